This is an optimization exercise on Yosys and OpenROAD, whose aim is small area, not a production implementation.
At most, simulation tests tie the RTL to the original design; equivalence was not proved.
Order is by start time. A run may have started before the one above it ended, and the first run may already hold edits.
Not every run is shown, and edits may drop behaviour that the tests do not exercise.
Function not checked in runs 4, 7, 11 to 20, 22, 23, 28, 30 and 34: the RTL went through the layout flow alone.

[config.mk]
export PLATFORM = sky130hd
export DESIGN_NAME = cordic_pipe_rtl
export DESIGN_NICKNAME = cordic_pipe_rtl
export VERILOG_FILES = /design/flow/design.v
export SDC_FILE = /design/flow/constraint.sdc
export NUM_CORES = 4
export LEC_CHECK = 0
export CAP_MARGIN = 20
export CORE_MARGIN = 2
export CORE_UTILIZATION = 40
export SLEW_MARGIN = 20
[constraint.sdc]
create_clock -name core_clock -period 5.0 [get_ports {clock}]
set_input_delay 1.0000 -clock core_clock [delete_from_list [all_inputs] [get_ports {clock}]]
set_output_delay 1.0000 -clock core_clock [all_outputs]
set_load 0.01 [all_outputs]
[design.v]
module cordic_step ( clock, ce, sin_in, cos_in, angle_in, t_angle, atan,
sin_out, cos_out, angle_out, t_angle_out );
parameter integer step = 0;  
parameter integer W = 12;  
input clock, ce;
input signed [W-1:0] sin_in, cos_in, angle_in, t_angle, atan;
output reg signed [W-1:0] sin_out, cos_out, angle_out, t_angle_out;
always @ (posedge clock)
begin
    if( ce == 1'b1 )
    begin
    if(t_angle > angle_in)
    begin
        cos_out <= cos_in - (sin_in >>> step);  
        sin_out <= (cos_in >>> step) + sin_in;
        angle_out <= angle_in + atan;
    end
    else
    begin
        cos_out <= cos_in + (sin_in >>> step);
        sin_out <= -(cos_in >>> step) + sin_in;
        angle_out <= angle_in - atan;
    end
    t_angle_out <= t_angle;
    end  
end
endmodule
`timescale 1ns / 1ps
module mul_Kn(clock, ce, value_in, value_out);
    parameter integer W = 12;  
    parameter FXP_SHIFT = 10;  
    input clock, ce;
    input signed[W-1:0] value_in;
    output reg signed[W-1:0] value_out;
    reg signed [2*W-1:0] val, val_0, val_2, val_4, val_5, val_7, val_7_9_d, val_9;  
    reg signed [2*W-1:0] val_0_2, val_4_5, val_7_9, val_0_2_4_5, val_0_2_4_5_7_9;  
    always @ (posedge clock)
    begin
        if( ce == 1'b1 )
        begin
            val = value_in; val_0 <= val; val_2 <= val << 2; val_4 <= val << 4;
            val_5 <= val << 5; val_7 <= val << 7; val_9 <= val << 9;
            val_0_2 <= val_0 - val_2; val_4_5 <= val_4 - val_5; val_7_9 <= val_7 + val_9;
            val_0_2_4_5 <= val_0_2 + val_4_5;
            val_7_9_d <= val_7_9;  
            val_0_2_4_5_7_9 = val_0_2_4_5 + val_7_9_d;
            value_out <= val_0_2_4_5_7_9 >>> FXP_SHIFT;
        end
    end
endmodule
module cordic_pipe_rtl( clock, reset, ce, angle_in, sin_out, cos_out, valid_out );
parameter integer W = 12;  
parameter FXP_MUL = 1024;  
parameter PIPE_LATENCY = 15;  
input clock, reset, ce;
input [W-1:0] angle_in;  
output [W-1:0] sin_out, cos_out;
output valid_out;  
  wire signed [11:0] atan[0:10];
  assign atan[0] = 12'b001100100100;
  assign atan[1] = 12'b000111011011;
  assign atan[2] = 12'b000011111011;
  assign atan[3] = 12'b000001111111;
  assign atan[4] = 12'b000001000000;
  assign atan[5] = 12'b000000100000;
  assign atan[6] = 12'b000000010000;
  assign atan[7] = 12'b000000001000;
  assign atan[8] = 12'b000000000100;
  assign atan[9] = 12'b000000000010;
  assign atan[10] = 12'b000000000001;
wire signed [W-1:0] sin_tab [0:11];
wire signed [W-1:0] cos_tab [0:11];
wire signed [W-1:0] t_angle_tab [0:11];  
wire signed [W-1:0] angle_tab [0:11];
reg [4:0] valid_cnt;  
always@(posedge clock)
begin
    if ( reset == 1'b1 )
    valid_cnt <= PIPE_LATENCY;  
    else
    if( ( valid_cnt != 0 ) && ( ce == 1'b1 ) )
    valid_cnt <= valid_cnt - 1;  
end
assign valid_out = ( valid_cnt == 0 )? 1'b1 : 1'b0;  
assign cos_tab[0] = 1.0 * FXP_MUL;
assign sin_tab[0] = 0;
assign angle_tab[0] = 0;
assign t_angle_tab[0] = angle_in;
genvar j;
generate for (j=0; j<11; j=j+1)
begin: cordic_step_loop
    cordic_step #(j) cordic_step_0 ( clock, ce, sin_tab[j], cos_tab[j], angle_tab[j], t_angle_tab[j], atan[j],
                                 sin_tab[j+1], cos_tab[j+1], angle_tab[j+1], t_angle_tab[j+1] );
end  
endgenerate  
mul_Kn mul_Kn_sin ( clock, ce, sin_tab[11], sin_out );
mul_Kn mul_Kn_cos ( clock, ce, cos_tab[11], cos_out );
endmodule
[run.sh]
#!/bin/bash
# synth_recipe.tcl (not shown) runs the flow's synth.tcl, then flattens the netlist and writes it again
# the make line also repeats each setting of config.mk as NAME=value (left out here)
make -C /OpenROAD-flow-scripts/flow DESIGN_CONFIG=/design/flow/config.mk WORK_HOME=/design/flow/orfs CLKGATE_MAP_FILE= SYNTH_SCRIPT=/design/flow/synth_recipe.tcl finish
==> results of run 1 <==
## through the flow
step	hold WS (ns)	cell area, um^2	std cells
finish	0.412	39200	4237
global route	0.419	39200	4237
CTS	0.414	39200	4234
detailed placement	0.405	36900	4108
global placement	0.401	36900	4108
floorplan	0.400	35000	2924
## Yosys cell counts (22+ instances only)
library cell  number
edfxtp_1         590
nor3_1            64
mux2i_1           22
inv_1            299
a21oi_1          196
fa_1              28
xor2_1            94
o21a_1            47
o21ai_0          107
nand2_1           96
nand3_1           27
o21bai_1          43
nand2b_1          39
nor2b_1           39
ha_1             451
a21o_1            85
xnor2_1          233
nor2_1           216
clkbuf_1          24
## cells by family (layout without fill, tap and decap cells)
group | count (synthesis) | after routing | share of synthesized area
AO/OA/AOI/OAI | 600 | 600 | 0.109
flip-flops | 595 | 595 | 0.510
AND/OR/NAND/NOR | 553 | 553 | 0.0740
adder cells (fa/ha/maj) | 483 | 483 | 0.179
buffers and inverters | 331 | 489 | 0.0357
XOR/XNOR | 329 | 329 | 0.0832
multiplexers | 33 | 33 | 0.00984
## how the worst max path moves through the flow
stage / start / slack [ns] / to
global placement: cordic_step_loop[4].cordic_step_0.angle_out[2]$_DFFE_PP_ / 0.39 / cordic_step_loop[5].cordic_step_0.sin_out[11]$_DFFE_PP_
global route: cordic_step_loop[4].cordic_step_0.t_angle_out[2]$_DFFE_PP_ / 0.03 / cordic_step_loop[5].cordic_step_0.sin_out[11]$_DFFE_PP_
finish: cordic_step_loop[4].cordic_step_0.t_angle_out[2]$_DFFE_PP_ / 0.42 / cordic_step_loop[5].cordic_step_0.sin_out[11]$_DFFE_PP_
detailed placement: cordic_step_loop[4].cordic_step_0.t_angle_out[2]$_DFFE_PP_ / 0.35 / cordic_step_loop[5].cordic_step_0.cos_out[11]$_DFFE_PP_
floorplan: cordic_step_loop[4].cordic_step_0.t_angle_out[2]$_DFFE_PP_ / 0.37 / cordic_step_loop[5].cordic_step_0.cos_out[11]$_DFFE_PP_
CTS: cordic_step_loop[4].cordic_step_0.t_angle_out[2]$_DFFE_PP_ / 0.34 / cordic_step_loop[5].cordic_step_0.cos_out[11]$_DFFE_PP_
## flip-flops by register name, summed over array words and instances, names as in the netlist, 14 cells and up
signal / flops
cordic_step_loop.cordic_step_0.sin_out: 95
cordic_step_loop.cordic_step_0.t_angle_out: 120
mul_Kn_sin.val_0_2_4_5: 14
cordic_step_loop.cordic_step_0.cos_out: 95
cordic_step_loop.cordic_step_0.angle_out: 100
mul_Kn_cos.val_0_2_4_5: 14
## final cells by class
type	count	area share
Clock buffer	91	0.0472
Clock inverter	35	0.0105
Inverter	301	0.0289
Multi-Input combinational cell	1998	0.406
Sequential cell	595	0.455
Tap cell	1155	0.0369
Timing Repair Buffer	62	0.0159
## routing by layer
| metal | GRT usage | vias up | wire length [um] | share of wire |
|---|---|---|---|---|
| met4 | 0.0492 | 0 | 1880 | 0.033 |
| met2 | 0.253 | 170 | 30300 | 0.53 |
| met5 | 0 | - | 0 | 0 |
| met1 | 0.139 | 9426 | 23200 | 0.41 |
| met3 | 0.0208 | 114 | 1350 | 0.024 |
| li1 | - | 10759 | - | - |
## worst max-delay path, cell delays in order (launching register included)
cell and delay (ns):
edfxtp_1 0.39, ha_1 0.30, a21o_1 0.18, a21o_1 0.17, a21o_1 0.18, a21o_1 0.17, a21oi_1 0.19, o211ai_1 0.15
a31oi_2 0.21, buf_6 0.18, mux2i_2 0.24, inv_1 0.06, ha_1 0.29, o21a_1 0.21, o21a_1 0.18, o21ai_0 0.19
a21boi_0 0.14, o21ai_0 0.17, nand2b_1 0.10, a21o_1 0.20, a21oi_2 0.16, o21ai_0 0.12, xnor2_1 0.14
## repair_timing
action | CTS | global route
hold endpoints to repair | 0 | 0
buffers inserted | 0 | 3
setup endpoints to repair | 0 | 2
hold buffers | 0 | 0
gates resized for setup | 0 | 4
==> metrics.cfg, run 1 <==
[global_route]
grt_usage = 0.130
grt_pass1_wl_mm = 96.7
grt_max_degree = 123
grt_pass1_vias = 20768
grt-ovfl-total = 0
antenna_found_initial = 0

[routing]
vias_per_cell = 4.83
ant_nets = 0
detail_route.iter0.violations = 720
routedWlPerCell_um = 13.4
drc_errors = 0
vias = 20469
drtPass1Iterations = 4
wl_mm = 56.7

[cts]
cts_buffers = 71
htreeDepth = 3
clock_path_buffers = 3
cts_tree = done
cts.clk_slew.worst_paths_ns = 0.06
insertion_delay_ns = 0.61
root_buffer = clkbuf_16
clock-sinks = 595

[flow_run]
maxCapViolCount = 0

[placed_design]
dpl_worst_slack_ns = 0.352
io_buffer_count = 39
gp_congestion = 0.789
dp_hpwl_mm = 42.4

[timing]
hold_viol = 0
fin_skew_ns = 0.0306
rsz0062_at_grt = false
slew_viol_final = 0
period_share = 0.916
worst_pin_slew_ns = 0.726
setup_violations = 0
finalWorstSetupSlack_ns = 0.420
finalSetupTns_ns = 0
finalCriticalPeriod_ns = 4.58
max_clock_freq_mhz = 218
slew-limit-headroom = 0.503

[logic_synthesis]
synthArstFlopShare = 0
yosysSeqAreaShare = 0.510
syn_avg_cell_area_um2 = 12.0
ys_types = 72
synth.top_cell.area_share = 0.507
synthCells = 2924
synth-edff-count = 590
yosys_register_bits = 595
synth_largest_area_cell = edfxtp_1
synthesis.nets = 3418
syn_area_um2 = 35000
yosys-top-cells-area = edfxtp_1, ha_1, xnor2_1
yosys_warnings = 15
synth_top_flop_cell = edfxtp_1

[cells_and_area]
final_common_cell = edfxtp_1
fill_cells = 7945
multi_input_area_um2 = 15900
drive_above_1_share = 0.0513
utilization = 0.452
layout_common_cells = edfxtp_1, ha_1, inv_1, xnor2_1, nor2_1
regArea_um2 = 17800
diodes = 0
synthToLayoutAreaGrowth_pct = 12.1
final_nets = 3523

[hold_path]
hp-start = mul_Kn_sin.val_0_2[1]$_DFFE_PP_
hold_path.class = flop to flop
min_path_cells = 0
min_to = mul_Kn_sin.val_0_2_4_5[1]$_DFFE_PP_

[floorplanning]
ios = 40
die-area_um2 = 89800
die_h_um = 300
fp-row-count = 108
core_area_um2 = 86800
fp.dieW_um = 300
start_util = 0.403

[worst_setup_path]
crit_required_ns = 5.34
reg2reg_depth = 22
endpoint_kind = flop
cp.arrival_ns = 4.92
criticalPathCategory = flop to flop
rr_startpoint = cordic_step_loop[4].cordic_step_0.t_angle_out[2]$_DFFE_PP_
startpoint_type = flop
cp_max_fo = 10
r2r_end = cordic_step_loop[5].cordic_step_0.sin_out[11]$_DFFE_PP_
reg2reg_slack_ns = 0.42

[outcome]
status = no timing/DRC/antenna violations

Power of run 1 is not shown: default switching activity piles up to over one toggle a cycle in this logic, so the estimate is an artifact.
==> run 2: changes to the inputs <==
==> design.v (replaced) <==
module rca12 #(parameter J = 0) (input [11:0] a, input [11:0] b, input neg, output [11:0] y);
wire signed [11:0] bs = b;
wire [11:0] x = (bs >>> J) ^ {12{neg}};
wire [12:0] c;
assign c[0] = neg;
genvar i;
generate for (i = 0; i < 12; i = i + 1) begin : g
  assign y[i] = a[i] ^ x[i] ^ c[i];
  assign c[i+1] = (a[i] & x[i]) | (a[i] & c[i]) | (x[i] & c[i]);
end endgenerate
endmodule
module hyb12 #(parameter J = 1) (input [11:0] a, input [11:0] b, input neg, output [11:0] y);
localparam N = 12 - J;
wire signed [11:0] bs = b;
wire [11:0] x = (bs >>> J) ^ {12{neg}};
wire [N:0] c;
assign c[0] = neg;
genvar i;
generate for (i = 0; i < N; i = i + 1) begin : g
  assign y[i] = a[i] ^ x[i] ^ c[i];
  assign c[i+1] = (a[i] & x[i]) | (a[i] & c[i]) | (x[i] & c[i]);
end endgenerate
wire k = b[11] ^ neg;
wire chg = k ^ c[N];
wire up = c[N];
wire [J:0] run;
assign run[0] = chg;
generate for (i = 0; i < J; i = i + 1) begin : h
  assign y[N+i] = a[N+i] ^ run[i];
  assign run[i+1] = run[i] & ~(a[N+i] ^ up);
end endgenerate
endmodule
module mul621_fast (input [11:0] x, output [11:0] y);
wire signed [11:0] xx = x;
wire signed [21:0] xs = xx;
wire signed [21:0] a = (xs <<< 3) + xs;
wire signed [21:0] p = (a <<< 6) + (a <<< 2) + a;
assign y = p[21:10];
endmodule
module rcaN #(parameter N = 8) (input [N-1:0] a, input [N-1:0] b, input ci, output [N-1:0] s);
wire [N:0] c; assign c[0] = ci;
genvar i;
generate for (i = 0; i < N; i = i + 1) begin : g
  assign s[i] = a[i] ^ b[i] ^ c[i];
  assign c[i+1] = (a[i] & b[i]) | (a[i] & c[i]) | (b[i] & c[i]);
end endgenerate
endmodule
module mul621_rca (input [11:0] x, output [11:0] y);
wire signed [11:0] xx = x;
wire signed [21:0] xs = xx;
wire [21:0] a, b, p;
rcaN #(22) u1 (xs <<< 3, xs, 1'b0, a);
rcaN #(22) u2 (a << 4, a, 1'b0, b);
rcaN #(22) u3 (b << 2, a, 1'b0, p);
assign y = p[21:10];
endmodule
module cordic_pipe_rtl( clock, reset, ce, angle_in, sin_out, cos_out, valid_out );
input clock, reset, ce;
input [11:0] angle_in;
output [11:0] sin_out, cos_out;
output valid_out;
reg [3:0] vcnt;
always @(posedge clock) if (reset) vcnt <= 4'd0; else if (ce && vcnt != 4'd15) vcnt <= vcnt + 4'd1;
assign valid_out = (vcnt == 4'd15);
wire signed [11:0] a = angle_in;
wire d0 = (a > 12'sd0);
wire signed [12:0] z1 = d0 ? a - 13'sd804 : a + 13'sd804;
wire signed [10:0] z1c = (z1 > 13'sd1023) ? 11'sd1023 : (z1 < -13'sd1024) ? -11'sd1024 : z1[10:0];
reg [11:0] r0; always @(posedge clock) if (ce) r0 <= {d0, z1c};
wire signed [10:0] q1 = r0[10:0];
wire d1 = (q1 > 11'sd0);
wire signed [11:0] z2 = d1 ? q1 - 12'sd475 : q1 + 12'sd475;
wire signed [9:0] z2c = (z2 > 12'sd511) ? 10'sd511 : (z2 < -12'sd512) ? -10'sd512 : z2[9:0];
reg [11:0] r1; always @(posedge clock) if (ce) r1 <= {r0[11], d1, z2c};
wire signed [9:0] q2 = r1[9:0];
wire d2 = (q2 > 10'sd0);
wire signed [10:0] z3 = d2 ? q2 - 11'sd251 : q2 + 11'sd251;
wire signed [8:0] z3c = (z3 > 11'sd255) ? 9'sd255 : (z3 < -11'sd256) ? -9'sd256 : z3[8:0];
reg [11:0] r2; always @(posedge clock) if (ce) r2 <= {r1[11:10], d2, z3c};
wire signed [8:0] q3 = r2[8:0];
wire d3 = (q3 > 9'sd0);
wire signed [9:0] y = d3 ? q3 : q3 + 10'sd254;
wire [6:0] v = y[9] ? 7'd0 : y[8] ? 7'd127 : y[7:1];
reg [10:0] r3; always @(posedge clock) if (ce) r3 <= {r2[11:9], d3, v};
reg [10:0] r4; always @(posedge clock) if (ce) r4 <= r3;
reg [10:0] r5; always @(posedge clock) if (ce) r5 <= r4;
reg [10:0] r6; always @(posedge clock) if (ce) r6 <= r5;
reg [10:0] r7; always @(posedge clock) if (ce) r7 <= r6;
reg [10:0] r8; always @(posedge clock) if (ce) r8 <= r7;
reg [11:0] sl1, cl2;
always @* case (r8[10:6])
  5'd0: begin sl1 = 12'd2421; cl2 = 12'd3911; end
  5'd1: begin sl1 = 12'd2411; cl2 = 12'd25; end
  5'd2: begin sl1 = 12'd2427; cl2 = 12'd233; end
  5'd3: begin sl1 = 12'd2469; cl2 = 12'd439; end
  5'd4: begin sl1 = 12'd2531; cl2 = 12'd625; end
  5'd5: begin sl1 = 12'd2621; cl2 = 12'd815; end
  5'd6: begin sl1 = 12'd2733; cl2 = 12'd991; end
  5'd7: begin sl1 = 12'd2867; cl2 = 12'd1153; end
  5'd8: begin sl1 = 12'd2943; cl2 = 12'd1229; end
  5'd9: begin sl1 = 12'd3105; cl2 = 12'd1363; end
  5'd10: begin sl1 = 12'd3281; cl2 = 12'd1475; end
  5'd11: begin sl1 = 12'd3471; cl2 = 12'd1565; end
  5'd12: begin sl1 = 12'd3657; cl2 = 12'd1627; end
  5'd13: begin sl1 = 12'd3863; cl2 = 12'd1669; end
  5'd14: begin sl1 = 12'd4071; cl2 = 12'd1685; end
  5'd15: begin sl1 = 12'd185; cl2 = 12'd1675; end
  5'd16: begin sl1 = 12'd3911; cl2 = 12'd1675; end
  5'd17: begin sl1 = 12'd25; cl2 = 12'd1685; end
  5'd18: begin sl1 = 12'd233; cl2 = 12'd1669; end
  5'd19: begin sl1 = 12'd439; cl2 = 12'd1627; end
  5'd20: begin sl1 = 12'd625; cl2 = 12'd1565; end
  5'd21: begin sl1 = 12'd815; cl2 = 12'd1475; end
  5'd22: begin sl1 = 12'd991; cl2 = 12'd1363; end
  5'd23: begin sl1 = 12'd1153; cl2 = 12'd1229; end
  5'd24: begin sl1 = 12'd1229; cl2 = 12'd1153; end
  5'd25: begin sl1 = 12'd1363; cl2 = 12'd991; end
  5'd26: begin sl1 = 12'd1475; cl2 = 12'd815; end
  5'd27: begin sl1 = 12'd1565; cl2 = 12'd625; end
  5'd28: begin sl1 = 12'd1627; cl2 = 12'd439; end
  5'd29: begin sl1 = 12'd1669; cl2 = 12'd233; end
  5'd30: begin sl1 = 12'd1685; cl2 = 12'd25; end
  5'd31: begin sl1 = 12'd1675; cl2 = 12'd3911; end
endcase
wire [11:0] s3, c4;
hyb12 #(5) us3 (.a(sl1), .b(cl2), .neg(~r8[5]), .y(s3));
hyb12 #(5) uc4 (.a(cl2), .b(sl1), .neg(r8[5]), .y(c4));
reg [11:0] rs9, rc9;
reg [4:0] rd9;
always @(posedge clock) if (ce) begin rs9 <= s3; rc9 <= c4; rd9 <= r8[4:0]; end
wire [11:0] s5, c6;
hyb12 #(6) us5 (.a(rs9), .b(rc9), .neg(~rd9[4]), .y(s5));
hyb12 #(6) uc6 (.a(rc9), .b(rs9), .neg(rd9[4]), .y(c6));
reg [11:0] rs10, rc10;
reg [3:0] rd10;
always @(posedge clock) if (ce) begin rs10 <= s5; rc10 <= c6; rd10 <= rd9[3:0]; end
wire [11:0] s7, c8;
hyb12 #(7) us7 (.a(rs10), .b(rc10), .neg(~rd10[3]), .y(s7));
hyb12 #(7) uc8 (.a(rc10), .b(rs10), .neg(rd10[3]), .y(c8));
reg [11:0] rs11, rc11;
reg [2:0] rd11;
always @(posedge clock) if (ce) begin rs11 <= s7; rc11 <= c8; rd11 <= rd10[2:0]; end
wire [11:0] s9, c10;
hyb12 #(8) us9 (.a(rs11), .b(rc11), .neg(~rd11[2]), .y(s9));
hyb12 #(8) uc10 (.a(rc11), .b(rs11), .neg(rd11[2]), .y(c10));
reg [11:0] rs12, rc12;
reg [1:0] rd12;
always @(posedge clock) if (ce) begin rs12 <= s9; rc12 <= c10; rd12 <= rd11[1:0]; end
wire [11:0] s11, c12;
hyb12 #(9) us11 (.a(rs12), .b(rc12), .neg(~rd12[1]), .y(s11));
hyb12 #(9) uc12 (.a(rc12), .b(rs12), .neg(rd12[1]), .y(c12));
wire [11:0] s13, c14;
hyb12 #(10) us13 (.a(s11), .b(c12), .neg(~rd12[0]), .y(s13));
hyb12 #(10) uc14 (.a(c12), .b(s11), .neg(rd12[0]), .y(c14));
reg [11:0] rs13, rc13;
always @(posedge clock) if (ce) begin rs13 <= s13; rc13 <= c14; end
wire [11:0] ms15, mc16;
mul621_fast ums15 (.x(rs13), .y(ms15));
mul621_fast umc16 (.x(rc13), .y(mc16));
reg [11:0] rs14, rc14;
always @(posedge clock) if (ce) begin rs14 <= ms15; rc14 <= mc16; end
assign sin_out = rs14; assign cos_out = rc14;
endmodule
--- a/config.mk
+++ b/config.mk
@@ -7,5 +7,5 @@
 export LEC_CHECK = 0
 export CAP_MARGIN = 20
 export CORE_MARGIN = 2
-export CORE_UTILIZATION = 40
+export CORE_UTILIZATION = 60
 export SLEW_MARGIN = 20
==> metrics.cfg, run 2 <==
[logic_synthesis]
synth.top_cells.by_count = edfxtp_1, inv_1, xnor2_1, nor2_1, nand2_1
synthCells = 1582  ; -46%
synth_top_flop_cell = edfxtp_1
yosysMostFrequentCell = edfxtp_1
yosys_warnings = 1  ; -14
yosys-top-cells-area = edfxtp_1, xnor2_1, fa_1
synth.top_cell.area_share = 0.438  ; -0.0688
synth_largest_area_cell = edfxtp_1
synthesis.nets = 1761  ; -48%
synthArstFlopShare = 0  ; unchanged
synth-edff-count = 260  ; -56%
yosys_register_bits = 286  ; -52%
yosysSeqAreaShare = 0.467  ; -0.0425
syn_area_um2 = 17800  ; -49%
syn_avg_cell_area_um2 = 11.3  ; -5.7%
ys_types = 72  ; unchanged

[routing]
vias = 11092  ; -46%
routedWlPerCell_um = 14.6  ; +9.0%
drtPass1Iterations = 5  ; +1
vias_per_cell = 5.35  ; +11%
ant_nets = 0  ; unchanged
drc_errors = 0  ; unchanged
wl_mm = 30.2  ; -47%
detail_route.iter0.violations = 541  ; -25%

[floorplanning]
fp.dieW_um = 176  ; -41%
start_util = 0.605  ; +0.202
fp-row-count = 63  ; -42%
die-area_um2 = 31100  ; -65%
core_area_um2 = 29500  ; -66%
ios = 40  ; unchanged
die_h_um = 176  ; -41%

[flow_run]
maxCapViolCount = 0  ; unchanged

[worst_setup_path]
endpoint_kind = flop
cp_max_fo = 5  ; -5
crit_required_ns = 5.30  ; -0.04 ns
rr_startpoint = rd12[1]$_DFFE_PP_
worstSetupStartpoint = rd12[1]$_DFFE_PP_
critPathBufInv = 1  ; -1
criticalPathCategory = flop to flop
path_cells = nor2_1 > a21oi_2 > fa_1 > inv_1 > fa_2 > nand2_1 > nor4_2 > or2_2 > nand2_1 > a21oi_2 > xnor2_1 > mux2_2 > fa_2 > or3_1 > mux2i_2 > o21ai_4 > a211oi_4 > mux2i_1 > xor2_1
crit_path_top_delay_cell = edfxtp_1
startpoint_type = flop
cp_slowest_stage_delay_ns = 0.48  ; +0.09 ns
cp.arrival_ns = 5.07  ; +0.15 ns
cpLargestDelayFamily = simple AND/OR/NAND/NOR gates

[timing]
fin_skew_ns = 0.00788  ; -0.0227 ns
max_clock_freq_mhz = 210  ; -3.9%
slew-limit-headroom = 0.313  ; -0.191
hold_viol = 0  ; unchanged
rsz0062_at_grt = true
setup_violations = 0  ; unchanged
finalCriticalPeriod_ns = 4.77  ; +0.186 ns
finalWorstSetupSlack_ns = 0.234  ; -0.186 ns
worst_pin_slew_ns = 1.00  ; +0.276 ns
slew_viol_final = 0  ; unchanged
finalSetupTns_ns = 0  ; unchanged
period_share = 0.953  ; +0.0371

[cts]
clock-sinks = 286  ; -52%
cts.clk_slew.worst_paths_ns = 0.06  ; about the same
insertion_delay_ns = 0.55  ; -0.06 ns
cts_tree = done
clock_path_buffers = 3  ; unchanged
cts_buffers = 31  ; -56%
root_buffer = clkbuf_16
htreeDepth = 1  ; -2

[cells_and_area]
layout_common_cells = edfxtp_1, inv_1, xnor2_1, nor2_1, nand2_1
final_nets = 1839  ; -48%
drive_above_1_share = 0.0963  ; +0.0450
synthToLayoutAreaGrowth_pct = 12.9
fill_cells = 2218  ; -72%
diodes = 0  ; unchanged
final_common_cell = edfxtp_1

[hold_path]
hp-start = r3[9]$_DFFE_PP_
hold_path.class = flop to flop

[global_route]
grt_pass1_wl_mm = 50.4  ; -48%
antenna_found_initial = 0  ; unchanged
grt_pass1_vias = 10829  ; -48%
grt_usage = 0.197  ; +0.0671
grt_max_degree = 168  ; +37%
grt-ovfl-total = 0  ; unchanged

[placed_design]
gp_congestion = 0.859  ; +8.9%
dp_hpwl_mm = 22.1  ; -48%
io_buffer_count = 39  ; unchanged
dpl_worst_slack_ns = -0.0204  ; -0.372 ns

[outcome]
status = no timing/DRC/antenna violations

[run 2: kinds of logic (layout without fill, tap and decap cells)]
group / after synthesis / count (layout) / synth area share
and+or+nand+nor: 362 / 362 / 0.0994
DFF: 286 / 286 / 0.467
AOI/OAI and AO/OA: 273 / 273 / 0.0989
muxes: 32 / 32 / 0.0188
buffers and inverters: 209 / 310 / 0.0446
adders and majority gates: 167 / 167 / 0.146
xor gates and xnor gates: 253 / 253 / 0.125
[run 2: metrics by stage]
step | cell area (um^2) | utilization | cells | hold WS, ns
after global placement | 18800 | 0.639 | 2003 | 0.403
after CTS | 19900 | 0.675 | 2060 | 0.419
after floorplan | 17800 | - | 1582 | 0.400
after global routing | 20100 | 0.683 | 2073 | 0.422
after detailed placement | 18800 | 0.639 | 2003 | 0.405
final | 20100 | 0.683 | 2073 | 0.417
[run 2: worst paths after layout]
kind / end / cells after the start / slack [ns]
min reg2reg: r4[9]$_DFFE_PP_ / 0 / 0.42
min: r4[9]$_DFFE_PP_ / 0 / 0.42
max: rc13[9]$_DFFE_PP_ / 19 / 0.23
max reg2reg: rc13[9]$_DFFE_PP_ / 19 / 0.23
[run 2: layout make-up]
| class | count | area, um^2 | area share |
|---|---|---|---|
| multi-input combinational | 1087 | 8860 | 0.440 |
| tap | 390 | 488 | 0.0242 |
| sequential | 286 | 8330 | 0.414 |
| clock buffer | 35 | 791 | 0.0393 |
| inverter | 161 | 604 | 0.0300 |
| clock inverter | 21 | 246 | 0.0122 |
| timing repair buffer | 93 | 813 | 0.0404 |
[run 2: layer usage]
metal  GRT usage  vias up  share of wire
met5           0        -              0
met4      0.0465        0          0.018
met3      0.0243       41          0.030
met2       0.355      135           0.50
met1       0.253     5233           0.45
li1            -     5683              -
[run 2: what timing repair did]
item | in CTS | in global routing
gates cloned | 0 | 0
setup endpoints to repair | 2 | 23
hold endpoints to repair | 0 | 0
resized for setup | 2 | 31
hold buffers | 0 | 0
buffers inserted | 1 | 13
pin swaps | 0 | 12
[run 2: worst reg2reg max path: stages, from the launching register on]
cell	delay [ns]
edfxtp_1	0.48
nor2_1	0.18
a21oi_2	0.05
fa_1	0.37
inv_1	0.08
fa_2	0.24
nand2_1	0.09
nor4_2	0.24
or2_2	0.16
nand2_1	0.09
a21oi_2	0.17
xnor2_1	0.16
mux2_2	0.37
fa_2	0.36
or3_1	0.40
mux2i_2	0.26
o21ai_4	0.13
a211oi_4	0.34
mux2i_1	0.25
xor2_1	0.08
Power of run 2 is left out for the same reason.
==> run 3: changes to the inputs <==
==> design.v (replaced) <==
module add_sh_rca #(parameter J = 0) (input [11:0] a, input [11:0] b, input neg, output [11:0] y);
wire signed [11:0] bs = b;
wire [11:0] x = (bs >>> J) ^ {12{neg}};
wire [12:0] c;
assign c[0] = neg;
genvar i;
generate for (i = 0; i < 12; i = i + 1) begin : g
  assign y[i] = a[i] ^ x[i] ^ c[i];
  assign c[i+1] = (a[i] & x[i]) | (a[i] & c[i]) | (x[i] & c[i]);
end endgenerate
endmodule
module add_sh_hyb #(parameter J = 1) (input [11:0] a, input [11:0] b, input neg, output [11:0] y);
localparam N = 12 - J;
wire signed [11:0] bs = b;
wire [11:0] x = (bs >>> J) ^ {12{neg}};
wire [N:0] c;
assign c[0] = neg;
genvar i;
generate for (i = 0; i < N; i = i + 1) begin : g
  assign y[i] = a[i] ^ x[i] ^ c[i];
  assign c[i+1] = (a[i] & x[i]) | (a[i] & c[i]) | (x[i] & c[i]);
end endgenerate
wire k = b[11] ^ neg;      
wire chg = k ^ c[N];       
wire [J:0] run;
assign run[0] = chg;
generate for (i = 0; i < J; i = i + 1) begin : h
  assign y[N+i] = a[N+i] ^ run[i];
  assign run[i+1] = run[i] & (a[N+i] ^ ~c[N]);
end endgenerate
endmodule
module add_sh_fast #(parameter J = 0) (input [11:0] a, input [11:0] b, input neg, output [11:0] y);
wire signed [11:0] bs = b;
wire [11:0] x = (bs >>> J) ^ {12{neg}};
wire [12:0] t = {a, 1'b1} + {x, neg};
assign y = t[12:1];
endmodule
module rcaN #(parameter N = 8) (input [N-1:0] a, input [N-1:0] b, input ci, output [N-1:0] s);
wire [N:0] c;
assign c[0] = ci;
genvar i;
generate for (i = 0; i < N; i = i + 1) begin : g
  assign s[i] = a[i] ^ b[i] ^ c[i];
  assign c[i+1] = (a[i] & b[i]) | (a[i] & c[i]) | (b[i] & c[i]);
end endgenerate
endmodule
module mul621_fast (input [11:0] x, output [11:0] y);
wire signed [11:0] xx = x;
wire signed [21:0] xs = xx;
wire signed [21:0] a = (xs <<< 3) + xs;
wire signed [21:0] p = (a <<< 6) + (a <<< 2) + a;
assign y = p[21:10];
endmodule
module mul621_rca (input [11:0] x, output [11:0] y);
wire signed [11:0] xx = x;
wire signed [21:0] xs = xx;
wire [21:0] a, b, p;
rcaN #(22) u1 (xs <<< 3, xs, 1'b0, a);
rcaN #(22) u2 (a << 4, a, 1'b0, b);
rcaN #(22) u3 (b << 2, a, 1'b0, p);
assign y = p[21:10];
endmodule
module mul9_rca (input [11:0] x, output [15:0] y);
wire signed [11:0] xx = x;
wire signed [15:0] xs = xx;
rcaN #(16) u1 (xs <<< 3, xs, 1'b0, y);
endmodule
module mul9_fast (input [11:0] x, output [15:0] y);
wire signed [11:0] xx = x;
wire signed [15:0] xs = xx;
assign y = (xs <<< 3) + xs;
endmodule
module mul69_rca (input [15:0] x, output [11:0] y);
wire signed [15:0] xx = x;
wire signed [21:0] a = xx;
wire [21:0] b, p;
rcaN #(22) u2 (a << 4, a, 1'b0, b);
rcaN #(22) u3 (b << 2, a, 1'b0, p);
assign y = p[21:10];
endmodule
module mul69_fast (input [15:0] x, output [11:0] y);
wire signed [15:0] xx = x;
wire signed [21:0] a = xx;
wire signed [21:0] p = (a <<< 6) + (a <<< 2) + a;
assign y = p[21:10];
endmodule
module csa3 #(parameter N = 8) (input [N-1:0] a, input [N-1:0] b, input [N-1:0] c, output [N-1:0] s, output [N-1:0] k);
assign s = a ^ b ^ c;
assign k = {(a[N-2:0] & b[N-2:0]) | (a[N-2:0] & c[N-2:0]) | (b[N-2:0] & c[N-2:0]), 1'b0};
endmodule
module mul621_csa (input [11:0] x, output [11:0] y);
wire signed [11:0] xx = x;
wire signed [21:0] xs = xx;
wire signed [21:0] a = (xs <<< 3) + xs;
wire [21:0] s, k;
csa3 #(22) u (a << 6, a << 2, a, s, k);
wire [21:0] p = s + k;
assign y = p[21:10];
endmodule
module mul621_csa2 (input [11:0] x, output [11:0] y);
wire signed [11:0] xx = x;
wire signed [21:0] xs = xx;
wire [21:0] s1, k1, s2, k2, s3, k3, s4, k4;
csa3 #(22) u1 (xs << 9, xs << 6, xs << 5, s1, k1);
csa3 #(22) u2 (xs << 3, xs << 2, xs, s2, k2);
csa3 #(22) u3 (s1, k1, s2, s3, k3);
csa3 #(22) u4 (s3, k3, k2, s4, k4);
wire [21:0] p = s4 + k4;
assign y = p[21:10];
endmodule
module cordic_pipe_rtl( clock, reset, ce, angle_in, sin_out, cos_out, valid_out );
input clock, reset, ce;
input [11:0] angle_in;
output [11:0] sin_out, cos_out;
output valid_out;
reg [3:0] vcnt;
always @(posedge clock) if (reset) vcnt <= 4'd0; else if (ce && vcnt != 4'd15) vcnt <= vcnt + 4'd1;
assign valid_out = (vcnt == 4'd15);
reg signed [11:0] r0;
always @(posedge clock) if (ce) r0 <= angle_in;
wire d0 = r0 > 12'sd0;
wire d1 = d0 ? (r0 > 12'sd804) : (r0 > -12'sd804);
reg d2, d3;
always @* case ({d0,d1})
  2'b11: d2 = r0 > 12'sd1279; 2'b10: d2 = r0 > 12'sd329; 2'b01: d2 = r0 > -12'sd329; default: d2 = r0 > -12'sd1279;
endcase
always @* case ({d0,d1,d2})
  3'b111: d3 = r0 > 12'sd1530; 3'b110: d3 = r0 > 12'sd1028; 3'b101: d3 = r0 > 12'sd580;  3'b100: d3 = r0 > 12'sd78;
  3'b011: d3 = r0 > -12'sd78;  3'b010: d3 = r0 > -12'sd580; 3'b001: d3 = r0 > -12'sd1028; default: d3 = r0 > -12'sd1530;
endcase
reg [15:0] r1;
always @(posedge clock) if (ce) r1 <= {d0, d1, d2, d3, r0};
wire signed [12:0] t4;    
wire [15:0] t4_b0 = 16'h0000;
assign t4[0] = t4_b0[r1[15:12]];
wire [15:0] t4_b1 = 16'h9696;
assign t4[1] = t4_b1[r1[15:12]];
wire [15:0] t4_b2 = 16'he8e8;
assign t4[2] = t4_b2[r1[15:12]];
wire [15:0] t4_b3 = 16'h3cc3;
assign t4[3] = t4_b3[r1[15:12]];
wire [15:0] t4_b4 = 16'h3f03;
assign t4[4] = t4_b4[r1[15:12]];
wire [15:0] t4_b5 = 16'h3f03;
assign t4[5] = t4_b5[r1[15:12]];
wire [15:0] t4_b6 = 16'h30f3;
assign t4[6] = t4_b6[r1[15:12]];
wire [15:0] t4_b7 = 16'h3f03;
assign t4[7] = t4_b7[r1[15:12]];
wire [15:0] t4_b8 = 16'h6a56;
assign t4[8] = t4_b8[r1[15:12]];
wire [15:0] t4_b9 = 16'he631;
assign t4[9] = t4_b9[r1[15:12]];
wire [15:0] t4_b10 = 16'h1e0f;
assign t4[10] = t4_b10[r1[15:12]];
wire [15:0] t4_b11 = 16'hfe00;
assign t4[11] = t4_b11[r1[15:12]];
wire [15:0] t4_b12 = 16'hfe00;
assign t4[12] = t4_b12[r1[15:12]];
wire signed [11:0] q1 = r1[11:0];
wire signed [12:0] y4 = q1 + t4;
wire [6:0] v = y4[12] ? 7'd0 : (y4[11:8] != 4'd0) ? 7'd127 : y4[7:1];
reg [10:0] r2;
always @(posedge clock) if (ce) r2 <= {r1[15:12], v};
reg [10:0] r3;
always @(posedge clock) if (ce) r3 <= r2;
reg [10:0] r4;
always @(posedge clock) if (ce) r4 <= r3;
reg [10:0] r5;
always @(posedge clock) if (ce) r5 <= r4;
reg [10:0] r6;
always @(posedge clock) if (ce) r6 <= r5;
reg [10:0] r7;
always @(posedge clock) if (ce) r7 <= r6;
reg [10:0] r8;
always @(posedge clock) if (ce) r8 <= r7;
wire [11:0] sl1, cl2;   
wire [31:0] sl1_b0 = 32'hffffffff;
assign sl1[0] = sl1_b0[r8[10:6]];
wire [31:0] sl1_b1 = 32'h96696996;
assign sl1[1] = sl1_b1[r8[10:6]];
wire [31:0] sl1_b2 = 32'h69696969;
assign sl1[2] = sl1_b2[r8[10:6]];
wire [31:0] sl1_b3 = 32'h99669966;
assign sl1[3] = sl1_b3[r8[10:6]];
wire [31:0] sl1_b4 = 32'h5a5aa5a5;
assign sl1[4] = sl1_b4[r8[10:6]];
wire [31:0] sl1_b5 = 32'h003cc3ff;
assign sl1[5] = sl1_b5[r8[10:6]];
wire [31:0] sl1_b6 = 32'h17555517;
assign sl1[6] = sl1_b6[r8[10:6]];
wire [31:0] sl1_b7 = 32'he5cccc58;
assign sl1[7] = sl1_b7[r8[10:6]];
wire [31:0] sl1_b8 = 32'h0669699f;
assign sl1[8] = sl1_b8[r8[10:6]];
wire [31:0] sl1_b9 = 32'hf87171e0;
assign sl1[9] = sl1_b9[r8[10:6]];
wire [31:0] sl1_b10 = 32'hff817e00;
assign sl1[10] = sl1_b10[r8[10:6]];
wire [31:0] sl1_b11 = 32'h00017fff;
assign sl1[11] = sl1_b11[r8[10:6]];
wire [31:0] cl2_b0 = 32'hffffffff;
assign cl2[0] = cl2_b0[r8[10:6]];
wire [31:0] cl2_b1 = 32'h96699669;
assign cl2[1] = cl2_b1[r8[10:6]];
wire [31:0] cl2_b2 = 32'h96966969;
assign cl2[2] = cl2_b2[r8[10:6]];
wire [31:0] cl2_b3 = 32'h66999966;
assign cl2[3] = cl2_b3[r8[10:6]];
wire [31:0] cl2_b4 = 32'h5a5a5a5a;
assign cl2[4] = cl2_b4[r8[10:6]];
wire [31:0] cl2_b5 = 32'h3c00003c;
assign cl2[5] = cl2_b5[r8[10:6]];
wire [31:0] cl2_b6 = 32'haae81755;
assign cl2[6] = cl2_b6[r8[10:6]];
wire [31:0] cl2_b7 = 32'h33a7e5cc;
assign cl2[7] = cl2_b7[r8[10:6]];
wire [31:0] cl2_b8 = 32'h96600669;
assign cl2[8] = cl2_b8[r8[10:6]];
wire [31:0] cl2_b9 = 32'h8e1ff871;
assign cl2[9] = cl2_b9[r8[10:6]];
wire [31:0] cl2_b10 = 32'h81ffff81;
assign cl2[10] = cl2_b10[r8[10:6]];
wire [31:0] cl2_b11 = 32'h80000001;
assign cl2[11] = cl2_b11[r8[10:6]];
wire [11:0] s3, c4;   
add_sh_hyb #(5) u_s3 (.a(sl1), .b(cl2), .neg(~r8[5]), .y(s3));
add_sh_hyb #(5) u_c4 (.a(cl2), .b(sl1), .neg(r8[5]), .y(c4));
reg [11:0] rs9, rc9;
reg [4:0] rd9;
always @(posedge clock) if (ce) begin rs9 <= s3; rc9 <= c4; rd9 <= r8[4:0]; end
wire [11:0] s5, c6;   
add_sh_hyb #(6) u_s5 (.a(rs9), .b(rc9), .neg(~rd9[4]), .y(s5));
add_sh_hyb #(6) u_c6 (.a(rc9), .b(rs9), .neg(rd9[4]), .y(c6));
reg [11:0] rs10, rc10;
reg [3:0] rd10;
always @(posedge clock) if (ce) begin rs10 <= s5; rc10 <= c6; rd10 <= rd9[3:0]; end
wire [11:0] s7, c8;   
add_sh_hyb #(7) u_s7 (.a(rs10), .b(rc10), .neg(~rd10[3]), .y(s7));
add_sh_hyb #(7) u_c8 (.a(rc10), .b(rs10), .neg(rd10[3]), .y(c8));
reg [11:0] rs11, rc11;
reg [2:0] rd11;
always @(posedge clock) if (ce) begin rs11 <= s7; rc11 <= c8; rd11 <= rd10[2:0]; end
wire [11:0] s9, c10;   
add_sh_hyb #(8) u_s9 (.a(rs11), .b(rc11), .neg(~rd11[2]), .y(s9));
add_sh_hyb #(8) u_c10 (.a(rc11), .b(rs11), .neg(rd11[2]), .y(c10));
reg [11:0] rs12, rc12;
reg [1:0] rd12;
always @(posedge clock) if (ce) begin rs12 <= s9; rc12 <= c10; rd12 <= rd11[1:0]; end
wire [11:0] s11, c12;   
add_sh_hyb #(9) u_s11 (.a(rs12), .b(rc12), .neg(~rd12[1]), .y(s11));
add_sh_hyb #(9) u_c12 (.a(rc12), .b(rs12), .neg(rd12[1]), .y(c12));
wire [11:0] s13, c14;   
add_sh_hyb #(10) u_s13 (.a(s11), .b(c12), .neg(~rd12[0]), .y(s13));
add_sh_hyb #(10) u_c14 (.a(c12), .b(s11), .neg(rd12[0]), .y(c14));
reg [11:0] rs13, rc13;
always @(posedge clock) if (ce) begin rs13 <= s13; rc13 <= c14; end
wire [11:0] ms15, mc16;
mul621_fast u_ms15 (.x(rs13), .y(ms15));
mul621_fast u_mc16 (.x(rc13), .y(mc16));
reg [11:0] rs14, rc14;
always @(posedge clock) if (ce) begin rs14 <= ms15; rc14 <= mc16; end
assign sin_out = rs14;
assign cos_out = rc14;
endmodule
--- a/config.mk
+++ b/config.mk
@@ -5,6 +5,7 @@
 export SDC_FILE = /design/flow/constraint.sdc
 export NUM_CORES = 4
 export LEC_CHECK = 0
+export ABC_CLOCK_PERIOD_IN_PS = 4400
 export CAP_MARGIN = 20
 export CORE_MARGIN = 2
 export CORE_UTILIZATION = 60
==> metrics.cfg, run 3 <==
[logic_synthesis]
ys_types = 82  ; +14%
yosys-top-cells-area = edfxtp_1, fa_1, xnor2_1
yosys_warnings = 1  ; unchanged
syn_avg_cell_area_um2 = 11.5  ; +2.3%
synth_top_flop_cell = edfxtp_1
synth.top_cells.by_count = edfxtp_1, xnor2_1, inv_1, ha_1, nor2_1
syn_area_um2 = 16900  ; -5.5%
synth_largest_area_cell = edfxtp_1
synth-edff-count = 262  ; +0.77%
synthesis.nets = 1638  ; -7.0%
synthCells = 1461  ; -7.6%
synth.top_cell.area_share = 0.467  ; +0.0290
yosysSeqAreaShare = 0.472  ; +0.00455
yosysMostFrequentCell = edfxtp_1
synthArstFlopShare = 0  ; unchanged
yosys_register_bits = 266  ; -7.0%

[cts]
cts_buffers = 29  ; -6.5%
cts.clk_slew.worst_paths_ns = 0.06  ; about the same
insertion_delay_ns = 0.54  ; about the same
clock_path_buffers = 3  ; unchanged
postCtsHoldBufs = 0  ; unchanged
cts_tree = done
clock-sinks = 266  ; -7.0%
htreeDepth = 1  ; unchanged
root_buffer = clkbuf_16

[cells_and_area]
synthToLayoutAreaGrowth_pct = 13.0  ; about the same
layout_common_cells = edfxtp_1, xnor2_1, inv_1, ha_1, nor2_1
final_nets = 1698  ; -7.7%
largest_reg_flops = 15
utilization = 0.687  ; +0.00429
drive_above_1_share = 0.111  ; +0.0145
final_common_cell = edfxtp_1
regArea_um2 = 7950  ; -4.6%
fin_cells = 1922  ; -7.3%
multi_input_area_um2 = 8370  ; -5.6%
top_register = r1
diodes = 0  ; unchanged
final_area_um2 = 19000  ; -5.4%
fill_cells = 2085  ; -6.0%

[routing]
ant_nets = 0  ; unchanged
routedWlPerCell_um = 14.9  ; +2.1%
vias_per_cell = 5.42  ; +1.3%
vias = 10417  ; -6.1%
detail_route.iter0.violations = 490  ; -9.4%
drc_errors = 0  ; unchanged
wl_mm = 28.6  ; -5.3%
drtPass1Iterations = 5  ; unchanged

[worst_setup_path]
cp.arrival_ns = 5.05  ; -0.02 ns
critPathBufInv = 2  ; +1
criticalPathCategory = flop to flop
path_cells = ha_1 > fa_1 > a21o_1 > a21oi_2 > o21bai_1 > a21oi_2 > xnor2_2 > inv_1 > fa_1 > inv_1 > ha_1 > a21o_1 > a2111oi_1 > o31ai_1 > a31oi_1 > a21oi_2 > and2_1 > a21oi_1 > xnor2_1
cp_slowest_stage_delay_ns = 0.54  ; +0.06 ns
crit_path_top_delay_cell = fa_1
r2r_end = rs14[10]$_DFFE_PP_
crit_required_ns = 5.30  ; about the same
startpoint_type = flop
endpoint_kind = flop
crit_top_cell = a21oi_2
reg2reg_slack_ns = 0.25  ; about the same
cp_max_fo = 3  ; -2
reg2reg_depth = 19  ; unchanged
rr_startpoint = rs13[3]$_DFFE_PP_
cpLargestDelayFamily = compound AO/OA/AOI/OAI gates

[global_route]
antenna_found_initial = 0  ; unchanged
grt_pass1_vias = 10182  ; -6.0%
grt_usage = 0.196  ; -0.000381
grt-ovfl-total = 0  ; unchanged
grt_pass1_wl_mm = 47.2  ; -6.3%
grt_max_degree = 123  ; -27%

[timing]
hold_viol = 0  ; unchanged
max_clock_freq_mhz = 210  ; +0.27%
fin_skew_ns = 0.0123  ; +0.00438 ns
slew-limit-headroom = 0.399  ; +0.0863
slew_viol_final = 0  ; unchanged
period_share = 0.951  ; -0.00261
worst_pin_slew_ns = 0.901  ; -0.101 ns
finalCriticalPeriod_ns = 4.75  ; -0.0131 ns
rsz0062_at_grt = true
setup_violations = 0  ; unchanged

[placed_design]
dp_hpwl_mm = 20.7  ; -6.4%
dpl_cell_area_um2 = 17800  ; -5.6%
dp_cells = 1858  ; -7.2%
gp_congestion = 0.880  ; +2.5%
io_buffer_count = 39  ; unchanged

[floorplanning]
start_util = 0.608  ; +0.00344
die_h_um = 172  ; -2.7%
ios = 40  ; unchanged
fp-row-count = 61  ; -3.2%
die-area_um2 = 29400  ; -5.4%
core_area_um2 = 27700  ; -6.0%
fp.dieW_um = 172  ; -2.7%

[hold_path]
min_path_cells = 0  ; unchanged
hold_path.class = flop to flop
hp-start = r2[5]$_SDFFCE_PP0P_
min_to = r3[5]$_DFFE_PP_

[outcome]
status = no timing/DRC/antenna violations

[flow_run]
maxCapViolCount = 0  ; unchanged

[run 3: area by class of cell]
class	count	area share
multi-input combinational	1004	0.440
sequential	266	0.417
clock buffer	41	0.0426
timing repair buffer	86	0.0405
inverter	134	0.0264
tap	378	0.0248
clock inverter	13	0.00861
[run 3: cell families (layout without fill, tap and decap cells)]
group	Yosys count	count (layout)	synth area share
compound gates	246	246	0.0958
xor+xnor	230	230	0.120
fa+ha+maj	164	164	0.151
buf+inv	191	274	0.0431
flops	266	266	0.472
mux	29	29	0.0192
simple gates	335	335	0.0991
[run 3: how the worst max path moves through the flow]
stage	start	endpoint	slack (ns)	cells after the start
2_1_floorplan	r8[9]$_DFFE_PP_	rs9[11]$_DFFE_PP_	0.01	22
3_3_place_gp	rc13[0]$_DFFE_PP_	rc14[10]$_DFFE_PP_	0.08	21
3_5_place_dp	rc13[0]$_DFFE_PP_	rc14[10]$_DFFE_PP_	-0.06	21
5_1_grt	rc13[0]$_DFFE_PP_	rc14[10]$_DFFE_PP_	-0.04	21
6_report	rs13[3]$_DFFE_PP_	rs14[10]$_DFFE_PP_	0.25	19
4_1_cts	rs13[0]$_DFFE_PP_	rs14[10]$_DFFE_PP_	0.002	19
[run 3: repair_timing]
action / 4_1_cts / 5_1_grt
buffers inserted: 1 / 9
endpoints found under the setup margin: 4 / 23
pin swaps: 1 / 10
endpoints found under the hold margin: 0 / 0
gates resized for setup: 2 / 43
[run 3: through the flow]
step                      worst slack, ns  TNS (ns)  hold slack (ns)
after floorplan                    0.0141         0            0.400
after detailed placement          -0.0564    -0.135            0.405
final                               0.247         0            0.414
after global placement             0.0755         0            0.401
after global routing              -0.0436   -0.0970            0.422
after CTS                         0.00192         0            0.415
[run 3: worst reg2reg max path, cell delays in order, from the launching register on]
cell	delay, ns
edfxtp_1	0.41
ha_1	0.23
fa_1	0.40
a21o_1	0.20
a21oi_2	0.17
o21bai_1	0.10
a21oi_2	0.21
xnor2_2	0.16
inv_1	0.12
fa_1	0.54
inv_1	0.04
ha_1	0.32
a21o_1	0.20
a2111oi_1	0.37
o31ai_1	0.17
a31oi_1	0.27
a21oi_2	0.13
and2_1	0.21
a21oi_1	0.18
xnor2_1	0.08
[run 3: routing by layer]
metal  global-route usage  routed length [um]  part of all wire
met5                    0                   0                 0
met4               0.0656                 908             0.032
met3               0.0255                 755             0.026
met2                0.362               14700              0.51
met1                0.237               12200              0.43
Power of run 3 is left out for the same reason.
==> run 4: changes to the inputs <==
--- a/design.v
+++ b/design.v
@@ -174,92 +174,88 @@
 always @(posedge clock) if (ce) r7 <= r6;
 reg [10:0] r8;
 always @(posedge clock) if (ce) r8 <= r7;
+reg [10:0] r9;
+always @(posedge clock) if (ce) r9 <= r8;
+reg [10:0] r10;
+always @(posedge clock) if (ce) r10 <= r9;
 wire [11:0] sl1, cl2;   
-wire [31:0] sl1_b0 = 32'hffffffff;
-assign sl1[0] = sl1_b0[r8[10:6]];
-wire [31:0] sl1_b1 = 32'h96696996;
-assign sl1[1] = sl1_b1[r8[10:6]];
-wire [31:0] sl1_b2 = 32'h69696969;
-assign sl1[2] = sl1_b2[r8[10:6]];
-wire [31:0] sl1_b3 = 32'h99669966;
-assign sl1[3] = sl1_b3[r8[10:6]];
-wire [31:0] sl1_b4 = 32'h5a5aa5a5;
-assign sl1[4] = sl1_b4[r8[10:6]];
-wire [31:0] sl1_b5 = 32'h003cc3ff;
-assign sl1[5] = sl1_b5[r8[10:6]];
-wire [31:0] sl1_b6 = 32'h17555517;
-assign sl1[6] = sl1_b6[r8[10:6]];
-wire [31:0] sl1_b7 = 32'he5cccc58;
-assign sl1[7] = sl1_b7[r8[10:6]];
-wire [31:0] sl1_b8 = 32'h0669699f;
-assign sl1[8] = sl1_b8[r8[10:6]];
-wire [31:0] sl1_b9 = 32'hf87171e0;
-assign sl1[9] = sl1_b9[r8[10:6]];
-wire [31:0] sl1_b10 = 32'hff817e00;
-assign sl1[10] = sl1_b10[r8[10:6]];
-wire [31:0] sl1_b11 = 32'h00017fff;
-assign sl1[11] = sl1_b11[r8[10:6]];
-wire [31:0] cl2_b0 = 32'hffffffff;
-assign cl2[0] = cl2_b0[r8[10:6]];
-wire [31:0] cl2_b1 = 32'h96699669;
-assign cl2[1] = cl2_b1[r8[10:6]];
-wire [31:0] cl2_b2 = 32'h96966969;
-assign cl2[2] = cl2_b2[r8[10:6]];
-wire [31:0] cl2_b3 = 32'h66999966;
-assign cl2[3] = cl2_b3[r8[10:6]];
-wire [31:0] cl2_b4 = 32'h5a5a5a5a;
-assign cl2[4] = cl2_b4[r8[10:6]];
-wire [31:0] cl2_b5 = 32'h3c00003c;
-assign cl2[5] = cl2_b5[r8[10:6]];
-wire [31:0] cl2_b6 = 32'haae81755;
-assign cl2[6] = cl2_b6[r8[10:6]];
-wire [31:0] cl2_b7 = 32'h33a7e5cc;
-assign cl2[7] = cl2_b7[r8[10:6]];
-wire [31:0] cl2_b8 = 32'h96600669;
-assign cl2[8] = cl2_b8[r8[10:6]];
-wire [31:0] cl2_b9 = 32'h8e1ff871;
-assign cl2[9] = cl2_b9[r8[10:6]];
-wire [31:0] cl2_b10 = 32'h81ffff81;
-assign cl2[10] = cl2_b10[r8[10:6]];
-wire [31:0] cl2_b11 = 32'h80000001;
-assign cl2[11] = cl2_b11[r8[10:6]];
+wire [63:0] sl1_b0 = 64'hf00ffffffffff00f;
+assign sl1[0] = sl1_b0[r10[10:5]];
+wire [63:0] sl1_b1 = 64'h0550c0033ffcfaaf;
+assign sl1[1] = sl1_b1[r10[10:5]];
+wire [63:0] sl1_b2 = 64'hbd24987cc1e6de12;
+assign sl1[2] = sl1_b2[r10[10:5]];
+wire [63:0] sl1_b3 = 64'h0f7168aaaae9704f;
+assign sl1[3] = sl1_b3[r10[10:5]];
+wire [63:0] sl1_b4 = 64'h74ae583333e58bd1;
+assign sl1[4] = sl1_b4[r10[10:5]];
+wire [63:0] sl1_b5 = 64'h069f929696b6069f;
+assign sl1[5] = sl1_b5[r10[10:5]];
+wire [63:0] sl1_b6 = 64'h072a498e8e6dab1f;
+assign sl1[6] = sl1_b6[r10[10:5]];
+wire [63:0] sl1_b7 = 64'hf83392d4d4b633e0;
+assign sl1[7] = sl1_b7[r10[10:5]];
+wire [63:0] sl1_b8 = 64'h003c1ce718c7c3ff;
+assign sl1[8] = sl1_b8[r10[10:5]];
+wire [63:0] sl1_b9 = 64'hffc01f071f07fc00;
+assign sl1[9] = sl1_b9[r10[10:5]];
+wire [63:0] sl1_b10 = 64'hffffe0071ff80000;
+assign sl1[10] = sl1_b10[r10[10:5]];
+wire [63:0] sl1_b11 = 64'h000000071fffffff;
+assign sl1[11] = sl1_b11[r10[10:5]];
+wire [63:0] cl2_b0 = 64'hfffff00f0ff00000;
+assign cl2[0] = cl2_b0[r10[10:5]];
+wire [63:0] cl2_b1 = 64'hc0030aa0a00a6aa9;
+assign cl2[1] = cl2_b1[r10[10:5]];
+wire [63:0] cl2_b2 = 64'h3e1924bdbd24187e;
+assign cl2[2] = cl2_b2[r10[10:5]];
+wire [63:0] cl2_b3 = 64'h55168ef00f71e8aa;
+assign cl2[3] = cl2_b3[r10[10:5]];
+wire [63:0] cl2_b4 = 64'hcc1a752e74ae5833;
+assign cl2[4] = cl2_b4[r10[10:5]];
+wire [63:0] cl2_b5 = 64'h6949f960069f9296;
+assign cl2[5] = cl2_b5[r10[10:5]];
+wire [63:0] cl2_b6 = 64'h719254e0072a498e;
+assign cl2[6] = cl2_b6[r10[10:5]];
+wire [63:0] cl2_b7 = 64'h2b49cc1ff83392d4;
+assign cl2[7] = cl2_b7[r10[10:5]];
+wire [63:0] cl2_b8 = 64'he7383c00003c1ce7;
+assign cl2[8] = cl2_b8[r10[10:5]];
+wire [63:0] cl2_b9 = 64'he0f803ffffc01f07;
+assign cl2[9] = cl2_b9[r10[10:5]];
+wire [63:0] cl2_b10 = 64'he007ffffffffe007;
+assign cl2[10] = cl2_b10[r10[10:5]];
+wire [63:0] cl2_b11 = 64'he000000000000007;
+assign cl2[11] = cl2_b11[r10[10:5]];
 wire [11:0] s3, c4;   
-add_sh_hyb #(5) u_s3 (.a(sl1), .b(cl2), .neg(~r8[5]), .y(s3));
-add_sh_hyb #(5) u_c4 (.a(cl2), .b(sl1), .neg(r8[5]), .y(c4));
-reg [11:0] rs9, rc9;
-reg [4:0] rd9;
-always @(posedge clock) if (ce) begin rs9 <= s3; rc9 <= c4; rd9 <= r8[4:0]; end
+add_sh_hyb #(6) u_s3 (.a(sl1), .b(cl2), .neg(~r10[4]), .y(s3));
+add_sh_hyb #(6) u_c4 (.a(cl2), .b(sl1), .neg(r10[4]), .y(c4));
+reg [11:0] rs11, rc11;
+reg [3:0] rd11;
+always @(posedge clock) if (ce) begin rs11 <= s3; rc11 <= c4; rd11 <= r10[3:0]; end
 wire [11:0] s5, c6;   
-add_sh_hyb #(6) u_s5 (.a(rs9), .b(rc9), .neg(~rd9[4]), .y(s5));
-add_sh_hyb #(6) u_c6 (.a(rc9), .b(rs9), .neg(rd9[4]), .y(c6));
-reg [11:0] rs10, rc10;
-reg [3:0] rd10;
-always @(posedge clock) if (ce) begin rs10 <= s5; rc10 <= c6; rd10 <= rd9[3:0]; end
+add_sh_hyb #(7) u_s5 (.a(rs11), .b(rc11), .neg(~rd11[3]), .y(s5));
+add_sh_hyb #(7) u_c6 (.a(rc11), .b(rs11), .neg(rd11[3]), .y(c6));
+reg [11:0] rs12, rc12;
+reg [2:0] rd12;
+always @(posedge clock) if (ce) begin rs12 <= s5; rc12 <= c6; rd12 <= rd11[2:0]; end
 wire [11:0] s7, c8;   
-add_sh_hyb #(7) u_s7 (.a(rs10), .b(rc10), .neg(~rd10[3]), .y(s7));
-add_sh_hyb #(7) u_c8 (.a(rc10), .b(rs10), .neg(rd10[3]), .y(c8));
-reg [11:0] rs11, rc11;
-reg [2:0] rd11;
-always @(posedge clock) if (ce) begin rs11 <= s7; rc11 <= c8; rd11 <= rd10[2:0]; end
+add_sh_hyb #(8) u_s7 (.a(rs12), .b(rc12), .neg(~rd12[2]), .y(s7));
+add_sh_hyb #(8) u_c8 (.a(rc12), .b(rs12), .neg(rd12[2]), .y(c8));
+reg [11:0] rs13, rc13;
+reg [1:0] rd13;
+always @(posedge clock) if (ce) begin rs13 <= s7; rc13 <= c8; rd13 <= rd12[1:0]; end
 wire [11:0] s9, c10;   
-add_sh_hyb #(8) u_s9 (.a(rs11), .b(rc11), .neg(~rd11[2]), .y(s9));
-add_sh_hyb #(8) u_c10 (.a(rc11), .b(rs11), .neg(rd11[2]), .y(c10));
-reg [11:0] rs12, rc12;
-reg [1:0] rd12;
-always @(posedge clock) if (ce) begin rs12 <= s9; rc12 <= c10; rd12 <= rd11[1:0]; end
+add_sh_hyb #(9) u_s9 (.a(rs13), .b(rc13), .neg(~rd13[1]), .y(s9));
+add_sh_hyb #(9) u_c10 (.a(rc13), .b(rs13), .neg(rd13[1]), .y(c10));
 wire [11:0] s11, c12;   
-add_sh_hyb #(9) u_s11 (.a(rs12), .b(rc12), .neg(~rd12[1]), .y(s11));
-add_sh_hyb #(9) u_c12 (.a(rc12), .b(rs12), .neg(rd12[1]), .y(c12));
-wire [11:0] s13, c14;   
-add_sh_hyb #(10) u_s13 (.a(s11), .b(c12), .neg(~rd12[0]), .y(s13));
-add_sh_hyb #(10) u_c14 (.a(c12), .b(s11), .neg(rd12[0]), .y(c14));
-reg [11:0] rs13, rc13;
-always @(posedge clock) if (ce) begin rs13 <= s13; rc13 <= c14; end
-wire [11:0] ms15, mc16;
-mul621_fast u_ms15 (.x(rs13), .y(ms15));
-mul621_fast u_mc16 (.x(rc13), .y(mc16));
+add_sh_hyb #(10) u_s11 (.a(s9), .b(c10), .neg(~rd13[0]), .y(s11));
+add_sh_hyb #(10) u_c12 (.a(c10), .b(s9), .neg(rd13[0]), .y(c12));
 reg [11:0] rs14, rc14;
-always @(posedge clock) if (ce) begin rs14 <= ms15; rc14 <= mc16; end
-assign sin_out = rs14;
-assign cos_out = rc14;
-endmodule
+always @(posedge clock) if (ce) begin rs14 <= s11; rc14 <= c12; end
+wire [11:0] ms13, mc14;
+mul621_fast u_ms13 (.x(rs14), .y(ms13));
+mul621_fast u_mc14 (.x(rc14), .y(mc14));
+assign sin_out = ms13;
+assign cos_out = mc14;
+endmodule
==> metrics.cfg, run 4 <==
[cells_and_area]
final_nets = 1862  ; +9.7%
top_register = r1
fin_cells = 2051  ; +6.7%
final_common_cell = edfxtp_1
synthToLayoutAreaGrowth_pct = 23.1
final_area_um2 = 19700  ; +3.6%
largest_reg_flops = 15  ; unchanged
diodes = 0  ; unchanged
drive_above_1_share = 0.262  ; +0.151
layout_common_cells = edfxtp_1, buf_4, xnor2_1, inv_1, nor2_1

[timing]
finalSetupTns_ns = -13.44  ; -13.44 ns
slew-limit-headroom = 0.375  ; -0.0243
rsz0062_at_grt = true
finalWorstSetupSlack_ns = -0.874  ; -1.12 ns
worst_pin_slew_ns = 0.938  ; +0.0365 ns
finalCriticalPeriod_ns = 5.87  ; +1.12 ns
max_clock_freq_mhz = 170  ; -19%
hold_ws_ns = 0.408  ; -0.00577 ns
setup_violations = 22  ; +22
period_share = 1.17  ; +0.224
hold_viol = 0  ; unchanged
fin_skew_ns = 0.0124  ; +0.000143 ns
slew_viol_final = 0  ; unchanged

[logic_synthesis]
yosys_register_bits = 235  ; -12%
synthesis.nets = 1642  ; +0.24%
yosys_warnings = 1  ; unchanged
yosysSeqAreaShare = 0.438  ; -0.0335
syn_area_um2 = 16000  ; -5.0%
syn_avg_cell_area_um2 = 10.8  ; -6.0%
synthArstFlopShare = 0  ; unchanged
synth_largest_area_cell = edfxtp_1
synth_top_flop_cell = edfxtp_1
yosys-top-cells-area = edfxtp_1, ha_1, xnor2_1
synth.top_cells.by_count = edfxtp_1, xnor2_1, inv_1, nor2_1, ha_1
ys_types = 83  ; +1.2%
synth.top_cell.area_share = 0.433  ; -0.0338
synth-edff-count = 231  ; -12%
yosysMostFrequentCell = edfxtp_1
synthCells = 1478  ; +1.2%

[cts]
cts_buffers = 24  ; -17%
insertion_delay_ns = 0.53  ; about the same
htreeDepth = 1  ; unchanged
cts_tree = done
cts.clk_slew.worst_paths_ns = 0.06  ; about the same
clock-sinks = 235  ; -12%
clock_path_buffers = 3  ; unchanged
root_buffer = clkbuf_16

[worst_setup_path]
criticalPathCategory = flop to primary output
cp_max_fo = 2  ; -1
crit_required_ns = 4.00  ; -1.30 ns
cp.arrival_ns = 4.87  ; -0.18 ns
crit_path_top_delay_cell = or4_4
path_cells = ha_2 > fa_2 > a21o_1 > a21oi_2 > o21bai_1 > a21oi_2 > o21bai_1 > a21oi_2 > mux2i_1 > nor2_1 > fa_1 > inv_1 > ha_2 > or4_4 > o21ai_2 > o211ai_1 > a31oi_1 > buf_4 > o21bai_1 > xor2_1 > buf_2
cp_slowest_stage_delay_ns = 0.53  ; about the same
endpoint_kind = primary output
startpoint_type = flop

[floorplanning]
start_util = 0.613  ; +0.00467
ios = 40  ; unchanged
fp.dieW_um = 167  ; -2.4%
fp-row-count = 59  ; -3.3%
die-area_um2 = 28000  ; -4.8%
die_h_um = 167  ; -2.4%
core_area_um2 = 26100  ; -5.7%

[routing]
detail_route.iter0.violations = 582  ; +19%
routedWlPerCell_um = 15.8  ; +6.1%
ant_nets = 0  ; unchanged
vias = 11652  ; +12%
vias_per_cell = 5.68  ; +4.8%
drc_errors = 0  ; unchanged
wl_mm = 32.4  ; +13%
drtPass1Iterations = 16  ; +11

[global_route]
grt_pass1_wl_mm = 53.5  ; +13%
antenna_found_initial = 0  ; unchanged
grt-ovfl-total = 0  ; unchanged
grt_max_degree = 129  ; +4.9%
grt_pass1_vias = 11329  ; +11%
grt_usage = 0.230  ; +0.0334

[placed_design]
dp_hpwl_mm = 23.4  ; +13%
dpl_cell_area_um2 = 18200  ; +2.1%
dp_cells = 1969  ; +6.0%
gp_congestion = 0.928  ; +5.4%
io_buffer_count = 39  ; unchanged

[outcome]
status = complete, but fails checks
check.faults = setup timing

[hold_path]
hold_path.class = flop to flop

[flow_run]
maxCapViolCount = 0  ; unchanged

-- run 4: changes by cell type in the layout (fill, tap and decap cells not counted), sizes merged, moves of 10 or more --
| cell | before | now |
|---|---|---|
| nor2 | 91 | 103 |
| fa | 67 | 55 |
| o21a | 8 | 18 |
| xnor2 | 141 | 127 |
| inv | 137 | 109 |
| buf | 48 | 249 |
| o21ai | 49 | 62 |
| clkdlybuf4s50 | 38 | 14 |
| xor2 | 89 | 69 |
| nor3 | 31 | 43 |
| clkbuf | 41 | 28 |
| edfxtp | 262 | 231 |
-- run 4: final cells by class --
cell class	count	area (um^2)
Sequential cell	235	7020
Fill cell	1755	6410
Inverter	108	408
Tap cell	335	419
Clock buffer	27	612
Clock inverter	17	156
Timing Repair Buffer	264	2100
Multi-Input combinational cell	1065	9010
-- run 4: per-layer routing --
| layer | track usage | routed length, um | share of wire |
|---|---|---|---|
| met2 | 0.436 | 17400 | 0.54 |
| met3 | 0.0232 | 1160 | 0.036 |
| met4 | 0.0552 | 638 | 0.020 |
| met1 | 0.282 | 13200 | 0.41 |
| met5 | 0 | 0 | 0 |
-- run 4: kinds of logic (layout without fill, tap and decap cells) --
family,Yosys count,in the layout,synth area share
AND/OR/NAND/NOR,397,397,0.125
AO/OA/AOI/OAI,284,284,0.114
flip-flops,235,235,0.438
XOR/XNOR,197,197,0.109
buffers and inverters,178,416,0.0427
adder cells (fa/ha/maj),149,149,0.142
multiplexers,38,38,0.0285
-- run 4: final timing paths --
kind | from | depth (start not counted) | to | slack, ns
setup / recovery | rs14[0]$_DFFE_PP_ | 21 | sin_out[11] | -0.87
setup reg to reg | r10[7]$_DFFE_PP_ | 16 | rs11[11]$_DFFE_PP_ | 0.05
hold reg to reg | r2[6]$_SDFFCE_PP0P_ | 0 | r3[6]$_DFFE_PP_ | 0.41
hold / removal | r2[6]$_SDFFCE_PP0P_ | 0 | r3[6]$_DFFE_PP_ | 0.41
-- run 4: worst max-delay path, delay by kind of cell, from the launching register on --
kind,cells,cell delay (ns)
DFF,1,0.40
and+or+nand+nor,2,0.62
AOI/OAI and AO/OA,10,1.41
muxes,1,0.25
xor gates and xnor gates,1,0.14
buffers and inverters,3,0.32
adders and majority gates,4,1.21
-- run 4: what timing repair did --
item / CTS / global route
setup endpoints to repair: 31 / 42
pin swaps: 50 / 49
buffers inserted: 33 / 23
resized for setup: 137 / 83
hold buffers: 0 / 0
-- run 4: per-stage QoR --
stage / setup slack, ns / util
2_1_floorplan: -0.212 / -
3_3_place_gp: -0.785 / 0.695
3_5_place_dp: -0.921 / 0.695
4_1_cts: -0.975 / 0.733
5_1_grt: -1.24 / 0.755
6_report: -0.874 / 0.755
Power of run 4 is left out for the same reason.
==> run 5: changes to the inputs <==
==> design.v: back to that of run 3 <==
--- a/config.mk
+++ b/config.mk
@@ -5,8 +5,10 @@
 export SDC_FILE = /design/flow/constraint.sdc
 export NUM_CORES = 4
 export LEC_CHECK = 0
-export ABC_CLOCK_PERIOD_IN_PS = 4400
 export CAP_MARGIN = 20
 export CORE_MARGIN = 2
 export CORE_UTILIZATION = 60
+export CTS_BUF_LIST = sky130_fd_sc_hd__clkbuf_8 sky130_fd_sc_hd__clkbuf_16
+export CTS_CLUSTER_DIAMETER = 60
+export CTS_CLUSTER_SIZE = 20
 export SLEW_MARGIN = 20
==> metrics.cfg, run 5 <==
[cells_and_area]
multi_input_area_um2 = 8380  ; -7.0%
fin_cells = 1914  ; -6.7%
regArea_um2 = 7950  ; +13%
layout_common_cells = edfxtp_1, xnor2_1, inv_1, ha_1, nor2_1
synthToLayoutAreaGrowth_pct = 12.9
largest_reg_flops = 15  ; unchanged
diodes = 0  ; unchanged
utilization = 0.687  ; -0.0678
final_common_cell = edfxtp_1
drive_above_1_share = 0.110  ; -0.152
top_register = r1
fill_cells = 2091  ; +19%
final_nets = 1693  ; -9.1%

[worst_setup_path]
reg2reg_slack_ns = 0.23  ; +0.18 ns
criticalPathCategory = flop to flop
r2r_end = rs14[10]$_DFFE_PP_
reg2reg_depth = 20  ; +4
crit_required_ns = 5.31  ; +1.31 ns
cp.arrival_ns = 5.08  ; +0.21 ns
cp_slowest_stage_delay_ns = 0.53  ; about the same
crit_top_cell = a21oi_2
endpoint_kind = flop
crit_path_top_delay_cell = fa_1
startpoint_type = flop
rr_startpoint = rs13[3]$_DFFE_PP_
cp_max_fo = 4  ; +2
path_cells = ha_1 > fa_1 > a21o_1 > a21oi_2 > o21bai_1 > a21oi_2 > o21bai_1 > a21o_1 > xor2_2 > inv_1 > fa_1 > inv_1 > ha_1 > a2111oi_1 > o31ai_1 > a31oi_1 > a21oi_2 > and2_1 > a21oi_1 > xnor2_1

[logic_synthesis]
yosysMostFrequentCell = edfxtp_1
ys_types = 82  ; -1.2%
synth_simple_gate_area_frac = 0.0991  ; -0.0263
synth_compound_area_frac = 0.0958  ; -0.0183
synth_top_family_by_area = adder cells
yosys_register_bits = 266  ; +13%
syn_area_um2 = 16900  ; +5.2%
synth.top_cell.area_share = 0.467  ; +0.0338
synthCells = 1461  ; -1.2%
syn_avg_cell_area_um2 = 11.5  ; +6.4%
yosys_warnings = 1  ; unchanged
synthesis.nets = 1638  ; -0.24%
synth_largest_area_cell = edfxtp_1
synth_top_flop_cell = edfxtp_1
synth_xor_area_frac = 0.120  ; +0.0109
synthArstFlopShare = 0  ; unchanged
synth-edff-count = 262  ; +13%
yosysSeqAreaShare = 0.472  ; +0.0335
synth_mux_area_frac = 0.0192  ; -0.00936
yosys-top-cells-area = edfxtp_1, fa_1, xnor2_1
synth.top_cells.by_count = edfxtp_1, xnor2_1, inv_1, ha_1, nor2_1
synth_fa_ha_area_frac = 0.151  ; +0.00915

[global_route]
grt_pass1_vias = 10239  ; -9.6%
grt_max_degree = 123  ; -4.7%
grt_pass1_wl_mm = 47.1  ; -12%
grt-ovfl-total = 0  ; unchanged
grt_usage = 0.196  ; -0.0336
antenna_found_initial = 0  ; unchanged

[cts]
root_buffer = clkbuf_16
cts.clk_slew.worst_paths_ns = 0.08  ; +0.02 ns
insertion_delay_ns = 0.56  ; +0.03 ns
cts_tree = done
clock-sinks = 266  ; +13%
htreeDepth = 1  ; unchanged
clock_path_buffers = 3  ; unchanged
cts_buffers = 27  ; +13%

[timing]
hold_viol = 0  ; unchanged
worst_pin_slew_ns = 0.897  ; -0.0406 ns
slew_viol_final = 0  ; unchanged
fin_skew_ns = 0.0184  ; +0.00598 ns
slew-limit-headroom = 0.402  ; +0.0271
setup_violations = 0  ; -100%
finalCriticalPeriod_ns = 4.77  ; -1.10 ns
finalSetupTns_ns = 0  ; +13.44 ns
period_share = 0.954  ; -0.220
max_clock_freq_mhz = 210  ; +23%

[routing]
wl_met1_mm = 12.2  ; -7.6%
highest_layer = met4
routedWlPerCell_um = 14.9  ; -5.4%
drtPass1Iterations = 5  ; -11
met2_length_mm = 14.8  ; -15%
vias = 10418  ; -11%
ant_nets = 0  ; unchanged
detail_route.iter0.violations = 501  ; -14%
drc_errors = 0  ; unchanged
met3_length_um = 825  ; -29%
wl_mm = 28.6  ; -12%
vias_per_cell = 5.44  ; -4.2%

[floorplanning]
die-area_um2 = 29400  ; +5.1%
die_h_um = 172  ; +2.5%
fp.dieW_um = 172  ; +2.5%
ios = 40  ; unchanged
fp-row-count = 61  ; +3.4%
start_util = 0.608  ; -0.00467
core_area_um2 = 27700  ; +6.0%

[hold_path]
min_to = r7[0]$_DFFE_PP_
hold_path.class = flop to flop
hp-start = r6[0]$_DFFE_PP_
min_path_cells = 0  ; unchanged

[outcome]
status = no timing/DRC/antenna violations

[placed_design]
dp_hpwl_mm = 20.7  ; -11%
gp_congestion = 0.880  ; -5.1%
io_buffer_count = 39  ; unchanged
dp_cells = 1858  ; -5.6%

[flow_run]
maxCapViolCount = 0  ; unchanged

==> run 5: changes by cell type after synthesis, sizes merged, moves of 6 or more <==
cell	before	now
buf	17	11
clkbuf	53	46
edfxtp	231	262
fa	55	67
inv	108	134
nand2	89	80
nand2b	17	11
nor2	103	91
nor3	43	31
o21a	18	8
o21ai	62	49
xnor2	127	141
xor2	69	89
==> run 5: final cells by class <==
type	instances	area share
Inverter	134	0.0264
Clock buffer	27	0.0355
Sequential cell	266	0.418
Tap cell	378	0.0249
Clock inverter	22	0.0162
Multi-Input combinational cell	1004	0.441
Timing Repair Buffer	83	0.0388
==> run 5: what timing repair did <==
action                                  CTS  global route
endpoints found under the setup margin    5            22
cloned                                    0             0
buffers inserted                          2             5
pin swaps                                 1             9
gates resized for setup                   2            39
hold buffers                              0             0
==> run 5: metal layers <==
layer	up-vias	global-route usage
met5	-	0
met4	0	0.0663
met3	48	0.0262
met2	133	0.362
met1	4981	0.236
li1	5256	-
==> run 5: kinds of logic (layout without fill, tap and decap cells) <==
family	Yosys count	in the layout
xor gates and xnor gates	230	230
buffers and inverters	191	266
and+or+nand+nor	335	335
AOI/OAI and AO/OA	246	246
DFF	266	266
muxes	29	29
adders and majority gates	164	164
==> run 5: metrics by stage <==
stage / hold slack (ns) / cell area, um^2 / worst slack [ns]
2_1_floorplan: 0.400 / 16900 / 0.0141
3_3_place_gp: 0.401 / 17800 / 0.0755
3_5_place_dp: 0.405 / 17800 / -0.0564
4_1_cts: 0.415 / 18800 / 0.0000968
5_1_grt: 0.420 / 19000 / -0.0180
6_report: 0.415 / 19000 / 0.228
==> run 5: worst max-delay path: cells and delay by family, from the launching register on <==
kind	cells	cell delay, ns
compound gates	11	2.12
fa+ha+maj	4	1.37
flops	1	0.42
xor+xnor	2	0.25
simple gates	1	0.21
buf+inv	2	0.14
==> run 5: how the worst max path moves through the flow <==
stage | startpoint | endpoint | slack (ns) | depth (start not counted)
5_1_grt | r8[8]$_DFFE_PP_ | rs9[10]$_DFFE_PP_ | -0.02 | 19
6_report | rs13[3]$_DFFE_PP_ | rs14[10]$_DFFE_PP_ | 0.23 | 20
3_5_place_dp | rc13[0]$_DFFE_PP_ | rc14[10]$_DFFE_PP_ | -0.06 | 21
2_1_floorplan | r8[9]$_DFFE_PP_ | rs9[11]$_DFFE_PP_ | 0.01 | 22
3_3_place_gp | rc13[0]$_DFFE_PP_ | rc14[10]$_DFFE_PP_ | 0.08 | 21
4_1_cts | rs13[3]$_DFFE_PP_ | rs14[10]$_DFFE_PP_ | 0.0001 | 19
Power of run 5 is left out for the same reason.
==> run 6: changes to the inputs <==
--- a/config.mk
+++ b/config.mk
@@ -8,7 +8,7 @@
 export CAP_MARGIN = 20
 export CORE_MARGIN = 2
 export CORE_UTILIZATION = 60
-export CTS_BUF_LIST = sky130_fd_sc_hd__clkbuf_8 sky130_fd_sc_hd__clkbuf_16
+export CTS_BUF_LIST = sky130_fd_sc_hd__clkbuf_8
 export CTS_CLUSTER_DIAMETER = 60
-export CTS_CLUSTER_SIZE = 20
+export CTS_CLUSTER_SIZE = 16
 export SLEW_MARGIN = 20
==> metrics.cfg, run 6 <==
[worst_setup_path]
cp_max_fo = 4  ; unchanged
criticalPathCategory = flop to flop
crit_required_ns = 5.36  ; +0.05 ns
reg2reg_slack_ns = 0.27  ; +0.04 ns
startpoint_type = flop
cp.arrival_ns = 5.10  ; +0.02 ns
endpoint_kind = flop

[placed_design]
io_buffer_count = 39  ; unchanged
dp_hpwl_mm = 20.7  ; unchanged
dpl_cell_area_um2 = 17800  ; unchanged
gp_congestion = 0.880  ; unchanged

[cts]
cts_buffers = 29  ; +7.4%
clock_path_buffers = 3  ; unchanged
cts.clk_slew.worst_paths_ns = 0.10  ; +0.02 ns
insertion_delay_ns = 0.60  ; +0.04 ns
root_buffer = clkbuf_8
cts_tree = done
htreeDepth = 1  ; unchanged
clock-sinks = 266  ; unchanged

[cells_and_area]
top_register = r1
layout_common_cells = edfxtp_1, xnor2_1, inv_1, ha_1, nor2_1
synthToLayoutAreaGrowth_pct = 11.0
largest_reg_flops = 15  ; unchanged
drive_above_1_share = 0.111  ; +0.00101
final_area_um2 = 18700  ; -1.7%
diodes = 0  ; unchanged
final_common_cell = edfxtp_1
final_nets = 1695  ; +0.12%
fill_cells = 2148  ; +2.7%
utilization = 0.675  ; -0.0117

[logic_synthesis]
yosysMostFrequentCell = edfxtp_1
synth_largest_area_cell = edfxtp_1
yosys_register_bits = 266  ; unchanged
synthesis.nets = 1638  ; unchanged
syn_avg_cell_area_um2 = 11.5  ; unchanged
synth-edff-count = 262  ; unchanged
synth.top_cell.area_share = 0.467  ; unchanged
synthArstFlopShare = 0  ; unchanged
synth_top_flop_cell = edfxtp_1
synth.top_cells.by_count = edfxtp_1, xnor2_1, inv_1, ha_1, nor2_1
syn_area_um2 = 16900  ; unchanged
ys_types = 82  ; unchanged
yosysSeqAreaShare = 0.472  ; unchanged
yosys-top-cells-area = edfxtp_1, fa_1, xnor2_1
synthCells = 1461  ; unchanged
yosys_warnings = 1  ; unchanged

[floorplanning]
die_h_um = 172  ; unchanged
fp.dieW_um = 172  ; unchanged
ios = 40  ; unchanged
die-area_um2 = 29400  ; unchanged
start_util = 0.608  ; unchanged
core_area_um2 = 27700  ; unchanged
fp-row-count = 61  ; unchanged

[routing]
routedWlPerCell_um = 14.9  ; -0.22%
vias_per_cell = 5.45  ; +0.13%
drtPass1Iterations = 4  ; -1
detail_route.iter0.violations = 449  ; -10%
ant_nets = 0  ; unchanged
wl_mm = 28.6  ; about the same
vias = 10453  ; +0.34%
drc_errors = 0  ; unchanged

[timing]
hold_ws_ns = 0.411  ; -0.00424 ns
hold_viol = 0  ; unchanged
worst_pin_slew_ns = 0.921  ; +0.0242 ns
slew-limit-headroom = 0.386  ; -0.0161
fin_skew_ns = 0.0299  ; +0.0115 ns
period_share = 0.947  ; -0.00784
max_clock_freq_mhz = 211  ; +0.83%
setup_violations = 0  ; unchanged
rsz0062_at_grt = true
finalSetupTns_ns = 0  ; unchanged
slew_viol_final = 0  ; unchanged
finalCriticalPeriod_ns = 4.73  ; -0.0392 ns

[global_route]
grt_pass1_wl_mm = 47.0  ; about the same
grt_usage = 0.196  ; -0.000625
grt_pass1_vias = 10194  ; -0.44%
antenna_found_initial = 0  ; unchanged
grt-ovfl-total = 0  ; unchanged
grt_max_degree = 123  ; unchanged

[hold_path]
hold_path.class = flop to flop

[flow_run]
maxCapViolCount = 0  ; unchanged

[outcome]
status = no timing/DRC/antenna violations

[run 6: cell counts after synthesis]
Identical to the previous run, type by type.
[run 6: repair_timing]
action / 4_1_cts / 5_1_grt
hold endpoints to repair: 0 / 0
setup endpoints to repair: 5 / 24
hold buffers: 0 / 0
cloned: 0 / 0
pin swaps: 1 / 8
buffers inserted: 2 / 5
resized for setup: 3 / 39
[run 6: final timing paths]
kind	endpoint	start	cells after the start
worst max-delay path	rc14[10]$_DFFE_PP_	rc13[0]$_DFFE_PP_	21
worst min-delay path	rd10[2]$_DFFE_PP_	rd9[2]$_DFFE_PP_	0
worst max register to register	rc14[10]$_DFFE_PP_	rc13[0]$_DFFE_PP_	21
worst min register to register	rd10[2]$_DFFE_PP_	rd9[2]$_DFFE_PP_	0
[run 6: layer usage]
metal  track usage  vias up  routed length [um]
li1              -     5246                   -
met1         0.236     4988               12200
met2         0.358      163               14600
met3        0.0267       56                 917
met4        0.0674        0                 816
met5             0        -                   0
[run 6: worst max-delay path: stages, from the launching register on]
cell,delay [ns]
edfxtp_1,0.45
ha_2,0.23
fa_1,0.39
a21o_1,0.18
a21oi_2,0.15
o21bai_1,0.09
a21oi_2,0.16
o21bai_1,0.09
a21oi_2,0.21
xnor2_2,0.15
inv_1,0.11
fa_1,0.54
inv_1,0.04
ha_1,0.34
and2_1,0.19
o21ai_2,0.19
a31oi_2,0.15
o41ai_2,0.35
buf_4,0.19
nor2b_1,0.06
a21oi_2,0.15
xnor2_1,0.07
[run 6: metrics by stage]
stage | setup WS, ns | std cells
final | 0.267 | 1918
after CTS | 0.0324 | 1913
after global placement | 0.0755 | 1858
after floorplan | 0.0141 | 1461
after global routing | -0.0383 | 1918
after detailed placement | -0.0564 | 1858
[run 6: logic make-up (layout without fill, tap and decap cells)]
logic type / Yosys count / count (layout) / share of synthesized area
adders and majority gates: 164 / 164 / 0.151
and+or+nand+nor: 335 / 335 / 0.0991
xor gates and xnor gates: 230 / 230 / 0.120
muxes: 29 / 29 / 0.0192
DFF: 266 / 266 / 0.472
AOI/OAI and AO/OA: 246 / 246 / 0.0958
buffers and inverters: 191 / 270 / 0.0431
[run 6: final cells by class]
type | instances | area, um^2 | area share
inverter | 134 | 503 | 0.0269
multi-input combinational | 1004 | 8380 | 0.448
timing repair buffer | 83 | 738 | 0.0395
tap | 378 | 473 | 0.0253
clock inverter | 22 | 234 | 0.0125
sequential | 266 | 7950 | 0.425
clock buffer | 31 | 427 | 0.0228
Power of run 6 is left out for the same reason.
==> run 7: changes to the inputs <==
--- a/design.v
+++ b/design.v
@@ -1,6 +1,7 @@
 module add_sh_rca #(parameter J = 0) (input [11:0] a, input [11:0] b, input neg, output [11:0] y);
 wire signed [11:0] bs = b;
-wire [11:0] x = (bs >>> J) ^ {12{neg}};
+wire signed [11:0] sh = bs >>> J;
+wire [11:0] x = sh ^ {12{neg}};
 wire [12:0] c;
 assign c[0] = neg;
 genvar i;
@@ -11,8 +12,7 @@
 endmodule
 module add_sh_hyb #(parameter J = 1) (input [11:0] a, input [11:0] b, input neg, output [11:0] y);
 localparam N = 12 - J;
-wire signed [11:0] bs = b;
-wire [11:0] x = (bs >>> J) ^ {12{neg}};
+wire [11:0] x = (b >> J) ^ {12{neg}};    
 wire [N:0] c;
 assign c[0] = neg;
 genvar i;
@@ -31,7 +31,8 @@
 endmodule
 module add_sh_fast #(parameter J = 0) (input [11:0] a, input [11:0] b, input neg, output [11:0] y);
 wire signed [11:0] bs = b;
-wire [11:0] x = (bs >>> J) ^ {12{neg}};
+wire signed [11:0] sh = bs >>> J;
+wire [11:0] x = sh ^ {12{neg}};
 wire [12:0] t = {a, 1'b1} + {x, neg};
 assign y = t[12:1];
 endmodule
@@ -107,6 +108,44 @@
 csa3 #(22) u4 (s3, k3, k2, s4, k4);
 wire [21:0] p = s4 + k4;
 assign y = p[21:10];
+endmodule
+module add_sh_hyb2 #(parameter J = 1) (input [11:0] a, input [11:0] b, input neg, output [11:0] y);
+localparam N = 12 - J;
+wire [11:0] x = (b >> J) ^ {12{neg}};    
+wire [N:0] c;
+assign c[0] = neg;
+genvar i;
+generate for (i = 0; i < N; i = i + 1) begin : g
+  assign y[i] = a[i] ^ x[i] ^ c[i];
+  assign c[i+1] = (a[i] & x[i]) | (a[i] & c[i]) | (x[i] & c[i]);
+end endgenerate
+wire k = b[11] ^ neg;      
+wire [J:0] pinc, pdec;
+assign pinc[0] = 1'b1;
+assign pdec[0] = 1'b1;
+generate for (i = 0; i < J; i = i + 1) begin : h
+  assign pinc[i+1] = pinc[i] & a[N+i];
+  assign pdec[i+1] = pdec[i] & ~a[N+i];
+  assign y[N+i] = c[N] ? (a[N+i] ^ (~k & pinc[i])) : (a[N+i] ^ (k & pdec[i]));
+end endgenerate
+endmodule
+module add_sh_hyb3 #(parameter J = 1) (input [11:0] a, input [11:0] b, input neg, output [11:0] y);
+localparam N = 12 - J;
+wire [11:0] x = (b >> J) ^ {12{neg}};    
+wire [N:0] c;
+assign c[0] = neg;
+genvar i;
+generate for (i = 0; i < N; i = i + 1) begin : g
+  assign {c[i+1], y[i]} = a[i] + x[i] + c[i];
+end endgenerate
+wire k = b[11] ^ neg;      
+wire chg = k ^ c[N];       
+wire [J:0] run;
+assign run[0] = chg;
+generate for (i = 0; i < J; i = i + 1) begin : h
+  assign y[N+i] = a[N+i] ^ run[i];
+  assign run[i+1] = run[i] & (a[N+i] ^ ~c[N]);
+end endgenerate
 endmodule
 module cordic_pipe_rtl( clock, reset, ce, angle_in, sin_out, cos_out, valid_out );
 input clock, reset, ce;
@@ -174,76 +213,75 @@
 always @(posedge clock) if (ce) r7 <= r6;
 reg [10:0] r8;
 always @(posedge clock) if (ce) r8 <= r7;
+reg [10:0] r9;
+always @(posedge clock) if (ce) r9 <= r8;
 wire [11:0] sl1, cl2;   
 wire [31:0] sl1_b0 = 32'hffffffff;
-assign sl1[0] = sl1_b0[r8[10:6]];
+assign sl1[0] = sl1_b0[r9[10:6]];
 wire [31:0] sl1_b1 = 32'h96696996;
-assign sl1[1] = sl1_b1[r8[10:6]];
+assign sl1[1] = sl1_b1[r9[10:6]];
 wire [31:0] sl1_b2 = 32'h69696969;
-assign sl1[2] = sl1_b2[r8[10:6]];
+assign sl1[2] = sl1_b2[r9[10:6]];
 wire [31:0] sl1_b3 = 32'h99669966;
-assign sl1[3] = sl1_b3[r8[10:6]];
+assign sl1[3] = sl1_b3[r9[10:6]];
 wire [31:0] sl1_b4 = 32'h5a5aa5a5;
-assign sl1[4] = sl1_b4[r8[10:6]];
+assign sl1[4] = sl1_b4[r9[10:6]];
 wire [31:0] sl1_b5 = 32'h003cc3ff;
-assign sl1[5] = sl1_b5[r8[10:6]];
+assign sl1[5] = sl1_b5[r9[10:6]];
 wire [31:0] sl1_b6 = 32'h17555517;
-assign sl1[6] = sl1_b6[r8[10:6]];
+assign sl1[6] = sl1_b6[r9[10:6]];
 wire [31:0] sl1_b7 = 32'he5cccc58;
-assign sl1[7] = sl1_b7[r8[10:6]];
+assign sl1[7] = sl1_b7[r9[10:6]];
 wire [31:0] sl1_b8 = 32'h0669699f;
-assign sl1[8] = sl1_b8[r8[10:6]];
+assign sl1[8] = sl1_b8[r9[10:6]];
 wire [31:0] sl1_b9 = 32'hf87171e0;
-assign sl1[9] = sl1_b9[r8[10:6]];
+assign sl1[9] = sl1_b9[r9[10:6]];
 wire [31:0] sl1_b10 = 32'hff817e00;
-assign sl1[10] = sl1_b10[r8[10:6]];
+assign sl1[10] = sl1_b10[r9[10:6]];
 wire [31:0] sl1_b11 = 32'h00017fff;
-assign sl1[11] = sl1_b11[r8[10:6]];
+assign sl1[11] = sl1_b11[r9[10:6]];
 wire [31:0] cl2_b0 = 32'hffffffff;
-assign cl2[0] = cl2_b0[r8[10:6]];
+assign cl2[0] = cl2_b0[r9[10:6]];
 wire [31:0] cl2_b1 = 32'h96699669;
-assign cl2[1] = cl2_b1[r8[10:6]];
+assign cl2[1] = cl2_b1[r9[10:6]];
 wire [31:0] cl2_b2 = 32'h96966969;
-assign cl2[2] = cl2_b2[r8[10:6]];
+assign cl2[2] = cl2_b2[r9[10:6]];
 wire [31:0] cl2_b3 = 32'h66999966;
-assign cl2[3] = cl2_b3[r8[10:6]];
+assign cl2[3] = cl2_b3[r9[10:6]];
 wire [31:0] cl2_b4 = 32'h5a5a5a5a;
-assign cl2[4] = cl2_b4[r8[10:6]];
+assign cl2[4] = cl2_b4[r9[10:6]];
 wire [31:0] cl2_b5 = 32'h3c00003c;
-assign cl2[5] = cl2_b5[r8[10:6]];
+assign cl2[5] = cl2_b5[r9[10:6]];
 wire [31:0] cl2_b6 = 32'haae81755;
-assign cl2[6] = cl2_b6[r8[10:6]];
+assign cl2[6] = cl2_b6[r9[10:6]];
 wire [31:0] cl2_b7 = 32'h33a7e5cc;
-assign cl2[7] = cl2_b7[r8[10:6]];
+assign cl2[7] = cl2_b7[r9[10:6]];
 wire [31:0] cl2_b8 = 32'h96600669;
-assign cl2[8] = cl2_b8[r8[10:6]];
+assign cl2[8] = cl2_b8[r9[10:6]];
 wire [31:0] cl2_b9 = 32'h8e1ff871;
-assign cl2[9] = cl2_b9[r8[10:6]];
+assign cl2[9] = cl2_b9[r9[10:6]];
 wire [31:0] cl2_b10 = 32'h81ffff81;
-assign cl2[10] = cl2_b10[r8[10:6]];
+assign cl2[10] = cl2_b10[r9[10:6]];
 wire [31:0] cl2_b11 = 32'h80000001;
-assign cl2[11] = cl2_b11[r8[10:6]];
+assign cl2[11] = cl2_b11[r9[10:6]];
 wire [11:0] s3, c4;   
-add_sh_hyb #(5) u_s3 (.a(sl1), .b(cl2), .neg(~r8[5]), .y(s3));
-add_sh_hyb #(5) u_c4 (.a(cl2), .b(sl1), .neg(r8[5]), .y(c4));
-reg [11:0] rs9, rc9;
-reg [4:0] rd9;
-always @(posedge clock) if (ce) begin rs9 <= s3; rc9 <= c4; rd9 <= r8[4:0]; end
+add_sh_hyb #(5) u_s3 (.a(sl1), .b(cl2), .neg(~r9[5]), .y(s3));
+add_sh_hyb #(5) u_c4 (.a(cl2), .b(sl1), .neg(r9[5]), .y(c4));
+reg [11:0] rs10, rc10;
+reg [4:0] rd10;
+always @(posedge clock) if (ce) begin rs10 <= s3; rc10 <= c4; rd10 <= r9[4:0]; end
 wire [11:0] s5, c6;   
-add_sh_hyb #(6) u_s5 (.a(rs9), .b(rc9), .neg(~rd9[4]), .y(s5));
-add_sh_hyb #(6) u_c6 (.a(rc9), .b(rs9), .neg(rd9[4]), .y(c6));
-reg [11:0] rs10, rc10;
-reg [3:0] rd10;
-always @(posedge clock) if (ce) begin rs10 <= s5; rc10 <= c6; rd10 <= rd9[3:0]; end
+add_sh_hyb #(6) u_s5 (.a(rs10), .b(rc10), .neg(~rd10[4]), .y(s5));
+add_sh_hyb #(6) u_c6 (.a(rc10), .b(rs10), .neg(rd10[4]), .y(c6));
+reg [11:0] rs11, rc11;
+reg [3:0] rd11;
+always @(posedge clock) if (ce) begin rs11 <= s5; rc11 <= c6; rd11 <= rd10[3:0]; end
 wire [11:0] s7, c8;   
-add_sh_hyb #(7) u_s7 (.a(rs10), .b(rc10), .neg(~rd10[3]), .y(s7));
-add_sh_hyb #(7) u_c8 (.a(rc10), .b(rs10), .neg(rd10[3]), .y(c8));
-reg [11:0] rs11, rc11;
-reg [2:0] rd11;
-always @(posedge clock) if (ce) begin rs11 <= s7; rc11 <= c8; rd11 <= rd10[2:0]; end
+add_sh_hyb #(7) u_s7 (.a(rs11), .b(rc11), .neg(~rd11[3]), .y(s7));
+add_sh_hyb #(7) u_c8 (.a(rc11), .b(rs11), .neg(rd11[3]), .y(c8));
 wire [11:0] s9, c10;   
-add_sh_hyb #(8) u_s9 (.a(rs11), .b(rc11), .neg(~rd11[2]), .y(s9));
-add_sh_hyb #(8) u_c10 (.a(rc11), .b(rs11), .neg(rd11[2]), .y(c10));
+add_sh_hyb #(8) u_s9 (.a(s7), .b(c8), .neg(~rd11[2]), .y(s9));
+add_sh_hyb #(8) u_c10 (.a(c8), .b(s7), .neg(rd11[2]), .y(c10));
 reg [11:0] rs12, rc12;
 reg [1:0] rd12;
 always @(posedge clock) if (ce) begin rs12 <= s9; rc12 <= c10; rd12 <= rd11[1:0]; end
--- a/config.mk
+++ b/config.mk
@@ -5,6 +5,7 @@
 export SDC_FILE = /design/flow/constraint.sdc
 export NUM_CORES = 4
 export LEC_CHECK = 0
+export ABC_AREA = 1
 export CAP_MARGIN = 20
 export CORE_MARGIN = 2
 export CORE_UTILIZATION = 60
==> metrics.cfg, run 7 <==
[routing]
vias = 11453  ; +9.6%
vias_per_cell = 5.20  ; -4.7%
routedWlPerCell_um = 14.1  ; -5.2%
ant_nets = 0  ; unchanged
drc_errors = 0  ; unchanged
detail_route.iter0.violations = 571  ; +27%
wl_mm = 31.2  ; +9.0%
drtPass1Iterations = 5  ; +1

[cells_and_area]
final_nets = 1987  ; +17%
layout_common_cells = nand2_1, edfxtp_1, inv_1, xor2_1, buf_4
fill_cells = 2047  ; -4.7%
diodes = 0  ; unchanged
final_common_cell = nand2_1
top_register = r1
drive_above_1_share = 0.173  ; +0.0620
utilization = 0.704  ; +0.0287
synthToLayoutAreaGrowth_pct = 14.6
largest_reg_flops = 15  ; unchanged
final_area_um2 = 19100  ; +2.0%

[timing]
max_clock_freq_mhz = 190  ; -10%
finalCriticalPeriod_ns = 5.26  ; +0.528 ns
setup_violations = 14  ; +14
slew_viol_final = 0  ; unchanged
finalWorstSetupSlack_ns = -0.261  ; -0.528 ns
hold_ws_ns = 0.411  ; +0.000360 ns
rsz0062_at_grt = true
period_share = 1.05  ; +0.106
fin_skew_ns = 0.0311  ; +0.00117 ns
slew-limit-headroom = 0.399  ; +0.0133
worst_pin_slew_ns = 0.901  ; -0.0200 ns
hold_viol = 0  ; unchanged

[logic_synthesis]
synth_compound_area_frac = 0.0727  ; -0.0231
syn_avg_cell_area_um2 = 10.1  ; -12%
synth.top_cells.by_count = nand2_1, edfxtp_1, inv_1, xor2_1, ha_1
synth_xor_area_frac = 0.102  ; -0.0179
yosys_warnings = 1  ; unchanged
synth_largest_area_cell = edfxtp_1
synth_fa_ha_area_frac = 0.150  ; -0.00154
yosysMostFrequentCell = nand2_1
yosys_register_bits = 250  ; -6.0%
synth_top_family_by_area = simple AND/OR/NAND/NOR gates
synth_simple_gate_area_frac = 0.165  ; +0.0655
ys_types = 56  ; -32%
synth_top_flop_cell = edfxtp_1
yosysSeqAreaShare = 0.449  ; -0.0229
synthArstFlopShare = 0  ; unchanged
synthCells = 1648  ; +13%
synth-edff-count = 246  ; -6.1%
syn_area_um2 = 16600  ; -1.3%
synthesis.nets = 1822  ; +11%
synth.top_cell.area_share = 0.444  ; -0.0229
yosys-top-cells-area = edfxtp_1, fa_1, xor2_1
synth_mux_area_frac = 0.00120  ; -0.0180

[cts]
clock_path_buffers = 3  ; unchanged
cts_buffers = 26  ; -10%
insertion_delay_ns = 0.59  ; about the same
clock-sinks = 250  ; -6.0%
root_buffer = clkbuf_8
htreeDepth = 1  ; unchanged
cts_tree = done
cts.clk_slew.worst_paths_ns = 0.09  ; about the same

[global_route]
grt_max_degree = 123  ; unchanged
grt_usage = 0.220  ; +0.0247
grt_pass1_wl_mm = 51.9  ; +10%
grt-ovfl-total = 0  ; unchanged
grt_pass1_vias = 11383  ; +12%
antenna_found_initial = 0  ; unchanged

[outcome]
check.faults = setup timing
status = complete, but fails checks

[worst_setup_path]
criticalPathCategory = flop to flop
startpoint_type = flop
cp.arrival_ns = 5.59  ; +0.49 ns
crit_path_top_delay_cell = fa_2
crit_top_cell = fa_2
cp_max_fo = 5  ; +1
endpoint_kind = flop
cp_slowest_stage_delay_ns = 0.42  ; -0.12 ns
crit_required_ns = 5.33  ; -0.03 ns

[placed_design]
io_buffer_count = 39  ; unchanged
dp_hpwl_mm = 23.3  ; +12%
dpl_cell_area_um2 = 18000  ; +1.3%
gp_congestion = 0.900  ; +2.3%

[floorplanning]
start_util = 0.614  ; +0.00576
fp.dieW_um = 171  ; -0.61%
die-area_um2 = 29100  ; -1.2%
fp-row-count = 60  ; -1.6%
ios = 40  ; unchanged
die_h_um = 171  ; -0.61%
core_area_um2 = 27100  ; -2.2%

[flow_run]
maxCapViolCount = 0  ; unchanged

[hold_path]
hold_path.class = flop to flop

==> run 7: per-layer routing <==
metal  wire, um  vias to the layer above  part of all wire  GRT usage
met5          0                        -                 0          0
li1           -                     5838                 -          -
met3       1160                       74             0.037     0.0303
met4        886                        0             0.028     0.0710
met2      15700                      214              0.50      0.401
met1      13400                     5327              0.43      0.271
==> run 7: path summary, 6_finish.rpt <==
kind                          start                  to  slack [ns]  depth (start not counted)
setup / recovery  rd11[3]$_DFFE_PP_  rc12[11]$_DFFE_PP_       -0.26                         28
hold / removal      r5[8]$_DFFE_PP_     r6[8]$_DFFE_PP_        0.41                          0
setup reg to reg  rd11[3]$_DFFE_PP_  rc12[11]$_DFFE_PP_       -0.26                         28
hold reg to reg     r5[8]$_DFFE_PP_     r6[8]$_DFFE_PP_        0.41                          0
==> run 7: through the flow <==
step	setup TNS [ns]	setup WS (ns)	std cells
6_report	-1.91	-0.261	2204
3_5_place_dp	-2.31	-0.294	2111
4_1_cts	-1.11	-0.159	2201
2_1_floorplan	-2.03	-0.273	1648
5_1_grt	-5.24	-0.485	2204
3_3_place_gp	-1.28	-0.185	2111
==> run 7: cell type report <==
class | count | area [um^2] | share of cell area
Multi-Input combinational cell | 1140 | 8390 | 0.440
Sequential cell | 250 | 7470 | 0.391
Timing Repair Buffer | 154 | 1300 | 0.0682
Inverter | 241 | 910 | 0.0477
Tap cell | 372 | 465 | 0.0244
Clock buffer | 27 | 372 | 0.0195
Clock inverter | 20 | 171 | 0.00899
==> run 7: timing repair <==
item	CTS	global route
hold buffers	0	0
setup buffers	43	8
gates cloned	0	0
resized for setup	18	31
setup endpoints to repair	14	32
pin swaps	18	3
==> run 7: kinds of logic after synthesis <==
logic type | Yosys count
buf+inv | 258
compound gates | 207
simple gates | 582
mux | 2
fa+ha+maj | 159
xor+xnor | 190
flops | 250
==> run 7: critical path: cells and delay by family, from the launching register on <==
family,cells,cell delay (ns)
simple gates,8,0.85
compound gates,5,0.63
xor+xnor,1,0.16
buf+inv,7,0.63
flops,1,0.34
fa+ha+maj,7,2.38
Power of run 7 is left out for the same reason.
==> run 8: changes to the inputs <==
==> design.v: back to that of run 3 <==
==> flow/run.sh (new file) <==
#!/bin/bash
# Layout flow: the standard ORFS flow with a smaller clock tree (no dummy loads,
# clkbuf_8 leaf buffers in clusters of at most 16 sinks) and buf_1 port buffers.
set -o pipefail
cp standard.sh standard_sh_copy.txt
export CTS_ARGS="-sink_clustering_enable -repair_clock_nets -dont_use_dummy_load -buf_list sky130_fd_sc_hd__clkbuf_8 -sink_clustering_size 16 -sink_clustering_max_diameter 60"
export BUFFER_PORTS_ARGS="-buffer_cell sky130_fd_sc_hd__buf_1"
bash standard.sh > standard.log 2>&1
==> standard.sh (new file) <==
#!/bin/bash
# synth_recipe.tcl (not shown) runs the flow's synth.tcl, then flattens the netlist and writes it again
# the make line also repeats each setting of config.mk as NAME=value (left out here)
make -C /OpenROAD-flow-scripts/flow DESIGN_CONFIG=/design/flow/config.mk WORK_HOME=/design/flow/orfs CLKGATE_MAP_FILE= SYNTH_SCRIPT=/design/flow/synth_recipe.tcl "${@:-finish}"
--- a/config.mk
+++ b/config.mk
@@ -5,7 +5,6 @@
 export SDC_FILE = /design/flow/constraint.sdc
 export NUM_CORES = 4
 export LEC_CHECK = 0
-export ABC_AREA = 1
 export CAP_MARGIN = 20
 export CORE_MARGIN = 2
 export CORE_UTILIZATION = 60
removed: run.sh
==> metrics.cfg, run 8 <==
[outcome]
status = no timing/DRC/antenna violations

[floorplanning]
core_area_um2 = 27700  ; +2.2%
die-area_um2 = 29400  ; +1.2%
fp.dieW_um = 172  ; +0.62%
die_h_um = 172  ; +0.62%
ios = 40  ; unchanged
fp-row-count = 61  ; +1.7%
start_util = 0.608  ; -0.00576

[worst_setup_path]
cp.arrival_ns = 5.01  ; -0.58 ns
reg2reg_depth = 17  ; -39%
reg2reg_slack_ns = 0.27  ; +0.53 ns
r2r_end = rc9[10]$_DFFE_PP_
startpoint_type = flop
crit_required_ns = 5.28  ; -0.05 ns
crit_end = rc9[10]$_DFFE_PP_
cp_max_fo = 5  ; unchanged
worstSetupStartpoint = r8[9]$_DFFE_PP_
endpoint_kind = flop
rr_startpoint = r8[9]$_DFFE_PP_
criticalPathCategory = flop to flop

[placed_design]
gp_congestion = 0.859  ; -4.6%
dp_hpwl_mm = 20.8  ; -10%
dpl_worst_slack_ns = -0.00816  ; +0.286 ns
io_buffer_count = 39  ; unchanged
dp_cells = 1859  ; -12%

[logic_synthesis]
ys_types = 82  ; +46%
synth_top_flop_cell = edfxtp_1
synth.top_cells.by_count = edfxtp_1, xnor2_1, inv_1, ha_1, nor2_1
yosys_register_bits = 266  ; +6.4%
yosysMostFrequentCell = edfxtp_1
synth.top_cell.area_share = 0.467  ; +0.0229
syn_area_um2 = 16900  ; +1.3%
synthesis.nets = 1638  ; -10%
syn_avg_cell_area_um2 = 11.5  ; +14%
yosys_warnings = 1  ; unchanged
synthArstFlopShare = 0  ; unchanged
yosysSeqAreaShare = 0.472  ; +0.0229
synthCells = 1461  ; -11%
yosys-top-cells-area = edfxtp_1, fa_1, xnor2_1
synth_largest_area_cell = edfxtp_1
synth-edff-count = 262  ; +6.5%

[hold_path]
hold_path.class = flop to flop

[cts]
postCtsHoldBufs = 0  ; unchanged
insertion_delay_ns = 0.58  ; about the same
cts_buffers = 26  ; unchanged
clock_path_buffers = 3  ; unchanged
cts_tree = done
root_buffer = clkbuf_8
clock-sinks = 266  ; +6.4%
htreeDepth = 1  ; unchanged
cts.clk_slew.worst_paths_ns = 0.10  ; about the same

[timing]
setup_violations = 0  ; -14
finalWorstSetupSlack_ns = 0.268  ; +0.529 ns
worst_pin_slew_ns = 0.724  ; -0.177 ns
fin_skew_ns = 0.0734  ; +0.0423 ns
slew_viol_final = 0  ; unchanged
period_share = 0.946  ; -0.106
max_clock_freq_mhz = 211  ; +11%
finalCriticalPeriod_ns = 4.73  ; -0.529 ns
rsz0062_at_grt = false
slew-limit-headroom = 0.517  ; +0.118
hold_viol = 0  ; unchanged
finalSetupTns_ns = 0  ; +1.91 ns

[cells_and_area]
synthToLayoutAreaGrowth_pct = 7.14
top_register = r1
fill_cells = 2171  ; +6.1%
final_nets = 1688  ; -15%
fin_cells = 1887  ; -14%
largest_reg_flops = 15  ; unchanged
diodes = 0  ; unchanged
drive_above_1_share = 0.0848  ; -0.0882
layout_common_cells = edfxtp_1, xnor2_1, inv_1, ha_1, nor2_1
final_common_cell = edfxtp_1

[global_route]
grt_usage = 0.193  ; -0.0269
antenna_found_initial = 0  ; unchanged
grt-ovfl-total = 0  ; unchanged
grt_max_degree = 140  ; +14%
grt_pass1_vias = 9955  ; -13%
grt_pass1_wl_mm = 46.0  ; -11%

[routing]
vias = 10351  ; -9.6%
routedWlPerCell_um = 15.0  ; +6.2%
drc_errors = 0  ; unchanged
ant_nets = 0  ; unchanged
drtPass1Iterations = 5  ; unchanged
vias_per_cell = 5.49  ; +5.6%
detail_route.iter0.violations = 496  ; -13%
wl_mm = 28.3  ; -9.1%

[flow_run]
maxCapViolCount = 0  ; unchanged

-- run 8: cell types whose count changed after synthesis, sizes merged, moves of 25 or more --
cell | before | now
inv | 241 | 134
nand3 | 95 | 29
clkbuf | 8 | 46
nand2 | 325 | 80
xnor2 | 56 | 141
xor2 | 134 | 89
o21ai | 74 | 49
-- run 8: cell type report --
| type | count | area (um^2) | share of cell area |
|---|---|---|---|
| Inverter | 134 | 503 | 0.0279 |
| Tap cell | 378 | 473 | 0.0262 |
| Timing Repair Buffer | 79 | 463 | 0.0256 |
| Sequential cell | 266 | 7950 | 0.440 |
| Clock buffer | 26 | 358 | 0.0198 |
| Multi-Input combinational cell | 1004 | 8310 | 0.460 |
-- run 8: how the worst min path moves through the flow --
| stage | startpoint | end | slack, ns | depth (start not counted) |
|---|---|---|---|---|
| after CTS | rd9[2]$_DFFE_PP_ | rd10[2]$_DFFE_PP_ | 0.42 | 0 |
| after global placement | r2[3]$_SDFFCE_PP0P_ | r3[3]$_DFFE_PP_ | 0.40 | 0 |
| after detailed placement | r4[3]$_DFFE_PP_ | r5[3]$_DFFE_PP_ | 0.41 | 0 |
| after floorplan | r2[0]$_SDFFCE_PP0P_ | r3[0]$_DFFE_PP_ | 0.40 | 0 |
| final | rd9[2]$_DFFE_PP_ | rd10[2]$_DFFE_PP_ | 0.41 | 0 |
| after global routing | rd9[2]$_DFFE_PP_ | rd10[2]$_DFFE_PP_ | 0.42 | 0 |
-- run 8: routing by layer --
| metal | routed length (um) | part of all wire | global-route usage | up-vias |
|---|---|---|---|---|
| met1 | 12300 | 0.43 | 0.239 | 4902 |
| met3 | 877 | 0.031 | 0.0237 | 59 |
| met5 | 0 | 0 | 0 | - |
| met2 | 14400 | 0.51 | 0.355 | 169 |
| li1 | - | - | - | 5221 |
| met4 | 776 | 0.027 | 0.0575 | 0 |
-- run 8: stage by stage --
stage / cell area, um^2 / util / hold WS [ns]
final: 18100 / 0.652 / 0.410
after global routing: 18100 / 0.652 / 0.422
after detailed placement: 17600 / 0.634 / 0.405
after global placement: 17600 / 0.634 / 0.402
after CTS: 17900 / 0.647 / 0.416
after floorplan: 16900 / - / 0.400
-- run 8: critical path, cell delays in order, from the launching register on --
cell and delay (ns):
edfxtp_1 0.50, xnor2_1 0.46, nor3_1 0.09, a21oi_1 0.24
buf_4 0.18, xnor2_1 0.13, fa_1 0.21, inv_1 0.05
fa_1 0.37, fa_1 0.39, fa_1 0.37, inv_1 0.09
fa_1 0.18, inv_1 0.05, fa_1 0.39, or3_1 0.40
mux2i_1 0.22, xor2_1 0.09
-- run 8: repair_timing --
action,in CTS,in global routing
pin swaps,1,1
setup endpoints to repair,1,19
buffers inserted,0,2
gates resized for setup,2,23
-- run 8: cell families (layout without fill, tap and decap cells) --
logic type      after synthesis  after routing  share of synthesized area
fa+ha+maj                   164            164                      0.151
flops                       266            266                      0.472
simple gates                335            335                     0.0991
mux                          29             29                     0.0192
compound gates              246            246                     0.0958
buf+inv                     191            239                     0.0431
xor+xnor                    230            230                      0.120
Power of run 8 is left out for the same reason.
==> run 9: changes to the inputs <==
==> flow/run.sh (replaced) <==
#!/bin/bash
# Layout flow: the standard ORFS flow with a smaller clock tree (no dummy loads,
# clkbuf_8 leaf buffers in clusters of at most 16 sinks) and buf_1 port buffers.
set -o pipefail
cp standard.sh standard_sh_copy.txt
export CTS_ARGS="-sink_clustering_enable -repair_clock_nets -dont_use_dummy_load -buf_list {sky130_fd_sc_hd__clkbuf_4 sky130_fd_sc_hd__clkbuf_8} -sink_clustering_size 14 -sink_clustering_max_diameter 60"
export BUFFER_PORTS_ARGS="-buffer_cell sky130_fd_sc_hd__buf_1"
bash standard.sh > standard.log 2>&1
==> metrics.cfg, run 9 <==
[global_route]
grt_max_degree = 140  ; unchanged
grt_usage = 0.195  ; +0.00113
grt_pass1_vias = 10012  ; +0.57%
grt_pass1_wl_mm = 46.4  ; +0.72%
antenna_found_initial = 0  ; unchanged
grt-ovfl-total = 0  ; unchanged

[cells_and_area]
drive_above_1_share = 0.0867  ; +0.00187
synthToLayoutAreaGrowth_pct = 7.35
fin_cells = 1889  ; +0.11%
final_area_um2 = 18100  ; +0.19%
final_common_cell = edfxtp_1
diodes = 0  ; unchanged
layout_common_cells = edfxtp_1, xnor2_1, inv_1, ha_1, nor2_1
top_register = r1
largest_reg_flops = 15  ; unchanged
final_nets = 1690  ; +0.12%

[placed_design]
dp_hpwl_mm = 20.8  ; unchanged
dpl_cell_area_um2 = 17600  ; unchanged
io_buffer_count = 39  ; unchanged
gp_congestion = 0.859  ; unchanged
dp_cells = 1859  ; unchanged

[timing]
hold_ws_ns = 0.419  ; +0.00900 ns
slew_viol_final = 0  ; unchanged
worst_pin_slew_ns = 0.775  ; +0.0508 ns
setup_violations = 0  ; unchanged
fin_skew_ns = 0.0830  ; +0.00965 ns
period_share = 0.944  ; -0.00222
hold_viol = 0  ; unchanged
finalSetupTns_ns = 0  ; unchanged
slew-limit-headroom = 0.484  ; -0.0338
finalCriticalPeriod_ns = 4.72  ; -0.0111 ns
max_clock_freq_mhz = 212  ; +0.23%

[logic_synthesis]
synthesis.nets = 1638  ; unchanged
yosysMostFrequentCell = edfxtp_1
yosys_register_bits = 266  ; unchanged
synthArstFlopShare = 0  ; unchanged
synth_top_flop_cell = edfxtp_1
yosysSeqAreaShare = 0.472  ; unchanged
synth.top_cells.by_count = edfxtp_1, xnor2_1, inv_1, ha_1, nor2_1
syn_avg_cell_area_um2 = 11.5  ; unchanged
yosys-top-cells-area = edfxtp_1, fa_1, xnor2_1
syn_area_um2 = 16900  ; unchanged
synthCells = 1461  ; unchanged
synth.top_cell.area_share = 0.467  ; unchanged
synth_largest_area_cell = edfxtp_1
ys_types = 82  ; unchanged
yosys_warnings = 1  ; unchanged
synth-edff-count = 262  ; unchanged

[cts]
htreeDepth = 1  ; unchanged
clock-sinks = 266  ; unchanged
cts_tree = done
root_buffer = clkbuf_8
insertion_delay_ns = 0.59  ; about the same
clock_path_buffers = 3  ; unchanged
cts.clk_slew.worst_paths_ns = 0.09  ; about the same
cts_buffers = 28  ; +7.7%

[routing]
drc_errors = 0  ; unchanged
vias = 10341  ; -0.097%
ant_nets = 0  ; unchanged
routedWlPerCell_um = 15.0  ; -0.26%
vias_per_cell = 5.47  ; -0.20%
detail_route.iter0.violations = 584  ; +18%
drtPass1Iterations = 5  ; unchanged
wl_mm = 28.3  ; -0.16%

[worst_setup_path]
endpoint_kind = flop
crit_path_top_delay_cell = fa_1
cp_max_fo = 4  ; -1
cp.arrival_ns = 5.06  ; +0.05 ns
path_cells = ha_1 > fa_1 > a21o_1 > a21oi_2 > o21bai_1 > a21oi_2 > xnor2_1 > inv_1 > fa_1 > inv_1 > ha_1 > nand3_1 > a211oi_1 > o2111ai_1 > a31oi_2 > o41ai_2 > buf_4 > nor2b_1 > a21oi_2 > xnor2_1
startpoint_type = flop
cp_slowest_stage_delay_ns = 0.56  ; +0.06 ns
crit_required_ns = 5.34  ; +0.06 ns
cpLargestDelayFamily = compound AO/OA/AOI/OAI gates
rr_startpoint = rc13[0]$_DFFE_PP_
worstSetupStartpoint = rc13[0]$_DFFE_PP_
criticalPathCategory = flop to flop
crit_top_cell = a21oi_2
critPathBufInv = 3  ; -1

[floorplanning]
ios = 40  ; unchanged
core_area_um2 = 27700  ; unchanged
die-area_um2 = 29400  ; unchanged
fp-row-count = 61  ; unchanged
fp.dieW_um = 172  ; unchanged
die_h_um = 172  ; unchanged
start_util = 0.608  ; unchanged

[flow_run]
maxCapViolCount = 0  ; unchanged

[hold_path]
hp-start = rd10[1]$_DFFE_PP_
hold_path.class = flop to flop

[outcome]
status = no timing/DRC/antenna violations

==> run 9: cell count changes in the layout (fill, tap and decap cells not counted) <==
| cell | before | now |
|---|---|---|
| clkbuf_8 | 26 | 28 |
| xnor2_1 | 140 | 139 |
| xnor2_2 | 1 | 2 |
==> run 9: kinds of logic after synthesis <==
group / Yosys count / share of synthesized area
buf+inv: 191 / 0.0431
fa+ha+maj: 164 / 0.151
simple gates: 335 / 0.0991
flops: 266 / 0.472
compound gates: 246 / 0.0958
mux: 29 / 0.0192
xor+xnor: 230 / 0.120
==> run 9: area by class of cell <==
class                      instances  area, um^2
tap                              378         473
clock buffer                      28         385
inverter                         134         503
timing repair buffer              79         463
fill                            2173        9610
sequential                       266        7950
multi-input combinational       1004        8320
==> run 9: worst paths after layout <==
| check | to | slack (ns) | cells after the start |
|---|---|---|---|
| hold reg to reg | rd11[1]$_DFFE_PP_ | 0.42 | 0 |
| setup reg to reg | rc14[10]$_DFFE_PP_ | 0.28 | 20 |
| setup / recovery | rc14[10]$_DFFE_PP_ | 0.28 | 20 |
| hold / removal | rd11[1]$_DFFE_PP_ | 0.42 | 0 |
==> run 9: worst register-to-register path: stages, from the launching register on <==
cell and delay, ns:
edfxtp_1 0.43, ha_1 0.25, fa_1 0.40, a21o_1 0.19
a21oi_2 0.17, o21bai_1 0.09, a21oi_2 0.17, xnor2_1 0.19
inv_1 0.14, fa_1 0.56, inv_1 0.04, ha_1 0.33
nand3_1 0.09, a211oi_1 0.31, o2111ai_1 0.24, a31oi_2 0.25
o41ai_2 0.09, buf_4 0.15, nor2b_1 0.20, a21oi_2 0.09
xnor2_1 0.12
==> run 9: what timing repair did <==
item,4_1_cts,5_1_grt
pin swaps,1,1
buffers inserted,0,2
hold buffers,0,0
setup endpoints to repair,1,20
gates resized for setup,2,24
==> run 9: per-layer routing <==
layer	share of wire	track usage
met1	0.43	0.241
met4	0.028	0.0623
met5	0	0
met3	0.032	0.0242
met2	0.51	0.354
==> run 9: through the flow <==
stage / worst slack [ns] / utilization
after global placement: 0.102 / 0.634
after global routing: -0.00263 / 0.653
after CTS: 0.00410 / 0.648
final: 0.279 / 0.653
after detailed placement: -0.00816 / 0.634
after floorplan: 0.0141 / -
Power of run 9 is left out for the same reason.
==> run 10: changes to the inputs <==
==> flow/run.sh (replaced) <==
#!/bin/bash
# Layout flow: the standard ORFS flow with a smaller clock tree (no dummy loads,
# clkbuf_8 leaf buffers in clusters of at most 16 sinks) and buf_1 port buffers.
set -o pipefail
cp standard.sh standard_sh_copy.txt
export CTS_ARGS="-sink_clustering_enable -repair_clock_nets -dont_use_dummy_load -buf_list sky130_fd_sc_hd__clkbuf_8 -sink_clustering_size 16 -sink_clustering_max_diameter 60"
export BUFFER_PORTS_ARGS="-buffer_cell sky130_fd_sc_hd__buf_1"
bash standard.sh > standard.log 2>&1
==> config.mk (replaced) <==
export PLATFORM = sky130hd
export DESIGN_NAME = cordic_pipe_rtl
export DESIGN_NICKNAME = cordic_pipe_rtl
export VERILOG_FILES = /design/flow/design.v
export SDC_FILE = /design/flow/constraint.sdc
export NUM_CORES = 4
export LEC_CHECK = 0
export ABC_AREA = 1
export CAP_MARGIN = 20
export CORE_MARGIN = 2
export CORE_UTILIZATION = 60
export SLEW_MARGIN = 20
==> metrics.cfg, run 10 <==
[outcome]
status = no timing/DRC/antenna violations

[cts]
cts_tree = done
root_buffer = clkbuf_8
htreeDepth = 1  ; unchanged
clock-sinks = 266  ; unchanged
cts.clk_slew.worst_paths_ns = 0.08  ; about the same
cts_buffers = 26  ; -7.1%
insertion_delay_ns = 0.57  ; -0.02 ns
clock_path_buffers = 3  ; unchanged

[timing]
hold_ws_ns = 0.412  ; -0.00767 ns
max_clock_freq_mhz = 209  ; -1.5%
fin_skew_ns = 0.0416  ; -0.0414 ns
slew_viol_final = 0  ; unchanged
finalCriticalPeriod_ns = 4.79  ; +0.0719 ns
setup_violations = 0  ; unchanged
worst_pin_slew_ns = 0.685  ; -0.0895 ns
hold_viol = 0  ; unchanged
slew-limit-headroom = 0.540  ; +0.0561
period_share = 0.959  ; +0.0144
finalWorstSetupSlack_ns = 0.207  ; -0.0719 ns

[worst_setup_path]
reg2reg_slack_ns = 0.21  ; -0.07 ns
path_cells = buf_4 > ha_1 > inv_1 > nor2_1 > nor4_2 > a211oi_4 > xor2_1 > fa_1 > fa_2 > fa_1 > fa_1 > inv_1 > fa_1 > inv_1 > fa_2 > inv_2 > nand2_1 > mux2i_2 > nand2_1 > nor2_1 > xor2_1
cp.arrival_ns = 5.08  ; +0.02 ns
crit_required_ns = 5.29  ; -0.05 ns
worstSetupStartpoint = r8[6]$_DFFE_PP_
rr_startpoint = r8[6]$_DFFE_PP_
critPathBufInv = 5  ; +2
reg2reg_depth = 21  ; +5.0%
cp_max_fo = 4  ; unchanged
startpoint_type = flop
r2r_end = rs9[11]$_DFFE_PP_
cp_slowest_stage_delay_ns = 0.44  ; -0.12 ns
crit_path_top_delay_cell = fa_1
endpoint_kind = flop
cp.depth = 21  ; +5.0%
crit_end = rs9[11]$_DFFE_PP_
crit_top_cell = fa_1
cpLargestDelayFamily = adder cells
criticalPathCategory = flop to flop

[routing]
vias_per_cell = 5.18  ; -5.4%
routedWlPerCell_um = 14.0  ; -6.3%
highest_layer = met4
met3_length_um = 800  ; -13%
wl_met1_mm = 12.0  ; -1.8%
detail_route.iter0.violations = 474  ; -19%
wl_mm = 28.8  ; +1.8%
ant_nets = 0  ; unchanged
drc_errors = 0  ; unchanged
met2_length_mm = 15.4  ; +7.1%
drtPass1Iterations = 5  ; unchanged
vias = 10625  ; +2.7%

[cells_and_area]
fill_cells = 2160  ; -0.60%
multi_input_area_um2 = 7970  ; -4.3%
utilization = 0.653  ; about the same
largest_reg_flops = 15  ; unchanged
drive_above_1_share = 0.0789  ; -0.00784
final_common_cell = edfxtp_1
layout_common_cells = edfxtp_1, nand2_1, inv_1, xor2_1, ha_1
top_register = r1
synthToLayoutAreaGrowth_pct = 7.24
diodes = 0  ; unchanged
final_nets = 1853  ; +9.6%
regArea_um2 = 7950  ; unchanged
fin_cells = 2052  ; +8.6%

[placed_design]
dpl_worst_slack_ns = -0.120  ; -0.112 ns
gp_congestion = 0.885  ; +3.0%
dp_cells = 2014  ; +8.3%
dp_hpwl_mm = 22.2  ; +6.8%
io_buffer_count = 39  ; unchanged

[floorplanning]
fp-row-count = 61  ; unchanged
ios = 40  ; unchanged
core_area_um2 = 27700  ; unchanged
die-area_um2 = 29500  ; +0.16%
die_h_um = 172  ; about the same
start_util = 0.609  ; +0.000948
fp.dieW_um = 172  ; about the same

[logic_synthesis]
ys_types = 62  ; -24%
synth-edff-count = 262  ; unchanged
synth.top_cell.area_share = 0.466  ; -0.000727
syn_area_um2 = 16900  ; +0.16%
synth_largest_area_cell = edfxtp_1
syn_avg_cell_area_um2 = 10.6  ; -8.3%
yosys_register_bits = 266  ; unchanged
synthCells = 1595  ; +9.2%
synth_top_flop_cell = edfxtp_1
yosysMostFrequentCell = edfxtp_1
yosysSeqAreaShare = 0.471  ; -0.000734
yosys-top-cells-area = edfxtp_1, fa_1, xor2_1
yosys_warnings = 1  ; unchanged
synthArstFlopShare = 0  ; unchanged
synthesis.nets = 1772  ; +8.2%
synth.top_cells.by_count = edfxtp_1, nand2_1, inv_1, xor2_1, ha_1

[flow_run]
maxCapViolCount = 0  ; unchanged

[global_route]
grt-ovfl-total = 0  ; unchanged
grt_usage = 0.200  ; +0.00552
antenna_found_initial = 0  ; unchanged
grt_max_degree = 100  ; -29%
grt_pass1_vias = 10419  ; +4.1%
grt_pass1_wl_mm = 47.7  ; +3.0%

[hold_path]
hold_path.class = flop to flop

-- run 10: cell count changes after synthesis, sizes merged, moves of 11 or more --
| cell | delta |
|---|---|
| xnor2 | -70 |
| a21oi | -11 |
| nand2 | +182 |
| mux2i | -13 |
| nand2b | -11 |
| clkbuf | -44 |
| and3 | -12 |
| nand3 | +54 |
| nor2b | -11 |
| inv | +113 |
| xor2 | +61 |
-- run 10: kinds of logic (layout without fill, tap and decap cells) --
family | count (synthesis) | count (layout) | share of synthesized area
AOI/OAI and AO/OA | 185 | 185 | 0.0637
xor gates and xnor gates | 221 | 221 | 0.117
muxes | 5 | 5 | 0.00297
buffers and inverters | 266 | 345 | 0.0620
and+or+nand+nor | 490 | 490 | 0.133
adders and majority gates | 162 | 162 | 0.150
DFF | 266 | 266 | 0.471
-- run 10: area by class of cell --
| type | instances | area share |
|---|---|---|
| multi-input cells | 1063 | 0.440 |
| flip-flops and latches | 266 | 0.439 |
| inverters | 249 | 0.0518 |
| well taps | 378 | 0.0261 |
| repair buffers | 70 | 0.0232 |
| clock buffers | 26 | 0.0198 |
-- run 10: metrics by stage --
stage	area, um^2	setup TNS [ns]
6_report	18100	0
5_1_grt	18100	-0.0652
4_1_cts	17900	0
3_5_place_dp	17600	-0.245
3_3_place_gp	17600	-0.141
2_1_floorplan	16900	0
-- run 10: how the worst min path moves through the flow --
| stage | start | end | slack, ns | cells past startpoint |
|---|---|---|---|---|
| floorplan | r2[0]$_SDFFCE_PP0P_ | r3[0]$_DFFE_PP_ | 0.40 | 0 |
| global placement | r4[0]$_DFFE_PP_ | r5[0]$_DFFE_PP_ | 0.40 | 0 |
| detailed placement | r4[8]$_DFFE_PP_ | r5[8]$_DFFE_PP_ | 0.41 | 0 |
| CTS | r4[7]$_DFFE_PP_ | r5[7]$_DFFE_PP_ | 0.41 | 0 |
| global route | r2[8]$_DFFE_PP_ | r3[8]$_DFFE_PP_ | 0.42 | 0 |
| finish | r2[10]$_DFFE_PP_ | r3[10]$_DFFE_PP_ | 0.41 | 0 |
-- run 10: routing by layer --
metal / global-route usage / vias up
met3: 0.0232 / 53
met1: 0.236 / 4987
met5: 0 / -
met2: 0.383 / 133
met4: 0.0542 / 0
li1: - / 5452
-- run 10: what timing repair did --
action,4_1_cts,5_1_grt
setup buffers,0,12
hold buffers,0,0
resized for setup,1,26
setup endpoints to repair,3,24
pin swaps,0,4
Power of run 10 is left out for the same reason.
==> run 11: changes to the inputs <==
==> design.v: back to that of run 7 <==
--- a/config.mk
+++ b/config.mk
@@ -9,4 +9,6 @@
 export CAP_MARGIN = 20
 export CORE_MARGIN = 2
 export CORE_UTILIZATION = 60
+export SETUP_SLACK_MARGIN = 0.2
 export SLEW_MARGIN = 20
+export TNS_END_PERCENT = 100
==> metrics.cfg, run 11 <==
[worst_setup_path]
endpoint_kind = flop
cpLargestDelayFamily = adder cells
startpoint_type = flop
crit_required_ns = 5.29  ; about the same
r2r_end = rc12[10]$_DFFE_PP_
cp_max_fo = 6  ; +2
rr_startpoint = rd11[3]$_DFFE_PP_
cp.arrival_ns = 5.56  ; +0.48 ns
crit_top_cell = fa_2
cp_slowest_stage_delay_ns = 0.43  ; about the same
criticalPathCategory = flop to flop
critPathBufInv = 8  ; +3
reg2reg_slack_ns = -0.27  ; -0.48 ns
crit_path_top_delay_cell = fa_2
reg2reg_depth = 26  ; +24%

[cells_and_area]
fin_cells = 2187  ; +6.6%
fill_cells = 2033  ; -5.9%
utilization = 0.699  ; +0.0458
largest_reg_flops = 15  ; unchanged
diodes = 0  ; unchanged
drive_above_1_share = 0.186  ; +0.107
final_area_um2 = 18900  ; +4.7%
final_common_cell = nand2_1
final_nets = 1991  ; +7.4%
synthToLayoutAreaGrowth_pct = 13.9
layout_common_cells = nand2_1, edfxtp_1, inv_1, xor2_1, buf_4
top_register = r1

[logic_synthesis]
synth_compound_area_frac = 0.0727  ; +0.00903
synth_xor_area_frac = 0.102  ; -0.0153
synth_top_flop_cell = edfxtp_1
synth-edff-count = 246  ; -6.1%
yosys-top-cells-area = edfxtp_1, fa_1, xor2_1
yosys_warnings = 1  ; unchanged
yosys_register_bits = 250  ; -6.0%
syn_avg_cell_area_um2 = 10.1  ; -4.6%
synth.top_cell.area_share = 0.444  ; -0.0222
synthCells = 1648  ; +3.3%
syn_area_um2 = 16600  ; -1.4%
synth_top_family_by_area = simple AND/OR/NAND/NOR gates
synth_simple_gate_area_frac = 0.165  ; +0.0313
yosysMostFrequentCell = nand2_1
synth_mux_area_frac = 0.00120  ; -0.00176
ys_types = 56  ; -9.7%
synthArstFlopShare = 0  ; unchanged
synth_fa_ha_area_frac = 0.150  ; about the same
yosysSeqAreaShare = 0.449  ; -0.0221
synthesis.nets = 1822  ; +2.8%
synth.top_cells.by_count = nand2_1, edfxtp_1, inv_1, xor2_1, ha_1
synth_largest_area_cell = edfxtp_1

[cts]
cts.clk_slew.worst_paths_ns = 0.08  ; about the same
cts_buffers = 27  ; +3.8%
clock_path_buffers = 3  ; unchanged
insertion_delay_ns = 0.60  ; +0.03 ns
cts_tree = done
htreeDepth = 1  ; unchanged
root_buffer = clkbuf_8
clock-sinks = 250  ; -6.0%

[timing]
worst_pin_slew_ns = 0.886  ; +0.201 ns
finalCriticalPeriod_ns = 5.27  ; +0.476 ns
slew_viol_final = 0  ; unchanged
slew-limit-headroom = 0.409  ; -0.130
finalWorstSetupSlack_ns = -0.269  ; -0.476 ns
hold_viol = 0  ; unchanged
period_share = 1.05  ; +0.0953
setup_violations = 11  ; +11
rsz0062_at_grt = true
fin_skew_ns = 0.0935  ; +0.0519 ns
max_clock_freq_mhz = 190  ; -9.0%

[floorplanning]
die_h_um = 171  ; -0.69%
fp-row-count = 60  ; -1.6%
fp.dieW_um = 171  ; -0.69%
core_area_um2 = 27100  ; -2.2%
die-area_um2 = 29100  ; -1.4%
start_util = 0.614  ; +0.00481
ios = 40  ; unchanged

[global_route]
grt_pass1_wl_mm = 50.9  ; +6.6%
grt_usage = 0.216  ; +0.0160
grt_pass1_vias = 11166  ; +7.2%
antenna_found_initial = 0  ; unchanged
grt-ovfl-total = 0  ; unchanged
grt_max_degree = 62  ; -38%

[routing]
wl_mm = 31.8  ; +10%
routedWlPerCell_um = 14.5  ; +3.6%
drc_errors = 0  ; unchanged
vias_per_cell = 5.26  ; +1.6%
vias = 11510  ; +8.3%
drtPass1Iterations = 6  ; +1
ant_nets = 0  ; unchanged
detail_route.iter0.violations = 573  ; +21%

[hold_path]
hold_path.class = flop to flop
min_path_cells = 0  ; unchanged
hp-start = r6[9]$_DFFE_PP_
min_to = r7[9]$_DFFE_PP_

[placed_design]
dp_cells = 2120  ; +5.3%
dp_hpwl_mm = 23.8  ; +7.0%
io_buffer_count = 39  ; unchanged
dpl_cell_area_um2 = 17800  ; +1.5%
gp_congestion = 0.886  ; +0.10%

[flow_run]
maxCapViolCount = 0  ; unchanged

[outcome]
check.faults = setup timing
status = complete, but fails checks

-- run 11: worst reg2reg max path, cell delays in order, from the launching register on --
cell and delay, ns:
edfxtp_1 0.34, buf_6 0.17, inv_6 0.05, buf_6 0.11, o21ai_4 0.13, fa_2 0.22, inv_2 0.04, fa_2 0.34
fa_2 0.35, fa_2 0.36, or2_4 0.26, o21ai_4 0.18, buf_4 0.14, nand4_1 0.13, nand2_1 0.14, xor2_1 0.10
fa_2 0.38, fa_2 0.35, fa_2 0.43, inv_4 0.13, buf_6 0.12, nand2_2 0.07, nor2_1 0.16, a21oi_2 0.07
nor2_4 0.14, buf_6 0.12, xnor2_2 0.06
-- run 11: worst max path at each step --
stage                            startpoint            endpoint  slack, ns  cells past startpoint
after floorplan           rc11[7]$_DFFE_PP_  rc12[11]$_DFFE_PP_      -0.27                     28
after global placement    rd11[3]$_DFFE_PP_  rs12[10]$_DFFE_PP_      -0.20                     25
after detailed placement  rd11[3]$_DFFE_PP_  rs12[11]$_DFFE_PP_      -0.30                     25
after CTS                 rs11[0]$_DFFE_PP_  rc12[11]$_DFFE_PP_      -0.10                     26
after global routing      rd11[3]$_DFFE_PP_  rc12[11]$_DFFE_PP_      -0.48                     27
final                     rd11[3]$_DFFE_PP_  rc12[10]$_DFFE_PP_      -0.27                     26
-- run 11: logic make-up (layout without fill, tap and decap cells) --
kind of cell               Yosys count  count (layout)
xor gates and xnor gates           190             190
and+or+nand+nor                    582             582
DFF                                250             250
buffers and inverters              258             425
AOI/OAI and AO/OA                  207             207
muxes                                2               2
adders and majority gates          159             159
-- run 11: stage by stage --
| step | setup WS [ns] | TNS (ns) | hold slack (ns) |
|---|---|---|---|
| final | -0.269 | -1.48 | 0.368 |
| after global routing | -0.476 | -4.31 | 0.386 |
| after CTS | -0.104 | -0.331 | 0.383 |
| after detailed placement | -0.300 | -2.76 | 0.405 |
| after global placement | -0.199 | -1.38 | 0.402 |
| after floorplan | -0.273 | -2.03 | 0.400 |
-- run 11: repair_timing --
item | in CTS | in global routing
gates cloned | 0 | 0
pin swaps | 18 | 27
hold buffers | 0 | 0
resized for setup | 29 | 84
setup endpoints to repair | 18 | 48
setup buffers | 15 | 25
-- run 11: layout make-up --
| class | count | area [um^2] | area share |
|---|---|---|---|
| tap | 372 | 465 | 0.0246 |
| sequential | 250 | 7470 | 0.394 |
| multi-input combinational | 1140 | 8630 | 0.455 |
| timing repair buffer | 157 | 1100 | 0.0582 |
| clock buffer | 27 | 372 | 0.0196 |
| inverter | 241 | 915 | 0.0483 |
-- run 11: routing by layer --
layer,GRT usage,part of all wire,vias to the layer above
met5,0,0,-
met4,0.0740,0.032,0
met3,0.0315,0.034,77
met2,0.392,0.51,171
met1,0.264,0.42,5448
li1,-,-,5814
Power of run 11 is left out for the same reason.
==> run 12: changes to the inputs <==
--- a/design.v
+++ b/design.v
@@ -147,6 +147,89 @@
   assign run[i+1] = run[i] & (a[N+i] ^ ~c[N]);
 end endgenerate
 endmodule
+module add_sh_hyb4 #(parameter J = 1) (input [11:0] a, input [11:0] b, input neg, output [11:0] y);
+localparam N = 12 - J;
+wire [11:0] x = (b >> J) ^ {12{neg}};    
+wire [N:0] c;
+assign c[0] = neg;
+genvar i;
+generate for (i = 0; i < N; i = i + 1) begin : g
+  assign y[i] = a[i] ^ x[i] ^ c[i];
+  assign c[i+1] = (a[i] & x[i]) | (a[i] & c[i]) | (x[i] & c[i]);
+end endgenerate
+wire [N:0] f;
+assign f[0] = neg;
+generate for (i = 0; i < N; i = i + 1) begin : q
+  assign f[i+1] = (a[i] & x[i]) | ((a[i] | x[i]) & f[i]);
+end endgenerate
+wire k = b[11] ^ neg;      
+wire [J:0] pinc, pdec;
+assign pinc[0] = 1'b1;
+assign pdec[0] = 1'b1;
+generate for (i = 0; i < J; i = i + 1) begin : h
+  assign pinc[i+1] = pinc[i] & a[N+i];
+  assign pdec[i+1] = pdec[i] & ~a[N+i];
+  assign y[N+i] = f[N] ? (a[N+i] ^ (~k & pinc[i])) : (a[N+i] ^ (k & pdec[i]));
+end endgenerate
+endmodule
+module add_sh_hyb5 #(parameter J = 1) (input [11:0] a, input [11:0] b, input neg, output [11:0] y);
+localparam N = 12 - J;
+wire [11:0] x = (b >> J) ^ {12{neg}};    
+wire [N:0] c;
+assign c[0] = neg;
+genvar i;
+generate for (i = 0; i < N; i = i + 1) begin : g
+  assign y[i] = a[i] ^ x[i] ^ c[i];
+  assign c[i+1] = (a[i] & x[i]) | ((a[i] ^ x[i]) & c[i]);
+end endgenerate
+wire k = b[11] ^ neg;      
+wire [J:0] pinc, pdec;
+assign pinc[0] = 1'b1;
+assign pdec[0] = 1'b1;
+generate for (i = 0; i < J; i = i + 1) begin : h
+  assign pinc[i+1] = pinc[i] & a[N+i];
+  assign pdec[i+1] = pdec[i] & ~a[N+i];
+  assign y[N+i] = c[N] ? (a[N+i] ^ (~k & pinc[i])) : (a[N+i] ^ (k & pdec[i]));
+end endgenerate
+endmodule
+module add_sh_hyb6 #(parameter J = 1) (input [11:0] a, input [11:0] b, input neg, output [11:0] y);
+localparam N = 12 - J;
+wire [11:0] x = (b >> J) ^ {12{neg}};    
+wire [N:0] c;
+assign c[0] = neg;
+genvar i;
+generate for (i = 0; i < N; i = i + 1) begin : g
+  assign y[i] = a[i] ^ x[i] ^ c[i];
+  assign c[i+1] = (a[i] & x[i]) | (c[i] & (a[i] | x[i]));
+end endgenerate
+wire k = b[11] ^ neg;      
+wire chg = k ^ c[N];       
+wire [J:0] run;
+assign run[0] = chg;
+generate for (i = 0; i < J; i = i + 1) begin : h
+  assign y[N+i] = a[N+i] ^ run[i];
+  assign run[i+1] = run[i] & (a[N+i] ^ ~c[N]);
+end endgenerate
+endmodule
+module add_sh_hyb7 #(parameter J = 1) (input [11:0] a, input [11:0] b, input neg, output [11:0] y);
+localparam N = 12 - J;
+wire [11:0] x = (b >> J) ^ {12{neg}};    
+wire [N:0] c;
+assign c[0] = neg;
+genvar i;
+generate for (i = 0; i < N; i = i + 1) begin : g
+  assign y[i] = a[i] ^ x[i] ^ c[i];
+  assign c[i+1] = ~((~a[i] & ~x[i]) | (~c[i] & (~a[i] | ~x[i])));
+end endgenerate
+wire k = b[11] ^ neg;      
+wire chg = k ^ c[N];       
+wire [J:0] run;
+assign run[0] = chg;
+generate for (i = 0; i < J; i = i + 1) begin : h
+  assign y[N+i] = a[N+i] ^ run[i];
+  assign run[i+1] = run[i] & (a[N+i] ^ ~c[N]);
+end endgenerate
+endmodule
 module cordic_pipe_rtl( clock, reset, ce, angle_in, sin_out, cos_out, valid_out );
 input clock, reset, ce;
 input [11:0] angle_in;
@@ -213,84 +296,85 @@
 always @(posedge clock) if (ce) r7 <= r6;
 reg [10:0] r8;
 always @(posedge clock) if (ce) r8 <= r7;
-reg [10:0] r9;
-always @(posedge clock) if (ce) r9 <= r8;
 wire [11:0] sl1, cl2;   
 wire [31:0] sl1_b0 = 32'hffffffff;
-assign sl1[0] = sl1_b0[r9[10:6]];
+assign sl1[0] = sl1_b0[r8[10:6]];
 wire [31:0] sl1_b1 = 32'h96696996;
-assign sl1[1] = sl1_b1[r9[10:6]];
+assign sl1[1] = sl1_b1[r8[10:6]];
 wire [31:0] sl1_b2 = 32'h69696969;
-assign sl1[2] = sl1_b2[r9[10:6]];
+assign sl1[2] = sl1_b2[r8[10:6]];
 wire [31:0] sl1_b3 = 32'h99669966;
-assign sl1[3] = sl1_b3[r9[10:6]];
+assign sl1[3] = sl1_b3[r8[10:6]];
 wire [31:0] sl1_b4 = 32'h5a5aa5a5;
-assign sl1[4] = sl1_b4[r9[10:6]];
+assign sl1[4] = sl1_b4[r8[10:6]];
 wire [31:0] sl1_b5 = 32'h003cc3ff;
-assign sl1[5] = sl1_b5[r9[10:6]];
+assign sl1[5] = sl1_b5[r8[10:6]];
 wire [31:0] sl1_b6 = 32'h17555517;
-assign sl1[6] = sl1_b6[r9[10:6]];
+assign sl1[6] = sl1_b6[r8[10:6]];
 wire [31:0] sl1_b7 = 32'he5cccc58;
-assign sl1[7] = sl1_b7[r9[10:6]];
+assign sl1[7] = sl1_b7[r8[10:6]];
 wire [31:0] sl1_b8 = 32'h0669699f;
-assign sl1[8] = sl1_b8[r9[10:6]];
+assign sl1[8] = sl1_b8[r8[10:6]];
 wire [31:0] sl1_b9 = 32'hf87171e0;
-assign sl1[9] = sl1_b9[r9[10:6]];
+assign sl1[9] = sl1_b9[r8[10:6]];
 wire [31:0] sl1_b10 = 32'hff817e00;
-assign sl1[10] = sl1_b10[r9[10:6]];
+assign sl1[10] = sl1_b10[r8[10:6]];
 wire [31:0] sl1_b11 = 32'h00017fff;
-assign sl1[11] = sl1_b11[r9[10:6]];
+assign sl1[11] = sl1_b11[r8[10:6]];
 wire [31:0] cl2_b0 = 32'hffffffff;
-assign cl2[0] = cl2_b0[r9[10:6]];
+assign cl2[0] = cl2_b0[r8[10:6]];
 wire [31:0] cl2_b1 = 32'h96699669;
-assign cl2[1] = cl2_b1[r9[10:6]];
+assign cl2[1] = cl2_b1[r8[10:6]];
 wire [31:0] cl2_b2 = 32'h96966969;
-assign cl2[2] = cl2_b2[r9[10:6]];
+assign cl2[2] = cl2_b2[r8[10:6]];
 wire [31:0] cl2_b3 = 32'h66999966;
-assign cl2[3] = cl2_b3[r9[10:6]];
+assign cl2[3] = cl2_b3[r8[10:6]];
 wire [31:0] cl2_b4 = 32'h5a5a5a5a;
-assign cl2[4] = cl2_b4[r9[10:6]];
+assign cl2[4] = cl2_b4[r8[10:6]];
 wire [31:0] cl2_b5 = 32'h3c00003c;
-assign cl2[5] = cl2_b5[r9[10:6]];
+assign cl2[5] = cl2_b5[r8[10:6]];
 wire [31:0] cl2_b6 = 32'haae81755;
-assign cl2[6] = cl2_b6[r9[10:6]];
+assign cl2[6] = cl2_b6[r8[10:6]];
 wire [31:0] cl2_b7 = 32'h33a7e5cc;
-assign cl2[7] = cl2_b7[r9[10:6]];
+assign cl2[7] = cl2_b7[r8[10:6]];
 wire [31:0] cl2_b8 = 32'h96600669;
-assign cl2[8] = cl2_b8[r9[10:6]];
+assign cl2[8] = cl2_b8[r8[10:6]];
 wire [31:0] cl2_b9 = 32'h8e1ff871;
-assign cl2[9] = cl2_b9[r9[10:6]];
+assign cl2[9] = cl2_b9[r8[10:6]];
 wire [31:0] cl2_b10 = 32'h81ffff81;
-assign cl2[10] = cl2_b10[r9[10:6]];
+assign cl2[10] = cl2_b10[r8[10:6]];
 wire [31:0] cl2_b11 = 32'h80000001;
-assign cl2[11] = cl2_b11[r9[10:6]];
+assign cl2[11] = cl2_b11[r8[10:6]];
 wire [11:0] s3, c4;   
-add_sh_hyb #(5) u_s3 (.a(sl1), .b(cl2), .neg(~r9[5]), .y(s3));
-add_sh_hyb #(5) u_c4 (.a(cl2), .b(sl1), .neg(r9[5]), .y(c4));
-reg [11:0] rs10, rc10;
-reg [4:0] rd10;
-always @(posedge clock) if (ce) begin rs10 <= s3; rc10 <= c4; rd10 <= r9[4:0]; end
+add_sh_hyb6 #(5) u_s3 (.a(sl1), .b(cl2), .neg(~r8[5]), .y(s3));
+add_sh_hyb6 #(5) u_c4 (.a(cl2), .b(sl1), .neg(r8[5]), .y(c4));
+reg [11:0] rs9, rc9;
+reg [4:0] rd9;
+always @(posedge clock) if (ce) begin rs9 <= s3; rc9 <= c4; rd9 <= r8[4:0]; end
 wire [11:0] s5, c6;   
-add_sh_hyb #(6) u_s5 (.a(rs10), .b(rc10), .neg(~rd10[4]), .y(s5));
-add_sh_hyb #(6) u_c6 (.a(rc10), .b(rs10), .neg(rd10[4]), .y(c6));
-reg [11:0] rs11, rc11;
-reg [3:0] rd11;
-always @(posedge clock) if (ce) begin rs11 <= s5; rc11 <= c6; rd11 <= rd10[3:0]; end
+add_sh_hyb6 #(6) u_s5 (.a(rs9), .b(rc9), .neg(~rd9[4]), .y(s5));
+add_sh_hyb6 #(6) u_c6 (.a(rc9), .b(rs9), .neg(rd9[4]), .y(c6));
+reg [11:0] rs10, rc10;
+reg [3:0] rd10;
+always @(posedge clock) if (ce) begin rs10 <= s5; rc10 <= c6; rd10 <= rd9[3:0]; end
 wire [11:0] s7, c8;   
-add_sh_hyb #(7) u_s7 (.a(rs11), .b(rc11), .neg(~rd11[3]), .y(s7));
-add_sh_hyb #(7) u_c8 (.a(rc11), .b(rs11), .neg(rd11[3]), .y(c8));
+add_sh_hyb6 #(7) u_s7 (.a(rs10), .b(rc10), .neg(~rd10[3]), .y(s7));
+add_sh_hyb6 #(7) u_c8 (.a(rc10), .b(rs10), .neg(rd10[3]), .y(c8));
+reg [11:0] rs11, rc11;
+reg [2:0] rd11;
+always @(posedge clock) if (ce) begin rs11 <= s7; rc11 <= c8; rd11 <= rd10[2:0]; end
 wire [11:0] s9, c10;   
-add_sh_hyb #(8) u_s9 (.a(s7), .b(c8), .neg(~rd11[2]), .y(s9));
-add_sh_hyb #(8) u_c10 (.a(c8), .b(s7), .neg(rd11[2]), .y(c10));
+add_sh_hyb6 #(8) u_s9 (.a(rs11), .b(rc11), .neg(~rd11[2]), .y(s9));
+add_sh_hyb6 #(8) u_c10 (.a(rc11), .b(rs11), .neg(rd11[2]), .y(c10));
 reg [11:0] rs12, rc12;
 reg [1:0] rd12;
 always @(posedge clock) if (ce) begin rs12 <= s9; rc12 <= c10; rd12 <= rd11[1:0]; end
 wire [11:0] s11, c12;   
-add_sh_hyb #(9) u_s11 (.a(rs12), .b(rc12), .neg(~rd12[1]), .y(s11));
-add_sh_hyb #(9) u_c12 (.a(rc12), .b(rs12), .neg(rd12[1]), .y(c12));
+add_sh_hyb6 #(9) u_s11 (.a(rs12), .b(rc12), .neg(~rd12[1]), .y(s11));
+add_sh_hyb6 #(9) u_c12 (.a(rc12), .b(rs12), .neg(rd12[1]), .y(c12));
 wire [11:0] s13, c14;   
-add_sh_hyb #(10) u_s13 (.a(s11), .b(c12), .neg(~rd12[0]), .y(s13));
-add_sh_hyb #(10) u_c14 (.a(c12), .b(s11), .neg(rd12[0]), .y(c14));
+add_sh_hyb6 #(10) u_s13 (.a(s11), .b(c12), .neg(~rd12[0]), .y(s13));
+add_sh_hyb6 #(10) u_c14 (.a(c12), .b(s11), .neg(rd12[0]), .y(c14));
 reg [11:0] rs13, rc13;
 always @(posedge clock) if (ce) begin rs13 <= s13; rc13 <= c14; end
 wire [11:0] ms15, mc16;
--- a/config.mk
+++ b/config.mk
@@ -5,10 +5,7 @@
 export SDC_FILE = /design/flow/constraint.sdc
 export NUM_CORES = 4
 export LEC_CHECK = 0
-export ABC_AREA = 1
 export CAP_MARGIN = 20
 export CORE_MARGIN = 2
 export CORE_UTILIZATION = 60
-export SETUP_SLACK_MARGIN = 0.2
 export SLEW_MARGIN = 20
-export TNS_END_PERCENT = 100
==> metrics.cfg, run 12 <==
[routing]
highest_layer = met4
drtPass1Iterations = 5  ; -1
ant_nets = 0  ; unchanged
met3_length_um = 674  ; -37%
drc_errors = 0  ; unchanged
met2_length_mm = 14.2  ; -13%
wl_met1_mm = 11.9  ; -11%
wl_mm = 27.2  ; -14%
vias_per_cell = 5.40  ; +2.6%
routedWlPerCell_um = 14.6  ; +0.32%
detail_route.iter0.violations = 495  ; -14%
vias = 10075  ; -12%

[worst_setup_path]
reg2reg_depth = 17  ; -35%
crit_required_ns = 5.40  ; +0.11 ns
cp_max_fo = 4  ; -2
endpoint_kind = flop
rr_startpoint = r8[7]$_DFFE_PP_
cp.arrival_ns = 5.19  ; -0.37 ns
criticalPathCategory = flop to flop
reg2reg_slack_ns = 0.22  ; +0.49 ns
worstSetupStartpoint = r8[7]$_DFFE_PP_
startpoint_type = flop
r2r_end = rs9[11]$_DFFE_PP_

[timing]
finalSetupTns_ns = 0  ; +1.48 ns
worst_pin_slew_ns = 0.899  ; +0.0128 ns
hold_viol = 0  ; unchanged
max_clock_freq_mhz = 209  ; +10%
period_share = 0.957  ; -0.0972
fin_skew_ns = 0.0578  ; -0.0357 ns
slew_viol_final = 0  ; unchanged
slew-limit-headroom = 0.401  ; -0.00852
finalWorstSetupSlack_ns = 0.217  ; +0.486 ns
finalCriticalPeriod_ns = 4.78  ; -0.486 ns
setup_violations = 0  ; -11

[logic_synthesis]
yosysSeqAreaShare = 0.478  ; +0.0295
synthArstFlopShare = 0  ; unchanged
yosys_warnings = 1  ; unchanged
syn_avg_cell_area_um2 = 11.7  ; +15%
syn_area_um2 = 16600  ; -0.14%
yosysMostFrequentCell = edfxtp_1
synth-edff-count = 262  ; +6.5%
synth_top_flop_cell = edfxtp_1
yosys-top-cells-area = edfxtp_1, fa_1, xnor2_1
ys_types = 77  ; +38%
synthesis.nets = 1597  ; -12%
yosys_register_bits = 266  ; +6.4%
synthCells = 1425  ; -14%
synth.top_cell.area_share = 0.473  ; +0.0295
synth.top_cells.by_count = edfxtp_1, xnor2_1, inv_1, ha_1, nand2_1
synth_largest_area_cell = edfxtp_1

[cells_and_area]
final_nets = 1667  ; -16%
drive_above_1_share = 0.100  ; -0.0852
layout_common_cells = edfxtp_1, xnor2_1, inv_1, ha_1, nand2_1
largest_reg_flops = 15  ; unchanged
diodes = 0  ; unchanged
fill_cells = 2087  ; +2.7%
utilization = 0.663  ; -0.0359
final_common_cell = edfxtp_1
fin_cells = 1865  ; -15%
synthToLayoutAreaGrowth_pct = 8.17
top_register = r1

[global_route]
grt_max_degree = 89  ; +44%
grt-ovfl-total = 0  ; unchanged
antenna_found_initial = 0  ; unchanged
grt_pass1_wl_mm = 45.4  ; -11%
grt_pass1_vias = 9800  ; -12%
grt_usage = 0.192  ; -0.0244

[placed_design]
dpl_worst_slack_ns = -0.0233  ; +0.277 ns
dp_hpwl_mm = 20.0  ; -16%
gp_congestion = 0.852  ; -3.9%
io_buffer_count = 39  ; unchanged
dp_cells = 1832  ; -14%

[hold_path]
hold_path.class = flop to flop
hp-start = r6[0]$_DFFE_PP_
min_path_cells = 0  ; unchanged
min_to = r7[0]$_DFFE_PP_

[cts]
cts_buffers = 26  ; -3.7%
cts_tree = done
postCtsHoldBufs = 0  ; unchanged
clock-sinks = 266  ; +6.4%
clock_path_buffers = 3  ; unchanged
root_buffer = clkbuf_8
insertion_delay_ns = 0.58  ; -0.02 ns
cts.clk_slew.worst_paths_ns = 0.10  ; +0.02 ns
htreeDepth = 1  ; unchanged

[floorplanning]
ios = 40  ; unchanged
die_h_um = 170  ; about the same
fp-row-count = 60  ; unchanged
core_area_um2 = 27100  ; unchanged
fp.dieW_um = 170  ; about the same
die-area_um2 = 29000  ; -0.13%
start_util = 0.613  ; -0.000831

[outcome]
status = no timing/DRC/antenna violations

[flow_run]
maxCapViolCount = 0  ; unchanged

## run 12: layer usage
layer	vias to the layer above	global-route usage
met5	-	0
met1	4791	0.242
met2	106	0.352
li1	5142	-
met3	36	0.0228
met4	0	0.0468
## run 12: how the worst max path moves through the flow
stage | endpoint | slack, ns
after floorplan | rs9[11]$_DFFE_PP_ | 0.01
after global placement | rs9[11]$_DFFE_PP_ | 0.10
after global routing | rc14[8]$_DFFE_PP_ | -0.03
after detailed placement | rs9[11]$_DFFE_PP_ | -0.02
after CTS | rs9[11]$_DFFE_PP_ | 0.01
final | rs9[11]$_DFFE_PP_ | 0.22
## run 12: timing repair
item | 4_1_cts | 5_1_grt
pin swaps | 1 | 6
buffers inserted | 0 | 7
setup endpoints to repair | 1 | 20
gates resized for setup | 2 | 38
## run 12: cell families (layout without fill, tap and decap cells)
| kind of cell | count (synthesis) | after routing | synth area share |
|---|---|---|---|
| AOI/OAI and AO/OA | 250 | 250 | 0.0981 |
| xor gates and xnor gates | 221 | 221 | 0.117 |
| adders and majority gates | 158 | 158 | 0.149 |
| buffers and inverters | 174 | 242 | 0.0399 |
| DFF | 266 | 266 | 0.478 |
| muxes | 22 | 22 | 0.0145 |
| and+or+nand+nor | 334 | 334 | 0.103 |
## run 12: per-stage QoR
step                      hold slack [ns]  instance area, um^2
after global routing                0.408                18000
after floorplan                     0.400                16600
final                               0.409                18000
after detailed placement            0.405                17400
after CTS                           0.413                17800
after global placement              0.401                17400
## run 12: area by class of cell
cell class / count / area (um^2) / share of cell area
multi-input cells: 985 / 8180 / 0.455
clock buffers: 26 / 358 / 0.0199
flip-flops and latches: 266 / 7950 / 0.442
well taps: 372 / 465 / 0.0259
inverters: 128 / 480 / 0.0267
repair buffers: 88 / 543 / 0.0302
## run 12: worst max-delay path, cell delays in order (launching register included)
cell and delay [ns]:
edfxtp_1 0.47, ha_2 0.22, or2_2 0.33, o21ai_0 0.16, o21ai_1 0.12, xnor2_1 0.15
fa_2 0.35, fa_2 0.35, fa_2 0.35, fa_2 0.36, fa_1 0.38, fa_1 0.39
inv_1 0.09, nand2_1 0.10, nor4bb_4 0.33, a21oi_2 0.09, o22a_1 0.20, o221ai_1 0.18
Power of run 12 is left out for the same reason.
==> run 13: changes to the inputs <==
--- a/design.v
+++ b/design.v
@@ -230,6 +230,26 @@
   assign run[i+1] = run[i] & (a[N+i] ^ ~c[N]);
 end endgenerate
 endmodule
+module add_sh_hyb8 #(parameter J = 1) (input [11:0] a, input [11:0] b, input neg, output [11:0] y);
+localparam N = 12 - J;
+wire [11:0] bj = b >> J;
+wire [11:0] x = neg ? ~bj : bj;    
+wire [N:0] c;
+assign c[0] = neg;
+genvar i;
+generate for (i = 0; i < N; i = i + 1) begin : g
+  assign y[i] = a[i] ^ x[i] ^ c[i];
+  assign c[i+1] = (a[i] & x[i]) | (c[i] & (a[i] | x[i]));
+end endgenerate
+wire k = b[11] ^ neg;      
+wire chg = k ^ c[N];       
+wire [J:0] run;
+assign run[0] = chg;
+generate for (i = 0; i < J; i = i + 1) begin : h
+  assign y[N+i] = a[N+i] ^ run[i];
+  assign run[i+1] = run[i] & (a[N+i] ^ ~c[N]);
+end endgenerate
+endmodule
 module cordic_pipe_rtl( clock, reset, ce, angle_in, sin_out, cos_out, valid_out );
 input clock, reset, ce;
 input [11:0] angle_in;
@@ -346,35 +366,35 @@
 wire [31:0] cl2_b11 = 32'h80000001;
 assign cl2[11] = cl2_b11[r8[10:6]];
 wire [11:0] s3, c4;   
-add_sh_hyb6 #(5) u_s3 (.a(sl1), .b(cl2), .neg(~r8[5]), .y(s3));
-add_sh_hyb6 #(5) u_c4 (.a(cl2), .b(sl1), .neg(r8[5]), .y(c4));
+add_sh_hyb8 #(5) u_s3 (.a(sl1), .b(cl2), .neg(~r8[5]), .y(s3));
+add_sh_hyb8 #(5) u_c4 (.a(cl2), .b(sl1), .neg(r8[5]), .y(c4));
 reg [11:0] rs9, rc9;
 reg [4:0] rd9;
 always @(posedge clock) if (ce) begin rs9 <= s3; rc9 <= c4; rd9 <= r8[4:0]; end
 wire [11:0] s5, c6;   
-add_sh_hyb6 #(6) u_s5 (.a(rs9), .b(rc9), .neg(~rd9[4]), .y(s5));
-add_sh_hyb6 #(6) u_c6 (.a(rc9), .b(rs9), .neg(rd9[4]), .y(c6));
+add_sh_hyb8 #(6) u_s5 (.a(rs9), .b(rc9), .neg(~rd9[4]), .y(s5));
+add_sh_hyb8 #(6) u_c6 (.a(rc9), .b(rs9), .neg(rd9[4]), .y(c6));
 reg [11:0] rs10, rc10;
 reg [3:0] rd10;
 always @(posedge clock) if (ce) begin rs10 <= s5; rc10 <= c6; rd10 <= rd9[3:0]; end
 wire [11:0] s7, c8;   
-add_sh_hyb6 #(7) u_s7 (.a(rs10), .b(rc10), .neg(~rd10[3]), .y(s7));
-add_sh_hyb6 #(7) u_c8 (.a(rc10), .b(rs10), .neg(rd10[3]), .y(c8));
+add_sh_hyb8 #(7) u_s7 (.a(rs10), .b(rc10), .neg(~rd10[3]), .y(s7));
+add_sh_hyb8 #(7) u_c8 (.a(rc10), .b(rs10), .neg(rd10[3]), .y(c8));
 reg [11:0] rs11, rc11;
 reg [2:0] rd11;
 always @(posedge clock) if (ce) begin rs11 <= s7; rc11 <= c8; rd11 <= rd10[2:0]; end
 wire [11:0] s9, c10;   
-add_sh_hyb6 #(8) u_s9 (.a(rs11), .b(rc11), .neg(~rd11[2]), .y(s9));
-add_sh_hyb6 #(8) u_c10 (.a(rc11), .b(rs11), .neg(rd11[2]), .y(c10));
+add_sh_hyb8 #(8) u_s9 (.a(rs11), .b(rc11), .neg(~rd11[2]), .y(s9));
+add_sh_hyb8 #(8) u_c10 (.a(rc11), .b(rs11), .neg(rd11[2]), .y(c10));
 reg [11:0] rs12, rc12;
 reg [1:0] rd12;
 always @(posedge clock) if (ce) begin rs12 <= s9; rc12 <= c10; rd12 <= rd11[1:0]; end
 wire [11:0] s11, c12;   
-add_sh_hyb6 #(9) u_s11 (.a(rs12), .b(rc12), .neg(~rd12[1]), .y(s11));
-add_sh_hyb6 #(9) u_c12 (.a(rc12), .b(rs12), .neg(rd12[1]), .y(c12));
+add_sh_hyb8 #(9) u_s11 (.a(rs12), .b(rc12), .neg(~rd12[1]), .y(s11));
+add_sh_hyb8 #(9) u_c12 (.a(rc12), .b(rs12), .neg(rd12[1]), .y(c12));
 wire [11:0] s13, c14;   
-add_sh_hyb6 #(10) u_s13 (.a(s11), .b(c12), .neg(~rd12[0]), .y(s13));
-add_sh_hyb6 #(10) u_c14 (.a(c12), .b(s11), .neg(rd12[0]), .y(c14));
+add_sh_hyb8 #(10) u_s13 (.a(s11), .b(c12), .neg(~rd12[0]), .y(s13));
+add_sh_hyb8 #(10) u_c14 (.a(c12), .b(s11), .neg(rd12[0]), .y(c14));
 reg [11:0] rs13, rc13;
 always @(posedge clock) if (ce) begin rs13 <= s13; rc13 <= c14; end
 wire [11:0] ms15, mc16;
==> metrics.cfg, run 13 <==
[timing]
worst_pin_slew_ns = 0.670  ; -0.229 ns
max_clock_freq_mhz = 207  ; -0.96%
slew_viol_final = 0  ; unchanged
fin_skew_ns = 0.0812  ; +0.0234 ns
hold_viol = 0  ; unchanged
finalCriticalPeriod_ns = 4.83  ; +0.0463 ns
setup_violations = 0  ; unchanged
period_share = 0.966  ; +0.00925
rsz0062_at_grt = true
slew-limit-headroom = 0.553  ; +0.153

[global_route]
grt_usage = 0.194  ; +0.00186
grt-busiest-layer = met2
met3_usage = 0.0250  ; +0.00219
grt_util_met1 = 0.243  ; +0.000783
grt_pass1_vias = 9962  ; +1.7%
antenna_found_initial = 0  ; unchanged
grt-ovfl-total = 0  ; unchanged
grt_max_degree = 108  ; +21%
use_met2 = 0.350  ; -0.00231
grt_pass1_wl_mm = 46.1  ; +1.5%

[cts]
insertion_delay_ns = 0.59  ; about the same
cts_buffers = 26  ; unchanged
cts.clk_slew.worst_paths_ns = 0.10  ; about the same
cts_tree = done
clock-sinks = 266  ; unchanged
clock_path_buffers = 3  ; unchanged
postCtsHoldBufs = 0  ; unchanged
htreeDepth = 1  ; unchanged
root_buffer = clkbuf_8

[logic_synthesis]
synthArstFlopShare = 0  ; unchanged
yosys-top-cells-area = edfxtp_1, fa_1, xnor2_1
yosys_register_bits = 266  ; unchanged
synthCells = 1452  ; +1.9%
synth_largest_area_cell = edfxtp_1
synth.top_cell.area_share = 0.470  ; -0.00357
yosys_warnings = 1  ; unchanged
synthesis.nets = 1624  ; +1.7%
yosysSeqAreaShare = 0.475  ; -0.00361
syn_avg_cell_area_um2 = 11.5  ; -1.1%
ys_types = 75  ; -2.6%
synth-edff-count = 262  ; unchanged
yosysMostFrequentCell = edfxtp_1
synth.top_cells.by_count = edfxtp_1, xnor2_1, inv_1, ha_1, nor2_1
syn_area_um2 = 16700  ; +0.76%
synth_top_flop_cell = edfxtp_1

[placed_design]
io_buffer_count = 39  ; unchanged
dp_hpwl_mm = 20.8  ; +4.3%
gp_congestion = 0.904  ; +6.2%

[floorplanning]
die_h_um = 171  ; +0.37%
die-area_um2 = 29300  ; +0.74%
ios = 40  ; unchanged
start_util = 0.606  ; -0.00714
fp.dieW_um = 171  ; +0.37%
core_area_um2 = 27600  ; +1.9%
fp-row-count = 61  ; +1.7%

[routing]
wl_mm = 27.9  ; +2.5%
drc_errors = 0  ; unchanged
drtPass1Iterations = 5  ; unchanged
detail_route.iter0.violations = 519  ; +4.8%
routedWlPerCell_um = 14.8  ; +1.2%
vias_per_cell = 5.47  ; +1.3%
ant_nets = 0  ; unchanged
vias = 10329  ; +2.5%

[flow_run]
maxCapViolCount = 0  ; unchanged

[worst_setup_path]
startpoint_type = flop
criticalPathCategory = flop to flop
path_cells = ha_2 > nand2b_1 > o21ai_2 > mux2_4 > o21ai_2 > xnor2_1 > fa_2 > fa_2 > fa_2 > fa_2 > fa_2 > fa_2 > or4_4 > mux2i_4 > a31oi_1 > o22a_1 > o211ai_1
cp_max_fo = 4  ; unchanged
crit_top_cell = fa_2
cp_slowest_stage_delay_ns = 0.46  ; about the same
crit_path_top_delay_cell = or4_4
cp.arrival_ns = 5.18  ; about the same
crit_required_ns = 5.35  ; -0.05 ns
endpoint_kind = flop

[cells_and_area]
layout_common_cells = edfxtp_1, xnor2_1, inv_1, ha_1
diodes = 0  ; unchanged
drive_above_1_share = 0.0980  ; -0.00246
final_common_cell = edfxtp_1
largest_reg_flops = 15  ; unchanged
utilization = 0.654  ; -0.00919
synthToLayoutAreaGrowth_pct = 7.93
final_nets = 1684  ; +1.0%
top_register = r1
fill_cells = 2202  ; +5.5%

[hold_path]
hold_path.class = flop to flop

[outcome]
status = no timing/DRC/antenna violations

run 13: stage by stage:
step	setup TNS (ns)	hold slack (ns)	setup WS [ns]	area, um^2	std cells
2_1_floorplan	0	0.400	0.0290	16800	1452
3_3_place_gp	0	0.401	0.128	17500	1853
3_5_place_dp	-0.00682	0.405	-0.00682	17500	1853
4_1_cts	0	0.417	0.0187	17900	1882
5_1_grt	-0.00595	0.433	-0.00566	18100	1888
6_report	0	0.415	0.171	18100	1888
run 13: worst paths after layout:
path / startpoint / endpoint / slack [ns] / cells after the start
worst max-delay path: r8[6]$_DFFE_PP_ / rs9[11]$_DFFE_PP_ / 0.17 / 17
worst min-delay path: r3[5]$_DFFE_PP_ / r4[5]$_DFFE_PP_ / 0.41 / 0
worst max register to register: r8[6]$_DFFE_PP_ / rs9[11]$_DFFE_PP_ / 0.17 / 17
worst min register to register: r3[5]$_DFFE_PP_ / r4[5]$_DFFE_PP_ / 0.41 / 0
run 13: cell type report:
| type | instances | area (um^2) | area share |
|---|---|---|---|
| clock buffers | 26 | 358 | 0.0198 |
| repair buffers | 85 | 524 | 0.0290 |
| multi-input cells | 1000 | 8270 | 0.458 |
| well taps | 378 | 473 | 0.0262 |
| inverters | 133 | 499 | 0.0276 |
| flip-flops and latches | 266 | 7950 | 0.440 |
run 13: worst max-delay path, delay by kind of cell (launching register included):
kind / cells / cell delay, ns
mux: 2 / 0.47
fa+ha+maj: 7 / 2.36
xor+xnor: 1 / 0.10
flops: 1 / 0.44
compound gates: 5 / 0.71
simple gates: 2 / 0.58
run 13: repair_timing:
| item | in CTS | in global routing |
|---|---|---|
| gates resized for setup | 2 | 39 |
| setup buffers | 3 | 6 |
| pin swaps | 0 | 6 |
| endpoints found under the setup margin | 1 | 23 |
run 13: kinds of logic (layout without fill, tap and decap cells):
group | Yosys count | after routing | synth area share
buffers and inverters | 186 | 244 | 0.0427
AND/OR/NAND/NOR | 340 | 340 | 0.102
XOR/XNOR | 224 | 224 | 0.118
adder cells (fa/ha/maj) | 158 | 158 | 0.148
multiplexers | 29 | 29 | 0.0188
AO/OA/AOI/OAI | 249 | 249 | 0.0956
flip-flops | 266 | 266 | 0.475
run 13: routing by layer:
layer	routed length (um)	vias to the layer above
li1	-	5192
met2	14000	155
met5	0	-
met4	727	0
met1	12300	4922
met3	892	60
Power of run 13 is left out for the same reason.
==> run 14: changes to the inputs <==
==> design.v: back to that of run 12 <==
--- a/config.mk
+++ b/config.mk
@@ -5,6 +5,7 @@
 export SDC_FILE = /design/flow/constraint.sdc
 export NUM_CORES = 4
 export LEC_CHECK = 0
+export ABC_AREA = 1
 export CAP_MARGIN = 20
 export CORE_MARGIN = 2
 export CORE_UTILIZATION = 60
==> metrics.cfg, run 14 <==
[flow_run]
maxCapViolCount = 0  ; unchanged

[floorplanning]
die-area_um2 = 29300  ; +0.15%
die_h_um = 171  ; about the same
start_util = 0.607  ; +0.000951
fp-row-count = 61  ; unchanged
ios = 40  ; unchanged
fp.dieW_um = 171  ; about the same
core_area_um2 = 27600  ; unchanged

[routing]
ant_nets = 0  ; unchanged
vias = 10625  ; +2.9%
drc_errors = 0  ; unchanged
detail_route.iter0.violations = 543  ; +4.6%
drtPass1Iterations = 5  ; unchanged
vias_per_cell = 5.24  ; -4.2%
wl_mm = 28.1  ; +0.61%
routedWlPerCell_um = 13.8  ; -6.3%

[logic_synthesis]
syn_area_um2 = 16800  ; +0.16%
synth_largest_area_cell = edfxtp_1
synthCells = 1591  ; +9.6%
yosys_warnings = 1  ; unchanged
syn_avg_cell_area_um2 = 10.5  ; -8.6%
synth_top_flop_cell = edfxtp_1
yosysMostFrequentCell = edfxtp_1
synth-edff-count = 262  ; unchanged
yosysSeqAreaShare = 0.474  ; -0.000744
synthesis.nets = 1763  ; +8.6%
yosys-top-cells-area = edfxtp_1, xor2_1, fa_1
yosys_register_bits = 266  ; unchanged
synthArstFlopShare = 0  ; unchanged
synth.top_cells.by_count = edfxtp_1, nand2_1, inv_1, xor2_1, ha_1
ys_types = 58  ; -23%
synth.top_cell.area_share = 0.469  ; -0.000736

[timing]
setup_violations = 0  ; unchanged
worst_pin_slew_ns = 0.773  ; +0.103 ns
slew-limit-headroom = 0.484  ; -0.0688
max_clock_freq_mhz = 216  ; +4.1%
slew_viol_final = 0  ; unchanged
finalSetupTns_ns = 0  ; unchanged
fin_skew_ns = 0.0536  ; -0.0277 ns
period_share = 0.928  ; -0.0378
finalCriticalPeriod_ns = 4.64  ; -0.189 ns
rsz0062_at_grt = false
hold_viol = 0  ; unchanged

[cells_and_area]
multi_input_area_um2 = 7800  ; -5.7%
fill_cells = 2250  ; +2.2%
drive_above_1_share = 0.0661  ; -0.0319
top_register = r1
regArea_um2 = 7950  ; unchanged
final_common_cell = edfxtp_1
final_nets = 1823  ; +8.3%
synthToLayoutAreaGrowth_pct = 6.04
utilization = 0.644  ; -0.0105
diodes = 0  ; unchanged
layout_common_cells = edfxtp_1, nand2_1, inv_1, xor2_1, ha_1
largest_reg_flops = 15  ; unchanged

[cts]
clock-sinks = 266  ; unchanged
cts_resized = 0  ; -2
clock_path_buffers = 3  ; unchanged
root_buffer = clkbuf_8
cts_tree = done
cts.clk_slew.worst_paths_ns = 0.10  ; about the same
htreeDepth = 1  ; unchanged
post_cts_buffers = 0  ; -3
postCtsHoldBufs = 0  ; unchanged
cts_buffers = 26  ; unchanged
insertion_delay_ns = 0.57  ; -0.02 ns

[worst_setup_path]
worstSetupStartpoint = r8[9]$_DFFE_PP_
critPathBufInv = 6  ; +6
startpoint_type = flop
rr_startpoint = r8[9]$_DFFE_PP_
path_cells = inv_1 > nor2_1 > nor2_1 > inv_1 > o21ai_1 > xor2_1 > inv_1 > fa_1 > fa_1 > fa_1 > fa_1 > inv_1 > fa_1 > inv_1 > fa_1 > inv_1 > nand2_1 > o21ai_1 > nand2_1 > xor2_1
crit_required_ns = 5.27  ; -0.08 ns
cp_max_fo = 10  ; +6
endpoint_kind = flop
cp.arrival_ns = 4.92  ; -0.26 ns
cpLargestDelayFamily = adder cells
crit_path_top_delay_cell = edfxtp_1
cp_slowest_stage_delay_ns = 0.56  ; +0.10 ns
criticalPathCategory = flop to flop

[placed_design]
io_buffer_count = 39  ; unchanged
gp_congestion = 0.879  ; -2.8%
dp_hpwl_mm = 21.4  ; +2.5%

[global_route]
grt_usage = 0.202  ; +0.00817
grt_max_degree = 109  ; +0.93%
antenna_found_initial = 0  ; unchanged
grt_pass1_wl_mm = 48.3  ; +4.8%
grt-ovfl-total = 0  ; unchanged
grt_pass1_vias = 10666  ; +7.1%

[hold_path]
hp-start = r2[4]$_SDFFCE_PP0P_
hold_path.class = flop to flop

[outcome]
status = no timing/DRC/antenna violations

==> run 14: cell types whose count changed in the layout (fill, tap and decap cells not counted), moves of 13 or more <==
cell      change
a21oi_2      -13
buf_4        -31
inv_1       +103
mux2i_1      -15
nand2_1     +166
nand2b_1     -17
nand3_1      +54
nor2_1       -15
nor2b_1      -14
nor3_1       -14
o21ai_0      +21
xnor2_1      -80
xor2_1       +76
==> run 14: kinds of logic (layout without fill, tap and decap cells) <==
logic type                 Yosys count  in the layout  synth area share
buffers and inverters              266            324            0.0623
AOI/OAI and AO/OA                  200            200            0.0692
DFF                                266            266             0.474
adders and majority gates          157            157             0.147
xor gates and xnor gates           220            220             0.117
and+or+nand+nor                    479            479             0.129
muxes                                3              3           0.00187
==> run 14: cell type report <==
class / instances / area share
clock buffers: 26 / 0.0201
repair buffers: 53 / 0.0158
flip-flops and latches: 266 / 0.447
inverters: 245 / 0.0521
well taps: 378 / 0.0266
multi-input cells: 1059 / 0.438
==> run 14: per-stage QoR <==
stage	area [um^2]	hold slack, ns	instances	worst slack [ns]
5_1_grt	17800	0.410	2027	0.0150
6_report	17800	0.401	2027	0.360
3_3_place_gp	17400	0.403	2001	0.262
3_5_place_dp	17400	0.405	2001	0.205
2_1_floorplan	16800	0.400	1591	0.188
4_1_cts	17800	0.399	2027	0.169
==> run 14: final timing paths <==
kind                      end  slack [ns]  cells past startpoint
max          rc9[9]$_DFFE_PP_        0.36                     20
min           r3[4]$_DFFE_PP_        0.40                      0
max reg2reg  rc9[9]$_DFFE_PP_        0.36                     20
min reg2reg   r3[4]$_DFFE_PP_        0.40                      0
==> run 14: worst register-to-register path, delay by kind of cell (launching register included) <==
kind	cells	cell delay [ns]
AOI/OAI and AO/OA	2	0.44
xor gates and xnor gates	2	0.31
adders and majority gates	6	2.12
buffers and inverters	6	0.55
DFF	1	0.56
and+or+nand+nor	4	0.36
==> run 14: per-layer routing <==
layer | vias to the layer above | wire (um) | track usage
met1 | 5034 | 12100 | 0.250
met3 | 39 | 899 | 0.0244
li1 | 5402 | - | -
met2 | 150 | 14500 | 0.375
met5 | - | 0 | 0
met4 | 0 | 548 | 0.0497
Power of run 14 is left out for the same reason.
==> run 15: changes to the inputs <==
==> design.v: back to that of run 13 <==
==> metrics.cfg, run 15 <==
[worst_setup_path]
cp_max_fo = 5  ; -5
rr_startpoint = r8[7]$_DFFE_PP_
crit_required_ns = 5.29  ; +0.02 ns
cp.arrival_ns = 5.13  ; +0.21 ns
endpoint_kind = flop
criticalPathCategory = flop to flop
reg2reg_depth = 20  ; unchanged
worstSetupStartpoint = r8[7]$_DFFE_PP_
startpoint_type = flop

[flow_run]
maxCapViolCount = 0  ; unchanged

[logic_synthesis]
ys_types = 60  ; +3.4%
synth.top_cell.area_share = 0.468  ; -0.00101
synth_largest_area_cell = edfxtp_1
syn_avg_cell_area_um2 = 10.4  ; -1.2%
yosys_register_bits = 266  ; unchanged
yosys-top-cells-area = edfxtp_1, fa_1, xor2_1
yosysMostFrequentCell = nand2_1
synth.top_cells.by_count = nand2_1, edfxtp_1, inv_1, xor2_1, ha_1
synthArstFlopShare = 0  ; unchanged
yosysSeqAreaShare = 0.473  ; -0.00102
syn_area_um2 = 16800  ; +0.22%
synthCells = 1614  ; +1.4%
synthesis.nets = 1786  ; +1.3%
synth-edff-count = 262  ; unchanged
yosys_warnings = 1  ; unchanged
synth_top_flop_cell = edfxtp_1

[hold_path]
hp-start = rd10[0]$_DFFE_PP_
min_path_cells = 0  ; unchanged
hold_path.class = flop to flop

[floorplanning]
start_util = 0.607  ; about the same
core_area_um2 = 27700  ; +0.28%
fp-row-count = 61  ; unchanged
fp.dieW_um = 171  ; +0.11%
die_h_um = 171  ; +0.11%
die-area_um2 = 29400  ; +0.22%
ios = 40  ; unchanged

[outcome]
status = no timing/DRC/antenna violations

[cts]
cts.clk_slew.worst_paths_ns = 0.09  ; about the same
clock-sinks = 266  ; unchanged
htreeDepth = 1  ; unchanged
root_buffer = clkbuf_8
clock_path_buffers = 3  ; unchanged
insertion_delay_ns = 0.56  ; about the same
cts_tree = done
cts_buffers = 25  ; -3.8%

[cells_and_area]
synthToLayoutAreaGrowth_pct = 6.87
utilization = 0.648  ; +0.00468
layout_common_cells = nand2_1, edfxtp_1, inv_1, xor2_1, ha_1
final_common_cell = nand2_1
largest_reg_flops = 15  ; unchanged
diodes = 0  ; unchanged
final_nets = 1860  ; +2.0%
final_area_um2 = 18000  ; +1.0%
top_register = r1
drive_above_1_share = 0.0712  ; +0.00507

[routing]
vias_per_cell = 5.15  ; -1.7%
drc_errors = 0  ; unchanged
vias = 10635  ; +0.094%
detail_route.iter0.violations = 502  ; -7.6%
drtPass1Iterations = 5  ; unchanged
routedWlPerCell_um = 13.6  ; -1.7%
wl_mm = 28.1  ; about the same
ant_nets = 0  ; unchanged

[global_route]
grt_pass1_vias = 10379  ; -2.7%
antenna_found_initial = 0  ; unchanged
grt_usage = 0.195  ; -0.00632
grt_max_degree = 99  ; -9.2%
grt-ovfl-total = 0  ; unchanged
grt_pass1_wl_mm = 46.7  ; -3.4%

[timing]
finalSetupTns_ns = 0  ; unchanged
setup_violations = 0  ; unchanged
slew-limit-headroom = 0.500  ; +0.0160
fin_skew_ns = 0.0397  ; -0.0139 ns
slew_viol_final = 0  ; unchanged
finalCriticalPeriod_ns = 4.84  ; +0.202 ns
hold_viol = 0  ; unchanged
period_share = 0.969  ; +0.0405
max_clock_freq_mhz = 207  ; -4.2%
worst_pin_slew_ns = 0.741  ; -0.0318 ns

[placed_design]
dpl_cell_area_um2 = 17500  ; +0.78%
dp_hpwl_mm = 21.6  ; +0.94%
gp_congestion = 0.885  ; +0.66%
io_buffer_count = 39  ; unchanged

## run 15: cell count changes in the layout (fill, tap and decap cells not counted), moves of 4 or more
cell     delta
inv_2       -5
buf_4      +13
nor2_2      -4
inv_1      +21
nand3_1     -8
nand2_1    +15
xor2_1      -6
o21ai_1     +4
xnor2_1     +5
## run 15: what timing repair did
item	CTS	global route
resized for setup	0	20
hold buffers	0	0
endpoints found under the setup margin	0	22
setup buffers	0	2
## run 15: metal layers
metal | share of wire | wire length (um) | track usage | vias to the layer above
met1 | 0.42 | 11700 | 0.232 | 4977
met3 | 0.031 | 880 | 0.0255 | 48
met4 | 0.026 | 727 | 0.0527 | 0
li1 | - | - | - | 5465
met2 | 0.53 | 14800 | 0.372 | 145
met5 | 0 | 0 | 0 | -
## run 15: final cells by class
type	count	area (um^2)
inverter	261	985
timing repair buffer	66	378
tap	378	473
fill	2239	9740
clock buffer	25	344
sequential	266	7950
multi-input combinational	1068	7840
## run 15: kinds of logic after synthesis
logic type | after synthesis | share of synthesized area
XOR/XNOR | 219 | 0.115
multiplexers | 1 | 0.000893
buffers and inverters | 280 | 0.0646
flip-flops | 266 | 0.473
AO/OA/AOI/OAI | 205 | 0.0697
adder cells (fa/ha/maj) | 157 | 0.147
AND/OR/NAND/NOR | 486 | 0.130
## run 15: stage by stage
step,hold WS (ns),cells,worst slack (ns)
final,0.402,2064,0.157
after global routing,0.408,2064,-0.0382
after CTS,0.403,2062,0.0643
after detailed placement,0.405,2037,0.0466
after global placement,0.401,2037,0.0973
after floorplan,0.400,1614,0.0407
## run 15: worst paths after layout
check	to	slack, ns
setup / recovery	rs9[11]$_DFFE_PP_	0.16
hold / removal	rd11[0]$_DFFE_PP_	0.40
setup reg to reg	rs9[11]$_DFFE_PP_	0.16
hold reg to reg	rd11[0]$_DFFE_PP_	0.40
## run 15: worst max-delay path, cell delays in order (launching register included)
cell and delay [ns]:
edfxtp_1 0.47, ha_2 0.24, nor2_1 0.13, inv_1 0.09
o21ai_1 0.11, nand2_1 0.07, o211ai_1 0.09, nand2_1 0.11
xor2_1 0.16, fa_1 0.39, fa_2 0.36, fa_1 0.40
fa_1 0.39, fa_1 0.39, fa_1 0.38, or2_2 0.31
nand2_1 0.06, nand2_1 0.08, nor3_2 0.14, nand2_1 0.09
xnor2_1 0.13
Power of run 15 is left out for the same reason.
==> run 16: changes to the inputs <==
--- a/design.v
+++ b/design.v
@@ -316,92 +316,88 @@
 always @(posedge clock) if (ce) r7 <= r6;
 reg [10:0] r8;
 always @(posedge clock) if (ce) r8 <= r7;
+reg [10:0] r9;
+always @(posedge clock) if (ce) r9 <= r8;
 wire [11:0] sl1, cl2;   
-wire [31:0] sl1_b0 = 32'hffffffff;
-assign sl1[0] = sl1_b0[r8[10:6]];
-wire [31:0] sl1_b1 = 32'h96696996;
-assign sl1[1] = sl1_b1[r8[10:6]];
-wire [31:0] sl1_b2 = 32'h69696969;
-assign sl1[2] = sl1_b2[r8[10:6]];
-wire [31:0] sl1_b3 = 32'h99669966;
-assign sl1[3] = sl1_b3[r8[10:6]];
-wire [31:0] sl1_b4 = 32'h5a5aa5a5;
-assign sl1[4] = sl1_b4[r8[10:6]];
-wire [31:0] sl1_b5 = 32'h003cc3ff;
-assign sl1[5] = sl1_b5[r8[10:6]];
-wire [31:0] sl1_b6 = 32'h17555517;
-assign sl1[6] = sl1_b6[r8[10:6]];
-wire [31:0] sl1_b7 = 32'he5cccc58;
-assign sl1[7] = sl1_b7[r8[10:6]];
-wire [31:0] sl1_b8 = 32'h0669699f;
-assign sl1[8] = sl1_b8[r8[10:6]];
-wire [31:0] sl1_b9 = 32'hf87171e0;
-assign sl1[9] = sl1_b9[r8[10:6]];
-wire [31:0] sl1_b10 = 32'hff817e00;
-assign sl1[10] = sl1_b10[r8[10:6]];
-wire [31:0] sl1_b11 = 32'h00017fff;
-assign sl1[11] = sl1_b11[r8[10:6]];
-wire [31:0] cl2_b0 = 32'hffffffff;
-assign cl2[0] = cl2_b0[r8[10:6]];
-wire [31:0] cl2_b1 = 32'h96699669;
-assign cl2[1] = cl2_b1[r8[10:6]];
-wire [31:0] cl2_b2 = 32'h96966969;
-assign cl2[2] = cl2_b2[r8[10:6]];
-wire [31:0] cl2_b3 = 32'h66999966;
-assign cl2[3] = cl2_b3[r8[10:6]];
-wire [31:0] cl2_b4 = 32'h5a5a5a5a;
-assign cl2[4] = cl2_b4[r8[10:6]];
-wire [31:0] cl2_b5 = 32'h3c00003c;
-assign cl2[5] = cl2_b5[r8[10:6]];
-wire [31:0] cl2_b6 = 32'haae81755;
-assign cl2[6] = cl2_b6[r8[10:6]];
-wire [31:0] cl2_b7 = 32'h33a7e5cc;
-assign cl2[7] = cl2_b7[r8[10:6]];
-wire [31:0] cl2_b8 = 32'h96600669;
-assign cl2[8] = cl2_b8[r8[10:6]];
-wire [31:0] cl2_b9 = 32'h8e1ff871;
-assign cl2[9] = cl2_b9[r8[10:6]];
-wire [31:0] cl2_b10 = 32'h81ffff81;
-assign cl2[10] = cl2_b10[r8[10:6]];
-wire [31:0] cl2_b11 = 32'h80000001;
-assign cl2[11] = cl2_b11[r8[10:6]];
+wire [63:0] sl1_b0 = 64'hf00ffffffffff00f;
+assign sl1[0] = sl1_b0[r9[10:5]];
+wire [63:0] sl1_b1 = 64'h0550c0033ffcfaaf;
+assign sl1[1] = sl1_b1[r9[10:5]];
+wire [63:0] sl1_b2 = 64'hbd24987cc1e6de12;
+assign sl1[2] = sl1_b2[r9[10:5]];
+wire [63:0] sl1_b3 = 64'h0f7168aaaae9704f;
+assign sl1[3] = sl1_b3[r9[10:5]];
+wire [63:0] sl1_b4 = 64'h74ae583333e58bd1;
+assign sl1[4] = sl1_b4[r9[10:5]];
+wire [63:0] sl1_b5 = 64'h069f929696b6069f;
+assign sl1[5] = sl1_b5[r9[10:5]];
+wire [63:0] sl1_b6 = 64'h072a498e8e6dab1f;
+assign sl1[6] = sl1_b6[r9[10:5]];
+wire [63:0] sl1_b7 = 64'hf83392d4d4b633e0;
+assign sl1[7] = sl1_b7[r9[10:5]];
+wire [63:0] sl1_b8 = 64'h003c1ce718c7c3ff;
+assign sl1[8] = sl1_b8[r9[10:5]];
+wire [63:0] sl1_b9 = 64'hffc01f071f07fc00;
+assign sl1[9] = sl1_b9[r9[10:5]];
+wire [63:0] sl1_b10 = 64'hffffe0071ff80000;
+assign sl1[10] = sl1_b10[r9[10:5]];
+wire [63:0] sl1_b11 = 64'h000000071fffffff;
+assign sl1[11] = sl1_b11[r9[10:5]];
+wire [63:0] cl2_b0 = 64'hfffff00f0ff00000;
+assign cl2[0] = cl2_b0[r9[10:5]];
+wire [63:0] cl2_b1 = 64'hc0030aa0a00a6aa9;
+assign cl2[1] = cl2_b1[r9[10:5]];
+wire [63:0] cl2_b2 = 64'h3e1924bdbd24187e;
+assign cl2[2] = cl2_b2[r9[10:5]];
+wire [63:0] cl2_b3 = 64'h55168ef00f71e8aa;
+assign cl2[3] = cl2_b3[r9[10:5]];
+wire [63:0] cl2_b4 = 64'hcc1a752e74ae5833;
+assign cl2[4] = cl2_b4[r9[10:5]];
+wire [63:0] cl2_b5 = 64'h6949f960069f9296;
+assign cl2[5] = cl2_b5[r9[10:5]];
+wire [63:0] cl2_b6 = 64'h719254e0072a498e;
+assign cl2[6] = cl2_b6[r9[10:5]];
+wire [63:0] cl2_b7 = 64'h2b49cc1ff83392d4;
+assign cl2[7] = cl2_b7[r9[10:5]];
+wire [63:0] cl2_b8 = 64'he7383c00003c1ce7;
+assign cl2[8] = cl2_b8[r9[10:5]];
+wire [63:0] cl2_b9 = 64'he0f803ffffc01f07;
+assign cl2[9] = cl2_b9[r9[10:5]];
+wire [63:0] cl2_b10 = 64'he007ffffffffe007;
+assign cl2[10] = cl2_b10[r9[10:5]];
+wire [63:0] cl2_b11 = 64'he000000000000007;
+assign cl2[11] = cl2_b11[r9[10:5]];
 wire [11:0] s3, c4;   
-add_sh_hyb8 #(5) u_s3 (.a(sl1), .b(cl2), .neg(~r8[5]), .y(s3));
-add_sh_hyb8 #(5) u_c4 (.a(cl2), .b(sl1), .neg(r8[5]), .y(c4));
-reg [11:0] rs9, rc9;
-reg [4:0] rd9;
-always @(posedge clock) if (ce) begin rs9 <= s3; rc9 <= c4; rd9 <= r8[4:0]; end
-wire [11:0] s5, c6;   
-add_sh_hyb8 #(6) u_s5 (.a(rs9), .b(rc9), .neg(~rd9[4]), .y(s5));
-add_sh_hyb8 #(6) u_c6 (.a(rc9), .b(rs9), .neg(rd9[4]), .y(c6));
+add_sh_hyb6 #(6) u_s3 (.a(sl1), .b(cl2), .neg(~r9[4]), .y(s3));
+add_sh_hyb6 #(6) u_c4 (.a(cl2), .b(sl1), .neg(r9[4]), .y(c4));
 reg [11:0] rs10, rc10;
 reg [3:0] rd10;
-always @(posedge clock) if (ce) begin rs10 <= s5; rc10 <= c6; rd10 <= rd9[3:0]; end
-wire [11:0] s7, c8;   
-add_sh_hyb8 #(7) u_s7 (.a(rs10), .b(rc10), .neg(~rd10[3]), .y(s7));
-add_sh_hyb8 #(7) u_c8 (.a(rc10), .b(rs10), .neg(rd10[3]), .y(c8));
+always @(posedge clock) if (ce) begin rs10 <= s3; rc10 <= c4; rd10 <= r9[3:0]; end
+wire [11:0] s5, c6;   
+add_sh_hyb6 #(7) u_s5 (.a(rs10), .b(rc10), .neg(~rd10[3]), .y(s5));
+add_sh_hyb6 #(7) u_c6 (.a(rc10), .b(rs10), .neg(rd10[3]), .y(c6));
 reg [11:0] rs11, rc11;
 reg [2:0] rd11;
-always @(posedge clock) if (ce) begin rs11 <= s7; rc11 <= c8; rd11 <= rd10[2:0]; end
+always @(posedge clock) if (ce) begin rs11 <= s5; rc11 <= c6; rd11 <= rd10[2:0]; end
+wire [11:0] s7, c8;   
+add_sh_hyb6 #(8) u_s7 (.a(rs11), .b(rc11), .neg(~rd11[2]), .y(s7));
+add_sh_hyb6 #(8) u_c8 (.a(rc11), .b(rs11), .neg(rd11[2]), .y(c8));
 wire [11:0] s9, c10;   
-add_sh_hyb8 #(8) u_s9 (.a(rs11), .b(rc11), .neg(~rd11[2]), .y(s9));
-add_sh_hyb8 #(8) u_c10 (.a(rc11), .b(rs11), .neg(rd11[2]), .y(c10));
+add_sh_hyb6 #(9) u_s9 (.a(s7), .b(c8), .neg(~rd11[1]), .y(s9));
+add_sh_hyb6 #(9) u_c10 (.a(c8), .b(s7), .neg(rd11[1]), .y(c10));
 reg [11:0] rs12, rc12;
-reg [1:0] rd12;
-always @(posedge clock) if (ce) begin rs12 <= s9; rc12 <= c10; rd12 <= rd11[1:0]; end
+reg [0:0] rd12;
+always @(posedge clock) if (ce) begin rs12 <= s9; rc12 <= c10; rd12 <= rd11[0:0]; end
 wire [11:0] s11, c12;   
-add_sh_hyb8 #(9) u_s11 (.a(rs12), .b(rc12), .neg(~rd12[1]), .y(s11));
-add_sh_hyb8 #(9) u_c12 (.a(rc12), .b(rs12), .neg(rd12[1]), .y(c12));
-wire [11:0] s13, c14;   
-add_sh_hyb8 #(10) u_s13 (.a(s11), .b(c12), .neg(~rd12[0]), .y(s13));
-add_sh_hyb8 #(10) u_c14 (.a(c12), .b(s11), .neg(rd12[0]), .y(c14));
+add_sh_hyb6 #(10) u_s11 (.a(rs12), .b(rc12), .neg(~rd12[0]), .y(s11));
+add_sh_hyb6 #(10) u_c12 (.a(rc12), .b(rs12), .neg(rd12[0]), .y(c12));
 reg [11:0] rs13, rc13;
-always @(posedge clock) if (ce) begin rs13 <= s13; rc13 <= c14; end
-wire [11:0] ms15, mc16;
-mul621_fast u_ms15 (.x(rs13), .y(ms15));
-mul621_fast u_mc16 (.x(rc13), .y(mc16));
+always @(posedge clock) if (ce) begin rs13 <= s11; rc13 <= c12; end
+wire [11:0] ms13, mc14;
+mul621_fast u_ms13 (.x(rs13), .y(ms13));
+mul621_fast u_mc14 (.x(rc13), .y(mc14));
 reg [11:0] rs14, rc14;
-always @(posedge clock) if (ce) begin rs14 <= ms15; rc14 <= mc16; end
+always @(posedge clock) if (ce) begin rs14 <= ms13; rc14 <= mc14; end
 assign sin_out = rs14;
 assign cos_out = rc14;
 endmodule
--- a/config.mk
+++ b/config.mk
@@ -5,7 +5,6 @@
 export SDC_FILE = /design/flow/constraint.sdc
 export NUM_CORES = 4
 export LEC_CHECK = 0
-export ABC_AREA = 1
 export CAP_MARGIN = 20
 export CORE_MARGIN = 2
 export CORE_UTILIZATION = 60
==> metrics.cfg, run 16 <==
[outcome]
status = complete, but fails checks
check.faults = setup timing

[floorplanning]
start_util = 0.611  ; +0.00473
die-area_um2 = 28800  ; -1.9%
die_h_um = 170  ; -0.97%
fp.dieW_um = 170  ; -0.97%
ios = 40  ; unchanged
fp-row-count = 60  ; -1.6%
core_area_um2 = 27000  ; -2.7%

[cells_and_area]
layout_common_cells = edfxtp_1, xnor2_1, buf_4, nand2_1, inv_1
fill_cells = 2022  ; -9.7%
top_register = r1
synthToLayoutAreaGrowth_pct = 12.6
largest_reg_flops = 15  ; unchanged
final_common_cell = edfxtp_1
drive_above_1_share = 0.171  ; +0.0998
final_nets = 1772  ; -4.7%
diodes = 0  ; unchanged

[logic_synthesis]
synth_top_flop_cell = edfxtp_1
synth-edff-count = 243  ; -7.3%
syn_area_um2 = 16500  ; -2.0%
ys_types = 85  ; +42%
yosys_warnings = 1  ; unchanged
synth.top_cells.by_count = edfxtp_1, xnor2_1, nand2_1, inv_1, ha_1
yosysMostFrequentCell = edfxtp_1
yosysSeqAreaShare = 0.448  ; -0.0251
yosys_register_bits = 247  ; -7.1%
synth.top_cell.area_share = 0.443  ; -0.0252
synth_largest_area_cell = edfxtp_1
yosys-top-cells-area = edfxtp_1, ha_1, fa_1
synthCells = 1495  ; -7.4%
syn_avg_cell_area_um2 = 11.0  ; +5.8%
synthesis.nets = 1657  ; -7.2%
synthArstFlopShare = 0  ; unchanged

[worst_setup_path]
worstSetupStartpoint = rd11[2]$_DFFE_PP_
reg2reg_slack_ns = -0.13  ; -0.29 ns
cp_max_fo = 6  ; +1
reg2reg_depth = 20  ; unchanged
cp.depth = 20  ; unchanged
critPathBufInv = 4  ; +3
cp.arrival_ns = 5.41  ; +0.28 ns
crit_path_top_delay_cell = edfxtp_1
startpoint_type = flop
cp_slowest_stage_delay_ns = 0.44  ; -0.03 ns
path_cells = buf_4 > buf_6 > xnor2_2 > fa_2 > fa_2 > fa_2 > or3_4 > nor3_4 > buf_4 > o21ai_1 > xor2_1 > xor2_1 > inv_1 > fa_2 > or3_4 > a21oi_2 > nor2_1 > a31oi_4 > o211ai_1 > xnor2_1
crit_top_cell = fa_2
endpoint_kind = flop
rr_startpoint = rd11[2]$_DFFE_PP_
crit_required_ns = 5.28  ; about the same
cpLargestDelayFamily = adder cells
criticalPathCategory = flop to flop

[timing]
finalCriticalPeriod_ns = 5.13  ; +0.289 ns
slew_viol_final = 0  ; unchanged
period_share = 1.03  ; +0.0578
rsz0062_at_grt = true
slew-limit-headroom = 0.378  ; -0.122
worst_pin_slew_ns = 0.933  ; +0.191 ns
fin_skew_ns = 0.0506  ; +0.0109 ns
hold_viol = 0  ; unchanged
finalWorstSetupSlack_ns = -0.132  ; -0.289 ns
setup_violations = 12  ; +12
hold_ws_ns = 0.421  ; +0.0198 ns
max_clock_freq_mhz = 195  ; -5.6%

[routing]
routedWlPerCell_um = 16.5  ; +21%
drtPass1Iterations = 5  ; unchanged
drc_errors = 0  ; unchanged
wl_mm = 32.2  ; +15%
detail_route.iter0.violations = 648  ; +29%
ant_nets = 0  ; unchanged
vias = 11388  ; +7.1%
vias_per_cell = 5.84  ; +13%

[global_route]
grt_usage = 0.222  ; +0.0263
grt_max_degree = 77  ; -22%
grt_pass1_wl_mm = 52.1  ; +12%
antenna_found_initial = 0  ; unchanged
grt-ovfl-total = 0  ; unchanged
grt_pass1_vias = 10851  ; +4.5%

[hold_path]
hold_path.class = flop to flop
min_path_cells = 0  ; unchanged
hp-start = r8[1]$_DFFE_PP_

[cts]
cts_buffers = 25  ; unchanged
htreeDepth = 1  ; unchanged
cts.clk_slew.worst_paths_ns = 0.09  ; about the same
root_buffer = clkbuf_8
postCtsHoldBufs = 0  ; unchanged
clock_path_buffers = 3  ; unchanged
clock-sinks = 247  ; -7.1%
cts_tree = done
insertion_delay_ns = 0.55  ; about the same

[placed_design]
dp_hpwl_mm = 23.6  ; +9.3%
io_buffer_count = 39  ; unchanged
gp_congestion = 0.902  ; +1.9%

[flow_run]
maxCapViolCount = 0  ; unchanged

## run 16: layout make-up
type	count	area (um^2)	share of cell area
sequential	247	7380	0.398
timing repair buffer	157	1120	0.0601
multi-input combinational	1080	8920	0.481
tap	341	427	0.0230
clock buffer	25	344	0.0185
inverter	99	374	0.0202
## run 16: cell families after synthesis
family / share of synthesized area
XOR/XNOR: 0.104
AND/OR/NAND/NOR: 0.120
AO/OA/AOI/OAI: 0.122
buffers and inverters: 0.0399
adder cells (fa/ha/maj): 0.138
flip-flops: 0.448
multiplexers: 0.0289
## run 16: worst paths after layout
path	to
min	r9[1]$_DFFE_PP_
max	rc12[11]$_DFFE_PP_
min reg2reg	r9[1]$_DFFE_PP_
max reg2reg	rc12[11]$_DFFE_PP_
## run 16: per-layer routing
layer,vias to the layer above,track usage,wire [um]
met4,0,0.0598,730
li1,5641,-,-
met5,-,0,0
met3,49,0.0219,943
met2,210,0.397,16400
met1,5488,0.289,14100
## run 16: through the flow
| stage | util | area [um^2] | worst slack (ns) | setup TNS, ns | std cells |
|---|---|---|---|---|---|
| after global placement | 0.657 | 17700 | -0.0806 | -0.345 | 1905 |
| after floorplan | - | 16700 | -0.104 | -0.177 | 1495 |
| after CTS | 0.677 | 18200 | -0.112 | -0.635 | 1939 |
| final | 0.688 | 18600 | -0.132 | -1.01 | 1949 |
| after global routing | 0.688 | 18600 | -0.362 | -3.83 | 1949 |
| after detailed placement | 0.657 | 17700 | -0.158 | -1.28 | 1905 |
## run 16: what timing repair did
action                     CTS  global route
gates resized for setup     31            63
pin swaps                   25            26
setup buffers                9            10
setup endpoints to repair   14            34
## run 16: worst reg2reg max path, delay by kind of cell, from the launching register on
family	cells	cell delay, ns
adders and majority gates	4	1.47
and+or+nand+nor	4	1.13
xor gates and xnor gates	4	0.71
AOI/OAI and AO/OA	4	0.61
buffers and inverters	4	0.52
DFF	1	0.44
Power of run 16 is not shown: the default activity estimate is doubtful for this run.
==> run 17: changes to the inputs <==
--- a/config.mk
+++ b/config.mk
@@ -5,6 +5,7 @@
 export SDC_FILE = /design/flow/constraint.sdc
 export NUM_CORES = 4
 export LEC_CHECK = 0
+export ABC_AREA = 1
 export CAP_MARGIN = 20
 export CORE_MARGIN = 2
 export CORE_UTILIZATION = 60
==> metrics.cfg, run 17 <==
[outcome]
status = no timing/DRC/antenna violations

[routing]
detail_route.iter0.violations = 609  ; -6.0%
vias_per_cell = 5.40  ; -7.6%
routedWlPerCell_um = 15.1  ; -8.8%
vias = 11340  ; -0.42%
drtPass1Iterations = 5  ; unchanged
ant_nets = 0  ; unchanged
wl_mm = 31.6  ; -1.7%
drc_errors = 0  ; unchanged

[logic_synthesis]
synthesis.nets = 1820  ; +9.8%
synth_mux_area_frac = 0.00185  ; -0.0271
yosys-top-cells-area = edfxtp_1, ha_1, fa_1
synthArstFlopShare = 0  ; unchanged
synth_top_flop_cell = edfxtp_1
synth_top_family_by_area = simple AND/OR/NAND/NOR gates
synth_xor_area_frac = 0.0951  ; -0.00878
synth_fa_ha_area_frac = 0.138  ; +0.000487
yosysMostFrequentCell = nand2_1
yosysSeqAreaShare = 0.453  ; +0.00558
synthCells = 1658  ; +11%
synth_simple_gate_area_frac = 0.159  ; +0.0385
synth_largest_area_cell = edfxtp_1
syn_area_um2 = 16300  ; -1.2%
synth.top_cell.area_share = 0.448  ; +0.00552
synth.top_cells.by_count = nand2_1, edfxtp_1, inv_1, xor2_1, nor2_1
ys_types = 67  ; -21%
synth_compound_area_frac = 0.0911  ; -0.0305
syn_avg_cell_area_um2 = 9.82  ; -11%
yosys_warnings = 1  ; unchanged
yosys_register_bits = 247  ; unchanged
synth-edff-count = 243  ; unchanged

[flow_run]
maxCapViolCount = 0  ; unchanged

[timing]
fin_skew_ns = 0.0740  ; +0.0234 ns
slew-limit-headroom = 0.385  ; +0.00714
max_clock_freq_mhz = 209  ; +7.3%
setup_violations = 0  ; -12
period_share = 0.957  ; -0.0695
worst_pin_slew_ns = 0.899  ; -0.0340 ns
hold_viol = 0  ; unchanged
finalWorstSetupSlack_ns = 0.216  ; +0.347 ns
slew_viol_final = 0  ; unchanged
finalCriticalPeriod_ns = 4.78  ; -0.347 ns

[cells_and_area]
diodes = 0  ; unchanged
largest_reg_flops = 15  ; unchanged
fill_cells = 2154  ; +6.5%
final_common_cell = nand2_1
top_register = r1
synthToLayoutAreaGrowth_pct = 8.76
final_nets = 1924  ; +8.6%
layout_common_cells = nand2_1, edfxtp_1, inv_1, xor2_1, nor2_1
drive_above_1_share = 0.109  ; -0.0625

[worst_setup_path]
startpoint_type = flop
crit_top_cell = fa_1
endpoint_kind = flop
path_cells = buf_4 > ha_1 > nand2_1 > nand2_2 > nor2_1 > nor2_1 > o21ai_2 > nand2_1 > nand2_2 > o21ai_0 > fa_1 > fa_1 > fa_1 > fa_1 > fa_2 > inv_1 > nand3_1 > o21ai_1 > nand3_1 > xor2_1
cp_max_fo = 5  ; -1
cp.arrival_ns = 5.03  ; -0.38 ns
cp_slowest_stage_delay_ns = 0.48  ; +0.04 ns
cpLargestDelayFamily = adder cells
cp.depth = 20  ; unchanged
criticalPathCategory = flop to flop
reg2reg_depth = 20  ; unchanged
critPathBufInv = 2  ; -2
crit_required_ns = 5.24  ; -0.04 ns
crit_path_top_delay_cell = edfxtp_1

[placed_design]
gp_congestion = 0.923  ; +2.3%
dp_hpwl_mm = 24.6  ; +4.5%
io_buffer_count = 39  ; unchanged
dpl_worst_slack_ns = -0.0504  ; +0.107 ns

[cts]
htreeDepth = 1  ; unchanged
root_buffer = clkbuf_8
cts.clk_slew.worst_paths_ns = 0.10  ; about the same
clock_path_buffers = 3  ; unchanged
clock-sinks = 247  ; unchanged
insertion_delay_ns = 0.57  ; +0.02 ns
cts_buffers = 23  ; -8.0%
cts_tree = done
postCtsHoldBufs = 0  ; unchanged

[global_route]
grt-ovfl-total = 0  ; unchanged
grt_max_degree = 95  ; +23%
grt_usage = 0.226  ; +0.00437
antenna_found_initial = 1  ; +1
grt_pass1_wl_mm = 52.7  ; +1.3%
grt_pass1_vias = 11240  ; +3.6%

[floorplanning]
die_h_um = 169  ; -0.60%
die-area_um2 = 28500  ; -1.2%
fp.dieW_um = 169  ; -0.60%
start_util = 0.607  ; -0.00414
ios = 40  ; unchanged
fp-row-count = 60  ; unchanged
core_area_um2 = 26800  ; -0.56%

[hold_path]
hold_path.class = flop to flop
min_path_cells = 0  ; unchanged

## run 17: cell count changes in the layout (fill, tap and decap cells not counted), sizes merged, moves of 15 or more
cell and delta:
nand2 +200, inv +129, xnor2 -64, nand3 +57, buf -56, nor2 +52
xor2 +47, mux2i -24, nor3 -23, o21ai +22, or3 -21, nand2b -15
## run 17: timing repair
action,4_1_cts,5_1_grt
endpoints found under the setup margin,4,30
buffers inserted,0,10
pin swaps,0,13
gates resized for setup,1,42
## run 17: final timing paths
| kind | from | to | slack, ns |
|---|---|---|---|
| setup / recovery | r9[5]$_DFFE_PP_ | rs10[10]$_DFFE_PP_ | 0.22 |
| hold / removal | r6[4]$_DFFE_PP_ | r7[4]$_DFFE_PP_ | 0.39 |
| setup reg to reg | r9[5]$_DFFE_PP_ | rs10[10]$_DFFE_PP_ | 0.22 |
| hold reg to reg | r6[4]$_DFFE_PP_ | r7[4]$_DFFE_PP_ | 0.39 |
## run 17: per-stage QoR
| step | std cells | setup TNS, ns | hold slack (ns) | area (um^2) | utilization |
|---|---|---|---|---|---|
| global route | 2101 | -0.0181 | 0.408 | 17700 | 0.660 |
| floorplan | 1658 | 0 | 0.400 | 16300 | - |
| CTS | 2091 | 0 | 0.390 | 17500 | 0.653 |
| finish | 2101 | 0 | 0.386 | 17700 | 0.660 |
| global placement | 2068 | 0 | 0.401 | 17200 | 0.641 |
| detailed placement | 2068 | -0.145 | 0.405 | 17200 | 0.641 |
## run 17: cells by family after synthesis
| group | count (synthesis) |
|---|---|
| AND/OR/NAND/NOR | 577 |
| AO/OA/AOI/OAI | 257 |
| buffers and inverters | 252 |
| flip-flops | 247 |
| XOR/XNOR | 175 |
| adder cells (fa/ha/maj) | 147 |
| multiplexers | 3 |
## run 17: area by class of cell
type	instances	area, um^2	area share
clock buffers	23	317	0.0179
inverters	230	870	0.0491
multi-input cells	1159	8030	0.454
flip-flops and latches	247	7380	0.417
well taps	341	427	0.0241
repair buffers	101	682	0.0385
## run 17: worst register-to-register path: cells and delay by family, from the launching register on
kind / cells / cell delay [ns]
buffers and inverters: 2 / 0.32
XOR/XNOR: 1 / 0.15
flip-flops: 1 / 0.48
adder cells (fa/ha/maj): 6 / 2.28
AND/OR/NAND/NOR: 8 / 0.90
AO/OA/AOI/OAI: 3 / 0.41
## run 17: metal layers
layer / vias up / global-route usage / share of wire
li1: 5779 / - / -
met1: 5317 / 0.287 / 0.44
met2: 191 / 0.407 / 0.50
met3: 51 / 0.0257 / 0.035
met4: 2 / 0.0697 / 0.027
met5: - / 0 / 0.00041
Power of run 17 is not shown: the default activity estimate is doubtful for this run.
==> run 18: changes to the inputs <==
--- a/design.v
+++ b/design.v
@@ -318,79 +318,78 @@
 always @(posedge clock) if (ce) r8 <= r7;
 reg [10:0] r9;
 always @(posedge clock) if (ce) r9 <= r8;
+reg [10:0] r10;
+always @(posedge clock) if (ce) r10 <= r9;
 wire [11:0] sl1, cl2;   
 wire [63:0] sl1_b0 = 64'hf00ffffffffff00f;
-assign sl1[0] = sl1_b0[r9[10:5]];
+assign sl1[0] = sl1_b0[r10[10:5]];
 wire [63:0] sl1_b1 = 64'h0550c0033ffcfaaf;
-assign sl1[1] = sl1_b1[r9[10:5]];
+assign sl1[1] = sl1_b1[r10[10:5]];
 wire [63:0] sl1_b2 = 64'hbd24987cc1e6de12;
-assign sl1[2] = sl1_b2[r9[10:5]];
+assign sl1[2] = sl1_b2[r10[10:5]];
 wire [63:0] sl1_b3 = 64'h0f7168aaaae9704f;
-assign sl1[3] = sl1_b3[r9[10:5]];
+assign sl1[3] = sl1_b3[r10[10:5]];
 wire [63:0] sl1_b4 = 64'h74ae583333e58bd1;
-assign sl1[4] = sl1_b4[r9[10:5]];
+assign sl1[4] = sl1_b4[r10[10:5]];
 wire [63:0] sl1_b5 = 64'h069f929696b6069f;
-assign sl1[5] = sl1_b5[r9[10:5]];
+assign sl1[5] = sl1_b5[r10[10:5]];
 wire [63:0] sl1_b6 = 64'h072a498e8e6dab1f;
-assign sl1[6] = sl1_b6[r9[10:5]];
+assign sl1[6] = sl1_b6[r10[10:5]];
 wire [63:0] sl1_b7 = 64'hf83392d4d4b633e0;
-assign sl1[7] = sl1_b7[r9[10:5]];
+assign sl1[7] = sl1_b7[r10[10:5]];
 wire [63:0] sl1_b8 = 64'h003c1ce718c7c3ff;
-assign sl1[8] = sl1_b8[r9[10:5]];
+assign sl1[8] = sl1_b8[r10[10:5]];
 wire [63:0] sl1_b9 = 64'hffc01f071f07fc00;
-assign sl1[9] = sl1_b9[r9[10:5]];
+assign sl1[9] = sl1_b9[r10[10:5]];
 wire [63:0] sl1_b10 = 64'hffffe0071ff80000;
-assign sl1[10] = sl1_b10[r9[10:5]];
+assign sl1[10] = sl1_b10[r10[10:5]];
 wire [63:0] sl1_b11 = 64'h000000071fffffff;
-assign sl1[11] = sl1_b11[r9[10:5]];
+assign sl1[11] = sl1_b11[r10[10:5]];
 wire [63:0] cl2_b0 = 64'hfffff00f0ff00000;
-assign cl2[0] = cl2_b0[r9[10:5]];
+assign cl2[0] = cl2_b0[r10[10:5]];
 wire [63:0] cl2_b1 = 64'hc0030aa0a00a6aa9;
-assign cl2[1] = cl2_b1[r9[10:5]];
+assign cl2[1] = cl2_b1[r10[10:5]];
 wire [63:0] cl2_b2 = 64'h3e1924bdbd24187e;
-assign cl2[2] = cl2_b2[r9[10:5]];
+assign cl2[2] = cl2_b2[r10[10:5]];
 wire [63:0] cl2_b3 = 64'h55168ef00f71e8aa;
-assign cl2[3] = cl2_b3[r9[10:5]];
+assign cl2[3] = cl2_b3[r10[10:5]];
 wire [63:0] cl2_b4 = 64'hcc1a752e74ae5833;
-assign cl2[4] = cl2_b4[r9[10:5]];
+assign cl2[4] = cl2_b4[r10[10:5]];
 wire [63:0] cl2_b5 = 64'h6949f960069f9296;
-assign cl2[5] = cl2_b5[r9[10:5]];
+assign cl2[5] = cl2_b5[r10[10:5]];
 wire [63:0] cl2_b6 = 64'h719254e0072a498e;
-assign cl2[6] = cl2_b6[r9[10:5]];
+assign cl2[6] = cl2_b6[r10[10:5]];
 wire [63:0] cl2_b7 = 64'h2b49cc1ff83392d4;
-assign cl2[7] = cl2_b7[r9[10:5]];
+assign cl2[7] = cl2_b7[r10[10:5]];
 wire [63:0] cl2_b8 = 64'he7383c00003c1ce7;
-assign cl2[8] = cl2_b8[r9[10:5]];
+assign cl2[8] = cl2_b8[r10[10:5]];
 wire [63:0] cl2_b9 = 64'he0f803ffffc01f07;
-assign cl2[9] = cl2_b9[r9[10:5]];
+assign cl2[9] = cl2_b9[r10[10:5]];
 wire [63:0] cl2_b10 = 64'he007ffffffffe007;
-assign cl2[10] = cl2_b10[r9[10:5]];
+assign cl2[10] = cl2_b10[r10[10:5]];
 wire [63:0] cl2_b11 = 64'he000000000000007;
-assign cl2[11] = cl2_b11[r9[10:5]];
+assign cl2[11] = cl2_b11[r10[10:5]];
 wire [11:0] s3, c4;   
-add_sh_hyb6 #(6) u_s3 (.a(sl1), .b(cl2), .neg(~r9[4]), .y(s3));
-add_sh_hyb6 #(6) u_c4 (.a(cl2), .b(sl1), .neg(r9[4]), .y(c4));
-reg [11:0] rs10, rc10;
-reg [3:0] rd10;
-always @(posedge clock) if (ce) begin rs10 <= s3; rc10 <= c4; rd10 <= r9[3:0]; end
-wire [11:0] s5, c6;   
-add_sh_hyb6 #(7) u_s5 (.a(rs10), .b(rc10), .neg(~rd10[3]), .y(s5));
-add_sh_hyb6 #(7) u_c6 (.a(rc10), .b(rs10), .neg(rd10[3]), .y(c6));
+add_sh_hyb6 #(6) u_s3 (.a(sl1), .b(cl2), .neg(~r10[4]), .y(s3));
+add_sh_hyb6 #(6) u_c4 (.a(cl2), .b(sl1), .neg(r10[4]), .y(c4));
 reg [11:0] rs11, rc11;
-reg [2:0] rd11;
-always @(posedge clock) if (ce) begin rs11 <= s5; rc11 <= c6; rd11 <= rd10[2:0]; end
+reg [3:0] rd11;
+always @(posedge clock) if (ce) begin rs11 <= s3; rc11 <= c4; rd11 <= r10[3:0]; end
+wire [11:0] s5, c6;   
+add_sh_hyb6 #(7) u_s5 (.a(rs11), .b(rc11), .neg(~rd11[3]), .y(s5));
+add_sh_hyb6 #(7) u_c6 (.a(rc11), .b(rs11), .neg(rd11[3]), .y(c6));
 wire [11:0] s7, c8;   
-add_sh_hyb6 #(8) u_s7 (.a(rs11), .b(rc11), .neg(~rd11[2]), .y(s7));
-add_sh_hyb6 #(8) u_c8 (.a(rc11), .b(rs11), .neg(rd11[2]), .y(c8));
-wire [11:0] s9, c10;   
-add_sh_hyb6 #(9) u_s9 (.a(s7), .b(c8), .neg(~rd11[1]), .y(s9));
-add_sh_hyb6 #(9) u_c10 (.a(c8), .b(s7), .neg(rd11[1]), .y(c10));
+add_sh_hyb6 #(8) u_s7 (.a(s5), .b(c6), .neg(~rd11[2]), .y(s7));
+add_sh_hyb6 #(8) u_c8 (.a(c6), .b(s5), .neg(rd11[2]), .y(c8));
 reg [11:0] rs12, rc12;
-reg [0:0] rd12;
-always @(posedge clock) if (ce) begin rs12 <= s9; rc12 <= c10; rd12 <= rd11[0:0]; end
+reg [1:0] rd12;
+always @(posedge clock) if (ce) begin rs12 <= s7; rc12 <= c8; rd12 <= rd11[1:0]; end
+wire [11:0] s9, c10;   
+add_sh_hyb6 #(9) u_s9 (.a(rs12), .b(rc12), .neg(~rd12[1]), .y(s9));
+add_sh_hyb6 #(9) u_c10 (.a(rc12), .b(rs12), .neg(rd12[1]), .y(c10));
 wire [11:0] s11, c12;   
-add_sh_hyb6 #(10) u_s11 (.a(rs12), .b(rc12), .neg(~rd12[0]), .y(s11));
-add_sh_hyb6 #(10) u_c12 (.a(rc12), .b(rs12), .neg(rd12[0]), .y(c12));
+add_sh_hyb6 #(10) u_s11 (.a(s9), .b(c10), .neg(~rd12[0]), .y(s11));
+add_sh_hyb6 #(10) u_c12 (.a(c10), .b(s9), .neg(rd12[0]), .y(c12));
 reg [11:0] rs13, rc13;
 always @(posedge clock) if (ce) begin rs13 <= s11; rc13 <= c12; end
 wire [11:0] ms13, mc14;
==> metrics.cfg, run 18 <==
[timing]
hold_ws_ns = 0.398  ; +0.0118 ns
hold_viol = 0  ; unchanged
max_clock_freq_mhz = 196  ; -6.1%
worst_pin_slew_ns = 0.942  ; +0.0429 ns
finalCriticalPeriod_ns = 5.10  ; +0.312 ns
slew-limit-headroom = 0.372  ; -0.0131
slew_viol_final = 0  ; unchanged
fin_skew_ns = 0.0469  ; -0.0272 ns
rsz0062_at_grt = true
setup_violations = 12  ; +12
finalWorstSetupSlack_ns = -0.0960  ; -0.312 ns
period_share = 1.02  ; +0.0624

[routing]
detail_route.iter0.violations = 638  ; +4.8%
ant_nets = 0  ; unchanged
drtPass1Iterations = 17  ; +12
wl_mm = 32.0  ; +1.0%
vias = 11473  ; +1.2%
drc_errors = 0  ; unchanged
vias_per_cell = 5.35  ; -0.86%
routedWlPerCell_um = 14.9  ; -0.99%

[cells_and_area]
multi_input_area_um2 = 8260  ; +2.9%
fill_cells = 2054  ; -4.6%
utilization = 0.687  ; +0.0264
drive_above_1_share = 0.172  ; +0.0634
final_common_cell = nand2_1
layout_common_cells = nand2_1, edfxtp_1, inv_1, xor2_1, buf_4
regArea_um2 = 6930  ; -6.1%
diodes = 0  ; unchanged
final_nets = 1973  ; +2.5%
final_area_um2 = 17900  ; +1.4%
synthToLayoutAreaGrowth_pct = 12.0
largest_reg_flops = 15  ; unchanged
top_register = r1
fin_cells = 2144  ; +2.0%

[worst_setup_path]
crit_top_cell = fa_2
path_cells = buf_4 > buf_6 > xnor2_1 > fa_2 > inv_2 > fa_2 > fa_2 > buf_4 > xnor2_2 > nor2_8 > xor2_2 > o21ai_0 > o21ai_0 > fa_2 > fa_2 > fa_2 > inv_4 > nor2_2 > mux2_4 > nand3_4 > nor2_4 > nand2_1 > nand2_1
cp_slowest_stage_delay_ns = 0.49  ; about the same
criticalPathCategory = flop to flop
cpLargestDelayFamily = adder cells
cp.arrival_ns = 5.38  ; +0.35 ns
crit_required_ns = 5.29  ; +0.05 ns
crit_path_top_delay_cell = fa_2
startpoint_type = flop
critPathBufInv = 5  ; +3
endpoint_kind = flop
cp_max_fo = 7  ; +2

[cts]
cts.clk_slew.worst_paths_ns = 0.09  ; about the same
clock_path_buffers = 3  ; unchanged
root_buffer = clkbuf_8
htreeDepth = 1  ; unchanged
cts_buffers = 22  ; -4.3%
postCtsHoldBufs = 0  ; unchanged
insertion_delay_ns = 0.53  ; -0.04 ns
clock-sinks = 232  ; -6.1%
cts_tree = done

[placed_design]
dpl_cell_area_um2 = 17300  ; +0.78%
dp_hpwl_mm = 25.1  ; +2.0%
dp_cells = 2103  ; +1.7%
io_buffer_count = 39  ; unchanged
gp_congestion = 0.897  ; -2.7%

[floorplanning]
core_area_um2 = 26100  ; -2.5%
fp-row-count = 59  ; -1.7%
fp.dieW_um = 167  ; -0.76%
die-area_um2 = 28000  ; -1.5%
start_util = 0.613  ; +0.00595
ios = 40  ; unchanged
die_h_um = 167  ; -0.76%

[global_route]
grt_pass1_vias = 11554  ; +2.8%
antenna_found_initial = 0  ; -1
grt_pass1_wl_mm = 53.9  ; +2.3%
grt_usage = 0.234  ; +0.00737
grt_max_degree = 69  ; -27%
grt-ovfl-total = 0  ; unchanged

[logic_synthesis]
yosysMostFrequentCell = nand2_1
syn_area_um2 = 16000  ; -1.5%
yosysSeqAreaShare = 0.432  ; -0.0210
yosys_warnings = 1  ; unchanged
synth_top_flop_cell = edfxtp_1
synth-edff-count = 228  ; -6.2%
synth_largest_area_cell = edfxtp_1
synth.top_cells.by_count = nand2_1, inv_1, edfxtp_1, xor2_1, nand3_1
synthCells = 1658  ; unchanged
ys_types = 67  ; unchanged
yosys-top-cells-area = edfxtp_1, nand2_1, ha_1
synthArstFlopShare = 0  ; unchanged
synth.top_cell.area_share = 0.427  ; -0.0211
yosys_register_bits = 232  ; -6.1%
syn_avg_cell_area_um2 = 9.66  ; -1.5%
synthesis.nets = 1820  ; unchanged

[outcome]
status = complete, but fails checks
check.faults = setup timing

[hold_path]
hold_path.class = flop to flop

[flow_run]
maxCapViolCount = 0  ; unchanged

## run 18: cell families (layout without fill, tap and decap cells)
group / after synthesis / count (layout) / synth area share
simple gates: 608 / 608 / 0.181
compound gates: 225 / 225 / 0.0835
buf+inv: 280 / 431 / 0.0693
fa+ha+maj: 147 / 147 / 0.141
mux: 2 / 2 / 0.00133
flops: 232 / 232 / 0.432
xor+xnor: 164 / 164 / 0.0920
## run 18: per-stage QoR
stage          worst slack (ns)  setup TNS [ns]
3_3_place_gp             -0.121          -0.550
6_report                -0.0960          -0.558
4_1_cts                  -0.109          -0.332
5_1_grt                  -0.321           -3.46
2_1_floorplan           0.00640               0
3_5_place_dp             -0.176           -1.46
## run 18: what timing repair did
| item | in CTS | in global routing |
|---|---|---|
| buffers inserted | 10 | 9 |
| gates resized for setup | 18 | 49 |
| endpoints found under the setup margin | 14 | 41 |
| pin swaps | 4 | 25 |
## run 18: per-layer routing
metal	vias to the layer above	wire length, um	GRT usage
met2	221	15900	0.416
met3	55	1290	0.0272
met1	5371	14000	0.305
met5	-	0	0
met4	0	772	0.0605
li1	5826	-	-
## run 18: path summary, 6_finish.rpt
kind	from	to	slack (ns)	cells past startpoint
worst max-delay path	rd11[3]$_DFFE_PP_	rc12[10]$_DFFE_PP_	-0.1	23
worst min-delay path	r2[3]$_SDFFCE_PP0P_	r3[3]$_DFFE_PP_	0.40	0
worst max register to register	rd11[3]$_DFFE_PP_	rc12[10]$_DFFE_PP_	-0.1	23
worst min register to register	r2[3]$_SDFFCE_PP0P_	r3[3]$_DFFE_PP_	0.40	0
## run 18: final cells by class
class                           instances  area share
Multi-Input combinational cell       1146       0.460
Timing Repair Buffer                  156      0.0600
Sequential cell                       232       0.386
Clock buffer                           22      0.0169
Inverter                              253      0.0535
Tap cell                              335      0.0234
Power of run 18 is not shown: default switching activity piles up to over one toggle a cycle in this logic, so the estimate is an artifact.
==> run 19: changes to the inputs <==
==> design.v: back to that of run 16 <==
==> flow/run.sh (replaced) <==
#!/bin/bash
# Layout flow: the standard ORFS flow (standard.sh) with
#  - synthesis without the generic ABC pass that yosys's synth runs before full-adder
#    extraction (registers are unchanged; only the combinational mapping differs),
#  - a smaller clock tree: no dummy loads, clkbuf_8 leaf buffers, clusters of at most 16 sinks,
#  - buf_1 cells as the port buffers.
# Each tool's output goes to standard.log in this folder.
set -o pipefail
export SYNTH_ARGS="-noabc"
export CTS_ARGS="-sink_clustering_enable -repair_clock_nets -dont_use_dummy_load -buf_list sky130_fd_sc_hd__clkbuf_8 -sink_clustering_size 16 -sink_clustering_max_diameter 60"
export BUFFER_PORTS_ARGS="-buffer_cell sky130_fd_sc_hd__buf_1"
bash standard.sh > standard.log 2>&1
==> metrics.cfg, run 19 <==
[outcome]
status = complete, but fails checks
check.faults = setup timing

[placed_design]
dp_hpwl_mm = 23.6  ; -5.9%
io_buffer_count = 39  ; unchanged
gp_congestion = 0.918  ; +2.3%

[floorplanning]
start_util = 0.609  ; -0.00432
fp-row-count = 59  ; unchanged
core_area_um2 = 25900  ; -0.85%
ios = 40  ; unchanged
fp.dieW_um = 166  ; -0.76%
die-area_um2 = 27600  ; -1.5%
die_h_um = 166  ; -0.76%

[worst_setup_path]
reg2reg_slack_ns = -0.43  ; -0.33 ns
startpoint_type = flop
cp.arrival_ns = 5.75  ; +0.37 ns
criticalPathCategory = flop to flop
crit_required_ns = 5.32  ; +0.03 ns
cp_max_fo = 7  ; unchanged
endpoint_kind = flop

[logic_synthesis]
synth.top_cell.area_share = 0.463  ; +0.0353
yosys_register_bits = 247  ; +6.5%
synthCells = 1529  ; -7.8%
synthArstFlopShare = 0  ; unchanged
synth-edff-count = 243  ; +6.6%
yosysSeqAreaShare = 0.468  ; +0.0353
synth_largest_area_cell = edfxtp_1
yosys_warnings = 1  ; unchanged
yosysMostFrequentCell = nand2_1
syn_avg_cell_area_um2 = 10.3  ; +6.8%
ys_types = 58  ; -13%
syn_area_um2 = 15800  ; -1.5%
synthesis.nets = 1692  ; -7.0%
synth.top_cells.by_count = nand2_1, edfxtp_1, inv_1, xor2_1
yosys-top-cells-area = edfxtp_1, fa_1, xor2_1
synth_top_flop_cell = edfxtp_1

[cts]
cts_buffers = 24  ; +9.1%
cts_tree = done
insertion_delay_ns = 0.56  ; +0.03 ns
root_buffer = clkbuf_8
clock_path_buffers = 3  ; unchanged
htreeDepth = 1  ; unchanged
clock-sinks = 247  ; +6.5%
cts.clk_slew.worst_paths_ns = 0.08  ; about the same
postCtsHoldBufs = 0  ; unchanged

[global_route]
grt_usage = 0.225  ; -0.00809
grt_pass1_wl_mm = 51.4  ; -4.7%
grt_pass1_vias = 10977  ; -5.0%
grt_max_degree = 130  ; +88%
grt-ovfl-total = 0  ; unchanged
antenna_found_initial = 0  ; unchanged

[timing]
slew_viol_final = 0  ; unchanged
finalCriticalPeriod_ns = 5.43  ; +0.333 ns
setup_violations = 17  ; +5
slew-limit-headroom = 0.506  ; +0.134
finalWorstSetupSlack_ns = -0.429  ; -0.333 ns
hold_viol = 0  ; unchanged
fin_skew_ns = 0.0543  ; +0.00739 ns
rsz0062_at_grt = true
max_clock_freq_mhz = 184  ; -6.1%
period_share = 1.09  ; +0.0666
finalSetupTns_ns = -5.95  ; -5.39 ns
worst_pin_slew_ns = 0.741  ; -0.200 ns

[routing]
met2_length_mm = 16.6  ; +4.7%
vias_per_cell = 5.53  ; +3.3%
detail_route.iter0.violations = 616  ; -3.4%
routedWlPerCell_um = 15.7  ; +5.2%
met3_length_mm = 1.18  ; -8.4%
highest_layer = met4
wl_met1_mm = 13.2  ; -5.5%
ant_nets = 0  ; unchanged
drc_errors = 0  ; unchanged
drtPass1Iterations = 5  ; -12
wl_mm = 31.8  ; -0.51%
vias = 11208  ; -2.3%

[cells_and_area]
layout_common_cells = nand2_1, edfxtp_1, inv_1, xor2_1, buf_4
final_nets = 1857  ; -5.9%
largest_reg_flops = 15  ; unchanged
diodes = 0  ; unchanged
synthToLayoutAreaGrowth_pct = 14.1
drive_above_1_share = 0.168  ; -0.00348
fill_cells = 1910  ; -7.0%
final_common_cell = nand2_1
top_register = r1

[hold_path]
hold_path.class = flop to flop

[flow_run]
maxCapViolCount = 0  ; unchanged

## run 19: cell count changes in the layout (fill, tap and decap cells not counted), sizes merged, moves of 15 or more
cell,delta
a21oi,+27
edfxtp,+15
inv,-105
nand2,-51
nand3,-15
xnor2,+17
## run 19: worst paths after layout
check | cells past startpoint | startpoint | to
max | 23 | rd11[2]$_DFFE_PP_ | rs12[11]$_DFFE_PP_
min | 0 | r4[8]$_DFFE_PP_ | r5[8]$_DFFE_PP_
max reg2reg | 23 | rd11[2]$_DFFE_PP_ | rs12[11]$_DFFE_PP_
min reg2reg | 0 | r4[8]$_DFFE_PP_ | r5[8]$_DFFE_PP_
## run 19: cells by family (layout without fill, tap and decap cells)
kind of cell / after synthesis / after routing / synth area share
fa+ha+maj: 148 / 148 / 0.148
simple gates: 534 / 534 / 0.148
mux: 1 / 1 / 0.000634
flops: 247 / 247 / 0.468
xor+xnor: 182 / 182 / 0.101
compound gates: 241 / 241 / 0.0901
buf+inv: 176 / 339 / 0.0448
## run 19: worst max-delay path, stage by stage (launching register included)
cell and delay, ns:
edfxtp_1 0.43, buf_6 0.15, xor2_1 0.17, fa_2 0.38, fa_2 0.37, fa_2 0.37
fa_2 0.39, or2_4 0.26, o21ai_4 0.15, inv_2 0.06, nor2_4 0.13, xor2_2 0.18
xor2_1 0.22, fa_2 0.22, inv_1 0.05, fa_2 0.36, fa_2 0.42, inv_4 0.12
xor2_2 0.17, nand4_1 0.20, nor2_4 0.25, nand3_2 0.08, nand2_1 0.06, nand2_1 0.05
## run 19: per-layer routing
metal,GRT usage,up-vias
li1,-,5557
met1,0.281,5377
met2,0.415,216
met3,0.0260,58
met4,0.0628,0
met5,0,-
## run 19: through the flow
step / hold WS, ns / util / setup slack [ns] / std cells / instance area (um^2)
2_1_floorplan: 0.400 / - / -0.504 / 1529 / 15900
3_3_place_gp: 0.401 / 0.658 / -0.369 / 1971 / 17100
3_5_place_dp: 0.405 / 0.658 / -0.516 / 1971 / 17100
4_1_cts: 0.389 / 0.682 / -0.333 / 2010 / 17700
5_1_grt: 0.398 / 0.695 / -0.640 / 2027 / 18000
6_report: 0.393 / 0.695 / -0.429 / 2027 / 18000
## run 19: area by class of cell
type	instances	area (um^2)	area share
clock buffers	24	330	0.0184
inverters	149	572	0.0318
multi-input cells	1106	8120	0.451
flip-flops and latches	247	7380	0.410
well taps	335	419	0.0233
repair buffers	166	1180	0.0657
## run 19: what timing repair did
action                     CTS  global route
setup endpoints to repair   28            32
pin swaps                   22            29
gates resized for setup     46            46
hold endpoints to repair     0             0
buffers inserted            15            17
Power of run 19 is left out for the same reason.
==> run 20: changes to the inputs <==
==> design.v (replaced) <==
module mul621_fast (input [11:0] x, output [11:0] y);
wire signed [11:0] xx = x;
wire signed [21:0] xs = xx;
wire signed [21:0] a = (xs <<< 3) + xs;
wire signed [21:0] p = (a <<< 6) + (a <<< 2) + a;
assign y = p[21:10];
endmodule
module add_sh_hyb6 #(parameter J = 1) (input [11:0] a, input [11:0] b, input neg, output [11:0] y);
localparam N = 12 - J;
wire [11:0] x = (b >> J) ^ {12{neg}};    
wire [N:0] c;
assign c[0] = neg;
genvar i;
generate for (i = 0; i < N; i = i + 1) begin : g
  assign y[i] = a[i] ^ x[i] ^ c[i];
  assign c[i+1] = (a[i] & x[i]) | (c[i] & (a[i] | x[i]));
end endgenerate
wire k = b[11] ^ neg;      
wire chg = k ^ c[N];       
wire [J:0] run;
assign run[0] = chg;
generate for (i = 0; i < J; i = i + 1) begin : h
  assign y[N+i] = a[N+i] ^ run[i];
  assign run[i+1] = run[i] & (a[N+i] ^ ~c[N]);
end endgenerate
endmodule
module cordic_pipe_rtl( clock, reset, ce, angle_in, sin_out, cos_out, valid_out );
input clock, reset, ce;
input [11:0] angle_in;
output [11:0] sin_out, cos_out;
output valid_out;
reg [3:0] vcnt;
always @(posedge clock) if (reset) vcnt <= 4'd0; else if (ce && vcnt != 4'd15) vcnt <= vcnt + 4'd1;
assign valid_out = (vcnt == 4'd15);
reg signed [11:0] r0;
always @(posedge clock) if (ce) r0 <= angle_in;
wire d0 = r0 > 12'sd0;
wire d1 = d0 ? (r0 > 12'sd804) : (r0 > -12'sd804);
reg d2, d3;
always @* case ({d0,d1})
  2'b11: d2 = r0 > 12'sd1279; 2'b10: d2 = r0 > 12'sd329; 2'b01: d2 = r0 > -12'sd329; default: d2 = r0 > -12'sd1279;
endcase
always @* case ({d0,d1,d2})
  3'b111: d3 = r0 > 12'sd1530; 3'b110: d3 = r0 > 12'sd1028; 3'b101: d3 = r0 > 12'sd580;  3'b100: d3 = r0 > 12'sd78;
  3'b011: d3 = r0 > -12'sd78;  3'b010: d3 = r0 > -12'sd580; 3'b001: d3 = r0 > -12'sd1028; default: d3 = r0 > -12'sd1530;
endcase
reg [15:0] r1;
always @(posedge clock) if (ce) r1 <= {d0, d1, d2, d3, r0};
wire signed [12:0] t4;    
wire [15:0] t4_b0 = 16'h0000;
assign t4[0] = t4_b0[r1[15:12]];
wire [15:0] t4_b1 = 16'h9696;
assign t4[1] = t4_b1[r1[15:12]];
wire [15:0] t4_b2 = 16'he8e8;
assign t4[2] = t4_b2[r1[15:12]];
wire [15:0] t4_b3 = 16'h3cc3;
assign t4[3] = t4_b3[r1[15:12]];
wire [15:0] t4_b4 = 16'h3f03;
assign t4[4] = t4_b4[r1[15:12]];
wire [15:0] t4_b5 = 16'h3f03;
assign t4[5] = t4_b5[r1[15:12]];
wire [15:0] t4_b6 = 16'h30f3;
assign t4[6] = t4_b6[r1[15:12]];
wire [15:0] t4_b7 = 16'h3f03;
assign t4[7] = t4_b7[r1[15:12]];
wire [15:0] t4_b8 = 16'h6a56;
assign t4[8] = t4_b8[r1[15:12]];
wire [15:0] t4_b9 = 16'he631;
assign t4[9] = t4_b9[r1[15:12]];
wire [15:0] t4_b10 = 16'h1e0f;
assign t4[10] = t4_b10[r1[15:12]];
wire [15:0] t4_b11 = 16'hfe00;
assign t4[11] = t4_b11[r1[15:12]];
wire [15:0] t4_b12 = 16'hfe00;
assign t4[12] = t4_b12[r1[15:12]];
wire signed [11:0] q1 = r1[11:0];
wire signed [12:0] y4 = q1 + t4;
wire [6:0] v = y4[12] ? 7'd0 : (y4[11:8] != 4'd0) ? 7'd127 : y4[7:1];
reg [10:0] r2;
always @(posedge clock) if (ce) r2 <= {r1[15:12], v};
reg [10:0] r3;
always @(posedge clock) if (ce) r3 <= r2;
reg [10:0] r4;
always @(posedge clock) if (ce) r4 <= r3;
reg [10:0] r5;
always @(posedge clock) if (ce) r5 <= r4;
reg [10:0] r6;
always @(posedge clock) if (ce) r6 <= r5;
reg [10:0] r7;
always @(posedge clock) if (ce) r7 <= r6;
reg [10:0] r8;
always @(posedge clock) if (ce) r8 <= r7;
wire [11:0] sl1, cl2;   
wire [31:0] sl1_b0 = 32'hffffffff;
assign sl1[0] = sl1_b0[r8[10:6]];
wire [31:0] sl1_b1 = 32'h96696996;
assign sl1[1] = sl1_b1[r8[10:6]];
wire [31:0] sl1_b2 = 32'h69696969;
assign sl1[2] = sl1_b2[r8[10:6]];
wire [31:0] sl1_b3 = 32'h99669966;
assign sl1[3] = sl1_b3[r8[10:6]];
wire [31:0] sl1_b4 = 32'h5a5aa5a5;
assign sl1[4] = sl1_b4[r8[10:6]];
wire [31:0] sl1_b5 = 32'h003cc3ff;
assign sl1[5] = sl1_b5[r8[10:6]];
wire [31:0] sl1_b6 = 32'h17555517;
assign sl1[6] = sl1_b6[r8[10:6]];
wire [31:0] sl1_b7 = 32'he5cccc58;
assign sl1[7] = sl1_b7[r8[10:6]];
wire [31:0] sl1_b8 = 32'h0669699f;
assign sl1[8] = sl1_b8[r8[10:6]];
wire [31:0] sl1_b9 = 32'hf87171e0;
assign sl1[9] = sl1_b9[r8[10:6]];
wire [31:0] sl1_b10 = 32'hff817e00;
assign sl1[10] = sl1_b10[r8[10:6]];
wire [31:0] sl1_b11 = 32'h00017fff;
assign sl1[11] = sl1_b11[r8[10:6]];
wire [31:0] cl2_b0 = 32'hffffffff;
assign cl2[0] = cl2_b0[r8[10:6]];
wire [31:0] cl2_b1 = 32'h96699669;
assign cl2[1] = cl2_b1[r8[10:6]];
wire [31:0] cl2_b2 = 32'h96966969;
assign cl2[2] = cl2_b2[r8[10:6]];
wire [31:0] cl2_b3 = 32'h66999966;
assign cl2[3] = cl2_b3[r8[10:6]];
wire [31:0] cl2_b4 = 32'h5a5a5a5a;
assign cl2[4] = cl2_b4[r8[10:6]];
wire [31:0] cl2_b5 = 32'h3c00003c;
assign cl2[5] = cl2_b5[r8[10:6]];
wire [31:0] cl2_b6 = 32'haae81755;
assign cl2[6] = cl2_b6[r8[10:6]];
wire [31:0] cl2_b7 = 32'h33a7e5cc;
assign cl2[7] = cl2_b7[r8[10:6]];
wire [31:0] cl2_b8 = 32'h96600669;
assign cl2[8] = cl2_b8[r8[10:6]];
wire [31:0] cl2_b9 = 32'h8e1ff871;
assign cl2[9] = cl2_b9[r8[10:6]];
wire [31:0] cl2_b10 = 32'h81ffff81;
assign cl2[10] = cl2_b10[r8[10:6]];
wire [31:0] cl2_b11 = 32'h80000001;
assign cl2[11] = cl2_b11[r8[10:6]];
wire [11:0] s3, c4;   
add_sh_hyb6 #(5) u_s3 (.a(sl1), .b(cl2), .neg(~r8[5]), .y(s3));
add_sh_hyb6 #(5) u_c4 (.a(cl2), .b(sl1), .neg(r8[5]), .y(c4));
reg [11:0] rs9, rc9;
reg [4:0] rd9;
always @(posedge clock) if (ce) begin rs9 <= s3; rc9 <= c4; rd9 <= r8[4:0]; end
wire [11:0] s5, c6;   
add_sh_hyb6 #(6) u_s5 (.a(rs9), .b(rc9), .neg(~rd9[4]), .y(s5));
add_sh_hyb6 #(6) u_c6 (.a(rc9), .b(rs9), .neg(rd9[4]), .y(c6));
reg [11:0] rs10, rc10;
reg [3:0] rd10;
always @(posedge clock) if (ce) begin rs10 <= s5; rc10 <= c6; rd10 <= rd9[3:0]; end
wire [11:0] s7, c8;   
add_sh_hyb6 #(7) u_s7 (.a(rs10), .b(rc10), .neg(~rd10[3]), .y(s7));
add_sh_hyb6 #(7) u_c8 (.a(rc10), .b(rs10), .neg(rd10[3]), .y(c8));
reg [11:0] rs11, rc11;
reg [2:0] rd11;
always @(posedge clock) if (ce) begin rs11 <= s7; rc11 <= c8; rd11 <= rd10[2:0]; end
wire [11:0] s9, c10;   
add_sh_hyb6 #(8) u_s9 (.a(rs11), .b(rc11), .neg(~rd11[2]), .y(s9));
add_sh_hyb6 #(8) u_c10 (.a(rc11), .b(rs11), .neg(rd11[2]), .y(c10));
reg [11:0] rs12, rc12;
reg [1:0] rd12;
always @(posedge clock) if (ce) begin rs12 <= s9; rc12 <= c10; rd12 <= rd11[1:0]; end
wire [11:0] s11, c12;   
add_sh_hyb6 #(9) u_s11 (.a(rs12), .b(rc12), .neg(~rd12[1]), .y(s11));
add_sh_hyb6 #(9) u_c12 (.a(rc12), .b(rs12), .neg(rd12[1]), .y(c12));
wire [11:0] s13, c14;   
add_sh_hyb6 #(10) u_s13 (.a(s11), .b(c12), .neg(~rd12[0]), .y(s13));
add_sh_hyb6 #(10) u_c14 (.a(c12), .b(s11), .neg(rd12[0]), .y(c14));
reg [11:0] rs13, rc13;
always @(posedge clock) if (ce) begin rs13 <= s13; rc13 <= c14; end
wire [11:0] ms15, mc16;
mul621_fast u_ms15 (.x(rs13), .y(ms15));
mul621_fast u_mc16 (.x(rc13), .y(mc16));
reg [11:0] rs14, rc14;
always @(posedge clock) if (ce) begin rs14 <= ms15; rc14 <= mc16; end
assign sin_out = rs14;
assign cos_out = rc14;
endmodule
==> metrics.cfg, run 20 <==
[outcome]
status = no timing/DRC/antenna violations

[timing]
hold_viol = 0  ; unchanged
period_share = 0.965  ; -0.121
slew_viol_final = 0  ; unchanged
max_clock_freq_mhz = 207  ; +13%
worst_pin_slew_ns = 0.847  ; +0.105 ns
finalWorstSetupSlack_ns = 0.177  ; +0.606 ns
finalCriticalPeriod_ns = 4.82  ; -0.606 ns
hold_ws_ns = 0.401  ; +0.00788 ns
slew-limit-headroom = 0.436  ; -0.0701
fin_skew_ns = 0.0696  ; +0.0154 ns
setup_violations = 0  ; -17

[floorplanning]
fp-row-count = 60  ; +1.7%
ios = 40  ; unchanged
die-area_um2 = 28900  ; +4.6%
start_util = 0.611  ; +0.00252
die_h_um = 170  ; +2.3%
fp.dieW_um = 170  ; +2.3%
core_area_um2 = 27000  ; +4.3%

[logic_synthesis]
yosys_warnings = 1  ; unchanged
synth.top_cells.by_count = edfxtp_1, nand2_1, xor2_1, inv_1, a21oi_1
ys_types = 63  ; +8.6%
synthArstFlopShare = 0  ; unchanged
syn_area_um2 = 16500  ; +4.7%
synth-edff-count = 262  ; +7.8%
yosysMostFrequentCell = edfxtp_1
synth_top_flop_cell = edfxtp_1
synthCells = 1478  ; -3.3%
yosysSeqAreaShare = 0.481  ; +0.0134
yosys_register_bits = 266  ; +7.7%
yosys-top-cells-area = edfxtp_1, fa_1, xor2_1
syn_avg_cell_area_um2 = 11.2  ; +8.3%
synth.top_cell.area_share = 0.476  ; +0.0136
synthesis.nets = 1657  ; -2.1%
synth_largest_area_cell = edfxtp_1

[cells_and_area]
final_area_um2 = 18100  ; +0.45%
largest_reg_flops = 15  ; unchanged
drive_above_1_share = 0.123  ; -0.0456
top_register = r1
final_common_cell = edfxtp_1
diodes = 0  ; unchanged
utilization = 0.669  ; -0.0257
fill_cells = 2040  ; +6.8%
layout_common_cells = edfxtp_1, nand2_1, xor2_1, inv_1, a21oi_1
synthToLayoutAreaGrowth_pct = 9.41
final_nets = 1768  ; -4.8%

[hold_path]
min_to = r7[3]$_DFFE_PP_
min_path_cells = 0  ; unchanged
hp-start = r6[3]$_DFFE_PP_
hold_path.class = flop to flop

[placed_design]
dpl_cell_area_um2 = 17300  ; +1.7%
gp_congestion = 0.911  ; -0.74%
dp_hpwl_mm = 21.9  ; -7.2%
dpl_worst_slack_ns = -0.0566  ; +0.460 ns
io_buffer_count = 39  ; unchanged

[global_route]
grt_pass1_vias = 10292  ; -6.2%
grt_usage = 0.203  ; -0.0228
grt-busiest-layer = met2
grt_util_met1 = 0.245  ; -0.0357
use_met2 = 0.375  ; -0.0407
grt_max_degree = 70  ; -46%
grt-ovfl-total = 0  ; unchanged
grt_pass1_wl_mm = 47.5  ; -7.6%
met3_usage = 0.0265  ; +0.000535
antenna_found_initial = 0  ; unchanged

[worst_setup_path]
r2r_end = rs13[9]$_DFFE_PP_
startpoint_type = flop
crit_required_ns = 5.28  ; -0.04 ns
rr_startpoint = rd12[1]$_DFFE_PP_
endpoint_kind = flop
reg2reg_slack_ns = 0.18  ; +0.61 ns
cp_max_fo = 7  ; unchanged
reg2reg_depth = 19  ; -17%
criticalPathCategory = flop to flop
cp.arrival_ns = 5.10  ; -0.65 ns

[cts]
clock_path_buffers = 3  ; unchanged
cts.clk_slew.worst_paths_ns = 0.09  ; about the same
insertion_delay_ns = 0.57  ; about the same
cts_buffers = 27  ; +13%
htreeDepth = 1  ; unchanged
root_buffer = clkbuf_8
clock-sinks = 266  ; +7.7%
cts_tree = done

[routing]
routedWlPerCell_um = 15.0  ; -4.5%
drc_errors = 0  ; unchanged
detail_route.iter0.violations = 569  ; -7.6%
vias_per_cell = 5.44  ; -1.5%
vias = 10496  ; -6.4%
drtPass1Iterations = 5  ; unchanged
ant_nets = 0  ; unchanged
wl_mm = 28.9  ; -9.2%

[flow_run]
maxCapViolCount = 0  ; unchanged

## run 20: cell count changes after synthesis, sizes merged, moves of 17 or more
cell	change
nor2	-20
xor2	+17
nand2	-25
edfxtp	+19
nand3	-20
o21ai	-24
xnor2	+22
## run 20: kinds of logic (layout without fill, tap and decap cells)
logic type               Yosys count  in the layout  synth area share
AO/OA/AOI/OAI                    192            192            0.0672
multiplexers                       6              6           0.00401
buffers and inverters            159            268            0.0385
AND/OR/NAND/NOR                  470            470             0.132
XOR/XNOR                         221            221             0.119
adder cells (fa/ha/maj)          164            164             0.159
flip-flops                       266            266             0.481
## run 20: per-stage QoR
| step | TNS (ns) | std cells |
|---|---|---|
| detailed placement | -0.222 | 1880 |
| finish | 0 | 1928 |
| global placement | 0 | 1880 |
| global route | -0.129 | 1928 |
| CTS | -0.0137 | 1909 |
| floorplan | 0 | 1478 |
## run 20: repair_timing
action                     CTS  global route
resized for setup            5            44
buffers inserted             2            19
setup endpoints to repair    7            26
hold buffers                 0             0
pin swaps                    2            22
## run 20: routing by layer
layer | wire [um] | part of all wire | up-vias
met4 | 922 | 0.032 | 0
met1 | 11800 | 0.41 | 5003
met3 | 940 | 0.033 | 63
met5 | 0 | 0 | -
li1 | - | - | 5239
met2 | 15200 | 0.53 | 191
## run 20: layout make-up
cell class	count	area, um^2	share of cell area
Clock buffer	27	372	0.0206
Inverter	140	533	0.0295
Multi-Input combinational cell	1053	8160	0.452
Sequential cell	266	7950	0.440
Tap cell	341	427	0.0236
Timing Repair Buffer	101	636	0.0352
## run 20: how the worst max path moves through the flow
stage	startpoint	end	slack, ns	cells past startpoint
floorplan	rd12[1]$_DFFE_PP_	rs13[9]$_DFFE_PP_	0.03	21
global placement	r8[6]$_DFFE_PP_	rs9[11]$_DFFE_PP_	0.06	23
detailed placement	rd12[1]$_DFFE_PP_	rs13[9]$_DFFE_PP_	-0.06	19
CTS	rd12[1]$_DFFE_PP_	rs13[9]$_DFFE_PP_	-0.01	19
global route	rd12[1]$_DFFE_PP_	rc13[11]$_DFFE_PP_	-0.04	20
finish	rd12[1]$_DFFE_PP_	rs13[9]$_DFFE_PP_	0.18	19
## run 20: worst max-delay path, stage by stage (launching register included)
cell	delay, ns
edfxtp_1	0.52
buf_6	0.19
fa_2	0.37
fa_2	0.38
fa_2	0.42
buf_6	0.16
xnor2_4	0.17
nand4_4	0.12
nor2_4	0.17
xor2_2	0.20
xor2_2	0.18
fa_2	0.21
inv_1	0.06
fa_2	0.47
clkinv_4	0.15
xor2_4	0.18
nand4_4	0.14
nor2_4	0.22
nand2_1	0.09
xor2_1	0.14
Power of run 20 is left out for the same reason.
==> run 21: changes to the inputs <==
==> design.v (replaced) <==
module mul621_fast (input [11:0] x, output [11:0] y);
wire signed [11:0] xx = x;
wire signed [21:0] xs = xx;
wire signed [21:0] a = (xs <<< 3) + xs;
wire signed [21:0] p = (a <<< 6) + (a <<< 2) + a;
assign y = p[21:10];
endmodule
module add_sh_hyb6 #(parameter J = 1) (input [11:0] a, input [11:0] b, input neg, output [11:0] y);
localparam N = 12 - J;
wire [11:0] x = (b >> J) ^ {12{neg}};    
wire [N:0] c;
assign c[0] = neg;
genvar i;
generate for (i = 0; i < N; i = i + 1) begin : g
  assign y[i] = a[i] ^ x[i] ^ c[i];
  assign c[i+1] = (a[i] & x[i]) | (c[i] & (a[i] | x[i]));
end endgenerate
wire k = b[11] ^ neg;      
wire chg = k ^ c[N];       
wire [J:0] run;
assign run[0] = chg;
generate for (i = 0; i < J; i = i + 1) begin : h
  assign y[N+i] = a[N+i] ^ run[i];
  assign run[i+1] = run[i] & (a[N+i] ^ ~c[N]);
end endgenerate
endmodule
module cordic_pipe_rtl( clock, reset, ce, angle_in, sin_out, cos_out, valid_out );
input clock, reset, ce;
input [11:0] angle_in;
output [11:0] sin_out, cos_out;
output valid_out;
reg [3:0] vcnt;
always @(posedge clock) if (reset) vcnt <= 4'd0; else if (ce && vcnt != 4'd15) vcnt <= vcnt + 4'd1;
assign valid_out = (vcnt == 4'd15);
reg signed [11:0] r0;
always @(posedge clock) if (ce) r0 <= angle_in;
wire d0 = r0 > 12'sd0;
wire d1 = d0 ? (r0 > 12'sd804) : (r0 > -12'sd804);
reg d2, d3;
always @* case ({d0,d1})
  2'b11: d2 = r0 > 12'sd1279; 2'b10: d2 = r0 > 12'sd329; 2'b01: d2 = r0 > -12'sd329; default: d2 = r0 > -12'sd1279;
endcase
always @* case ({d0,d1,d2})
  3'b111: d3 = r0 > 12'sd1530; 3'b110: d3 = r0 > 12'sd1028; 3'b101: d3 = r0 > 12'sd580;  3'b100: d3 = r0 > 12'sd78;
  3'b011: d3 = r0 > -12'sd78;  3'b010: d3 = r0 > -12'sd580; 3'b001: d3 = r0 > -12'sd1028; default: d3 = r0 > -12'sd1530;
endcase
reg [15:0] r1;
always @(posedge clock) if (ce) r1 <= {d0, d1, d2, d3, r0};
wire signed [12:0] t4;    
wire [15:0] t4_b0 = 16'h0000;
assign t4[0] = t4_b0[r1[15:12]];
wire [15:0] t4_b1 = 16'h9696;
assign t4[1] = t4_b1[r1[15:12]];
wire [15:0] t4_b2 = 16'he8e8;
assign t4[2] = t4_b2[r1[15:12]];
wire [15:0] t4_b3 = 16'h3cc3;
assign t4[3] = t4_b3[r1[15:12]];
wire [15:0] t4_b4 = 16'h3f03;
assign t4[4] = t4_b4[r1[15:12]];
wire [15:0] t4_b5 = 16'h3f03;
assign t4[5] = t4_b5[r1[15:12]];
wire [15:0] t4_b6 = 16'h30f3;
assign t4[6] = t4_b6[r1[15:12]];
wire [15:0] t4_b7 = 16'h3f03;
assign t4[7] = t4_b7[r1[15:12]];
wire [15:0] t4_b8 = 16'h6a56;
assign t4[8] = t4_b8[r1[15:12]];
wire [15:0] t4_b9 = 16'he631;
assign t4[9] = t4_b9[r1[15:12]];
wire [15:0] t4_b10 = 16'h1e0f;
assign t4[10] = t4_b10[r1[15:12]];
wire [15:0] t4_b11 = 16'hfe00;
assign t4[11] = t4_b11[r1[15:12]];
wire [15:0] t4_b12 = 16'hfe00;
assign t4[12] = t4_b12[r1[15:12]];
wire signed [11:0] q1 = r1[11:0];
wire signed [12:0] y4 = q1 + t4;
wire [6:0] v = y4[12] ? 7'd0 : (y4[11:8] != 4'd0) ? 7'd127 : y4[7:1];
reg [10:0] r2;
always @(posedge clock) if (ce) r2 <= {r1[15:12], v};
reg [10:0] r3;
always @(posedge clock) if (ce) r3 <= r2;
reg [10:0] r4;
always @(posedge clock) if (ce) r4 <= r3;
reg [10:0] r5;
always @(posedge clock) if (ce) r5 <= r4;
reg [10:0] r6;
always @(posedge clock) if (ce) r6 <= r5;
reg [10:0] r7;
always @(posedge clock) if (ce) r7 <= r6;
reg [10:0] r8;
always @(posedge clock) if (ce) r8 <= r7;
reg [10:0] r9;
always @(posedge clock) if (ce) r9 <= r8;
wire [11:0] sl1, cl2;   
wire [63:0] sl1_b0 = 64'hf00ffffffffff00f;
assign sl1[0] = sl1_b0[r9[10:5]];
wire [63:0] sl1_b1 = 64'h0550c0033ffcfaaf;
assign sl1[1] = sl1_b1[r9[10:5]];
wire [63:0] sl1_b2 = 64'hbd24987cc1e6de12;
assign sl1[2] = sl1_b2[r9[10:5]];
wire [63:0] sl1_b3 = 64'h0f7168aaaae9704f;
assign sl1[3] = sl1_b3[r9[10:5]];
wire [63:0] sl1_b4 = 64'h74ae583333e58bd1;
assign sl1[4] = sl1_b4[r9[10:5]];
wire [63:0] sl1_b5 = 64'h069f929696b6069f;
assign sl1[5] = sl1_b5[r9[10:5]];
wire [63:0] sl1_b6 = 64'h072a498e8e6dab1f;
assign sl1[6] = sl1_b6[r9[10:5]];
wire [63:0] sl1_b7 = 64'hf83392d4d4b633e0;
assign sl1[7] = sl1_b7[r9[10:5]];
wire [63:0] sl1_b8 = 64'h003c1ce718c7c3ff;
assign sl1[8] = sl1_b8[r9[10:5]];
wire [63:0] sl1_b9 = 64'hffc01f071f07fc00;
assign sl1[9] = sl1_b9[r9[10:5]];
wire [63:0] sl1_b10 = 64'hffffe0071ff80000;
assign sl1[10] = sl1_b10[r9[10:5]];
wire [63:0] sl1_b11 = 64'h000000071fffffff;
assign sl1[11] = sl1_b11[r9[10:5]];
wire [63:0] cl2_b0 = 64'hfffff00f0ff00000;
assign cl2[0] = cl2_b0[r9[10:5]];
wire [63:0] cl2_b1 = 64'hc0030aa0a00a6aa9;
assign cl2[1] = cl2_b1[r9[10:5]];
wire [63:0] cl2_b2 = 64'h3e1924bdbd24187e;
assign cl2[2] = cl2_b2[r9[10:5]];
wire [63:0] cl2_b3 = 64'h55168ef00f71e8aa;
assign cl2[3] = cl2_b3[r9[10:5]];
wire [63:0] cl2_b4 = 64'hcc1a752e74ae5833;
assign cl2[4] = cl2_b4[r9[10:5]];
wire [63:0] cl2_b5 = 64'h6949f960069f9296;
assign cl2[5] = cl2_b5[r9[10:5]];
wire [63:0] cl2_b6 = 64'h719254e0072a498e;
assign cl2[6] = cl2_b6[r9[10:5]];
wire [63:0] cl2_b7 = 64'h2b49cc1ff83392d4;
assign cl2[7] = cl2_b7[r9[10:5]];
wire [63:0] cl2_b8 = 64'he7383c00003c1ce7;
assign cl2[8] = cl2_b8[r9[10:5]];
wire [63:0] cl2_b9 = 64'he0f803ffffc01f07;
assign cl2[9] = cl2_b9[r9[10:5]];
wire [63:0] cl2_b10 = 64'he007ffffffffe007;
assign cl2[10] = cl2_b10[r9[10:5]];
wire [63:0] cl2_b11 = 64'he000000000000007;
assign cl2[11] = cl2_b11[r9[10:5]];
wire [11:0] s3, c4;   
add_sh_hyb6 #(6) u_s3 (.a(sl1), .b(cl2), .neg(~r9[4]), .y(s3));
add_sh_hyb6 #(6) u_c4 (.a(cl2), .b(sl1), .neg(r9[4]), .y(c4));
reg [11:0] rs10, rc10;
reg [3:0] rd10;
always @(posedge clock) if (ce) begin rs10 <= s3; rc10 <= c4; rd10 <= r9[3:0]; end
wire [11:0] s5, c6;   
add_sh_hyb6 #(7) u_s5 (.a(rs10), .b(rc10), .neg(~rd10[3]), .y(s5));
add_sh_hyb6 #(7) u_c6 (.a(rc10), .b(rs10), .neg(rd10[3]), .y(c6));
reg [11:0] rs11, rc11;
reg [2:0] rd11;
always @(posedge clock) if (ce) begin rs11 <= s5; rc11 <= c6; rd11 <= rd10[2:0]; end
wire [11:0] s7, c8;   
add_sh_hyb6 #(8) u_s7 (.a(rs11), .b(rc11), .neg(~rd11[2]), .y(s7));
add_sh_hyb6 #(8) u_c8 (.a(rc11), .b(rs11), .neg(rd11[2]), .y(c8));
reg [11:0] rs12, rc12;
reg [1:0] rd12;
always @(posedge clock) if (ce) begin rs12 <= s7; rc12 <= c8; rd12 <= rd11[1:0]; end
wire [11:0] s9, c10;   
add_sh_hyb6 #(9) u_s9 (.a(rs12), .b(rc12), .neg(~rd12[1]), .y(s9));
add_sh_hyb6 #(9) u_c10 (.a(rc12), .b(rs12), .neg(rd12[1]), .y(c10));
wire [11:0] s11, c12;   
add_sh_hyb6 #(10) u_s11 (.a(s9), .b(c10), .neg(~rd12[0]), .y(s11));
add_sh_hyb6 #(10) u_c12 (.a(c10), .b(s9), .neg(rd12[0]), .y(c12));
reg [11:0] rs13, rc13;
always @(posedge clock) if (ce) begin rs13 <= s11; rc13 <= c12; end
wire [11:0] ms13, mc14;
mul621_fast u_ms13 (.x(rs13), .y(ms13));
mul621_fast u_mc14 (.x(rc13), .y(mc14));
reg [11:0] rs14, rc14;
always @(posedge clock) if (ce) begin rs14 <= ms13; rc14 <= mc14; end
assign sin_out = rs14;
assign cos_out = rc14;
endmodule
==> metrics.cfg, run 21 <==
[floorplanning]
die_h_um = 166  ; -2.2%
start_util = 0.608  ; -0.00372
fp-row-count = 59  ; -1.7%
die-area_um2 = 27600  ; -4.3%
core_area_um2 = 26000  ; -3.9%
fp.dieW_um = 166  ; -2.2%
ios = 40  ; unchanged

[cts]
htreeDepth = 1  ; unchanged
cts_buffers = 25  ; -7.4%
cts.clk_slew.worst_paths_ns = 0.09  ; about the same
postCtsHoldBufs = 0  ; unchanged
root_buffer = clkbuf_8
cts_tree = done
clock-sinks = 248  ; -6.8%
insertion_delay_ns = 0.58  ; about the same
clock_path_buffers = 3  ; unchanged

[logic_synthesis]
synth_top_family_by_area = adder cells
synth_mux_area_frac = 0.00269  ; -0.00132
synth_fa_ha_area_frac = 0.148  ; -0.0110
yosys_register_bits = 248  ; -6.8%
ys_types = 64  ; +1.6%
syn_avg_cell_area_um2 = 10.5  ; -6.2%
yosys-top-cells-area = edfxtp_1, fa_1, ha_1
synth-edff-count = 244  ; -6.9%
synth_simple_gate_area_frac = 0.143  ; +0.0113
synth_compound_area_frac = 0.0904  ; +0.0232
yosysSeqAreaShare = 0.469  ; -0.0119
synth.top_cell.area_share = 0.464  ; -0.0121
synth.top_cells.by_count = nand2_1, edfxtp_1, inv_1, xor2_1, a21oi_1
synth_xor_area_frac = 0.101  ; -0.0179
syn_area_um2 = 15800  ; -4.4%
synthesis.nets = 1668  ; +0.66%
synth_largest_area_cell = edfxtp_1
synth_top_flop_cell = edfxtp_1
yosysMostFrequentCell = nand2_1
yosys_warnings = 1  ; unchanged
synthArstFlopShare = 0  ; unchanged
synthCells = 1505  ; +1.8%

[flow_run]
maxCapViolCount = 0  ; unchanged

[worst_setup_path]
crit_path_top_delay_cell = edfxtp_1
path_cells = inv_1 > nand2_1 > nand2_1 > o21ai_4 > o21ai_2 > a21oi_2 > o22ai_2 > xor2_2 > fa_2 > fa_2 > fa_2 > fa_2 > fa_2 > fa_2 > buf_6 > inv_4 > nor2_1 > inv_1 > nor2_2 > mux2_4 > xor2_1
startpoint_type = flop
rr_startpoint = r9[5]$_DFFE_PP_
reg2reg_depth = 21  ; +2
crit_end = rc10[8]$_DFFE_PP_
reg2reg_slack_ns = 0.09  ; -0.09 ns
cp.depth = 21  ; +2
critPathBufInv = 4  ; unchanged
worstSetupStartpoint = r9[5]$_DFFE_PP_
crit_top_cell = fa_2
cp_slowest_stage_delay_ns = 0.49  ; -0.03 ns
cpLargestDelayFamily = adder cells
criticalPathCategory = flop to flop
cp_max_fo = 5  ; -2
endpoint_kind = flop
cp.arrival_ns = 5.21  ; +0.11 ns
crit_required_ns = 5.30  ; +0.02 ns
r2r_end = rc10[8]$_DFFE_PP_

[outcome]
status = no timing/DRC/antenna violations

[routing]
vias_per_cell = 5.51  ; +1.3%
drc_errors = 0  ; unchanged
ant_nets = 0  ; unchanged
wl_mm = 30.4  ; +5.4%
routedWlPerCell_um = 15.4  ; +2.9%
detail_route.iter0.violations = 560  ; -1.6%
drtPass1Iterations = 5  ; unchanged
vias = 10893  ; +3.8%

[timing]
period_share = 0.982  ; +0.0177
slew-limit-headroom = 0.291  ; -0.144
rsz0062_at_grt = true
max_clock_freq_mhz = 204  ; -1.8%
finalCriticalPeriod_ns = 4.91  ; +0.0887 ns
setup_violations = 0  ; unchanged
worst_pin_slew_ns = 1.06  ; +0.216 ns
hold_viol = 0  ; unchanged
slew_viol_final = 0  ; unchanged
fin_skew_ns = 0.0679  ; -0.00178 ns

[placed_design]
dp_hpwl_mm = 23.3  ; +6.5%
dpl_cell_area_um2 = 16900  ; -2.7%
dp_cells = 1934  ; +2.9%
io_buffer_count = 39  ; unchanged
gp_congestion = 0.918  ; +0.78%

[global_route]
grt_pass1_wl_mm = 50.5  ; +6.4%
grt_usage = 0.220  ; +0.0175
antenna_found_initial = 0  ; unchanged
grt-ovfl-total = 0  ; unchanged
grt_pass1_vias = 10693  ; +3.9%
grt_max_degree = 80  ; +14%

[cells_and_area]
top_register = r1
layout_common_cells = nand2_1, edfxtp_1, inv_1, xor2_1, buf_4
diodes = 0  ; unchanged
final_common_cell = nand2_1
drive_above_1_share = 0.153  ; +0.0301
fill_cells = 1982  ; -2.8%
final_area_um2 = 17700  ; -2.3%
fin_cells = 1976  ; +2.5%
largest_reg_flops = 15  ; unchanged
final_nets = 1806  ; +2.1%
synthToLayoutAreaGrowth_pct = 11.9

[hold_path]
hold_path.class = flop to flop

## run 21: worst min-delay path by stage
stage                   startpoint         endpoint  slack (ns)  cells past startpoint
3_5_place_dp       r3[5]$_DFFE_PP_  r4[5]$_DFFE_PP_        0.40                      0
2_1_floorplan  r2[0]$_SDFFCE_PP0P_  r3[0]$_DFFE_PP_        0.40                      0
4_1_cts            r3[1]$_DFFE_PP_  r4[1]$_DFFE_PP_        0.39                      0
3_3_place_gp       r4[0]$_DFFE_PP_  r5[0]$_DFFE_PP_        0.40                      0
6_report           r3[1]$_DFFE_PP_  r4[1]$_DFFE_PP_        0.39                      0
5_1_grt            r3[1]$_DFFE_PP_  r4[1]$_DFFE_PP_        0.39                      0
## run 21: logic make-up (layout without fill, tap and decap cells)
kind of cell | count (synthesis) | in the layout
multiplexers | 4 | 4
buffers and inverters | 180 | 316
flip-flops | 248 | 248
AND/OR/NAND/NOR | 506 | 506
AO/OA/AOI/OAI | 241 | 241
XOR/XNOR | 178 | 178
adder cells (fa/ha/maj) | 148 | 148
## run 21: worst reg2reg max path, delay by kind of cell, from the launching register on
kind	cells	cell delay [ns]
simple gates	4	0.30
buf+inv	4	0.42
fa+ha+maj	6	2.37
compound gates	4	0.56
mux	1	0.28
xor+xnor	2	0.25
flops	1	0.49
## run 21: area by class of cell
| type | instances | area (um^2) | share of cell area |
|---|---|---|---|
| Timing Repair Buffer | 139 | 945 | 0.0535 |
| Tap cell | 335 | 419 | 0.0237 |
| Sequential cell | 248 | 7410 | 0.419 |
| Multi-Input combinational cell | 1077 | 7970 | 0.451 |
| Inverter | 152 | 576 | 0.0326 |
| Clock buffer | 25 | 344 | 0.0195 |
## run 21: metal layers
layer  part of all wire  vias to the layer above  global-route usage  routed length (um)
li1                   -                     5434                   -                   -
met1               0.41                     5182               0.277               12600
met2               0.52                      211               0.399               15800
met3              0.037                       66              0.0269                1120
met4              0.030                        0              0.0671                 906
met5                  0                        -                   0                   0
## run 21: metrics by stage
stage / setup WS (ns) / utilization / hold WS, ns / setup TNS, ns
after floorplan: -0.00682 / - / 0.400 / -0.00682
after global placement: -0.0906 / 0.649 / 0.401 / -0.391
after detailed placement: -0.184 / 0.649 / 0.405 / -1.32
after CTS: 0.00583 / 0.665 / 0.389 / 0
after global routing: -0.0992 / 0.680 / 0.391 / -0.487
final: 0.0880 / 0.680 / 0.391 / 0
## run 21: what timing repair did
item,4_1_cts,5_1_grt
buffers inserted,6,12
pin swaps,4,40
endpoints found under the setup margin,9,33
gates cloned,0,0
gates resized for setup,8,71
Power of run 21 is left out for the same reason.
==> run 22: changes to the inputs <==
--- a/design.v
+++ b/design.v
@@ -20,6 +20,27 @@
 wire [J:0] run;
 assign run[0] = chg;
 generate for (i = 0; i < J; i = i + 1) begin : h
+  assign y[N+i] = a[N+i] ^ run[i];
+  assign run[i+1] = run[i] & (a[N+i] ^ ~c[N]);
+end endgenerate
+endmodule
+module add_sh_hybn #(parameter J = 1, parameter N = 11) (input [11:0] a, input [11:0] b, input neg, output [11:0] y);
+localparam M = 12 - N;
+wire signed [11:0] bs = b;
+wire signed [11:0] sh = bs >>> J;
+wire [11:0] x = sh ^ {12{neg}};
+wire [N:0] c;
+assign c[0] = neg;
+genvar i;
+generate for (i = 0; i < N; i = i + 1) begin : g
+  assign y[i] = a[i] ^ x[i] ^ c[i];
+  assign c[i+1] = (a[i] & x[i]) | (c[i] & (a[i] | x[i]));
+end endgenerate
+wire k = b[11] ^ neg;      
+wire chg = k ^ c[N];       
+wire [M:0] run;
+assign run[0] = chg;
+generate for (i = 0; i < M; i = i + 1) begin : h
   assign y[N+i] = a[N+i] ^ run[i];
   assign run[i+1] = run[i] & (a[N+i] ^ ~c[N]);
 end endgenerate
@@ -148,14 +169,14 @@
 reg [3:0] rd10;
 always @(posedge clock) if (ce) begin rs10 <= s3; rc10 <= c4; rd10 <= r9[3:0]; end
 wire [11:0] s5, c6;   
-add_sh_hyb6 #(7) u_s5 (.a(rs10), .b(rc10), .neg(~rd10[3]), .y(s5));
-add_sh_hyb6 #(7) u_c6 (.a(rc10), .b(rs10), .neg(rd10[3]), .y(c6));
+add_sh_hybn #(7, 8) u_s5 (.a(rs10), .b(rc10), .neg(~rd10[3]), .y(s5));
+add_sh_hybn #(7, 8) u_c6 (.a(rc10), .b(rs10), .neg(rd10[3]), .y(c6));
 reg [11:0] rs11, rc11;
 reg [2:0] rd11;
 always @(posedge clock) if (ce) begin rs11 <= s5; rc11 <= c6; rd11 <= rd10[2:0]; end
 wire [11:0] s7, c8;   
-add_sh_hyb6 #(8) u_s7 (.a(rs11), .b(rc11), .neg(~rd11[2]), .y(s7));
-add_sh_hyb6 #(8) u_c8 (.a(rc11), .b(rs11), .neg(rd11[2]), .y(c8));
+add_sh_hybn #(8, 8) u_s7 (.a(rs11), .b(rc11), .neg(~rd11[2]), .y(s7));
+add_sh_hybn #(8, 8) u_c8 (.a(rc11), .b(rs11), .neg(rd11[2]), .y(c8));
 reg [11:0] rs12, rc12;
 reg [1:0] rd12;
 always @(posedge clock) if (ce) begin rs12 <= s7; rc12 <= c8; rd12 <= rd11[1:0]; end
==> metrics.cfg, run 22 <==
[cells_and_area]
final_area_um2 = 17900  ; +1.3%
drive_above_1_share = 0.178  ; +0.0248
final_nets = 1799  ; -0.39%
top_register = r1
fill_cells = 1940  ; -2.1%
final_common_cell = nand2_1
largest_reg_flops = 15  ; unchanged
synthToLayoutAreaGrowth_pct = 12.7
diodes = 0  ; unchanged
fin_cells = 1955  ; -1.1%
utilization = 0.688  ; +0.00852
layout_common_cells = nand2_1, edfxtp_1, inv_1, buf_4, xor2_1

[global_route]
grt_pass1_wl_mm = 50.8  ; +0.48%
grt-ovfl-total = 0  ; unchanged
met3_usage = 0.0250  ; -0.00198
use_met2 = 0.416  ; +0.0167
grt_util_met1 = 0.272  ; -0.00464
grt-busiest-layer = met2
grt_usage = 0.222  ; +0.00172
antenna_found_initial = 0  ; unchanged
grt_pass1_vias = 10879  ; +1.7%
grt_max_degree = 93  ; +16%

[worst_setup_path]
cp_slowest_stage_delay_ns = 0.47  ; -0.02 ns
crit_top_cell = fa_1
crit_path_top_delay_cell = fa_2
criticalPathCategory = flop to flop
reg2reg_depth = 14  ; -33%
rr_startpoint = rd11[2]$_DFFE_PP_
cp.arrival_ns = 5.10  ; -0.11 ns
worstSetupStartpoint = rd11[2]$_DFFE_PP_
r2r_end = rc12[11]$_DFFE_PP_
crit_required_ns = 5.28  ; -0.02 ns
crit_end = rc12[11]$_DFFE_PP_
cp_max_fo = 5  ; unchanged
reg2reg_slack_ns = 0.18  ; +0.09 ns
startpoint_type = flop
endpoint_kind = flop
path_cells = xor2_1 > fa_1 > fa_2 > fa_1 > fa_1 > fa_1 > fa_1 > fa_2 > fa_2 > xor2_2 > nand2_2 > a21oi_2 > nand2_1 > xnor2_1

[logic_synthesis]
synthCells = 1465  ; -2.7%
synth_simple_gate_area_frac = 0.143  ; +0.000315
synth_mux_area_frac = 0.00134  ; -0.00135
synth.top_cell.area_share = 0.462  ; -0.00230
syn_avg_cell_area_um2 = 10.8  ; +3.2%
synth_largest_area_cell = edfxtp_1
synthesis.nets = 1642  ; -1.6%
synth_fa_ha_area_frac = 0.165  ; +0.0169
synthArstFlopShare = 0  ; unchanged
synth_compound_area_frac = 0.0848  ; -0.00557
synth_top_flop_cell = edfxtp_1
yosys-top-cells-area = edfxtp_1, fa_1, ha_1
yosys_warnings = 1  ; unchanged
synth_xor_area_frac = 0.0931  ; -0.00752
yosysMostFrequentCell = nand2_1
yosys_register_bits = 248  ; unchanged
synth.top_cells.by_count = nand2_1, edfxtp_1, inv_1, xor2_1, nand3_1
ys_types = 67  ; +4.7%
synth-edff-count = 244  ; unchanged
yosysSeqAreaShare = 0.467  ; -0.00233
synth_top_family_by_area = adder cells
syn_area_um2 = 15900  ; +0.50%

[cts]
root_buffer = clkbuf_8
clock-sinks = 248  ; unchanged
clock_path_buffers = 3  ; unchanged
htreeDepth = 1  ; unchanged
cts_buffers = 27  ; +8.0%
cts_tree = done
postCtsHoldBufs = 0  ; unchanged
insertion_delay_ns = 0.59  ; about the same
cts.clk_slew.worst_paths_ns = 0.09  ; about the same

[floorplanning]
die_h_um = 167  ; +0.24%
ios = 40  ; unchanged
die-area_um2 = 27800  ; +0.49%
start_util = 0.611  ; +0.00303
core_area_um2 = 26000  ; unchanged
fp-row-count = 59  ; unchanged
fp.dieW_um = 167  ; +0.24%

[placed_design]
dp_cells = 1915  ; -0.98%
io_buffer_count = 39  ; unchanged
gp_congestion = 0.942  ; +2.6%
dpl_cell_area_um2 = 17100  ; +1.5%
dp_hpwl_mm = 23.7  ; +1.7%

[flow_run]
maxCapViolCount = 0  ; unchanged

[timing]
worst_pin_slew_ns = 0.958  ; -0.105 ns
setup_violations = 0  ; unchanged
slew_viol_final = 0  ; unchanged
max_clock_freq_mhz = 208  ; +2.0%
hold_viol = 0  ; unchanged
finalSetupTns_ns = 0  ; unchanged
slew-limit-headroom = 0.359  ; +0.0678
finalCriticalPeriod_ns = 4.82  ; -0.0944 ns
period_share = 0.964  ; -0.0189
fin_skew_ns = 0.0804  ; +0.0126 ns

[routing]
drtPass1Iterations = 7  ; +2
vias_per_cell = 5.45  ; -1.1%
ant_nets = 0  ; unchanged
detail_route.iter0.violations = 653  ; +17%
wl_mm = 30.4  ; about the same
drc_errors = 0  ; unchanged
routedWlPerCell_um = 15.6  ; +0.98%
vias = 10662  ; -2.1%

[outcome]
status = no timing/DRC/antenna violations

[hold_path]
hold_path.class = flop to flop
min_path_cells = 0  ; unchanged

## run 22: cell types whose count changed after synthesis, sizes merged, moves of 5 or more
cell | before | now
fa | 65 | 79
xor2 | 115 | 110
o31ai | 10 | 4
clkbuf | 15 | 10
a21oi | 97 | 86
a21o | 5 | 10
nand3 | 79 | 95
o21ai | 80 | 71
nor2 | 103 | 85
xnor2 | 63 | 54
nor3 | 20 | 11
## run 22: kinds of logic after synthesis
family,Yosys count
simple gates,486
flops,248
compound gates,223
buf+inv,180
xor+xnor,164
fa+ha+maj,162
mux,2
## run 22: worst max-delay path, delay by kind of cell, from the launching register on
family	cells	cell delay, ns
AO/OA/AOI/OAI	1	0.16
XOR/XNOR	3	0.53
flip-flops	1	0.45
AND/OR/NAND/NOR	2	0.17
adder cells (fa/ha/maj)	8	3.26
## run 22: how the worst min path moves through the flow
stage                              startpoint           endpoint  slack (ns)
final                         r8[2]$_DFFE_PP_    r9[2]$_DFFE_PP_        0.37
after CTS                     r8[2]$_DFFE_PP_    r9[2]$_DFFE_PP_        0.37
after global placement      rd10[0]$_DFFE_PP_  rd11[0]$_DFFE_PP_        0.40
after floorplan           r2[0]$_SDFFCE_PP0P_    r3[0]$_DFFE_PP_        0.40
after detailed placement  r2[3]$_SDFFCE_PP0P_    r3[3]$_DFFE_PP_        0.40
after global routing          r4[1]$_DFFE_PP_    r5[1]$_DFFE_PP_        0.37
## run 22: final cells by class
class / count / area (um^2) / area share
repair buffers: 155 / 1050 / 0.0589
clock buffers: 27 / 372 / 0.0208
well taps: 335 / 419 / 0.0234
inverters: 153 / 582 / 0.0325
flip-flops and latches: 248 / 7410 / 0.414
multi-input cells: 1037 / 8050 / 0.450
## run 22: layer usage
layer | wire [um] | vias up
met5 | 0 | -
met4 | 655 | 0
met3 | 1060 | 47
met2 | 16100 | 211
met1 | 12600 | 5080
li1 | - | 5324
## run 22: stage by stage
| stage | hold slack (ns) | worst slack [ns] |
|---|---|---|
| finish | 0.370 | 0.182 |
| global route | 0.374 | -0.0483 |
| CTS | 0.370 | 0.00251 |
| detailed placement | 0.405 | -0.0848 |
| global placement | 0.400 | 0.0525 |
| floorplan | 0.400 | 0.00689 |
## run 22: repair_timing
action                     CTS  global route
hold endpoints to repair     0             0
setup buffers                0            13
setup endpoints to repair   12            39
gates resized for setup     12            58
pin swaps                    0            16
Power of run 22 is left out for the same reason.
==> run 23: changes to the inputs <==
--- a/design.v
+++ b/design.v
@@ -169,14 +169,14 @@
 reg [3:0] rd10;
 always @(posedge clock) if (ce) begin rs10 <= s3; rc10 <= c4; rd10 <= r9[3:0]; end
 wire [11:0] s5, c6;   
-add_sh_hybn #(7, 8) u_s5 (.a(rs10), .b(rc10), .neg(~rd10[3]), .y(s5));
-add_sh_hybn #(7, 8) u_c6 (.a(rc10), .b(rs10), .neg(rd10[3]), .y(c6));
+add_sh_hybn #(7, 10) u_s5 (.a(rs10), .b(rc10), .neg(~rd10[3]), .y(s5));
+add_sh_hybn #(7, 10) u_c6 (.a(rc10), .b(rs10), .neg(rd10[3]), .y(c6));
 reg [11:0] rs11, rc11;
 reg [2:0] rd11;
 always @(posedge clock) if (ce) begin rs11 <= s5; rc11 <= c6; rd11 <= rd10[2:0]; end
 wire [11:0] s7, c8;   
-add_sh_hybn #(8, 8) u_s7 (.a(rs11), .b(rc11), .neg(~rd11[2]), .y(s7));
-add_sh_hybn #(8, 8) u_c8 (.a(rc11), .b(rs11), .neg(rd11[2]), .y(c8));
+add_sh_hybn #(8, 10) u_s7 (.a(rs11), .b(rc11), .neg(~rd11[2]), .y(s7));
+add_sh_hybn #(8, 10) u_c8 (.a(rc11), .b(rs11), .neg(rd11[2]), .y(c8));
 reg [11:0] rs12, rc12;
 reg [1:0] rd12;
 always @(posedge clock) if (ce) begin rs12 <= s7; rc12 <= c8; rd12 <= rd11[1:0]; end
==> metrics.cfg, run 23 <==
[outcome]
status = complete, but fails checks
check.faults = setup timing

[logic_synthesis]
yosysMostFrequentCell = edfxtp_1
synthesis.nets = 1630  ; -0.73%
syn_avg_cell_area_um2 = 10.9  ; +0.58%
synth_top_flop_cell = edfxtp_1
ys_types = 60  ; -10%
yosys-top-cells-area = edfxtp_1, fa_1, ha_1
syn_area_um2 = 15700  ; -0.79%
synthArstFlopShare = 0  ; unchanged
yosys_register_bits = 248  ; unchanged
yosysSeqAreaShare = 0.470  ; +0.00371
yosys_warnings = 1  ; unchanged
synth_largest_area_cell = edfxtp_1
synth.top_cells.by_count = edfxtp_1, nand2_1, inv_1, xor2_1, nand3_1
synth.top_cell.area_share = 0.465  ; +0.00367
synth-edff-count = 244  ; unchanged
synthCells = 1445  ; -1.4%

[worst_setup_path]
cp.arrival_ns = 5.32  ; +0.22 ns
startpoint_type = flop
crit_required_ns = 5.31  ; +0.03 ns
cp_max_fo = 3  ; -2
criticalPathCategory = flop to flop
reg2reg_depth = 16  ; +2
endpoint_kind = flop
worstSetupStartpoint = rd10[3]$_DFFE_PP_
rr_startpoint = rd10[3]$_DFFE_PP_

[cts]
clock-sinks = 248  ; unchanged
root_buffer = clkbuf_8
cts.clk_slew.worst_paths_ns = 0.09  ; about the same
htreeDepth = 1  ; unchanged
cts_buffers = 26  ; -3.7%
insertion_delay_ns = 0.58  ; about the same
cts_tree = done
clock_path_buffers = 3  ; unchanged

[timing]
fin_skew_ns = 0.0850  ; +0.00455 ns
finalCriticalPeriod_ns = 5.02  ; +0.200 ns
finalWorstSetupSlack_ns = -0.0174  ; -0.200 ns
hold_viol = 0  ; unchanged
slew_viol_final = 0  ; unchanged
slew-limit-headroom = 0.402  ; +0.0425
max_clock_freq_mhz = 199  ; -4.0%
setup_violations = 1  ; +1
worst_pin_slew_ns = 0.897  ; -0.0605 ns
rsz0062_at_grt = true
period_share = 1.00  ; +0.0400

[global_route]
grt_pass1_vias = 11025  ; +1.3%
grt_usage = 0.234  ; +0.0124
antenna_found_initial = 0  ; unchanged
grt-ovfl-total = 0  ; unchanged
grt_pass1_wl_mm = 52.8  ; +4.0%
grt_max_degree = 66  ; -29%

[routing]
vias_per_cell = 5.51  ; +0.97%
drc_errors = 0  ; unchanged
vias = 10837  ; +1.6%
wl_mm = 32.2  ; +6.0%
routedWlPerCell_um = 16.4  ; +5.3%
ant_nets = 0  ; unchanged
detail_route.iter0.violations = 582  ; -11%
drtPass1Iterations = 5  ; -2

[floorplanning]
fp-row-count = 59  ; unchanged
die_h_um = 166  ; -0.39%
core_area_um2 = 25900  ; -0.28%
start_util = 0.608  ; -0.00309
die-area_um2 = 27600  ; -0.77%
ios = 40  ; unchanged
fp.dieW_um = 166  ; -0.39%

[cells_and_area]
synthToLayoutAreaGrowth_pct = 15.4
final_nets = 1820  ; +1.2%
final_area_um2 = 18200  ; +1.6%
fin_cells = 1968  ; +0.66%
top_register = r1
layout_common_cells = edfxtp_1, nand2_1, inv_1, buf_4, xor2_1
diodes = 0  ; unchanged
largest_reg_flops = 15  ; unchanged
final_common_cell = edfxtp_1
drive_above_1_share = 0.209  ; +0.0310
utilization = 0.701  ; +0.0129

[hold_path]
hold_path.class = flop to flop
min_path_cells = 0  ; unchanged
hp-start = r3[7]$_DFFE_PP_

[placed_design]
gp_congestion = 0.950  ; +0.88%
dp_cells = 1911  ; -0.21%
io_buffer_count = 39  ; unchanged
dp_hpwl_mm = 24.6  ; +3.5%
dpl_cell_area_um2 = 17200  ; +0.50%

[flow_run]
maxCapViolCount = 0  ; unchanged

[run 23: logic make-up after synthesis]
kind of cell	share of synthesized area
AO/OA/AOI/OAI	0.0799
XOR/XNOR	0.0843
adder cells (fa/ha/maj)	0.177
buffers and inverters	0.0438
flip-flops	0.470
multiplexers	0.00389
AND/OR/NAND/NOR	0.141
[run 23: worst paths after layout]
kind | end | slack (ns)
worst max-delay path | rc11[11]$_DFFE_PP_ | -0.02
worst min-delay path | r4[7]$_DFFE_PP_ | 0.40
worst max register to register | rc11[11]$_DFFE_PP_ | -0.02
worst min register to register | r4[7]$_DFFE_PP_ | 0.40
[run 23: repair_timing]
| action | CTS | global route |
|---|---|---|
| pin swaps | 5 | 39 |
| setup buffers | 7 | 24 |
| hold endpoints to repair | 0 | 0 |
| endpoints found under the setup margin | 17 | 44 |
| hold buffers | 0 | 0 |
| cloned | 0 | 0 |
| resized for setup | 19 | 77 |
[run 23: metal layers]
layer,global-route usage,vias up,wire [um]
li1,-,5323,-
met1,0.295,5245,13400
met4,0.0654,0,777
met5,0,-,0
met2,0.426,211,16900
met3,0.0305,58,1180
[run 23: cell type report]
cell class / count / area, um^2
multi-input cells: 1023 / 8080
clock buffers: 26 / 358
repair buffers: 184 / 1330
flip-flops and latches: 248 / 7410
inverters: 152 / 578
well taps: 335 / 419
fillers: 1935 / 7740
[run 23: worst max-delay path, cell delays in order (launching register included)]
cell	delay (ns)
edfxtp_1	0.44
buf_6	0.15
xor2_1	0.17
fa_2	0.39
fa_2	0.37
fa_2	0.37
fa_2	0.42
fa_2	0.35
fa_2	0.35
fa_2	0.35
fa_2	0.35
fa_2	0.35
fa_2	0.34
inv_2	0.07
or2_2	0.11
mux2i_1	0.08
xor2_1	0.15
[run 23: per-stage QoR]
stage | hold slack, ns | TNS, ns | setup WS, ns
global route | 0.405 | -0.713 | -0.129
finish | 0.403 | -0.0174 | -0.0174
global placement | 0.401 | 0 | 0.0141
CTS | 0.404 | -0.0105 | -0.0105
detailed placement | 0.405 | -1.13 | -0.182
floorplan | 0.400 | -0.0128 | -0.0128
Power of run 23 is left out for the same reason.
==> run 24: changes to the inputs <==
--- a/design.v
+++ b/design.v
@@ -20,27 +20,6 @@
 wire [J:0] run;
 assign run[0] = chg;
 generate for (i = 0; i < J; i = i + 1) begin : h
-  assign y[N+i] = a[N+i] ^ run[i];
-  assign run[i+1] = run[i] & (a[N+i] ^ ~c[N]);
-end endgenerate
-endmodule
-module add_sh_hybn #(parameter J = 1, parameter N = 11) (input [11:0] a, input [11:0] b, input neg, output [11:0] y);
-localparam M = 12 - N;
-wire signed [11:0] bs = b;
-wire signed [11:0] sh = bs >>> J;
-wire [11:0] x = sh ^ {12{neg}};
-wire [N:0] c;
-assign c[0] = neg;
-genvar i;
-generate for (i = 0; i < N; i = i + 1) begin : g
-  assign y[i] = a[i] ^ x[i] ^ c[i];
-  assign c[i+1] = (a[i] & x[i]) | (c[i] & (a[i] | x[i]));
-end endgenerate
-wire k = b[11] ^ neg;      
-wire chg = k ^ c[N];       
-wire [M:0] run;
-assign run[0] = chg;
-generate for (i = 0; i < M; i = i + 1) begin : h
   assign y[N+i] = a[N+i] ^ run[i];
   assign run[i+1] = run[i] & (a[N+i] ^ ~c[N]);
 end endgenerate
@@ -169,14 +148,14 @@
 reg [3:0] rd10;
 always @(posedge clock) if (ce) begin rs10 <= s3; rc10 <= c4; rd10 <= r9[3:0]; end
 wire [11:0] s5, c6;   
-add_sh_hybn #(7, 10) u_s5 (.a(rs10), .b(rc10), .neg(~rd10[3]), .y(s5));
-add_sh_hybn #(7, 10) u_c6 (.a(rc10), .b(rs10), .neg(rd10[3]), .y(c6));
+add_sh_hyb6 #(7) u_s5 (.a(rs10), .b(rc10), .neg(~rd10[3]), .y(s5));
+add_sh_hyb6 #(7) u_c6 (.a(rc10), .b(rs10), .neg(rd10[3]), .y(c6));
 reg [11:0] rs11, rc11;
 reg [2:0] rd11;
 always @(posedge clock) if (ce) begin rs11 <= s5; rc11 <= c6; rd11 <= rd10[2:0]; end
 wire [11:0] s7, c8;   
-add_sh_hybn #(8, 10) u_s7 (.a(rs11), .b(rc11), .neg(~rd11[2]), .y(s7));
-add_sh_hybn #(8, 10) u_c8 (.a(rc11), .b(rs11), .neg(rd11[2]), .y(c8));
+add_sh_hyb6 #(8) u_s7 (.a(rs11), .b(rc11), .neg(~rd11[2]), .y(s7));
+add_sh_hyb6 #(8) u_c8 (.a(rc11), .b(rs11), .neg(rd11[2]), .y(c8));
 reg [11:0] rs12, rc12;
 reg [1:0] rd12;
 always @(posedge clock) if (ce) begin rs12 <= s7; rc12 <= c8; rd12 <= rd11[1:0]; end
--- a/flow/run.sh
+++ b/flow/run.sh
@@ -8,5 +8,6 @@
 set -o pipefail
 export SYNTH_ARGS="-noabc"
 export CTS_ARGS="-sink_clustering_enable -repair_clock_nets -dont_use_dummy_load -buf_list sky130_fd_sc_hd__clkbuf_8 -sink_clustering_size 16 -sink_clustering_max_diameter 60"
+export GPL_KEEP_OVERFLOW=0
 export BUFFER_PORTS_ARGS="-buffer_cell sky130_fd_sc_hd__buf_1"
 bash standard.sh > standard.log 2>&1
==> metrics.cfg, run 24 <==
[outcome]
status = complete, but fails checks
check.faults = setup timing

[timing]
finalCriticalPeriod_ns = 5.05  ; +0.0324 ns
rsz0062_at_grt = true
slew-limit-headroom = 0.458  ; +0.0559
worst_pin_slew_ns = 0.807  ; -0.0901 ns
hold_viol = 0  ; unchanged
fin_skew_ns = 0.0493  ; -0.0357 ns
hold_ws_ns = 0.382  ; -0.0205 ns
finalWorstSetupSlack_ns = -0.0498  ; -0.0324 ns
max_clock_freq_mhz = 198  ; -0.64%
setup_violations = 3  ; +2
period_share = 1.01  ; +0.00648
slew_viol_final = 0  ; unchanged

[placed_design]
io_buffer_count = 39  ; unchanged
dp_hpwl_mm = 22.4  ; -8.7%
gp_congestion = 0.879  ; -7.5%
dpl_worst_slack_ns = -1.04  ; -0.858 ns

[logic_synthesis]
synthArstFlopShare = 0  ; unchanged
synth_top_flop_cell = edfxtp_1
synth-edff-count = 244  ; unchanged
yosysMostFrequentCell = nand2_1
yosys_register_bits = 248  ; unchanged
synthesis.nets = 1668  ; +2.3%
yosys_warnings = 1  ; unchanged
yosys-top-cells-area = edfxtp_1, fa_1, ha_1
yosysSeqAreaShare = 0.469  ; -0.00138
synth.top_cells.by_count = nand2_1, edfxtp_1, inv_1, xor2_1, a21oi_1
ys_types = 64  ; +6.7%
syn_avg_cell_area_um2 = 10.5  ; -3.7%
synth.top_cell.area_share = 0.464  ; -0.00136
synthCells = 1505  ; +4.2%
syn_area_um2 = 15800  ; +0.29%
synth_largest_area_cell = edfxtp_1

[floorplanning]
die_h_um = 166  ; +0.14%
core_area_um2 = 26000  ; +0.28%
die-area_um2 = 27600  ; +0.29%
fp.dieW_um = 166  ; +0.14%
start_util = 0.608  ; about the same
ios = 40  ; unchanged
fp-row-count = 59  ; unchanged

[global_route]
grt_pass1_wl_mm = 50.2  ; -4.9%
antenna_found_initial = 0  ; unchanged
grt_pass1_vias = 10726  ; -2.7%
grt_max_degree = 37  ; -44%
grt-ovfl-total = 0  ; unchanged
grt_usage = 0.219  ; -0.0156

[cells_and_area]
layout_common_cells = nand2_1, edfxtp_1, inv_1, xor2_1, a21oi_1
largest_reg_flops = 15  ; unchanged
utilization = 0.685  ; -0.0158
synthToLayoutAreaGrowth_pct = 12.8
top_register = r1
final_nets = 1800  ; -1.1%
drive_above_1_share = 0.158  ; -0.0510
fill_cells = 1949  ; +0.72%
diodes = 0  ; unchanged
final_common_cell = nand2_1

[worst_setup_path]
crit_required_ns = 5.27  ; -0.04 ns
cpLargestDelayFamily = adder cells
cp_slowest_stage_delay_ns = 0.44  ; about the same
crit_path_top_delay_cell = edfxtp_1
rr_startpoint = r9[5]$_DFFE_PP_
path_cells = buf_4 > clkinvlp_4 > nand2_2 > nand2_1 > o21ai_2 > o21ai_2 > a21oi_2 > buf_4 > o22ai_4 > xor2_2 > fa_2 > fa_2 > fa_2 > fa_2 > fa_2 > fa_2 > inv_2 > nor2_1 > inv_1 > nor2_2 > mux2_4 > xor2_1
endpoint_kind = flop
cp_max_fo = 5  ; +2
crit_top_cell = fa_2
worstSetupStartpoint = r9[5]$_DFFE_PP_
startpoint_type = flop
criticalPathCategory = flop to flop
cp.arrival_ns = 5.32  ; about the same
critPathBufInv = 5  ; +3

[routing]
routedWlPerCell_um = 15.6  ; -4.7%
ant_nets = 0  ; unchanged
drc_errors = 0  ; unchanged
drtPass1Iterations = 7  ; +2
detail_route.iter0.violations = 583  ; +0.17%
vias = 11104  ; +2.5%
wl_mm = 30.8  ; -4.6%
vias_per_cell = 5.64  ; +2.4%

[cts]
clock-sinks = 248  ; unchanged
htreeDepth = 1  ; unchanged
insertion_delay_ns = 0.57  ; about the same
cts.clk_slew.worst_paths_ns = 0.09  ; about the same
cts_buffers = 26  ; unchanged
cts_tree = done
root_buffer = clkbuf_8
clock_path_buffers = 3  ; unchanged

[hold_path]
hp-start = r7[4]$_DFFE_PP_
hold_path.class = flop to flop

[flow_run]
maxCapViolCount = 0  ; unchanged

==> run 24: cell families (layout without fill, tap and decap cells) <==
logic type	count (synthesis)	count (layout)	share of synthesized area
flops	248	248	0.469
mux	4	4	0.00269
xor+xnor	178	178	0.101
simple gates	506	507	0.143
compound gates	241	241	0.0904
fa+ha+maj	148	148	0.148
buf+inv	180	309	0.0460
==> run 24: path summary, 6_finish.rpt <==
check	to	slack (ns)	depth (start not counted)
setup / recovery	rc10[8]$_DFFE_PP_	-0.05	22
hold / removal	r8[4]$_DFFE_PP_	0.38	0
setup reg to reg	rc10[8]$_DFFE_PP_	-0.05	22
hold reg to reg	r8[4]$_DFFE_PP_	0.38	0
==> run 24: worst register-to-register path, stage by stage (launching register included) <==
cell        delay, ns
edfxtp_1         0.44
buf_4            0.18
clkinvlp_4       0.11
nand2_2          0.08
nand2_1          0.10
o21ai_2          0.08
o21ai_2          0.14
a21oi_2          0.09
buf_4            0.15
o22ai_4          0.20
xor2_2           0.11
fa_2             0.42
fa_2             0.41
fa_2             0.41
fa_2             0.42
fa_2             0.36
fa_2             0.40
inv_2            0.09
nor2_1           0.04
inv_1            0.08
nor2_2           0.05
mux2_4           0.28
xor2_1           0.15
==> run 24: layout make-up <==
| type | instances | area (um^2) | area share |
|---|---|---|---|
| clock buffer | 26 | 358 | 0.0201 |
| inverter | 152 | 594 | 0.0334 |
| multi-input combinational | 1078 | 8080 | 0.453 |
| sequential | 248 | 7410 | 0.416 |
| tap | 335 | 419 | 0.0235 |
| timing repair buffer | 129 | 946 | 0.0531 |
| timing repair inverter | 2 | 10.0 | 0.000562 |
==> run 24: routing by layer <==
metal  global-route usage  vias up  share of wire
li1                     -     5433              -
met1                0.266     5327           0.40
met2                0.410      262           0.53
met3               0.0210       82          0.034
met4               0.0697        0          0.037
met5                    0        -              0
==> run 24: timing repair <==
item,in CTS,in global routing
buffers inserted,32,50
pin swaps,14,53
hold buffers,0,0
gates resized for setup,36,65
endpoints found under the setup margin,35,35
gates cloned,2,1
endpoints found under the hold margin,0,0
==> run 24: through the flow <==
step,setup TNS (ns),cell area [um^2],instances
after floorplan,-0.00682,15800,1505
after global placement,-1389.69,16200,1851
after detailed placement,-18.50,16400,1859
after CTS,0,17100,1919
after global routing,-1.48,17800,1970
final,-0.124,17800,1970
Power of run 24 is left out for the same reason.
==> run 25: changes to the inputs <==
--- a/flow/run.sh
+++ b/flow/run.sh
@@ -8,6 +8,5 @@
 set -o pipefail
 export SYNTH_ARGS="-noabc"
 export CTS_ARGS="-sink_clustering_enable -repair_clock_nets -dont_use_dummy_load -buf_list sky130_fd_sc_hd__clkbuf_8 -sink_clustering_size 16 -sink_clustering_max_diameter 60"
-export GPL_KEEP_OVERFLOW=0
 export BUFFER_PORTS_ARGS="-buffer_cell sky130_fd_sc_hd__buf_1"
 bash standard.sh > standard.log 2>&1
--- a/config.mk
+++ b/config.mk
@@ -9,4 +9,5 @@
 export CAP_MARGIN = 20
 export CORE_MARGIN = 2
 export CORE_UTILIZATION = 60
+export SETUP_SLACK_MARGIN = 0.1
 export SLEW_MARGIN = 20
==> metrics.cfg, run 25 <==
[routing]
routedWlPerCell_um = 15.3  ; -2.2%
wl_mm = 30.2  ; -1.8%
detail_route.iter0.violations = 559  ; -4.1%
vias_per_cell = 5.49  ; -2.6%
drc_errors = 0  ; unchanged
ant_nets = 0  ; unchanged
drtPass1Iterations = 5  ; -2
vias = 10856  ; -2.2%

[logic_synthesis]
yosysMostFrequentCell = nand2_1
synthesis.nets = 1668  ; unchanged
yosysSeqAreaShare = 0.469  ; unchanged
yosys_register_bits = 248  ; unchanged
yosys_warnings = 1  ; unchanged
synth_largest_area_cell = edfxtp_1
ys_types = 64  ; unchanged
synth-edff-count = 244  ; unchanged
yosys-top-cells-area = edfxtp_1, fa_1, ha_1
synth.top_cells.by_count = nand2_1, edfxtp_1, inv_1, xor2_1, a21oi_1
synthArstFlopShare = 0  ; unchanged
synth.top_cell.area_share = 0.464  ; unchanged
synth_top_flop_cell = edfxtp_1
synthCells = 1505  ; unchanged
syn_area_um2 = 15800  ; unchanged
syn_avg_cell_area_um2 = 10.5  ; unchanged

[placed_design]
gp_congestion = 0.908  ; +3.4%
io_buffer_count = 39  ; unchanged
dpl_cell_area_um2 = 16800  ; +2.7%
dp_cells = 1923  ; +3.4%
dp_hpwl_mm = 22.7  ; +1.3%

[floorplanning]
fp.dieW_um = 166  ; unchanged
fp-row-count = 59  ; unchanged
start_util = 0.608  ; unchanged
ios = 40  ; unchanged
die-area_um2 = 27600  ; unchanged
die_h_um = 166  ; unchanged
core_area_um2 = 26000  ; unchanged

[timing]
rsz0062_at_grt = true
period_share = 0.964  ; -0.0462
slew_viol_final = 0  ; unchanged
worst_pin_slew_ns = 0.693  ; -0.114 ns
fin_skew_ns = 0.0975  ; +0.0482 ns
setup_violations = 0  ; -3
finalCriticalPeriod_ns = 4.82  ; -0.231 ns
hold_viol = 0  ; unchanged
max_clock_freq_mhz = 208  ; +4.8%
slew-limit-headroom = 0.534  ; +0.0767

[cells_and_area]
fin_cells = 1978  ; +0.41%
final_area_um2 = 17700  ; -0.34%
fill_cells = 1956  ; +0.36%
layout_common_cells = nand2_1, edfxtp_1, inv_1, xor2_1, buf_4
largest_reg_flops = 15  ; unchanged
drive_above_1_share = 0.165  ; +0.00724
synthToLayoutAreaGrowth_pct = 12.4
final_nets = 1807  ; +0.39%
final_common_cell = nand2_1
top_register = r1

[cts]
clock_path_buffers = 3  ; unchanged
cts_tree = done
clock-sinks = 248  ; unchanged
cts_buffers = 25  ; -3.8%
htreeDepth = 1  ; unchanged
postCtsHoldBufs = 0  ; unchanged
insertion_delay_ns = 0.59  ; +0.02 ns
cts.clk_slew.worst_paths_ns = 0.08  ; about the same
root_buffer = clkbuf_8

[worst_setup_path]
cp_max_fo = 8  ; +3
endpoint_kind = flop
cp.arrival_ns = 5.13  ; -0.19 ns
crit_required_ns = 5.31  ; +0.04 ns
startpoint_type = flop
reg2reg_depth = 21  ; -4.5%
criticalPathCategory = flop to flop

[global_route]
grt-ovfl-total = 0  ; unchanged
grt_max_degree = 112  ; +200%
antenna_found_initial = 1  ; +1
grt_pass1_vias = 10567  ; -1.5%
grt_usage = 0.213  ; -0.00609
grt_pass1_wl_mm = 48.7  ; -3.0%

[outcome]
status = no timing/DRC/antenna violations

[hold_path]
hold_path.class = flop to flop
min_path_cells = 0  ; unchanged

[flow_run]
maxCapViolCount = 0  ; unchanged

run 25: cell counts after synthesis:
No cell type changed its count.
run 25: what timing repair did:
action                     4_1_cts  5_1_grt
gates cloned                     0        1
pin swaps                        3       45
setup endpoints to repair       18       34
setup buffers                    5       23
gates resized for setup         15       74
run 25: through the flow:
stage	util	worst slack (ns)	setup TNS, ns	hold WS [ns]
detailed placement	0.648	-0.0968	-0.492	0.405
global placement	0.648	-0.0218	-0.0518	0.402
finish	0.683	0.181	0	0.353
CTS	0.665	0.0574	0	0.360
floorplan	-	0.0820	0	0.400
global route	0.683	-0.112	-0.347	0.369
run 25: cell families (layout without fill, tap and decap cells):
kind of cell	after synthesis	count (layout)	share of synthesized area
AOI/OAI and AO/OA	241	241	0.0904
xor gates and xnor gates	178	178	0.101
adders and majority gates	148	148	0.148
buffers and inverters	180	316	0.0460
DFF	248	248	0.469
muxes	4	4	0.00269
other	0	1	0
and+or+nand+nor	506	507	0.143
run 25: metal layers:
layer | up-vias | share of wire | GRT usage | routed length [um]
met5 | - | 0 | 0 | 0
met4 | 0 | 0.030 | 0.0592 | 898
met3 | 73 | 0.037 | 0.0274 | 1110
met2 | 208 | 0.52 | 0.398 | 15800
met1 | 5135 | 0.41 | 0.258 | 12400
li1 | 5440 | - | - | -
run 25: cell type report:
cell class	instances	area [um^2]	share of cell area
repair buffers	139	950	0.0535
flip-flops and latches	248	7410	0.417
diodes	1	2.50	0.000141
multi-input cells	1078	8040	0.453
clock buffers	25	344	0.0194
well taps	335	419	0.0236
inverters	152	583	0.0329
run 25: critical path, stage by stage, from the launching register on:
cell,delay (ns)
edfxtp_1,0.45
xor2_1,0.22
fa_2,0.38
fa_2,0.37
fa_2,0.46
inv_2,0.13
nand3_1,0.11
nand2_2,0.09
nand4_1,0.17
nor2_4,0.19
xor2_2,0.21
xor2_2,0.19
fa_2,0.22
inv_2,0.04
fa_2,0.49
clkinv_4,0.13
xor2_4,0.18
nand4_4,0.14
nor2_4,0.18
nand3_2,0.09
nand2_1,0.09
nand2_1,0.05
run 25: path summary, 6_finish.rpt:
check,slack [ns],to,from
hold reg to reg,0.35,r7[5]$_DFFE_PP_,r6[5]$_DFFE_PP_
hold / removal,0.35,r7[5]$_DFFE_PP_,r6[5]$_DFFE_PP_
setup reg to reg,0.18,rs13[10]$_DFFE_PP_,rd12[1]$_DFFE_PP_
setup / recovery,0.18,rs13[10]$_DFFE_PP_,rd12[1]$_DFFE_PP_
Power of run 25 is left out for the same reason.
==> run 26: changes to the inputs <==
--- a/config.mk
+++ b/config.mk
@@ -8,6 +8,5 @@
 export ABC_AREA = 1
 export CAP_MARGIN = 20
 export CORE_MARGIN = 2
-export CORE_UTILIZATION = 60
-export SETUP_SLACK_MARGIN = 0.1
+export CORE_UTILIZATION = 75
 export SLEW_MARGIN = 20
==> metrics.cfg, run 26 <==
[outcome]
status = complete, but fails checks
check.faults = setup timing

[cells_and_area]
top_register = r1
layout_common_cells = nand2_1, edfxtp_1, inv_1, buf_4, xor2_1
utilization = 0.862  ; +0.179
final_nets = 1823  ; +0.89%
drive_above_1_share = 0.182  ; +0.0171
final_area_um2 = 18000  ; +1.1%
largest_reg_flops = 15  ; unchanged
final_common_cell = nand2_1
diodes = 0  ; -1
synthToLayoutAreaGrowth_pct = 13.7

[worst_setup_path]
crit_end = rs14[9]$_DFFE_PP_
crit_top_cell = a21oi_1
critPathBufInv = 2  ; -1
endpoint_kind = flop
cp.depth = 22  ; +4.8%
cp.arrival_ns = 6.22  ; +1.09 ns
crit_path_top_delay_cell = o21ai_1
reg2reg_slack_ns = -0.79  ; -0.97 ns
worstSetupStartpoint = rs13[0]$_DFFE_PP_
cp_slowest_stage_delay_ns = 0.52  ; +0.03 ns
path_cells = ha_1 > fa_1 > nand3_1 > nand2_1 > a21oi_1 > inv_1 > a21oi_2 > o21ai_0 > a21oi_1 > nor2_1 > nor2_1 > xor2_2 > fa_1 > ha_1 > nand2_1 > o21ai_1 > nor2_1 > o41ai_2 > buf_4 > a31o_2 > a21oi_1 > a21oi_1
cpLargestDelayFamily = compound AO/OA/AOI/OAI gates
criticalPathCategory = flop to flop
reg2reg_depth = 22  ; +4.8%
startpoint_type = flop
r2r_end = rs14[9]$_DFFE_PP_
crit_required_ns = 5.43  ; +0.12 ns
rr_startpoint = rs13[0]$_DFFE_PP_
cp_max_fo = 5  ; -3

[global_route]
grt_pass1_wl_mm = 59.1  ; +21%
grt_pass1_vias = 12243  ; +16%
antenna_found_initial = 0  ; -1
grt_usage = 0.337  ; +0.124
grt_max_degree = 93  ; -17%
grt-ovfl-total = 0  ; unchanged

[logic_synthesis]
synthCells = 1505  ; unchanged
yosys_register_bits = 248  ; unchanged
synth_largest_area_cell = edfxtp_1
yosysSeqAreaShare = 0.469  ; unchanged
synthArstFlopShare = 0  ; unchanged
synthesis.nets = 1668  ; unchanged
synth-edff-count = 244  ; unchanged
syn_avg_cell_area_um2 = 10.5  ; unchanged
syn_area_um2 = 15800  ; unchanged
yosys-top-cells-area = edfxtp_1, fa_1, ha_1
synth.top_cell.area_share = 0.464  ; unchanged
yosys_warnings = 1  ; unchanged
synth.top_cells.by_count = nand2_1, edfxtp_1, inv_1, xor2_1, a21oi_1
ys_types = 64  ; unchanged
yosysMostFrequentCell = nand2_1
synth_top_flop_cell = edfxtp_1

[timing]
hold_viol = 0  ; unchanged
rsz0062_at_grt = true
fin_skew_ns = 0.0778  ; -0.0197 ns
slew-limit-headroom = 0.361  ; -0.173
period_share = 1.16  ; +0.194
max_clock_freq_mhz = 173  ; -17%
slew_viol_final = 0  ; unchanged
finalWorstSetupSlack_ns = -0.790  ; -0.971 ns
finalCriticalPeriod_ns = 5.79  ; +0.971 ns
worst_pin_slew_ns = 0.958  ; +0.265 ns
setup_violations = 20  ; +20

[floorplanning]
start_util = 0.758  ; +0.151
die-area_um2 = 22200  ; -20%
ios = 40  ; unchanged
die_h_um = 149  ; -10%
fp.dieW_um = 149  ; -10%
fp-row-count = 53  ; -10%
core_area_um2 = 20800  ; -20%

[cts]
insertion_delay_ns = 0.57  ; -0.02 ns
cts_tree = done
cts_buffers = 22  ; -12%
cts.clk_slew.worst_paths_ns = 0.10  ; +0.02 ns
clock_path_buffers = 3  ; unchanged
clock-sinks = 248  ; unchanged
root_buffer = clkbuf_8
htreeDepth = 1  ; unchanged

[routing]
drc_errors = 0  ; unchanged
met3_length_mm = 4.79  ; +330%
ant_nets = 0  ; unchanged
detail_route.iter0.violations = 1650  ; +200%
highest_layer = met4
routedWlPerCell_um = 23.3  ; +52%
wl_met1_mm = 14.8  ; +20%
vias = 12976  ; +20%
drtPass1Iterations = 9  ; +4
vias_per_cell = 6.71  ; +22%
wl_mm = 45.0  ; +49%
met2_length_mm = 22.0  ; +39%

[placed_design]
dp_hpwl_mm = 26.8  ; +18%
gp_congestion = 0.928  ; +2.1%
io_buffer_count = 39  ; unchanged
dpl_cell_area_um2 = 16800  ; -0.50%

[hold_path]
hold_path.class = flop to flop
min_path_cells = 0  ; unchanged

[flow_run]
maxCapViolCount = 0  ; unchanged

## run 26: worst min path at each step
stage | from | endpoint | slack (ns)
floorplan | r2[0]$_SDFFCE_PP0P_ | r3[0]$_DFFE_PP_ | 0.40
global placement | r2[0]$_SDFFCE_PP0P_ | r3[0]$_DFFE_PP_ | 0.40
detailed placement | r7[10]$_DFFE_PP_ | r8[10]$_DFFE_PP_ | 0.40
CTS | r5[8]$_DFFE_PP_ | r6[8]$_DFFE_PP_ | 0.39
global route | r5[8]$_DFFE_PP_ | r6[8]$_DFFE_PP_ | 0.39
finish | r5[8]$_DFFE_PP_ | r6[8]$_DFFE_PP_ | 0.39
## run 26: repair_timing
action                                  4_1_cts  5_1_grt
hold buffers                                  0        0
cloned                                        0        2
buffers inserted                             11       33
resized for setup                            26      113
pin swaps                                     6       63
endpoints found under the setup margin       26       34
## run 26: logic make-up after synthesis
| family | share of synthesized area |
|---|---|
| flops | 0.469 |
| buf+inv | 0.0460 |
| simple gates | 0.143 |
| xor+xnor | 0.101 |
| compound gates | 0.0904 |
| mux | 0.00269 |
| fa+ha+maj | 0.148 |
## run 26: cell type report
cell class	count	area, um^2
fillers	912	2870
flip-flops and latches	248	7410
inverters	152	588
clock buffers	22	303
multi-input cells	1078	8190
repair buffers	158	1110
well taps	275	344
## run 26: through the flow
stage / setup WS (ns) / hold slack [ns] / std cells / setup TNS, ns
finish: -0.790 / 0.394 / 1933 / -5.26
global route: -0.826 / 0.392 / 1933 / -7.96
CTS: -0.0232 / 0.388 / 1901 / -0.0398
detailed placement: -0.354 / 0.405 / 1868 / -3.24
global placement: -0.0386 / 0.400 / 1868 / -0.0982
floorplan: -0.00682 / 0.400 / 1505 / -0.00682
## run 26: per-layer routing
metal,up-vias,global-route usage
li1,5468,-
met1,6137,0.396
met2,1057,0.613
met3,314,0.0462
met4,0,0.157
met5,-,0
Power of run 26 is left out for the same reason.
==> run 27: changes to the inputs <==
--- a/flow/run.sh
+++ b/flow/run.sh
@@ -7,6 +7,6 @@
 # Each tool's output goes to standard.log in this folder.
 set -o pipefail
 export SYNTH_ARGS="-noabc"
-export CTS_ARGS="-sink_clustering_enable -repair_clock_nets -dont_use_dummy_load -buf_list sky130_fd_sc_hd__clkbuf_8 -sink_clustering_size 16 -sink_clustering_max_diameter 60"
+export CTS_ARGS="-sink_clustering_enable -repair_clock_nets -dont_use_dummy_load -buf_list sky130_fd_sc_hd__clkbuf_8 -sink_clustering_size 20 -sink_clustering_max_diameter 60"
 export BUFFER_PORTS_ARGS="-buffer_cell sky130_fd_sc_hd__buf_1"
 bash standard.sh > standard.log 2>&1
--- a/config.mk
+++ b/config.mk
@@ -8,5 +8,5 @@
 export ABC_AREA = 1
 export CAP_MARGIN = 20
 export CORE_MARGIN = 2
-export CORE_UTILIZATION = 75
+export CORE_UTILIZATION = 60
 export SLEW_MARGIN = 20
==> metrics.cfg, run 27 <==
[floorplanning]
core_area_um2 = 26000  ; +25%
die-area_um2 = 27600  ; +24%
fp-row-count = 59  ; +11%
ios = 40  ; unchanged
start_util = 0.608  ; -0.151
die_h_um = 166  ; +11%
fp.dieW_um = 166  ; +11%

[cts]
clock_path_buffers = 3  ; unchanged
insertion_delay_ns = 0.58  ; about the same
cts_buffers = 24  ; +9.1%
clock-sinks = 248  ; unchanged
cts_tree = done
htreeDepth = 1  ; unchanged
root_buffer = clkbuf_8
cts.clk_slew.worst_paths_ns = 0.11  ; about the same

[worst_setup_path]
rr_startpoint = r9[5]$_DFFE_PP_
endpoint_kind = flop
crit_required_ns = 5.29  ; -0.14 ns
criticalPathCategory = flop to flop
cp.arrival_ns = 5.18  ; -1.04 ns
r2r_end = rc10[8]$_DFFE_PP_
reg2reg_slack_ns = 0.11  ; +0.90 ns
worstSetupStartpoint = r9[5]$_DFFE_PP_
cp_max_fo = 5  ; unchanged
startpoint_type = flop
reg2reg_depth = 21  ; -4.5%

[timing]
finalCriticalPeriod_ns = 4.89  ; -0.901 ns
max_clock_freq_mhz = 205  ; +18%
slew-limit-headroom = 0.287  ; -0.0744
rsz0062_at_grt = true
worst_pin_slew_ns = 1.07  ; +0.112 ns
setup_violations = 0  ; -100%
slew_viol_final = 0  ; unchanged
fin_skew_ns = 0.0730  ; -0.00480 ns
hold_viol = 0  ; unchanged
period_share = 0.978  ; -0.180

[routing]
detail_route.iter0.violations = 642  ; -61%
drtPass1Iterations = 5  ; -4
vias_per_cell = 5.50  ; -18%
routedWlPerCell_um = 15.4  ; -34%
drc_errors = 0  ; unchanged
vias = 10875  ; -16%
ant_nets = 0  ; unchanged
wl_mm = 30.4  ; -33%

[cells_and_area]
top_register = r1
fin_cells = 1976  ; +2.2%
layout_common_cells = nand2_1, edfxtp_1, inv_1, xor2_1, buf_4
drive_above_1_share = 0.151  ; -0.0310
synthToLayoutAreaGrowth_pct = 11.7
diodes = 0  ; unchanged
largest_reg_flops = 15  ; unchanged
fill_cells = 1991  ; +120%
final_common_cell = nand2_1
final_nets = 1806  ; -0.93%

[logic_synthesis]
synth.top_cell.area_share = 0.464  ; unchanged
yosys_warnings = 1  ; unchanged
synthesis.nets = 1668  ; unchanged
synth-edff-count = 244  ; unchanged
syn_area_um2 = 15800  ; unchanged
yosys-top-cells-area = edfxtp_1, fa_1, ha_1
synth.top_cells.by_count = nand2_1, edfxtp_1, inv_1, xor2_1, a21oi_1
ys_types = 64  ; unchanged
synthArstFlopShare = 0  ; unchanged
syn_avg_cell_area_um2 = 10.5  ; unchanged
synth_largest_area_cell = edfxtp_1
yosysMostFrequentCell = nand2_1
yosys_register_bits = 248  ; unchanged
synth_top_flop_cell = edfxtp_1
yosysSeqAreaShare = 0.469  ; unchanged
synthCells = 1505  ; unchanged

[hold_path]
min_to = r4[1]$_DFFE_PP_
hp-start = r3[1]$_DFFE_PP_
hold_path.class = flop to flop
min_path_cells = 0  ; unchanged

[placed_design]
dp_hpwl_mm = 23.3  ; -13%
dp_cells = 1934  ; +3.5%
io_buffer_count = 39  ; unchanged
gp_congestion = 0.918  ; -1.0%

[global_route]
grt-ovfl-total = 0  ; unchanged
grt_max_degree = 80  ; -14%
grt_pass1_vias = 10709  ; -13%
grt_usage = 0.220  ; -0.117
grt_pass1_wl_mm = 50.5  ; -15%
antenna_found_initial = 1  ; +1

[flow_run]
maxCapViolCount = 0  ; unchanged

[outcome]
status = no timing/DRC/antenna violations

-- run 27: cell types whose count changed in the layout (fill, tap and decap cells not counted), moves of 4 or more --
cell,before,now
buf_4,104,95
nor2_1,82,90
nor2_2,15,7
buf_6,11,4
nand2_1,248,253
nand3_1,71,76
nand3_2,8,3
xor2_1,99,104
xor2_2,13,9
-- run 27: worst max-delay path: stages, from the launching register on --
cell and delay [ns]:
edfxtp_1 0.50, nor2_4 0.23, buf_6 0.12, a21oi_1 0.05
nand2_1 0.09, o21ai_1 0.07, a21oi_2 0.18, o22ai_2 0.12
xor2_2 0.17, fa_2 0.42, fa_2 0.41, fa_2 0.40
fa_2 0.41, fa_2 0.35, fa_2 0.38, buf_6 0.13
inv_4 0.04, nor2_2 0.03, inv_2 0.07, nor2_4 0.04
mux2_4 0.28, xor2_1 0.14
-- run 27: cell families (layout without fill, tap and decap cells) --
| group | count (synthesis) | after routing | share of synthesized area |
|---|---|---|---|
| buffers and inverters | 180 | 316 | 0.0460 |
| and+or+nand+nor | 506 | 506 | 0.143 |
| DFF | 248 | 248 | 0.469 |
| adders and majority gates | 148 | 148 | 0.148 |
| AOI/OAI and AO/OA | 241 | 241 | 0.0904 |
| muxes | 4 | 4 | 0.00269 |
| xor gates and xnor gates | 178 | 178 | 0.101 |
-- run 27: worst max-delay path by stage --
stage                                    end  slack [ns]  depth (start not counted)
after floorplan            rs13[9]$_DFFE_PP_      -0.007                         23
after global placement     rc10[8]$_DFFE_PP_       -0.09                         22
after detailed placement  rs10[10]$_DFFE_PP_       -0.18                         23
after CTS                 rs10[10]$_DFFE_PP_       0.002                         23
after global routing      rs10[10]$_DFFE_PP_       -0.09                         24
final                      rc10[8]$_DFFE_PP_        0.11                         21
-- run 27: per-stage QoR --
stage / util / hold WS (ns) / TNS, ns / setup slack [ns] / area, um^2
floorplan: - / 0.400 / -0.00682 / -0.00682 / 15800
global placement: 0.649 / 0.401 / -0.391 / -0.0906 / 16900
detailed placement: 0.649 / 0.405 / -1.32 / -0.184 / 16900
CTS: 0.665 / 0.373 / 0 / 0.00168 / 17300
global route: 0.679 / 0.372 / -0.560 / -0.0937 / 17600
finish: 0.679 / 0.376 / 0 / 0.112 / 17600
-- run 27: routing by layer --
| metal | vias to the layer above | global-route usage | wire (um) |
|---|---|---|---|
| met4 | 2 | 0.0671 | 947 |
| li1 | 5431 | - | - |
| met2 | 226 | 0.399 | 15700 |
| met1 | 5146 | 0.276 | 12600 |
| met5 | - | 0 | 11 |
| met3 | 70 | 0.0296 | 1150 |
-- run 27: cell type report --
| class | count | area, um^2 | area share |
|---|---|---|---|
| tap | 335 | 419 | 0.0238 |
| timing repair buffer | 140 | 948 | 0.0538 |
| clock buffer | 24 | 330 | 0.0187 |
| inverter | 152 | 578 | 0.0328 |
| multi-input combinational | 1077 | 7950 | 0.451 |
| sequential | 248 | 7410 | 0.420 |
-- run 27: timing repair --
| item | CTS | global route |
|---|---|---|
| setup endpoints to repair | 11 | 32 |
| gates resized for setup | 10 | 66 |
| hold buffers | 0 | 0 |
| pin swaps | 5 | 40 |
| buffers inserted | 6 | 12 |
Power of run 27 is left out for the same reason.
==> run 28: changes to the inputs <==
--- a/design.v
+++ b/design.v
@@ -36,48 +36,47 @@
 always @(posedge clock) if (ce) r0 <= angle_in;
 wire d0 = r0 > 12'sd0;
 wire d1 = d0 ? (r0 > 12'sd804) : (r0 > -12'sd804);
-reg d2, d3;
+reg d2;
 always @* case ({d0,d1})
   2'b11: d2 = r0 > 12'sd1279; 2'b10: d2 = r0 > 12'sd329; 2'b01: d2 = r0 > -12'sd329; default: d2 = r0 > -12'sd1279;
 endcase
-always @* case ({d0,d1,d2})
-  3'b111: d3 = r0 > 12'sd1530; 3'b110: d3 = r0 > 12'sd1028; 3'b101: d3 = r0 > 12'sd580;  3'b100: d3 = r0 > 12'sd78;
-  3'b011: d3 = r0 > -12'sd78;  3'b010: d3 = r0 > -12'sd580; 3'b001: d3 = r0 > -12'sd1028; default: d3 = r0 > -12'sd1530;
-endcase
-reg [15:0] r1;
-always @(posedge clock) if (ce) r1 <= {d0, d1, d2, d3, r0};
-wire signed [12:0] t4;    
-wire [15:0] t4_b0 = 16'h0000;
-assign t4[0] = t4_b0[r1[15:12]];
-wire [15:0] t4_b1 = 16'h9696;
-assign t4[1] = t4_b1[r1[15:12]];
-wire [15:0] t4_b2 = 16'he8e8;
-assign t4[2] = t4_b2[r1[15:12]];
-wire [15:0] t4_b3 = 16'h3cc3;
-assign t4[3] = t4_b3[r1[15:12]];
-wire [15:0] t4_b4 = 16'h3f03;
-assign t4[4] = t4_b4[r1[15:12]];
-wire [15:0] t4_b5 = 16'h3f03;
-assign t4[5] = t4_b5[r1[15:12]];
-wire [15:0] t4_b6 = 16'h30f3;
-assign t4[6] = t4_b6[r1[15:12]];
-wire [15:0] t4_b7 = 16'h3f03;
-assign t4[7] = t4_b7[r1[15:12]];
-wire [15:0] t4_b8 = 16'h6a56;
-assign t4[8] = t4_b8[r1[15:12]];
-wire [15:0] t4_b9 = 16'he631;
-assign t4[9] = t4_b9[r1[15:12]];
-wire [15:0] t4_b10 = 16'h1e0f;
-assign t4[10] = t4_b10[r1[15:12]];
-wire [15:0] t4_b11 = 16'hfe00;
-assign t4[11] = t4_b11[r1[15:12]];
-wire [15:0] t4_b12 = 16'hfe00;
-assign t4[12] = t4_b12[r1[15:12]];
-wire signed [11:0] q1 = r1[11:0];
-wire signed [12:0] y4 = q1 + t4;
-wire [6:0] v = y4[12] ? 7'd0 : (y4[11:8] != 4'd0) ? 7'd127 : y4[7:1];
+wire signed [12:0] nang3;
+wire [7:0] nang3_b0 = 8'h00;
+assign nang3[0] = nang3_b0[{d0,d1,d2}];
+wire [7:0] nang3_b1 = 8'h99;
+assign nang3[1] = nang3_b1[{d0,d1,d2}];
+wire [7:0] nang3_b2 = 8'hee;
+assign nang3[2] = nang3_b2[{d0,d1,d2}];
+wire [7:0] nang3_b3 = 8'h69;
+assign nang3[3] = nang3_b3[{d0,d1,d2}];
+wire [7:0] nang3_b4 = 8'h71;
+assign nang3[4] = nang3_b4[{d0,d1,d2}];
+wire [7:0] nang3_b5 = 8'h71;
+assign nang3[5] = nang3_b5[{d0,d1,d2}];
+wire [7:0] nang3_b6 = 8'h4d;
+assign nang3[6] = nang3_b6[{d0,d1,d2}];
+wire [7:0] nang3_b7 = 8'h71;
+assign nang3[7] = nang3_b7[{d0,d1,d2}];
+wire [7:0] nang3_b8 = 8'h71;
+assign nang3[8] = nang3_b8[{d0,d1,d2}];
+wire [7:0] nang3_b9 = 8'hd4;
+assign nang3[9] = nang3_b9[{d0,d1,d2}];
+wire [7:0] nang3_b10 = 8'h33;
+assign nang3[10] = nang3_b10[{d0,d1,d2}];
+wire [7:0] nang3_b11 = 8'hf0;
+assign nang3[11] = nang3_b11[{d0,d1,d2}];
+wire [7:0] nang3_b12 = 8'hf0;
+assign nang3[12] = nang3_b12[{d0,d1,d2}];
+wire signed [12:0] z3 = r0 + nang3;
+wire [8:0] z3c = (z3[12:8] == 5'b00000 || z3[12:8] == 5'b11111) ? z3[8:0] : {z3[12], {8{~z3[12]}}};
+reg [11:0] r1;
+always @(posedge clock) if (ce) r1 <= {d0, d1, d2, z3c};
+wire signed [8:0] q3 = r1[8:0];
+wire d3 = q3 > 9'sd0;
+wire signed [9:0] y4 = d3 ? q3 : q3 + 10'sd254;    
+wire [6:0] v = y4[9] ? 7'd0 : y4[8] ? 7'd127 : y4[7:1];
 reg [10:0] r2;
-always @(posedge clock) if (ce) r2 <= {r1[15:12], v};
+always @(posedge clock) if (ce) r2 <= {r1[11:9], d3, v};
 reg [10:0] r3;
 always @(posedge clock) if (ce) r3 <= r2;
 reg [10:0] r4;
==> metrics.cfg, run 28 <==
[outcome]
status = no timing/DRC/antenna violations

[hold_path]
hp-start = r5[5]$_DFFE_PP_
hold_path.class = flop to flop

[global_route]
antenna_found_initial = 0  ; -1
grt-busiest-layer = met2
grt_max_degree = 74  ; -7.5%
grt_usage = 0.224  ; +0.00366
grt_pass1_vias = 10518  ; -1.8%
use_met2 = 0.419  ; +0.0204
grt_pass1_wl_mm = 48.6  ; -3.9%
met3_usage = 0.0260  ; -0.00358
grt_util_met1 = 0.272  ; -0.00356
grt-ovfl-total = 0  ; unchanged

[placed_design]
gp_congestion = 0.918  ; about the same
dp_hpwl_mm = 23.0  ; -1.3%
dp_cells = 1906  ; -1.4%
dpl_worst_slack_ns = -0.160  ; +0.0245 ns
io_buffer_count = 39  ; unchanged

[worst_setup_path]
criticalPathCategory = flop to flop
cp.arrival_ns = 5.06  ; -0.12 ns
cp_max_fo = 6  ; +1
rr_startpoint = rd12[1]$_DFFE_PP_
crit_required_ns = 5.25  ; -0.04 ns
endpoint_kind = flop
worstSetupStartpoint = rd12[1]$_DFFE_PP_
startpoint_type = flop

[logic_synthesis]
synth.top_cells.by_count = nand2_1, edfxtp_1, inv_1, xor2_1, a21oi_1
synth_largest_area_cell = edfxtp_1
synthCells = 1478  ; -1.8%
synth_top_flop_cell = edfxtp_1
ys_types = 60  ; -6.3%
synthesis.nets = 1642  ; -1.6%
yosysMostFrequentCell = nand2_1
syn_area_um2 = 15600  ; -1.4%
synth-edff-count = 241  ; -1.2%
synth.top_cell.area_share = 0.465  ; +0.000852
yosysSeqAreaShare = 0.470  ; +0.000924
synthArstFlopShare = 0  ; unchanged
syn_avg_cell_area_um2 = 10.5  ; +0.39%
yosys_warnings = 1  ; unchanged
yosys_register_bits = 245  ; -1.2%
yosys-top-cells-area = edfxtp_1, fa_1, xor2_1

[timing]
max_clock_freq_mhz = 208  ; +1.6%
period_share = 0.962  ; -0.0155
slew-limit-headroom = 0.325  ; +0.0379
setup_violations = 0  ; unchanged
hold_viol = 0  ; unchanged
slew_viol_final = 0  ; unchanged
worst_pin_slew_ns = 1.01  ; -0.0569 ns
finalCriticalPeriod_ns = 4.81  ; -0.0774 ns
fin_skew_ns = 0.104  ; +0.0307 ns
rsz0062_at_grt = true
finalWorstSetupSlack_ns = 0.189  ; +0.0774 ns

[cts]
root_buffer = clkbuf_8
clock_path_buffers = 3  ; unchanged
postCtsHoldBufs = 0  ; unchanged
htreeDepth = 1  ; unchanged
cts_buffers = 24  ; unchanged
cts_tree = done
cts.clk_slew.worst_paths_ns = 0.12  ; about the same
clock-sinks = 245  ; -1.2%
insertion_delay_ns = 0.59  ; about the same

[cells_and_area]
layout_common_cells = nand2_1, edfxtp_1, inv_1, xor2_1, buf_4
final_common_cell = nand2_1
fill_cells = 1887  ; -5.2%
diodes = 0  ; unchanged
drive_above_1_share = 0.156  ; +0.00470
fin_cells = 1960  ; -0.81%
synthToLayoutAreaGrowth_pct = 12.5
final_nets = 1796  ; -0.55%

[floorplanning]
start_util = 0.615  ; +0.00700
die-area_um2 = 27200  ; -1.4%
ios = 40  ; unchanged
fp-row-count = 58  ; -1.7%
die_h_um = 165  ; -0.69%
core_area_um2 = 25300  ; -2.5%
fp.dieW_um = 165  ; -0.69%

[routing]
drc_errors = 0  ; unchanged
detail_route.iter0.violations = 630  ; -1.9%
ant_nets = 0  ; unchanged
drtPass1Iterations = 5  ; unchanged
routedWlPerCell_um = 15.4  ; +0.40%
vias = 10644  ; -2.1%
wl_mm = 30.2  ; -0.41%
vias_per_cell = 5.43  ; -1.3%

[flow_run]
maxCapViolCount = 0  ; unchanged

run 28: metal layers:
metal | vias up | part of all wire
met5 | - | 0
met4 | 0 | 0.024
met3 | 49 | 0.032
met2 | 170 | 0.53
met1 | 5083 | 0.42
li1 | 5342 | -
run 28: through the flow:
| step | instance area [um^2] | utilization | hold slack (ns) | setup TNS, ns |
|---|---|---|---|---|
| after floorplan | 15600 | - | 0.400 | -0.00780 |
| after global placement | 16700 | 0.659 | 0.401 | -0.104 |
| after detailed placement | 16700 | 0.659 | 0.405 | -1.55 |
| after CTS | 17100 | 0.675 | 0.360 | -0.0152 |
| after global routing | 17500 | 0.692 | 0.386 | -0.119 |
| final | 17500 | 0.692 | 0.366 | 0 |
run 28: final timing paths:
check / to / slack [ns] / cells past startpoint
setup / recovery: rc13[11]$_DFFE_PP_ / 0.19 / 22
hold / removal: r6[5]$_DFFE_PP_ / 0.37 / 0
setup reg to reg: rc13[11]$_DFFE_PP_ / 0.19 / 22
hold reg to reg: r6[5]$_DFFE_PP_ / 0.37 / 0
run 28: worst max-delay path, stage by stage (launching register included):
cell and delay, ns:
edfxtp_1 0.49, buf_4 0.16, buf_4 0.13, fa_1 0.16
inv_1 0.05, fa_2 0.36, fa_2 0.43, inv_2 0.10
nand2_1 0.08, o21ai_2 0.22, nand4_4 0.14, nor2_4 0.16
xnor2_2 0.14, xor2_1 0.13, fa_2 0.39, fa_2 0.42
buf_4 0.18, or2_2 0.30, mux2i_1 0.14, buf_4 0.16
nand3_1 0.07, nand2_1 0.06, nand2_1 0.04
run 28: repair_timing:
action                     4_1_cts  5_1_grt
gates resized for setup          8       65
pin swaps                        1       28
gates cloned                     0        1
setup endpoints to repair       19       38
setup buffers                    5       24
run 28: final cells by class:
cell class              instances  area, um^2  share of cell area
clock buffers                  24         330              0.0189
well taps                     330         413              0.0236
flip-flops and latches        245        7320               0.418
inverters                     146         558              0.0319
repair buffers                152        1050              0.0600
multi-input cells            1063        7850               0.448
run 28: cells by family after synthesis:
group	share of synthesized area
AND/OR/NAND/NOR	0.144
flip-flops	0.470
AO/OA/AOI/OAI	0.0847
XOR/XNOR	0.106
buffers and inverters	0.0444
adder cells (fa/ha/maj)	0.151
multiplexers	0.000643
Power of run 28 is left out for the same reason.
==> run 29: changes to the inputs <==
--- a/design.v
+++ b/design.v
@@ -20,6 +20,27 @@
 wire [J:0] run;
 assign run[0] = chg;
 generate for (i = 0; i < J; i = i + 1) begin : h
+  assign y[N+i] = a[N+i] ^ run[i];
+  assign run[i+1] = run[i] & (a[N+i] ^ ~c[N]);
+end endgenerate
+endmodule
+module add_sh_hybn #(parameter J = 1, parameter N = 11) (input [11:0] a, input [11:0] b, input neg, output [11:0] y);
+localparam M = 12 - N;
+wire signed [11:0] bs = b;
+wire signed [11:0] sh = bs >>> J;
+wire [11:0] x = sh ^ {12{neg}};
+wire [N:0] c;
+assign c[0] = neg;
+genvar i;
+generate for (i = 0; i < N; i = i + 1) begin : g
+  assign y[i] = a[i] ^ x[i] ^ c[i];
+  assign c[i+1] = (a[i] & x[i]) | (c[i] & (a[i] | x[i]));
+end endgenerate
+wire k = b[11] ^ neg;      
+wire chg = k ^ c[N];       
+wire [M:0] run;
+assign run[0] = chg;
+generate for (i = 0; i < M; i = i + 1) begin : h
   assign y[N+i] = a[N+i] ^ run[i];
   assign run[i+1] = run[i] & (a[N+i] ^ ~c[N]);
 end endgenerate
@@ -153,8 +174,8 @@
 reg [2:0] rd11;
 always @(posedge clock) if (ce) begin rs11 <= s5; rc11 <= c6; rd11 <= rd10[2:0]; end
 wire [11:0] s7, c8;   
-add_sh_hyb6 #(8) u_s7 (.a(rs11), .b(rc11), .neg(~rd11[2]), .y(s7));
-add_sh_hyb6 #(8) u_c8 (.a(rc11), .b(rs11), .neg(rd11[2]), .y(c8));
+add_sh_hybn #(8, 9) u_s7 (.a(rs11), .b(rc11), .neg(~rd11[2]), .y(s7));
+add_sh_hybn #(8, 9) u_c8 (.a(rc11), .b(rs11), .neg(rd11[2]), .y(c8));
 reg [11:0] rs12, rc12;
 reg [1:0] rd12;
 always @(posedge clock) if (ce) begin rs12 <= s7; rc12 <= c8; rd12 <= rd11[1:0]; end
==> metrics.cfg, run 29 <==
[floorplanning]
fp.dieW_um = 165  ; -0.28%
start_util = 0.613  ; -0.00185
die-area_um2 = 27100  ; -0.57%
core_area_um2 = 25300  ; -0.29%
fp-row-count = 58  ; unchanged
die_h_um = 165  ; -0.28%
ios = 40  ; unchanged

[placed_design]
gp_congestion = 0.895  ; -2.5%
dpl_cell_area_um2 = 16700  ; about the same
io_buffer_count = 39  ; unchanged
dpl_worst_slack_ns = -0.180  ; -0.0200 ns
dp_hpwl_mm = 21.9  ; -5.0%

[worst_setup_path]
crit_required_ns = 5.25  ; about the same
cp_max_fo = 6  ; unchanged
cp_slowest_stage_delay_ns = 0.48  ; about the same
cpLargestDelayFamily = adder cells
critPathBufInv = 4  ; -2
endpoint_kind = flop
startpoint_type = flop
criticalPathCategory = flop to flop
crit_path_top_delay_cell = edfxtp_1
cp.arrival_ns = 5.13  ; +0.07 ns
path_cells = buf_4 > buf_4 > buf_4 > buf_4 > xor2_1 > fa_2 > fa_2 > fa_2 > fa_2 > fa_1 > fa_2 > fa_2 > fa_2 > xor2_2 > nand2_1 > xnor2_1
crit_top_cell = fa_2

[logic_synthesis]
synth_simple_gate_area_frac = 0.130  ; -0.0140
synthesis.nets = 1587  ; -3.3%
yosysSeqAreaShare = 0.473  ; +0.00277
ys_types = 61  ; +1.7%
syn_area_um2 = 15500  ; -0.59%
yosys_warnings = 1  ; unchanged
synth_top_family_by_area = adder cells
synthCells = 1413  ; -4.4%
synth_mux_area_frac = 0.00340  ; +0.00275
syn_avg_cell_area_um2 = 11.0  ; +4.0%
yosys_register_bits = 245  ; unchanged
synth-edff-count = 241  ; unchanged
synth.top_cells.by_count = edfxtp_1, nand2_1, inv_1, xor2_1, a21oi_1
yosysMostFrequentCell = edfxtp_1
synth_xor_area_frac = 0.103  ; -0.00293
yosys-top-cells-area = edfxtp_1, fa_1, xor2_1
synth_top_flop_cell = edfxtp_1
synthArstFlopShare = 0  ; unchanged
synth_largest_area_cell = edfxtp_1
synth_compound_area_frac = 0.0850  ; +0.000257
synth_fa_ha_area_frac = 0.165  ; +0.0138
synth.top_cell.area_share = 0.468  ; +0.00274

[cts]
cts_tree = done
cts_buffers = 22  ; -8.3%
root_buffer = clkbuf_8
htreeDepth = 1  ; unchanged
insertion_delay_ns = 0.55  ; -0.04 ns
clock_path_buffers = 3  ; unchanged
clock-sinks = 245  ; unchanged
postCtsHoldBufs = 0  ; unchanged
cts.clk_slew.worst_paths_ns = 0.11  ; about the same

[routing]
drc_errors = 0  ; unchanged
detail_route.iter0.violations = 621  ; -1.4%
drtPass1Iterations = 5  ; unchanged
vias_per_cell = 5.29  ; -2.6%
wl_mm = 28.4  ; -6.1%
ant_nets = 0  ; unchanged
routedWlPerCell_um = 15.0  ; -3.1%
vias = 10045  ; -5.6%

[timing]
fin_skew_ns = 0.0472  ; -0.0566 ns
finalSetupTns_ns = 0  ; unchanged
rsz0062_at_grt = true
hold_ws_ns = 0.400  ; +0.0342 ns
hold_viol = 0  ; unchanged
slew_viol_final = 0  ; unchanged
max_clock_freq_mhz = 205  ; -1.4%
slew-limit-headroom = 0.577  ; +0.252
finalWorstSetupSlack_ns = 0.119  ; -0.0703 ns
worst_pin_slew_ns = 0.628  ; -0.385 ns
finalCriticalPeriod_ns = 4.88  ; +0.0703 ns
period_share = 0.976  ; +0.0141
setup_violations = 0  ; unchanged

[outcome]
status = no timing/DRC/antenna violations

[hold_path]
hold_path.class = flop to flop

[cells_and_area]
diodes = 0  ; unchanged
fill_cells = 1916  ; +1.5%
final_nets = 1745  ; -2.8%
drive_above_1_share = 0.182  ; +0.0265
layout_common_cells = edfxtp_1, nand2_1, inv_1, buf_4, xor2_1
final_area_um2 = 17500  ; -0.16%
synthToLayoutAreaGrowth_pct = 13.0
final_common_cell = edfxtp_1

[global_route]
grt_pass1_wl_mm = 46.5  ; -4.2%
grt-ovfl-total = 0  ; unchanged
grt_pass1_vias = 9939  ; -5.5%
grt_max_degree = 91  ; +23%
grt_usage = 0.214  ; -0.00964
antenna_found_initial = 0  ; unchanged

[flow_run]
maxCapViolCount = 0  ; unchanged

-- run 29: cell types whose count changed in the layout (fill, tap and decap cells not counted), moves of 5 or more --
cell     before  now
nand2_1     265  234
nor2_1       74   58
fa_2         21   32
o21ai_0      58   47
a21oi_1      99   89
buf_4       106  116
inv_1       132  123
nand3_1      76   67
xnor2_1      57   48
nor2_2        3   11
nand4_1      11   17
a21oi_2       4    9
o21ai_1       8   13
-- run 29: final cells by class --
| cell class | instances | area [um^2] | share of cell area |
|---|---|---|---|
| sequential | 245 | 7320 | 0.418 |
| multi-input combinational | 1007 | 7840 | 0.448 |
| tap | 330 | 413 | 0.0236 |
| clock buffer | 22 | 303 | 0.0173 |
| timing repair buffer | 160 | 1100 | 0.0631 |
| inverter | 135 | 514 | 0.0294 |
-- run 29: timing repair --
item | 4_1_cts | 5_1_grt
endpoints found under the setup margin | 15 | 47
buffers inserted | 3 | 20
pin swaps | 4 | 35
gates cloned | 0 | 0
resized for setup | 9 | 71
-- run 29: cell families (layout without fill, tap and decap cells) --
group,count (synthesis),count (layout)
AND/OR/NAND/NOR,441,441
flip-flops,245,245
AO/OA/AOI/OAI,224,224
XOR/XNOR,178,178
buffers and inverters,161,317
adder cells (fa/ha/maj),159,159
multiplexers,5,5
-- run 29: final timing paths --
kind,from,to,slack [ns],depth (start not counted)
setup / recovery,rd11[2]$_DFFE_PP_,rc12[10]$_DFFE_PP_,0.12,16
hold / removal,r2[4]$_SDFFCE_PP0P_,r3[4]$_DFFE_PP_,0.40,0
setup reg to reg,rd11[2]$_DFFE_PP_,rc12[10]$_DFFE_PP_,0.12,16
hold reg to reg,r2[4]$_SDFFCE_PP0P_,r3[4]$_DFFE_PP_,0.40,0
-- run 29: routing by layer --
| layer | wire length (um) | global-route usage | vias up |
|---|---|---|---|
| met3 | 769 | 0.0246 | 43 |
| li1 | - | - | 5150 |
| met2 | 14600 | 0.390 | 133 |
| met1 | 12300 | 0.271 | 4719 |
| met5 | 0 | 0 | - |
| met4 | 722 | 0.0581 | 0 |
-- run 29: through the flow --
| step | utilization | std cells |
|---|---|---|
| finish | 0.693 | 1899 |
| global route | 0.693 | 1899 |
| CTS | 0.676 | 1879 |
| detailed placement | 0.662 | 1854 |
| global placement | 0.662 | 1854 |
| floorplan | - | 1413 |
Power of run 29 is left out for the same reason.
==> run 30: changes to the inputs <==
--- a/design.v
+++ b/design.v
@@ -168,14 +168,14 @@
 reg [3:0] rd10;
 always @(posedge clock) if (ce) begin rs10 <= s3; rc10 <= c4; rd10 <= r9[3:0]; end
 wire [11:0] s5, c6;   
-add_sh_hyb6 #(7) u_s5 (.a(rs10), .b(rc10), .neg(~rd10[3]), .y(s5));
-add_sh_hyb6 #(7) u_c6 (.a(rc10), .b(rs10), .neg(rd10[3]), .y(c6));
+add_sh_hybn #(7, 8) u_s5 (.a(rs10), .b(rc10), .neg(~rd10[3]), .y(s5));
+add_sh_hybn #(7, 8) u_c6 (.a(rc10), .b(rs10), .neg(rd10[3]), .y(c6));
 reg [11:0] rs11, rc11;
 reg [2:0] rd11;
 always @(posedge clock) if (ce) begin rs11 <= s5; rc11 <= c6; rd11 <= rd10[2:0]; end
 wire [11:0] s7, c8;   
-add_sh_hybn #(8, 9) u_s7 (.a(rs11), .b(rc11), .neg(~rd11[2]), .y(s7));
-add_sh_hybn #(8, 9) u_c8 (.a(rc11), .b(rs11), .neg(rd11[2]), .y(c8));
+add_sh_hybn #(8, 8) u_s7 (.a(rs11), .b(rc11), .neg(~rd11[2]), .y(s7));
+add_sh_hybn #(8, 8) u_c8 (.a(rc11), .b(rs11), .neg(rd11[2]), .y(c8));
 reg [11:0] rs12, rc12;
 reg [1:0] rd12;
 always @(posedge clock) if (ce) begin rs12 <= s7; rc12 <= c8; rd12 <= rd11[1:0]; end
==> metrics.cfg, run 30 <==
[logic_synthesis]
synthesis.nets = 1623  ; +2.3%
synth.top_cell.area_share = 0.460  ; -0.00715
ys_types = 66  ; +8.2%
yosys_warnings = 1  ; unchanged
synth.top_cells.by_count = nand2_1, edfxtp_1, inv_1, xor2_1, ha_1
yosys_register_bits = 245  ; unchanged
synthArstFlopShare = 0  ; unchanged
syn_area_um2 = 15700  ; +1.6%
synthCells = 1445  ; +2.3%
synth-edff-count = 241  ; unchanged
syn_avg_cell_area_um2 = 10.9  ; -0.70%
yosys-top-cells-area = edfxtp_1, fa_1, ha_1
synth_largest_area_cell = edfxtp_1
yosysSeqAreaShare = 0.466  ; -0.00723
yosysMostFrequentCell = nand2_1
synth_top_flop_cell = edfxtp_1

[worst_setup_path]
cp.arrival_ns = 5.11  ; -0.02 ns
crit_required_ns = 5.28  ; +0.03 ns
criticalPathCategory = flop to flop
endpoint_kind = flop
reg2reg_depth = 15  ; -1
cp_max_fo = 4  ; -2
startpoint_type = flop

[cts]
htreeDepth = 1  ; unchanged
cts_tree = done
cts_buffers = 24  ; +9.1%
root_buffer = clkbuf_8
cts.clk_slew.worst_paths_ns = 0.10  ; about the same
insertion_delay_ns = 0.61  ; +0.06 ns
clock_path_buffers = 3  ; unchanged
postCtsHoldBufs = 0  ; unchanged
clock-sinks = 245  ; unchanged

[hold_path]
min_path_cells = 0  ; unchanged
hold_path.class = flop to flop

[timing]
max_clock_freq_mhz = 207  ; +1.2%
finalCriticalPeriod_ns = 4.83  ; -0.0558 ns
period_share = 0.965  ; -0.0112
rsz0062_at_grt = true
finalWorstSetupSlack_ns = 0.175  ; +0.0558 ns
slew_viol_final = 0  ; unchanged
worst_pin_slew_ns = 0.821  ; +0.192 ns
fin_skew_ns = 0.111  ; +0.0637 ns
slew-limit-headroom = 0.451  ; -0.126
hold_viol = 0  ; unchanged
setup_violations = 0  ; unchanged

[floorplanning]
core_area_um2 = 25900  ; +2.6%
die_h_um = 166  ; +0.75%
ios = 40  ; unchanged
start_util = 0.607  ; -0.00626
fp.dieW_um = 166  ; +0.75%
fp-row-count = 59  ; +1.7%
die-area_um2 = 27500  ; +1.5%

[global_route]
grt_usage = 0.216  ; +0.00194
grt_pass1_vias = 10363  ; +4.3%
grt-ovfl-total = 0  ; unchanged
grt_pass1_wl_mm = 48.9  ; +5.1%
antenna_found_initial = 0  ; unchanged
grt_max_degree = 77  ; -15%

[outcome]
status = no timing/DRC/antenna violations

[cells_and_area]
utilization = 0.682  ; -0.0107
fin_cells = 1921  ; +1.2%
regArea_um2 = 7320  ; unchanged
layout_common_cells = nand2_1, edfxtp_1, inv_1, buf_4, xor2_1
final_nets = 1766  ; +1.2%
final_common_cell = nand2_1
drive_above_1_share = 0.188  ; +0.00561
multi_input_area_um2 = 8100  ; +3.3%
diodes = 0  ; unchanged
synthToLayoutAreaGrowth_pct = 12.4
final_area_um2 = 17700  ; +1.0%
fill_cells = 1985  ; +3.6%

[placed_design]
gp_congestion = 0.873  ; -2.5%
dpl_cell_area_um2 = 16800  ; +0.55%
io_buffer_count = 39  ; unchanged
dp_cells = 1872  ; +0.97%
dpl_worst_slack_ns = -0.0949  ; +0.0849 ns
dp_hpwl_mm = 23.1  ; +5.7%

[routing]
drc_errors = 0  ; unchanged
wl_mm = 30.0  ; +5.7%
drtPass1Iterations = 5  ; unchanged
routedWlPerCell_um = 15.6  ; +4.5%
ant_nets = 0  ; unchanged
vias_per_cell = 5.41  ; +2.2%
vias = 10387  ; +3.4%
detail_route.iter0.violations = 577  ; -7.1%

[flow_run]
maxCapViolCount = 0  ; unchanged

-- run 30: worst paths after layout --
check	from	to	slack [ns]
min reg2reg	r5[5]$_DFFE_PP_	r6[5]$_DFFE_PP_	0.34
max	rd10[3]$_DFFE_PP_	rs11[11]$_DFFE_PP_	0.17
min	r5[5]$_DFFE_PP_	r6[5]$_DFFE_PP_	0.34
max reg2reg	rd10[3]$_DFFE_PP_	rs11[11]$_DFFE_PP_	0.17
-- run 30: cell type report --
cell class,count,area share
sequential,245,0.414
timing repair buffer,143,0.0550
multi-input combinational,1034,0.458
tap,335,0.0237
inverter,140,0.0300
clock buffer,24,0.0187
-- run 30: logic make-up (layout without fill, tap and decap cells) --
family / after synthesis / in the layout / share of synthesized area
AOI/OAI and AO/OA: 217 / 217 / 0.0823
xor gates and xnor gates: 166 / 166 / 0.0954
adders and majority gates: 163 / 163 / 0.168
buffers and inverters: 167 / 307 / 0.0435
DFF: 245 / 245 / 0.466
muxes: 1 / 1 / 0.000716
and+or+nand+nor: 486 / 487 / 0.145
-- run 30: stage by stage --
stage / setup TNS (ns) / hold WS, ns
CTS: 0 / 0.335
global route: -0.144 / 0.316
detailed placement: -0.537 / 0.405
floorplan: 0 / 0.400
global placement: -0.0245 / 0.401
finish: 0 / 0.338
-- run 30: critical path, stage by stage, from the launching register on --
cell and delay [ns]:
edfxtp_1 0.51, xor2_2 0.19, fa_1 0.19, inv_1 0.05, fa_1 0.41, fa_1 0.43, fa_1 0.46, fa_1 0.41
fa_1 0.39, fa_1 0.40, fa_2 0.41, xor2_2 0.23, nand2_1 0.13, a21oi_2 0.16, nand2_1 0.08, xnor2_1 0.12
-- run 30: metal layers --
layer / routed length (um) / global-route usage
met5: 0 / 0
met4: 818 / 0.0654
met3: 1050 / 0.0322
met2: 15800 / 0.398
met1: 12400 / 0.263
-- run 30: timing repair --
action,4_1_cts,5_1_grt
gates resized for setup,16,69
setup buffers,2,22
gates cloned,0,1
pin swaps,2,31
setup endpoints to repair,15,43
Power of run 30 is left out for the same reason.
==> run 31: changes to the inputs <==
==> design.v (replaced) <==
module mul621_fast (input [11:0] x, output [11:0] y);
wire signed [11:0] xx = x;
wire signed [21:0] xs = xx;
wire signed [21:0] a = (xs <<< 3) + xs;
wire signed [21:0] p = (a <<< 6) + (a <<< 2) + a;
assign y = p[21:10];
endmodule
module add_sh_hyb6 #(parameter J = 1) (input [11:0] a, input [11:0] b, input neg, output [11:0] y);
localparam N = 12 - J;
wire [11:0] x = (b >> J) ^ {12{neg}};    
wire [N:0] c;
assign c[0] = neg;
genvar i;
generate for (i = 0; i < N; i = i + 1) begin : g
  assign y[i] = a[i] ^ x[i] ^ c[i];
  assign c[i+1] = (a[i] & x[i]) | (c[i] & (a[i] | x[i]));
end endgenerate
wire k = b[11] ^ neg;      
wire chg = k ^ c[N];       
wire [J:0] run;
assign run[0] = chg;
generate for (i = 0; i < J; i = i + 1) begin : h
  assign y[N+i] = a[N+i] ^ run[i];
  assign run[i+1] = run[i] & (a[N+i] ^ ~c[N]);
end endgenerate
endmodule
module cordic_pipe_rtl( clock, reset, ce, angle_in, sin_out, cos_out, valid_out );
input clock, reset, ce;
input [11:0] angle_in;
output [11:0] sin_out, cos_out;
output valid_out;
reg [3:0] vcnt;
always @(posedge clock) if (reset) vcnt <= 4'd0; else if (ce && vcnt != 4'd15) vcnt <= vcnt + 4'd1;
assign valid_out = (vcnt == 4'd15);
reg signed [11:0] r0;
always @(posedge clock) if (ce) r0 <= angle_in;
wire d0 = r0 > 12'sd0;
wire d1 = d0 ? (r0 > 12'sd804) : (r0 > -12'sd804);
reg d2;
always @* case ({d0,d1})
  2'b11: d2 = r0 > 12'sd1279; 2'b10: d2 = r0 > 12'sd329; 2'b01: d2 = r0 > -12'sd329; default: d2 = r0 > -12'sd1279;
endcase
wire signed [12:0] nang3;
wire [7:0] nang3_b0 = 8'h00;
assign nang3[0] = nang3_b0[{d0,d1,d2}];
wire [7:0] nang3_b1 = 8'h99;
assign nang3[1] = nang3_b1[{d0,d1,d2}];
wire [7:0] nang3_b2 = 8'hee;
assign nang3[2] = nang3_b2[{d0,d1,d2}];
wire [7:0] nang3_b3 = 8'h69;
assign nang3[3] = nang3_b3[{d0,d1,d2}];
wire [7:0] nang3_b4 = 8'h71;
assign nang3[4] = nang3_b4[{d0,d1,d2}];
wire [7:0] nang3_b5 = 8'h71;
assign nang3[5] = nang3_b5[{d0,d1,d2}];
wire [7:0] nang3_b6 = 8'h4d;
assign nang3[6] = nang3_b6[{d0,d1,d2}];
wire [7:0] nang3_b7 = 8'h71;
assign nang3[7] = nang3_b7[{d0,d1,d2}];
wire [7:0] nang3_b8 = 8'h71;
assign nang3[8] = nang3_b8[{d0,d1,d2}];
wire [7:0] nang3_b9 = 8'hd4;
assign nang3[9] = nang3_b9[{d0,d1,d2}];
wire [7:0] nang3_b10 = 8'h33;
assign nang3[10] = nang3_b10[{d0,d1,d2}];
wire [7:0] nang3_b11 = 8'hf0;
assign nang3[11] = nang3_b11[{d0,d1,d2}];
wire [7:0] nang3_b12 = 8'hf0;
assign nang3[12] = nang3_b12[{d0,d1,d2}];
wire signed [12:0] z3 = r0 + nang3;
wire [8:0] z3c = (z3[12:8] == 5'b00000 || z3[12:8] == 5'b11111) ? z3[8:0] : {z3[12], {8{~z3[12]}}};
reg [11:0] r1;
always @(posedge clock) if (ce) r1 <= {d0, d1, d2, z3c};
wire signed [8:0] q3 = r1[8:0];
wire d3 = q3 > 9'sd0;
wire signed [9:0] y4 = d3 ? q3 : q3 + 10'sd254;    
wire [6:0] v = y4[9] ? 7'd0 : y4[8] ? 7'd127 : y4[7:1];
reg [10:0] r2;
always @(posedge clock) if (ce) r2 <= {r1[11:9], d3, v};
reg [10:0] r3;
always @(posedge clock) if (ce) r3 <= r2;
reg [10:0] r4;
always @(posedge clock) if (ce) r4 <= r3;
reg [10:0] r5;
always @(posedge clock) if (ce) r5 <= r4;
reg [10:0] r6;
always @(posedge clock) if (ce) r6 <= r5;
reg [10:0] r7;
always @(posedge clock) if (ce) r7 <= r6;
reg [10:0] r8;
always @(posedge clock) if (ce) r8 <= r7;
reg [10:0] r9;
always @(posedge clock) if (ce) r9 <= r8;
reg [10:0] r10;
always @(posedge clock) if (ce) r10 <= r9;
wire [11:0] sl1, cl2;   
wire [127:0] sl1_b0 = 128'hc003c3f3cccf03ffffc0f333cfc3c003;
assign sl1[0] = sl1_b0[r10[10:4]];
wire [127:0] sl1_b1 = 128'h26fd42cb22d0abf0f015f8771c817f67;
assign sl1[1] = sl1_b1[r10[10:4]];
wire [127:0] sl1_b2 = 128'h3f8b63b16c403eaaaaa9f94152052e9b;
assign sl1[2] = sl1_b2[r10[10:4]];
wire [127:0] sl1_b3 = 128'h60d88982ba3f33333331072a9e56e4f9;
assign sl1[3] = sl1_b3[r10[10:4]];
wire [127:0] sl1_b4 = 128'h1f12a783ccaa6969696baa4c1e32b707;
assign sl1[4] = sl1_b4[r10[10:4]];
wire [127:0] sl1_b5 = 128'h001ccad6a59918e718e766dab4a4c7ff;
assign sl1[5] = sl1_b5[r10[10:4]];
wire [127:0] sl1_b6 = 128'h001f0ce436d252b552b5b493d8c707ff;
assign sl1[6] = sl1_b6[r10[10:4]];
wire [127:0] sl1_b7 = 128'hffe00f07c71c63396339c71c1f07f800;
assign sl1[7] = sl1_b7[r10[10:4]];
wire [127:0] sl1_b8 = 128'h00000ff807e07c3e83c1f81fe007ffff;
assign sl1[8] = sl1_b8[r10[10:4]];
wire [127:0] sl1_b9 = 128'hfffff00007ff803f03fe001ffff80000;
assign sl1[9] = sl1_b9[r10[10:4]];
wire [127:0] sl1_b10 = 128'hfffffffff800003f03ffffe000000000;
assign sl1[10] = sl1_b10[r10[10:4]];
wire [127:0] sl1_b11 = 128'h000000000000003f03ffffffffffffff;
assign sl1[11] = sl1_b11[r10[10:4]];
wire [127:0] cl2_b0 = 128'hffc0f333cfc3c003c003c3f3cccf03ff;
assign cl2[0] = cl2_b0[r10[10:4]];
wire [127:0] cl2_b1 = 128'h0fd50b44d342bf64bf64db52bb493269;
assign cl2[1] = cl2_b1[r10[10:4]];
wire [127:0] cl2_b2 = 128'h557c02368dc6d1fc2e0372297dc1a62b;
assign cl2[2] = cl2_b2[r10[10:4]];
wire [127:0] cl2_b3 = 128'hccccfc5d41911b0660509902ab3e3bb2;
assign cl2[3] = cl2_b3[r10[10:4]];
wire [127:0] cl2_b4 = 128'h96965533c1e548f81f9ab703cdaa6969;
assign cl2[4] = cl2_b4[r10[10:4]];
wire [127:0] cl2_b5 = 128'he71899a56b533800001cda56a49918e7;
assign cl2[5] = cl2_b5[r10[10:4]];
wire [127:0] cl2_b6 = 128'had4a4b6c2730f800001f1c6436d252b5;
assign cl2[6] = cl2_b6[r10[10:4]];
wire [127:0] cl2_b7 = 128'h9cc638e3e0f007ffffe01f87c71c6339;
assign cl2[7] = cl2_b7[r10[10:4]];
wire [127:0] cl2_b8 = 128'h7c3e07e01ff0000000001ff807e07c3e;
assign cl2[8] = cl2_b8[r10[10:4]];
wire [127:0] cl2_b9 = 128'hfc01ffe0000fffffffffe00007ff803f;
assign cl2[9] = cl2_b9[r10[10:4]];
wire [127:0] cl2_b10 = 128'hfc00001ffffffffffffffffff800003f;
assign cl2[10] = cl2_b10[r10[10:4]];
wire [127:0] cl2_b11 = 128'hfc00000000000000000000000000003f;
assign cl2[11] = cl2_b11[r10[10:4]];
wire [11:0] s3, c4;   
add_sh_hyb6 #(7) u_s3 (.a(sl1), .b(cl2), .neg(~r10[3]), .y(s3));
add_sh_hyb6 #(7) u_c4 (.a(cl2), .b(sl1), .neg(r10[3]), .y(c4));
reg [11:0] rs11, rc11;
reg [2:0] rd11;
always @(posedge clock) if (ce) begin rs11 <= s3; rc11 <= c4; rd11 <= r10[2:0]; end
wire [11:0] s5, c6;   
add_sh_hyb6 #(8) u_s5 (.a(rs11), .b(rc11), .neg(~rd11[2]), .y(s5));
add_sh_hyb6 #(8) u_c6 (.a(rc11), .b(rs11), .neg(rd11[2]), .y(c6));
reg [11:0] rs12, rc12;
reg [1:0] rd12;
always @(posedge clock) if (ce) begin rs12 <= s5; rc12 <= c6; rd12 <= rd11[1:0]; end
wire [11:0] s7, c8;   
add_sh_hyb6 #(9) u_s7 (.a(rs12), .b(rc12), .neg(~rd12[1]), .y(s7));
add_sh_hyb6 #(9) u_c8 (.a(rc12), .b(rs12), .neg(rd12[1]), .y(c8));
wire [11:0] s9, c10;   
add_sh_hyb6 #(10) u_s9 (.a(s7), .b(c8), .neg(~rd12[0]), .y(s9));
add_sh_hyb6 #(10) u_c10 (.a(c8), .b(s7), .neg(rd12[0]), .y(c10));
reg [11:0] rs13, rc13;
always @(posedge clock) if (ce) begin rs13 <= s9; rc13 <= c10; end
wire [11:0] ms11, mc12;
mul621_fast u_ms11 (.x(rs13), .y(ms11));
mul621_fast u_mc12 (.x(rc13), .y(mc12));
reg [11:0] rs14, rc14;
always @(posedge clock) if (ce) begin rs14 <= ms11; rc14 <= mc12; end
assign sin_out = rs14;
assign cos_out = rc14;
endmodule
==> metrics.cfg, run 31 <==
[timing]
slew-limit-headroom = 0.475  ; +0.0235
finalSetupTns_ns = 0  ; unchanged
worst_pin_slew_ns = 0.788  ; -0.0325 ns
period_share = 0.954  ; -0.0107
hold_viol = 0  ; unchanged
slew_viol_final = 0  ; unchanged
max_clock_freq_mhz = 210  ; +1.1%
finalCriticalPeriod_ns = 4.77  ; -0.0534 ns
fin_skew_ns = 0.0869  ; -0.0241 ns
setup_violations = 0  ; unchanged

[logic_synthesis]
synth_xor_area_frac = 0.0880  ; -0.00733
syn_area_um2 = 15500  ; -1.1%
yosysMostFrequentCell = nand2_1
ys_types = 63  ; -4.5%
synthCells = 1624  ; +12%
synth_simple_gate_area_frac = 0.177  ; +0.0316
synth-edff-count = 224  ; -7.1%
synth.top_cell.area_share = 0.433  ; -0.0278
syn_avg_cell_area_um2 = 9.57  ; -12%
yosys_warnings = 1  ; unchanged
synth_largest_area_cell = edfxtp_1
synth_fa_ha_area_frac = 0.136  ; -0.0316
synth_top_flop_cell = edfxtp_1
synthesis.nets = 1776  ; +9.4%
synth.top_cells.by_count = nand2_1, edfxtp_1, inv_1, nand3_1, xor2_1
synth_mux_area_frac = 0.000724  ; +0.00000784
yosys_register_bits = 228  ; -6.9%
yosys-top-cells-area = edfxtp_1, nand2_1, fa_1
synth_top_family_by_area = simple AND/OR/NAND/NOR gates
yosysSeqAreaShare = 0.438  ; -0.0277
synth_compound_area_frac = 0.110  ; +0.0279
synthArstFlopShare = 0  ; unchanged

[global_route]
antenna_found_initial = 0  ; unchanged
grt_usage = 0.279  ; +0.0632
grt_max_degree = 75  ; -2.6%
grt-ovfl-total = 0  ; unchanged
grt_pass1_vias = 11739  ; +13%
grt_pass1_wl_mm = 59.4  ; +21%

[worst_setup_path]
reg2reg_slack_ns = 0.23  ; +0.05 ns
endpoint_kind = flop
rr_startpoint = rs12[9]$_DFFE_PP_
cp.arrival_ns = 5.01  ; -0.10 ns
reg2reg_depth = 20  ; +5
crit_required_ns = 5.24  ; -0.04 ns
r2r_end = rs13[6]$_DFFE_PP_
criticalPathCategory = flop to flop
startpoint_type = flop
cp_max_fo = 8  ; +4

[routing]
routedWlPerCell_um = 18.2  ; +16%
drtPass1Iterations = 5  ; unchanged
vias = 12476  ; +20%
drc_errors = 0  ; unchanged
wl_mm = 38.2  ; +27%
ant_nets = 0  ; unchanged
detail_route.iter0.violations = 1268  ; +120%
vias_per_cell = 5.92  ; +9.6%

[hold_path]
min_to = r2[9]$_DFFE_PP_
hp-start = r1[10]$_DFFE_PP_
min_path_cells = 0  ; unchanged
hold_path.class = flop to flop

[cells_and_area]
diodes = 0  ; unchanged
layout_common_cells = nand2_1, edfxtp_1, inv_1, buf_4, nand3_1
synthToLayoutAreaGrowth_pct = 12.5  ; about the same
final_common_cell = nand2_1
drive_above_1_share = 0.152  ; -0.0359
final_nets = 1930  ; +9.3%
utilization = 0.690  ; +0.00847
final_area_um2 = 17500  ; -1.0%

[floorplanning]
fp.dieW_um = 165  ; -0.53%
start_util = 0.614  ; +0.00727
die_h_um = 165  ; -0.53%
die-area_um2 = 27200  ; -1.1%
core_area_um2 = 25300  ; -2.3%
ios = 40  ; unchanged
fp-row-count = 58  ; -1.7%

[cts]
postCtsHoldBufs = 0  ; unchanged
clock-sinks = 228  ; -6.9%
cts_tree = done
insertion_delay_ns = 0.56  ; -0.05 ns
cts.clk_slew.worst_paths_ns = 0.10  ; about the same
htreeDepth = 1  ; unchanged
clock_path_buffers = 3  ; unchanged
root_buffer = clkbuf_8
cts_buffers = 22  ; -8.3%

[placed_design]
gp_congestion = 1.01  ; +16%
dpl_cell_area_um2 = 16700  ; -0.42%
dp_hpwl_mm = 29.1  ; +26%
io_buffer_count = 39  ; unchanged

[flow_run]
maxCapViolCount = 0  ; unchanged

[outcome]
status = no timing/DRC/antenna violations

[run 31: cell types whose count changed in the layout (fill, tap and decap cells not counted), moves of 11 or more]
cell,change
nand3_1,+46
fa_2,-16
nand4_1,+13
xnor2_1,-11
o21ai_0,+20
a21oi_1,+23
edfxtp_1,-17
buf_4,+22
inv_1,+23
nor2_1,+12
nand2_1,+86
[run 31: how the worst max path moves through the flow]
stage	from	end	cells after the start
floorplan	rd12[1]$_DFFE_PP_	rc13[10]$_DFFE_PP_	23
global placement	rd12[1]$_DFFE_PP_	rs13[10]$_DFFE_PP_	20
detailed placement	rd12[1]$_DFFE_PP_	rc13[10]$_DFFE_PP_	20
CTS	rd12[1]$_DFFE_PP_	rs13[11]$_DFFE_PP_	20
global route	rs12[9]$_DFFE_PP_	rs13[6]$_DFFE_PP_	21
finish	rs12[9]$_DFFE_PP_	rs13[6]$_DFFE_PP_	20
[run 31: cells by family after synthesis]
| family | Yosys count |
|---|---|
| simple gates | 622 |
| compound gates | 289 |
| flops | 228 |
| buf+inv | 195 |
| xor+xnor | 152 |
| fa+ha+maj | 137 |
| mux | 1 |
[run 31: layer usage]
layer	vias to the layer above	share of wire	global-route usage
met5	-	0	0
met4	0	0.042	0.108
met3	118	0.060	0.0354
met2	529	0.49	0.474
met1	5923	0.41	0.367
li1	5906	-	-
[run 31: worst max-delay path: stages (launching register included)]
cell      delay [ns]
edfxtp_1        0.46
xor2_2          0.21
fa_2            0.38
fa_2            0.38
fa_2            0.43
buf_6           0.16
xnor2_2         0.17
nand4_1         0.18
nor2_4          0.21
xor2_4          0.19
xor2_2          0.10
fa_2            0.34
inv_1           0.09
fa_2            0.34
buf_4           0.16
nand3_1         0.09
nand2_2         0.12
nand2_2         0.09
nor2_4          0.13
nand3_1         0.11
xor2_1          0.16
[run 31: layout make-up]
type / count / area, um^2
Tap cell: 330 / 413
Sequential cell: 228 / 6810
Inverter: 158 / 606
Clock buffer: 22 / 303
Timing Repair Buffer: 166 / 1150
Fill cell: 1909 / 7840
Multi-Input combinational cell: 1202 / 8210
[run 31: timing repair]
action	CTS	global route
setup buffers	0	29
gates resized for setup	3	68
pin swaps	0	25
setup endpoints to repair	7	44
gates cloned	0	1
hold endpoints to repair	0	0
[run 31: stage by stage]
step	hold WS, ns	std cells	setup slack (ns)
after floorplan	0.400	1624	0.00218
after global placement	0.402	2054	0.0676
after detailed placement	0.405	2054	-0.0537
after CTS	0.370	2076	0.00976
after global routing	0.373	2106	-0.0715
final	0.372	2106	0.228
Power of run 31 is not shown: the default activity estimate is doubtful for this run.
==> run 32: changes to the inputs <==
--- a/config.mk
+++ b/config.mk
@@ -9,4 +9,5 @@
 export CAP_MARGIN = 20
 export CORE_MARGIN = 2
 export CORE_UTILIZATION = 60
+export PLACE_DENSITY = 0.75
 export SLEW_MARGIN = 20
==> metrics.cfg, run 32 <==
[cts]
postCtsHoldBufs = 0  ; unchanged
root_buffer = clkbuf_8
cts_tree = done
insertion_delay_ns = 0.57  ; about the same
cts_buffers = 22  ; unchanged
clock_path_buffers = 3  ; unchanged
cts.clk_slew.worst_paths_ns = 0.11  ; about the same
clock-sinks = 228  ; unchanged
htreeDepth = 1  ; unchanged

[worst_setup_path]
cpLargestDelayFamily = adder cells
crit_top_cell = fa_2
criticalPathCategory = flop to flop
critPathBufInv = 2  ; -1
cp.arrival_ns = 5.17  ; +0.16 ns
cp_max_fo = 6  ; -2
path_cells = xor2_1 > fa_2 > fa_2 > fa_2 > or2_1 > o21ai_1 > inv_1 > nor2_4 > xor2_2 > xor2_2 > fa_2 > inv_1 > fa_2 > xnor2_1 > nand2_1 > nor2_1 > nand3_1 > xor2_1
cp_slowest_stage_delay_ns = 0.49  ; +0.03 ns
endpoint_kind = flop
startpoint_type = flop
crit_required_ns = 5.29  ; +0.05 ns
crit_path_top_delay_cell = edfxtp_1

[routing]
vias_per_cell = 5.90  ; -0.38%
detail_route.iter0.violations = 1380  ; +8.8%
vias = 12552  ; +0.61%
drc_errors = 0  ; unchanged
drtPass1Iterations = 6  ; +1
routedWlPerCell_um = 18.9  ; +4.1%
wl_mm = 40.2  ; +5.1%
ant_nets = 0  ; unchanged

[cells_and_area]
final_common_cell = nand2_1
fin_cells = 2127  ; +1.0%
fill_cells = 1841  ; -3.6%
final_nets = 1951  ; +1.1%
utilization = 0.697  ; +0.00657
drive_above_1_share = 0.160  ; +0.00768
synthToLayoutAreaGrowth_pct = 13.5
layout_common_cells = nand2_1, edfxtp_1, buf_4, inv_1, nand3_1
diodes = 0  ; unchanged

[placed_design]
io_buffer_count = 39  ; unchanged
dp_hpwl_mm = 30.3  ; +4.0%
gp_congestion = 1.04  ; +2.4%
dp_cells = 2079  ; +1.2%

[global_route]
grt_pass1_wl_mm = 61.1  ; +2.9%
met3_usage = 0.0397  ; +0.00427
grt-busiest-layer = met2
grt-ovfl-total = 0  ; unchanged
grt_pass1_vias = 12061  ; +2.7%
grt_max_degree = 160  ; +110%
antenna_found_initial = 0  ; unchanged
grt_usage = 0.288  ; +0.00883
grt_util_met1 = 0.372  ; +0.00500
use_met2 = 0.490  ; +0.0158

[floorplanning]
die_h_um = 165  ; unchanged
fp-row-count = 58  ; unchanged
die-area_um2 = 27200  ; unchanged
ios = 40  ; unchanged
core_area_um2 = 25300  ; unchanged
fp.dieW_um = 165  ; unchanged
start_util = 0.614  ; unchanged

[timing]
worst_pin_slew_ns = 0.840  ; +0.0517 ns
slew-limit-headroom = 0.440  ; -0.0345
finalCriticalPeriod_ns = 4.88  ; +0.110 ns
setup_violations = 0  ; unchanged
hold_ws_ns = 0.382  ; +0.00968 ns
finalSetupTns_ns = 0  ; unchanged
hold_viol = 0  ; unchanged
rsz0062_at_grt = true
slew_viol_final = 0  ; unchanged
fin_skew_ns = 0.0840  ; -0.00286 ns
period_share = 0.976  ; +0.0220
max_clock_freq_mhz = 205  ; -2.3%

[logic_synthesis]
syn_area_um2 = 15500  ; unchanged
synthCells = 1624  ; unchanged
synthesis.nets = 1776  ; unchanged
synth_largest_area_cell = edfxtp_1
synth.top_cell.area_share = 0.433  ; unchanged
synth_top_flop_cell = edfxtp_1
yosysSeqAreaShare = 0.438  ; unchanged
synth-edff-count = 224  ; unchanged
syn_avg_cell_area_um2 = 9.57  ; unchanged
yosys_register_bits = 228  ; unchanged
synth.top_cells.by_count = nand2_1, edfxtp_1, inv_1, nand3_1, xor2_1
ys_types = 63  ; unchanged
synthArstFlopShare = 0  ; unchanged
yosysMostFrequentCell = nand2_1
yosys-top-cells-area = edfxtp_1, nand2_1, fa_1
yosys_warnings = 1  ; unchanged

[outcome]
status = no timing/DRC/antenna violations

[hold_path]
hold_path.class = flop to flop

[flow_run]
maxCapViolCount = 0  ; unchanged

-- run 32: stage by stage --
step / setup slack [ns] / cell area [um^2]
floorplan: 0.00218 / 15600
global placement: 0.106 / 16900
detailed placement: -0.0622 / 16900
CTS: 0.0161 / 17300
global route: -0.154 / 17700
finish: 0.118 / 17700
-- run 32: path summary, 6_finish.rpt --
kind	cells after the start	end	slack [ns]	from
worst max-delay path	18	rs13[6]$_DFFE_PP_	0.12	rd12[1]$_DFFE_PP_
worst min-delay path	0	r6[3]$_DFFE_PP_	0.38	r5[3]$_DFFE_PP_
worst max register to register	18	rs13[6]$_DFFE_PP_	0.12	rd12[1]$_DFFE_PP_
worst min register to register	0	r6[3]$_DFFE_PP_	0.38	r5[3]$_DFFE_PP_
-- run 32: metal layers --
layer  wire length [um]  share of wire
met2              19600           0.49
met5                  0              0
met4               1690          0.042
met3               2450          0.061
met1              16500           0.41
-- run 32: final cells by class --
class / instances / area [um^2] / share of cell area
inverter: 158 / 601 / 0.0340
clock buffer: 22 / 303 / 0.0172
multi-input combinational: 1202 / 8210 / 0.465
tap: 330 / 413 / 0.0234
sequential: 228 / 6810 / 0.386
timing repair buffer: 187 / 1320 / 0.0745
-- run 32: worst register-to-register path, cell delays in order (launching register included) --
cell	delay [ns]
edfxtp_1	0.49
xor2_1	0.22
fa_2	0.38
fa_2	0.38
fa_2	0.43
or2_1	0.27
o21ai_1	0.17
inv_1	0.09
nor2_4	0.15
xor2_2	0.22
xor2_2	0.18
fa_2	0.21
inv_1	0.05
fa_2	0.43
xnor2_1	0.35
nand2_1	0.17
nor2_1	0.17
nand3_1	0.11
xor2_1	0.16
-- run 32: logic make-up after synthesis --
| logic type | Yosys count | share of synthesized area |
|---|---|---|
| adders and majority gates | 137 | 0.136 |
| muxes | 1 | 0.000724 |
| buffers and inverters | 195 | 0.0506 |
| and+or+nand+nor | 622 | 0.177 |
| AOI/OAI and AO/OA | 289 | 0.110 |
| xor gates and xnor gates | 152 | 0.0880 |
| DFF | 228 | 0.438 |
-- run 32: what timing repair did --
action	4_1_cts	5_1_grt
gates resized for setup	5	56
setup endpoints to repair	12	41
cloned	0	1
buffers inserted	1	24
pin swaps	0	24
Power of run 32 is not shown: the default activity estimate is doubtful for this run.
==> run 33: changes to the inputs <==
--- a/config.mk
+++ b/config.mk
@@ -9,5 +9,5 @@
 export CAP_MARGIN = 20
 export CORE_MARGIN = 2
 export CORE_UTILIZATION = 60
-export PLACE_DENSITY = 0.75
 export SLEW_MARGIN = 20
+export TNS_END_PERCENT = 5
==> metrics.cfg, run 33 <==
[outcome]
status = no timing/DRC/antenna violations

[cts]
cts_buffers = 24  ; +9.1%
clock-sinks = 228  ; unchanged
cts_tree = done
htreeDepth = 1  ; unchanged
cts.clk_slew.worst_paths_ns = 0.10  ; about the same
insertion_delay_ns = 0.58  ; about the same
clock_path_buffers = 3  ; unchanged
root_buffer = clkbuf_8

[floorplanning]
ios = 40  ; unchanged
die-area_um2 = 27200  ; unchanged
fp.dieW_um = 165  ; unchanged
fp-row-count = 58  ; unchanged
core_area_um2 = 25300  ; unchanged
die_h_um = 165  ; unchanged
start_util = 0.614  ; unchanged

[logic_synthesis]
yosysSeqAreaShare = 0.438  ; unchanged
synth_compound_area_frac = 0.110  ; unchanged
yosysMostFrequentCell = nand2_1
synthCells = 1624  ; unchanged
syn_area_um2 = 15500  ; unchanged
synth_top_flop_cell = edfxtp_1
synth.top_cells.by_count = nand2_1, edfxtp_1, inv_1, nand3_1, xor2_1
synth_top_family_by_area = simple AND/OR/NAND/NOR gates
synth.top_cell.area_share = 0.433  ; unchanged
yosys_register_bits = 228  ; unchanged
synth_fa_ha_area_frac = 0.136  ; unchanged
yosys_warnings = 1  ; unchanged
synth_simple_gate_area_frac = 0.177  ; unchanged
synth_xor_area_frac = 0.0880  ; unchanged
ys_types = 63  ; unchanged
synth_largest_area_cell = edfxtp_1
yosys-top-cells-area = edfxtp_1, nand2_1, fa_1
synthArstFlopShare = 0  ; unchanged
synthesis.nets = 1776  ; unchanged
syn_avg_cell_area_um2 = 9.57  ; unchanged
synth_mux_area_frac = 0.000724  ; unchanged
synth-edff-count = 224  ; unchanged

[placed_design]
dp_cells = 2064  ; -0.72%
io_buffer_count = 39  ; unchanged
dpl_cell_area_um2 = 16800  ; -0.72%
gp_congestion = 1.04  ; about the same
dp_hpwl_mm = 29.1  ; -3.7%

[timing]
hold_viol = 0  ; unchanged
setup_violations = 0  ; unchanged
period_share = 0.978  ; +0.00174
worst_pin_slew_ns = 0.902  ; +0.0625 ns
slew_viol_final = 0  ; unchanged
hold_ws_ns = 0.347  ; -0.0346 ns
max_clock_freq_mhz = 204  ; -0.18%
fin_skew_ns = 0.107  ; +0.0227 ns
slew-limit-headroom = 0.398  ; -0.0417
finalCriticalPeriod_ns = 4.89  ; +0.00868 ns
rsz0062_at_grt = true

[worst_setup_path]
cpLargestDelayFamily = adder cells
rr_startpoint = rd12[1]$_DFFE_PP_
criticalPathCategory = flop to flop
path_cells = xor2_1 > fa_2 > fa_2 > fa_2 > buf_4 > xnor2_2 > nand4_1 > nor2_2 > xor2_2 > xor2_2 > fa_1 > inv_1 > fa_2 > clkinv_4 > xor2_4 > nand4_4 > nor2_4 > buf_4 > xor2_1
reg2reg_depth = 19  ; +1
crit_path_top_delay_cell = edfxtp_1
worstSetupStartpoint = rd12[1]$_DFFE_PP_
cp_slowest_stage_delay_ns = 0.47  ; -0.02 ns
r2r_end = rs13[7]$_DFFE_PP_
endpoint_kind = flop
critPathBufInv = 4  ; +2
reg2reg_slack_ns = 0.11  ; about the same
cp_max_fo = 8  ; +2
crit_top_cell = fa_2
cp.arrival_ns = 5.21  ; +0.04 ns
startpoint_type = flop
crit_required_ns = 5.32  ; +0.03 ns

[routing]
detail_route.iter0.violations = 1441  ; +4.4%
routedWlPerCell_um = 18.3  ; -3.3%
drc_errors = 0  ; unchanged
wl_mm = 38.7  ; -3.7%
vias = 12466  ; -0.69%
drtPass1Iterations = 7  ; +1
ant_nets = 0  ; unchanged
vias_per_cell = 5.89  ; -0.26%

[hold_path]
min_to = rd11[2]$_DFFE_PP_
hp-start = r10[2]$_DFFE_PP_
hold_path.class = flop to flop
min_path_cells = 0  ; unchanged

[cells_and_area]
fin_cells = 2118  ; -0.42%
diodes = 0  ; unchanged
final_nets = 1942  ; -0.46%
utilization = 0.694  ; -0.00296
drive_above_1_share = 0.149  ; -0.0104
final_common_cell = nand2_1
final_area_um2 = 17600  ; -0.42%
layout_common_cells = nand2_1, edfxtp_1, inv_1, buf_4, nand3_1
synthToLayoutAreaGrowth_pct = 13.1
fill_cells = 1863  ; +1.2%

[global_route]
antenna_found_initial = 0  ; unchanged
grt_usage = 0.282  ; -0.00592
grt-ovfl-total = 0  ; unchanged
grt_max_degree = 88  ; -45%
grt_pass1_wl_mm = 60.1  ; -1.6%
grt_pass1_vias = 11960  ; -0.84%

[flow_run]
maxCapViolCount = 0  ; unchanged

run 33: changes by cell type in the layout (fill, tap and decap cells not counted), moves of 2 or more:
cell	before	now
buf_4	143	132
fa_2	14	10
nand2_2	15	12
nand2_1	330	333
clkbuf_8	22	24
inv_2	12	9
fa_1	39	43
run 33: final cells by class:
| class | count | area [um^2] | share of cell area |
|---|---|---|---|
| clock buffers | 24 | 330 | 0.0188 |
| inverters | 158 | 604 | 0.0344 |
| multi-input cells | 1201 | 8170 | 0.465 |
| flip-flops and latches | 228 | 6810 | 0.387 |
| well taps | 330 | 413 | 0.0235 |
| repair buffers | 177 | 1250 | 0.0713 |
run 33: kinds of logic after synthesis:
logic type / Yosys count
AO/OA/AOI/OAI: 289
XOR/XNOR: 152
adder cells (fa/ha/maj): 137
buffers and inverters: 195
flip-flops: 228
multiplexers: 1
AND/OR/NAND/NOR: 622
run 33: how the worst max path moves through the flow:
stage | end | slack, ns | cells past startpoint
3_5_place_dp | rs13[10]$_DFFE_PP_ | -0.16 | 20
2_1_floorplan | rs13[10]$_DFFE_PP_ | -0.05 | 23
5_1_grt | rs13[10]$_DFFE_PP_ | -0.08 | 20
6_report | rs13[7]$_DFFE_PP_ | 0.11 | 19
4_1_cts | rs13[10]$_DFFE_PP_ | 0.02 | 20
3_3_place_gp | rs13[10]$_DFFE_PP_ | 0.13 | 20
run 33: what timing repair did:
| action | CTS | global route |
|---|---|---|
| endpoints found under the hold margin | 0 | 0 |
| gates resized for setup | 7 | 49 |
| buffers inserted | 2 | 28 |
| hold buffers | 0 | 0 |
| pin swaps | 1 | 22 |
| endpoints found under the setup margin | 9 | 41 |
run 33: stage by stage:
| step | setup slack [ns] | setup TNS, ns |
|---|---|---|
| 2_1_floorplan | -0.0513 | -0.146 |
| 3_3_place_gp | 0.126 | 0 |
| 3_5_place_dp | -0.161 | -0.624 |
| 4_1_cts | 0.0164 | 0 |
| 5_1_grt | -0.0830 | -0.731 |
| 6_report | 0.109 | 0 |
run 33: metal layers:
| metal | up-vias | part of all wire | track usage | wire length [um] |
|---|---|---|---|---|
| met4 | 0 | 0.046 | 0.121 | 1780 |
| met2 | 562 | 0.48 | 0.487 | 18700 |
| met5 | - | 0 | 0 | 0 |
| li1 | 5930 | - | - | - |
| met1 | 5829 | 0.41 | 0.355 | 15800 |
| met3 | 145 | 0.063 | 0.0412 | 2450 |
Power of run 33 is not shown: the default activity estimate is doubtful for this run.
==> run 34: changes to the inputs <==
--- a/design.v
+++ b/design.v
@@ -22,6 +22,32 @@
 generate for (i = 0; i < J; i = i + 1) begin : h
   assign y[N+i] = a[N+i] ^ run[i];
   assign run[i+1] = run[i] & (a[N+i] ^ ~c[N]);
+end endgenerate
+endmodule
+module add_sh_lo #(parameter J = 1) (input [11:0] a, input [11:0] b, input neg, output [11:0] y, output co);
+localparam N = 12 - J;
+wire [11:0] x = (b >> J) ^ {12{neg}};    
+wire [N:0] c;
+assign c[0] = neg;
+genvar i;
+generate for (i = 0; i < N; i = i + 1) begin : g
+  assign y[i] = a[i] ^ x[i] ^ c[i];
+  assign c[i+1] = (a[i] & x[i]) | (c[i] & (a[i] | x[i]));
+end endgenerate
+assign y[11:N] = a[11:N];
+assign co = c[N];
+endmodule
+module add_sh_hi #(parameter J = 1) (input [11:0] a, input b11, input neg, input ci, output [11:0] y);
+localparam N = 12 - J;
+wire k = b11 ^ neg;        
+wire chg = k ^ ci;         
+wire [J:0] run;
+assign run[0] = chg;
+assign y[N-1:0] = a[N-1:0];
+genvar i;
+generate for (i = 0; i < J; i = i + 1) begin : h
+  assign y[N+i] = a[N+i] ^ run[i];
+  assign run[i+1] = run[i] & (a[N+i] ^ ~ci);
 end endgenerate
 endmodule
 module cordic_pipe_rtl( clock, reset, ce, angle_in, sin_out, cos_out, valid_out );
@@ -151,22 +177,28 @@
 wire [11:0] s5, c6;   
 add_sh_hyb6 #(8) u_s5 (.a(rs11), .b(rc11), .neg(~rd11[2]), .y(s5));
 add_sh_hyb6 #(8) u_c6 (.a(rc11), .b(rs11), .neg(rd11[2]), .y(c6));
+wire [11:0] s7, c8;   
+wire s7_co, c8_co;
+add_sh_lo #(9) u_s7 (.a(s5), .b(c6), .neg(~rd11[1]), .y(s7), .co(s7_co));
+add_sh_lo #(9) u_c8 (.a(c6), .b(s5), .neg(rd11[1]), .y(c8), .co(c8_co));
 reg [11:0] rs12, rc12;
+reg [1:0] rx12;   
+always @(posedge clock) if (ce) rx12 <= {s7_co, c8_co};
 reg [1:0] rd12;
-always @(posedge clock) if (ce) begin rs12 <= s5; rc12 <= c6; rd12 <= rd11[1:0]; end
-wire [11:0] s7, c8;   
-add_sh_hyb6 #(9) u_s7 (.a(rs12), .b(rc12), .neg(~rd12[1]), .y(s7));
-add_sh_hyb6 #(9) u_c8 (.a(rc12), .b(rs12), .neg(rd12[1]), .y(c8));
+always @(posedge clock) if (ce) begin rs12 <= s7; rc12 <= c8; rd12 <= rd11[1:0]; end
 wire [11:0] s9, c10;   
-add_sh_hyb6 #(10) u_s9 (.a(s7), .b(c8), .neg(~rd12[0]), .y(s9));
-add_sh_hyb6 #(10) u_c10 (.a(c8), .b(s7), .neg(rd12[0]), .y(c10));
+add_sh_hi #(9) u_s9 (.a(rs12), .b11(rc12[11]), .neg(~rd12[1]), .ci(rx12[1]), .y(s9));
+add_sh_hi #(9) u_c10 (.a(rc12), .b11(rs12[11]), .neg(rd12[1]), .ci(rx12[0]), .y(c10));
+wire [11:0] s11, c12;   
+add_sh_hyb6 #(10) u_s11 (.a(s9), .b(c10), .neg(~rd12[0]), .y(s11));
+add_sh_hyb6 #(10) u_c12 (.a(c10), .b(s9), .neg(rd12[0]), .y(c12));
 reg [11:0] rs13, rc13;
-always @(posedge clock) if (ce) begin rs13 <= s9; rc13 <= c10; end
-wire [11:0] ms11, mc12;
-mul621_fast u_ms11 (.x(rs13), .y(ms11));
-mul621_fast u_mc12 (.x(rc13), .y(mc12));
+always @(posedge clock) if (ce) begin rs13 <= s11; rc13 <= c12; end
+wire [11:0] ms13, mc14;
+mul621_fast u_ms13 (.x(rs13), .y(ms13));
+mul621_fast u_mc14 (.x(rc13), .y(mc14));
 reg [11:0] rs14, rc14;
-always @(posedge clock) if (ce) begin rs14 <= ms11; rc14 <= mc12; end
+always @(posedge clock) if (ce) begin rs14 <= ms13; rc14 <= mc14; end
 assign sin_out = rs14;
 assign cos_out = rc14;
 endmodule
--- a/config.mk
+++ b/config.mk
@@ -10,4 +10,3 @@
 export CORE_MARGIN = 2
 export CORE_UTILIZATION = 60
 export SLEW_MARGIN = 20
-export TNS_END_PERCENT = 5
==> metrics.cfg, run 34 <==
[cells_and_area]
fin_cells = 2144  ; +1.2%
layout_common_cells = nand2_1, edfxtp_1, inv_1, buf_4, nor2_1
diodes = 0  ; unchanged
regArea_um2 = 6870  ; +0.88%
final_common_cell = nand2_1
final_nets = 1963  ; +1.1%
multi_input_area_um2 = 8230  ; +0.67%
drive_above_1_share = 0.150  ; +0.00103
fill_cells = 1962  ; +5.3%
synthToLayoutAreaGrowth_pct = 12.6

[timing]
period_share = 0.966  ; -0.0125
hold_viol = 0  ; unchanged
worst_pin_slew_ns = 0.972  ; +0.0697 ns
fin_skew_ns = 0.0667  ; -0.0401 ns
slew-limit-headroom = 0.344  ; -0.0547
finalCriticalPeriod_ns = 4.83  ; -0.0626 ns
max_clock_freq_mhz = 207  ; +1.3%
setup_violations = 0  ; unchanged
slew_viol_final = 0  ; unchanged

[outcome]
status = no timing/DRC/antenna violations

[logic_synthesis]
synth-edff-count = 226  ; +0.89%
synth_top_flop_cell = edfxtp_1
synthCells = 1646  ; +1.4%
yosys_register_bits = 230  ; +0.88%
yosys_warnings = 1  ; unchanged
yosysMostFrequentCell = nand2_1
synth.top_cell.area_share = 0.432  ; -0.000519
synthesis.nets = 1798  ; +1.2%
syn_avg_cell_area_um2 = 9.54  ; -0.34%
syn_area_um2 = 15700  ; +1.0%
yosys-top-cells-area = edfxtp_1, nand2_1, fa_1
synthArstFlopShare = 0  ; unchanged
yosysSeqAreaShare = 0.437  ; -0.000571
ys_types = 65  ; +3.2%
synth.top_cells.by_count = nand2_1, edfxtp_1, inv_1, nor2_1, xor2_1
synth_largest_area_cell = edfxtp_1

[routing]
vias = 12455  ; -0.088%
vias_per_cell = 5.81  ; -1.3%
routedWlPerCell_um = 18.1  ; -0.76%
detail_route.iter0.violations = 1032  ; -28%
drc_errors = 0  ; unchanged
ant_nets = 0  ; unchanged
drtPass1Iterations = 5  ; -2
wl_mm = 38.9  ; +0.45%

[floorplanning]
fp.dieW_um = 166  ; +0.49%
die-area_um2 = 27500  ; +0.99%
ios = 40  ; unchanged
die_h_um = 166  ; +0.49%
fp-row-count = 59  ; +1.7%
core_area_um2 = 25900  ; +2.3%
start_util = 0.606  ; -0.00776

[worst_setup_path]
crit_end = rc12[2]$_DFFE_PP_
worstSetupStartpoint = rd11[2]$_DFFE_PP_
cp_max_fo = 6  ; -2
cpLargestDelayFamily = adder cells
reg2reg_depth = 16  ; -3
crit_required_ns = 5.29  ; -0.03 ns
crit_path_top_delay_cell = edfxtp_1
r2r_end = rc12[2]$_DFFE_PP_
cp_slowest_stage_delay_ns = 0.51  ; +0.04 ns
rr_startpoint = rd11[2]$_DFFE_PP_
endpoint_kind = flop
cp.depth = 16  ; -3
path_cells = xor2_2 > fa_1 > inv_1 > fa_2 > fa_2 > fa_2 > xor2_1 > nand2_1 > a21oi_2 > nand2_1 > nor3_2 > xor2_1 > xor2_1 > fa_2 > fa_2 > fa_1
reg2reg_slack_ns = 0.17  ; +0.06 ns
criticalPathCategory = flop to flop
crit_top_cell = fa_2
cp.arrival_ns = 5.11  ; -0.10 ns
startpoint_type = flop
critPathBufInv = 1  ; -3

[global_route]
grt-ovfl-total = 0  ; unchanged
grt_pass1_wl_mm = 62.1  ; +3.2%
grt_usage = 0.278  ; -0.00409
antenna_found_initial = 0  ; unchanged
grt_max_degree = 92  ; +4.5%
grt_pass1_vias = 12196  ; +2.0%

[cts]
cts.clk_slew.worst_paths_ns = 0.10  ; about the same
root_buffer = clkbuf_8
cts_buffers = 23  ; -4.2%
htreeDepth = 1  ; unchanged
clock_path_buffers = 3  ; unchanged
clock-sinks = 230  ; +0.88%
cts_tree = done
insertion_delay_ns = 0.55  ; -0.03 ns

[placed_design]
dp_hpwl_mm = 29.7  ; +1.9%
io_buffer_count = 39  ; unchanged
dp_cells = 2100  ; +1.7%
gp_congestion = 1.02  ; -2.2%

[hold_path]
hold_path.class = flop to flop

[flow_run]
maxCapViolCount = 0  ; unchanged

## run 34: cell count changes in the layout (fill, tap and decap cells not counted), sizes merged, moves of 3 or more
cell,change
nand3,-11
clkinv,-3
nor3,+5
nand4,-7
o22ai,+3
o31ai,-4
nor2,+28
a21oi,-11
inv,+13
o2111ai,+3
a211oi,-5
a221oi,+7
## run 34: worst min path at each step
stage | start | end | slack, ns | cells past startpoint
CTS | r2[4]$_SDFFCE_PP0P_ | r3[4]$_DFFE_PP_ | 0.39 | 0
global route | r2[4]$_SDFFCE_PP0P_ | r3[4]$_DFFE_PP_ | 0.39 | 0
floorplan | r9[0]$_DFFE_PP_ | r10[0]$_DFFE_PP_ | 0.40 | 0
detailed placement | r5[9]$_DFFE_PP_ | r6[9]$_DFFE_PP_ | 0.40 | 0
global placement | r3[9]$_DFFE_PP_ | r4[9]$_DFFE_PP_ | 0.40 | 0
finish | r2[4]$_SDFFCE_PP0P_ | r3[4]$_DFFE_PP_ | 0.39 | 0
## run 34: layout make-up
cell class                 instances  area share
multi-input combinational       1212       0.465
timing repair buffer             176      0.0690
inverter                         168      0.0358
tap                              335      0.0237
sequential                       230       0.388
clock buffer                      23      0.0179
## run 34: worst reg2reg max path, cell delays in order, from the launching register on
cell      delay (ns)
edfxtp_1        0.51
xor2_2          0.21
fa_1            0.20
inv_1           0.06
fa_2            0.37
fa_2            0.38
fa_2            0.46
xor2_1          0.19
nand2_1         0.13
a21oi_2         0.15
nand2_1         0.11
nor3_2          0.17
xor2_1          0.24
xor2_1          0.15
fa_2            0.43
fa_2            0.37
fa_1            0.44
## run 34: cells by family (layout without fill, tap and decap cells)
logic type      count (synthesis)  after routing  synth area share
fa+ha+maj                     137            137             0.134
flops                         230            230             0.437
simple gates                  638            638             0.177
mux                             1              1          0.000717
compound gates                284            284             0.109
buf+inv                       204            367            0.0528
xor+xnor                      152            152            0.0881
## run 34: per-stage QoR
stage                     hold slack (ns)  setup slack (ns)  TNS (ns)  instance area (um^2)  utilization
after floorplan                     0.400          0.000786         0                 15700            -
after detailed placement            0.405           -0.0613    -0.104                 17000        0.656
after global placement              0.401            0.0997         0                 17000        0.656
after CTS                           0.390           -0.0118   -0.0118                 17300        0.669
final                               0.388             0.172         0                 17700        0.682
after global routing                0.391            -0.178     -1.63                 17700        0.682
## run 34: per-layer routing
layer | part of all wire | vias to the layer above | track usage
met1 | 0.42 | 5924 | 0.369
met3 | 0.057 | 117 | 0.0329
met2 | 0.49 | 442 | 0.478
li1 | - | 5972 | -
met4 | 0.037 | 0 | 0.0957
met5 | 0 | - | 0
## run 34: what timing repair did
item / in CTS / in global routing
buffers inserted: 1 / 20
setup endpoints to repair: 3 / 30
hold buffers: 0 / 0
pin swaps: 0 / 18
resized for setup: 2 / 48
Power of run 34 is not shown: the default activity estimate is doubtful for this run.
==> run 35: changes to the inputs <==
==> design.v: back to that of run 31 <==
--- a/flow/run.sh
+++ b/flow/run.sh
@@ -2,7 +2,7 @@
 # Layout flow: the standard ORFS flow (standard.sh) with
 #  - synthesis without the generic ABC pass that yosys's synth runs before full-adder
 #    extraction (registers are unchanged; only the combinational mapping differs),
-#  - a smaller clock tree: no dummy loads, clkbuf_8 leaf buffers, clusters of at most 16 sinks,
+#  - a smaller clock tree: no dummy loads, clkbuf_8 leaf buffers, clusters of at most 20 sinks,
 #  - buf_1 cells as the port buffers.
 # Each tool's output goes to standard.log in this folder.
 set -o pipefail
==> metrics.cfg, run 35 <==
[outcome]
status = no timing/DRC/antenna violations

[floorplanning]
fp.dieW_um = 165  ; -0.49%
fp-row-count = 58  ; -1.7%
core_area_um2 = 25300  ; -2.3%
die_h_um = 165  ; -0.49%
die-area_um2 = 27200  ; -0.98%
start_util = 0.614  ; +0.00776
ios = 40  ; unchanged

[worst_setup_path]
startpoint_type = flop
cp.arrival_ns = 5.01  ; -0.10 ns
crit_top_cell = fa_2
crit_required_ns = 5.24  ; -0.05 ns
path_cells = xor2_2 > fa_2 > fa_2 > fa_2 > buf_6 > xnor2_2 > nand4_1 > nor2_4 > xor2_4 > xor2_2 > fa_2 > inv_1 > fa_2 > buf_4 > nand3_1 > nand2_2 > nand2_2 > nor2_4 > nand3_1 > xor2_1
endpoint_kind = flop
cp_slowest_stage_delay_ns = 0.46  ; -0.05 ns
cpLargestDelayFamily = adder cells
crit_path_top_delay_cell = edfxtp_1
criticalPathCategory = flop to flop
critPathBufInv = 3  ; +2
cp_max_fo = 8  ; +2

[cts]
cts_buffers = 22  ; -4.3%
clock-sinks = 228  ; -0.87%
cts_tree = done
postCtsHoldBufs = 0  ; unchanged
htreeDepth = 1  ; unchanged
cts.clk_slew.worst_paths_ns = 0.10  ; about the same
insertion_delay_ns = 0.56  ; about the same
clock_path_buffers = 3  ; unchanged
root_buffer = clkbuf_8

[global_route]
grt-ovfl-total = 0  ; unchanged
grt_usage = 0.279  ; +0.00118
antenna_found_initial = 0  ; unchanged
grt_pass1_vias = 11739  ; -3.7%
grt_max_degree = 75  ; -18%
grt_pass1_wl_mm = 59.4  ; -4.3%

[timing]
finalCriticalPeriod_ns = 4.77  ; -0.0563 ns
setup_violations = 0  ; unchanged
fin_skew_ns = 0.0869  ; +0.0202 ns
slew-limit-headroom = 0.475  ; +0.131
period_share = 0.954  ; -0.0113
slew_viol_final = 0  ; unchanged
hold_viol = 0  ; unchanged
max_clock_freq_mhz = 210  ; +1.2%
worst_pin_slew_ns = 0.788  ; -0.184 ns

[logic_synthesis]
synth_largest_area_cell = edfxtp_1
synth_top_flop_cell = edfxtp_1
yosys-top-cells-area = edfxtp_1, nand2_1, fa_1
synthCells = 1624  ; -1.3%
yosys_warnings = 1  ; unchanged
syn_avg_cell_area_um2 = 9.57  ; +0.34%
yosys_register_bits = 228  ; -0.87%
synthArstFlopShare = 0  ; unchanged
syn_area_um2 = 15500  ; -1.0%
synthesis.nets = 1776  ; -1.2%
synth-edff-count = 224  ; -0.88%
synth.top_cells.by_count = nand2_1, edfxtp_1, inv_1, nand3_1, xor2_1
yosysSeqAreaShare = 0.438  ; +0.000571
ys_types = 63  ; -3.1%
synth.top_cell.area_share = 0.433  ; +0.000519
yosysMostFrequentCell = nand2_1

[cells_and_area]
final_nets = 1930  ; -1.7%
final_area_um2 = 17500  ; -1.1%
synthToLayoutAreaGrowth_pct = 12.5
diodes = 0  ; unchanged
final_common_cell = nand2_1
utilization = 0.690  ; +0.00804
layout_common_cells = nand2_1, edfxtp_1, inv_1, buf_4, nand3_1
drive_above_1_share = 0.152  ; +0.00167

[routing]
vias_per_cell = 5.92  ; +2.0%
ant_nets = 0  ; unchanged
wl_mm = 38.2  ; -1.6%
vias = 12476  ; +0.17%
drtPass1Iterations = 5  ; unchanged
routedWlPerCell_um = 18.2  ; +0.15%
drc_errors = 0  ; unchanged
detail_route.iter0.violations = 1268  ; +23%

[placed_design]
io_buffer_count = 39  ; unchanged
dp_hpwl_mm = 29.1  ; -2.0%
gp_congestion = 1.01  ; -0.18%
dpl_cell_area_um2 = 16700  ; -1.6%

[hold_path]
hold_path.class = flop to flop

[flow_run]
maxCapViolCount = 0  ; unchanged

[run 35: area by class of cell]
| type | instances | area [um^2] |
|---|---|---|
| inverter | 158 | 606 |
| tap | 330 | 413 |
| multi-input combinational | 1202 | 8210 |
| clock buffer | 22 | 303 |
| fill | 1909 | 7840 |
| sequential | 228 | 6810 |
| timing repair buffer | 166 | 1150 |
[run 35: repair_timing]
action / CTS / global route
cloned: 0 / 1
endpoints found under the setup margin: 7 / 44
hold endpoints to repair: 0 / 0
buffers inserted: 0 / 29
pin swaps: 0 / 25
gates resized for setup: 3 / 68
[run 35: final timing paths]
kind | start | slack, ns | to | cells after the start
worst max register to register | rs12[9]$_DFFE_PP_ | 0.23 | rs13[6]$_DFFE_PP_ | 20
worst max-delay path | rs12[9]$_DFFE_PP_ | 0.23 | rs13[6]$_DFFE_PP_ | 20
worst min register to register | r1[10]$_DFFE_PP_ | 0.37 | r2[9]$_DFFE_PP_ | 0
worst min-delay path | r1[10]$_DFFE_PP_ | 0.37 | r2[9]$_DFFE_PP_ | 0
[run 35: stage by stage]
stage | setup TNS (ns) | instances | hold slack (ns) | worst slack, ns
after global routing | -0.570 | 2106 | 0.373 | -0.0715
after global placement | 0 | 2054 | 0.402 | 0.0676
after detailed placement | -0.212 | 2054 | 0.405 | -0.0537
after CTS | 0 | 2076 | 0.370 | 0.00976
final | 0 | 2106 | 0.372 | 0.228
after floorplan | 0 | 1624 | 0.400 | 0.00218
[run 35: metal layers]
metal | track usage | vias up | wire [um]
met5 | 0 | - | 0
met4 | 0.108 | 0 | 1600
met3 | 0.0354 | 118 | 2310
met2 | 0.474 | 529 | 18600
met1 | 0.367 | 5923 | 15800
li1 | - | 5906 | -
[run 35: worst reg2reg max path: stages, from the launching register on]
cell	delay, ns
edfxtp_1	0.46
xor2_2	0.21
fa_2	0.38
fa_2	0.38
fa_2	0.43
buf_6	0.16
xnor2_2	0.17
nand4_1	0.18
nor2_4	0.21
xor2_4	0.19
xor2_2	0.10
fa_2	0.34
inv_1	0.09
fa_2	0.34
buf_4	0.16
nand3_1	0.09
nand2_2	0.12
nand2_2	0.09
nor2_4	0.13
nand3_1	0.11
xor2_1	0.16
[run 35: cells by family (layout without fill, tap and decap cells)]
group / Yosys count / count (layout) / share of synthesized area
and+or+nand+nor: 622 / 623 / 0.177
AOI/OAI and AO/OA: 289 / 289 / 0.110
DFF: 228 / 228 / 0.438
buffers and inverters: 195 / 346 / 0.0506
xor gates and xnor gates: 152 / 152 / 0.0880
adders and majority gates: 137 / 137 / 0.136
muxes: 1 / 1 / 0.000724
Power of run 35 is not shown: the default activity estimate is doubtful for this run.
==> run 36: changes to the inputs <==
--- a/config.mk
+++ b/config.mk
@@ -6,7 +6,7 @@
 export NUM_CORES = 4
 export LEC_CHECK = 0
 export ABC_AREA = 1
-export CAP_MARGIN = 20
+export CAP_MARGIN = 0
 export CORE_MARGIN = 2
 export CORE_UTILIZATION = 60
-export SLEW_MARGIN = 20
+export SLEW_MARGIN = 0
==> metrics.cfg, run 36 <==
[cts]
clock-sinks = 228  ; unchanged
cts.clk_slew.worst_paths_ns = 0.10  ; about the same
cts_tree = done
root_buffer = clkbuf_8
htreeDepth = 1  ; unchanged
insertion_delay_ns = 0.56  ; about the same
clock_path_buffers = 3  ; unchanged
cts_buffers = 22  ; unchanged

[cells_and_area]
final_area_um2 = 17500  ; unchanged
diodes = 0  ; unchanged
layout_common_cells = nand2_1, edfxtp_1, inv_1, buf_4, nand3_1
final_common_cell = nand2_1
synthToLayoutAreaGrowth_pct = 12.5  ; unchanged
final_nets = 1930  ; unchanged
drive_above_1_share = 0.152  ; unchanged
utilization = 0.690  ; unchanged

[routing]
ant_nets = 0  ; unchanged
vias = 12476  ; unchanged
wl_mm = 38.2  ; unchanged
drtPass1Iterations = 5  ; unchanged
detail_route.iter0.violations = 1268  ; unchanged
vias_per_cell = 5.92  ; unchanged
routedWlPerCell_um = 18.2  ; unchanged
drc_errors = 0  ; unchanged

[timing]
slew_viol_final = 0  ; unchanged
max_clock_freq_mhz = 210  ; unchanged
slew-limit-headroom = 0.475  ; unchanged
hold_viol = 0  ; unchanged
fin_skew_ns = 0.0869  ; unchanged
finalWorstSetupSlack_ns = 0.228  ; unchanged
setup_violations = 0  ; unchanged
finalSetupTns_ns = 0  ; unchanged
period_share = 0.954  ; unchanged
finalCriticalPeriod_ns = 4.77  ; unchanged
worst_pin_slew_ns = 0.788  ; unchanged

[logic_synthesis]
synth_xor_area_frac = 0.0880  ; unchanged
synthCells = 1624  ; unchanged
yosys-top-cells-area = edfxtp_1, nand2_1, fa_1
synth_top_flop_cell = edfxtp_1
syn_avg_cell_area_um2 = 9.57  ; unchanged
synth_largest_area_cell = edfxtp_1
yosys_register_bits = 228  ; unchanged
yosysSeqAreaShare = 0.438  ; unchanged
ys_types = 63  ; unchanged
synth_compound_area_frac = 0.110  ; unchanged
synth_top_family_by_area = simple AND/OR/NAND/NOR gates
synth-edff-count = 224  ; unchanged
synth_mux_area_frac = 0.000724  ; unchanged
synth.top_cell.area_share = 0.433  ; unchanged
yosys_warnings = 1  ; unchanged
syn_area_um2 = 15500  ; unchanged
synthArstFlopShare = 0  ; unchanged
synth.top_cells.by_count = nand2_1, edfxtp_1, inv_1, nand3_1, xor2_1
synth_fa_ha_area_frac = 0.136  ; unchanged
synth_simple_gate_area_frac = 0.177  ; unchanged
synthesis.nets = 1776  ; unchanged
yosysMostFrequentCell = nand2_1

[worst_setup_path]
reg2reg_depth = 20  ; unchanged
cp_max_fo = 8  ; unchanged
r2r_end = rs13[6]$_DFFE_PP_
startpoint_type = flop
reg2reg_slack_ns = 0.23  ; about the same
crit_required_ns = 5.24  ; about the same
endpoint_kind = flop
criticalPathCategory = flop to flop
rr_startpoint = rs12[9]$_DFFE_PP_
cp.arrival_ns = 5.01  ; about the same

[global_route]
grt_pass1_wl_mm = 59.4  ; unchanged
grt_pass1_vias = 11739  ; unchanged
antenna_found_initial = 0  ; unchanged
use_met2 = 0.474  ; unchanged
grt-ovfl-total = 0  ; unchanged
grt_max_degree = 75  ; unchanged
grt-busiest-layer = met2
grt_util_met1 = 0.367  ; unchanged
met3_usage = 0.0354  ; unchanged
grt_usage = 0.279  ; unchanged

[floorplanning]
ios = 40  ; unchanged
core_area_um2 = 25300  ; unchanged
start_util = 0.614  ; unchanged
fp.dieW_um = 165  ; unchanged
die-area_um2 = 27200  ; unchanged
die_h_um = 165  ; unchanged
fp-row-count = 58  ; unchanged

[hold_path]
min_path_cells = 0  ; unchanged
min_to = r2[9]$_DFFE_PP_
hold_path.class = flop to flop
hp-start = r1[10]$_DFFE_PP_

[outcome]
status = no timing/DRC/antenna violations

[placed_design]
dp_hpwl_mm = 29.1  ; unchanged
dpl_worst_slack_ns = -0.0537  ; unchanged
io_buffer_count = 39  ; unchanged
gp_congestion = 1.01  ; unchanged
dpl_cell_area_um2 = 16700  ; unchanged

[flow_run]
maxCapViolCount = 0  ; unchanged

## run 36: worst max-delay path by stage
stage / from / end / slack, ns / cells past startpoint
floorplan: rd12[1]$_DFFE_PP_ / rc13[10]$_DFFE_PP_ / 0.002 / 23
global placement: rd12[1]$_DFFE_PP_ / rs13[10]$_DFFE_PP_ / 0.07 / 20
detailed placement: rd12[1]$_DFFE_PP_ / rc13[10]$_DFFE_PP_ / -0.05 / 20
CTS: rd12[1]$_DFFE_PP_ / rs13[11]$_DFFE_PP_ / 0.01 / 20
global route: rs12[9]$_DFFE_PP_ / rs13[6]$_DFFE_PP_ / -0.07 / 21
finish: rs12[9]$_DFFE_PP_ / rs13[6]$_DFFE_PP_ / 0.23 / 20
## run 36: routing by layer
metal | part of all wire | vias to the layer above
met1 | 0.41 | 5923
met2 | 0.49 | 529
met4 | 0.042 | 0
met3 | 0.060 | 118
met5 | 0 | -
li1 | - | 5906
## run 36: worst max-delay path: stages (launching register included)
cell      delay, ns
edfxtp_1       0.46
xor2_2         0.21
fa_2           0.38
fa_2           0.38
fa_2           0.43
buf_6          0.16
xnor2_2        0.17
nand4_1        0.18
nor2_4         0.21
xor2_4         0.19
xor2_2         0.10
fa_2           0.34
inv_1          0.09
fa_2           0.34
buf_4          0.16
nand3_1        0.09
nand2_2        0.12
nand2_2        0.09
nor2_4         0.13
nand3_1        0.11
xor2_1         0.16
## run 36: cell type report
cell class	count	area, um^2
Clock buffer	22	303
Fill cell	1909	7840
Inverter	158	606
Multi-Input combinational cell	1202	8210
Sequential cell	228	6810
Tap cell	330	413
Timing Repair Buffer	166	1150
## run 36: timing repair
item                                    in CTS  in global routing
endpoints found under the setup margin       7                 44
pin swaps                                    0                 25
cloned                                       0                  1
hold buffers                                 0                  0
gates resized for setup                      3                 68
buffers inserted                             0                 29
## run 36: logic make-up (layout without fill, tap and decap cells)
family                     Yosys count  in the layout
and+or+nand+nor                    622            623
AOI/OAI and AO/OA                  289            289
DFF                                228            228
buffers and inverters              195            346
xor gates and xnor gates           152            152
adders and majority gates          137            137
muxes                                1              1
## run 36: per-stage QoR
stage | instances | hold WS (ns)
2_1_floorplan | 1624 | 0.400
3_3_place_gp | 2054 | 0.402
3_5_place_dp | 2054 | 0.405
4_1_cts | 2076 | 0.370
5_1_grt | 2106 | 0.373
6_report | 2106 | 0.372
Power of run 36 is not shown: the default activity estimate is doubtful for this run.
==> run 37: changes to the inputs <==
--- a/config.mk
+++ b/config.mk
@@ -5,8 +5,7 @@
 export SDC_FILE = /design/flow/constraint.sdc
 export NUM_CORES = 4
 export LEC_CHECK = 0
-export ABC_AREA = 1
-export CAP_MARGIN = 0
+export CAP_MARGIN = 20
 export CORE_MARGIN = 2
 export CORE_UTILIZATION = 60
-export SLEW_MARGIN = 0
+export SLEW_MARGIN = 20
==> metrics.cfg, run 37 <==
[cells_and_area]
fin_cells = 2168  ; +2.9%
final_nets = 1950  ; +1.0%
synthToLayoutAreaGrowth_pct = 17.8
drive_above_1_share = 0.226  ; +0.0740
layout_common_cells = edfxtp_1, buf_4, nand2_1, a21oi_1, nor2_1
diodes = 0  ; unchanged
final_common_cell = edfxtp_1

[routing]
ant_nets = 0  ; unchanged
detail_route.iter0.violations = 1153  ; -9.1%
vias = 13689  ; +9.7%
wl_met1_mm = 17.7  ; +12%
vias_per_cell = 6.31  ; +6.6%
wl_mm = 44.9  ; +17%
met3_length_mm = 2.92  ; +26%
drc_errors = 0  ; unchanged
drtPass1Iterations = 6  ; +1
met2_length_mm = 22.2  ; +20%
highest_layer = met4
routedWlPerCell_um = 20.7  ; +14%

[logic_synthesis]
yosysSeqAreaShare = 0.409  ; -0.0292
synth_simple_gate_area_frac = 0.139  ; -0.0378
syn_avg_cell_area_um2 = 10.4  ; +9.0%
synth_fa_ha_area_frac = 0.128  ; -0.00786
synthesis.nets = 1748  ; -1.6%
syn_area_um2 = 16700  ; +7.1%
synth_top_flop_cell = edfxtp_1
synth_mux_area_frac = 0.0110  ; +0.0103
synth_top_family_by_area = compound AO/OA/AOI/OAI gates
yosys_register_bits = 228  ; unchanged
synthCells = 1596  ; -1.7%
synth.top_cells.by_count = edfxtp_1, a21oi_1, nor2_1, nand2_1, xnor2_1
yosys_warnings = 1  ; unchanged
yosys-top-cells-area = edfxtp_1, fa_1, ha_1
synth-edff-count = 224  ; unchanged
synth.top_cell.area_share = 0.404  ; -0.0289
synth_largest_area_cell = edfxtp_1
ys_types = 106  ; +68%
yosysMostFrequentCell = edfxtp_1
synth_xor_area_frac = 0.0900  ; +0.00194
synthArstFlopShare = 0  ; unchanged
synth_compound_area_frac = 0.185  ; +0.0748

[timing]
max_clock_freq_mhz = 191  ; -8.9%
worst_pin_slew_ns = 0.977  ; +0.188 ns
fin_skew_ns = 0.0664  ; -0.0205 ns
hold_viol = 0  ; unchanged
setup_violations = 8  ; +8
slew-limit-headroom = 0.349  ; -0.126
finalCriticalPeriod_ns = 5.24  ; +0.465 ns
slew_viol_final = 0  ; unchanged
period_share = 1.05  ; +0.0930
finalWorstSetupSlack_ns = -0.237  ; -0.465 ns
rsz0062_at_grt = true

[worst_setup_path]
crit_required_ns = 5.32  ; +0.08 ns
criticalPathCategory = flop to flop
cp_max_fo = 5  ; -3
cp.arrival_ns = 5.56  ; +0.55 ns
crit_path_top_delay_cell = edfxtp_1
reg2reg_slack_ns = -0.24  ; -0.46 ns
cpLargestDelayFamily = compound AO/OA/AOI/OAI gates
endpoint_kind = flop
critPathBufInv = 3  ; unchanged
startpoint_type = flop
cp_slowest_stage_delay_ns = 0.43  ; -0.03 ns

[outcome]
status = complete, but fails checks
check.faults = setup timing

[floorplanning]
start_util = 0.615  ; +0.000813
fp.dieW_um = 171  ; +3.4%
die_h_um = 171  ; +3.4%
fp-row-count = 60  ; +3.4%
ios = 40  ; unchanged
die-area_um2 = 29100  ; +7.0%
core_area_um2 = 27100  ; +7.0%

[global_route]
grt-ovfl-total = 0  ; unchanged
grt_pass1_vias = 13178  ; +12%
grt_usage = 0.306  ; +0.0270
antenna_found_initial = 0  ; unchanged
grt_max_degree = 70  ; -6.7%
grt_pass1_wl_mm = 69.9  ; +18%

[placed_design]
dpl_worst_slack_ns = -0.135  ; -0.0815 ns
dp_cells = 2096  ; +2.0%
gp_congestion = 1.01  ; -0.13%
dp_hpwl_mm = 32.2  ; +11%
io_buffer_count = 39  ; unchanged

[cts]
postCtsHoldBufs = 0  ; unchanged
clock-sinks = 228  ; unchanged
insertion_delay_ns = 0.57  ; about the same
cts.clk_slew.worst_paths_ns = 0.11  ; about the same
htreeDepth = 1  ; unchanged
cts_tree = done
root_buffer = clkbuf_8
cts_buffers = 24  ; +9.1%
clock_path_buffers = 3  ; unchanged

[flow_run]
maxCapViolCount = 0  ; unchanged

[hold_path]
hold_path.class = flop to flop

-- run 37: cell count changes after synthesis, sizes merged, moves of 24 or more --
cell | previous run | this run
xor2 | 110 | 61
nand2 | 346 | 105
buf | 20 | 59
nor3 | 9 | 43
xnor2 | 42 | 105
nand3 | 119 | 39
inv | 156 | 47
nand2b | 0 | 24
-- run 37: worst paths after layout --
path	start	end	cells after the start
worst max-delay path	r0[7]$_DFFE_PP_	r1[2]$_DFFE_PP_	25
worst max register to register	r0[7]$_DFFE_PP_	r1[2]$_DFFE_PP_	25
worst min register to register	r5[0]$_DFFE_PP_	r6[0]$_DFFE_PP_	0
worst min-delay path	r5[0]$_DFFE_PP_	r6[0]$_DFFE_PP_	0
-- run 37: cell type report --
class / instances / area, um^2
inverter: 48 / 183
sequential: 228 / 6810
timing repair buffer: 270 / 2040
tap: 372 / 465
multi-input combinational: 1226 / 9800
clock buffer: 24 / 330
fill: 1912 / 7480
-- run 37: cell families after synthesis --
kind of cell	count (synthesis)
AO/OA/AOI/OAI	460
XOR/XNOR	166
multiplexers	15
AND/OR/NAND/NOR	446
flip-flops	228
buffers and inverters	142
adder cells (fa/ha/maj)	139
-- run 37: timing repair --
action | in CTS | in global routing
pin swaps | 22 | 45
buffers inserted | 31 | 18
resized for setup | 28 | 85
endpoints found under the setup margin | 24 | 48
-- run 37: through the flow --
stage	TNS (ns)	hold slack (ns)	cell area, um^2	util
after global routing	-4.03	0.371	19600	0.724
after floorplan	0	0.400	16800	-
after detailed placement	-1.39	0.405	18400	0.680
final	-1.57	0.369	19600	0.724
after global placement	-0.263	0.401	18400	0.680
after CTS	-0.786	0.371	19100	0.705
-- run 37: metal layers --
metal / up-vias / global-route usage
met2: 582 / 0.525
met3: 147 / 0.0419
met5: - / 0
met4: 0 / 0.130
li1: 6352 / -
met1: 6608 / 0.390
Power of run 37 is not shown: the default activity estimate is doubtful for this run.

[static timing again, ports no longer ideal]
No port has a modelled driver above. Below, the same layouts with a new extraction and two added sets of constraints.
Step 1: set_driving_cell puts a clkbuf_16 on clock and a buf_2 on each other input, an assumption about the parent block.
Step 2 also shifts input and output timing later by t, the mid clock arrival at the registers, as if the neighbouring blocks saw the same clock.
a / b / c = ideal / step 1 / step 2; a / b = the first two.
| run | t (ns) | slack for setup (ns) | worst setup path at the end | latest minus earliest clock arrival (ns) | worst register clock-pin slew, ns |
|---|---|---|---|---|---|
| run 1 | 0.658 | 0.420 / 0.420 / 0.420 | register to register | 0.032 / 0.032 | 0.06 / 0.06 |
| run 2 | 0.602 | 0.234 / 0.234 / 0.037 | input to register | 0.009 / 0.010 | 0.06 / 0.06 |
| run 3 | 0.589 | 0.247 / 0.247 / 0.247 | register to register | 0.014 / 0.013 | 0.06 / 0.06 |
| run 4 | 0.570 | -0.874 / -0.921 / -0.351 | register to output | 0.014 / 0.014 | 0.06 / 0.06 |
| run 5 | 0.599 | 0.228 / 0.228 / 0.228 | register to register | 0.019 / 0.019 | 0.08 / 0.08 |
| run 6 | 0.631 | 0.267 / 0.267 / 0.267 | register to register | 0.032 / 0.031 | 0.10 / 0.10 |
| run 7 | 0.611 | -0.261 / -0.261 / -0.261 | register to register | 0.032 / 0.031 | 0.10 / 0.10 |
| run 8 | 0.587 | 0.268 / 0.268 / 0.268 | register to register | 0.074 / 0.074 | 0.10 / 0.10 |
| run 9 | 0.589 | 0.279 / 0.279 / 0.279 | register to register | 0.083 / 0.083 | 0.09 / 0.09 |
| run 10 | 0.591 | 0.207 / 0.207 / 0.207 | register to register | 0.056 / 0.056 | 0.10 / 0.10 |
| run 11 | 0.602 | -0.269 / -0.269 / -0.269 | register to register | 0.095 / 0.095 | 0.09 / 0.09 |
| run 12 | 0.590 | 0.217 / 0.217 / 0.217 | register to register | 0.079 / 0.079 | 0.10 / 0.10 |
| run 13 | 0.594 | 0.171 / 0.171 / 0.171 | register to register | 0.082 / 0.081 | 0.10 / 0.10 |
| run 14 | 0.591 | 0.360 / 0.360 / 0.360 | register to register | 0.054 / 0.054 | 0.10 / 0.10 |
| run 15 | 0.588 | 0.157 / 0.157 / 0.157 | register to register | 0.051 / 0.051 | 0.09 / 0.09 |
| run 16 | 0.574 | -0.132 / -0.132 / -0.132 | register to register | 0.051 / 0.051 | 0.10 / 0.10 |
| run 17 | 0.572 | 0.216 / 0.216 / 0.216 | register to register | 0.084 / 0.084 | 0.10 / 0.10 |
| run 18 | 0.558 | -0.096 / -0.096 / -0.096 | register to register | 0.048 / 0.049 | 0.09 / 0.09 |
| run 19 | 0.575 | -0.429 / -0.429 / -0.429 | register to register | 0.074 / 0.074 | 0.10 / 0.10 |
| run 20 | 0.579 | 0.177 / 0.177 / 0.177 | register to register | 0.070 / 0.069 | 0.10 / 0.10 |
| run 21 | 0.588 | 0.088 / 0.088 / 0.088 | register to register | 0.068 / 0.068 | 0.10 / 0.10 |
| run 22 | 0.587 | 0.182 / 0.182 / 0.182 | register to register | 0.093 / 0.093 | 0.10 / 0.10 |
| run 23 | 0.583 | -0.017 / -0.017 / -0.017 | register to register | 0.086 / 0.087 | 0.10 / 0.10 |
| run 24 | 0.593 | -0.050 / -0.050 / -0.050 | register to register | 0.051 / 0.051 | 0.09 / 0.09 |
| run 25 | 0.585 | 0.181 / 0.181 / 0.181 | register to register | 0.098 / 0.098 | 0.10 / 0.10 |
| run 26 | 0.579 | -0.790 / -0.790 / -0.790 | register to register | 0.082 / 0.082 | 0.11 / 0.11 |
| run 27 | 0.587 | 0.112 / 0.112 / 0.112 | register to register | 0.074 / 0.075 | 0.11 / 0.11 |
| run 28 | 0.588 | 0.189 / 0.189 / 0.189 | register to register | 0.103 / 0.104 | 0.12 / 0.12 |
| run 29 | 0.572 | 0.119 / 0.119 / 0.119 | register to register | 0.052 / 0.052 | 0.11 / 0.11 |
| run 30 | 0.599 | 0.175 / 0.175 / 0.175 | register to register | 0.114 / 0.113 | 0.11 / 0.11 |
| run 31 | 0.559 | 0.228 / 0.228 / 0.228 | register to register | 0.087 / 0.087 | 0.10 / 0.10 |
| run 32 | 0.574 | 0.118 / 0.118 / 0.118 | register to register | 0.089 / 0.089 | 0.11 / 0.11 |
| run 33 | 0.580 | 0.109 / 0.109 / 0.109 | register to register | 0.120 / 0.120 | 0.11 / 0.11 |
| run 34 | 0.574 | 0.172 / 0.172 / 0.172 | register to register | 0.072 / 0.073 | 0.11 / 0.11 |
| run 35 | 0.559 | 0.228 / 0.228 / 0.228 | register to register | 0.087 / 0.087 | 0.10 / 0.10 |
| run 36 | 0.559 | 0.228 / 0.228 / 0.228 | register to register | 0.087 / 0.087 | 0.10 / 0.10 |
| run 37 | 0.593 | -0.237 / -0.237 / -0.237 | register to register | 0.091 / 0.091 | 0.11 / 0.11 |
For run 2, which loses most, drivers alone change the setup slack by 0.000 ns; drivers and shift together by -0.197 ns.
